Background: an optimization exercise with open tools, aiming at small area and a short achievable clock period. Do not read the settings as production practice. Where RTL was checked, it was by simulation tests only, not by an equivalence proof against the original. Runs are listed by start time; runs that overlapped did not see each other's results, and the first one shown may already differ from the original design. Not every run is shown, and edits may drop behaviour that the tests do not exercise. Function not checked in runs 1 to 11, 13, 15, 16, 30, 32, 35, 37 to 40 and 43 to 47: the RTL went through the layout flow alone. No driver is modelled on the clock port, so clock power and skew are understated where the tree is cut down; a real chip needs a root buffer or a tree. Power figures rest on the tool's default switching activity, not on a simulated workload.

**flow/design.v**
```verilog
module mac5 #(WIDTH=32)
   (input logic [(WIDTH/2)-1:0] a,
    input logic [(WIDTH/2)-1:0] b,
    input logic               clk, reset,
    output logic [WIDTH-1:0]  out);
   logic [(WIDTH/2)-1:0]        reg_a;
   logic [(WIDTH/2)-1:0]        reg_b;
   logic [WIDTH-1:0]          result[2];
   logic [WIDTH-1:0]          acc;
   always @(posedge clk) begin
      reg_a <= a;
      reg_b <= b;
      result[0] <= (reg_a * reg_b) + acc;
      result[1] <= result[0];
      out <= result[1];
   end
   always @(posedge clk or negedge reset)
      if (!reset)
        acc <= '0;
      else
        acc <= result[1];
endmodule  
```
**flow/run.sh**
```bash
#!/bin/bash
# synth_recipe.tcl (not shown) runs the flow's synth.tcl, then flattens the netlist and writes it again
# the make line also repeats each setting of config.mk as NAME=value (left out here)
make -C /OpenROAD-flow-scripts/flow DESIGN_CONFIG=/design/flow/config.mk WORK_HOME=/design/flow/orfs CLKGATE_MAP_FILE= SYNTH_SCRIPT=/design/flow/synth_recipe.tcl finish
```
**flow/config.mk**
```make
export PLATFORM = sky130hd
export DESIGN_NAME = mac5
export DESIGN_NICKNAME = mac5
export VERILOG_FILES = /design/flow/design.v
export SDC_FILE = /design/flow/constraint.sdc
export NUM_CORES = 4
export LEC_CHECK = 0
export CAP_MARGIN = 20
export CORE_MARGIN = 2
export CORE_UTILIZATION = 40
export SLEW_MARGIN = 20
```
**flow/constraint.sdc**
```tcl
create_clock -name core_clock -period 7.0 [get_ports {clk}]
set_input_delay 1.4000 -clock core_clock [delete_from_list [all_inputs] [get_ports {clk}]]
set_output_delay 1.4000 -clock core_clock [all_outputs]
set_load 0.01 [all_outputs]
```
==> flow_summary.toml, run 1 <==
[logic_synthesis]
seq_area_frac_synth_pct = 26.0
synthDistinctLibCells = 47
yosysWarnings = 2
synth_edf_count = 0
yosysTopAreaCell = "fa_1"
synth.top_cell.area_share_pct = 34.9
ys_ff_latch = 160
synth_ff_type = "dfxtp_1"
syn_inst = 1290
async_flop_share_pct = 20.0
synthTopCellsByArea = "fa_1 35%, dfxtp_1 20%, ha_1 9.6%"
synth_area_um2 = 12900
syn_area_per_cell_um2 = 10.0

[global_route]
antenna_found_initial = 0
grt_pass1_wl_um = 47300
grt_start_max_net_pins = 33
first_global_vias = 8885
track_usage_pct = 18.5
grt_overflow_total = 0

[clocking]
post_cts_resized = 0
postCtsSetupBuffers = 0
cts_made_buffers = 17
clock_path_buffers = 2
clock_latency_ps = 460
clock-root-buffer = "clkbuf_16"
holdBufCountCts = 0
tritoncts = "built"
clkTransAtPathRegs_ps = 70
cts_num_sinks = 160
cts_max_level = 4

[timing]
fmax_ghz = 0.156
clock_skew_ps = 10.7
rsz0062_at_grt = "no"
slew_headroom_pct = 39.7
timing.setup.tns_ps = 0
slew_violations = 0
final-setup-viol-count = 0
hold_viol = 0
setup_ws_ps = 594
final_min_period_over_clock_period_pct = 91.5
tightest_slew_ps = 905
period_needed_ps = 6410

[setup_path]
critPathRequiredTime_ps = 7340
crit_type = "flop to flop"
worstPathMaxFanout = 16
worstPathCellList = "nand2_1, fa_1, inv_1, fa_1, inv_1, fa_1, inv_1, fa_1, fa_1, inv_1, fa_1, inv_1, ha_1, nand3_1, o221ai_1, a211oi_1, o21ai_0, o221ai_2, nor4bb_1, a211o_1"
cp.arrival_ps = 6750
worstSetupEndpointType = "flop"
max_stage_delay_ps = 780
crit_path_start_kind = "flop"
cp_common_cell = "fa_1"
slowest_stage = "dfxtp_1"

[finish]
drive_gt1_share_pct = 3.34
fin_area_um2 = 14600
final_common_cell = "inv_1"
num_antenna_cells = 0
n_fill_cell = 2998
final_cells = 1748
nets = 1691
syn2layout_area_growth_pct = 12.6
layout_common_cells = "325 x inv_1, 225 x fa_1, 160 x nand2_1"

[route]
vias_per_cell = 4.70
drtIter0Drc = 468
wl_per_cell_um = 16.1
route.met2.wl_um = 13200
ant_nets = 0
wl_met1_um = 13100
drc = 0
wl_met3_um = 1260
top_layer_used = "met4"
dr_total_vias = 8213
first_pass_iters = 5
drt_wl_total_um = 28100

[floorplan]
ios = 66
dieHeight_um = 184
start_util_pct = 40.7
die_x_um = 184
row_count = 65
core_um2 = 31700
dieArea_um2 = 33700

[placement]
dp_slack_ps = 660
gp_congestion = 0.849
place_inst = 1716
place_area_um2 = 13900
io_buffers = 65
hpwl_um = 22600

[run]
cap_violations = 0

[outcome]
outcome = "complete, no violations"

[hold_path]
hold_class = "flop to flop"
-- critical path: cells and delay by family (launching register included) --
family | cells | cell delay, ps
and+or+nand+nor | 3 | 420
DFF | 1 | 780
AOI/OAI and AO/OA | 5 | 1230
adders and majority gates | 7 | 3560
buffers and inverters | 5 | 280
-- Yosys cell counts (2+ instances only) --
library cell  instances
a211oi_1              3
a211oi_2              2
a21boi_1              2
a21o_1               15
a21oi_1              26
a31oi_1               6
and2_1              117
and3_1                5
buf_2                 5
clkbuf_1             37
dfrtp_1              32
dfxtp_1             128
fa_1                225
ha_1                 99
inv_1               325
nand2_1             160
nand2b_1              3
nand3_1               9
nand4_1               4
nor2_1               11
nor2b_1               2
nor3_1                3
o211ai_1              3
o21a_1                2
o21ai_0              15
o21bai_1              2
xnor2_1              19
xor2_1               11
-- layer usage --
metal	global-route usage, %	up-vias
met3	4.04	40
li1	-	3862
met1	25.7	4151
met2	28.6	160
met4	6.37	0
met5	0	-
-- logic make-up (layout without fill, tap and decap cells) --
group | count (synthesis) | in the layout | synth area share, %
AOI/OAI and AO/OA | 88 | 88 | 4.52
and+or+nand+nor | 319 | 319 | 12.1
DFF | 160 | 160 | 26.0
xor gates and xnor gates | 30 | 30 | 2.03
adders and majority gates | 324 | 324 | 44.5
buffers and inverters | 369 | 425 | 10.8
-- area by class of cell --
cell class / count / area [um^2] / area share [%]
Multi-Input combinational cell: 761 / 8160 / 56.0
Sequential cell: 160 / 3360 / 23.1
Inverter: 325 / 1220 / 8.38
Timing Repair Buffer: 68 / 668 / 4.59
Tap cell: 402 / 503 / 3.46
Clock buffer: 19 / 453 / 3.11
Clock inverter: 13 / 188 / 1.29
-- through the flow --
| step | utilization [%] | hold slack, ps |
|---|---|---|
| after floorplan | - | 310 |
| after global placement | 43.9 | 310 |
| after detailed placement | 43.9 | 312 |
| after CTS | 45.9 | 328 |
| after global routing | 45.9 | 331 |
| final | 45.9 | 327 |
-- path summary, 6_finish.rpt --
check                                            from               endpoint  slack (ps)  cells past startpoint
worst max-delay path                 reg_b[7]$_DFF_P_  result[0][28]$_DFF_P_         590                     20
worst min-delay path            result[0][28]$_DFF_P_  result[1][28]$_DFF_P_         330                      0
worst max register to register       reg_b[7]$_DFF_P_  result[0][28]$_DFF_P_         590                     20
worst min register to register  result[0][28]$_DFF_P_  result[1][28]$_DFF_P_         330                      0
max in group asynchronous                       reset      acc[30]$_DFF_PN0_        5350                      1
min in group asynchronous                       reset       acc[3]$_DFF_PN0_        1060                      1
-- state kept, by name, indices dropped and copies added, names as in the netlist --
register,cells
reg_b,16
acc,32
result,64
out,32
reg_a,16
Power of run 1 is not shown: default switching activity piles up to over one toggle a cycle in this logic, so the estimate is an artifact.
==> run 2: too many edits to list; what changed since run 1 <==
flow/design.v: 22 -> 1158 lines; modules unchanged: 0
  mac5: edited, 22 -> 1154 lines, shown in part
  mac5_fa: new, 4 lines
==> module mac5, changes in run 2, first 33 of 1171 lines <==
@@ -1,22 +1,1154 @@
-module mac5 #(WIDTH=32)
+module mac5 #(parameter WIDTH=32)
    (input logic [(WIDTH/2)-1:0] a,
     input logic [(WIDTH/2)-1:0] b,
     input logic               clk, reset,
     output logic [WIDTH-1:0]  out);
-   logic [(WIDTH/2)-1:0]        reg_a;
-   logic [(WIDTH/2)-1:0]        reg_b;
-   logic [WIDTH-1:0]          result[2];
-   logic [WIDTH-1:0]          acc;
+   logic [15:0] ra, rb;
+   logic f;
+   logic q2_0_0;
+   logic q2_0_1;
+   logic q2_1_0;
+   logic q2_1_1;
+   logic q2_1_2;
+   logic q2_2_0;
+   logic q2_2_1;
+   logic q2_2_2;
+   logic q2_2_3;
+   logic q2_3_0;
+   logic q2_3_1;
+   logic q2_3_2;
+   logic q2_3_3;
+   logic q2_4_0;
+   logic q2_4_1;
+   logic q2_4_2;
+   logic q2_4_3;
+   logic q2_5_0;
+   logic q2_5_1;
+   logic q2_5_2;
==> module mac5_fa as of run 2 <==
module mac5_fa (input logic a, b, c, output logic s, co);
   assign s = a ^ b ^ c;
   assign co = (a & b) | (a & c) | (b & c);
endmodule
--- a/flow/config.mk
+++ b/flow/config.mk
@@ -10,2 +10,4 @@
 export CORE_UTILIZATION = 40
 export SLEW_MARGIN = 20
+export SYNTH_HIERARCHICAL = 1
+export SYNTH_MINIMUM_KEEP_SIZE = 0
==> flow_summary.toml, run 2 <==
[timing]
rsz0062_at_grt = "no"
fmax_ghz = 0.309
timing.setup.tns_ps = 0
tightest_slew_ps = 947
slew_violations = 0
hold_viol = 0
period_needed_ps = 3240
final-setup-viol-count = 0
slew_headroom_pct = 36.8
clock_skew_ps = 9.42
final_min_period_over_clock_period_pct = 46.3

[hold_path]
hold_class = "flop to flop"
whs_path_depth = 0

[floorplan]
core_um2 = 31600
dieHeight_um = 184
ios = 66
dieArea_um2 = 33700
row_count = 65
start_util_pct = 40.8
die_x_um = 184

[finish]
fin_area_um2 = 14700
multi_input_area_um2 = 7620
final_common_cell = "nand2_1"
num_antenna_cells = 0
top_regs = "out (32), ra (16), rb (16)"
drive_gt1_share_pct = 5.24
largest_reg_flops = 32
layout_common_cells = "304 x nand2_1, 248 x dfxtp_1, 241 x fa_1"
seq_area_um2 = 4990
nets = 1433
largest-register = "out"
n_fill_cell = 2870
syn2layout_area_growth_pct = 14.0

[route]
vias_per_cell = 5.07
drtIter0Drc = 492
wl_per_cell_um = 19.2
drc = 0
drt_wl_total_um = 29800
first_pass_iters = 6
dr_total_vias = 7846
ant_nets = 0

[logic_synthesis]
seq_area_frac_synth_pct = 38.7
synth_edf_count = 0
synth_ff_type = "dfxtp_1"
syn_area_per_cell_um2 = 11.8
yosysTopAreaCell = "dfxtp_1"
syn_inst = 1094
synthDistinctLibCells = 52
synthTopCellsByArea = "dfxtp_1 38%, fa_1 37%, nand2_1 8.8%"
ys_ff_latch = 249
synth_common_cells = "304 x nand2_1, 248 x dfxtp_1, 241 x fa_1"
synth_most_common_cell = "nand2_1"
synth_area_um2 = 12900
async_flop_share_pct = 0.402
yosysWarnings = 7
synth.top_cell.area_share_pct = 38.5

[clocking]
clock_latency_ps = 540
tritoncts = "built"
clock_path_buffers = 3
cts_made_buffers = 26
post_cts_resized = 0
holdBufCountCts = 0
clock-root-buffer = "clkbuf_16"
postCtsSetupBuffers = 0
cts_num_sinks = 249
clkTransAtPathRegs_ps = 60
cts_max_level = 1

[setup_path]
crit_path_start_kind = "flop"
slowest_stage = "dfxtp_1"
worstPathCellList = "nand2_1, fa_1, fa_1, fa_1, fa_1"
cp_common_cell = "fa_1"
cp.arrival_ps = 3650
critPathRequiredTime_ps = 7410
worstSetupEndpointType = "flop"
reg2reg_slack_ps = 3760
crit_type = "flop to flop"
worstPathMaxFanout = 16
max_stage_delay_ps = 800
r2r_cells = 5

[run]
cap_violations = 0

[global_route]
grt_pass1_wl_um = 47600
grt_start_max_net_pins = 21
antenna_found_initial = 0
grt_overflow_total = 0
track_usage_pct = 18.6
first_global_vias = 8713

[placement]
io_buffers = 65
gp_congestion = 0.853
hpwl_um = 23000
place_area_um2 = 13800

[pwr]
leakage_uw = 0.00556
power_density_nw_per_um2 = 463
ir_drop_mv = 0.196

[outcome]
outcome = "complete, no violations"
==> run 2: changes by cell type after synthesis, moves of 4 or more <==
cell / change
ha_1: -67
clkbuf_1: +35
xnor2_1: -4
nand2_1: +144
o21ai_0: -6
dfrtp_1: -31
a31oi_1: -4
fa_1: +16
inv_1: -313
and2_1: -113
dfxtp_1: +120
a21oi_1: +9
==> run 2: final timing paths <==
path,startpoint,endpoint
hold reg to reg,q2_31_0$_DFF_P_,q3_31_0$_DFF_P_
setup reg to reg,ra[6]$_DFF_P_,q2_18_0$_DFF_P_
max in group asynchronous,reset,f$_DFF_PN0_
min in group asynchronous,reset,f$_DFF_PN0_
hold / removal,q2_31_0$_DFF_P_,q3_31_0$_DFF_P_
setup / recovery,ra[6]$_DFF_P_,q2_18_0$_DFF_P_
==> run 2: per-layer routing <==
| layer | GRT usage, % | up-vias | share of wire (%) |
|---|---|---|---|
| li1 | - | 3479 | - |
| met1 | 23.5 | 4088 | 41 |
| met2 | 33.1 | 219 | 51 |
| met3 | 2.32 | 60 | 4.3 |
| met4 | 6.50 | 0 | 3.5 |
| met5 | 0 | - | 0 |
==> run 2: cells by family (layout without fill, tap and decap cells) <==
kind of cell | count (synthesis) | after routing | synth area share, %
other | 1 | 17 | 0.0291
flip-flops | 249 | 249 | 38.7
buffers and inverters | 90 | 125 | 2.73
adder cells (fa/ha/maj) | 273 | 273 | 40.5
AND/OR/NAND/NOR | 359 | 359 | 11.2
AO/OA/AOI/OAI | 95 | 95 | 5.00
XOR/XNOR | 27 | 27 | 1.83
==> run 2: final cells by class <==
cell class,instances,area share [%]
multi-input cells,771,51.8
inverters,12,0.306
clock buffers,33,4.94
clock inverters,14,1.14
repair buffers,66,4.47
flip-flops and latches,249,33.9
well taps,402,3.42
==> run 2: worst max-delay path, delay by kind of cell, from the launching register on <==
kind	cells	cell delay [ps]
adders and majority gates	4	2110
DFF	1	800
and+or+nand+nor	1	190
==> run 2: power breakdown <==
group          switching (uW)  internal, uW
clock                     578           846
combinational            1700          1390
sequential                314          1980
total                    2590          4220
==> run 2: per-module statistics from Yosys (local to each module, per instance) <==
module | times used | cell area [um^2]
mac5_fa | 240 | 20.0
mac5 | 1 | 8100
==> run 2: stage by stage <==
step	cells	power (uW)	setup slack, ps	util [%]	hold WS [ps]
6_report	1547	6800	3760	46.5	326
5_1_grt	1547	7350	3610	46.5	336
4_1_cts	1547	6900	3750	46.5	326
3_5_place_dp	1500	5440	3770	43.7	313
3_3_place_gp	1500	5390	3810	43.7	311
2_1_floorplan	1110	4370	4000	-	310
==> run 3: too many edits to list; what changed since run 2 <==
flow/design.v: 1158 -> 1104 lines; modules unchanged: 1
  mac5: edited, 1154 -> 1100 lines, shown in part
==> module mac5, changes in run 3, first 61 of 498 lines <==
@@ -14,115 +14,88 @@
    logic q2_2_1;
    logic q2_2_2;
-   logic q2_2_3;
    logic q2_3_0;
    logic q2_3_1;
    logic q2_3_2;
-   logic q2_3_3;
    logic q2_4_0;
    logic q2_4_1;
    logic q2_4_2;
-   logic q2_4_3;
    logic q2_5_0;
    logic q2_5_1;
    logic q2_5_2;
-   logic q2_5_3;
    logic q2_6_0;
    logic q2_6_1;
    logic q2_6_2;
-   logic q2_6_3;
    logic q2_7_0;
    logic q2_7_1;
    logic q2_7_2;
-   logic q2_7_3;
    logic q2_8_0;
    logic q2_8_1;
    logic q2_8_2;
-   logic q2_8_3;
    logic q2_9_0;
    logic q2_9_1;
    logic q2_9_2;
-   logic q2_9_3;
    logic q2_10_0;
    logic q2_10_1;
    logic q2_10_2;
-   logic q2_10_3;
    logic q2_11_0;
    logic q2_11_1;
    logic q2_11_2;
-   logic q2_11_3;
    logic q2_12_0;
    logic q2_12_1;
    logic q2_12_2;
-   logic q2_12_3;
    logic q2_13_0;
    logic q2_13_1;
    logic q2_13_2;
-   logic q2_13_3;
    logic q2_14_0;
    logic q2_14_1;
    logic q2_14_2;
-   logic q2_14_3;
    logic q2_15_0;
    logic q2_15_1;
    logic q2_15_2;
-   logic q2_15_3;
    logic q2_16_0;
    logic q2_16_1;
    logic q2_16_2;
-   logic q2_16_3;
    logic q2_17_0;
==> flow_summary.toml, run 3 <==
[clocking]
clkTransAtPathRegs_ps = 60
post_cts_resized = 0
cts_max_level = 1
cts_made_buffers = 26
postCtsSetupBuffers = 0
holdBufCountCts = 0
tritoncts = "built"
cts_num_sinks = 222
clock-root-buffer = "clkbuf_16"
clock_latency_ps = 530
clock_path_buffers = 3

[outcome]
outcome = "complete, no violations"

[timing]
tightest_slew_ps = 976
hold_viol = 0
setup_ws_ps = 3180
final-setup-viol-count = 0
period_needed_ps = 3820
clock_skew_ps = 16.6
fmax_ghz = 0.262
timing.setup.tns_ps = 0
slew_headroom_pct = 34.3
slew_violations = 0
rsz0062_at_grt = "no"
final_min_period_over_clock_period_pct = 54.5

[pwr]
ir_drop_mv = 0.178
leakage_uw = 0.00533
power_density_nw_per_um2 = 468

[logic_synthesis]
yosysWarnings = 7
synth_area_um2 = 12400
seq_area_frac_synth_pct = 36.0
synthTopCellsByArea = "fa_1 39%, dfxtp_1 36%, nand2_1 9.2%"
synth.top_cell.area_share_pct = 39.0
yosysTopAreaCell = "fa_1"
synth_most_common_cell = "nand2_1"
syn_inst = 1067
syn_area_per_cell_um2 = 11.6
synth_ff_type = "dfxtp_1"
synthDistinctLibCells = 52
synth_edf_count = 0
async_flop_share_pct = 0.450
synth_common_cells = "304 x nand2_1, 241 x fa_1, 221 x dfxtp_1"
ys_ff_latch = 222

[hold_path]
min_to = "q3_0_1$_DFF_P_"
hold_path_startpoint = "q2_0_1$_DFF_P_"
whs_path_depth = 0
hold_class = "flop to flop"

[finish]
drive_gt1_share_pct = 5.37
layout_common_cells = "304 x nand2_1, 241 x fa_1, 221 x dfxtp_1"
top_regs = "out (32), ra (16), rb (16)"
largest_reg_flops = 32
final_common_cell = "nand2_1"
syn2layout_area_growth_pct = 14.6
nets = 1407
num_antenna_cells = 0
fin_area_um2 = 14200
largest-register = "out"

[global_route]
first_global_vias = 8719
track_usage_pct = 19.3
grt_overflow_total = 0
grt_start_max_net_pins = 33
antenna_found_initial = 2
grt_pass1_wl_um = 48300

[setup_path]
cp_common_cell = "fa_1"
r2r_cells = 6
worstSetupEndpointType = "flop"
r2r_end = "q2_15_0$_DFF_P_"
path_buf_inv = 0
critPathTopFamily = "adder cells"
critPathRequiredTime_ps = 7390
worstPathMaxFanout = 16
cp.arrival_ps = 4210
reg2reg_slack_ps = 3180
crit_path_start_kind = "flop"
worstPathCellList = "nand2_1, fa_1, fa_1, fa_1, fa_1, fa_1"
reg2reg_from = "ra[9]$_DFF_P_"
slowest_stage = "dfxtp_1"
crit_type = "flop to flop"
max_stage_delay_ps = 880

[route]
drtIter0Drc = 474
ant_nets = 0
wl_per_cell_um = 19.6
dr_total_vias = 7686
vias_per_cell = 5.08
drc = 0
drt_wl_total_um = 29800
first_pass_iters = 5

[floorplan]
die_x_um = 180
dieArea_um2 = 32300
row_count = 64
dieHeight_um = 180
start_util_pct = 40.5
ios = 66
core_um2 = 30500

[placement]
dp_slack_ps = 3200
place_area_um2 = 13300
hpwl_um = 22300
io_buffers = 65
gp_congestion = 0.852

[run]
cap_violations = 0
-- run 3: changes by cell type after synthesis --
cell | before | now
dfxtp_1 | 248 | 221
-- run 3: cell families after synthesis --
family,after synthesis,synth area share [%]
and+or+nand+nor,359,11.7
adders and majority gates,273,42.3
DFF,222,36.0
AOI/OAI and AO/OA,95,5.21
buffers and inverters,90,2.84
xor gates and xnor gates,27,1.91
other,1,0.0303
-- run 3: worst max-delay path by stage --
stage                   start         endpoint  depth (start not counted)
6_report        ra[9]$_DFF_P_  q2_15_0$_DFF_P_                          6
5_1_grt         ra[9]$_DFF_P_  q2_15_0$_DFF_P_                          6
4_1_cts         ra[9]$_DFF_P_  q2_15_0$_DFF_P_                          6
3_5_place_dp    ra[9]$_DFF_P_  q2_15_0$_DFF_P_                          6
3_3_place_gp    rb[9]$_DFF_P_  q2_17_0$_DFF_P_                          6
2_1_floorplan  rb[15]$_DFF_P_  q2_18_0$_DFF_P_                          8
-- run 3: area by class of cell --
cell class,count,area (um^2)
Timing Repair Buffer,67,666
Sequential cell,222,4450
Tap cell,396,495
Inverter,12,45.0
Clock inverter,13,155
Clock buffer,33,738
Fill cell,2728,16300
Multi-Input combinational cell,771,7620
-- run 3: modules after synthesis, one instance, submodules excluded --
module / cells inside / flops+latches
mac5: 827 / 222
mac5_fa: 1 / 0
-- run 3: power breakdown --
group	leakage [uW]	internal [uW]	switching (uW)	total [uW]
clock	0.000435	855	528	1380
sequential	0.00187	1800	290	2090
combinational	0.00303	1400	1750	3160
total	0.00533	4060	2570	6630
-- run 3: worst reg2reg max path, stage by stage (launching register included) --
cell     delay, ps
dfxtp_1        880
nand2_1        190
fa_1           560
fa_1           600
fa_1           450
fa_1           520
fa_1           480
-- run 3: through the flow --
stage | util [%] | hold slack, ps | cells | power [uW]
floorplan | - | 310 | 1083 | 4190
global placement | 43.5 | 310 | 1468 | 5190
detailed placement | 43.5 | 312 | 1468 | 5250
CTS | 46.4 | 322 | 1514 | 6680
global route | 46.4 | 327 | 1514 | 7200
finish | 46.4 | 320 | 1514 | 6630
-- run 3: layer usage --
metal	up-vias	GRT usage, %	wire, um
li1	3398	-	-
met2	277	30.6	13800
met4	0	5.40	797
met3	67	3.57	1970
met5	-	0	0
met1	3944	27.3	13200
--- run 4: outline of the changes from run 3 ---
flow/design.v: 1104 -> 1160 lines; modules unchanged: 1
  mac5: edited, 1100 -> 1156 lines, shown in part
==> module mac5, changes in run 4, first 51 of 507 lines <==
@@ -14,88 +14,115 @@
    logic q2_2_1;
    logic q2_2_2;
+   logic q2_2_3;
    logic q2_3_0;
    logic q2_3_1;
    logic q2_3_2;
+   logic q2_3_3;
    logic q2_4_0;
    logic q2_4_1;
    logic q2_4_2;
+   logic q2_4_3;
    logic q2_5_0;
    logic q2_5_1;
    logic q2_5_2;
+   logic q2_5_3;
    logic q2_6_0;
    logic q2_6_1;
    logic q2_6_2;
+   logic q2_6_3;
    logic q2_7_0;
    logic q2_7_1;
    logic q2_7_2;
+   logic q2_7_3;
    logic q2_8_0;
    logic q2_8_1;
    logic q2_8_2;
+   logic q2_8_3;
    logic q2_9_0;
    logic q2_9_1;
    logic q2_9_2;
+   logic q2_9_3;
    logic q2_10_0;
    logic q2_10_1;
    logic q2_10_2;
+   logic q2_10_3;
    logic q2_11_0;
    logic q2_11_1;
    logic q2_11_2;
+   logic q2_11_3;
    logic q2_12_0;
    logic q2_12_1;
    logic q2_12_2;
+   logic q2_12_3;
    logic q2_13_0;
    logic q2_13_1;
    logic q2_13_2;
+   logic q2_13_3;
    logic q2_14_0;
    logic q2_14_1;
    logic q2_14_2;
--- a/flow/config.mk
+++ b/flow/config.mk
@@ -6,4 +6,5 @@
 export NUM_CORES = 4
 export LEC_CHECK = 0
+export ABC_CLOCK_PERIOD_IN_PS = 2500
 export CAP_MARGIN = 20
 export CORE_MARGIN = 2
==> flow_summary.toml, run 4 <==
[timing]
hold_slack_ps = 326
tightest_slew_ps = 947
clock_skew_ps = 9.42
final_min_period_over_clock_period_pct = 46.3
final-setup-viol-count = 0
slew_violations = 0
rsz0062_at_grt = "no"
slew_headroom_pct = 36.8
setup_ws_ps = 3760
timing.setup.tns_ps = 0
fmax_ghz = 0.309
hold_viol = 0
period_needed_ps = 3240

[floorplan]
core_um2 = 31600
row_count = 65
start_util_pct = 40.8
die_x_um = 184
ios = 66
dieHeight_um = 184
dieArea_um2 = 33700

[setup_path]
crit_path_start_kind = "flop"
worstPathCellList = "nand2_1, fa_1, fa_1, fa_1, fa_1"
path_buf_inv = 0
reg2reg_from = "ra[6]$_DFF_P_"
cp_common_cell = "fa_1"
r2r_cells = 5
critPathRequiredTime_ps = 7410
cp.arrival_ps = 3650
cp-startpoint = "ra[6]$_DFF_P_"
max_stage_delay_ps = 800
reg2reg_slack_ps = 3760
r2r_end = "q2_18_0$_DFF_P_"
critPathTopFamily = "adder cells"
worstPathMaxFanout = 16
worstSetupEndpointType = "flop"
slowest_stage = "dfxtp_1"
crit_type = "flop to flop"

[placement]
hpwl_um = 23000
gp_congestion = 0.853
io_buffers = 65
place_area_um2 = 13800
dp_slack_ps = 3770

[logic_synthesis]
synth_most_common_cell = "nand2_1"
synth_area_um2 = 12900
syn_inst = 1094
ys_ff_latch = 249
yosysTopAreaCell = "dfxtp_1"
synthTopCellsByArea = "dfxtp_1 38%, fa_1 37%, nand2_1 8.8%"
synthDistinctLibCells = 52
syn_area_per_cell_um2 = 11.8
synth_ff_type = "dfxtp_1"
synth_common_cells = "304 x nand2_1, 248 x dfxtp_1, 241 x fa_1"
seq_area_frac_synth_pct = 38.7
async_flop_share_pct = 0.402
synth_edf_count = 0
synth.top_cell.area_share_pct = 38.5
yosysWarnings = 7

[global_route]
grt_start_max_net_pins = 21
grt_pass1_wl_um = 47600
track_usage_pct = 18.6
first_global_vias = 8713
antenna_found_initial = 0
grt_overflow_total = 0

[clocking]
clock-root-buffer = "clkbuf_16"
cts_made_buffers = 26
cts_max_level = 1
post_cts_resized = 0
cts_num_sinks = 249
clkTransAtPathRegs_ps = 60
clock_path_buffers = 3
clock_latency_ps = 540
tritoncts = "built"
postCtsSetupBuffers = 0
holdBufCountCts = 0

[finish]
fin_area_um2 = 14700
layout_common_cells = "304 x nand2_1, 248 x dfxtp_1, 241 x fa_1"
top_regs = "out (32), ra (16), rb (16)"
n_fill_cell = 2870
num_antenna_cells = 0
largest-register = "out"
drive_gt1_share_pct = 5.24
final_common_cell = "nand2_1"
nets = 1433
largest_reg_flops = 32
syn2layout_area_growth_pct = 14.0

[pwr]
power_density_nw_per_um2 = 463
power_uw = 6800
leakage_uw = 0.00556
ir_drop_mv = 0.196

[route]
dr_total_vias = 7846
first_pass_iters = 6
drt_wl_total_um = 29800
drc = 0
drtIter0Drc = 492
ant_nets = 0
vias_per_cell = 5.07
wl_per_cell_um = 19.2

[run]
cap_violations = 0

[hold_path]
min_to = "q3_31_0$_DFF_P_"
hold_class = "flop to flop"
whs_path_depth = 0
hold_path_startpoint = "q2_31_0$_DFF_P_"

[outcome]
outcome = "complete, no violations"
-- run 4: kinds of logic after synthesis --
logic type	after synthesis	share of synthesized area, %
xor gates and xnor gates	27	1.83
DFF	249	38.7
other	1	0.0291
and+or+nand+nor	359	11.2
AOI/OAI and AO/OA	95	5.00
adders and majority gates	273	40.5
buffers and inverters	90	2.73
-- run 4: routing by layer --
layer / part of all wire, % / wire length (um) / up-vias / global-route usage [%]
li1: - / - / 3479 / -
met1: 41 / 12200 / 4088 / 23.5
met2: 51 / 15200 / 219 / 33.1
met3: 4.3 / 1280 / 60 / 2.32
met4: 3.5 / 1050 / 0 / 6.50
met5: 0 / 0 / - / 0
-- run 4: worst max-delay path by stage --
| stage | cells after the start | slack, ps | end |
|---|---|---|---|
| 2_1_floorplan | 7 | 4000 | q2_18_0$_DFF_P_ |
| 3_3_place_gp | 5 | 3810 | q2_16_0$_DFF_P_ |
| 3_5_place_dp | 5 | 3770 | q2_18_0$_DFF_P_ |
| 4_1_cts | 5 | 3750 | q2_18_0$_DFF_P_ |
| 5_1_grt | 5 | 3610 | q2_18_0$_DFF_P_ |
| 6_report | 5 | 3760 | q2_18_0$_DFF_P_ |
-- run 4: through the flow --
stage | instances | util (%)
floorplan | 1110 | -
global placement | 1500 | 43.7
detailed placement | 1500 | 43.7
CTS | 1547 | 46.5
global route | 1547 | 46.5
finish | 1547 | 46.5
-- run 4: layout make-up --
cell class                      instances  area [um^2]  share of cell area [%]
Multi-Input combinational cell        771         7620                    51.8
Sequential cell                       249         4990                    33.9
Clock buffer                           33          727                    4.94
Timing Repair Buffer                   66          658                    4.47
Tap cell                              402          503                    3.42
Clock inverter                         14          168                    1.14
Inverter                               12         45.0                   0.306
-- run 4: per-module statistics from Yosys (local to each module, per instance) --
module	cells inside	cell area, um^2	copies in the design	flip-flops and latches
mac5	854	8100	1	249
mac5_fa	1	20.0	240	0
-- run 4: where the power goes --
part	switching [uW]	total (uW)	leakage, uW	internal, uW
clock network	578	1420	0.000436	846
logic	1700	3090	0.00303	1390
registers	314	2300	0.00209	1980
total	2590	6800	0.00556	4220
-- run 4: worst reg2reg max path: cells and delay by family (launching register included) --
family        cells  cell delay [ps]
fa+ha+maj         4             2110
flops             1              800
simple gates      1              200
==> run 5: changes to the inputs <==
--- a/flow/config.mk
+++ b/flow/config.mk
@@ -10,4 +10,5 @@
 export CORE_MARGIN = 2
 export CORE_UTILIZATION = 40
+export SETUP_SLACK_MARGIN = 4.3
 export SLEW_MARGIN = 20
 export SYNTH_HIERARCHICAL = 1
==> flow_summary.toml, run 5 <==
[outcome]
outcome = "complete, no violations"

[finish]
fin_area_um2 = 15400
largest-register = "out"
final_common_cell = "nand2_1"
layout_common_cells = "298 x nand2_1, 238 x fa_1, 212 x dfxtp_1"
syn2layout_area_growth_pct = 19.6
drive_gt1_share_pct = 14.8
final_cells = 1613
num_antenna_cells = 0
nets = 1500
largest_reg_flops = 32
top_regs = "out (32), ra (16), rb (16)"

[placement]
place_area_um2 = 13800
io_buffers = 65
place_inst = 1502
hpwl_um = 22600
gp_congestion = 0.841

[global_route]
grt_pass1_wl_um = 49800
met3_usage_pct = 3.07
grtUsageMet1_pct = 26.9
first_global_vias = 8770
top_usage_layer = "met2"
grt_start_max_net_pins = 33
antenna_found_initial = 0
grt_overflow_total = 0
grt_util_met2_pct = 33.1
track_usage_pct = 19.7

[setup_path]
critPathRequiredTime_ps = 7430
crit_type = "flop to flop"
cp_common_cell = "fa_1"
slowest_stage = "fa_1"
reg2reg_from = "ra[7]$_DFF_P_"
worstPathMaxFanout = 7
cp.arrival_ps = 3130
path_buf_inv = 0
crit_path_start_kind = "flop"
r2r_end = "q2_18_0$_DFF_P_"
worstPathCellList = "nand2_1, fa_1, fa_1, fa_1, fa_1"
reg2reg_slack_ps = 4300
r2r_cells = 5
max_stage_delay_ps = 610
critPathTopFamily = "adder cells"
worstSetupEndpointType = "flop"

[logic_synthesis]
synth_edf_count = 0
yosysTopAreaCell = "dfxtp_1"
seq_area_frac_synth_pct = 38.7
syn_area_per_cell_um2 = 11.8
synth_area_um2 = 12900
synthTopCellsByArea = "dfxtp_1 38%, fa_1 37%, nand2_1 8.8%"
syn_inst = 1094
synth.top_cell.area_share_pct = 38.5
synthDistinctLibCells = 52
ys_ff_latch = 249
synth_ff_type = "dfxtp_1"
yosysWarnings = 7
async_flop_share_pct = 0.402
synth_most_common_cell = "nand2_1"
synth_common_cells = "304 x nand2_1, 248 x dfxtp_1, 241 x fa_1"

[pwr]
p_sw_uw = 2670
leakage_uw = 0.00597
clock_power_share_pct = 21.4
ir_drop_mv = 0.225
internal_power_uw = 4260
power_density_nw_per_um2 = 449
combinationalPowerShare_pct = 45.5
p_sw_share_pct = 38.6
pwr-share-seq_pct = 33.1

[route]
dr_total_vias = 8191
ant_nets = 0
first_pass_iters = 5
drt_wl_total_um = 32600
wl_per_cell_um = 20.2
vias_per_cell = 5.08
drtIter0Drc = 544
drc = 0

[hold_path]
hold_path_startpoint = "q2_0_0$_DFF_P_"
min_to = "q3_0_0$_DFF_P_"
hold_class = "flop to flop"
whs_path_depth = 0

[floorplan]
start_util_pct = 40.8
core_um2 = 31600
ios = 66
dieHeight_um = 184
dieArea_um2 = 33700
die_x_um = 184
row_count = 65

[timing]
fmax_ghz = 0.370
rsz0062_at_grt = "yes"
slew_headroom_pct = 63.2
period_needed_ps = 2700
slew_violations = 0
hold_viol = 0
final-setup-viol-count = 0
timing.setup.tns_ps = 0
clock_skew_ps = 14.6
final_min_period_over_clock_period_pct = 38.6
tightest_slew_ps = 552

[clocking]
clock_path_buffers = 3
tritoncts = "built"
cts_made_buffers = 29
clock-root-buffer = "clkbuf_16"
holdBufCountCts = 0
clkTransAtPathRegs_ps = 60
cts_max_level = 1
clock_latency_ps = 550
cts_num_sinks = 249

[run]
cap_violations = 0
==> run 5: routing by layer <==
layer,share of wire [%],up-vias
met2,48,283
met5,0,-
met3,6.6,48
li1,-,3611
met4,2.1,0
met1,43,4249
==> run 5: worst max path at each step <==
stage,from,cells past startpoint,to,slack (ps)
finish,ra[7]$_DFF_P_,5,q2_18_0$_DFF_P_,4300
global route,rb[15]$_DFF_P_,6,q2_19_0$_DFF_P_,4230
CTS,ra[6]$_DFF_P_,5,q2_18_0$_DFF_P_,4280
detailed placement,ra[7]$_DFF_P_,5,q2_18_0$_DFF_P_,3740
global placement,ra[7]$_DFF_P_,5,q2_18_0$_DFF_P_,3730
floorplan,rb[11]$_DFF_P_,7,q2_12_0$_DFF_P_,4300
==> run 5: kinds of logic (layout without fill, tap and decap cells) <==
kind of cell,Yosys count,count (layout),synth area share (%)
buffers and inverters,90,191,2.73
XOR/XNOR,27,27,1.83
flip-flops,249,249,38.7
adder cells (fa/ha/maj),273,273,40.5
other,1,17,0.0291
AND/OR/NAND/NOR,359,359,11.2
AO/OA/AOI/OAI,95,95,5.00
==> run 5: metrics by stage <==
step / total power, uW / hold slack (ps) / setup slack (ps) / utilization (%)
3_3_place_gp: 5340 / 311 / 3730 / 43.7
3_5_place_dp: 5420 / 315 / 3740 / 43.7
2_1_floorplan: 4380 / 310 / 4300 / -
5_1_grt: 7490 / 335 / 4230 / 48.8
4_1_cts: 6920 / 323 / 4280 / 47.8
6_report: 6930 / 322 / 4300 / 48.8
==> run 5: worst reg2reg max path: stages, from the launching register on <==
cell	delay, ps
dfxtp_4	430
nand2_1	110
fa_1	490
fa_1	610
fa_1	470
fa_1	480
==> run 5: timing repair <==
item | CTS | global route
setup endpoints to repair | 89 | 30
gates resized for setup | 95 | 21
buffers inserted | 33 | 28
cloned | 0 | 1
pin swaps | 4 | 18
==> run 5: power by group through the flow <==
stage | clock network [uW] | registers [uW] | logic, uW
global placement | 0 | 2340 | 3000
floorplan | 0 | 2240 | 2140
detailed placement | 0 | 2340 | 3080
global route | 1580 | 2340 | 3570
CTS | 1520 | 2300 | 3100
finish | 1480 | 2290 | 3160
==> run 5: modules after synthesis, one instance, submodules excluded <==
module   cells inside  times used  flip-flops and latches
mac5_fa             1         240                       0
mac5              854           1                     249
==> run 5: layout make-up <==
cell class | instances | area [um^2]
inverters | 12 | 45.0
clock buffers | 35 | 788
well taps | 402 | 503
clock inverters | 14 | 153
multi-input cells | 771 | 7690
fillers | 2813 | 16200
repair buffers | 130 | 1160
flip-flops and latches | 249 | 5090
==> run 6: changes to the inputs <==
--- a/flow/config.mk
+++ b/flow/config.mk
@@ -6,8 +6,8 @@
 export NUM_CORES = 4
 export LEC_CHECK = 0
-export ABC_CLOCK_PERIOD_IN_PS = 2500
+export ABC_CLOCK_PERIOD_IN_PS = 1000
 export CAP_MARGIN = 20
 export CORE_MARGIN = 2
-export CORE_UTILIZATION = 40
+export CORE_UTILIZATION = 60
 export SETUP_SLACK_MARGIN = 4.3
 export SLEW_MARGIN = 20
==> flow_summary.toml, run 6 <==
[route]
wl_per_cell_um = 21.3
vias_per_cell = 5.62
ant_nets = 0
drtIter0Drc = 642
dr_total_vias = 8334
drc = 0
drt_wl_total_um = 31500
first_pass_iters = 6

[timing]
tightest_slew_ps = 527
slew_violations = 0
fmax_ghz = 0.369
final_min_period_over_clock_period_pct = 38.7
period_needed_ps = 2710
rsz0062_at_grt = "yes"
final-setup-viol-count = 0
timing.setup.tns_ps = 0
clock_skew_ps = 15.9
slew_headroom_pct = 64.9
hold_viol = 0

[finish]
layout_common_cells = "300 x nand2_1, 240 x fa_1, 215 x dfxtp_1"
largest-register = "out"
drive_gt1_share_pct = 14.2
final_cells = 1482
top_regs = "out (32), ra (16), rb (16)"
n_fill_cell = 1529
final_common_cell = "nand2_1"
syn2layout_area_growth_pct = 18.1
num_antenna_cells = 0
nets = 1493
largest_reg_flops = 32

[clocking]
clock-root-buffer = "clkbuf_16"
clock_latency_ps = 550
cts_max_level = 1
cts_made_buffers = 27
clock_path_buffers = 3
clkTransAtPathRegs_ps = 60
holdBufCountCts = 0
tritoncts = "built"
cts_num_sinks = 249

[setup_path]
max_stage_delay_ps = 620
cp.depth = 5
crit_path_start_kind = "flop"
crit_type = "flop to flop"
reg2reg_from = "ra[6]$_DFF_P_"
cp-startpoint = "ra[6]$_DFF_P_"
slowest_stage = "fa_1"
worstPathMaxFanout = 9
path_buf_inv = 0
cp.arrival_ps = 3120
critPathRequiredTime_ps = 7410
worstSetupEndpointType = "flop"
r2r_cells = 5
cp_common_cell = "fa_1"
worstPathCellList = "nand2_1, fa_1, fa_1, fa_1, fa_1"
critPathTopFamily = "adder cells"

[logic_synthesis]
synth_edf_count = 0
yosysTopAreaCell = "dfxtp_1"
synth_area_um2 = 12900
synth_most_common_cell = "nand2_1"
synthTopCellsByArea = "dfxtp_1 38%, fa_1 37%, nand2_1 8.8%"
syn_area_per_cell_um2 = 11.8
synth.top_cell.area_share_pct = 38.5
ys_ff_latch = 249
async_flop_share_pct = 0.402
syn_inst = 1094
yosysWarnings = 7
synthDistinctLibCells = 52
synth_common_cells = "304 x nand2_1, 248 x dfxtp_1, 241 x fa_1"
synth_ff_type = "dfxtp_1"
seq_area_frac_synth_pct = 38.7

[hold_path]
hold_class = "flop to flop"
hold_path_startpoint = "q2_31_0$_DFF_P_"
whs_path_depth = 0

[global_route]
grt_util_met2_pct = 46.5
antenna_found_initial = 0
grt_overflow_total = 0
met3_usage_pct = 6.55
grt_pass1_wl_um = 48400
top_usage_layer = "met2"
first_global_vias = 8643
grtUsageMet1_pct = 40.3
grt_start_max_net_pins = 33
track_usage_pct = 29.2

[floorplan]
core_um2 = 21100
die_x_um = 151
dieHeight_um = 151
row_count = 53
start_util_pct = 61.2
ios = 66
dieArea_um2 = 22700

[placement]
place_inst = 1376
hpwl_um = 21800
gp_congestion = 0.890
io_buffers = 65

[pwr]
ir_drop_mv = 0.251
power_density_nw_per_um2 = 458
leakage_uw = 0.00594

[run]
cap_violations = 0

[outcome]
outcome = "complete, no violations"
[run 6: final cells by class]
cell class / instances / area, um^2 / area share, %
clock buffers: 38 / 807 / 5.30
clock inverters: 12 / 159 / 1.04
inverters: 12 / 45.0 / 0.296
multi-input cells: 771 / 7700 / 50.6
flip-flops and latches: 249 / 5080 / 33.4
well taps: 275 / 344 / 2.26
repair buffers: 125 / 1090 / 7.15
[run 6: final timing paths]
path / end / slack, ps
setup / recovery: q2_14_0$_DFF_P_ / 4290
hold / removal: q3_31_0$_DFF_P_ / 330
setup reg to reg: q2_14_0$_DFF_P_ / 4290
hold reg to reg: q3_31_0$_DFF_P_ / 330
max in group asynchronous: f$_DFF_PN0_ / 5900
min in group asynchronous: f$_DFF_PN0_ / 1000
[run 6: report_power, final]
group | internal [uW] | total, uW | switching (uW)
combinational | 1400 | 3190 | 1790
sequential | 1980 | 2280 | 296
clock | 917 | 1510 | 592
[run 6: worst reg2reg max path: stages (launching register included)]
cell     delay [ps]
dfxtp_4         430
nand2_1          90
fa_1            480
fa_1            620
fa_1            480
fa_1            480
[run 6: cells by family (layout without fill, tap and decap cells)]
| logic type | count (synthesis) | count (layout) | synth area share [%] |
|---|---|---|---|
| flip-flops | 249 | 249 | 38.7 |
| XOR/XNOR | 27 | 27 | 1.83 |
| buffers and inverters | 90 | 187 | 2.73 |
| AND/OR/NAND/NOR | 359 | 359 | 11.2 |
| adder cells (fa/ha/maj) | 273 | 273 | 40.5 |
| other | 1 | 17 | 0.0291 |
| AO/OA/AOI/OAI | 95 | 95 | 5.00 |
[run 6: stage by stage]
stage / hold slack (ps) / cell area (um^2) / util (%) / worst slack (ps) / power (uW)
final: 331 / 15200 / 72.2 / 4290 / 6980
after global routing: 340 / 15200 / 72.2 / 4220 / 7510
after CTS: 330 / 15000 / 71.4 / 4290 / 6930
after detailed placement: 314 / 13700 / 64.9 / 3800 / 5410
after global placement: 312 / 13700 / 64.9 / 3810 / 5350
after floorplan: 310 / 13400 / - / 4300 / 4380
[run 6: layer usage]
metal | vias up | wire, um
li1 | 3600 | -
met1 | 4211 | 12900
met2 | 448 | 14600
met3 | 75 | 2980
met4 | 0 | 1010
met5 | - | 0
[run 6: what timing repair did]
action / in CTS / in global routing
setup buffers: 39 / 17
gates resized for setup: 93 / 16
pin swaps: 3 / 9
setup endpoints to repair: 83 / 32
[run 6: modules after synthesis, one instance, submodules excluded]
module	copies in the design	area, um^2
mac5_fa	240	20.0
mac5	1	8100
==> run 7: changes to the inputs <==
--- a/flow/config.mk
+++ b/flow/config.mk
@@ -10,4 +10,6 @@
 export CORE_MARGIN = 2
 export CORE_UTILIZATION = 60
+export CTS_BUF_LIST = sky130_fd_sc_hd__clkbuf_4 sky130_fd_sc_hd__clkbuf_8
+export CTS_CLUSTER_SIZE = 30
 export SETUP_SLACK_MARGIN = 4.3
 export SLEW_MARGIN = 20
==> flow_summary.toml, run 7 <==
[logic_synthesis]
async_flop_share_pct = 0.402
yosysWarnings = 7
syn_inst = 1094
yosysTopAreaCell = "dfxtp_1"
synth_ff_type = "dfxtp_1"
ys_ff_latch = 249
synth_area_um2 = 12900
synth_common_cells = "304 x nand2_1, 248 x dfxtp_1, 241 x fa_1"
seq_area_frac_synth_pct = 38.7
syn_area_per_cell_um2 = 11.8
synth_most_common_cell = "nand2_1"
synth.top_cell.area_share_pct = 38.5
synthDistinctLibCells = 52
synth_edf_count = 0
synthTopCellsByArea = "dfxtp_1 38%, fa_1 37%, nand2_1 8.8%"

[placement]
place_inst = 1376
gp_congestion = 0.890
hpwl_um = 21800
io_buffers = 65

[timing]
hold_viol = 0
final-setup-viol-count = 0
clock_skew_ps = 39.5
tightest_slew_ps = 507
timing.setup.tns_ps = 0
slew_headroom_pct = 66.0
slew_violations = 0
period_needed_ps = 2730
rsz0062_at_grt = "yes"
fmax_ghz = 0.366
final_min_period_over_clock_period_pct = 39.0

[finish]
largest_reg_flops = 32
drive_gt1_share_pct = 18.4
n_fill_cell = 1504
final_common_cell = "nand2_1"
nets = 1527
syn2layout_area_growth_pct = 18.8
final_cells = 1525
num_antenna_cells = 0
largest-register = "out"
top_regs = "out (32), ra (16), rb (16)"
layout_common_cells = "290 x nand2_1, 236 x fa_1, 214 x dfxtp_1"

[pwr]
ir_drop_mv = 0.262
leakage_uw = 0.00604
power_density_nw_per_um2 = 443

[floorplan]
dieArea_um2 = 22700
ios = 66
start_util_pct = 61.2
die_x_um = 151
row_count = 53
dieHeight_um = 151
core_um2 = 21100

[setup_path]
max_stage_delay_ps = 570
cp.arrival_ps = 3190
cp_common_cell = "fa_1"
crit_type = "flop to flop"
worstPathMaxFanout = 5
worstPathCellList = "buf_4, nand2_1, fa_1, fa_1, fa_1, fa_1"
crit_path_start_kind = "flop"
critPathRequiredTime_ps = 7460
slowest_stage = "fa_1"
worstSetupEndpointType = "flop"

[global_route]
grt_overflow_total = 0
grt_start_max_net_pins = 33
antenna_found_initial = 1
first_global_vias = 8722
track_usage_pct = 29.2
grt_pass1_wl_um = 48300

[route]
drtIter0Drc = 626
ant_nets = 0
vias_per_cell = 5.57
wl_per_cell_um = 21.2
first_pass_iters = 5
drt_wl_total_um = 32300
dr_total_vias = 8496
drc = 0

[clocking]
holdBufCountCts = 0
tritoncts = "built"
clock_path_buffers = 3
cts_num_sinks = 249
clock_latency_ps = 580
cts_max_level = 2
clkTransAtPathRegs_ps = 60
cts_made_buffers = 42
clock-root-buffer = "clkbuf_8"

[run]
cap_violations = 0

[hold_path]
hold_class = "flop to flop"

[outcome]
outcome = "complete, no violations"
==> run 7: cell counts after synthesis <==
Identical to the previous run, type by type.
==> run 7: layer usage <==
metal | part of all wire, % | up-vias | GRT usage [%]
met4 | 2.4 | 2 | 8.50
met5 | 0.040 | - | 0
met3 | 9.7 | 76 | 6.39
met1 | 41 | 4312 | 40.7
met2 | 47 | 434 | 46.7
li1 | - | 3672 | -
==> run 7: power by group <==
part	switching (uW)	total [uW]	internal (uW)	leakage, uW
clock	587	1310	727	0.000465
combinational	1790	3200	1410	0.00347
sequential	298	2280	1980	0.00210
==> run 7: final cells by class <==
class / instances / area, um^2 / share of cell area [%]
multi-input cells: 771 / 7740 / 50.5
well taps: 275 / 344 / 2.24
clock inverters: 9 / 63.8 / 0.416
clock buffers: 65 / 795 / 5.18
inverters: 12 / 45.0 / 0.294
repair buffers: 144 / 1260 / 8.22
flip-flops and latches: 249 / 5080 / 33.2
==> run 7: modules after synthesis (local to each module, per instance) <==
module   cell area, um^2  flip-flops and latches  copies in the design
mac5                8100                     249                     1
mac5_fa             20.0                       0                   240
==> run 7: worst max-delay path, delay by kind of cell, from the launching register on <==
kind          cells  cell delay (ps)
fa+ha+maj         4             2010
buf+inv           1              150
flops             1              390
simple gates      1               70
==> run 7: cell families after synthesis <==
family | synth area share (%)
and+or+nand+nor | 11.2
buffers and inverters | 2.73
other | 0.0291
xor gates and xnor gates | 1.83
AOI/OAI and AO/OA | 5.00
adders and majority gates | 40.5
DFF | 38.7
==> run 7: final timing paths <==
path / from / to / slack, ps / cells after the start
hold reg to reg: q2_31_0$_DFF_P_ / q3_31_0$_DFF_P_ / 330 / 0
min in group asynchronous: reset / f$_DFF_PN0_ / 970 / 1
hold / removal: q2_31_0$_DFF_P_ / q3_31_0$_DFF_P_ / 330 / 0
setup / recovery: rb[13]$_DFF_P_ / q2_18_0$_DFF_P_ / 4270 / 6
max in group asynchronous: reset / f$_DFF_PN0_ / 5930 / 1
setup reg to reg: rb[13]$_DFF_P_ / q2_18_0$_DFF_P_ / 4270 / 6
==> run 7: metrics by stage <==
step	total power [uW]	worst slack, ps	hold WS (ps)	instance area, um^2	utilization, %
finish	6790	4270	329	15300	72.7
global route	7310	4240	339	15300	72.7
CTS	6730	4270	328	14900	70.7
detailed placement	5410	3800	314	13700	64.9
global placement	5350	3810	312	13700	64.9
floorplan	4380	4300	310	13400	-
==> run 7: repair_timing <==
item	in CTS	in global routing
resized for setup	92	45
pin swaps	2	31
setup buffers	36	39
endpoints found under the setup margin	81	32
--- run 8: outline of the changes from run 7 ---
flow/design.v: 1160 -> 1095 lines; modules unchanged: 1
  mac5: edited, 1156 -> 1091 lines, shown in part
==> module mac5, changes in run 8, first 37 of 1891 lines <==
@@ -4,47 +4,29 @@
     input logic               clk, reset,
     output logic [WIDTH-1:0]  out);
-   logic [15:0] ra, rb;
+   logic [15:0] ra;
+   logic [7:0] bneg, bone, btwo;
+   logic rb15;
+   wire [16:0] bx = {b, 1'b0};
    logic f;
    logic q2_0_0;
-   logic q2_0_1;
    logic q2_1_0;
-   logic q2_1_1;
-   logic q2_1_2;
    logic q2_2_0;
-   logic q2_2_1;
-   logic q2_2_2;
-   logic q2_2_3;
    logic q2_3_0;
    logic q2_3_1;
    logic q2_3_2;
-   logic q2_3_3;
    logic q2_4_0;
    logic q2_4_1;
-   logic q2_4_2;
-   logic q2_4_3;
    logic q2_5_0;
    logic q2_5_1;
-   logic q2_5_2;
-   logic q2_5_3;
    logic q2_6_0;
    logic q2_6_1;
-   logic q2_6_2;
-   logic q2_6_3;
    logic q2_7_0;
    logic q2_7_1;
-   logic q2_7_2;
--- a/flow/config.mk
+++ b/flow/config.mk
@@ -9,8 +9,6 @@
 export CAP_MARGIN = 20
 export CORE_MARGIN = 2
-export CORE_UTILIZATION = 60
-export CTS_BUF_LIST = sky130_fd_sc_hd__clkbuf_4 sky130_fd_sc_hd__clkbuf_8
-export CTS_CLUSTER_SIZE = 30
-export SETUP_SLACK_MARGIN = 4.3
+export CORE_UTILIZATION = 40
+export SETUP_SLACK_MARGIN = 4.5
 export SLEW_MARGIN = 20
 export SYNTH_HIERARCHICAL = 1
==> flow_summary.toml, run 8 <==
[hold_path]
min_to = "q3_29_1$_DFF_P_"
whs_path_depth = 0
hold_class = "flop to flop"
hold_path_startpoint = "q2_29_1$_DFF_P_"

[placement]
hpwl_um = 19800
gp_congestion = 0.877
io_buffers = 65
dp_slack_ps = 3990

[route]
first_pass_iters = 5
wl_per_cell_um = 18.1
vias_per_cell = 5.13
dr_total_vias = 7666
ant_nets = 0
drc = 0
drtIter0Drc = 576
drt_wl_total_um = 27000

[setup_path]
critPathRequiredTime_ps = 7380
worstPathMaxFanout = 16
worstPathCellList = "buf_4, a22oi_2, xnor2_1, fa_1, fa_1, fa_1"
cp.arrival_ps = 2890
cp_common_cell = "fa_1"
reg2reg_slack_ps = 4480
slowest_stage = "fa_1"
r2r_cells = 6
worstSetupEndpointType = "flop"
r2r_end = "q2_21_0$_DFF_P_"
reg2reg_from = "ra[14]$_DFF_P_"
crit_path_start_kind = "flop"
crit_type = "flop to flop"
max_stage_delay_ps = 540

[pwr]
leakage_uw = 0.00542
ir_drop_mv = 0.208
power_density_nw_per_um2 = 471

[floorplan]
start_util_pct = 40.5
row_count = 63
core_um2 = 29500
dieHeight_um = 177
ios = 66
dieArea_um2 = 31200
die_x_um = 177

[clocking]
cts_made_buffers = 23
tritoncts = "built"
clock_path_buffers = 3
clock_latency_ps = 510
cts_num_sinks = 218
cts_max_level = 1
clkTransAtPathRegs_ps = 50
holdBufCountCts = 0
clock-root-buffer = "clkbuf_16"

[finish]
layout_common_cells = "158 x fa_1, 151 x dfxtp_1, 139 x xnor2_1"
largest_reg_flops = 32
multi_input_area_um2 = 7470
seq_area_um2 = 4530
syn2layout_area_growth_pct = 19.8
top_regs = "out (32), ra (16)"
final_util_pct = 48.5
final_common_cell = "fa_1"
nets = 1311
num_antenna_cells = 0
n_fill_cell = 2642
largest-register = "out"
drive_gt1_share_pct = 20.7

[timing]
final-setup-viol-count = 0
period_needed_ps = 2520
slew_violations = 0
fmax_ghz = 0.397
slew_headroom_pct = 62.6
tightest_slew_ps = 556
hold_viol = 0
final_min_period_over_clock_period_pct = 36.0
rsz0062_at_grt = "yes"
clock_skew_ps = 11.1
setup_ws_ps = 4480
timing.setup.tns_ps = 0

[global_route]
track_usage_pct = 17.4
top_usage_layer = "met1"
antenna_found_initial = 0
grt_util_met2_pct = 25.8
met3_usage_pct = 2.68
grtUsageMet1_pct = 26.8
grt_pass1_wl_um = 43300
grt_start_max_net_pins = 33
grt_overflow_total = 0
first_global_vias = 7809

[logic_synthesis]
ys_ff_latch = 218
synth_ff_type = "dfxtp_1"
seq_area_frac_synth_pct = 36.6
syn_area_per_cell_um2 = 11.5
synth_area_um2 = 11900
synthTopCellsByArea = "dfxtp_1 36%, fa_1 26%, xnor2_1 11%"
yosysTopAreaCell = "dfxtp_1"
synth_most_common_cell = "dfxtp_1"
yosysWarnings = 7
synth_edf_count = 0
syn_inst = 1036
synth_common_cells = "217 x dfxtp_1, 158 x fa_1, 152 x xnor2_1"
async_flop_share_pct = 0.459
synthDistinctLibCells = 49
synth.top_cell.area_share_pct = 36.4

[run]
cap_violations = 0

[outcome]
outcome = "complete, no violations"
[run 8: cell types whose count changed in the layout (fill, tap and decap cells not counted), moves of 42 or more]
cell / delta
nand2_1: -207
xnor2_1: +124
a22oi_1: +97
fa_1: -78
dfxtp_1: -63
clkbuf_8: -42
[run 8: timing repair]
action,in CTS,in global routing
setup buffers,15,20
setup endpoints to repair,90,54
hold endpoints to repair,0,0
cloned,0,0
pin swaps,2,16
gates resized for setup,212,40
[run 8: layout make-up]
cell class                      instances  area share [%]
Timing Repair Buffer                  102            6.68
Sequential cell                       218            31.7
Inverter                               27           0.866
Multi-Input combinational cell        719            52.2
Tap cell                              390            3.41
Clock buffer                           34            4.80
Clock inverter                          3           0.306
[run 8: worst max-delay path: cells and delay by family, from the launching register on]
family | cells | cell delay, ps
xor gates and xnor gates | 1 | 160
adders and majority gates | 3 | 1550
buffers and inverters | 1 | 160
DFF | 1 | 470
AOI/OAI and AO/OA | 1 | 50
[run 8: worst max path at each step]
stage | from | endpoint | slack (ps)
2_1_floorplan | ra[11]$_DFF_P_ | q2_13_0$_DFF_P_ | 4480
3_3_place_gp | bneg[7]$_DFF_P_ | q2_14_0$_DFF_P_ | 3990
3_5_place_dp | bneg[7]$_DFF_P_ | q2_14_0$_DFF_P_ | 3990
4_1_cts | out[27]$_DFF_P_ | out[27] | 4490
5_1_grt | ra[12]$_DFF_P_ | q2_23_0$_DFF_P_ | 4410
6_report | ra[14]$_DFF_P_ | q2_21_0$_DFF_P_ | 4480
[run 8: per-module statistics from Yosys, one instance, submodules excluded]
module | cell area, um^2 | flops+latches
mac5 | 8780 | 218
mac5_fa | 20.0 | 0
[run 8: kinds of logic (layout without fill, tap and decap cells)]
| logic type | count (synthesis) | after routing | share of synthesized area (%) |
|---|---|---|---|
| adders and majority gates | 186 | 186 | 29.4 |
| buffers and inverters | 112 | 166 | 3.54 |
| AOI/OAI and AO/OA | 209 | 209 | 12.6 |
| xor gates and xnor gates | 168 | 168 | 12.3 |
| and+or+nand+nor | 142 | 142 | 5.44 |
| DFF | 218 | 218 | 36.6 |
| other | 1 | 14 | 0.0314 |
[run 8: per-layer routing]
layer  wire (um)  up-vias
met5           0        -
met4         576        0
met3        1670       41
met2       11500      237
met1       13200     3837
li1            -     3551
[run 8: where the power goes]
part           switching [uW]  leakage [uW]  internal (uW)
Clock                     464      0.000361            708
Combinational            1820       0.00320           1540
Sequential                317       0.00185           1880
[run 8: metrics by stage]
step / cells / instance area, um^2 / hold slack (ps) / total power [uW]
5_1_grt: 1493 / 14300 / 334 / 7360
6_report: 1493 / 14300 / 327 / 6740
3_3_place_gp: 1421 / 12900 / 313 / 5360
4_1_cts: 1473 / 14000 / 327 / 6740
2_1_floorplan: 1049 / 12300 / 310 / 4460
3_5_place_dp: 1421 / 12900 / 313 / 5450
==> run 9: changes to the inputs <==
--- a/flow/design.v
+++ b/flow/design.v
@@ -683,232 +683,134 @@
    wire [31:0] g = x & y, p = x ^ y;
    wire gc0 = g[0] | p[0];
-   wire G1 = g[31] | (p[31] & g[30]);
-   wire P1 = p[31] & p[30];
-   wire G2 = g[30] | (p[30] & g[29]);
-   wire P2 = p[30] & p[29];
-   wire G3 = g[29] | (p[29] & g[28]);
-   wire P3 = p[29] & p[28];
-   wire G4 = g[28] | (p[28] & g[27]);
-   wire P4 = p[28] & p[27];
-   wire G5 = g[27] | (p[27] & g[26]);
-   wire P5 = p[27] & p[26];
-   wire G6 = g[26] | (p[26] & g[25]);
-   wire P6 = p[26] & p[25];
-   wire G7 = g[25] | (p[25] & g[24]);
-   wire P7 = p[25] & p[24];
-   wire G8 = g[24] | (p[24] & g[23]);
-   wire P8 = p[24] & p[23];
-   wire G9 = g[23] | (p[23] & g[22]);
-   wire P9 = p[23] & p[22];
-   wire G10 = g[22] | (p[22] & g[21]);
-   wire P10 = p[22] & p[21];
+   wire G1 = g[1] | (p[1] & gc0);
+   wire G2 = g[3] | (p[3] & g[2]);
+   wire P2 = p[3] & p[2];
+   wire G3 = g[5] | (p[5] & g[4]);
+   wire P3 = p[5] & p[4];
+   wire G4 = g[7] | (p[7] & g[6]);
+   wire P4 = p[7] & p[6];
+   wire G5 = g[9] | (p[9] & g[8]);
+   wire P5 = p[9] & p[8];
+   wire G6 = g[11] | (p[11] & g[10]);
+   wire P6 = p[11] & p[10];
+   wire G7 = g[13] | (p[13] & g[12]);
+   wire P7 = p[13] & p[12];
+   wire G8 = g[15] | (p[15] & g[14]);
+   wire P8 = p[15] & p[14];
+   wire G9 = g[17] | (p[17] & g[16]);
+   wire P9 = p[17] & p[16];
+   wire G10 = g[19] | (p[19] & g[18]);
+   wire P10 = p[19] & p[18];
    wire G11 = g[21] | (p[21] & g[20]);
    wire P11 = p[21] & p[20];
-   wire G12 = g[20] | (p[20] & g[19]);
-   wire P12 = p[20] & p[19];
-   wire G13 = g[19] | (p[19] & g[18]);
-   wire P13 = p[19] & p[18];
-   wire G14 = g[18] | (p[18] & g[17]);
-   wire P14 = p[18] & p[17];
-   wire G15 = g[17] | (p[17] & g[16]);
-   wire P15 = p[17] & p[16];
-   wire G16 = g[16] | (p[16] & g[15]);
-   wire P16 = p[16] & p[15];
-   wire G17 = g[15] | (p[15] & g[14]);
-   wire P17 = p[15] & p[14];
-   wire G18 = g[14] | (p[14] & g[13]);
-   wire P18 = p[14] & p[13];
-   wire G19 = g[13] | (p[13] & g[12]);
-   wire P19 = p[13] & p[12];
-   wire G20 = g[12] | (p[12] & g[11]);
-   wire P20 = p[12] & p[11];
-   wire G21 = g[11] | (p[11] & g[10]);
-   wire P21 = p[11] & p[10];
-   wire G22 = g[10] | (p[10] & g[9]);
-   wire P22 = p[10] & p[9];
-   wire G23 = g[9] | (p[9] & g[8]);
-   wire P23 = p[9] & p[8];
-   wire G24 = g[8] | (p[8] & g[7]);
-   wire P24 = p[8] & p[7];
-   wire G25 = g[7] | (p[7] & g[6]);
-   wire P25 = p[7] & p[6];
-   wire G26 = g[6] | (p[6] & g[5]);
-   wire P26 = p[6] & p[5];
-   wire G27 = g[5] | (p[5] & g[4]);
-   wire P27 = p[5] & p[4];
-   wire G28 = g[4] | (p[4] & g[3]);
-   wire P28 = p[4] & p[3];
-   wire G29 = g[3] | (p[3] & g[2]);
-   wire P29 = p[3] & p[2];
-   wire G30 = g[2] | (p[2] & g[1]);
-   wire P30 = p[2] & p[1];
-   wire G31 = g[1] | (p[1] & gc0);
-   wire G32 = G1 | (P1 & G3);
-   wire P32 = P1 & P3;
-   wire G33 = G2 | (P2 & G4);
-   wire P33 = P2 & P4;
-   wire G34 = G3 | (P3 & G5);
-   wire P34 = P3 & P5;
-   wire G35 = G4 | (P4 & G6);
-   wire P35 = P4 & P6;
-   wire G36 = G5 | (P5 & G7);
-   wire P36 = P5 & P7;
-   wire G37 = G6 | (P6 & G8);
-   wire P37 = P6 & P8;
-   wire G38 = G7 | (P7 & G9);
-   wire P38 = P7 & P9;
-   wire G39 = G8 | (P8 & G10);
-   wire P39 = P8 & P10;
-   wire G40 = G9 | (P9 & G11);
-   wire P40 = P9 & P11;
-   wire G41 = G10 | (P10 & G12);
-   wire P41 = P10 & P12;
-   wire G42 = G11 | (P11 & G13);
-   wire P42 = P11 & P13;
-   wire G43 = G12 | (P12 & G14);
-   wire P43 = P12 & P14;
-   wire G44 = G13 | (P13 & G15);
-   wire P44 = P13 & P15;
-   wire G45 = G14 | (P14 & G16);
-   wire P45 = P14 & P16;
-   wire G46 = G15 | (P15 & G17);
-   wire P46 = P15 & P17;
-   wire G47 = G16 | (P16 & G18);
-   wire P47 = P16 & P18;
-   wire G48 = G17 | (P17 & G19);
-   wire P48 = P17 & P19;
-   wire G49 = G18 | (P18 & G20);
-   wire P49 = P18 & P20;
-   wire G50 = G19 | (P19 & G21);
-   wire P50 = P19 & P21;
-   wire G51 = G20 | (P20 & G22);
-   wire P51 = P20 & P22;
-   wire G52 = G21 | (P21 & G23);
-   wire P52 = P21 & P23;
-   wire G53 = G22 | (P22 & G24);
-   wire P53 = P22 & P24;
-   wire G54 = G23 | (P23 & G25);
-   wire P54 = P23 & P25;
-   wire G55 = G24 | (P24 & G26);
-   wire P55 = P24 & P26;
-   wire G56 = G25 | (P25 & G27);
-   wire P56 = P25 & P27;
-   wire G57 = G26 | (P26 & G28);
-   wire P57 = P26 & P28;
-   wire G58 = G27 | (P27 & G29);
-   wire P58 = P27 & P29;
-   wire G59 = G28 | (P28 & G30);
-   wire P59 = P28 & P30;
-   wire G60 = G29 | (P29 & G31);
-   wire G61 = G30 | (P30 & gc0);
-   wire G62 = G32 | (P32 & G36);
-   wire P62 = P32 & P36;
-   wire G63 = G33 | (P33 & G37);
-   wire P63 = P33 & P37;
-   wire G64 = G34 | (P34 & G38);
-   wire P64 = P34 & P38;
-   wire G65 = G35 | (P35 & G39);
-   wire P65 = P35 & P39;
-   wire G66 = G36 | (P36 & G40);
-   wire P66 = P36 & P40;
-   wire G67 = G37 | (P37 & G41);
-   wire P67 = P37 & P41;
-   wire G68 = G38 | (P38 & G42);
-   wire P68 = P38 & P42;
-   wire G69 = G39 | (P39 & G43);
-   wire P69 = P39 & P43;
-   wire G70 = G40 | (P40 & G44);
-   wire P70 = P40 & P44;
-   wire G71 = G41 | (P41 & G45);
-   wire P71 = P41 & P45;
-   wire G72 = G42 | (P42 & G46);
-   wire P72 = P42 & P46;
-   wire G73 = G43 | (P43 & G47);
-   wire P73 = P43 & P47;
-   wire G74 = G44 | (P44 & G48);
-   wire P74 = P44 & P48;
-   wire G75 = G45 | (P45 & G49);
-   wire P75 = P45 & P49;
-   wire G76 = G46 | (P46 & G50);
-   wire P76 = P46 & P50;
-   wire G77 = G47 | (P47 & G51);
-   wire P77 = P47 & P51;
-   wire G78 = G48 | (P48 & G52);
-   wire P78 = P48 & P52;
-   wire G79 = G49 | (P49 & G53);
-   wire P79 = P49 & P53;
-   wire G80 = G50 | (P50 & G54);
-   wire P80 = P50 & P54;
-   wire G81 = G51 | (P51 & G55);
-   wire P81 = P51 & P55;
-   wire G82 = G52 | (P52 & G56);
-   wire P82 = P52 & P56;
-   wire G83 = G53 | (P53 & G57);
-   wire P83 = P53 & P57;
-   wire G84 = G54 | (P54 & G58);
-   wire P84 = P54 & P58;
-   wire G85 = G55 | (P55 & G59);
-   wire P85 = P55 & P59;
-   wire G86 = G56 | (P56 & G60);
-   wire G87 = G57 | (P57 & G61);
-   wire G88 = G58 | (P58 & G31);
-   wire G89 = G59 | (P59 & gc0);
-   wire G90 = G62 | (P62 & G70);
-   wire P90 = P62 & P70;
-   wire G91 = G63 | (P63 & G71);
-   wire P91 = P63 & P71;
-   wire G92 = G64 | (P64 & G72);
-   wire P92 = P64 & P72;
-   wire G93 = G65 | (P65 & G73);
-   wire P93 = P65 & P73;
-   wire G94 = G66 | (P66 & G74);
-   wire P94 = P66 & P74;
-   wire G95 = G67 | (P67 & G75);
-   wire P95 = P67 & P75;
-   wire G96 = G68 | (P68 & G76);
-   wire P96 = P68 & P76;
-   wire G97 = G69 | (P69 & G77);
-   wire P97 = P69 & P77;
-   wire G98 = G70 | (P70 & G78);
-   wire P98 = P70 & P78;
-   wire G99 = G71 | (P71 & G79);
-   wire P99 = P71 & P79;
-   wire G100 = G72 | (P72 & G80);
-   wire P100 = P72 & P80;
-   wire G101 = G73 | (P73 & G81);
-   wire P101 = P73 & P81;
-   wire G102 = G74 | (P74 & G82);
-   wire P102 = P74 & P82;
-   wire G103 = G75 | (P75 & G83);
-   wire P103 = P75 & P83;
-   wire G104 = G76 | (P76 & G84);
-   wire P104 = P76 & P84;
-   wire G105 = G77 | (P77 & G85);
-   wire P105 = P77 & P85;
-   wire G106 = G78 | (P78 & G86);
-   wire G107 = G79 | (P79 & G87);
-   wire G108 = G80 | (P80 & G88);
-   wire G109 = G81 | (P81 & G89);
-   wire G110 = G82 | (P82 & G60);
-   wire G111 = G83 | (P83 & G61);
-   wire G112 = G84 | (P84 & G31);
-   wire G113 = G85 | (P85 & gc0);
-   wire G114 = G90 | (P90 & G106);
-   wire G115 = G91 | (P91 & G107);
-   wire G116 = G92 | (P92 & G108);
-   wire G117 = G93 | (P93 & G109);
-   wire G118 = G94 | (P94 & G110);
-   wire G119 = G95 | (P95 & G111);
-   wire G120 = G96 | (P96 & G112);
-   wire G121 = G97 | (P97 & G113);
-   wire G122 = G98 | (P98 & G86);
-   wire G123 = G99 | (P99 & G87);
-   wire G124 = G100 | (P100 & G88);
-   wire G125 = G101 | (P101 & G89);
-   wire G126 = G102 | (P102 & G60);
-   wire G127 = G103 | (P103 & G61);
-   wire G128 = G104 | (P104 & G31);
-   wire G129 = G105 | (P105 & gc0);
-   wire [32:0] c = {G114, G115, G116, G117, G118, G119, G120, G121, G122, G123, G124, G125, G126, G127, G128, G129, G106, G107, G108, G109, G110, G111, G112, G113, G86, G87, G88, G89, G60, G61, G31, gc0, 1'b1};
+   wire G12 = g[23] | (p[23] & g[22]);
+   wire P12 = p[23] & p[22];
+   wire G13 = g[25] | (p[25] & g[24]);
+   wire P13 = p[25] & p[24];
+   wire G14 = g[27] | (p[27] & g[26]);
+   wire P14 = p[27] & p[26];
+   wire G15 = g[29] | (p[29] & g[28]);
+   wire P15 = p[29] & p[28];
+   wire G16 = g[31] | (p[31] & g[30]);
+   wire P16 = p[31] & p[30];
+   wire G17 = g[2] | (p[2] & G1);
+   wire G18 = G2 | (P2 & G1);
+   wire G19 = g[6] | (p[6] & G3);
+   wire P19 = p[6] & P3;
+   wire G20 = G4 | (P4 & G3);
+   wire P20 = P4 & P3;
+   wire G21 = g[10] | (p[10] & G5);
+   wire P21 = p[10] & P5;
+   wire G22 = G6 | (P6 & G5);
+   wire P22 = P6 & P5;
+   wire G23 = g[14] | (p[14] & G7);
+   wire P23 = p[14] & P7;
+   wire G24 = G8 | (P8 & G7);
+   wire P24 = P8 & P7;
+   wire G25 = g[18] | (p[18] & G9);
+   wire P25 = p[18] & P9;
+   wire G26 = G10 | (P10 & G9);
+   wire P26 = P10 & P9;
+   wire G27 = g[22] | (p[22] & G11);
+   wire P27 = p[22] & P11;
+   wire G28 = G12 | (P12 & G11);
+   wire P28 = P12 & P11;
+   wire G29 = g[26] | (p[26] & G13);
+   wire P29 = p[26] & P13;
+   wire G30 = G14 | (P14 & G13);
+   wire P30 = P14 & P13;
+   wire G31 = g[30] | (p[30] & G15);
+   wire P31 = p[30] & P15;
+   wire G32 = G16 | (P16 & G15);
+   wire P32 = P16 & P15;
+   wire G33 = g[4] | (p[4] & G18);
+   wire G34 = G3 | (P3 & G18);
+   wire G35 = G19 | (P19 & G18);
+   wire G36 = G20 | (P20 & G18);
+   wire G37 = g[12] | (p[12] & G22);
+   wire P37 = p[12] & P22;
+   wire G38 = G7 | (P7 & G22);
+   wire P38 = P7 & P22;
+   wire G39 = G23 | (P23 & G22);
+   wire P39 = P23 & P22;
+   wire G40 = G24 | (P24 & G22);
+   wire P40 = P24 & P22;
+   wire G41 = g[20] | (p[20] & G26);
+   wire P41 = p[20] & P26;
+   wire G42 = G11 | (P11 & G26);
+   wire P42 = P11 & P26;
+   wire G43 = G27 | (P27 & G26);
+   wire P43 = P27 & P26;
+   wire G44 = G28 | (P28 & G26);
+   wire P44 = P28 & P26;
+   wire G45 = g[28] | (p[28] & G30);
+   wire P45 = p[28] & P30;
+   wire G46 = G15 | (P15 & G30);
+   wire P46 = P15 & P30;
+   wire G47 = G31 | (P31 & G30);
+   wire P47 = P31 & P30;
+   wire G48 = G32 | (P32 & G30);
+   wire P48 = P32 & P30;
+   wire G49 = g[8] | (p[8] & G36);
+   wire G50 = G5 | (P5 & G36);
+   wire G51 = G21 | (P21 & G36);
+   wire G52 = G22 | (P22 & G36);
+   wire G53 = G37 | (P37 & G36);
+   wire G54 = G38 | (P38 & G36);
+   wire G55 = G39 | (P39 & G36);
+   wire G56 = G40 | (P40 & G36);
+   wire G57 = g[24] | (p[24] & G44);
+   wire P57 = p[24] & P44;
+   wire G58 = G13 | (P13 & G44);
+   wire P58 = P13 & P44;
+   wire G59 = G29 | (P29 & G44);
+   wire P59 = P29 & P44;
+   wire G60 = G30 | (P30 & G44);
+   wire P60 = P30 & P44;
+   wire G61 = G45 | (P45 & G44);
+   wire P61 = P45 & P44;
+   wire G62 = G46 | (P46 & G44);
+   wire P62 = P46 & P44;
+   wire G63 = G47 | (P47 & G44);
+   wire P63 = P47 & P44;
+   wire G64 = G48 | (P48 & G44);
+   wire P64 = P48 & P44;
+   wire G65 = g[16] | (p[16] & G56);
+   wire G66 = G9 | (P9 & G56);
+   wire G67 = G25 | (P25 & G56);
+   wire G68 = G26 | (P26 & G56);
+   wire G69 = G41 | (P41 & G56);
+   wire G70 = G42 | (P42 & G56);
+   wire G71 = G43 | (P43 & G56);
+   wire G72 = G44 | (P44 & G56);
+   wire G73 = G57 | (P57 & G56);
+   wire G74 = G58 | (P58 & G56);
+   wire G75 = G59 | (P59 & G56);
+   wire G76 = G60 | (P60 & G56);
+   wire G77 = G61 | (P61 & G56);
+   wire G78 = G62 | (P62 & G56);
+   wire G79 = G63 | (P63 & G56);
+   wire G80 = G64 | (P64 & G56);
+   wire [32:0] c = {G80, G79, G78, G77, G76, G75, G74, G73, G72, G71, G70, G69, G68, G67, G66, G65, G56, G55, G54, G53, G52, G51, G50, G49, G36, G35, G34, G33, G18, G17, G1, gc0, 1'b1};
    wire [31:0] nsum = ~(p ^ c[31:0]);
    always @(posedge clk or negedge reset)
==> flow_summary.toml, run 9 <==
[outcome]
outcome = "complete, no violations"

[route]
wl_per_cell_um = 17.7
drc = 0
top_layer_used = "met4"
wl_met3_um = 1420
route.met2.wl_um = 11400
vias_per_cell = 4.99
first_pass_iters = 5
drt_wl_total_um = 25400
dr_total_vias = 7148
drtIter0Drc = 452
ant_nets = 0
wl_met1_um = 12300

[logic_synthesis]
synth.top_cell.area_share_pct = 37.4
synth_edf_count = 0
syn_inst = 968
yosysTopAreaCell = "dfxtp_1"
ys_ff_latch = 218
synth_most_common_cell = "dfxtp_1"
async_flop_share_pct = 0.459
synthDistinctLibCells = 46
synth_area_um2 = 11600
synth_common_cells = "217 x dfxtp_1, 161 x fa_1, 145 x xnor2_1"
syn_area_per_cell_um2 = 12.0
seq_area_frac_synth_pct = 37.6
yosysWarnings = 7
synthTopCellsByArea = "dfxtp_1 37%, fa_1 28%, xnor2_1 11%"
synth_ff_type = "dfxtp_1"

[hold_path]
hold_class = "flop to flop"
min_to = "q3_29_1$_DFF_P_"
hold_path_startpoint = "q2_29_1$_DFF_P_"
whs_path_depth = 0

[clocking]
clock-root-buffer = "clkbuf_16"
clock_latency_ps = 520
clock_path_buffers = 3
holdBufCountCts = 0
clkTransAtPathRegs_ps = 60
tritoncts = "built"
cts_made_buffers = 23
cts_num_sinks = 218
cts_max_level = 1

[finish]
final_common_cell = "fa_1"
nets = 1254
final_cells = 1432
num_antenna_cells = 0
syn2layout_area_growth_pct = 21.2
largest-register = "out"
top_regs = "out (32), ra (16)"
largest_reg_flops = 32
drive_gt1_share_pct = 23.6
layout_common_cells = "161 x fa_1, 148 x dfxtp_1, 135 x xnor2_1"

[global_route]
track_usage_pct = 17.0
antenna_found_initial = 0
grt_start_max_net_pins = 33
first_global_vias = 7445
grt_overflow_total = 0
grt_pass1_wl_um = 41200

[floorplan]
die_x_um = 174
core_um2 = 28600
start_util_pct = 40.6
ios = 66
dieHeight_um = 174
row_count = 62
dieArea_um2 = 30400

[timing]
final-setup-viol-count = 0
period_needed_ps = 2560
slew_violations = 0
final_min_period_over_clock_period_pct = 36.6
fmax_ghz = 0.390
rsz0062_at_grt = "yes"
clock_skew_ps = 12.7
hold_viol = 0
timing.setup.tns_ps = 0

[setup_path]
r2r_end = "q2_16_0$_DFF_P_"
reg2reg_from = "ra[14]$_DFF_P_"
worstPathMaxFanout = 10
worstSetupEndpointType = "flop"
crit_path_start_kind = "flop"
crit_type = "flop to flop"
r2r_cells = 6
reg2reg_slack_ps = 4440
cp.arrival_ps = 2960
critPathRequiredTime_ps = 7390

[placement]
io_buffers = 65
place_inst = 1355
gp_congestion = 0.805
hpwl_um = 18200

[run]
cap_violations = 0

[pwr]
leakage_uw = 0.00533
ir_drop_mv = 0.169
power_density_nw_per_um2 = 460
## run 9: cell count changes in the layout (fill, tap and decap cells not counted), moves of 5 or more
cell,previous run,this run
a21o_1,10,3
a21oi_1,25,5
a22oi_1,97,106
a22oi_2,23,14
buf_2,9,22
clkdlybuf4s15_2,21,10
ha_1,28,18
ha_4,0,8
nand2_1,83,77
nand3_1,6,1
o21ai_0,21,8
## run 9: final cells by class
type	instances	area (um^2)
Inverter	25	116
Tap cell	384	480
Multi-Input combinational cell	661	7240
Clock buffer	31	666
Clock inverter	11	150
Timing Repair Buffer	102	878
Sequential cell	218	4540
Fill cell	2522	14500
## run 9: worst max-delay path, cell delays in order (launching register included)
cell     delay [ps]
dfxtp_4         400
buf_6           160
a22oi_1         200
xnor2_1         120
fa_1            620
fa_1            470
fa_1            470
## run 9: timing repair
action / in CTS / in global routing
endpoints found under the hold margin: 0 / 0
pin swaps: 9 / 17
setup buffers: 16 / 19
gates resized for setup: 242 / 36
setup endpoints to repair: 93 / 59
## run 9: stage by stage
step	power (uW)	hold slack, ps	util [%]	cell area, um^2	setup slack (ps)
5_1_grt	7070	337	49.2	14100	4370
4_1_cts	6450	327	48.4	13800	4480
3_3_place_gp	4860	312	44.0	12600	4040
3_5_place_dp	4980	312	44.0	12600	3950
6_report	6480	325	49.2	14100	4440
2_1_floorplan	4090	310	-	12000	4480
## run 9: kinds of logic (layout without fill, tap and decap cells)
logic type      after synthesis  after routing  synth area share [%]
compound gates              166            166                  10.9
buf+inv                     102            169                  3.30
xor+xnor                    162            162                  12.2
fa+ha+maj                   189            189                  30.8
simple gates                130            130                  5.17
other cells                   1             14                0.0323
flops                       218            218                  37.6
## run 9: power by group
part | switching (uW) | total (uW) | internal [uW]
combinational | 1500 | 2970 | 1470
clock | 499 | 1280 | 781
sequential | 344 | 2230 | 1880
## run 9: metal layers
metal / track usage [%] / vias up
li1: - / 3309
met1: 25.9 / 3615
met2: 25.4 / 194
met3: 2.84 / 30
met4: 3.57 / 0
met5: 0 / -
## run 9: Yosys stat by module, one instance, submodules excluded
module / area, um^2 / cells inside / times used
mac5: 8450 / 810 / 1
mac5_fa: 20.0 / 1 / 158
## run 9: how the worst max path moves through the flow
stage                    startpoint              end  slack [ps]  depth (start not counted)
global placement    bneg[7]$_DFF_P_  q2_14_0$_DFF_P_        4040                          5
finish               ra[14]$_DFF_P_  q2_16_0$_DFF_P_        4440                          6
CTS                  ra[14]$_DFF_P_  q2_16_0$_DFF_P_        4480                          6
global route          ra[4]$_DFF_P_   q2_8_0$_DFF_P_        4370                          5
floorplan            ra[11]$_DFF_P_  q2_13_0$_DFF_P_        4480                          7
detailed placement  bneg[7]$_DFF_P_  q2_19_0$_DFF_P_        3950                          5
==> run 10: changes to the inputs <==
==> flow/flow/run.sh (new file) <==
#!/bin/bash
# Standard layout, with port buffers of a plain buffer cell, sizing not held to
# the cells' footprints, and a clock tree without dummy loads.
bash standard.sh MATCH_CELL_FOOTPRINT=0 \
  BUFFER_PORTS_ARGS="-buffer_cell sky130_fd_sc_hd__buf_2" \
  CTS_ARGS="-sink_clustering_enable -repair_clock_nets -dont_use_dummy_load -sink_clustering_size 30 -sink_clustering_max_diameter 60" \
  finish > standard.log 2>&1
==> flow/standard.sh (new file) <==
#!/bin/bash
# synth_recipe.tcl (not shown) runs the flow's synth.tcl, then flattens the netlist and writes it again
# the make line also repeats each setting of config.mk as NAME=value (left out here)
make -C /OpenROAD-flow-scripts/flow DESIGN_CONFIG=/design/flow/config.mk WORK_HOME=/design/flow/orfs CLKGATE_MAP_FILE= SYNTH_SCRIPT=/design/flow/synth_recipe.tcl "${@:-finish}"
removed: flow/run.sh
==> flow_summary.toml, run 10 <==
[logic_synthesis]
synth_top_family_by_area = "adder cells"
synthXorXnorAreaFrac_pct = 12.2
synth-compound-area-share_pct = 10.9
synth_area_um2 = 11600
yosysTopAreaCell = "dfxtp_1"
synth_most_common_cell = "dfxtp_1"
synth_ff_type = "dfxtp_1"
synth.top_cell.area_share_pct = 37.4
synth_common_cells = "217 x dfxtp_1, 161 x fa_1, 145 x xnor2_1"
synthMuxAreaShare_pct = 0
synthTopCellsByArea = "dfxtp_1 37%, fa_1 28%, xnor2_1 11%"
syn_inst = 968
synthSimpleGateAreaFrac_pct = 5.17
ys_ff_latch = 218
synthDistinctLibCells = 46
syn_area_per_cell_um2 = 12.0
yosysWarnings = 7
synth_edf_count = 0
seq_area_frac_synth_pct = 37.6
synth_fa_ha_area_share_pct = 30.8
async_flop_share_pct = 0.459

[floorplan]
dieHeight_um = 174
core_um2 = 28600
die_x_um = 174
ios = 66
row_count = 62
dieArea_um2 = 30400
start_util_pct = 40.6

[finish]
largest-register = "out"
layout_common_cells = "172 x dfxtp_1, 160 x fa_1, 139 x xnor2_1"
n_fill_cell = 2627
nets = 1229
drive_gt1_share_pct = 19.5
final_common_cell = "dfxtp_1"
syn2layout_area_growth_pct = 13.1
final_cells = 1388
largest_reg_flops = 32
final_util_pct = 45.9
fin_area_um2 = 13100
top_regs = "out (32), ra (16)"
multi_input_area_um2 = 7100
num_antenna_cells = 0
seq_area_um2 = 4510

[timing]
hold_viol = 0
fmax_ghz = 0.396
period_needed_ps = 2530
final-setup-viol-count = 0
slew_violations = 0
final_min_period_over_clock_period_pct = 36.1
clock_skew_ps = 57.1
timing.setup.tns_ps = 0
rsz0062_at_grt = "yes"

[pwr]
power_density_nw_per_um2 = 437
ir_drop_mv = 0.193
power_uw = 5740
leakage_uw = 0.00502

[setup_path]
crit_type = "flop to flop"
critPathRequiredTime_ps = 7370
crit_path_start_kind = "flop"
cp.arrival_ps = 2900
worstPathMaxFanout = 17
worstSetupEndpointType = "flop"

[route]
vias_per_cell = 4.97
dr_total_vias = 6900
ant_nets = 0
drt_wl_total_um = 23900
drtIter0Drc = 419
drc = 0
first_pass_iters = 6
wl_per_cell_um = 17.2

[clocking]
holdBufCountCts = 0
clock_path_buffers = 3
cts_made_buffers = 17
tritoncts = "built"
cts_num_sinks = 218
clock_latency_ps = 510
cts_max_level = 1
clock-root-buffer = "clkbuf_16"
clkTransAtPathRegs_ps = 100

[run]
cap_violations = 0

[global_route]
antenna_found_initial = 0
track_usage_pct = 16.1
grt_pass1_wl_um = 39300
grt_start_max_net_pins = 33
grt_overflow_total = 0
first_global_vias = 7098

[outcome]
outcome = "complete, no violations"

[placement]
place_area_um2 = 12200
gp_congestion = 0.818
hpwl_um = 18000
place_inst = 1354
io_buffers = 65

[hold_path]
hold_class = "flop to flop"
## run 10: cell counts after synthesis
Identical to the previous run, type by type.
## run 10: path summary, 6_finish.rpt
check / from / to / slack [ps] / cells past startpoint
worst max-delay path: ra[11]$_DFF_P_ / q2_15_0$_DFF_P_ / 4470 / 5
worst max register to register: ra[11]$_DFF_P_ / q2_15_0$_DFF_P_ / 4470 / 5
min in group asynchronous: reset / f$_DFF_PN0_ / 650 / 1
max in group asynchronous: reset / f$_DFF_PN0_ / 6270 / 1
worst min register to register: q2_30_0$_DFF_P_ / q3_30_0$_DFF_P_ / 310 / 0
worst min-delay path: q2_30_0$_DFF_P_ / q3_30_0$_DFF_P_ / 310 / 0
## run 10: timing repair
action | CTS | global route
resized for setup | 111 | 16
setup buffers | 7 | 10
pin swaps | 12 | 6
endpoints found under the setup margin | 73 | 52
hold endpoints to repair | 0 | 0
## run 10: Yosys stat by module (local to each module, per instance)
module / flip-flops and latches / cells / area, um^2 / copies in the design
mac5: 218 / 810 / 8450 / 1
mac5_fa: 0 / 1 / 20.0 / 158
## run 10: cells by family after synthesis
group,Yosys count
flops,218
xor+xnor,162
other cells,1
fa+ha+maj,189
compound gates,166
buf+inv,102
simple gates,130
## run 10: final cells by class
class	count	share of cell area, %
multi-input combinational	661	54.1
clock buffer	17	3.24
inverter	25	0.886
sequential	218	34.3
timing repair buffer	83	3.85
tap	384	3.66
## run 10: per-layer routing
metal,GRT usage (%),share of wire (%)
met5,0,0
met4,3.08,1.2
met3,2.27,4.8
met2,24.2,44
met1,24.8,50
## run 10: stage by stage
step	worst slack, ps	hold slack [ps]
6_report	4470	311
5_1_grt	4370	306
4_1_cts	4480	311
3_5_place_dp	3830	316
3_3_place_gp	3890	312
2_1_floorplan	4500	310
## run 10: power breakdown
| part | switching (uW) | leakage [uW] | internal [uW] |
|---|---|---|---|
| Clock | 398 | 0.000209 | 429 |
| Combinational | 1410 | 0.00295 | 1300 |
| Sequential | 342 | 0.00185 | 1860 |
## run 10: critical path, stage by stage, from the launching register on
cell	delay, ps
dfxtp_4	490
a22oi_1	140
xnor2_1	200
fa_1	530
fa_1	540
fa_1	490
==> run 11: changes to the inputs <==
==> flow/flow/run.sh (replaced) <==
#!/bin/bash
# Standard layout, with port buffers of a plain buffer cell and sizing not
# held to the cells' footprints. Full tool output goes to orfs/logs and standard.log.
bash standard.sh MATCH_CELL_FOOTPRINT=0 \
  BUFFER_PORTS_ARGS="-buffer_cell sky130_fd_sc_hd__buf_2" \
  finish > standard.log 2>&1
==> flow_summary.toml, run 11 <==
[placement]
gp_congestion = 0.818
place_inst = 1354
io_buffers = 65
place_area_um2 = 12200
hpwl_um = 18000

[setup_path]
cp.arrival_ps = 2960
slowest_stage = "fa_1"
critPathRequiredTime_ps = 7390
crit_type = "flop to flop"
max_stage_delay_ps = 540
crit_path_start_kind = "flop"
worstSetupEndpointType = "flop"
reg2reg_slack_ps = 4430
worstPathCellList = "clkbuf_4, a22oi_1, xnor2_1, fa_1, fa_1, fa_1"
worstPathMaxFanout = 6
cp_common_cell = "fa_1"

[floorplan]
ios = 66
start_util_pct = 40.6
dieArea_um2 = 30400
core_um2 = 28600
die_x_um = 174
row_count = 62
dieHeight_um = 174

[timing]
hold_slack_ps = 328
rsz0062_at_grt = "yes"
hold_viol = 0
final-setup-viol-count = 0
period_needed_ps = 2570
final_min_period_over_clock_period_pct = 36.7
clock_skew_ps = 10.3
slew_violations = 0
fmax_ghz = 0.389
timing.setup.tns_ps = 0

[route]
first_pass_iters = 5
drt_wl_total_um = 25000
vias_per_cell = 4.97
ant_nets = 0
drc = 0
dr_total_vias = 7052
wl_per_cell_um = 17.7
drtIter0Drc = 415

[finish]
num_antenna_cells = 0
top_regs = "out (32), ra (16)"
layout_common_cells = "173 x dfxtp_1, 157 x fa_1, 134 x xnor2_1"
largest-register = "out"
nets = 1243
n_fill_cell = 2599
fin_area_um2 = 13600
largest_reg_flops = 32
final_common_cell = "dfxtp_1"
drive_gt1_share_pct = 23.8
syn2layout_area_growth_pct = 17.4
final_cells = 1419

[pwr]
leakage_uw = 0.00525
ir_drop_mv = 0.229
power_density_nw_per_um2 = 456

[clocking]
cts_max_level = 1
clock-root-buffer = "clkbuf_16"
tritoncts = "built"
cts_made_buffers = 22
clock_path_buffers = 3
clkTransAtPathRegs_ps = 60
holdBufCountCts = 0
cts_num_sinks = 218
clock_latency_ps = 510

[logic_synthesis]
synth_common_cells = "217 x dfxtp_1, 161 x fa_1, 145 x xnor2_1"
synth_area_um2 = 11600
synthDistinctLibCells = 46
synthTopCellsByArea = "dfxtp_1 37%, fa_1 28%, xnor2_1 11%"
yosysTopAreaCell = "dfxtp_1"
async_flop_share_pct = 0.459
seq_area_frac_synth_pct = 37.6
syn_inst = 968
yosysWarnings = 7
ys_ff_latch = 218
synth_edf_count = 0
synth_ff_type = "dfxtp_1"
synth_most_common_cell = "dfxtp_1"
syn_area_per_cell_um2 = 12.0
synth.top_cell.area_share_pct = 37.4

[global_route]
grt_start_max_net_pins = 33
track_usage_pct = 16.4
first_global_vias = 7215
grt_pass1_wl_um = 40000
grt_overflow_total = 0
antenna_found_initial = 0

[run]
cap_violations = 0

[hold_path]
hold_class = "flop to flop"

[outcome]
outcome = "complete, no violations"
==> run 11: cell counts after synthesis <==
No cell type changed its count.
==> run 11: cells by family (layout without fill, tap and decap cells) <==
family / count (synthesis) / after routing / share of synthesized area (%)
flip-flops: 218 / 218 / 37.6
adder cells (fa/ha/maj): 189 / 189 / 30.8
AO/OA/AOI/OAI: 166 / 166 / 10.9
XOR/XNOR: 162 / 162 / 12.2
AND/OR/NAND/NOR: 130 / 130 / 5.17
buffers and inverters: 102 / 156 / 3.30
other: 1 / 14 / 0.0323
==> run 11: stage by stage <==
stage / utilization, % / power [uW] / setup WS (ps)
6_report: 47.6 / 6220 / 4430
5_1_grt: 47.6 / 6810 / 4360
4_1_cts: 46.5 / 6240 / 4500
3_5_place_dp: 42.6 / 4830 / 3830
3_3_place_gp: 42.6 / 4740 / 3890
2_1_floorplan: - / 4080 / 4500
==> run 11: cell type report <==
type	instances	area (um^2)	share of cell area (%)
clock buffer	26	607	4.45
clock inverter	13	174	1.28
inverter	25	114	0.835
multi-input combinational	661	7210	52.9
sequential	218	4510	33.0
tap	384	480	3.52
timing repair buffer	92	543	3.98
==> run 11: final timing paths <==
path,start,end,cells after the start
worst max-delay path,ra[5]$_DFF_P_,q2_10_0$_DFF_P_,6
worst min-delay path,q2_3_2$_DFF_P_,q3_3_1$_DFF_P_,0
worst max register to register,ra[5]$_DFF_P_,q2_10_0$_DFF_P_,6
worst min register to register,q2_3_2$_DFF_P_,q3_3_1$_DFF_P_,0
max in group asynchronous,reset,f$_DFF_PN0_,1
min in group asynchronous,reset,f$_DFF_PN0_,1
==> run 11: report_power, final <==
part	leakage [uW]	switching [uW]	total [uW]	internal, uW
Clock	0.000384	483	1250	767
Sequential	0.00185	350	2210	1860
Combinational	0.00302	1430	2760	1330
==> run 11: Yosys stat by module, one instance, submodules excluded <==
module / cells inside / flip-flops and latches
mac5: 810 / 218
mac5_fa: 1 / 0
==> run 11: metal layers <==
layer	global-route usage, %	share of wire [%]	up-vias
met1	24.9	49	3562
met2	24.7	44	171
li1	-	-	3281
met5	0	0	-
met4	3.64	1.9	0
met3	2.30	4.4	38
==> run 11: critical path: cells and delay by family, from the launching register on <==
kind	cells	cell delay, ps
buffers and inverters	1	190
AOI/OAI and AO/OA	1	190
DFF	1	380
adders and majority gates	3	1530
xor gates and xnor gates	1	170
==> run 11: what timing repair did <==
item	in CTS	in global routing
setup buffers	6	20
gates cloned	0	0
gates resized for setup	110	41
pin swaps	9	30
endpoints found under the setup margin	71	51
==> run 12: changes to the inputs <==
--- a/flow/design.v
+++ b/flow/design.v
@@ -680,138 +680,5 @@
    wire [31:0] sx = {q3_31_0, q3_30_0, q3_29_0, q3_28_0, q3_27_0, q3_26_0, q3_25_0, q3_24_0, q3_23_0, q3_22_0, q3_21_0, q3_20_0, q3_19_0, q3_18_0, q3_17_0, q3_16_0, q3_15_0, q3_14_0, q3_13_0, q3_12_0, q3_11_0, q3_10_0, q3_9_0, q3_8_0, q3_7_0, q3_6_0, q3_5_0, q3_4_0, q3_3_0, q3_2_0, q3_1_0, q3_0_0};
    wire [31:0] sy = {q3_31_1, q3_30_1, q3_29_1, q3_28_1, q3_27_1, q3_26_1, q3_25_1, q3_24_1, q3_23_1, q3_22_1, q3_21_1, q3_20_1, q3_19_1, q3_18_1, q3_17_1, q3_16_1, q3_15_1, q3_14_1, q3_13_1, q3_12_1, q3_11_1, q3_10_1, q3_9_1, q3_8_1, q3_7_1, q3_6_1, q3_5_1, q3_4_1, q3_3_1, 1'b1, 1'b1, 1'b1};
-   wire [31:0] x = sx, y = sy;
-   wire [31:0] g = x & y, p = x ^ y;
-   wire gc0 = g[0] | p[0];
-   wire G1 = g[1] | (p[1] & gc0);
-   wire G2 = g[3] | (p[3] & g[2]);
-   wire P2 = p[3] & p[2];
-   wire G3 = g[5] | (p[5] & g[4]);
-   wire P3 = p[5] & p[4];
-   wire G4 = g[7] | (p[7] & g[6]);
-   wire P4 = p[7] & p[6];
-   wire G5 = g[9] | (p[9] & g[8]);
-   wire P5 = p[9] & p[8];
-   wire G6 = g[11] | (p[11] & g[10]);
-   wire P6 = p[11] & p[10];
-   wire G7 = g[13] | (p[13] & g[12]);
-   wire P7 = p[13] & p[12];
-   wire G8 = g[15] | (p[15] & g[14]);
-   wire P8 = p[15] & p[14];
-   wire G9 = g[17] | (p[17] & g[16]);
-   wire P9 = p[17] & p[16];
-   wire G10 = g[19] | (p[19] & g[18]);
-   wire P10 = p[19] & p[18];
-   wire G11 = g[21] | (p[21] & g[20]);
-   wire P11 = p[21] & p[20];
-   wire G12 = g[23] | (p[23] & g[22]);
-   wire P12 = p[23] & p[22];
-   wire G13 = g[25] | (p[25] & g[24]);
-   wire P13 = p[25] & p[24];
-   wire G14 = g[27] | (p[27] & g[26]);
-   wire P14 = p[27] & p[26];
-   wire G15 = g[29] | (p[29] & g[28]);
-   wire P15 = p[29] & p[28];
-   wire G16 = g[31] | (p[31] & g[30]);
-   wire P16 = p[31] & p[30];
-   wire G17 = g[2] | (p[2] & G1);
-   wire G18 = G2 | (P2 & G1);
-   wire G19 = g[6] | (p[6] & G3);
-   wire P19 = p[6] & P3;
-   wire G20 = G4 | (P4 & G3);
-   wire P20 = P4 & P3;
-   wire G21 = g[10] | (p[10] & G5);
-   wire P21 = p[10] & P5;
-   wire G22 = G6 | (P6 & G5);
-   wire P22 = P6 & P5;
-   wire G23 = g[14] | (p[14] & G7);
-   wire P23 = p[14] & P7;
-   wire G24 = G8 | (P8 & G7);
-   wire P24 = P8 & P7;
-   wire G25 = g[18] | (p[18] & G9);
-   wire P25 = p[18] & P9;
-   wire G26 = G10 | (P10 & G9);
-   wire P26 = P10 & P9;
-   wire G27 = g[22] | (p[22] & G11);
-   wire P27 = p[22] & P11;
-   wire G28 = G12 | (P12 & G11);
-   wire P28 = P12 & P11;
-   wire G29 = g[26] | (p[26] & G13);
-   wire P29 = p[26] & P13;
-   wire G30 = G14 | (P14 & G13);
-   wire P30 = P14 & P13;
-   wire G31 = g[30] | (p[30] & G15);
-   wire P31 = p[30] & P15;
-   wire G32 = G16 | (P16 & G15);
-   wire P32 = P16 & P15;
-   wire G33 = g[4] | (p[4] & G18);
-   wire G34 = G3 | (P3 & G18);
-   wire G35 = G19 | (P19 & G18);
-   wire G36 = G20 | (P20 & G18);
-   wire G37 = g[12] | (p[12] & G22);
-   wire P37 = p[12] & P22;
-   wire G38 = G7 | (P7 & G22);
-   wire P38 = P7 & P22;
-   wire G39 = G23 | (P23 & G22);
-   wire P39 = P23 & P22;
-   wire G40 = G24 | (P24 & G22);
-   wire P40 = P24 & P22;
-   wire G41 = g[20] | (p[20] & G26);
-   wire P41 = p[20] & P26;
-   wire G42 = G11 | (P11 & G26);
-   wire P42 = P11 & P26;
-   wire G43 = G27 | (P27 & G26);
-   wire P43 = P27 & P26;
-   wire G44 = G28 | (P28 & G26);
-   wire P44 = P28 & P26;
-   wire G45 = g[28] | (p[28] & G30);
-   wire P45 = p[28] & P30;
-   wire G46 = G15 | (P15 & G30);
-   wire P46 = P15 & P30;
-   wire G47 = G31 | (P31 & G30);
-   wire P47 = P31 & P30;
-   wire G48 = G32 | (P32 & G30);
-   wire P48 = P32 & P30;
-   wire G49 = g[8] | (p[8] & G36);
-   wire G50 = G5 | (P5 & G36);
-   wire G51 = G21 | (P21 & G36);
-   wire G52 = G22 | (P22 & G36);
-   wire G53 = G37 | (P37 & G36);
-   wire G54 = G38 | (P38 & G36);
-   wire G55 = G39 | (P39 & G36);
-   wire G56 = G40 | (P40 & G36);
-   wire G57 = g[24] | (p[24] & G44);
-   wire P57 = p[24] & P44;
-   wire G58 = G13 | (P13 & G44);
-   wire P58 = P13 & P44;
-   wire G59 = G29 | (P29 & G44);
-   wire P59 = P29 & P44;
-   wire G60 = G30 | (P30 & G44);
-   wire P60 = P30 & P44;
-   wire G61 = G45 | (P45 & G44);
-   wire P61 = P45 & P44;
-   wire G62 = G46 | (P46 & G44);
-   wire P62 = P46 & P44;
-   wire G63 = G47 | (P47 & G44);
-   wire P63 = P47 & P44;
-   wire G64 = G48 | (P48 & G44);
-   wire P64 = P48 & P44;
-   wire G65 = g[16] | (p[16] & G56);
-   wire G66 = G9 | (P9 & G56);
-   wire G67 = G25 | (P25 & G56);
-   wire G68 = G26 | (P26 & G56);
-   wire G69 = G41 | (P41 & G56);
-   wire G70 = G42 | (P42 & G56);
-   wire G71 = G43 | (P43 & G56);
-   wire G72 = G44 | (P44 & G56);
-   wire G73 = G57 | (P57 & G56);
-   wire G74 = G58 | (P58 & G56);
-   wire G75 = G59 | (P59 & G56);
-   wire G76 = G60 | (P60 & G56);
-   wire G77 = G61 | (P61 & G56);
-   wire G78 = G62 | (P62 & G56);
-   wire G79 = G63 | (P63 & G56);
-   wire G80 = G64 | (P64 & G56);
-   wire [32:0] c = {G80, G79, G78, G77, G76, G75, G74, G73, G72, G71, G70, G69, G68, G67, G66, G65, G56, G55, G54, G53, G52, G51, G50, G49, G36, G35, G34, G33, G18, G17, G1, gc0, 1'b1};
-   wire [31:0] nsum = ~(p ^ c[31:0]);
+   wire [32:0] sum = {sx, 1'b1} + {sy, 1'b1};
    always @(posedge clk or negedge reset)
      if (!reset) f <= 1'b0;
@@ -989,5 +856,5 @@
       q3_31_0 <= q2_31_0;
       q3_31_1 <= q2_31_1;
-      out <= nsum;
+      out <= ~sum[32:1];
    end
 endmodule
==> flow/run.sh (new file) <==
#!/bin/bash
# synth_recipe.tcl (not shown) runs the flow's synth.tcl, then flattens the netlist and writes it again
# the make line also repeats each setting of config.mk as NAME=value (left out here)
make -C /OpenROAD-flow-scripts/flow DESIGN_CONFIG=/design/flow/config.mk WORK_HOME=/design/flow/orfs CLKGATE_MAP_FILE= SYNTH_SCRIPT=/design/flow/synth_recipe.tcl finish
--- a/flow/config.mk
+++ b/flow/config.mk
@@ -10,5 +10,5 @@
 export CORE_MARGIN = 2
 export CORE_UTILIZATION = 40
-export SETUP_SLACK_MARGIN = 4.5
+export SETUP_SLACK_MARGIN = 4.4
 export SLEW_MARGIN = 20
 export SYNTH_HIERARCHICAL = 1
removed: flow/flow/run.sh
removed: flow/standard.sh
==> flow_summary.toml, run 12 <==
[setup_path]
critPathRequiredTime_ps = 5600
worstSetupEndpointType = "output port"
worstPathCellList = "clkdlybuf4s15_2"
crit_path_start_kind = "flop"
cp.arrival_ps = 1160
critPathTopFamily = "flip-flops"
crit_type = "flop to output port"
max_stage_delay_ps = 390
slowest_stage = "dfxtp_1"
path_buf_inv = 1
worstPathMaxFanout = 2

[logic_synthesis]
yosysTopAreaCell = "dfxtp_1"
synth_edf_count = 0
yosysWarnings = 7
synthXorXnorAreaFrac_pct = 12.5
synth-compound-area-share_pct = 12.9
synth_most_common_cell = "dfxtp_1"
synth_area_um2 = 12000
synthSimpleGateAreaFrac_pct = 5.00
seq_area_frac_synth_pct = 36.5
async_flop_share_pct = 0.459
synth.top_cell.area_share_pct = 36.3
syn_area_per_cell_um2 = 11.5
synthDistinctLibCells = 49
synth_fa_ha_area_share_pct = 29.5
ys_ff_latch = 218
synthTopCellsByArea = "dfxtp_1 36%, fa_1 27%, xnor2_1 11%"
synthMuxAreaShare_pct = 0
synth_ff_type = "dfxtp_1"
synth_top_family_by_area = "adder cells"
synth_common_cells = "217 x dfxtp_1, 159 x fa_1, 152 x xnor2_1"
syn_inst = 1039

[timing]
timing.setup.tns_ps = 0
final_min_period_over_clock_period_pct = 36.6
fmax_ghz = 0.390
clock_skew_ps = 18.5
rsz0062_at_grt = "yes"
period_needed_ps = 2560
hold_viol = 0
slew_violations = 0
final-setup-viol-count = 0

[pwr]
clock_power_share_pct = 18.7
p_sw_share_pct = 38.7
internal_power_uw = 4120
p_sw_uw = 2600
power_density_nw_per_um2 = 481
pwr-share-seq_pct = 32.8
ir_drop_mv = 0.202
leakage_uw = 0.00533
combinationalPowerShare_pct = 48.5

[route]
wl_met1_um = 13200
route.met2.wl_um = 10900
dr_total_vias = 7544
ant_nets = 0
wl_per_cell_um = 17.8
vias_per_cell = 5.12
drt_wl_total_um = 26200
wl_met3_um = 1610
top_layer_used = "met4"
drc = 0
drtIter0Drc = 502
first_pass_iters = 5

[finish]
largest_reg_flops = 32
layout_common_cells = "175 x dfxtp_1, 158 x fa_1, 145 x xnor2_1"
num_antenna_cells = 0
drive_gt1_share_pct = 12.2
top_regs = "out (32), ra (16)"
final_common_cell = "dfxtp_1"
nets = 1290
final_cells = 1474
syn2layout_area_growth_pct = 16.8
largest-register = "out"

[hold_path]
hold_class = "flop to flop"

[clocking]
tritoncts = "built"
clkTransAtPathRegs_ps = 60
clock-root-buffer = "clkbuf_16"
clock_latency_ps = 520
cts_num_sinks = 218
cts_made_buffers = 24
cts_max_level = 1
holdBufCountCts = 0
clock_path_buffers = 3

[global_route]
grt_pass1_wl_um = 42300
antenna_found_initial = 0
first_global_vias = 7697
grt_overflow_total = 0
grt_start_max_net_pins = 33
track_usage_pct = 17.1

[placement]
place_inst = 1425
io_buffers = 65
gp_congestion = 0.901
hpwl_um = 19800

[floorplan]
row_count = 63
dieArea_um2 = 31300
core_um2 = 29600
die_x_um = 177
ios = 66
dieHeight_um = 177
start_util_pct = 40.5

[run]
cap_violations = 0

[outcome]
outcome = "complete, no violations"
run 12: cell types whose count changed after synthesis, sizes merged, moves of 7 or more:
cell	previous run	this run
a21o	3	13
a21oi	13	30
nand2	78	85
o21ai	11	20
xnor2	145	152
run 12: final timing paths:
kind	from	cells past startpoint	endpoint	slack [ps]
max	out[12]$_DFF_P_	1	out[12]	4440
min	q2_28_0$_DFF_P_	0	q3_28_0$_DFF_P_	330
max reg2reg	q3_3_0$_DFF_P_	10	out[31]$_DFF_P_	4440
min reg2reg	q2_28_0$_DFF_P_	0	q3_28_0$_DFF_P_	330
max in group asynchronous	reset	1	f$_DFF_PN0_	5880
min in group asynchronous	reset	1	f$_DFF_PN0_	1020
run 12: through the flow:
| step | total power [uW] | hold slack, ps | setup slack [ps] | area [um^2] | utilization, % |
|---|---|---|---|---|---|
| after detailed placement | 5430 | 312 | 3890 | 12800 | 43.4 |
| after global placement | 5340 | 311 | 3970 | 12800 | 43.4 |
| after global routing | 7320 | 335 | 4370 | 14000 | 47.3 |
| after floorplan | 4420 | 310 | 4400 | 12100 | - |
| final | 6720 | 326 | 4440 | 14000 | 47.3 |
| after CTS | 6730 | 326 | 4360 | 13800 | 46.7 |
run 12: logic make-up (layout without fill, tap and decap cells):
logic type / Yosys count / count (layout)
AO/OA/AOI/OAI: 219 / 219
XOR/XNOR: 171 / 171
adder cells (fa/ha/maj): 187 / 187
buffers and inverters: 111 / 143
flip-flops: 218 / 218
other: 1 / 14
AND/OR/NAND/NOR: 132 / 132
run 12: metal layers:
metal,vias to the layer above,global-route usage [%]
met5,-,0
met1,3758,26.6
met3,41,2.73
met2,234,24.6
met4,0,4.75
li1,3511,-
run 12: cell type report:
class                      count  area (um^2)
tap                          390          488
clock buffer                  30          674
fill                        2664        15600
inverter                      28          125
timing repair buffer          74          702
sequential                   218         4500
multi-input combinational    723         7360
clock inverter                11          130
run 12: timing repair:
action                                 CTS  global route
setup endpoints to repair               84            56
resized for setup                      113            51
gates cloned                             0             0
endpoints found under the hold margin    0             0
buffers inserted                         2             6
pin swaps                                5             8
run 12: per-module statistics from Yosys, one instance, submodules excluded:
module	flip-flops and latches	cells inside
mac5	218	881
mac5_fa	0	1
run 12: power by group through the flow:
| stage | clock (uW) | combinational, uW | sequential (uW) |
|---|---|---|---|
| final | 1260 | 3260 | 2200 |
| after global routing | 1350 | 3710 | 2260 |
| after CTS | 1290 | 3230 | 2210 |
| after detailed placement | 0 | 3200 | 2230 |
| after global placement | 0 | 3110 | 2230 |
| after floorplan | 0 | 2300 | 2130 |
--- run 13: outline of the changes from run 12 ---
flow/design.v: 864 -> 1242 lines; modules unchanged: 1
  mac5: edited, 860 -> 1232 lines, not shown
  mac5_x2: new, 3 lines, not shown
  mac5_mj: new, 3 lines, not shown
removed: flow/run.sh
==> flow/flow/run.sh (new file) <==
#!/bin/bash
# Standard layout, with port buffers of a plain buffer cell, sizing not held to
# the cells' footprints, and a clock tree without dummy loads.
bash standard.sh MATCH_CELL_FOOTPRINT=0 \
  BUFFER_PORTS_ARGS="-buffer_cell sky130_fd_sc_hd__buf_2" \
  CTS_ARGS="-sink_clustering_enable -repair_clock_nets -dont_use_dummy_load -sink_clustering_size 30 -sink_clustering_max_diameter 60" \
  finish > standard.log 2>&1
==> flow/standard.sh (new file) <==
#!/bin/bash
# synth_recipe.tcl (not shown) runs the flow's synth.tcl, then flattens the netlist and writes it again
# the make line also repeats each setting of config.mk as NAME=value (left out here)
make -C /OpenROAD-flow-scripts/flow DESIGN_CONFIG=/design/flow/config.mk WORK_HOME=/design/flow/orfs CLKGATE_MAP_FILE= SYNTH_SCRIPT=/design/flow/synth_recipe.tcl "${@:-finish}"
--- a/flow/config.mk
+++ b/flow/config.mk
@@ -10,5 +10,5 @@
 export CORE_MARGIN = 2
 export CORE_UTILIZATION = 40
-export SETUP_SLACK_MARGIN = 4.4
+export SETUP_SLACK_MARGIN = 4.5
 export SLEW_MARGIN = 20
 export SYNTH_HIERARCHICAL = 1
==> flow_summary.toml, run 13 <==
[outcome]
outcome = "complete, no violations"

[finish]
largest-register = "out"
drive_gt1_share_pct = 21.9
num_antenna_cells = 0
layout_common_cells = "266 x xor2_1, 175 x dfxtp_1, 142 x xnor2_1"
nets = 1330
final_common_cell = "xor2_1"
top_regs = "out (32), q3_p (28), q3_g (27)"
syn2layout_area_growth_pct = 8.71
largest_reg_flops = 32

[pwr]
combinationalPowerShare_pct = 46.8
clock_power_share_pct = 14.3
internal_power_uw = 3610
power_density_nw_per_um2 = 427
leakage_uw = 0.00538
p_sw_uw = 2240
power_uw = 5850
pwr-share-seq_pct = 39.0
p_sw_share_pct = 38.3
ir_drop_mv = 0.197

[placement]
dp_slack_ps = 4370
gp_congestion = 0.818
io_buffers = 65
hpwl_um = 20100

[setup_path]
reg2reg_slack_ps = 4620
cp.arrival_ps = 1030
crit_path_start_kind = "flop"
worstSetupEndpointType = "output port"
max_stage_delay_ps = 380
worstPathCellList = "buf_2"
slowest_stage = "dfxtp_1"
crit_type = "flop to output port"
critPathTopFamily = "flip-flops"
critPathRequiredTime_ps = 5600
path_buf_inv = 1
worstPathMaxFanout = 2

[logic_synthesis]
ys_ff_latch = 217
syn_area_per_cell_um2 = 10.4
synthTopCellsByArea = "dfxtp_1 34%, xor2_1 19%, maj3_2 11%"
synth_most_common_cell = "xor2_1"
synth_edf_count = 0
synthDistinctLibCells = 39
async_flop_share_pct = 0.461
synth.top_cell.area_share_pct = 34.3
seq_area_frac_synth_pct = 34.5
yosysWarnings = 7
synth_common_cells = "266 x xor2_1, 216 x dfxtp_1, 143 x xnor2_1"
yosysTopAreaCell = "dfxtp_1"
synth_area_um2 = 12600
synth_ff_type = "dfxtp_1"
syn_inst = 1205

[global_route]
antenna_found_initial = 0
track_usage_pct = 16.8
grt_overflow_total = 0
grt_start_max_net_pins = 33
first_global_vias = 8090
grt_pass1_wl_um = 44600

[floorplan]
dieArea_um2 = 32900
die_x_um = 181
dieHeight_um = 181
row_count = 64
ios = 66
core_um2 = 30800
start_util_pct = 40.8

[timing]
rsz0062_at_grt = "yes"
hold_viol = 0
setup_ws_ps = 4570
slew_headroom_pct = 57.4
slew_violations = 0
fmax_ghz = 0.411
period_needed_ps = 2430
hold_slack_ps = 306
clock_skew_ps = 53.9
tightest_slew_ps = 638
timing.setup.tns_ps = 0
final_min_period_over_clock_period_pct = 34.7
final-setup-viol-count = 0

[clocking]
cts_made_buffers = 17
cts_max_level = 1
post_cts_resized = 8
postCtsSetupBuffers = 0
clock_path_buffers = 3
clkTransAtPathRegs_ps = 90
clock-root-buffer = "clkbuf_16"
tritoncts = "built"
holdBufCountCts = 0
clock_latency_ps = 510
cts_num_sinks = 217

[route]
ant_nets = 0
drt_wl_total_um = 27400
first_pass_iters = 5
drtIter0Drc = 522
vias_per_cell = 5.09
dr_total_vias = 8248
drc = 0
wl_per_cell_um = 16.9

[hold_path]
hold_class = "flop to flop"

[run]
cap_violations = 0
==> run 13: path summary, 6_finish.rpt <==
check | from | end | depth (start not counted)
worst min register to register | q2_1_0$_DFF_P_ | q3_lo1$_DFF_P_ | 1
max in group asynchronous | reset | f$_DFF_PN0_ | 1
worst min-delay path | q2_1_0$_DFF_P_ | q3_lo1$_DFF_P_ | 1
worst max-delay path | out[25]$_DFF_P_ | out[25] | 1
min in group asynchronous | reset | f$_DFF_PN0_ | 1
worst max register to register | q3_p[4]$_DFF_P_ | out[30]$_DFF_P_ | 9
==> run 13: modules after synthesis, one instance, submodules excluded <==
module / copies in the design / flops+latches / cell area [um^2]
mac5_mj: 120 / 0 / 11.3
mac5_fa: 36 / 0 / 20.0
mac5_x2: 244 / 0 / 8.76
mac5: 1 / 217 / 8380
==> run 13: power groups by stage <==
stage          sequential (uW)  combinational, uW  clock [uW]
2_1_floorplan             2180               2130           0
3_3_place_gp              2290               2660           0
3_5_place_dp              2300               2750           0
4_1_cts                   2280               2780         866
5_1_grt                   2350               3150         921
6_report                  2280               2730         834
==> run 13: final cells by class <==
type                            count  area (um^2)
Sequential cell                   217         4400
Tap cell                          396          495
Clock buffer                       17          425
Inverter                           29          111
Fill cell                        2918        17100
Multi-Input combinational cell    895         7910
Timing Repair Buffer               67          344
==> run 13: cells by family (layout without fill, tap and decap cells) <==
| group | count (synthesis) | after routing | synth area share (%) |
|---|---|---|---|
| buf+inv | 106 | 113 | 3.16 |
| other cells | 1 | 14 | 0.0298 |
| compound gates | 171 | 171 | 10.2 |
| fa+ha+maj | 189 | 189 | 19.7 |
| flops | 217 | 217 | 34.5 |
| xor+xnor | 409 | 409 | 28.5 |
| simple gates | 112 | 112 | 3.90 |
==> run 13: per-stage QoR <==
step | util [%] | std cells | area (um^2)
floorplan | - | 1218 | 12600
global placement | 42.8 | 1604 | 13200
detailed placement | 42.8 | 1604 | 13200
CTS | 44.2 | 1621 | 13600
global route | 44.4 | 1621 | 13700
finish | 44.4 | 1621 | 13700
==> run 13: layer usage <==
layer | GRT usage [%] | routed length, um | up-vias
met4 | 3.22 | 284 | 0
met3 | 2.27 | 1460 | 22
met1 | 25.4 | 13800 | 3974
li1 | - | - | 4042
met2 | 25.7 | 11900 | 210
met5 | 0 | 0 | -
## Run 14: large edit since run 13, in outline
flow/design.v: 1242 -> 870 lines; modules unchanged: 1
  mac5: edited, 1232 -> 866 lines, shown in part
  removed: mac5_x2, mac5_mj
==> module mac5, changes in run 14, first 28 of 1124 lines <==
@@ -302,687 +302,321 @@
    wire p208 = ~p150;
    wire s209, c210;
-   wire t211;
-   mac5_x2 u_t211 (.a(p18), .b(p169), .y(t211));
-   mac5_x2 u_s209 (.a(t211), .b(p1), .y(s209));
-   mac5_mj u_c210 (.a(p18), .b(p169), .c(p1), .y(c210));
-   wire s212, c213;
-   wire t214;
-   mac5_x2 u_t214 (.a(p37), .b(p171), .y(t214));
-   mac5_x2 u_s212 (.a(t214), .b(p3), .y(s212));
-   mac5_mj u_c213 (.a(p37), .b(p171), .c(p3), .y(c213));
+   mac5_fa u_s209 (.a(p18), .b(p169), .c(p1), .s(s209), .co(c210));
+   wire s211, c212;
+   mac5_fa u_s211 (.a(p37), .b(p171), .c(p3), .s(s211), .co(c212));
+   wire s213, c214;
+   mac5_fa u_s213 (.a(p172), .b(p4), .c(p21), .s(s213), .co(c214));
    wire s215, c216;
-   wire t217;
-   mac5_x2 u_t217 (.a(p172), .b(p4), .y(t217));
-   mac5_x2 u_s215 (.a(t217), .b(p21), .y(s215));
-   mac5_mj u_c216 (.a(p172), .b(p4), .c(p21), .y(c216));
-   wire s218, c219;
-   wire t220;
-   mac5_x2 u_t220 (.a(p56), .b(p173), .y(t220));
-   mac5_x2 u_s218 (.a(t220), .b(p5), .y(s218));
-   mac5_mj u_c219 (.a(p56), .b(p173), .c(p5), .y(c219));
+   mac5_fa u_s215 (.a(p56), .b(p173), .c(p5), .s(s215), .co(c216));
==> flow_summary.toml, run 14 <==
[setup_path]
crit_path_start_kind = "flop"
worstSetupEndpointType = "output port"
cp-startpoint = "out[17]$_DFF_P_"
crit_path_end = "out[17]"
reg2reg_from = "ra[2]$_DFF_P_"
max_stage_delay_ps = 410
crit_type = "flop to output port"
reg2reg_slack_ps = 4560
r2r_end = "q2_10_0$_DFF_P_"
path_buf_inv = 1
worstPathCellList = "buf_2"
slowest_stage = "dfxtp_1"
critPathTopFamily = "flip-flops"
r2r_cells = 5
critPathRequiredTime_ps = 5600
worstPathMaxFanout = 2
cp.depth = 1
cp.arrival_ps = 1050

[logic_synthesis]
synth_most_common_cell = "dfxtp_1"
synth_ff_type = "dfxtp_1"
synthMuxAreaShare_pct = 0
syn_area_per_cell_um2 = 12.0
synthXorXnorAreaFrac_pct = 12.7
ys_ff_latch = 217
async_flop_share_pct = 0.461
yosysWarnings = 7
yosysTopAreaCell = "dfxtp_1"
synthDistinctLibCells = 37
synthSimpleGateAreaFrac_pct = 4.41
synth_fa_ha_area_share_pct = 31.0
synth_area_um2 = 11500
syn_inst = 963
seq_area_frac_synth_pct = 37.7
synth_common_cells = "216 x dfxtp_1, 158 x fa_1, 145 x xnor2_1"
synthTopCellsByArea = "dfxtp_1 38%, fa_1 27%, xnor2_1 11%"
synth_top_family_by_area = "adder cells"
synth_edf_count = 0
synth.top_cell.area_share_pct = 37.5
synth-compound-area-share_pct = 10.7

[route]
ant_nets = 0
route.met2.wl_um = 12000
drc = 0
drtIter0Drc = 613
first_pass_iters = 6
vias_per_cell = 5.07
dr_total_vias = 6974
top_layer_used = "met5"
wl_met3_um = 1920
drt_wl_total_um = 25300
wl_met1_um = 11000
wl_per_cell_um = 18.4

[floorplan]
core_um2 = 28500
die_x_um = 174
dieArea_um2 = 30200
dieHeight_um = 174
row_count = 62
ios = 66
start_util_pct = 40.4

[finish]
num_antenna_cells = 0
layout_common_cells = "176 x dfxtp_1, 158 x fa_1, 141 x xnor2_1"
largest_reg_flops = 32
syn2layout_area_growth_pct = 11.7
drive_gt1_share_pct = 15.4
final_cells = 1375
top_regs = "out (32), q3_p (28), q3_g (27)"
fin_area_um2 = 12900
final_common_cell = "dfxtp_1"
final_util_pct = 45.1
nets = 1218
largest-register = "out"

[global_route]
antenna_found_initial = 1
grt_pass1_wl_um = 41400
grt_overflow_total = 0
first_global_vias = 7454
grt_start_max_net_pins = 33
track_usage_pct = 17.3

[placement]
dp_slack_ps = 3930
io_buffers = 65
place_inst = 1349
hpwl_um = 18400
place_area_um2 = 12100
gp_congestion = 0.838

[clocking]
tritoncts = "built"
clock-root-buffer = "clkbuf_16"
cts_max_level = 1
cts_made_buffers = 21
cts_num_sinks = 217
clkTransAtPathRegs_ps = 50
clock_latency_ps = 500
clock_path_buffers = 3

[timing]
timing.setup.tns_ps = 0
hold_viol = 0
slew_violations = 0
final_min_period_over_clock_period_pct = 35.0
fmax_ghz = 0.408
clock_skew_ps = 42.8
setup_ws_ps = 4550
period_needed_ps = 2450
final-setup-viol-count = 0
rsz0062_at_grt = "no"

[run]
cap_violations = 0

[pwr]
power_density_nw_per_um2 = 419
leakage_uw = 0.00498
ir_drop_mv = 0.228

[hold_path]
hold_class = "flop to flop"

[outcome]
outcome = "complete, no violations"
==> run 14: cell count changes after synthesis, sizes merged, moves of 2 or more <==
cell    previous run  this run
xnor2            143       145
maj3             120         0
nand2             77        73
xor2             266        22
nand4              0         3
fa                36       158
nor3               2         0
o211ai             1         3
a21o               7         4
nor2b              1         4
==> run 14: how the worst min path moves through the flow <==
stage	cells after the start	slack (ps)	endpoint	startpoint
CTS	0	320	out[0]$_DFF_P_	q3_lo0$_DFF_P_
global placement	0	310	out[1]$_DFF_P_	q3_lo1$_DFF_P_
global route	0	330	out[0]$_DFF_P_	q3_lo0$_DFF_P_
finish	0	310	out[0]$_DFF_P_	q3_lo0$_DFF_P_
detailed placement	0	310	out[0]$_DFF_P_	q3_lo0$_DFF_P_
floorplan	0	310	out[0]$_DFF_P_	q3_lo0$_DFF_P_
==> run 14: stage by stage <==
| stage | hold slack [ps] | power [uW] |
|---|---|---|
| after floorplan | 310 | 3750 |
| after global placement | 310 | 4440 |
| after detailed placement | 314 | 4510 |
| after CTS | 316 | 5510 |
| after global routing | 330 | 6020 |
| final | 313 | 5400 |
==> run 14: repair_timing <==
action / in CTS / in global routing
buffers inserted: 1 / 4
resized for setup: 61 / 39
hold buffers: 0 / 0
pin swaps: 1 / 1
gates cloned: 0 / 0
setup endpoints to repair: 54 / 28
==> run 14: cell type report <==
| class | instances | area [um^2] |
|---|---|---|
| fill | 2701 | 15700 |
| multi-input combinational | 654 | 6900 |
| sequential | 217 | 4470 |
| clock buffer | 21 | 526 |
| tap | 384 | 480 |
| timing repair buffer | 71 | 374 |
| inverter | 28 | 128 |
==> run 14: layer usage <==
metal	up-vias	global-route usage, %
li1	3198	-
met5	-	0
met3	38	3.46
met1	3461	23.7
met4	2	3.99
met2	275	28.5
==> run 14: power by group <==
| part | leakage [uW] | internal [uW] | switching (uW) |
|---|---|---|---|
| logic | 0.00288 | 1060 | 1130 |
| registers | 0.00184 | 1860 | 406 |
| clock network | 0.000259 | 525 | 417 |
| total | 0.00498 | 3450 | 1960 |
==> run 14: logic make-up after synthesis <==
| logic type | Yosys count |
|---|---|
| buf+inv | 105 |
| compound gates | 169 |
| other cells | 1 |
| xor+xnor | 167 |
| flops | 217 |
| simple gates | 113 |
| fa+ha+maj | 191 |
==> run 14: modules after synthesis, one instance, submodules excluded <==
| module | flops+latches | area [um^2] | times used | cells |
|---|---|---|---|---|
| mac5 | 217 | 8370 | 1 | 805 |
| mac5_fa | 0 | 20.0 | 158 | 1 |
==> run 15: too many edits to list; what changed since run 14 <==
flow/design.v: 870 -> 908 lines; modules unchanged: 1
  mac5: edited, 866 -> 904 lines, shown in part
==> module mac5, changes in run 15, first 48 of 766 lines <==
@@ -12,7 +12,8 @@
    logic q2_1_0;
    logic q2_2_0;
+   logic q2_2_1;
+   logic q2_2_2;
    logic q2_3_0;
    logic q2_3_1;
-   logic q2_3_2;
    logic q2_4_0;
    logic q2_4_1;
@@ -23,42 +24,54 @@
    logic q2_7_0;
    logic q2_7_1;
+   logic q2_7_2;
+   logic q2_7_3;
    logic q2_8_0;
    logic q2_8_1;
+   logic q2_8_2;
    logic q2_9_0;
    logic q2_9_1;
+   logic q2_9_2;
    logic q2_10_0;
    logic q2_10_1;
+   logic q2_10_2;
    logic q2_11_0;
    logic q2_11_1;
    logic q2_11_2;
    logic q2_11_3;
+   logic q2_11_4;
    logic q2_12_0;
    logic q2_12_1;
    logic q2_12_2;
+   logic q2_12_3;
    logic q2_13_0;
    logic q2_13_1;
    logic q2_13_2;
+   logic q2_13_3;
    logic q2_14_0;
    logic q2_14_1;
    logic q2_14_2;
+   logic q2_14_3;
    logic q2_15_0;
    logic q2_15_1;
    logic q2_15_2;
+   logic q2_15_3;
    logic q2_16_0;
    logic q2_16_1;
    logic q2_16_2;
--- a/flow/config.mk
+++ b/flow/config.mk
@@ -10,5 +10,5 @@
 export CORE_MARGIN = 2
 export CORE_UTILIZATION = 40
-export SETUP_SLACK_MARGIN = 4.5
+export SETUP_SLACK_MARGIN = 4.6
 export SLEW_MARGIN = 20
 export SYNTH_HIERARCHICAL = 1
==> flow_summary.toml, run 15 <==
[setup_path]
path_buf_inv = 1
worstPathMaxFanout = 2
worstPathCellList = "buf_6"
crit_type = "flop to output port"
slowest_stage = "dfxtp_4"
crit_path_start_kind = "flop"
max_stage_delay_ps = 370
worstSetupEndpointType = "output port"
critPathTopFamily = "flip-flops"
critPathRequiredTime_ps = 5600
cp.arrival_ps = 1000

[pwr]
internal_power_uw = 3830
p_sw_share_pct = 35.8
leakage_uw = 0.00521
pwr-share-seq_pct = 41.2
power_density_nw_per_um2 = 446
combinationalPowerShare_pct = 43.2
ir_drop_mv = 0.303
p_sw_uw = 2140
clock_power_share_pct = 15.6

[finish]
fin_area_um2 = 13400
n_fill_cell = 2777
seq_area_um2 = 4810
nets = 1253
largest-register = "out"
layout_common_cells = "176 x dfxtp_1, 159 x fa_1, 145 x xnor2_1"
syn2layout_area_growth_pct = 12.3
top_regs = "out (32), q3_p (28), q3_g (27)"
multi_input_area_um2 = 6880
drive_gt1_share_pct = 17.6
largest_reg_flops = 32
num_antenna_cells = 0
final_common_cell = "dfxtp_1"

[timing]
timing.setup.tns_ps = 0
final_min_period_over_clock_period_pct = 34.3
setup_ws_ps = 4600
fmax_ghz = 0.417
hold_viol = 0
final-setup-viol-count = 0
clock_skew_ps = 55.5
period_needed_ps = 2400
slew_headroom_pct = 54.6
tightest_slew_ps = 681
slew_violations = 0
rsz0062_at_grt = "yes"

[global_route]
track_usage_pct = 17.3
grt_overflow_total = 0
first_global_vias = 7584
antenna_found_initial = 0
grt_pass1_wl_um = 42300
grt_start_max_net_pins = 33

[logic_synthesis]
synthTopCellsByArea = "dfxtp_1 39%, fa_1 27%, xnor2_1 11%"
syn_inst = 983
synth_ff_type = "dfxtp_1"
synth_most_common_cell = "dfxtp_1"
ys_ff_latch = 236
syn_area_per_cell_um2 = 12.1
yosysTopAreaCell = "dfxtp_1"
synth_area_um2 = 11900
seq_area_frac_synth_pct = 39.6
synth.top_cell.area_share_pct = 39.4
synthDistinctLibCells = 37
synth_edf_count = 0
synth_common_cells = "235 x dfxtp_1, 159 x fa_1, 145 x xnor2_1"
async_flop_share_pct = 0.424
yosysWarnings = 7

[floorplan]
row_count = 63
dieHeight_um = 177
die_x_um = 177
ios = 66
dieArea_um2 = 31200
start_util_pct = 40.5
core_um2 = 29500

[route]
vias_per_cell = 5.04
drt_wl_total_um = 26000
drtIter0Drc = 479
dr_total_vias = 7129
drc = 0
ant_nets = 0
wl_per_cell_um = 18.4
first_pass_iters = 6

[run]
cap_violations = 0

[clocking]
clkTransAtPathRegs_ps = 90
clock-root-buffer = "clkbuf_16"
tritoncts = "built"
clock_latency_ps = 510
holdBufCountCts = 0
cts_num_sinks = 236
cts_made_buffers = 19
cts_max_level = 1
clock_path_buffers = 3

[placement]
hpwl_um = 19100
dp_slack_ps = 4340
place_area_um2 = 12500
gp_congestion = 0.810
io_buffers = 65

[outcome]
outcome = "complete, no violations"

[hold_path]
hold_class = "flop to flop"
run 15: changes by cell type after synthesis, sizes merged:
cell and change:
dfxtp +19, fa +1
run 15: per-stage QoR:
stage          power, uW  std cells  hold slack (ps)  utilization, %
3_5_place_dp        4950       1376              317            42.4
5_1_grt             6640       1415              330            45.4
4_1_cts             6010       1409              328            44.7
2_1_floorplan       4100        997              310               -
3_3_place_gp        4850       1376              310            42.4
6_report            5970       1415              325            45.4
run 15: path summary, 6_finish.rpt:
kind / end / startpoint / slack (ps) / depth (start not counted)
max: out[31] / out[31]$_DFF_P_ / 4600 / 1
min: out[3]$_DFF_P_ / q3_lo3$_DFF_P_ / 330 / 0
max reg2reg: q2_19_0$_DFF_P_ / bone[3]$_DFF_P_ / 4700 / 4
min reg2reg: out[3]$_DFF_P_ / q3_lo3$_DFF_P_ / 330 / 0
max in group asynchronous: f$_DFF_PN0_ / reset / 6270 / 1
min in group asynchronous: f$_DFF_PN0_ / reset / 650 / 1
run 15: repair_timing:
action,in CTS,in global routing
buffers inserted,14,6
gates resized for setup,48,44
gates cloned,0,0
pin swaps,1,0
endpoints found under the setup margin,60,60
run 15: power by group through the flow:
stage               combinational [uW]  sequential, uW  clock, uW
finish                            2580            2460        929
detailed placement                2470            2480          0
global route                      3080            2540       1010
global placement                  2380            2480          0
floorplan                         1740            2350          0
CTS                               2590            2460        963
run 15: modules after synthesis, one instance, submodules excluded:
module / flops+latches / cells inside / cell area (um^2) / times used
mac5_fa: 0 / 1 / 20.0 / 158
mac5: 236 / 825 / 8770 / 1
run 15: cell type report:
type	instances	share of cell area, %
Timing Repair Buffer	86	4.73
Sequential cell	236	35.9
Tap cell	390	3.64
Inverter	28	0.785
Clock buffer	19	3.55
Multi-Input combinational cell	656	51.4
run 15: logic make-up (layout without fill, tap and decap cells):
logic type	count (synthesis)	after routing	synth area share, %
DFF	236	236	39.6
and+or+nand+nor	113	113	4.26
AOI/OAI and AO/OA	169	169	10.4
buffers and inverters	105	133	3.30
other	1	15	0.0314
xor gates and xnor gates	167	167	12.3
adders and majority gates	192	192	30.1
run 15: layer usage:
| metal | part of all wire [%] | vias up | wire [um] | global-route usage, % |
|---|---|---|---|---|
| li1 | - | 3283 | - | - |
| met2 | 47 | 226 | 12300 | 28.5 |
| met1 | 44 | 3589 | 11500 | 23.9 |
| met3 | 6.9 | 31 | 1790 | 3.33 |
| met4 | 1.6 | 0 | 403 | 3.65 |
| met5 | 0 | - | 0 | 0 |
==> run 16: too many edits to list; what changed since run 15 <==
flow/design.v: 908 -> 870 lines; modules unchanged: 1
  mac5: edited, 904 -> 866 lines, shown in part
==> module mac5 as of run 16, first 45 of 866 lines <==
module mac5 #(parameter WIDTH=32)
   (input logic [(WIDTH/2)-1:0] a,
    input logic [(WIDTH/2)-1:0] b,
    input logic               clk, reset,
    output logic [WIDTH-1:0]  out);
   logic [15:0] ra;
   logic [7:0] bneg, bone, btwo;
   logic rb15;
   wire [16:0] bx = {b, 1'b0};
   logic f;
   logic q2_0_0;
   logic q2_1_0;
   logic q2_2_0;
   logic q2_3_0;
   logic q2_3_1;
   logic q2_3_2;
   logic q2_4_0;
   logic q2_4_1;
   logic q2_5_0;
   logic q2_5_1;
   logic q2_6_0;
   logic q2_6_1;
   logic q2_7_0;
   logic q2_7_1;
   logic q2_8_0;
   logic q2_8_1;
   logic q2_9_0;
   logic q2_9_1;
   logic q2_10_0;
   logic q2_10_1;
   logic q2_11_0;
   logic q2_11_1;
   logic q2_11_2;
   logic q2_11_3;
   logic q2_12_0;
   logic q2_12_1;
   logic q2_12_2;
   logic q2_13_0;
   logic q2_13_1;
   logic q2_13_2;
   logic q2_14_0;
   logic q2_14_1;
   logic q2_14_2;
   logic q2_15_0;
   logic q2_15_1;
--- a/flow/config.mk
+++ b/flow/config.mk
@@ -10,5 +10,5 @@
 export CORE_MARGIN = 2
 export CORE_UTILIZATION = 40
-export SETUP_SLACK_MARGIN = 4.6
+export SETUP_SLACK_MARGIN = 4.5
 export SLEW_MARGIN = 20
 export SYNTH_HIERARCHICAL = 1
==> flow_summary.toml, run 16 <==
[placement]
gp_congestion = 0.843
place_area_um2 = 11900
io_buffers = 65
dp_slack_ps = 3940
hpwl_um = 17400

[logic_synthesis]
synthTopCellsByArea = "dfxtp_1 37%, fa_1 28%, xnor2_1 11%"
synth_edf_count = 0
synth_ff_type = "dfxtp_1"
yosysTopAreaCell = "dfxtp_1"
synth_area_um2 = 11300
yosysWarnings = 7
ys_ff_latch = 209
synth.top_cell.area_share_pct = 36.7
synthDistinctLibCells = 40
synth_common_cells = "208 x dfxtp_1, 159 x fa_1, 145 x xnor2_1"
seq_area_frac_synth_pct = 37.0
syn_area_per_cell_um2 = 12.0
syn_inst = 944
synth_most_common_cell = "dfxtp_1"
async_flop_share_pct = 0.478

[route]
wl_per_cell_um = 17.8
drt_wl_total_um = 24300
dr_total_vias = 6807
drtIter0Drc = 450
first_pass_iters = 5
drc = 0
ant_nets = 0
vias_per_cell = 5.00

[floorplan]
row_count = 61
core_um2 = 27900
ios = 66
die_x_um = 172
start_util_pct = 40.7
dieHeight_um = 172
dieArea_um2 = 29700

[finish]
fin_area_um2 = 12800
largest_reg_flops = 32
syn2layout_area_growth_pct = 13.2
final_common_cell = "dfxtp_1"
drive_gt1_share_pct = 17.4
num_antenna_cells = 0
top_regs = "out (32), q3_p (20), q3_g (19)"
nets = 1212
seq_area_um2 = 4320
largest-register = "out"
multi_input_area_um2 = 6880
layout_common_cells = "168 x dfxtp_1, 157 x fa_1, 141 x xnor2_1"
n_fill_cell = 2556

[pwr]
power_density_nw_per_um2 = 434
ir_drop_mv = 0.187
leakage_uw = 0.00497
power_uw = 5560

[clocking]
holdBufCountCts = 0
tritoncts = "built"
clock_latency_ps = 520
clock-root-buffer = "clkbuf_16"
clkTransAtPathRegs_ps = 90
cts_max_level = 1
cts_num_sinks = 209
clock_path_buffers = 3
cts_made_buffers = 19

[run]
cap_violations = 0

[timing]
hold_slack_ps = 324
fmax_ghz = 0.383
timing.setup.tns_ps = 0
rsz0062_at_grt = "yes"
hold_viol = 0
clock_skew_ps = 58.6
final_min_period_over_clock_period_pct = 37.3
slew_headroom_pct = 53.8
period_needed_ps = 2610
tightest_slew_ps = 688
slew_violations = 0
final-setup-viol-count = 0
setup_ws_ps = 4390

[global_route]
antenna_found_initial = 0
first_global_vias = 7393
grtUsageMet1_pct = 25.6
grt_start_max_net_pins = 33
grt_pass1_wl_um = 40000
grt_util_met2_pct = 27.4
grt_overflow_total = 0
track_usage_pct = 17.4
top_usage_layer = "met2"
met3_usage_pct = 2.43

[setup_path]
slowest_stage = "fa_1"
worstSetupEndpointType = "flop"
cp_common_cell = "o21a_1"
worstPathCellList = "fa_1, buf_4, ha_4, o21a_1, o21a_1, o21ai_2, nand2b_4, a31o_4, a311oi_4, o21bai_1"
critPathRequiredTime_ps = 7360
crit_path_start_kind = "flop"
cp.arrival_ps = 2970
worstPathMaxFanout = 3
max_stage_delay_ps = 490
crit_type = "flop to flop"

[outcome]
outcome = "complete, no violations"

[hold_path]
hold_class = "flop to flop"
-- run 16: changes by cell type in the layout (fill, tap and decap cells not counted), moves of 5 or more --
cell     delta
buf_4       -8
dfxtp_2    -46
a21oi_1     -5
buf_12      +5
inv_2       -7
inv_4       +6
dfxtp_1     -8
buf_6      -22
dfxtp_4    +27
buf_2      +22
-- run 16: worst max-delay path: cells and delay by family, from the launching register on --
family	cells	cell delay, ps
simple gates	1	80
flops	1	330
buf+inv	1	170
fa+ha+maj	2	630
compound gates	6	1260
-- run 16: cells by family after synthesis --
group           Yosys count  synth area share [%]
simple gates            108                  4.37
fa+ha+maj               193                  31.8
other cells               1                0.0331
flops                   209                  37.0
compound gates          164                  10.7
buf+inv                 106                  3.52
xor+xnor                163                  12.6
-- run 16: power breakdown --
part	total (uW)	leakage [uW]	internal (uW)	switching (uW)
clock network	875	0.000234	477	398
registers	2160	0.00178	1800	365
logic	2530	0.00296	1260	1260
total	5560	0.00497	3530	2030
-- run 16: final timing paths --
path                                start              to  slack, ps  cells past startpoint
max                        q2_3_0$_DFF_P_   q3_ck$_DFF_P_       4390                     10
max in group asynchronous           reset     f$_DFF_PN0_       6280                      1
min in group asynchronous           reset     f$_DFF_PN0_        640                      1
min                        q3_lo7$_DFF_P_  out[7]$_DFF_P_        320                      0
min reg2reg                q3_lo7$_DFF_P_  out[7]$_DFF_P_        320                      0
max reg2reg                q2_3_0$_DFF_P_   q3_ck$_DFF_P_       4390                     10
-- run 16: through the flow --
step                      util (%)  std cells
final                         46.0       1361
after global routing          46.0       1361
after CTS                     44.9       1346
after detailed placement      42.7       1325
after global placement        42.7       1325
after floorplan                  -        957
-- run 16: modules after synthesis, one instance, submodules excluded --
| module | cells | flip-flops and latches | cell area (um^2) |
|---|---|---|---|
| mac5 | 786 | 209 | 8170 |
| mac5_fa | 1 | 0 | 20.0 |
-- run 16: layout make-up --
| cell class | count | area share [%] |
|---|---|---|
| inverters | 29 | 1.04 |
| clock buffers | 19 | 3.71 |
| multi-input cells | 642 | 53.6 |
| flip-flops and latches | 209 | 33.7 |
| well taps | 378 | 3.69 |
| repair buffers | 84 | 4.29 |
-- run 16: layer usage --
layer  vias up  wire length (um)
li1       3143                 -
met1      3414             11500
met2       224             10800
met3        26              1620
met4         0               374
met5         -                 0
-- run 16: timing repair --
| item | CTS | global route |
|---|---|---|
| gates resized for setup | 62 | 47 |
| buffers inserted | 2 | 15 |
| pin swaps | 8 | 8 |
| endpoints found under the setup margin | 59 | 28 |
==> run 17: changes to the inputs <==
==> flow/design.v: back to that of run 14 <==
--- a/flow/config.mk
+++ b/flow/config.mk
@@ -9,5 +9,5 @@
 export CAP_MARGIN = 20
 export CORE_MARGIN = 2
-export CORE_UTILIZATION = 40
+export CORE_UTILIZATION = 70
 export SETUP_SLACK_MARGIN = 4.5
 export SLEW_MARGIN = 20
==> flow_summary.toml, run 17 <==
[floorplan]
row_count = 46
core_um2 = 16000
ios = 66
dieArea_um2 = 17500
die_x_um = 132
start_util_pct = 72.1
dieHeight_um = 132

[clocking]
tritoncts = "built"
clock_latency_ps = 470
cts_made_buffers = 13
clock_path_buffers = 3
cts_num_sinks = 217
clkTransAtPathRegs_ps = 100
clock-root-buffer = "clkbuf_16"
cts_max_level = 1

[finish]
largest-register = "out"
syn2layout_area_growth_pct = 9.25
final_common_cell = "dfxtp_1"
drive_gt1_share_pct = 15.6
final_cells = 1212
fin_area_um2 = 12600
nets = 1223
largest_reg_flops = 32
num_antenna_cells = 0
top_regs = "out (32), q3_p (28), q3_g (27)"
layout_common_cells = "178 x dfxtp_1, 158 x fa_1, 142 x xnor2_1"

[setup_path]
worstPathMaxFanout = 16
cp.arrival_ps = 2800
crit_path_start_kind = "flop"
critPathRequiredTime_ps = 7340
path_buf_inv = 0
crit_type = "flop to flop"
worstPathCellList = "a22oi_1, xnor2_1, fa_1, fa_1, fa_1"
slowest_stage = "dfxtp_4"
max_stage_delay_ps = 520
worstSetupEndpointType = "flop"
cp_common_cell = "fa_1"
critPathTopFamily = "adder cells"

[route]
drc = 0
vias_per_cell = 6.02
ant_nets = 0
drt_wl_total_um = 25000
first_pass_iters = 6
wl_per_cell_um = 20.6
dr_total_vias = 7301
drtIter0Drc = 791

[logic_synthesis]
syn_inst = 963
ys_ff_latch = 217
synthTopCellsByArea = "dfxtp_1 38%, fa_1 27%, xnor2_1 11%"
yosysTopAreaCell = "dfxtp_1"
synth_common_cells = "216 x dfxtp_1, 158 x fa_1, 145 x xnor2_1"
synth_most_common_cell = "dfxtp_1"
synth.top_cell.area_share_pct = 37.5
seq_area_frac_synth_pct = 37.7
synthDistinctLibCells = 37
synth_ff_type = "dfxtp_1"
syn_area_per_cell_um2 = 12.0
async_flop_share_pct = 0.461
synth_area_um2 = 11500
synth_edf_count = 0
yosysWarnings = 7

[placement]
place_inst = 1181
gp_congestion = 0.905
hpwl_um = 18000
place_area_um2 = 11900
io_buffers = 65

[run]
cap_violations = 0

[pwr]
p_sw_uw = 1970
power_density_nw_per_um2 = 418
pwr-share-seq_pct = 42.7
ir_drop_mv = 0.373
clock_power_share_pct = 13.2
internal_power_uw = 3300
p_sw_share_pct = 37.3
leakage_uw = 0.00495
combinationalPowerShare_pct = 44.2

[global_route]
grt_pass1_wl_um = 39800
first_global_vias = 7666
grt_start_max_net_pins = 33
track_usage_pct = 28.7
antenna_found_initial = 0
grt_overflow_total = 0

[timing]
timing.setup.tns_ps = 0
final_min_period_over_clock_period_pct = 35.2
rsz0062_at_grt = "yes"
clock_skew_ps = 32.3
period_needed_ps = 2460
fmax_ghz = 0.406
hold_viol = 0
final-setup-viol-count = 0
slew_violations = 0
hold_slack_ps = 340

[outcome]
outcome = "complete, no violations"

[hold_path]
hold_class = "flop to flop"
-- run 17: worst paths after layout --
kind / end / slack, ps / cells past startpoint / from
setup / recovery: q2_22_0$_DFF_P_ / 4540 / 5 / bone[6]$_DFF_P_
hold / removal: out[3]$_DFF_P_ / 340 / 0 / q3_lo3$_DFF_P_
setup reg to reg: q2_22_0$_DFF_P_ / 4540 / 5 / bone[6]$_DFF_P_
hold reg to reg: out[3]$_DFF_P_ / 340 / 0 / q3_lo3$_DFF_P_
max in group asynchronous: f$_DFF_PN0_ / 6240 / 1 / reset
min in group asynchronous: f$_DFF_PN0_ / 670 / 1 / reset
-- run 17: metrics by stage --
step                      utilization, %  setup slack (ps)  power, uW
after floorplan                        -              4500       3750
after global placement              74.3              4060       4390
after detailed placement            74.3              3980       4570
after CTS                           77.0              4450       5300
after global routing                78.7              4470       5740
final                               78.7              4540       5270
-- run 17: area by class of cell --
class                           count  area, um^2
Multi-Input combinational cell    654        6890
Sequential cell                   217        4470
Fill cell                        1050        3400
Timing Repair Buffer               84         513
Clock buffer                       13         325
Tap cell                          216         270
Inverter                           28         125
-- run 17: timing repair --
item,in CTS,in global routing
setup endpoints to repair,53,21
hold endpoints to repair,0,0
pin swaps,1,3
buffers inserted,0,18
resized for setup,55,39
hold buffers,0,0
-- run 17: power groups by stage --
stage / combinational (uW) / sequential (uW) / clock [uW]
global placement: 2150 / 2240 / 0
CTS: 2330 / 2250 / 713
floorplan: 1580 / 2170 / 0
detailed placement: 2290 / 2270 / 0
finish: 2330 / 2250 / 695
global route: 2680 / 2310 / 754
-- run 17: per-layer routing --
metal	share of wire (%)	global-route usage (%)	vias to the layer above
li1	-	-	3196
met1	42	41.3	3658
met2	46	45.0	391
met3	9.2	5.84	56
met4	2.1	8.12	0
met5	0	0	-
-- run 17: cell families after synthesis --
family          synth area share, %
simple gates                   4.41
xor+xnor                       12.7
compound gates                 10.7
buf+inv                        3.42
other cells                  0.0325
fa+ha+maj                      31.0
flops                          37.7
-- run 17: per-module statistics from Yosys (local to each module, per instance) --
module   times used  flip-flops and latches  area, um^2
mac5              1                     217        8370
mac5_fa         158                       0        20.0
==> run 18: changes to the inputs <==
--- a/flow/config.mk
+++ b/flow/config.mk
@@ -9,6 +9,6 @@
 export CAP_MARGIN = 20
 export CORE_MARGIN = 2
-export CORE_UTILIZATION = 70
-export SETUP_SLACK_MARGIN = 4.5
+export CORE_UTILIZATION = 40
+export SETUP_SLACK_MARGIN = 4.6
 export SLEW_MARGIN = 20
 export SYNTH_HIERARCHICAL = 1
==> flow_summary.toml, run 18 <==
[global_route]
first_global_vias = 7529
track_usage_pct = 17.6
grt_pass1_wl_um = 41900
grt_start_max_net_pins = 33
antenna_found_initial = 0
grt_overflow_total = 0

[logic_synthesis]
synth_area_um2 = 11500
synth-compound-area-share_pct = 10.7
yosysWarnings = 7
syn_inst = 963
yosysTopAreaCell = "dfxtp_1"
synthTopCellsByArea = "dfxtp_1 38%, fa_1 27%, xnor2_1 11%"
synth_ff_type = "dfxtp_1"
synth_top_family_by_area = "adder cells"
ys_ff_latch = 217
synthSimpleGateAreaFrac_pct = 4.41
synth_edf_count = 0
synth_fa_ha_area_share_pct = 31.0
syn_area_per_cell_um2 = 12.0
synthDistinctLibCells = 37
synth_most_common_cell = "dfxtp_1"
synth_common_cells = "216 x dfxtp_1, 158 x fa_1, 145 x xnor2_1"
synthXorXnorAreaFrac_pct = 12.7
synthMuxAreaShare_pct = 0
async_flop_share_pct = 0.461
synth.top_cell.area_share_pct = 37.5
seq_area_frac_synth_pct = 37.7

[clocking]
clock-root-buffer = "clkbuf_16"
cts_max_level = 1
clock_path_buffers = 3
clkTransAtPathRegs_ps = 60
tritoncts = "built"
cts_made_buffers = 20
clock_latency_ps = 500
holdBufCountCts = 0
cts_num_sinks = 217

[setup_path]
worstPathMaxFanout = 5
cp.arrival_ps = 2720
worstSetupEndpointType = "flop"
slowest_stage = "fa_1"
critPathRequiredTime_ps = 7310
path_buf_inv = 1
worstPathCellList = "buf_12, a22oi_2, xnor2_2, fa_2, fa_1, fa_1"
cp_common_cell = "fa_1"
crit_path_start_kind = "flop"
max_stage_delay_ps = 520
critPathTopFamily = "adder cells"
crit_type = "flop to flop"

[floorplan]
core_um2 = 28500
ios = 66
start_util_pct = 40.4
row_count = 62
dieArea_um2 = 30200
dieHeight_um = 174
die_x_um = 174

[finish]
final_util_pct = 48.6
layout_common_cells = "147 x fa_1, 147 x dfxtp_1, 132 x xnor2_1"
top_regs = "out (32), q3_p (28), q3_g (27)"
largest-register = "out"
largest_reg_flops = 32
num_antenna_cells = 0
nets = 1295
syn2layout_area_growth_pct = 20.2
drive_gt1_share_pct = 28.3
final_cells = 1452

[timing]
hold_viol = 0
rsz0062_at_grt = "yes"
final_min_period_over_clock_period_pct = 34.4
fmax_ghz = 0.416
timing.setup.tns_ps = 0
period_needed_ps = 2410
clock_skew_ps = 65.1
final-setup-viol-count = 0
slew_violations = 0

[outcome]
outcome = "complete, no violations"

[route]
dr_total_vias = 7358
drc = 0
wl_per_cell_um = 18.4
drtIter0Drc = 464
ant_nets = 0
vias_per_cell = 5.07
drt_wl_total_um = 26700
first_pass_iters = 5

[pwr]
ir_drop_mv = 0.257
leakage_uw = 0.00545
clock_power_share_pct = 16.3
p_sw_share_pct = 36.0
power_density_nw_per_um2 = 405
combinationalPowerShare_pct = 43.4
pwr-share-seq_pct = 40.2
internal_power_uw = 3600
p_sw_uw = 2020

[hold_path]
hold_class = "flop to flop"

[run]
cap_violations = 0

[placement]
io_buffers = 65
hpwl_um = 18500
place_inst = 1349
gp_congestion = 0.847
[run 18: per-layer routing]
metal  up-vias  part of all wire (%)  wire (um)  global-route usage [%]
met5         -                     0          0                       0
met4         0                   2.7        710                    4.59
met3        51                   6.1       1640                    2.76
met2       265                    48      12800                    29.4
met1      3690                    43      11600                    24.1
li1       3352                     -          -                       -
[run 18: per-stage QoR]
step	total power [uW]	area, um^2	worst slack (ps)	hold slack [ps]
6_report	5620	13900	4590	325
5_1_grt	6210	13900	4530	329
4_1_cts	5570	13100	4530	326
3_5_place_dp	4530	12100	4050	312
3_3_place_gp	4440	12100	4100	310
2_1_floorplan	3770	11700	4580	310
[run 18: cell type report]
cell class	instances	area, um^2
clock buffer	20	500
fill	2630	14700
inverter	28	143
multi-input combinational	654	7120
sequential	217	4530
tap	384	480
timing repair buffer	149	1090
[run 18: cells by family after synthesis]
| group | Yosys count |
|---|---|
| xor gates and xnor gates | 167 |
| DFF | 217 |
| adders and majority gates | 191 |
| and+or+nand+nor | 113 |
| other | 1 |
| AOI/OAI and AO/OA | 169 |
| buffers and inverters | 105 |
[run 18: worst paths after layout]
check	startpoint	slack, ps	end	cells past startpoint
max in group asynchronous	reset	6260	f$_DFF_PN0_	1
max	btwo[2]$_DFF_P_	4590	q2_15_0$_DFF_P_	6
min reg2reg	q3_lo1$_DFF_P_	330	out[1]$_DFF_P_	0
min in group asynchronous	reset	660	f$_DFF_PN0_	1
min	q3_lo1$_DFF_P_	330	out[1]$_DFF_P_	0
max reg2reg	btwo[2]$_DFF_P_	4590	q2_15_0$_DFF_P_	6
[run 18: power by group through the flow]
stage | Clock (uW) | Combinational, uW | Sequential (uW)
global route | 994 | 2880 | 2330
global placement | 0 | 2150 | 2290
CTS | 950 | 2350 | 2270
finish | 918 | 2440 | 2260
floorplan | 0 | 1590 | 2170
detailed placement | 0 | 2230 | 2300
[run 18: what timing repair did]
action / CTS / global route
gates resized for setup: 120 / 73
setup endpoints to repair: 82 / 47
setup buffers: 31 / 52
pin swaps: 1 / 12
[run 18: per-module statistics from Yosys, one instance, submodules excluded]
module	copies in the design	cells	flops+latches
mac5	1	805	217
mac5_fa	158	1	0
[run 18: worst reg2reg max path, delay by kind of cell, from the launching register on]
kind,cells,cell delay [ps]
adder cells (fa/ha/maj),3,1360
buffers and inverters,1,140
XOR/XNOR,1,110
flip-flops,1,380
AO/OA/AOI/OAI,1,220
==> run 19: changes to the inputs <==
--- a/flow/config.mk
+++ b/flow/config.mk
@@ -10,5 +10,5 @@
 export CORE_MARGIN = 2
 export CORE_UTILIZATION = 40
-export SETUP_SLACK_MARGIN = 4.6
+export SETUP_SLACK_MARGIN = 4.7
 export SLEW_MARGIN = 20
 export SYNTH_HIERARCHICAL = 1
==> flow_summary.toml, run 19 <==
[outcome]
outcome = "complete, no violations"

[finish]
num_antenna_cells = 0
largest-register = "out"
final_common_cell = "dfxtp_1"
layout_common_cells = "145 x dfxtp_1, 131 x fa_1, 130 x xnor2_1"
syn2layout_area_growth_pct = 24.5
top_regs = "out (32), q3_p (28), q3_g (27)"
n_fill_cell = 2579
nets = 1325
drive_gt1_share_pct = 33.3
largest_reg_flops = 32
final_util_pct = 50.3

[setup_path]
worstPathMaxFanout = 10
max_stage_delay_ps = 540
crit_path_start_kind = "flop"
crit_type = "flop to flop"
cp.depth = 6
slowest_stage = "fa_2"
critPathTopFamily = "adder cells"
path_buf_inv = 1
cp.arrival_ps = 2780
worstSetupEndpointType = "flop"
critPathRequiredTime_ps = 7390
r2r_cells = 6
cp_common_cell = "fa_2"
worstPathCellList = "buf_12, a22oi_2, xnor2_2, fa_2, fa_2, fa_1"

[placement]
hpwl_um = 18600
dp_slack_ps = 4110
io_buffers = 65
gp_congestion = 0.853

[clocking]
cts_made_buffers = 18
cts_num_sinks = 217
clock_path_buffers = 3
clock_latency_ps = 510
clock-root-buffer = "clkbuf_16"
tritoncts = "built"
clkTransAtPathRegs_ps = 90
cts_max_level = 1

[route]
wl_met1_um = 12000
vias_per_cell = 5.07
wl_met3_um = 1540
route.met2.wl_um = 13500
drtIter0Drc = 552
ant_nets = 0
drt_wl_total_um = 27700
top_layer_used = "met4"
first_pass_iters = 5
wl_per_cell_um = 18.7
dr_total_vias = 7508
drc = 0

[logic_synthesis]
syn_inst = 963
yosysWarnings = 7
synth_common_cells = "216 x dfxtp_1, 158 x fa_1, 145 x xnor2_1"
synth_ff_type = "dfxtp_1"
yosysTopAreaCell = "dfxtp_1"
synth_edf_count = 0
synth.top_cell.area_share_pct = 37.5
synth_most_common_cell = "dfxtp_1"
synth_area_um2 = 11500
async_flop_share_pct = 0.461
syn_area_per_cell_um2 = 12.0
synthTopCellsByArea = "dfxtp_1 38%, fa_1 27%, xnor2_1 11%"
synthDistinctLibCells = 37
ys_ff_latch = 217
seq_area_frac_synth_pct = 37.7

[global_route]
grt_pass1_wl_um = 44200
first_global_vias = 8134
track_usage_pct = 18.5
grt_start_max_net_pins = 33
grt_overflow_total = 0
antenna_found_initial = 0

[timing]
fmax_ghz = 0.418
rsz0062_at_grt = "yes"
period_needed_ps = 2390
final_min_period_over_clock_period_pct = 34.2
final-setup-viol-count = 0
clock_skew_ps = 50.1
timing.setup.tns_ps = 0
slew_violations = 0
setup_ws_ps = 4610
hold_slack_ps = 261
hold_viol = 0

[floorplan]
row_count = 62
ios = 66
dieHeight_um = 174
die_x_um = 174
dieArea_um2 = 30200
start_util_pct = 40.4
core_um2 = 28500

[pwr]
p_sw_uw = 2060
leakage_uw = 0.00565
clock_power_share_pct = 15.2
power_density_nw_per_um2 = 401
internal_power_uw = 3700
ir_drop_mv = 0.273
combinationalPowerShare_pct = 45.6
p_sw_share_pct = 35.7
pwr-share-seq_pct = 39.2

[hold_path]
whs_path_depth = 0
hold_class = "flop to flop"

[run]
cap_violations = 0
[run 19: cell counts after synthesis]
Identical to the previous run, type by type.
[run 19: logic make-up (layout without fill, tap and decap cells)]
logic type | count (synthesis) | after routing | synth area share (%)
other | 1 | 14 | 0.0325
flip-flops | 217 | 217 | 37.7
AND/OR/NAND/NOR | 113 | 113 | 4.41
buffers and inverters | 105 | 227 | 3.42
adder cells (fa/ha/maj) | 191 | 191 | 31.0
AO/OA/AOI/OAI | 169 | 169 | 10.7
XOR/XNOR | 167 | 167 | 12.7
[run 19: worst paths after layout]
path                                 from        endpoint  slack, ps
max in group asynchronous           reset     f$_DFF_PN0_       6260
min in group asynchronous           reset     f$_DFF_PN0_        650
min                        q3_lo2$_DFF_P_  out[2]$_DFF_P_        260
max                         ra[7]$_DFF_P_  q2_8_0$_DFF_P_       4610
max reg2reg                 ra[7]$_DFF_P_  q2_8_0$_DFF_P_       4610
min reg2reg                q3_lo2$_DFF_P_  out[2]$_DFF_P_        260
[run 19: stage by stage]
step                      cells  instance area, um^2  total power [uW]
after floorplan             976                11900              3780
final                      1482                14400              5760
after CTS                  1449                13900              5780
after detailed placement   1350                12200              4540
after global routing       1482                14400              6390
after global placement     1350                12200              4450
[run 19: per-layer routing]
metal  global-route usage (%)  up-vias
met2                     31.4      253
met1                     24.8     3795
met3                     2.89       51
met5                        0        -
met4                     4.66        0
li1                         -     3409
[run 19: worst reg2reg max path, cell delays in order, from the launching register on]
cell and delay [ps]:
dfxtp_4 370, buf_12 150, a22oi_2 220, xnor2_2 140, fa_2 470, fa_2 540, fa_1 390
[run 19: final cells by class]
| type | instances | area, um^2 | share of cell area, % |
|---|---|---|---|
| Timing Repair Buffer | 181 | 1520 | 10.6 |
| Inverter | 28 | 140 | 0.976 |
| Clock buffer | 18 | 450 | 3.14 |
| Tap cell | 384 | 480 | 3.35 |
| Sequential cell | 217 | 4520 | 31.5 |
| Multi-Input combinational cell | 654 | 7240 | 50.4 |
[run 19: per-module statistics from Yosys (local to each module, per instance)]
module	area, um^2	copies in the design	cells
mac5	8370	1	805
mac5_fa	20.0	158	1
[run 19: power groups by stage]
stage               clock network (uW)  registers, uW  logic (uW)
global route                       946           2330        3110
global placement                     0           2280        2170
floorplan                            0           2180        1610
detailed placement                   0           2290        2250
CTS                                904           2260        2610
finish                             874           2260        2630
[run 19: timing repair]
item / CTS / global route
hold buffers: 0 / 0
pin swaps: 20 / 28
setup buffers: 81 / 32
setup endpoints to repair: 107 / 76
gates resized for setup: 201 / 45
gates cloned: 0 / 1
==> run 20: changes to the inputs <==
--- a/flow/config.mk
+++ b/flow/config.mk
@@ -10,5 +10,5 @@
 export CORE_MARGIN = 2
 export CORE_UTILIZATION = 40
-export SETUP_SLACK_MARGIN = 4.7
+export SETUP_SLACK_MARGIN = 4.4
 export SLEW_MARGIN = 20
 export SYNTH_HIERARCHICAL = 1
==> flow_summary.toml, run 20 <==
[timing]
fmax_ghz = 0.396
timing.setup.tns_ps = 0
hold_slack_ps = 306
slew_violations = 0
hold_viol = 0
period_needed_ps = 2520
rsz0062_at_grt = "yes"
final_min_period_over_clock_period_pct = 36.0
final-setup-viol-count = 0
clock_skew_ps = 66.2

[finish]
final_common_cell = "dfxtp_1"
multi_input_area_um2 = 6840
largest_reg_flops = 32
seq_area_um2 = 4430
layout_common_cells = "183 x dfxtp_1, 158 x fa_1, 145 x xnor2_1"
syn2layout_area_growth_pct = 10.6
drive_gt1_share_pct = 13.7
nets = 1213
largest-register = "out"
n_fill_cell = 2697
top_regs = "out (32), q3_p (28), q3_g (27)"

[run]
cap_violations = 0

[route]
drtIter0Drc = 559
vias_per_cell = 5.06
dr_total_vias = 6941
drt_wl_total_um = 25300
first_pass_iters = 5
wl_per_cell_um = 18.5
drc = 0
ant_nets = 0

[logic_synthesis]
synth_edf_count = 0
synthDistinctLibCells = 37
synth_top_family_by_area = "adder cells"
seq_area_frac_synth_pct = 37.7
synth_common_cells = "216 x dfxtp_1, 158 x fa_1, 145 x xnor2_1"
syn_area_per_cell_um2 = 12.0
async_flop_share_pct = 0.461
syn_inst = 963
synth_most_common_cell = "dfxtp_1"
synthMuxAreaShare_pct = 0
synth_fa_ha_area_share_pct = 31.0
synth_ff_type = "dfxtp_1"
synthSimpleGateAreaFrac_pct = 4.41
synth_area_um2 = 11500
synthTopCellsByArea = "dfxtp_1 38%, fa_1 27%, xnor2_1 11%"
synth.top_cell.area_share_pct = 37.5
synth-compound-area-share_pct = 10.7
yosysTopAreaCell = "dfxtp_1"
ys_ff_latch = 217
synthXorXnorAreaFrac_pct = 12.7
yosysWarnings = 7

[placement]
hpwl_um = 18400
gp_congestion = 0.846
io_buffers = 65

[clocking]
clock_path_buffers = 3
clock_latency_ps = 510
cts_max_level = 1
tritoncts = "built"
clock-root-buffer = "clkbuf_16"
cts_made_buffers = 21
cts_num_sinks = 217
clkTransAtPathRegs_ps = 60

[setup_path]
crit_path_end = "q2_10_0$_DFF_P_"
worstPathMaxFanout = 16
r2r_cells = 5
r2r_end = "q2_10_0$_DFF_P_"
critPathRequiredTime_ps = 7370
cp-startpoint = "bone[3]$_DFF_P_"
worstSetupEndpointType = "flop"
reg2reg_slack_ps = 4480
crit_type = "flop to flop"
reg2reg_from = "bone[3]$_DFF_P_"
crit_path_start_kind = "flop"
cp.arrival_ps = 2890

[floorplan]
dieArea_um2 = 30200
ios = 66
row_count = 62
core_um2 = 28500
dieHeight_um = 174
start_util_pct = 40.4
die_x_um = 174

[global_route]
track_usage_pct = 17.5
first_global_vias = 7462
grt_start_max_net_pins = 33
grt_pass1_wl_um = 41800
grt_overflow_total = 0
antenna_found_initial = 1

[pwr]
power_density_nw_per_um2 = 424
clock_power_share_pct = 17.5
p_sw_uw = 1950
leakage_uw = 0.00492
internal_power_uw = 3450
pwr-share-seq_pct = 41.8
p_sw_share_pct = 36.1
combinationalPowerShare_pct = 40.7
ir_drop_mv = 0.220

[outcome]
outcome = "complete, no violations"

[hold_path]
hold_class = "flop to flop"
run 20: cell counts after synthesis:
Identical to the previous run, type by type.
run 20: cell type report:
class	count	area share, %
tap	384	3.77
clock buffer	21	4.12
sequential	217	34.8
inverter	28	0.982
multi-input combinational	654	53.7
timing repair buffer	66	2.64
antenna	1	0.0196
run 20: worst min-delay path by stage:
stage	startpoint	slack (ps)	depth (start not counted)	to
floorplan	q3_lo0$_DFF_P_	310	0	out[0]$_DFF_P_
global placement	q3_lo0$_DFF_P_	310	0	out[0]$_DFF_P_
detailed placement	q3_lo0$_DFF_P_	310	0	out[0]$_DFF_P_
CTS	q3_lo0$_DFF_P_	310	0	out[0]$_DFF_P_
global route	q3_lo0$_DFF_P_	310	0	out[0]$_DFF_P_
finish	q3_lo0$_DFF_P_	310	0	out[0]$_DFF_P_
run 20: modules after synthesis (local to each module, per instance):
module	times used	cell area (um^2)	flip-flops and latches	cells
mac5	1	8370	217	805
mac5_fa	158	20.0	0	1
run 20: worst max-delay path: stages (launching register included):
cell,delay [ps]
dfxtp_2,550
a22oi_1,160
xnor2_1,230
fa_1,480
fa_1,530
fa_1,430
run 20: per-stage QoR:
stage | instance area [um^2] | setup WS (ps) | std cells | power (uW) | utilization (%)
final | 12700 | 4480 | 1371 | 5400 | 44.7
after global routing | 12700 | 4380 | 1370 | 5990 | 44.6
after CTS | 12700 | 4390 | 1370 | 5520 | 44.4
after detailed placement | 12100 | 3900 | 1349 | 4520 | 42.4
after global placement | 12100 | 4060 | 1349 | 4420 | 42.4
after floorplan | 11600 | 4390 | 976 | 3750 | -
run 20: cell families (layout without fill, tap and decap cells):
group | Yosys count | in the layout
adder cells (fa/ha/maj) | 191 | 191
AO/OA/AOI/OAI | 169 | 169
AND/OR/NAND/NOR | 113 | 113
XOR/XNOR | 167 | 167
other | 1 | 15
buffers and inverters | 105 | 115
flip-flops | 217 | 217
run 20: power groups by stage:
stage                     clock [uW]  sequential, uW  combinational [uW]
after CTS                        980            2260                2270
after detailed placement           0            2280                2230
after global routing            1030            2330                2630
after floorplan                    0            2170                1580
final                            947            2260                2200
after global placement             0            2280                2140
run 20: per-layer routing:
metal	GRT usage [%]	wire length, um
met1	24.6	11000
met2	28.7	12100
met3	3.05	1790
met4	3.50	427
met5	0	0
run 20: repair_timing:
| action | in CTS | in global routing |
|---|---|---|
| resized for setup | 39 | 29 |
| setup buffers | 0 | 0 |
| hold buffers | 0 | 0 |
| pin swaps | 1 | 0 |
| endpoints found under the setup margin | 51 | 11 |
| hold endpoints to repair | 0 | 0 |
==> run 21: changes to the inputs <==
--- a/flow/design.v
+++ b/flow/design.v
@@ -623,128 +623,126 @@
    wire lG2 = sg[2] | (sp[2] & sg[1]);
    wire lP2 = sp[2] & sp[1];
-   wire lG3 = sg[1] | (sp[1] & lG1);
-   wire lG4 = lG2 | (lP2 & lG1);
-   wire lG5 = sg[3] | (sp[3] & lG4);
+   wire lG3 = sg[4] | (sp[4] & sg[3]);
+   wire lP3 = sp[4] & sp[3];
+   wire lG4 = sg[6] | (sp[6] & sg[5]);
+   wire lP4 = sp[6] & sp[5];
+   wire lG5 = sg[1] | (sp[1] & lG1);
+   wire lG6 = lG2 | (lP2 & lG1);
+   wire lG7 = sg[5] | (sp[5] & lG3);
+   wire lP7 = sp[5] & lP3;
+   wire lG8 = lG4 | (lP4 & lG3);
+   wire lP8 = lP4 & lP3;
+   wire lG9 = sg[3] | (sp[3] & lG6);
+   wire lG10 = lG3 | (lP3 & lG6);
+   wire lG11 = lG7 | (lP7 & lG6);
+   wire lG12 = lG8 | (lP8 & lG6);
+   wire lG13 = sg[7] | (sp[7] & lG12);
    logic q3_lo0;
    logic q3_lo1;
    logic q3_lo2;
    logic q3_lo3;
+   logic q3_lo4;
+   logic q3_lo5;
+   logic q3_lo6;
+   logic q3_lo7;
    logic q3_ck;
-   logic [31:4] q3_p, q3_g;
-   wire hG1 = q3_g[4] | (q3_p[4] & q3_ck);
-   wire hG2 = q3_g[6] | (q3_p[6] & q3_g[5]);
-   wire hP2 = q3_p[6] & q3_p[5];
-   wire hG3 = q3_g[8] | (q3_p[8] & q3_g[7]);
-   wire hP3 = q3_p[8] & q3_p[7];
-   wire hG4 = q3_g[10] | (q3_p[10] & q3_g[9]);
-   wire hP4 = q3_p[10] & q3_p[9];
-   wire hG5 = q3_g[12] | (q3_p[12] & q3_g[11]);
-   wire hP5 = q3_p[12] & q3_p[11];
-   wire hG6 = q3_g[14] | (q3_p[14] & q3_g[13]);
-   wire hP6 = q3_p[14] & q3_p[13];
-   wire hG7 = q3_g[16] | (q3_p[16] & q3_g[15]);
-   wire hP7 = q3_p[16] & q3_p[15];
-   wire hG8 = q3_g[18] | (q3_p[18] & q3_g[17]);
-   wire hP8 = q3_p[18] & q3_p[17];
-   wire hG9 = q3_g[20] | (q3_p[20] & q3_g[19]);
-   wire hP9 = q3_p[20] & q3_p[19];
-   wire hG10 = q3_g[22] | (q3_p[22] & q3_g[21]);
-   wire hP10 = q3_p[22] & q3_p[21];
-   wire hG11 = q3_g[24] | (q3_p[24] & q3_g[23]);
-   wire hP11 = q3_p[24] & q3_p[23];
-   wire hG12 = q3_g[26] | (q3_p[26] & q3_g[25]);
-   wire hP12 = q3_p[26] & q3_p[25];
-   wire hG13 = q3_g[28] | (q3_p[28] & q3_g[27]);
-   wire hP13 = q3_p[28] & q3_p[27];
-   wire hG14 = q3_g[30] | (q3_p[30] & q3_g[29]);
-   wire hP14 = q3_p[30] & q3_p[29];
-   wire hG15 = q3_g[5] | (q3_p[5] & hG1);
-   wire hG16 = hG2 | (hP2 & hG1);
-   wire hG17 = q3_g[9] | (q3_p[9] & hG3);
-   wire hP17 = q3_p[9] & hP3;
-   wire hG18 = hG4 | (hP4 & hG3);
-   wire hP18 = hP4 & hP3;
-   wire hG19 = q3_g[13] | (q3_p[13] & hG5);
-   wire hP19 = q3_p[13] & hP5;
-   wire hG20 = hG6 | (hP6 & hG5);
-   wire hP20 = hP6 & hP5;
-   wire hG21 = q3_g[17] | (q3_p[17] & hG7);
-   wire hP21 = q3_p[17] & hP7;
-   wire hG22 = hG8 | (hP8 & hG7);
-   wire hP22 = hP8 & hP7;
-   wire hG23 = q3_g[21] | (q3_p[21] & hG9);
-   wire hP23 = q3_p[21] & hP9;
-   wire hG24 = hG10 | (hP10 & hG9);
-   wire hP24 = hP10 & hP9;
-   wire hG25 = q3_g[25] | (q3_p[25] & hG11);
-   wire hP25 = q3_p[25] & hP11;
-   wire hG26 = hG12 | (hP12 & hG11);
-   wire hP26 = hP12 & hP11;
-   wire hG27 = q3_g[29] | (q3_p[29] & hG13);
-   wire hP27 = q3_p[29] & hP13;
-   wire hG28 = hG14 | (hP14 & hG13);
-   wire hP28 = hP14 & hP13;
-   wire hG29 = q3_g[7] | (q3_p[7] & hG16);
-   wire hG30 = hG3 | (hP3 & hG16);
-   wire hG31 = hG17 | (hP17 & hG16);
-   wire hG32 = hG18 | (hP18 & hG16);
-   wire hG33 = q3_g[15] | (q3_p[15] & hG20);
-   wire hP33 = q3_p[15] & hP20;
-   wire hG34 = hG7 | (hP7 & hG20);
-   wire hP34 = hP7 & hP20;
-   wire hG35 = hG21 | (hP21 & hG20);
-   wire hP35 = hP21 & hP20;
-   wire hG36 = hG22 | (hP22 & hG20);
-   wire hP36 = hP22 & hP20;
-   wire hG37 = q3_g[23] | (q3_p[23] & hG24);
-   wire hP37 = q3_p[23] & hP24;
-   wire hG38 = hG11 | (hP11 & hG24);
-   wire hP38 = hP11 & hP24;
-   wire hG39 = hG25 | (hP25 & hG24);
-   wire hP39 = hP25 & hP24;
-   wire hG40 = hG26 | (hP26 & hG24);
-   wire hP40 = hP26 & hP24;
-   wire hG41 = q3_g[31] | (q3_p[31] & hG28);
-   wire hP41 = q3_p[31] & hP28;
-   wire hG42 = q3_g[11] | (q3_p[11] & hG32);
-   wire hG43 = hG5 | (hP5 & hG32);
-   wire hG44 = hG19 | (hP19 & hG32);
-   wire hG45 = hG20 | (hP20 & hG32);
-   wire hG46 = hG33 | (hP33 & hG32);
-   wire hG47 = hG34 | (hP34 & hG32);
-   wire hG48 = hG35 | (hP35 & hG32);
-   wire hG49 = hG36 | (hP36 & hG32);
-   wire hG50 = q3_g[27] | (q3_p[27] & hG40);
-   wire hP50 = q3_p[27] & hP40;
-   wire hG51 = hG13 | (hP13 & hG40);
-   wire hP51 = hP13 & hP40;
-   wire hG52 = hG27 | (hP27 & hG40);
-   wire hP52 = hP27 & hP40;
-   wire hG53 = hG28 | (hP28 & hG40);
-   wire hP53 = hP28 & hP40;
-   wire hG54 = hG41 | (hP41 & hG40);
-   wire hP54 = hP41 & hP40;
-   wire hG55 = q3_g[19] | (q3_p[19] & hG49);
-   wire hG56 = hG9 | (hP9 & hG49);
-   wire hG57 = hG23 | (hP23 & hG49);
-   wire hG58 = hG24 | (hP24 & hG49);
-   wire hG59 = hG37 | (hP37 & hG49);
-   wire hG60 = hG38 | (hP38 & hG49);
-   wire hG61 = hG39 | (hP39 & hG49);
-   wire hG62 = hG40 | (hP40 & hG49);
-   wire hG63 = hG50 | (hP50 & hG49);
-   wire hG64 = hG51 | (hP51 & hG49);
-   wire hG65 = hG52 | (hP52 & hG49);
-   wire hG66 = hG53 | (hP53 & hG49);
-   wire hG67 = hG54 | (hP54 & hG49);
-   wire [31:0] nsum = {~(q3_p[31] ^ hG66), ~(q3_p[30] ^ hG65), ~(q3_p[29] ^ hG64), ~(q3_p[28] ^ hG63), ~(q3_p[27] ^ hG62), ~(q3_p[26] ^ hG61), ~(q3_p[25] ^ hG60), ~(q3_p[24] ^ hG59), ~(q3_p[23] ^ hG58), ~(q3_p[22] ^ hG57), ~(q3_p[21] ^ hG56), ~(q3_p[20] ^ hG55), ~(q3_p[19] ^ hG49), ~(q3_p[18] ^ hG48), ~(q3_p[17] ^ hG47), ~(q3_p[16] ^ hG46), ~(q3_p[15] ^ hG45), ~(q3_p[14] ^ hG44), ~(q3_p[13] ^ hG43), ~(q3_p[12] ^ hG42), ~(q3_p[11] ^ hG32), ~(q3_p[10] ^ hG31), ~(q3_p[9] ^ hG30), ~(q3_p[8] ^ hG29), ~(q3_p[7] ^ hG16), ~(q3_p[6] ^ hG15), ~(q3_p[5] ^ hG1), ~(q3_p[4] ^ q3_ck), q3_lo3, q3_lo2, q3_lo1, q3_lo0};
+   logic [31:8] q3_p, q3_g;
+   wire hG1 = q3_g[8] | (q3_p[8] & q3_ck);
+   wire hG2 = q3_g[10] | (q3_p[10] & q3_g[9]);
+   wire hP2 = q3_p[10] & q3_p[9];
+   wire hG3 = q3_g[12] | (q3_p[12] & q3_g[11]);
+   wire hP3 = q3_p[12] & q3_p[11];
+   wire hG4 = q3_g[14] | (q3_p[14] & q3_g[13]);
+   wire hP4 = q3_p[14] & q3_p[13];
+   wire hG5 = q3_g[16] | (q3_p[16] & q3_g[15]);
+   wire hP5 = q3_p[16] & q3_p[15];
+   wire hG6 = q3_g[18] | (q3_p[18] & q3_g[17]);
+   wire hP6 = q3_p[18] & q3_p[17];
+   wire hG7 = q3_g[20] | (q3_p[20] & q3_g[19]);
+   wire hP7 = q3_p[20] & q3_p[19];
+   wire hG8 = q3_g[22] | (q3_p[22] & q3_g[21]);
+   wire hP8 = q3_p[22] & q3_p[21];
+   wire hG9 = q3_g[24] | (q3_p[24] & q3_g[23]);
+   wire hP9 = q3_p[24] & q3_p[23];
+   wire hG10 = q3_g[26] | (q3_p[26] & q3_g[25]);
+   wire hP10 = q3_p[26] & q3_p[25];
+   wire hG11 = q3_g[28] | (q3_p[28] & q3_g[27]);
+   wire hP11 = q3_p[28] & q3_p[27];
+   wire hG12 = q3_g[30] | (q3_p[30] & q3_g[29]);
+   wire hP12 = q3_p[30] & q3_p[29];
+   wire hG13 = q3_g[9] | (q3_p[9] & hG1);
+   wire hG14 = hG2 | (hP2 & hG1);
+   wire hG15 = q3_g[13] | (q3_p[13] & hG3);
+   wire hP15 = q3_p[13] & hP3;
+   wire hG16 = hG4 | (hP4 & hG3);
+   wire hP16 = hP4 & hP3;
+   wire hG17 = q3_g[17] | (q3_p[17] & hG5);
+   wire hP17 = q3_p[17] & hP5;
+   wire hG18 = hG6 | (hP6 & hG5);
+   wire hP18 = hP6 & hP5;
+   wire hG19 = q3_g[21] | (q3_p[21] & hG7);
+   wire hP19 = q3_p[21] & hP7;
+   wire hG20 = hG8 | (hP8 & hG7);
+   wire hP20 = hP8 & hP7;
+   wire hG21 = q3_g[25] | (q3_p[25] & hG9);
+   wire hP21 = q3_p[25] & hP9;
+   wire hG22 = hG10 | (hP10 & hG9);
+   wire hP22 = hP10 & hP9;
+   wire hG23 = q3_g[29] | (q3_p[29] & hG11);
+   wire hP23 = q3_p[29] & hP11;
+   wire hG24 = hG12 | (hP12 & hG11);
+   wire hP24 = hP12 & hP11;
+   wire hG25 = q3_g[11] | (q3_p[11] & hG14);
+   wire hG26 = hG3 | (hP3 & hG14);
+   wire hG27 = hG15 | (hP15 & hG14);
+   wire hG28 = hG16 | (hP16 & hG14);
+   wire hG29 = q3_g[19] | (q3_p[19] & hG18);
+   wire hP29 = q3_p[19] & hP18;
+   wire hG30 = hG7 | (hP7 & hG18);
+   wire hP30 = hP7 & hP18;
+   wire hG31 = hG19 | (hP19 & hG18);
+   wire hP31 = hP19 & hP18;
+   wire hG32 = hG20 | (hP20 & hG18);
+   wire hP32 = hP20 & hP18;
+   wire hG33 = q3_g[27] | (q3_p[27] & hG22);
+   wire hP33 = q3_p[27] & hP22;
+   wire hG34 = hG11 | (hP11 & hG22);
+   wire hP34 = hP11 & hP22;
+   wire hG35 = hG23 | (hP23 & hG22);
+   wire hP35 = hP23 & hP22;
+   wire hG36 = hG24 | (hP24 & hG22);
+   wire hP36 = hP24 & hP22;
+   wire hG37 = q3_g[15] | (q3_p[15] & hG28);
+   wire hG38 = hG5 | (hP5 & hG28);
+   wire hG39 = hG17 | (hP17 & hG28);
+   wire hG40 = hG18 | (hP18 & hG28);
+   wire hG41 = hG29 | (hP29 & hG28);
+   wire hG42 = hG30 | (hP30 & hG28);
+   wire hG43 = hG31 | (hP31 & hG28);
+   wire hG44 = hG32 | (hP32 & hG28);
+   wire hG45 = q3_g[31] | (q3_p[31] & hG36);
+   wire hP45 = q3_p[31] & hP36;
+   wire hG46 = q3_g[23] | (q3_p[23] & hG44);
+   wire hG47 = hG9 | (hP9 & hG44);
+   wire hG48 = hG21 | (hP21 & hG44);
+   wire hG49 = hG22 | (hP22 & hG44);
+   wire hG50 = hG33 | (hP33 & hG44);
+   wire hG51 = hG34 | (hP34 & hG44);
+   wire hG52 = hG35 | (hP35 & hG44);
+   wire hG53 = hG36 | (hP36 & hG44);
+   wire hG54 = hG45 | (hP45 & hG44);
+   wire [31:0] nsum = {~(q3_p[31] ^ hG53), ~(q3_p[30] ^ hG52), ~(q3_p[29] ^ hG51), ~(q3_p[28] ^ hG50), ~(q3_p[27] ^ hG49), ~(q3_p[26] ^ hG48), ~(q3_p[25] ^ hG47), ~(q3_p[24] ^ hG46), ~(q3_p[23] ^ hG44), ~(q3_p[22] ^ hG43), ~(q3_p[21] ^ hG42), ~(q3_p[20] ^ hG41), ~(q3_p[19] ^ hG40), ~(q3_p[18] ^ hG39), ~(q3_p[17] ^ hG38), ~(q3_p[16] ^ hG37), ~(q3_p[15] ^ hG28), ~(q3_p[14] ^ hG27), ~(q3_p[13] ^ hG26), ~(q3_p[12] ^ hG25), ~(q3_p[11] ^ hG14), ~(q3_p[10] ^ hG13), ~(q3_p[9] ^ hG1), ~(q3_p[8] ^ q3_ck), q3_lo7, q3_lo6, q3_lo5, q3_lo4, q3_lo3, q3_lo2, q3_lo1, q3_lo0};
    always @(posedge clk) begin
       q3_lo0 <= ~(sp[0] ^ 1'b1);
       q3_lo1 <= ~(sp[1] ^ lG1);
-      q3_lo2 <= ~(sp[2] ^ lG3);
-      q3_lo3 <= ~(sp[3] ^ lG4);
-      q3_ck <= lG5;
-      q3_p <= sp[31:4];
-      q3_g <= sg[31:4];
+      q3_lo2 <= ~(sp[2] ^ lG5);
+      q3_lo3 <= ~(sp[3] ^ lG6);
+      q3_lo4 <= ~(sp[4] ^ lG9);
+      q3_lo5 <= ~(sp[5] ^ lG10);
+      q3_lo6 <= ~(sp[6] ^ lG11);
+      q3_lo7 <= ~(sp[7] ^ lG12);
+      q3_ck <= lG13;
+      q3_p <= sp[31:8];
+      q3_g <= sg[31:8];
    end
    always @(posedge clk or negedge reset)
--- a/flow/config.mk
+++ b/flow/config.mk
@@ -10,5 +10,5 @@
 export CORE_MARGIN = 2
 export CORE_UTILIZATION = 40
-export SETUP_SLACK_MARGIN = 4.4
+export SETUP_SLACK_MARGIN = 4.5
 export SLEW_MARGIN = 20
 export SYNTH_HIERARCHICAL = 1
==> flow_summary.toml, run 21 <==
[outcome]
outcome = "complete, no violations"

[route]
vias_per_cell = 5.14
drc = 0
dr_total_vias = 7100
drtIter0Drc = 502
drt_wl_total_um = 25900
first_pass_iters = 8
wl_per_cell_um = 18.8
ant_nets = 0

[logic_synthesis]
synth_common_cells = "212 x dfxtp_1, 159 x fa_1, 143 x xnor2_1"
synth_fa_ha_area_share_pct = 31.3
yosysTopAreaCell = "dfxtp_1"
syn_inst = 966
synth_ff_type = "dfxtp_1"
seq_area_frac_synth_pct = 37.1
async_flop_share_pct = 0.469
synth_top_family_by_area = "adder cells"
ys_ff_latch = 213
synthTopCellsByArea = "dfxtp_1 37%, fa_1 28%, xnor2_1 11%"
syn_area_per_cell_um2 = 11.9
synth_most_common_cell = "dfxtp_1"
synthDistinctLibCells = 47
synth_edf_count = 0
synthMuxAreaShare_pct = 0.185
yosysWarnings = 7
synth.top_cell.area_share_pct = 36.9
synth-compound-area-share_pct = 10.6
synthXorXnorAreaFrac_pct = 12.3
synthSimpleGateAreaFrac_pct = 5.09
synth_area_um2 = 11500

[timing]
hold_viol = 0
fmax_ghz = 0.409
slew_headroom_pct = 61.4
clock_skew_ps = 58.9
tightest_slew_ps = 575
final_min_period_over_clock_period_pct = 34.9
rsz0062_at_grt = "yes"
slew_violations = 0
final-setup-viol-count = 0
timing.setup.tns_ps = 0
period_needed_ps = 2440

[clocking]
cts_max_level = 1
clock_latency_ps = 510
tritoncts = "built"
cts_made_buffers = 20
holdBufCountCts = 0
clkTransAtPathRegs_ps = 70
cts_num_sinks = 213
clock-root-buffer = "clkbuf_16"
clock_path_buffers = 3

[pwr]
power_density_nw_per_um2 = 422
ir_drop_mv = 0.220
leakage_uw = 0.00496

[global_route]
grt_start_max_net_pins = 33
track_usage_pct = 17.7
antenna_found_initial = 0
grt_pass1_wl_um = 41600
first_global_vias = 7525
grt_overflow_total = 0

[hold_path]
hold_class = "flop to flop"
min_to = "out[4]$_DFF_P_"
whs_path_depth = 0
hold_path_startpoint = "q3_lo4$_DFF_P_"

[finish]
largest_reg_flops = 32
syn2layout_area_growth_pct = 11.4
num_antenna_cells = 0
layout_common_cells = "175 x dfxtp_1, 159 x fa_1, 143 x xnor2_1"
top_regs = "out (32), q3_p (24), q3_g (23)"
final_common_cell = "dfxtp_1"
fin_area_um2 = 12800
nets = 1226
largest-register = "out"
drive_gt1_share_pct = 15.1

[setup_path]
cp-startpoint = "ra[3]$_DFF_P_"
reg2reg_from = "ra[3]$_DFF_P_"
r2r_end = "q2_10_0$_DFF_P_"
crit_type = "flop to flop"
reg2reg_slack_ps = 4560
r2r_cells = 5
cp.arrival_ps = 2830
worstSetupEndpointType = "flop"
critPathRequiredTime_ps = 7390
worstPathMaxFanout = 17
crit_path_start_kind = "flop"

[floorplan]
row_count = 62
die_x_um = 174
ios = 66
dieHeight_um = 174
dieArea_um2 = 30100
core_um2 = 28500
start_util_pct = 40.3

[placement]
hpwl_um = 18400
io_buffers = 65
place_area_um2 = 12100
gp_congestion = 0.873

[run]
cap_violations = 0
==> run 21: cell types whose count changed in the layout (fill, tap and decap cells not counted), sizes merged, moves of 4 or more <==
cell | before | now
dfxtp | 216 | 212
xor2 | 22 | 18
nor3 | 0 | 4
nand2 | 73 | 69
a21oi | 17 | 11
nor2 | 9 | 14
buf | 66 | 76
==> run 21: report_power, final <==
group | switching (uW) | internal (uW) | total [uW]
combinational | 1180 | 1110 | 2290
clock | 418 | 501 | 919
sequential | 377 | 1830 | 2200
==> run 21: metal layers <==
metal	global-route usage, %	vias to the layer above	wire length, um
li1	-	3222	-
met1	23.6	3575	10900
met2	28.7	247	12200
met3	3.51	56	1770
met4	6.79	0	1100
met5	0	-	0
==> run 21: kinds of logic after synthesis <==
family          after synthesis
other cells                   1
fa+ha+maj                   192
buf+inv                     106
flops                       213
xor+xnor                    161
simple gates                125
mux                           2
compound gates              166
==> run 21: final cells by class <==
type,instances,area (um^2)
timing repair buffer,76,428
inverter,29,129
clock buffer,20,500
multi-input combinational,660,6890
tap,384,480
sequential,213,4390
fill,2710,15700
==> run 21: what timing repair did <==
action                                  in CTS  in global routing
buffers inserted                             0                  9
endpoints found under the setup margin      56                 16
gates resized for setup                     58                 28
==> run 21: worst max path at each step <==
| stage | end | slack [ps] | cells after the start |
|---|---|---|---|
| floorplan | q2_22_0$_DFF_P_ | 4500 | 7 |
| global placement | q2_22_0$_DFF_P_ | 3920 | 5 |
| detailed placement | q2_22_0$_DFF_P_ | 3850 | 5 |
| CTS | q2_22_0$_DFF_P_ | 4490 | 5 |
| global route | q2_22_0$_DFF_P_ | 4490 | 5 |
| finish | q2_10_0$_DFF_P_ | 4560 | 5 |
==> run 21: worst max-delay path, cell delays in order (launching register included) <==
cell and delay [ps]:
dfxtp_2 560, a22oi_1 170, xnor2_1 180, fa_1 440, fa_1 560, fa_1 400
==> run 21: modules after synthesis, one instance, submodules excluded <==
| module | flip-flops and latches | cells inside | copies in the design |
|---|---|---|---|
| mac5 | 213 | 808 | 1 |
| mac5_fa | 0 | 1 | 158 |
==> run 21: stage by stage <==
step	util, %	std cells	total power (uW)	worst slack, ps	hold WS (ps)
3_5_place_dp	42.3	1353	4580	3850	313
4_1_cts	44.4	1373	5530	4490	310
2_1_floorplan	-	979	3800	4500	310
5_1_grt	44.9	1382	6010	4490	314
6_report	44.9	1382	5410	4560	305
3_3_place_gp	42.3	1353	4490	3920	311
==> run 22: changes to the inputs <==
==> flow/flow/run.sh (replaced) <==
#!/bin/bash
# Standard layout, with port buffers of a plain buffer cell, sizing not held to
# the cells' footprints, and a clock tree without dummy loads.
bash standard.sh MATCH_CELL_FOOTPRINT=0 \
  BUFFER_PORTS_ARGS="-buffer_cell sky130_fd_sc_hd__buf_2" \
  CTS_ARGS="-sink_clustering_enable -repair_clock_nets -dont_use_dummy_load -sink_clustering_size 30 -sink_clustering_max_diameter 60 -sink_clustering_levels 1" \
  finish > standard.log 2>&1
==> flow_summary.toml, run 22 <==
[clocking]
cts_max_level = 1
cts_num_sinks = 213
clkTransAtPathRegs_ps = 70
clock_latency_ps = 510
tritoncts = "built"
cts_made_buffers = 20
clock_path_buffers = 3
clock-root-buffer = "clkbuf_16"

[floorplan]
die_x_um = 174
row_count = 62
ios = 66
start_util_pct = 40.3
dieArea_um2 = 30100
dieHeight_um = 174
core_um2 = 28500

[placement]
gp_congestion = 0.873
io_buffers = 65
hpwl_um = 18400

[setup_path]
worstPathCellList = "a22oi_1, xnor2_1, fa_1, fa_1, fa_1"
worstPathMaxFanout = 17
path_buf_inv = 0
cp.arrival_ps = 2830
critPathTopFamily = "adder cells"
worstSetupEndpointType = "flop"
reg2reg_slack_ps = 4560
crit_type = "flop to flop"
critPathRequiredTime_ps = 7390
cp_common_cell = "fa_1"
slowest_stage = "dfxtp_2"
crit_path_start_kind = "flop"
max_stage_delay_ps = 560

[timing]
final_min_period_over_clock_period_pct = 34.9
period_needed_ps = 2440
slew_headroom_pct = 61.4
timing.setup.tns_ps = 0
rsz0062_at_grt = "yes"
tightest_slew_ps = 575
clock_skew_ps = 58.9
final-setup-viol-count = 0
fmax_ghz = 0.409
hold_viol = 0
slew_violations = 0
hold_slack_ps = 305

[logic_synthesis]
yosysTopAreaCell = "dfxtp_1"
synth_common_cells = "212 x dfxtp_1, 159 x fa_1, 143 x xnor2_1"
synth_edf_count = 0
synth_area_um2 = 11500
synthTopCellsByArea = "dfxtp_1 37%, fa_1 28%, xnor2_1 11%"
syn_inst = 966
yosysWarnings = 7
synthDistinctLibCells = 47
syn_area_per_cell_um2 = 11.9
seq_area_frac_synth_pct = 37.1
synth.top_cell.area_share_pct = 36.9
synth_most_common_cell = "dfxtp_1"
async_flop_share_pct = 0.469
synth_ff_type = "dfxtp_1"
ys_ff_latch = 213

[route]
drc = 0
drt_wl_total_um = 25900
ant_nets = 0
drtIter0Drc = 502
first_pass_iters = 8
wl_per_cell_um = 18.8
vias_per_cell = 5.14
dr_total_vias = 7100

[finish]
nets = 1226
final_common_cell = "dfxtp_1"
final_util_pct = 44.9
num_antenna_cells = 0
syn2layout_area_growth_pct = 11.4
top_regs = "out (32), q3_p (24), q3_g (23)"
largest-register = "out"
largest_reg_flops = 32
layout_common_cells = "175 x dfxtp_1, 159 x fa_1, 143 x xnor2_1"
drive_gt1_share_pct = 15.1
n_fill_cell = 2710

[pwr]
power_density_nw_per_um2 = 422
leakage_uw = 0.00496
ir_drop_mv = 0.220

[global_route]
first_global_vias = 7525
track_usage_pct = 17.7
grt_overflow_total = 0
antenna_found_initial = 0
grt_start_max_net_pins = 33
grt_pass1_wl_um = 41600

[run]
cap_violations = 0

[outcome]
outcome = "complete, no violations"

[hold_path]
hold_class = "flop to flop"
## run 22: layer usage
layer / part of all wire (%) / vias to the layer above / global-route usage (%)
li1: - / 3222 / -
met1: 42 / 3575 / 23.6
met2: 47 / 247 / 28.7
met3: 6.8 / 56 / 3.51
met4: 4.3 / 0 / 6.79
met5: 0 / - / 0
## run 22: final timing paths
kind	from	cells past startpoint	endpoint
max in group asynchronous	reset	1	f$_DFF_PN0_
min reg2reg	q3_lo4$_DFF_P_	0	out[4]$_DFF_P_
max reg2reg	ra[3]$_DFF_P_	5	q2_10_0$_DFF_P_
min	q3_lo4$_DFF_P_	0	out[4]$_DFF_P_
max	ra[3]$_DFF_P_	5	q2_10_0$_DFF_P_
min in group asynchronous	reset	1	f$_DFF_PN0_
## run 22: layout make-up
type	instances	area (um^2)	area share (%)
clock buffers	20	500	3.91
inverters	29	129	1.01
flip-flops and latches	213	4390	34.3
repair buffers	76	428	3.34
well taps	384	480	3.75
multi-input cells	660	6890	53.7
## run 22: modules after synthesis (local to each module, per instance)
module   cell area, um^2  copies in the design
mac5_fa             20.0                   158
mac5                8340                     1
## run 22: report_power, final
group / internal [uW] / switching [uW] / leakage [uW] / total (uW)
Clock: 501 / 418 / 0.000246 / 919
Sequential: 1830 / 377 / 0.00181 / 2200
Combinational: 1110 / 1180 / 0.00291 / 2290
## run 22: repair_timing
| item | CTS | global route |
|---|---|---|
| hold endpoints to repair | 0 | 0 |
| setup endpoints to repair | 56 | 16 |
| resized for setup | 58 | 28 |
| hold buffers | 0 | 0 |
| setup buffers | 0 | 9 |
## run 22: kinds of logic after synthesis
logic type                 Yosys count  synth area share [%]
xor gates and xnor gates           161                  12.3
adders and majority gates          192                  31.3
muxes                                2                 0.185
AOI/OAI and AO/OA                  166                  10.6
DFF                                213                  37.1
buffers and inverters              106                  3.47
other                                1                0.0326
and+or+nand+nor                    125                  5.09
## run 22: worst reg2reg max path: cells and delay by family, from the launching register on
kind	cells	cell delay, ps
flops	1	560
fa+ha+maj	3	1400
xor+xnor	1	180
compound gates	1	180
## run 22: metrics by stage
| stage | power (uW) | std cells | worst slack, ps | cell area [um^2] |
|---|---|---|---|---|
| 2_1_floorplan | 3800 | 979 | 4500 | 11600 |
| 3_3_place_gp | 4490 | 1353 | 3920 | 12100 |
| 3_5_place_dp | 4580 | 1353 | 3850 | 12100 |
| 4_1_cts | 5530 | 1373 | 4490 | 12700 |
| 5_1_grt | 6010 | 1382 | 4490 | 12800 |
| 6_report | 5410 | 1382 | 4560 | 12800 |
==> run 23: changes to the inputs <==
==> flow/flow/run.sh (replaced) <==
#!/bin/bash
# Standard layout, with port buffers of a plain buffer cell, sizing not held to
# the cells' footprints, and a clock tree without dummy loads.
bash standard.sh MATCH_CELL_FOOTPRINT=0 \
  BUFFER_PORTS_ARGS="-buffer_cell sky130_fd_sc_hd__buf_2" \
  CTS_ARGS="-sink_clustering_enable -repair_clock_nets -dont_use_dummy_load -sink_clustering_size 30 -sink_clustering_max_diameter 60 -num_static_layers 1" \
  finish > standard.log 2>&1
==> flow_summary.toml, run 23 <==
[hold_path]
hold_path_startpoint = "q3_lo4$_DFF_P_"
hold_class = "flop to flop"
whs_path_depth = 0

[setup_path]
r2r_cells = 5
reg2reg_slack_ps = 4530
worstSetupEndpointType = "flop"
worstPathMaxFanout = 17
slowest_stage = "dfxtp_2"
cp-startpoint = "ra[3]$_DFF_P_"
max_stage_delay_ps = 580
crit_path_start_kind = "flop"
r2r_end = "q2_10_0$_DFF_P_"
cp.arrival_ps = 2850
cp_common_cell = "fa_1"
critPathRequiredTime_ps = 7390
crit_path_end = "q2_10_0$_DFF_P_"
crit_type = "flop to flop"
reg2reg_from = "ra[3]$_DFF_P_"
worstPathCellList = "a22oi_1, xnor2_1, fa_1, fa_1, fa_1"

[logic_synthesis]
syn_area_per_cell_um2 = 11.9
seq_area_frac_synth_pct = 37.1
yosysTopAreaCell = "dfxtp_1"
async_flop_share_pct = 0.469
syn_inst = 966
synth_area_um2 = 11500
synth.top_cell.area_share_pct = 36.9
yosysWarnings = 7
synthDistinctLibCells = 47
synthTopCellsByArea = "dfxtp_1 37%, fa_1 28%, xnor2_1 11%"
ys_ff_latch = 213
synth_common_cells = "212 x dfxtp_1, 159 x fa_1, 143 x xnor2_1"
synth_ff_type = "dfxtp_1"
synth_edf_count = 0
synth_most_common_cell = "dfxtp_1"

[finish]
num_antenna_cells = 0
layout_common_cells = "175 x dfxtp_1, 159 x fa_1, 143 x xnor2_1"
top_regs = "out (32), q3_p (24), q3_g (23)"
seq_area_um2 = 4390
drive_gt1_share_pct = 15.2
nets = 1227
multi_input_area_um2 = 6890
n_fill_cell = 2705
final_common_cell = "dfxtp_1"
largest_reg_flops = 32
syn2layout_area_growth_pct = 11.4
largest-register = "out"

[route]
drt_wl_total_um = 26100
dr_total_vias = 7122
drc = 0
drtIter0Drc = 545
vias_per_cell = 5.15
ant_nets = 0
first_pass_iters = 6
wl_per_cell_um = 18.8

[clocking]
clock_path_buffers = 3
cts_max_level = 1
clkTransAtPathRegs_ps = 70
clock_latency_ps = 510
tritoncts = "built"
clock-root-buffer = "clkbuf_16"
cts_made_buffers = 20
cts_num_sinks = 213
holdBufCountCts = 0

[timing]
timing.setup.tns_ps = 0
final-setup-viol-count = 0
period_needed_ps = 2470
hold_viol = 0
rsz0062_at_grt = "yes"
slew_violations = 0
final_min_period_over_clock_period_pct = 35.2
clock_skew_ps = 57.5
slew_headroom_pct = 60.3
tightest_slew_ps = 592
fmax_ghz = 0.406

[placement]
io_buffers = 65
hpwl_um = 18400
gp_congestion = 0.873

[floorplan]
ios = 66
start_util_pct = 40.3
dieArea_um2 = 30100
dieHeight_um = 174
die_x_um = 174
core_um2 = 28500
row_count = 62

[global_route]
grt_pass1_wl_um = 41700
antenna_found_initial = 0
first_global_vias = 7553
grt_start_max_net_pins = 33
track_usage_pct = 17.7
grt_overflow_total = 0

[run]
cap_violations = 0

[pwr]
ir_drop_mv = 0.220
power_uw = 5420
leakage_uw = 0.00497
power_density_nw_per_um2 = 423

[outcome]
outcome = "complete, no violations"
run 23: power by group:
part / switching, uW / internal [uW] / total [uW] / leakage (uW)
Combinational: 1180 / 1110 / 2290 / 0.00291
Clock: 419 / 501 / 919 / 0.000246
Sequential: 379 / 1830 / 2200 / 0.00181
run 23: logic make-up (layout without fill, tap and decap cells):
group | after synthesis | after routing | share of synthesized area [%]
AND/OR/NAND/NOR | 125 | 125 | 5.09
flip-flops | 213 | 213 | 37.1
adder cells (fa/ha/maj) | 192 | 192 | 31.3
buffers and inverters | 106 | 126 | 3.47
AO/OA/AOI/OAI | 166 | 166 | 10.6
multiplexers | 2 | 2 | 0.185
other | 1 | 14 | 0.0326
XOR/XNOR | 161 | 161 | 12.3
run 23: critical path, delay by kind of cell, from the launching register on:
kind,cells,cell delay [ps]
compound gates,1,180
xor+xnor,1,180
fa+ha+maj,3,1400
flops,1,580
run 23: metrics by stage:
| stage | cell area (um^2) | util [%] | setup slack (ps) | hold WS [ps] | cells |
|---|---|---|---|---|---|
| after floorplan | 11600 | - | 4500 | 310 | 979 |
| after global placement | 12100 | 42.3 | 3920 | 311 | 1353 |
| after detailed placement | 12100 | 42.3 | 3850 | 313 | 1353 |
| after CTS | 12700 | 44.4 | 4500 | 310 | 1373 |
| after global routing | 12800 | 44.9 | 4490 | 314 | 1383 |
| final | 12800 | 44.9 | 4530 | 306 | 1383 |
run 23: layout make-up:
class,instances,share of cell area (%)
tap,384,3.75
timing repair buffer,77,3.40
inverter,29,1.01
multi-input combinational,660,53.7
sequential,213,34.2
clock buffer,20,3.90
run 23: Yosys stat by module (local to each module, per instance):
| module | cells inside | area [um^2] |
|---|---|---|
| mac5 | 808 | 8340 |
| mac5_fa | 1 | 20.0 |
run 23: worst min-delay path by stage:
stage                endpoint  slack, ps
2_1_floorplan  out[0]$_DFF_P_        310
3_5_place_dp   out[3]$_DFF_P_        310
6_report       out[4]$_DFF_P_        310
3_3_place_gp   out[3]$_DFF_P_        310
4_1_cts        out[4]$_DFF_P_        310
5_1_grt        out[4]$_DFF_P_        310
run 23: per-layer routing:
metal | part of all wire (%) | global-route usage, % | vias to the layer above
met3 | 7.0 | 3.55 | 55
met1 | 42 | 23.5 | 3599
met2 | 47 | 29.0 | 248
li1 | - | - | 3220
met5 | 0 | 0 | -
met4 | 3.8 | 6.62 | 0
run 23: timing repair:
action / 4_1_cts / 5_1_grt
endpoints found under the setup margin: 56 / 15
hold endpoints to repair: 0 / 0
buffers inserted: 0 / 10
pin swaps: 0 / 0
gates resized for setup: 59 / 27
==> run 24: changes to the inputs <==
==> flow/flow/run.sh (replaced) <==
#!/bin/bash
# Standard layout, with port buffers of a plain buffer cell, sizing not held to
# the cells' footprints, and a clock tree without dummy loads.
bash standard.sh MATCH_CELL_FOOTPRINT=0 \
  BUFFER_PORTS_ARGS="-buffer_cell sky130_fd_sc_hd__buf_1" \
  CTS_ARGS="-sink_clustering_enable -repair_clock_nets -dont_use_dummy_load -sink_clustering_size 30 -sink_clustering_max_diameter 60" \
  finish > standard.log 2>&1
--- a/flow/config.mk
+++ b/flow/config.mk
@@ -6,5 +6,5 @@
 export NUM_CORES = 4
 export LEC_CHECK = 0
-export ABC_CLOCK_PERIOD_IN_PS = 1000
+export ABC_CLOCK_PERIOD_IN_PS = 2000
 export CAP_MARGIN = 20
 export CORE_MARGIN = 2
==> flow_summary.toml, run 24 <==
[outcome]
outcome = "complete, no violations"

[finish]
final_cells = 1380
nets = 1224
largest_reg_flops = 32
num_antenna_cells = 0
largest-register = "out"
syn2layout_area_growth_pct = 10.7
final_common_cell = "dfxtp_1"
multi_input_area_um2 = 6900
layout_common_cells = "176 x dfxtp_1, 159 x fa_1, 143 x xnor2_1"
n_fill_cell = 2764
drive_gt1_share_pct = 8.73
top_regs = "out (32), q3_p (24), q3_g (23)"
seq_area_um2 = 4380

[timing]
tightest_slew_ps = 603
final_min_period_over_clock_period_pct = 34.8
period_needed_ps = 2430
slew_violations = 0
final-setup-viol-count = 0
clock_skew_ps = 59.2
rsz0062_at_grt = "yes"
fmax_ghz = 0.411
timing.setup.tns_ps = 0
setup_ws_ps = 4570
hold_viol = 0
slew_headroom_pct = 59.6

[global_route]
antenna_found_initial = 0
grt_overflow_total = 0
first_global_vias = 7475
grt_pass1_wl_um = 42000
grt_start_max_net_pins = 33
track_usage_pct = 17.9

[route]
first_pass_iters = 6
drc = 0
dr_total_vias = 7091
wl_per_cell_um = 18.9
ant_nets = 0
drt_wl_total_um = 26100
vias_per_cell = 5.14
drtIter0Drc = 575

[pwr]
leakage_uw = 0.00477
p_sw_share_pct = 37.0
internal_power_uw = 3400
power_uw = 5390
combinationalPowerShare_pct = 43.1
p_sw_uw = 1990
clock_power_share_pct = 16.0
ir_drop_mv = 0.191
pwr-share-seq_pct = 41.0
power_density_nw_per_um2 = 423

[logic_synthesis]
synth_common_cells = "212 x dfxtp_1, 159 x fa_1, 143 x xnor2_1"
yosysTopAreaCell = "dfxtp_1"
synth_area_um2 = 11500
seq_area_frac_synth_pct = 37.1
syn_area_per_cell_um2 = 11.9
ys_ff_latch = 213
syn_inst = 966
synth.top_cell.area_share_pct = 36.9
synth_most_common_cell = "dfxtp_1"
synthTopCellsByArea = "dfxtp_1 37%, fa_1 28%, xnor2_1 11%"
async_flop_share_pct = 0.469
synth_ff_type = "dfxtp_1"
synth_edf_count = 0
yosysWarnings = 7
synthDistinctLibCells = 47

[setup_path]
reg2reg_from = "q2_3_0$_DFF_P_"
cp.arrival_ps = 2820
cp-startpoint = "q2_3_0$_DFF_P_"
critPathRequiredTime_ps = 7390
worstSetupEndpointType = "flop"
crit_type = "flop to flop"
worstPathMaxFanout = 3
crit_path_start_kind = "flop"

[placement]
place_inst = 1353
dp_slack_ps = 3850
io_buffers = 65
gp_congestion = 0.876
hpwl_um = 18200

[clocking]
cts_max_level = 1
clock-root-buffer = "clkbuf_16"
clock_latency_ps = 510
tritoncts = "built"
cts_made_buffers = 18
cts_num_sinks = 213
clkTransAtPathRegs_ps = 70
clock_path_buffers = 3

[floorplan]
row_count = 62
die_x_um = 174
dieHeight_um = 174
dieArea_um2 = 30100
start_util_pct = 40.3
ios = 66
core_um2 = 28500

[hold_path]
hold_path_startpoint = "q3_lo5$_DFF_P_"
hold_class = "flop to flop"

[run]
cap_violations = 0
## run 24: power by group through the flow
| stage | Sequential (uW) | Clock [uW] | Combinational [uW] |
|---|---|---|---|
| 2_1_floorplan | 2130 | 0 | 1670 |
| 3_3_place_gp | 2230 | 0 | 2240 |
| 3_5_place_dp | 2230 | 0 | 2320 |
| 4_1_cts | 2220 | 889 | 2340 |
| 5_1_grt | 2270 | 937 | 2780 |
| 6_report | 2210 | 860 | 2320 |
## run 24: worst max-delay path: stages, from the launching register on
cell,delay (ps)
dfxtp_2,320
fa_1,560
inv_2,60
ha_4,210
o21a_1,200
o21a_1,220
o21ai_2,150
nand2b_1,90
fa_1,480
inv_1,30
## run 24: final cells by class
class,instances,area share (%)
clock buffers,18,3.54
multi-input cells,660,54.2
inverters,29,1.01
well taps,384,3.77
repair buffers,76,3.06
flip-flops and latches,213,34.4
## run 24: what timing repair did
action,CTS,global route
hold buffers,0,0
buffers inserted,0,9
gates resized for setup,53,36
endpoints found under the setup margin,56,24
pin swaps,0,4
## run 24: cell families (layout without fill, tap and decap cells)
family | after synthesis | after routing | synth area share, %
muxes | 2 | 2 | 0.185
xor gates and xnor gates | 161 | 161 | 12.3
adders and majority gates | 192 | 192 | 31.3
and+or+nand+nor | 125 | 125 | 5.09
AOI/OAI and AO/OA | 166 | 166 | 10.6
buffers and inverters | 106 | 123 | 3.47
other | 1 | 14 | 0.0326
DFF | 213 | 213 | 37.1
## run 24: layer usage
layer  vias to the layer above  track usage [%]  share of wire [%]
met5                         -                0                  0
met4                         0             6.55                4.1
met3                        51             3.00                6.9
met2                       265             28.7                 47
met1                      3557             24.5                 42
li1                       3218                -                  -
## run 24: per-module statistics from Yosys, one instance, submodules excluded
module   flip-flops and latches  cell area (um^2)  times used
mac5                        213              8340           1
mac5_fa                       0              20.0         158
## run 24: worst paths after layout
| path | end | cells after the start | slack (ps) |
|---|---|---|---|
| max reg2reg | q3_lo7$_DFF_P_ | 9 | 4570 |
| max | q3_lo7$_DFF_P_ | 9 | 4570 |
| min reg2reg | out[5]$_DFF_P_ | 0 | 330 |
| max in group asynchronous | f$_DFF_PN0_ | 1 | 6240 |
| min in group asynchronous | f$_DFF_PN0_ | 1 | 670 |
| min | out[5]$_DFF_P_ | 0 | 330 |
## run 24: stage by stage
| stage | hold slack, ps | utilization [%] | cell area [um^2] |
|---|---|---|---|
| floorplan | 310 | - | 11600 |
| global placement | 311 | 42.0 | 12000 |
| detailed placement | 313 | 42.0 | 12000 |
| CTS | 327 | 43.9 | 12500 |
| global route | 328 | 44.6 | 12700 |
| finish | 326 | 44.6 | 12700 |
==> run 25: changes to the inputs <==
==> flow/flow/run.sh (replaced) <==
#!/bin/bash
# Standard layout, with port buffers of a plain buffer cell, sizing not held to
# the cells' footprints, and a clock tree without dummy loads.
bash standard.sh MATCH_CELL_FOOTPRINT=0 \
  BUFFER_PORTS_ARGS="-buffer_cell sky130_fd_sc_hd__buf_1" \
  CTS_ARGS="-sink_clustering_enable -repair_clock_nets -dont_use_dummy_load -sink_clustering_size 24 -sink_clustering_max_diameter 50 -root_buf sky130_fd_sc_hd__clkbuf_16 -buf_list sky130_fd_sc_hd__clkbuf_8" \
  finish > standard.log 2>&1
--- a/flow/config.mk
+++ b/flow/config.mk
@@ -6,5 +6,5 @@
 export NUM_CORES = 4
 export LEC_CHECK = 0
-export ABC_CLOCK_PERIOD_IN_PS = 2000
+export ABC_CLOCK_PERIOD_IN_PS = 1000
 export CAP_MARGIN = 20
 export CORE_MARGIN = 2
==> flow_summary.toml, run 25 <==
[outcome]
outcome = "complete, no violations"

[floorplan]
ios = 66
dieHeight_um = 174
dieArea_um2 = 30100
start_util_pct = 40.3
row_count = 62
core_um2 = 28500
die_x_um = 174

[hold_path]
hold_path_startpoint = "q3_lo5$_DFF_P_"
whs_path_depth = 0
hold_class = "flop to flop"
min_to = "out[5]$_DFF_P_"

[logic_synthesis]
synthTopCellsByArea = "dfxtp_1 37%, fa_1 28%, xnor2_1 11%"
synth_most_common_cell = "dfxtp_1"
yosysTopAreaCell = "dfxtp_1"
async_flop_share_pct = 0.469
synth_common_cells = "212 x dfxtp_1, 159 x fa_1, 143 x xnor2_1"
synth_ff_type = "dfxtp_1"
synth_edf_count = 0
synth_area_um2 = 11500
ys_ff_latch = 213
seq_area_frac_synth_pct = 37.1
synth.top_cell.area_share_pct = 36.9
synthDistinctLibCells = 47
syn_inst = 966
yosysWarnings = 7
syn_area_per_cell_um2 = 11.9

[placement]
io_buffers = 65
hpwl_um = 18200
gp_congestion = 0.876
place_inst = 1353

[clocking]
clock_latency_ps = 500
clock_path_buffers = 3
clkTransAtPathRegs_ps = 90
clock-root-buffer = "clkbuf_16"
cts_max_level = 1
cts_made_buffers = 24
tritoncts = "built"
cts_num_sinks = 213

[route]
dr_total_vias = 7132
vias_per_cell = 5.16
first_pass_iters = 5
drtIter0Drc = 585
ant_nets = 0
drt_wl_total_um = 26000
wl_met3_um = 1640
wl_per_cell_um = 18.8
route.met2.wl_um = 12300
wl_met1_um = 11100
drc = 0
top_layer_used = "met4"

[timing]
period_needed_ps = 2500
final_min_period_over_clock_period_pct = 35.7
tightest_slew_ps = 599
slew_headroom_pct = 59.9
final-setup-viol-count = 0
clock_skew_ps = 61.2
timing.setup.tns_ps = 0
rsz0062_at_grt = "yes"
hold_viol = 0
slew_violations = 0
fmax_ghz = 0.401

[global_route]
first_global_vias = 7510
track_usage_pct = 17.8
grt_overflow_total = 0
grt_pass1_wl_um = 41800
grt_start_max_net_pins = 33
antenna_found_initial = 0

[pwr]
power_density_nw_per_um2 = 417
p_sw_uw = 1980
leakage_uw = 0.00472
p_sw_share_pct = 37.6
internal_power_uw = 3280
ir_drop_mv = 0.180
pwr-share-seq_pct = 41.9
clock_power_share_pct = 14.1
combinationalPowerShare_pct = 43.9

[setup_path]
cp.arrival_ps = 2880
reg2reg_slack_ps = 4500
worstPathMaxFanout = 3
reg2reg_from = "q2_3_0$_DFF_P_"
worstSetupEndpointType = "flop"
r2r_end = "q3_lo7$_DFF_P_"
r2r_cells = 9
crit_path_start_kind = "flop"
critPathRequiredTime_ps = 7380
crit_type = "flop to flop"

[finish]
final_cells = 1383
nets = 1227
top_regs = "out (32), q3_p (24), q3_g (23)"
drive_gt1_share_pct = 9.41
final_common_cell = "dfxtp_1"
syn2layout_area_growth_pct = 9.76
layout_common_cells = "172 x dfxtp_1, 159 x fa_1, 143 x xnor2_1"
n_fill_cell = 2792
largest-register = "out"
largest_reg_flops = 32
num_antenna_cells = 0
multi_input_area_um2 = 6900
seq_area_um2 = 4400

[run]
cap_violations = 0
## run 25: cell counts after synthesis
No cell type changed its count.
## run 25: power groups by stage
| stage | clock, uW | combinational [uW] | sequential [uW] |
|---|---|---|---|
| 2_1_floorplan | 0 | 1670 | 2130 |
| 3_3_place_gp | 0 | 2240 | 2230 |
| 3_5_place_dp | 0 | 2320 | 2230 |
| 4_1_cts | 774 | 2330 | 2210 |
| 5_1_grt | 823 | 2780 | 2270 |
| 6_report | 744 | 2310 | 2200 |
## run 25: modules after synthesis, one instance, submodules excluded
module   times used  cells  flip-flops and latches  area, um^2
mac5              1    808                     213        8340
mac5_fa         158      1                       0        20.0
## run 25: cells by family (layout without fill, tap and decap cells)
logic type | count (synthesis) | count (layout) | synth area share (%)
muxes | 2 | 2 | 0.185
other | 1 | 14 | 0.0326
buffers and inverters | 106 | 126 | 3.47
and+or+nand+nor | 125 | 125 | 5.09
xor gates and xnor gates | 161 | 161 | 12.3
adders and majority gates | 192 | 192 | 31.3
AOI/OAI and AO/OA | 166 | 166 | 10.6
DFF | 213 | 213 | 37.1
## run 25: how the worst max path moves through the flow
| stage | startpoint | endpoint |
|---|---|---|
| after global placement | bneg[7]$_DFF_P_ | q2_22_0$_DFF_P_ |
| after CTS | ra[9]$_DFF_P_ | q2_22_0$_DFF_P_ |
| after detailed placement | bneg[7]$_DFF_P_ | q2_22_0$_DFF_P_ |
| final | q2_3_0$_DFF_P_ | q3_lo7$_DFF_P_ |
| after global routing | q2_3_0$_DFF_P_ | q3_lo7$_DFF_P_ |
| after floorplan | bone[6]$_DFF_P_ | q2_22_0$_DFF_P_ |
## run 25: what timing repair did
| action | in CTS | in global routing |
|---|---|---|
| setup buffers | 0 | 6 |
| setup endpoints to repair | 56 | 23 |
| pin swaps | 0 | 4 |
| resized for setup | 68 | 28 |
| hold buffers | 0 | 0 |
## run 25: worst max-delay path: stages, from the launching register on
cell and delay, ps:
dfxtp_2 330, fa_1 560, inv_2 60, ha_4 210, o21a_1 200, o21a_1 240
o21ai_2 170, nand2b_1 90, fa_1 480, inv_1 30
## run 25: metrics by stage
| step | hold slack [ps] | setup WS (ps) | cell area [um^2] | power, uW | utilization (%) |
|---|---|---|---|---|---|
| finish | 324 | 4500 | 12600 | 5260 | 44.2 |
| global route | 328 | 4400 | 12600 | 5870 | 44.2 |
| CTS | 326 | 4480 | 12500 | 5320 | 43.7 |
| detailed placement | 313 | 3850 | 12000 | 4550 | 42.0 |
| global placement | 311 | 3940 | 12000 | 4470 | 42.0 |
| floorplan | 310 | 4500 | 11600 | 3800 | - |
## run 25: routing by layer
metal	track usage [%]	vias up
met4	6.62	0
met1	24.3	3576
met3	2.87	57
met5	0	-
li1	-	3217
met2	28.6	282
## run 25: final cells by class
class	count	share of cell area, %
Sequential cell	213	34.8
Multi-Input combinational cell	660	54.7
Inverter	29	1.02
Timing Repair Buffer	73	2.81
Tap cell	384	3.80
Clock buffer	24	2.88
==> run 26: changes to the inputs <==
==> flow/flow/run.sh (replaced) <==
#!/bin/bash
# Standard layout, with port buffers of a plain buffer cell, sizing not held to
# the cells' footprints, and a clock tree without dummy loads.
bash standard.sh MATCH_CELL_FOOTPRINT=0 \
  BUFFER_PORTS_ARGS="-buffer_cell sky130_fd_sc_hd__buf_1" \
  CTS_ARGS="-sink_clustering_enable -repair_clock_nets -dont_use_dummy_load -sink_clustering_size 30 -sink_clustering_max_diameter 60 -root_buf sky130_fd_sc_hd__clkbuf_16 -buf_list {sky130_fd_sc_hd__clkbuf_4 sky130_fd_sc_hd__clkbuf_8 sky130_fd_sc_hd__clkbuf_16}" \
  finish > standard.log 2>&1
==> flow_summary.toml, run 26 <==
[clocking]
clkTransAtPathRegs_ps = 70
clock-root-buffer = "clkbuf_16"
clock_path_buffers = 3
holdBufCountCts = 0
tritoncts = "built"
cts_max_level = 1
cts_made_buffers = 18
cts_num_sinks = 213
clock_latency_ps = 510

[finish]
top_regs = "out (32), q3_p (24), q3_g (23)"
layout_common_cells = "176 x dfxtp_1, 159 x fa_1, 143 x xnor2_1"
syn2layout_area_growth_pct = 10.7
num_antenna_cells = 0
fin_area_um2 = 12700
nets = 1224
drive_gt1_share_pct = 8.73
final_common_cell = "dfxtp_1"
largest_reg_flops = 32
final_cells = 1380
largest-register = "out"

[logic_synthesis]
async_flop_share_pct = 0.469
synth.top_cell.area_share_pct = 36.9
yosysTopAreaCell = "dfxtp_1"
synth_ff_type = "dfxtp_1"
synth_area_um2 = 11500
yosysWarnings = 7
seq_area_frac_synth_pct = 37.1
synthTopCellsByArea = "dfxtp_1 37%, fa_1 28%, xnor2_1 11%"
synthDistinctLibCells = 47
syn_area_per_cell_um2 = 11.9
ys_ff_latch = 213
synth_edf_count = 0
syn_inst = 966
synth_common_cells = "212 x dfxtp_1, 159 x fa_1, 143 x xnor2_1"
synth_most_common_cell = "dfxtp_1"

[setup_path]
crit_path_start_kind = "flop"
worstSetupEndpointType = "flop"
critPathRequiredTime_ps = 7390
worstPathMaxFanout = 3
crit_type = "flop to flop"
cp.arrival_ps = 2820

[pwr]
clock_power_share_pct = 16.0
ir_drop_mv = 0.191
combinationalPowerShare_pct = 43.1
leakage_uw = 0.00477
power_density_nw_per_um2 = 423
internal_power_uw = 3400
p_sw_share_pct = 37.0
pwr-share-seq_pct = 41.0
p_sw_uw = 1990

[floorplan]
dieHeight_um = 174
start_util_pct = 40.3
dieArea_um2 = 30100
core_um2 = 28500
row_count = 62
ios = 66
die_x_um = 174

[timing]
slew_headroom_pct = 59.6
hold_viol = 0
timing.setup.tns_ps = 0
final_min_period_over_clock_period_pct = 34.8
slew_violations = 0
tightest_slew_ps = 603
period_needed_ps = 2430
final-setup-viol-count = 0
fmax_ghz = 0.411
setup_ws_ps = 4570
clock_skew_ps = 59.2
hold_slack_ps = 326
rsz0062_at_grt = "yes"

[global_route]
grt_start_max_net_pins = 33
antenna_found_initial = 0
first_global_vias = 7475
grt_overflow_total = 0
grt_pass1_wl_um = 42000
track_usage_pct = 17.9

[route]
wl_per_cell_um = 18.9
first_pass_iters = 6
drc = 0
drtIter0Drc = 575
drt_wl_total_um = 26100
ant_nets = 0
dr_total_vias = 7091
vias_per_cell = 5.14

[placement]
place_area_um2 = 12000
dp_slack_ps = 3850
gp_congestion = 0.876
hpwl_um = 18200
io_buffers = 65
place_inst = 1353

[outcome]
outcome = "complete, no violations"

[hold_path]
hold_class = "flop to flop"

[run]
cap_violations = 0
-- run 26: per-stage QoR --
| stage | total power (uW) | util [%] |
|---|---|---|
| after floorplan | 3800 | - |
| after global placement | 4470 | 42.0 |
| after detailed placement | 4550 | 42.0 |
| after CTS | 5450 | 43.9 |
| after global routing | 5990 | 44.6 |
| final | 5390 | 44.6 |
-- run 26: repair_timing --
item | 4_1_cts | 5_1_grt
buffers inserted | 0 | 9
resized for setup | 53 | 36
endpoints found under the hold margin | 0 | 0
endpoints found under the setup margin | 56 | 24
pin swaps | 0 | 4
-- run 26: worst paths after layout --
| check | to | slack [ps] | cells past startpoint | start |
|---|---|---|---|---|
| min | out[5]$_DFF_P_ | 330 | 0 | q3_lo5$_DFF_P_ |
| max | q3_lo7$_DFF_P_ | 4570 | 9 | q2_3_0$_DFF_P_ |
| max reg2reg | q3_lo7$_DFF_P_ | 4570 | 9 | q2_3_0$_DFF_P_ |
| min in group asynchronous | f$_DFF_PN0_ | 670 | 1 | reset |
| min reg2reg | out[5]$_DFF_P_ | 330 | 0 | q3_lo5$_DFF_P_ |
| max in group asynchronous | f$_DFF_PN0_ | 6240 | 1 | reset |
-- run 26: per-module statistics from Yosys, one instance, submodules excluded --
module,flip-flops and latches,times used,cell area [um^2]
mac5_fa,0,158,20.0
mac5,213,1,8340
-- run 26: cells by family after synthesis --
family	after synthesis	share of synthesized area, %
compound gates	166	10.6
buf+inv	106	3.47
xor+xnor	161	12.3
other cells	1	0.0326
simple gates	125	5.09
flops	213	37.1
fa+ha+maj	192	31.3
mux	2	0.185
-- run 26: power by group through the flow --
stage	Sequential, uW	Combinational [uW]	Clock [uW]
detailed placement	2230	2320	0
CTS	2220	2340	889
global route	2270	2780	937
finish	2210	2320	860
global placement	2230	2240	0
floorplan	2130	1670	0
-- run 26: per-layer routing --
layer	global-route usage [%]	vias to the layer above	share of wire [%]
met5	0	-	0
met1	24.5	3557	42
met2	28.7	265	47
met3	3.00	51	6.9
li1	-	3218	-
met4	6.55	0	4.1
-- run 26: cell type report --
cell class	count	area, um^2
inverter	29	129
timing repair buffer	76	389
clock buffer	18	450
multi-input combinational	660	6900
fill	2764	15800
sequential	213	4380
tap	384	480
-- run 26: worst max-delay path: stages (launching register included) --
cell and delay [ps]:
dfxtp_2 320, fa_1 560, inv_2 60, ha_4 210, o21a_1 200, o21a_1 220
o21ai_2 150, nand2b_1 90, fa_1 480, inv_1 30
==> run 27: changes to the inputs <==
==> flow/flow/run.sh (replaced) <==
#!/bin/bash
# Standard layout, with port buffers of a plain buffer cell, sizing not held to
# the cells' footprints, and a clock tree without dummy loads.
bash standard.sh MATCH_CELL_FOOTPRINT=0 \
  BUFFER_PORTS_ARGS="-buffer_cell sky130_fd_sc_hd__buf_1" \
  CTS_ARGS="-sink_clustering_enable -repair_clock_nets -dont_use_dummy_load -sink_clustering_size 30 -sink_clustering_max_diameter 60" \
  finish > standard.log 2>&1
==> flow_summary.toml, run 27 <==
[placement]
gp_congestion = 0.876
io_buffers = 65
hpwl_um = 18200
place_inst = 1353

[finish]
layout_common_cells = "176 x dfxtp_1, 159 x fa_1, 143 x xnor2_1"
nets = 1224
num_antenna_cells = 0
top_regs = "out (32), q3_p (24), q3_g (23)"
largest_reg_flops = 32
final_common_cell = "dfxtp_1"
final_util_pct = 44.6
n_fill_cell = 2764
final_cells = 1380
syn2layout_area_growth_pct = 10.7
multi_input_area_um2 = 6900
drive_gt1_share_pct = 8.73
seq_area_um2 = 4380
largest-register = "out"

[logic_synthesis]
seq_area_frac_synth_pct = 37.1
yosysTopAreaCell = "dfxtp_1"
async_flop_share_pct = 0.469
synthDistinctLibCells = 47
yosysWarnings = 7
synth_area_um2 = 11500
synthTopCellsByArea = "dfxtp_1 37%, fa_1 28%, xnor2_1 11%"
synth_edf_count = 0
synth_most_common_cell = "dfxtp_1"
synth_ff_type = "dfxtp_1"
synth.top_cell.area_share_pct = 36.9
syn_area_per_cell_um2 = 11.9
ys_ff_latch = 213
synth_common_cells = "212 x dfxtp_1, 159 x fa_1, 143 x xnor2_1"
syn_inst = 966

[route]
dr_total_vias = 7091
drtIter0Drc = 575
drt_wl_total_um = 26100
drc = 0
vias_per_cell = 5.14
wl_per_cell_um = 18.9
ant_nets = 0
first_pass_iters = 6

[floorplan]
ios = 66
dieHeight_um = 174
dieArea_um2 = 30100
row_count = 62
core_um2 = 28500
start_util_pct = 40.3
die_x_um = 174

[clocking]
clock_latency_ps = 510
cts_max_level = 1
clock_path_buffers = 3
cts_made_buffers = 18
tritoncts = "built"
holdBufCountCts = 0
clkTransAtPathRegs_ps = 70
clock-root-buffer = "clkbuf_16"
cts_num_sinks = 213

[setup_path]
slowest_stage = "fa_1"
critPathRequiredTime_ps = 7390
path_buf_inv = 2
crit_path_start_kind = "flop"
crit_type = "flop to flop"
worstPathMaxFanout = 3
cp.arrival_ps = 2820
critPathTopFamily = "adder cells"
worstSetupEndpointType = "flop"
max_stage_delay_ps = 560
worstPathCellList = "fa_1, inv_2, ha_4, o21a_1, o21a_1, o21ai_2, nand2b_1, fa_1, inv_1"

[timing]
clock_skew_ps = 59.2
period_needed_ps = 2430
fmax_ghz = 0.411
tightest_slew_ps = 603
slew_violations = 0
timing.setup.tns_ps = 0
final-setup-viol-count = 0
hold_viol = 0
slew_headroom_pct = 59.6
final_min_period_over_clock_period_pct = 34.8
rsz0062_at_grt = "yes"

[global_route]
track_usage_pct = 17.9
grt_pass1_wl_um = 42000
antenna_found_initial = 0
first_global_vias = 7475
grt_start_max_net_pins = 33
grt_overflow_total = 0

[pwr]
ir_drop_mv = 0.191
leakage_uw = 0.00477
power_density_nw_per_um2 = 423

[run]
cap_violations = 0

[hold_path]
hold_class = "flop to flop"

[outcome]
outcome = "complete, no violations"
==> run 27: metal layers <==
metal,global-route usage [%],up-vias,wire [um]
li1,-,3218,-
met1,24.5,3557,11000
met2,28.7,265,12300
met3,3.00,51,1790
met4,6.55,0,1070
met5,0,-,0
==> run 27: stage by stage <==
stage               total power [uW]  setup WS [ps]  hold WS, ps  cell area, um^2
global placement                4470           3940          311            12000
floorplan                       3800           4500          310            11600
detailed placement              4550           3850          313            12000
CTS                             5450           4490          327            12500
global route                    5990           4450          328            12700
finish                          5390           4570          326            12700
==> run 27: what timing repair did <==
item | in CTS | in global routing
gates resized for setup | 53 | 36
pin swaps | 0 | 4
endpoints found under the setup margin | 56 | 24
setup buffers | 0 | 9
gates cloned | 0 | 0
==> run 27: per-module statistics from Yosys (local to each module, per instance) <==
module | cells inside | flops+latches
mac5_fa | 1 | 0
mac5 | 808 | 213
==> run 27: worst reg2reg max path, delay by kind of cell, from the launching register on <==
kind / cells / cell delay, ps
compound gates: 3 / 570
fa+ha+maj: 3 / 1250
buf+inv: 2 / 90
flops: 1 / 320
simple gates: 1 / 90
==> run 27: final cells by class <==
type / count / share of cell area [%]
clock buffer: 18 / 3.54
inverter: 29 / 1.01
multi-input combinational: 660 / 54.2
sequential: 213 / 34.4
tap: 384 / 3.77
timing repair buffer: 76 / 3.06
==> run 27: cell families after synthesis <==
logic type | Yosys count | synth area share (%)
compound gates | 166 | 10.6
xor+xnor | 161 | 12.3
fa+ha+maj | 192 | 31.3
buf+inv | 106 | 3.47
flops | 213 | 37.1
mux | 2 | 0.185
other cells | 1 | 0.0326
simple gates | 125 | 5.09
==> run 27: report_power, final <==
part           switching [uW]  internal, uW
clock network             407           453
registers                 381          1830
logic                    1200          1120
==> run 27: worst paths after layout <==
check	startpoint	to	slack, ps	cells past startpoint
worst max register to register	q2_3_0$_DFF_P_	q3_lo7$_DFF_P_	4570	9
min in group asynchronous	reset	f$_DFF_PN0_	670	1
max in group asynchronous	reset	f$_DFF_PN0_	6240	1
worst min-delay path	q3_lo5$_DFF_P_	out[5]$_DFF_P_	330	0
worst min register to register	q3_lo5$_DFF_P_	out[5]$_DFF_P_	330	0
worst max-delay path	q2_3_0$_DFF_P_	q3_lo7$_DFF_P_	4570	9
==> run 28: changes to the inputs <==
--- a/flow/config.mk
+++ b/flow/config.mk
@@ -14,2 +14,3 @@
 export SYNTH_HIERARCHICAL = 1
 export SYNTH_MINIMUM_KEEP_SIZE = 0
+export TNS_END_PERCENT = 5
==> flow_summary.toml, run 28 <==
[clocking]
clock_path_buffers = 3
holdBufCountCts = 0
cts_made_buffers = 19
postCtsSetupBuffers = 0
clock-root-buffer = "clkbuf_16"
clkTransAtPathRegs_ps = 70
tritoncts = "built"
cts_num_sinks = 213
clock_latency_ps = 510
cts_max_level = 1

[placement]
io_buffers = 65
hpwl_um = 18100
place_inst = 1353
gp_congestion = 0.866
dp_slack_ps = 3870
place_area_um2 = 12000

[timing]
hold_slack_ps = 326
setup_ws_ps = 4530
timing.setup.tns_ps = 0
clock_skew_ps = 44.5
rsz0062_at_grt = "yes"
slew_headroom_pct = 61.9
hold_viol = 0
tightest_slew_ps = 568
slew_violations = 0
period_needed_ps = 2470
final_min_period_over_clock_period_pct = 35.3
final-setup-viol-count = 0
fmax_ghz = 0.404

[logic_synthesis]
synth_common_cells = "212 x dfxtp_1, 159 x fa_1, 143 x xnor2_1"
ys_ff_latch = 213
synth_edf_count = 0
synth_most_common_cell = "dfxtp_1"
async_flop_share_pct = 0.469
syn_inst = 966
synthDistinctLibCells = 47
synthTopCellsByArea = "dfxtp_1 37%, fa_1 28%, xnor2_1 11%"
synth.top_cell.area_share_pct = 36.9
synth_area_um2 = 11500
yosysTopAreaCell = "dfxtp_1"
seq_area_frac_synth_pct = 37.1
synth_ff_type = "dfxtp_1"
yosysWarnings = 7
syn_area_per_cell_um2 = 11.9

[route]
ant_nets = 0
dr_total_vias = 7035
drtIter0Drc = 608
vias_per_cell = 5.13
wl_per_cell_um = 18.7
drc = 0
drt_wl_total_um = 25600
first_pass_iters = 6

[floorplan]
die_x_um = 174
core_um2 = 28500
ios = 66
dieArea_um2 = 30100
start_util_pct = 40.3
row_count = 62
dieHeight_um = 174

[setup_path]
critPathTopFamily = "adder cells"
critPathRequiredTime_ps = 7360
slowest_stage = "dfxtp_2"
path_buf_inv = 0
worstPathCellList = "nand2_1, xnor2_1, fa_1, fa_1, fa_1"
cp_common_cell = "fa_1"
worstSetupEndpointType = "flop"
crit_path_start_kind = "flop"
reg2reg_from = "btwo[3]$_DFF_P_"
crit_type = "flop to flop"
worstPathMaxFanout = 16
cp-startpoint = "btwo[3]$_DFF_P_"
cp.arrival_ps = 2830
max_stage_delay_ps = 550

[finish]
fin_area_um2 = 12600
num_antenna_cells = 0
nets = 1216
drive_gt1_share_pct = 7.79
largest-register = "out"
syn2layout_area_growth_pct = 9.83
final_common_cell = "dfxtp_1"
final_cells = 1372
largest_reg_flops = 32
layout_common_cells = "177 x dfxtp_1, 159 x fa_1, 141 x xnor2_1"
top_regs = "out (32), q3_p (24), q3_g (23)"

[global_route]
track_usage_pct = 17.5
antenna_found_initial = 0
first_global_vias = 7508
grt_overflow_total = 0
grt_pass1_wl_um = 41300
grt_start_max_net_pins = 33

[outcome]
outcome = "complete, no violations"

[pwr]
p_sw_uw = 1980
p_sw_share_pct = 36.8
clock_power_share_pct = 16.6
combinationalPowerShare_pct = 42.2
internal_power_uw = 3390
power_density_nw_per_um2 = 425
leakage_uw = 0.00474
pwr-share-seq_pct = 41.2
ir_drop_mv = 0.209

[hold_path]
hold_class = "flop to flop"
hold_path_startpoint = "q3_lo0$_DFF_P_"

[run]
cap_violations = 0
## run 28: logic make-up (layout without fill, tap and decap cells)
group                    Yosys count  count (layout)  synth area share (%)
buffers and inverters            106             115                  3.47
flip-flops                       213             213                  37.1
other                              1              14                0.0326
XOR/XNOR                         161             161                  12.3
multiplexers                       2               2                 0.185
adder cells (fa/ha/maj)          192             192                  31.3
AND/OR/NAND/NOR                  125             125                  5.09
AO/OA/AOI/OAI                    166             166                  10.6
## run 28: path summary, 6_finish.rpt
check                      cells after the start  slack, ps               to
setup / recovery                               5       4530  q2_22_0$_DFF_P_
hold / removal                                 0        330   out[0]$_DFF_P_
setup reg to reg                               5       4530  q2_22_0$_DFF_P_
hold reg to reg                                0        330   out[0]$_DFF_P_
max in group asynchronous                      1       6230      f$_DFF_PN0_
min in group asynchronous                      1        670      f$_DFF_PN0_
## run 28: power by group through the flow
stage	clock network, uW	registers [uW]	logic [uW]
CTS	920	2220	2330
finish	889	2210	2270
global placement	0	2230	2240
detailed placement	0	2240	2310
floorplan	0	2130	1670
global route	962	2280	2700
## run 28: what timing repair did
item | in CTS | in global routing
endpoints found under the setup margin | 56 | 19
pin swaps | 0 | 0
cloned | 0 | 0
gates resized for setup | 52 | 33
## run 28: area by class of cell
type                    instances  area, um^2
clock buffers                  19         475
fillers                      2710       15900
inverters                      29         129
multi-input cells             660        6900
flip-flops and latches        213        4380
well taps                     384         480
repair buffers                 67         267
## run 28: per-layer routing
metal	up-vias	share of wire, %	GRT usage, %	wire [um]
met5	-	0	0	0
li1	3200	-	-	-
met2	278	46	28.0	11800
met3	58	6.4	2.15	1650
met4	0	5.1	7.88	1320
met1	3499	42	23.9	10900
## run 28: through the flow
stage	total power [uW]	util, %
finish	5370	44.3
global route	5940	44.3
CTS	5470	44.0
detailed placement	4550	42.0
global placement	4470	42.0
floorplan	3800	-
## run 28: modules after synthesis, one instance, submodules excluded
module | cell area, um^2 | flip-flops and latches | cells
mac5 | 8340 | 213 | 808
mac5_fa | 20.0 | 0 | 1
==> run 29: changes to the inputs <==
--- a/flow/config.mk
+++ b/flow/config.mk
@@ -7,9 +7,9 @@
 export LEC_CHECK = 0
 export ABC_CLOCK_PERIOD_IN_PS = 1000
-export CAP_MARGIN = 20
+export CAP_MARGIN = 10
 export CORE_MARGIN = 2
 export CORE_UTILIZATION = 40
 export SETUP_SLACK_MARGIN = 4.5
-export SLEW_MARGIN = 20
+export SLEW_MARGIN = 10
 export SYNTH_HIERARCHICAL = 1
 export SYNTH_MINIMUM_KEEP_SIZE = 0
==> flow_summary.toml, run 29 <==
[pwr]
leakage_uw = 0.00474
p_sw_share_pct = 36.8
power_density_nw_per_um2 = 425
power_uw = 5370
p_sw_uw = 1980
ir_drop_mv = 0.209
internal_power_uw = 3390
pwr-share-seq_pct = 41.2
clock_power_share_pct = 16.6
combinationalPowerShare_pct = 42.2

[run]
cap_violations = 0

[finish]
syn2layout_area_growth_pct = 9.83
layout_common_cells = "177 x dfxtp_1, 159 x fa_1, 141 x xnor2_1"
largest_reg_flops = 32
drive_gt1_share_pct = 7.79
final_common_cell = "dfxtp_1"
top_regs = "out (32), q3_p (24), q3_g (23)"
num_antenna_cells = 0
nets = 1216
largest-register = "out"

[route]
drtIter0Drc = 608
wl_per_cell_um = 18.7
drt_wl_total_um = 25600
dr_total_vias = 7035
ant_nets = 0
first_pass_iters = 6
drc = 0
vias_per_cell = 5.13

[logic_synthesis]
syn_area_per_cell_um2 = 11.9
yosysWarnings = 7
synthDistinctLibCells = 47
synthTopCellsByArea = "dfxtp_1 37%, fa_1 28%, xnor2_1 11%"
synth_ff_type = "dfxtp_1"
synth.top_cell.area_share_pct = 36.9
async_flop_share_pct = 0.469
synth_edf_count = 0
synthSimpleGateAreaFrac_pct = 5.09
synthMuxAreaShare_pct = 0.185
synth-compound-area-share_pct = 10.6
synth_top_family_by_area = "adder cells"
ys_ff_latch = 213
synth_area_um2 = 11500
seq_area_frac_synth_pct = 37.1
synth_fa_ha_area_share_pct = 31.3
syn_inst = 966
synth_most_common_cell = "dfxtp_1"
synth_common_cells = "212 x dfxtp_1, 159 x fa_1, 143 x xnor2_1"
synthXorXnorAreaFrac_pct = 12.3
yosysTopAreaCell = "dfxtp_1"

[timing]
fmax_ghz = 0.404
slew_violations = 0
final_min_period_over_clock_period_pct = 35.3
timing.setup.tns_ps = 0
final-setup-viol-count = 0
tightest_slew_ps = 568
period_needed_ps = 2470
hold_viol = 0
hold_slack_ps = 326
slew_headroom_pct = 61.9
clock_skew_ps = 44.5
rsz0062_at_grt = "yes"

[setup_path]
critPathRequiredTime_ps = 7360
worstPathMaxFanout = 16
crit_path_start_kind = "flop"
slowest_stage = "dfxtp_2"
cp_common_cell = "fa_1"
cp.arrival_ps = 2830
max_stage_delay_ps = 550
crit_type = "flop to flop"
worstSetupEndpointType = "flop"
worstPathCellList = "nand2_1, xnor2_1, fa_1, fa_1, fa_1"

[global_route]
grt_pass1_wl_um = 41300
first_global_vias = 7508
track_usage_pct = 17.5
grt_overflow_total = 0
grt_start_max_net_pins = 33
antenna_found_initial = 0

[floorplan]
dieHeight_um = 174
core_um2 = 28500
ios = 66
start_util_pct = 40.3
row_count = 62
dieArea_um2 = 30100
die_x_um = 174

[clocking]
cts_num_sinks = 213
cts_made_buffers = 19
clock_path_buffers = 3
clkTransAtPathRegs_ps = 70
clock-root-buffer = "clkbuf_16"
cts_max_level = 1
holdBufCountCts = 0
tritoncts = "built"
postCtsSetupBuffers = 0
clock_latency_ps = 510

[placement]
io_buffers = 65
gp_congestion = 0.866
hpwl_um = 18100

[outcome]
outcome = "complete, no violations"

[hold_path]
hold_class = "flop to flop"
run 29: cell counts after synthesis:
Identical to the previous run, type by type.
run 29: power groups by stage:
stage,sequential [uW],combinational (uW),clock [uW]
final,2210,2270,889
after global routing,2280,2700,962
after CTS,2220,2330,920
after detailed placement,2240,2310,0
after global placement,2230,2240,0
after floorplan,2130,1670,0
run 29: area by class of cell:
cell class	count	area [um^2]
flip-flops and latches	213	4380
well taps	384	480
inverters	29	129
fillers	2710	15900
repair buffers	67	267
multi-input cells	660	6900
clock buffers	19	475
run 29: metrics by stage:
stage / setup slack, ps / util [%] / cells / area (um^2)
finish: 4530 / 44.3 / 1372 / 12600
global route: 4450 / 44.3 / 1372 / 12600
CTS: 4460 / 44.0 / 1372 / 12500
detailed placement: 3870 / 42.0 / 1353 / 12000
global placement: 3940 / 42.0 / 1353 / 12000
floorplan: 4500 / - / 979 / 11600
run 29: kinds of logic after synthesis:
logic type / Yosys count
AOI/OAI and AO/OA: 166
DFF: 213
adders and majority gates: 192
buffers and inverters: 106
and+or+nand+nor: 125
muxes: 2
xor gates and xnor gates: 161
other: 1
run 29: modules after synthesis (local to each module, per instance):
| module | area [um^2] | copies in the design | flip-flops and latches |
|---|---|---|---|
| mac5_fa | 20.0 | 158 | 0 |
| mac5 | 8340 | 1 | 213 |
run 29: timing repair:
item,in CTS,in global routing
resized for setup,52,33
cloned,0,0
endpoints found under the hold margin,0,0
pin swaps,0,0
setup endpoints to repair,56,19
run 29: final timing paths:
check                                startpoint               to  slack (ps)  depth (start not counted)
worst max-delay path            btwo[3]$_DFF_P_  q2_22_0$_DFF_P_        4530                          5
worst min-delay path             q3_lo0$_DFF_P_   out[0]$_DFF_P_         330                          0
worst max register to register  btwo[3]$_DFF_P_  q2_22_0$_DFF_P_        4530                          5
worst min register to register   q3_lo0$_DFF_P_   out[0]$_DFF_P_         330                          0
max in group asynchronous                 reset      f$_DFF_PN0_        6230                          1
min in group asynchronous                 reset      f$_DFF_PN0_         670                          1
run 29: metal layers:
metal,global-route usage (%),wire (um)
met1,23.9,10900
met2,28.0,11800
met3,2.15,1650
met4,7.88,1320
met5,0,0
run 29: worst max-delay path: cells and delay by family (launching register included):
family / cells / cell delay [ps]
XOR/XNOR: 1 / 240
adder cells (fa/ha/maj): 3 / 1450
flip-flops: 1 / 550
AND/OR/NAND/NOR: 1 / 120
==> run 30: changes to the inputs <==
--- a/flow/design.v
+++ b/flow/design.v
@@ -546,13 +546,18 @@
    mac5_fa u_s451 (.a(c322), .b(c402), .c(s323), .s(s451), .co(c452));
    wire s453, c454;
-   mac5_fa u_s453 (.a(1'b1), .b(q2_11_0), .c(q2_11_1), .s(s453), .co(c454));
+   mac5_xn u_s453 (.a(q2_11_0), .b(q2_11_1), .y(s453));
+   mac5_or u_c454 (.a(q2_11_0), .b(q2_11_1), .y(c454));
    wire s455, c456;
-   mac5_fa u_s455 (.a(1'b1), .b(q2_12_0), .c(q2_12_1), .s(s455), .co(c456));
+   mac5_xn u_s455 (.a(q2_12_0), .b(q2_12_1), .y(s455));
+   mac5_or u_c456 (.a(q2_12_0), .b(q2_12_1), .y(c456));
    wire s457, c458;
-   mac5_fa u_s457 (.a(1'b1), .b(q2_13_0), .c(q2_13_1), .s(s457), .co(c458));
+   mac5_xn u_s457 (.a(q2_13_0), .b(q2_13_1), .y(s457));
+   mac5_or u_c458 (.a(q2_13_0), .b(q2_13_1), .y(c458));
    wire s459, c460;
-   mac5_fa u_s459 (.a(1'b1), .b(q2_14_0), .c(q2_14_1), .s(s459), .co(c460));
+   mac5_xn u_s459 (.a(q2_14_0), .b(q2_14_1), .y(s459));
+   mac5_or u_c460 (.a(q2_14_0), .b(q2_14_1), .y(c460));
    wire s461, c462;
-   mac5_fa u_s461 (.a(1'b1), .b(q2_15_0), .c(q2_15_1), .s(s461), .co(c462));
+   mac5_xn u_s461 (.a(q2_15_0), .b(q2_15_1), .y(s461));
+   mac5_or u_c462 (.a(q2_15_0), .b(q2_15_1), .y(c462));
    wire s463, c464;
    mac5_fa u_s463 (.a(q2_16_0), .b(q2_16_1), .c(q2_16_2), .s(s463), .co(c464));
@@ -568,29 +573,37 @@
    mac5_fa u_s473 (.a(q2_21_0), .b(q2_21_1), .c(q2_21_2), .s(s473), .co(c474));
    wire s475, c476;
-   mac5_fa u_s475 (.a(1'b1), .b(q2_3_0), .c(q2_3_1), .s(s475), .co(c476));
+   mac5_xn u_s475 (.a(q2_3_0), .b(q2_3_1), .y(s475));
+   mac5_or u_c476 (.a(q2_3_0), .b(q2_3_1), .y(c476));
    wire s477, c478;
-   mac5_fa u_s477 (.a(1'b1), .b(q2_4_0), .c(q2_4_1), .s(s477), .co(c478));
+   mac5_xn u_s477 (.a(q2_4_0), .b(q2_4_1), .y(s477));
+   mac5_or u_c478 (.a(q2_4_0), .b(q2_4_1), .y(c478));
    wire s479, c480;
-   mac5_fa u_s479 (.a(1'b1), .b(q2_5_0), .c(q2_5_1), .s(s479), .co(c480));
+   mac5_xn u_s479 (.a(q2_5_0), .b(q2_5_1), .y(s479));
+   mac5_or u_c480 (.a(q2_5_0), .b(q2_5_1), .y(c480));
    wire s481, c482;
-   mac5_fa u_s481 (.a(1'b1), .b(q2_6_0), .c(q2_6_1), .s(s481), .co(c482));
+   mac5_xn u_s481 (.a(q2_6_0), .b(q2_6_1), .y(s481));
+   mac5_or u_c482 (.a(q2_6_0), .b(q2_6_1), .y(c482));
    wire s483, c484;
-   mac5_fa u_s483 (.a(1'b1), .b(q2_7_0), .c(q2_7_1), .s(s483), .co(c484));
+   mac5_xn u_s483 (.a(q2_7_0), .b(q2_7_1), .y(s483));
+   mac5_or u_c484 (.a(q2_7_0), .b(q2_7_1), .y(c484));
    wire s485, c486;
-   mac5_fa u_s485 (.a(1'b1), .b(q2_8_0), .c(q2_8_1), .s(s485), .co(c486));
+   mac5_xn u_s485 (.a(q2_8_0), .b(q2_8_1), .y(s485));
+   mac5_or u_c486 (.a(q2_8_0), .b(q2_8_1), .y(c486));
    wire s487, c488;
-   mac5_fa u_s487 (.a(1'b1), .b(q2_9_0), .c(q2_9_1), .s(s487), .co(c488));
+   mac5_xn u_s487 (.a(q2_9_0), .b(q2_9_1), .y(s487));
+   mac5_or u_c488 (.a(q2_9_0), .b(q2_9_1), .y(c488));
    wire s489, c490;
-   mac5_fa u_s489 (.a(1'b1), .b(q2_10_0), .c(q2_10_1), .s(s489), .co(c490));
+   mac5_xn u_s489 (.a(q2_10_0), .b(q2_10_1), .y(s489));
+   mac5_or u_c490 (.a(q2_10_0), .b(q2_10_1), .y(c490));
    wire s491, c492;
    mac5_fa u_s491 (.a(q2_11_2), .b(q2_11_3), .c(s453), .s(s491), .co(c492));
    wire s493, c494;
-   mac5_fa u_s493 (.a(q2_12_2), .b(c454), .c(s455), .s(s493), .co(c494));
+   mac5_fa u_s493 (.a(q2_12_2), .b(s455), .c(c454), .s(s493), .co(c494));
    wire s495, c496;
-   mac5_fa u_s495 (.a(q2_13_2), .b(c456), .c(s457), .s(s495), .co(c496));
+   mac5_fa u_s495 (.a(q2_13_2), .b(s457), .c(c456), .s(s495), .co(c496));
    wire s497, c498;
-   mac5_fa u_s497 (.a(q2_14_2), .b(c458), .c(s459), .s(s497), .co(c498));
+   mac5_fa u_s497 (.a(q2_14_2), .b(s459), .c(c458), .s(s497), .co(c498));
    wire s499, c500;
-   mac5_fa u_s499 (.a(q2_15_2), .b(c460), .c(s461), .s(s499), .co(c500));
+   mac5_fa u_s499 (.a(q2_15_2), .b(s461), .c(c460), .s(s499), .co(c500));
    wire s501, c502;
    mac5_fa u_s501 (.a(q2_16_3), .b(c462), .c(s463), .s(s501), .co(c502));
@@ -867,2 +880,8 @@
    assign co = (a & b) | (a & c) | (b & c);
 endmodule
+module mac5_xn (input logic a, b, output logic y);
+   assign y = ~(a ^ b);
+endmodule
+module mac5_or (input logic a, b, output logic y);
+   assign y = a | b;
+endmodule
--- a/flow/config.mk
+++ b/flow/config.mk
@@ -7,10 +7,9 @@
 export LEC_CHECK = 0
 export ABC_CLOCK_PERIOD_IN_PS = 1000
-export CAP_MARGIN = 10
+export CAP_MARGIN = 20
 export CORE_MARGIN = 2
 export CORE_UTILIZATION = 40
 export SETUP_SLACK_MARGIN = 4.5
-export SLEW_MARGIN = 10
+export SLEW_MARGIN = 20
 export SYNTH_HIERARCHICAL = 1
 export SYNTH_MINIMUM_KEEP_SIZE = 0
-export TNS_END_PERCENT = 5
==> flow_summary.toml, run 30 <==
[outcome]
outcome = "complete, no violations"

[timing]
hold_viol = 0
clock_skew_ps = 36.0
slew_violations = 0
slew_headroom_pct = 66.1
tightest_slew_ps = 506
final_min_period_over_clock_period_pct = 35.2
rsz0062_at_grt = "yes"
fmax_ghz = 0.406
period_needed_ps = 2460
timing.setup.tns_ps = 0
final-setup-viol-count = 0
setup_ws_ps = 4540

[floorplan]
dieHeight_um = 173
die_x_um = 173
ios = 66
core_um2 = 27900
row_count = 61
start_util_pct = 41.0
dieArea_um2 = 30000

[placement]
place_inst = 1346
place_area_um2 = 11900
dp_slack_ps = 4010
gp_congestion = 0.836
hpwl_um = 19200
io_buffers = 65

[route]
drtIter0Drc = 618
drc = 0
dr_total_vias = 7063
drt_wl_total_um = 26100
first_pass_iters = 7
vias_per_cell = 5.17
ant_nets = 0
wl_per_cell_um = 19.1

[global_route]
grt_pass1_wl_um = 41700
grt_start_max_net_pins = 33
grt_overflow_total = 0
first_global_vias = 7465
antenna_found_initial = 0
track_usage_pct = 17.7

[logic_synthesis]
async_flop_share_pct = 0.469
synth_ff_type = "dfxtp_1"
seq_area_frac_synth_pct = 37.3
yosysTopAreaCell = "dfxtp_1"
synth_top_family_by_area = "adder cells"
synthSimpleGateAreaFrac_pct = 5.83
synthXorXnorAreaFrac_pct = 13.3
synth_most_common_cell = "dfxtp_1"
synth_edf_count = 0
synth-compound-area-share_pct = 10.7
syn_area_per_cell_um2 = 11.7
synth.top_cell.area_share_pct = 37.1
synth_area_um2 = 11400
synthTopCellsByArea = "dfxtp_1 37%, fa_1 26%, xnor2_1 12%"
ys_ff_latch = 213
synth_fa_ha_area_share_pct = 29.2
yosysWarnings = 7
synthDistinctLibCells = 48
synth_common_cells = "212 x dfxtp_1, 156 x xnor2_1, 146 x fa_1"
synthMuxAreaShare_pct = 0.186
syn_inst = 979

[clocking]
cts_made_buffers = 18
clock-root-buffer = "clkbuf_16"
cts_num_sinks = 213
holdBufCountCts = 0
clock_latency_ps = 490
clkTransAtPathRegs_ps = 70
cts_max_level = 1
clock_path_buffers = 3
tritoncts = "built"

[finish]
final_cells = 1366
fin_area_um2 = 12500
final_common_cell = "dfxtp_1"
num_antenna_cells = 0
top_regs = "out (32), q3_p (24), q3_g (23)"
syn2layout_area_growth_pct = 9.36
largest-register = "out"
nets = 1203
drive_gt1_share_pct = 8.30
layout_common_cells = "172 x dfxtp_1, 156 x xnor2_1, 146 x fa_1"
largest_reg_flops = 32

[hold_path]
whs_path_depth = 0
hold_class = "flop to flop"
hold_path_startpoint = "q3_lo6$_DFF_P_"
min_to = "out[6]$_DFF_P_"

[pwr]
leakage_uw = 0.00463
power_density_nw_per_um2 = 432
ir_drop_mv = 0.195

[setup_path]
r2r_cells = 6
slowest_stage = "dfxtp_1"
crit_type = "flop to output port"
reg2reg_slack_ps = 4570
critPathTopFamily = "flip-flops"
worstSetupEndpointType = "output port"
crit_path_start_kind = "flop"
critPathRequiredTime_ps = 5600
worstPathMaxFanout = 2
reg2reg_from = "ra[15]$_DFF_P_"
r2r_end = "q2_22_0$_DFF_P_"
path_buf_inv = 1
worstPathCellList = "clkbuf_2"
cp.arrival_ps = 1060
max_stage_delay_ps = 410

[run]
cap_violations = 0
==> run 30: worst max-delay path by stage <==
stage                               start              end  slack, ps  cells after the start
after floorplan           bone[6]$_DFF_P_  q2_22_0$_DFF_P_       4500                      7
after global placement    bneg[7]$_DFF_P_  q2_22_0$_DFF_P_       4080                      5
after detailed placement  bneg[7]$_DFF_P_  q2_22_0$_DFF_P_       4010                      5
after CTS                  ra[12]$_DFF_P_  q2_22_0$_DFF_P_       4490                      5
after global routing       ra[15]$_DFF_P_  q2_22_0$_DFF_P_       4480                      6
final                     out[10]$_DFF_P_          out[10]       4540                      1
==> run 30: per-module statistics from Yosys (local to each module, per instance) <==
module	copies in the design	cells	cell area, um^2	flip-flops and latches
mac5	1	808	8340	213
mac5_fa	145	1	20.0	0
mac5_or	13	1	6.26	0
mac5_xn	13	1	8.76	0
==> run 30: area by class of cell <==
| type | instances | area [um^2] |
|---|---|---|
| timing repair buffer | 68 | 285 |
| fill | 2624 | 15400 |
| multi-input combinational | 660 | 6780 |
| sequential | 213 | 4390 |
| tap | 378 | 473 |
| clock buffer | 18 | 450 |
| inverter | 29 | 131 |
==> run 30: metal layers <==
metal,global-route usage (%),wire length [um],vias up
li1,-,-,3235
met1,24.9,11900,3562
met2,29.0,12400,240
met3,2.31,1430,26
met4,4.31,361,0
met5,0,0,-
==> run 30: what timing repair did <==
action / 4_1_cts / 5_1_grt
setup buffers: 0 / 2
gates resized for setup: 65 / 26
pin swaps: 0 / 0
gates cloned: 0 / 0
endpoints found under the setup margin: 52 / 19
==> run 30: cell families after synthesis <==
logic type,count (synthesis)
flops,213
fa+ha+maj,179
xor+xnor,174
compound gates,166
simple gates,138
buf+inv,106
mux,2
other cells,1
==> run 30: through the flow <==
step                hold slack (ps)  utilization [%]  power [uW]
floorplan                       310                -        3830
global placement                310             42.5        4510
detailed placement              312             42.5        4620
CTS                             325             44.5        5500
global route                    335             44.8        5980
finish                          324             44.8        5400
==> run 30: worst register-to-register path: cells and delay by family, from the launching register on <==
kind,cells,cell delay (ps)
flip-flops,1,490
buffers and inverters,1,110
AND/OR/NAND/NOR,1,100
XOR/XNOR,1,240
adder cells (fa/ha/maj),3,1360
==> run 30: where the power goes <==
part / switching [uW] / leakage (uW) / internal, uW / total, uW
clock: 393 / 0.000222 / 453 / 847
combinational: 1190 / 0.00260 / 1120 / 2300
sequential: 419 / 0.00181 / 1830 / 2250
==> run 31: changes to the inputs <==
==> flow/design.v: back to that of run 21 <==
--- a/flow/config.mk
+++ b/flow/config.mk
@@ -10,6 +10,7 @@
 export CORE_MARGIN = 2
 export CORE_UTILIZATION = 40
-export SETUP_SLACK_MARGIN = 4.5
+export SETUP_SLACK_MARGIN = 4.6
 export SLEW_MARGIN = 20
 export SYNTH_HIERARCHICAL = 1
 export SYNTH_MINIMUM_KEEP_SIZE = 0
+export TNS_END_PERCENT = 10
==> flow_summary.toml, run 31 <==
[setup_path]
path_buf_inv = 1
r2r_cells = 5
crit_type = "flop to output port"
crit_path_start_kind = "flop"
worstSetupEndpointType = "output port"
critPathTopFamily = "flip-flops"
cp.arrival_ps = 1020
worstPathMaxFanout = 2
max_stage_delay_ps = 350
cp.depth = 1
slowest_stage = "dfxtp_1"
critPathRequiredTime_ps = 5600
worstPathCellList = "buf_1"

[floorplan]
start_util_pct = 40.3
core_um2 = 28500
dieHeight_um = 174
dieArea_um2 = 30100
die_x_um = 174
row_count = 62
ios = 66

[route]
first_pass_iters = 5
wl_per_cell_um = 18.2
ant_nets = 0
drc = 0
dr_total_vias = 7087
drt_wl_total_um = 25400
drtIter0Drc = 552
vias_per_cell = 5.09

[timing]
clock_skew_ps = 65.4
period_needed_ps = 2420
rsz0062_at_grt = "yes"
hold_slack_ps = 310
slew_violations = 0
fmax_ghz = 0.414
hold_viol = 0
final_min_period_over_clock_period_pct = 34.5
final-setup-viol-count = 0
timing.setup.tns_ps = 0

[clocking]
clkTransAtPathRegs_ps = 80
cts_num_sinks = 213
holdBufCountCts = 0
cts_made_buffers = 19
clock_path_buffers = 3
cts_max_level = 1
clock_latency_ps = 510
tritoncts = "built"
clock-root-buffer = "clkbuf_16"

[logic_synthesis]
syn_inst = 966
synth_most_common_cell = "dfxtp_1"
yosysTopAreaCell = "dfxtp_1"
synthTopCellsByArea = "dfxtp_1 37%, fa_1 28%, xnor2_1 11%"
seq_area_frac_synth_pct = 37.1
ys_ff_latch = 213
yosysWarnings = 7
async_flop_share_pct = 0.469
synth.top_cell.area_share_pct = 36.9
synth_common_cells = "212 x dfxtp_1, 159 x fa_1, 143 x xnor2_1"
synth_area_um2 = 11500
synth_edf_count = 0
synthDistinctLibCells = 47
syn_area_per_cell_um2 = 11.9
synth_ff_type = "dfxtp_1"

[finish]
syn2layout_area_growth_pct = 12.5
final_util_pct = 45.3
fin_area_um2 = 12900
num_antenna_cells = 0
nets = 1236
layout_common_cells = "160 x dfxtp_1, 158 x fa_1, 138 x xnor2_1"
largest-register = "out"
drive_gt1_share_pct = 13.9
final_common_cell = "dfxtp_1"
top_regs = "out (32), q3_p (24), q3_g (23)"
largest_reg_flops = 32

[placement]
hpwl_um = 18200
gp_congestion = 0.845
place_area_um2 = 12000
io_buffers = 65

[global_route]
antenna_found_initial = 0
grt_pass1_wl_um = 40600
track_usage_pct = 16.9
grt_overflow_total = 0
first_global_vias = 7333
grt_start_max_net_pins = 33

[pwr]
power_density_nw_per_um2 = 419
ir_drop_mv = 0.172
leakage_uw = 0.00492

[run]
cap_violations = 0

[hold_path]
hold_class = "flop to flop"
whs_path_depth = 0

[outcome]
outcome = "complete, no violations"
-- run 31: cell count changes after synthesis, sizes merged --
cell and change:
buf -1, or2 -13, fa +13, clkbuf +1
xnor2 -13
-- run 31: cells by family (layout without fill, tap and decap cells) --
family | Yosys count | in the layout | share of synthesized area (%)
DFF | 213 | 213 | 37.1
adders and majority gates | 192 | 192 | 31.3
AOI/OAI and AO/OA | 166 | 166 | 10.6
xor gates and xnor gates | 161 | 161 | 12.3
and+or+nand+nor | 125 | 125 | 5.09
buffers and inverters | 106 | 135 | 3.47
muxes | 2 | 2 | 0.185
other | 1 | 14 | 0.0326
-- run 31: area by class of cell --
type,instances,area (um^2)
flip-flops and latches,213,4420
well taps,384,480
inverters,29,141
clock buffers,19,475
repair buffers,87,473
multi-input cells,660,6960
fillers,2718,15600
-- run 31: power breakdown --
| part | switching (uW) | total [uW] | internal, uW |
|---|---|---|---|
| clock | 410 | 887 | 477 |
| combinational | 1190 | 2310 | 1120 |
| sequential | 390 | 2220 | 1830 |
| total | 1990 | 5420 | 3440 |
-- run 31: routing by layer --
| layer | up-vias | wire (um) | track usage, % |
|---|---|---|---|
| met5 | - | 0 | 0 |
| met4 | 0 | 423 | 3.57 |
| met3 | 35 | 1760 | 3.22 |
| met2 | 237 | 11400 | 26.6 |
| met1 | 3565 | 11800 | 24.6 |
| li1 | 3250 | - | - |
-- run 31: path summary, 6_finish.rpt --
path,startpoint,end,slack [ps]
worst max-delay path,out[9]$_DFF_P_,out[9],4580
worst min-delay path,q3_lo3$_DFF_P_,out[3]$_DFF_P_,310
worst max register to register,ra[4]$_DFF_P_,q2_10_0$_DFF_P_,4610
worst min register to register,q3_lo3$_DFF_P_,out[3]$_DFF_P_,310
max in group asynchronous,reset,f$_DFF_PN0_,6250
min in group asynchronous,reset,f$_DFF_PN0_,650
-- run 31: timing repair --
item                                    in CTS  in global routing
endpoints found under the setup margin      85                 51
buffers inserted                             3                 18
endpoints found under the hold margin        0                  0
resized for setup                          122                 23
-- run 31: modules after synthesis (local to each module, per instance) --
| module | cells inside | times used |
|---|---|---|
| mac5 | 808 | 1 |
| mac5_fa | 1 | 158 |
-- run 31: stage by stage --
step                setup slack, ps  power [uW]  std cells
floorplan                      4570        3810        979
global placement               4040        4470       1352
detailed placement             3960        4550       1352
CTS                            4570        5510       1374
global route                   4530        6010       1392
finish                         4580        5420       1392
## Run 32: large edit since run 31, in outline
flow/design.v: 868 -> 915 lines; modules unchanged: 1
  mac5: edited, 864 -> 905 lines, shown in part
  mac5_xn: new, 3 lines
  mac5_or: new, 3 lines
==> module mac5, changes in run 32, first 48 of 771 lines <==
@@ -23,14 +23,18 @@
    logic q2_7_0;
    logic q2_7_1;
+   logic q2_7_2;
+   logic q2_7_3;
    logic q2_8_0;
    logic q2_8_1;
+   logic q2_8_2;
    logic q2_9_0;
    logic q2_9_1;
+   logic q2_9_2;
    logic q2_10_0;
    logic q2_10_1;
+   logic q2_10_2;
    logic q2_11_0;
    logic q2_11_1;
    logic q2_11_2;
-   logic q2_11_3;
    logic q2_12_0;
    logic q2_12_1;
@@ -39,22 +43,27 @@
    logic q2_13_1;
    logic q2_13_2;
+   logic q2_13_3;
+   logic q2_13_4;
    logic q2_14_0;
    logic q2_14_1;
    logic q2_14_2;
+   logic q2_14_3;
    logic q2_15_0;
    logic q2_15_1;
    logic q2_15_2;
+   logic q2_15_3;
    logic q2_16_0;
    logic q2_16_1;
    logic q2_16_2;
    logic q2_16_3;
+   logic q2_16_4;
    logic q2_17_0;
    logic q2_17_1;
    logic q2_17_2;
    logic q2_17_3;
+   logic q2_17_4;
    logic q2_18_0;
    logic q2_18_1;
    logic q2_18_2;
-   logic q2_18_3;
    logic q2_19_0;
==> module mac5_xn as of run 32 <==
module mac5_xn (input logic a, b, output logic y);
   assign y = ~(a ^ b);
endmodule
==> module mac5_or as of run 32 <==
module mac5_or (input logic a, b, output logic y);
   assign y = a | b;
endmodule
==> flow_summary.toml, run 32 <==
[logic_synthesis]
synth.top_cell.area_share_pct = 38.6
synth_most_common_cell = "dfxtp_1"
syn_inst = 992
yosysWarnings = 7
synth_common_cells = "226 x dfxtp_1, 156 x xnor2_1, 146 x fa_1"
synthTopCellsByArea = "dfxtp_1 39%, fa_1 25%, xnor2_1 12%"
synthDistinctLibCells = 48
yosysTopAreaCell = "dfxtp_1"
syn_area_per_cell_um2 = 11.8
ys_ff_latch = 227
synth_edf_count = 0
seq_area_frac_synth_pct = 38.8
async_flop_share_pct = 0.441
synth_ff_type = "dfxtp_1"
synth_area_um2 = 11700

[route]
vias_per_cell = 5.09
first_pass_iters = 6
drtIter0Drc = 636
drc = 0
drt_wl_total_um = 24800
wl_per_cell_um = 17.9
dr_total_vias = 7057
ant_nets = 0

[finish]
layout_common_cells = "194 x dfxtp_1, 156 x xnor2_1, 146 x fa_1"
largest-register = "out"
largest_reg_flops = 32
final_common_cell = "dfxtp_1"
top_regs = "out (32), q3_p (24), q3_g (23)"
num_antenna_cells = 0
syn2layout_area_growth_pct = 8.61
final_util_pct = 44.2
drive_gt1_share_pct = 8.48
nets = 1217

[timing]
clock_skew_ps = 63.5
fmax_ghz = 0.413
timing.setup.tns_ps = 0
slew_headroom_pct = 53.9
final-setup-viol-count = 0
tightest_slew_ps = 690
rsz0062_at_grt = "yes"
period_needed_ps = 2420
slew_violations = 0
hold_viol = 0
final_min_period_over_clock_period_pct = 34.6

[setup_path]
max_stage_delay_ps = 370
critPathRequiredTime_ps = 5600
r2r_end = "q2_20_3$_DFF_P_"
cp.depth = 1
crit_path_start_kind = "flop"
critPathTopFamily = "flip-flops"
r2r_cells = 5
cp.arrival_ps = 1020
slowest_stage = "dfxtp_1"
crit_path_end = "out[17]"
reg2reg_slack_ps = 4580
cp-startpoint = "out[17]$_DFF_P_"
reg2reg_from = "f$_DFF_PN0_"
crit_type = "flop to output port"
worstSetupEndpointType = "output port"
worstPathCellList = "buf_1"
path_buf_inv = 1
worstPathMaxFanout = 2

[clocking]
cts_made_buffers = 19
cts_max_level = 1
cts_num_sinks = 227
holdBufCountCts = 0
clock_path_buffers = 3
clkTransAtPathRegs_ps = 60
clock-root-buffer = "clkbuf_16"
clock_latency_ps = 510
tritoncts = "built"

[run]
cap_violations = 0

[global_route]
first_global_vias = 7331
track_usage_pct = 16.6
grt_overflow_total = 0
grt_start_max_net_pins = 33
antenna_found_initial = 0
grt_pass1_wl_um = 40200

[floorplan]
dieArea_um2 = 30700
row_count = 62
core_um2 = 28800
ios = 66
die_x_um = 175
start_util_pct = 40.7
dieHeight_um = 175

[placement]
gp_congestion = 0.903
hpwl_um = 19200
io_buffers = 65

[outcome]
outcome = "complete, no violations"

[hold_path]
hold_class = "flop to flop"

[pwr]
power_density_nw_per_um2 = 451
ir_drop_mv = 0.229
leakage_uw = 0.00480
==> run 32: worst min-delay path by stage <==
stage / startpoint / to / slack [ps] / cells after the start
global placement: q3_lo7$_DFF_P_ / out[7]$_DFF_P_ / 310 / 0
floorplan: q3_lo0$_DFF_P_ / out[0]$_DFF_P_ / 310 / 0
global route: q3_lo7$_DFF_P_ / out[7]$_DFF_P_ / 340 / 0
finish: q3_lo5$_DFF_P_ / out[5]$_DFF_P_ / 320 / 0
CTS: q3_lo5$_DFF_P_ / out[5]$_DFF_P_ / 320 / 0
detailed placement: q3_lo5$_DFF_P_ / out[5]$_DFF_P_ / 310 / 0
==> run 32: metrics by stage <==
step,hold slack (ps),cell area [um^2],worst slack (ps),total power (uW),std cells
after floorplan,310,11700,4530,4110,992
after global placement,310,12200,4380,4820,1367
after detailed placement,312,12200,4410,4910,1367
after CTS,323,12700,4550,5860,1386
after global routing,337,12700,4510,6390,1386
final,322,12700,4580,5740,1386
==> run 32: area by class of cell <==
cell class	count	area (um^2)
Tap cell	384	480
Multi-Input combinational cell	660	6770
Clock buffer	19	475
Sequential cell	227	4590
Inverter	28	113
Fill cell	2699	16100
Timing Repair Buffer	68	295
==> run 32: timing repair <==
item,CTS,global route
buffers inserted,0,0
resized for setup,40,14
endpoints found under the hold margin,0,0
endpoints found under the setup margin,45,58
==> run 32: cell families (layout without fill, tap and decap cells) <==
family                   after synthesis  after routing  synth area share (%)
flip-flops                           227            227                  38.8
adder cells (fa/ha/maj)              179            179                  28.5
XOR/XNOR                             174            174                  13.0
AO/OA/AOI/OAI                        166            166                  10.4
AND/OR/NAND/NOR                      138            138                  5.69
buffers and inverters                105            115                  3.37
multiplexers                           2              2                 0.182
other                                  1              1                0.0320
==> run 32: power breakdown <==
part	switching [uW]	total, uW	internal, uW
logic	1270	2470	1200
registers	404	2360	1960
clock network	433	912	478
total	2100	5740	3640
==> run 32: modules after synthesis, one instance, submodules excluded <==
module	flops+latches	times used
mac5_fa	0	145
mac5_or	0	13
mac5_xn	0	13
mac5	227	1
==> run 32: layer usage <==
metal	share of wire, %	track usage, %
met2	44	25.6
met4	2.0	3.72
met1	46	24.3
met5	0	0
met3	8.1	3.18
--- run 33: outline of the changes from run 32 ---
flow/design.v: 915 -> 887 lines; modules unchanged: 3
  mac5: edited, 905 -> 877 lines, shown in part
==> module mac5, changes in run 33, first 60 of 767 lines <==
@@ -23,18 +23,14 @@
    logic q2_7_0;
    logic q2_7_1;
-   logic q2_7_2;
-   logic q2_7_3;
    logic q2_8_0;
    logic q2_8_1;
-   logic q2_8_2;
    logic q2_9_0;
    logic q2_9_1;
-   logic q2_9_2;
    logic q2_10_0;
    logic q2_10_1;
-   logic q2_10_2;
    logic q2_11_0;
    logic q2_11_1;
    logic q2_11_2;
+   logic q2_11_3;
    logic q2_12_0;
    logic q2_12_1;
@@ -43,27 +39,22 @@
    logic q2_13_1;
    logic q2_13_2;
-   logic q2_13_3;
-   logic q2_13_4;
    logic q2_14_0;
    logic q2_14_1;
    logic q2_14_2;
-   logic q2_14_3;
    logic q2_15_0;
    logic q2_15_1;
    logic q2_15_2;
-   logic q2_15_3;
    logic q2_16_0;
    logic q2_16_1;
    logic q2_16_2;
    logic q2_16_3;
-   logic q2_16_4;
    logic q2_17_0;
    logic q2_17_1;
    logic q2_17_2;
    logic q2_17_3;
-   logic q2_17_4;
    logic q2_18_0;
    logic q2_18_1;
    logic q2_18_2;
+   logic q2_18_3;
    logic q2_19_0;
    logic q2_19_1;
@@ -80,27 +71,22 @@
    logic q2_22_0;
    logic q2_22_1;
-   logic q2_22_2;
-   logic q2_22_3;
    logic q2_23_0;
    logic q2_23_1;
    logic q2_23_2;
-   logic q2_23_3;
    logic q2_24_0;
    logic q2_24_1;
==> flow_summary.toml, run 33 <==
[outcome]
outcome = "complete, no violations"

[floorplan]
start_util_pct = 40.9
die_x_um = 173
dieHeight_um = 173
row_count = 61
dieArea_um2 = 30000
core_um2 = 27900
ios = 66

[setup_path]
cp.arrival_ps = 1030
critPathRequiredTime_ps = 5600
max_stage_delay_ps = 390
crit_type = "flop to output port"
path_buf_inv = 1
worstPathCellList = "clkbuf_2"
worstSetupEndpointType = "output port"
slowest_stage = "dfxtp_1"
critPathTopFamily = "flip-flops"
crit_path_start_kind = "flop"
worstPathMaxFanout = 2

[global_route]
grt_pass1_wl_um = 41900
antenna_found_initial = 1
grt_start_max_net_pins = 33
grt_overflow_total = 0
first_global_vias = 7489
track_usage_pct = 17.4

[hold_path]
hold_class = "flop to flop"

[finish]
n_fill_cell = 2621
top_regs = "out (32), q3_p (24), q3_g (23)"
nets = 1231
fin_area_um2 = 12800
largest-register = "out"
drive_gt1_share_pct = 13.0
largest_reg_flops = 32
syn2layout_area_growth_pct = 12.3
layout_common_cells = "171 x dfxtp_1, 152 x xnor2_1, 143 x fa_1"
final_common_cell = "dfxtp_1"
num_antenna_cells = 0
final_util_pct = 46.0

[timing]
fmax_ghz = 0.411
final_min_period_over_clock_period_pct = 34.8
clock_skew_ps = 50.3
final-setup-viol-count = 0
hold_viol = 0
rsz0062_at_grt = "yes"
timing.setup.tns_ps = 0
setup_ws_ps = 4570
period_needed_ps = 2430
slew_violations = 0

[logic_synthesis]
synth_ff_type = "dfxtp_1"
seq_area_frac_synth_pct = 37.3
syn_area_per_cell_um2 = 11.7
synthDistinctLibCells = 48
synthSimpleGateAreaFrac_pct = 5.83
syn_inst = 978
yosysWarnings = 7
yosysTopAreaCell = "dfxtp_1"
synth-compound-area-share_pct = 10.7
synth_fa_ha_area_share_pct = 29.2
synth_common_cells = "212 x dfxtp_1, 156 x xnor2_1, 146 x fa_1"
synthTopCellsByArea = "dfxtp_1 37%, fa_1 26%, xnor2_1 12%"
synth_top_family_by_area = "adder cells"
synth_most_common_cell = "dfxtp_1"
synth_area_um2 = 11400
synthMuxAreaShare_pct = 0.186
async_flop_share_pct = 0.469
synthXorXnorAreaFrac_pct = 13.3
ys_ff_latch = 213
synth.top_cell.area_share_pct = 37.1
synth_edf_count = 0

[placement]
hpwl_um = 18200
gp_congestion = 0.882
io_buffers = 65
dp_slack_ps = 4060
place_area_um2 = 11900

[route]
drc = 0
first_pass_iters = 5
vias_per_cell = 5.13
dr_total_vias = 7157
drt_wl_total_um = 25600
ant_nets = 0
drtIter0Drc = 574
wl_per_cell_um = 18.4

[pwr]
power_density_nw_per_um2 = 422
power_uw = 5420
leakage_uw = 0.00484
ir_drop_mv = 0.203

[clocking]
cts_num_sinks = 213
tritoncts = "built"
holdBufCountCts = 0
cts_made_buffers = 17
clock-root-buffer = "clkbuf_16"
clkTransAtPathRegs_ps = 70
clock_latency_ps = 510
cts_max_level = 1
clock_path_buffers = 3

[run]
cap_violations = 0
[run 33: layout make-up]
type / count / area [um^2] / area share [%]
multi-input cells: 660 / 6850 / 53.3
flip-flops and latches: 213 / 4400 / 34.2
repair buffers: 98 / 562 / 4.37
well taps: 378 / 473 / 3.68
clock buffers: 17 / 425 / 3.31
inverters: 28 / 138 / 1.07
[run 33: metrics by stage]
stage / cells / hold slack [ps]
after detailed placement: 1346 / 313
after floorplan: 978 / 310
after global routing: 1394 / 340
after global placement: 1346 / 310
after CTS: 1371 / 332
final: 1394 / 329
[run 33: final timing paths]
| kind | slack [ps] | endpoint | from | depth (start not counted) |
|---|---|---|---|---|
| min in group asynchronous | 660 | f$_DFF_PN0_ | reset | 1 |
| setup reg to reg | 4600 | q2_22_0$_DFF_P_ | ra[14]$_DFF_P_ | 5 |
| hold reg to reg | 330 | out[7]$_DFF_P_ | q3_lo7$_DFF_P_ | 0 |
| max in group asynchronous | 6250 | f$_DFF_PN0_ | reset | 1 |
| hold / removal | 330 | out[7]$_DFF_P_ | q3_lo7$_DFF_P_ | 0 |
| setup / recovery | 4570 | out[19] | out[19]$_DFF_P_ | 1 |
[run 33: Yosys stat by module, one instance, submodules excluded]
| module | flip-flops and latches | cell area (um^2) |
|---|---|---|
| mac5_xn | 0 | 8.76 |
| mac5 | 213 | 8340 |
| mac5_or | 0 | 6.26 |
| mac5_fa | 0 | 20.0 |
[run 33: metal layers]
| layer | up-vias | GRT usage [%] | part of all wire (%) |
|---|---|---|---|
| met5 | - | 0 | 0 |
| met4 | 0 | 3.85 | 1.6 |
| met3 | 36 | 3.76 | 8.1 |
| met2 | 282 | 26.7 | 45 |
| met1 | 3553 | 25.1 | 46 |
| li1 | 3286 | - | - |
[run 33: where the power goes]
part	switching, uW	internal (uW)	leakage, uW
Sequential	383	1830	0.00181
Combinational	1220	1160	0.00282
Clock	401	429	0.000209
[run 33: cell families after synthesis]
kind of cell	after synthesis
other	1
XOR/XNOR	174
multiplexers	2
flip-flops	213
adder cells (fa/ha/maj)	179
buffers and inverters	105
AO/OA/AOI/OAI	166
AND/OR/NAND/NOR	138
[run 33: timing repair]
item,4_1_cts,5_1_grt
pin swaps,0,1
buffers inserted,8,23
gates cloned,0,0
endpoints found under the hold margin,0,0
setup endpoints to repair,82,52
resized for setup,96,24
==> run 34: changes to the inputs <==
--- a/flow/config.mk
+++ b/flow/config.mk
@@ -10,7 +10,6 @@
 export CORE_MARGIN = 2
 export CORE_UTILIZATION = 40
-export SETUP_SLACK_MARGIN = 4.6
+export SETUP_SLACK_MARGIN = 4.5
 export SLEW_MARGIN = 20
 export SYNTH_HIERARCHICAL = 1
 export SYNTH_MINIMUM_KEEP_SIZE = 0
-export TNS_END_PERCENT = 10
==> flow_summary.toml, run 34 <==
[route]
ant_nets = 0
drt_wl_total_um = 24500
first_pass_iters = 5
wl_per_cell_um = 18.0
vias_per_cell = 5.06
drtIter0Drc = 470
drc = 0
dr_total_vias = 6898

[setup_path]
reg2reg_slack_ps = 4590
crit_path_start_kind = "flop"
cp.arrival_ps = 1070
critPathRequiredTime_ps = 5600
slowest_stage = "dfxtp_1"
worstPathMaxFanout = 2
path_buf_inv = 1
crit_type = "flop to output port"
reg2reg_from = "bneg[4]$_DFF_P_"
critPathTopFamily = "flip-flops"
worstSetupEndpointType = "output port"
r2r_cells = 5
max_stage_delay_ps = 390
worstPathCellList = "buf_1"
r2r_end = "q2_15_0$_DFF_P_"

[clocking]
cts_num_sinks = 213
cts_max_level = 1
tritoncts = "built"
clock-root-buffer = "clkbuf_16"
cts_made_buffers = 17
clkTransAtPathRegs_ps = 80
clock_path_buffers = 3
clock_latency_ps = 500

[floorplan]
core_um2 = 27900
dieArea_um2 = 30000
start_util_pct = 40.9
dieHeight_um = 173
ios = 66
die_x_um = 173
row_count = 61

[pwr]
clock_power_share_pct = 15.4
internal_power_uw = 3400
leakage_uw = 0.00464
ir_drop_mv = 0.247
p_sw_share_pct = 36.8
pwr-share-seq_pct = 41.3
p_sw_uw = 1980
power_density_nw_per_um2 = 431
combinationalPowerShare_pct = 43.3

[finish]
final_cells = 1362
largest_reg_flops = 32
nets = 1199
n_fill_cell = 2677
drive_gt1_share_pct = 8.33
final_common_cell = "dfxtp_1"
num_antenna_cells = 0
layout_common_cells = "173 x dfxtp_1, 155 x xnor2_1, 146 x fa_1"
top_regs = "out (32), q3_p (24), q3_g (23)"
syn2layout_area_growth_pct = 8.98
largest-register = "out"

[logic_synthesis]
synthDistinctLibCells = 48
synth_most_common_cell = "dfxtp_1"
async_flop_share_pct = 0.469
synth_area_um2 = 11400
synth_edf_count = 0
synth_common_cells = "212 x dfxtp_1, 156 x xnor2_1, 146 x fa_1"
yosysTopAreaCell = "dfxtp_1"
synth.top_cell.area_share_pct = 37.1
syn_area_per_cell_um2 = 11.7
seq_area_frac_synth_pct = 37.3
syn_inst = 978
yosysWarnings = 7
ys_ff_latch = 213
synthTopCellsByArea = "dfxtp_1 37%, fa_1 26%, xnor2_1 12%"
synth_ff_type = "dfxtp_1"

[global_route]
grt_overflow_total = 0
first_global_vias = 7275
grt_start_max_net_pins = 33
track_usage_pct = 16.7
antenna_found_initial = 1
grt_pass1_wl_um = 40200

[timing]
timing.setup.tns_ps = 0
setup_ws_ps = 4530
rsz0062_at_grt = "no"
fmax_ghz = 0.405
clock_skew_ps = 52.5
final-setup-viol-count = 0
slew_violations = 0
period_needed_ps = 2470
final_min_period_over_clock_period_pct = 35.3
hold_viol = 0

[hold_path]
whs_path_depth = 0
hold_path_startpoint = "q3_lo5$_DFF_P_"
hold_class = "flop to flop"
min_to = "out[5]$_DFF_P_"

[placement]
place_inst = 1345
gp_congestion = 0.896
hpwl_um = 18100
io_buffers = 65
dp_slack_ps = 4050

[run]
cap_violations = 0

[outcome]
outcome = "complete, no violations"
==> run 34: cell counts after synthesis <==
No cell type changed its count.
==> run 34: what timing repair did <==
action,4_1_cts,5_1_grt
hold buffers,0,0
buffers inserted,0,0
resized for setup,61,35
endpoints found under the hold margin,0,0
endpoints found under the setup margin,50,19
==> run 34: per-stage QoR <==
step                cell area (um^2)  util [%]  total power, uW  hold slack, ps
detailed placement             11900      42.5             4620             312
floorplan                      11500         -             3860             310
global route                   12500      44.6             5990             331
global placement               11900      42.5             4510             312
CTS                            12400      44.3             5480             328
finish                         12500      44.6             5380             328
==> run 34: area by class of cell <==
cell class,count,area (um^2),share of cell area (%)
multi-input cells,660,6780,54.4
clock buffers,17,425,3.41
well taps,378,473,3.79
repair buffers,66,265,2.13
inverters,28,128,1.02
flip-flops and latches,213,4390,35.2
==> run 34: worst max-delay path by stage <==
stage | start | end | slack [ps] | cells after the start
after CTS | bneg[3]$_DFF_P_ | q2_22_0$_DFF_P_ | 4490 | 5
final | out[18]$_DFF_P_ | out[18] | 4530 | 1
after detailed placement | bneg[7]$_DFF_P_ | q2_22_0$_DFF_P_ | 4050 | 5
after floorplan | btwo[5]$_DFF_P_ | q2_15_0$_DFF_P_ | 4500 | 7
after global routing | btwo[0]$_DFF_P_ | q2_15_0$_DFF_P_ | 4500 | 5
after global placement | bneg[7]$_DFF_P_ | q2_22_0$_DFF_P_ | 4120 | 5
==> run 34: cells by family after synthesis <==
group | synth area share, %
xor gates and xnor gates | 13.3
other | 0.0328
DFF | 37.3
and+or+nand+nor | 5.83
buffers and inverters | 3.46
AOI/OAI and AO/OA | 10.7
muxes | 0.186
adders and majority gates | 29.2
==> run 34: power by group through the flow <==
stage | clock, uW | sequential, uW | combinational, uW
after floorplan | 0 | 2150 | 1720
after global placement | 0 | 2240 | 2270
after detailed placement | 0 | 2250 | 2370
after CTS | 857 | 2230 | 2390
after global routing | 901 | 2300 | 2800
final | 826 | 2220 | 2330
==> run 34: per-layer routing <==
metal / track usage (%) / part of all wire [%] / wire [um] / vias up
met1: 24.2 / 47 / 11500 / 3453
met4: 3.46 / 1.5 / 375 / 0
met3: 2.66 / 6.2 / 1510 / 30
met2: 26.5 / 45 / 11100 / 188
li1: - / - / - / 3227
met5: 0 / 0 / 0 / -
==> run 34: modules after synthesis (local to each module, per instance) <==
module / area (um^2) / flip-flops and latches / copies in the design / cells inside
mac5: 8340 / 213 / 1 / 807
mac5_fa: 20.0 / 0 / 145 / 1
mac5_xn: 8.76 / 0 / 13 / 1
mac5_or: 6.26 / 0 / 13 / 1
==> run 35: changes to the inputs <==
==> flow/design.v: back to that of run 32 <==
==> flow/flow/run.sh (replaced) <==
#!/bin/bash
# Standard layout (bash standard.sh) with: port buffers of a plain buffer cell,
# sizing not held to the cells' footprints, a clock tree without dummy loads,
# and the root clock buffer removed after CTS, so that the clock port drives the two buffers below it (clock_root.tcl).
# Each tool's output goes to its own log here and under orfs/logs.
set -e
ARGS=(MATCH_CELL_FOOTPRINT=0
  BUFFER_PORTS_ARGS="-buffer_cell sky130_fd_sc_hd__buf_1"
  CTS_ARGS="-sink_clustering_enable -repair_clock_nets -dont_use_dummy_load -sink_clustering_size 30 -sink_clustering_max_diameter 60")
bash standard.sh "${ARGS[@]}" cts > standard_cts.log 2>&1
CTS_DB=$PWD/orfs/results/sky130hd/mac5/base/4_cts.odb openroad -no_init -exit flow/clock_root.tcl > flatten_clock.log 2>&1
bash standard.sh "${ARGS[@]}" finish > standard.log 2>&1
==> flow/flow/clock_root.tcl (new file) <==
set db_file $::env(CTS_DB)
read_db $db_file
set block [ord::get_db_block]
set clk_net [$block findNet clk]
set roots {}
foreach it [$clk_net getITerms] { lappend roots [$it getInst] }
foreach root $roots {
  set rout [[$root findITerm X] getNet]
  set sinks {}
  foreach it [$rout getITerms] { if {[$it getInst] ne $root} { lappend sinks $it } }
  puts "removing root [$root getName] ([llength $sinks] sinks)"
  foreach it $sinks { $it disconnect; $it connect $clk_net }
  [$root findITerm A] disconnect
  [$root findITerm X] disconnect
  odb::dbInst_destroy $root
  odb::dbNet_destroy $rout
}
set n 0
foreach it [$clk_net getITerms] { incr n }
puts "clock port now drives $n cell pins"
write_db $db_file
==> flow_summary.toml, run 35 <==
[finish]
fin_area_um2 = 12600
largest_reg_flops = 32
nets = 1215
top_regs = "out (32), q3_p (24), q3_g (23)"
num_antenna_cells = 0
largest-register = "out"
syn2layout_area_growth_pct = 7.80
drive_gt1_share_pct = 6.40
final_common_cell = "dfxtp_1"
layout_common_cells = "200 x dfxtp_1, 156 x xnor2_1, 146 x fa_1"

[floorplan]
ios = 66
start_util_pct = 40.7
dieHeight_um = 175
row_count = 62
dieArea_um2 = 30700
core_um2 = 28800
die_x_um = 175

[route]
first_pass_iters = 7
wl_per_cell_um = 17.8
ant_nets = 0
drt_wl_total_um = 24700
vias_per_cell = 5.11
drc = 0
dr_total_vias = 7066
drtIter0Drc = 537

[timing]
clock_skew_ps = 44.4
period_needed_ps = 2490
timing.setup.tns_ps = 0
hold_viol = 0
fmax_ghz = 0.402
slew_headroom_pct = 54.0
slew_violations = 0
final-setup-viol-count = 0
rsz0062_at_grt = "yes"
final_min_period_over_clock_period_pct = 35.5
tightest_slew_ps = 689

[logic_synthesis]
ys_ff_latch = 227
async_flop_share_pct = 0.441
synthDistinctLibCells = 48
synth_ff_type = "dfxtp_1"
seq_area_frac_synth_pct = 38.8
synth_area_um2 = 11700
synth_top_family_by_area = "adder cells"
synth.top_cell.area_share_pct = 38.6
synth_most_common_cell = "dfxtp_1"
synthTopCellsByArea = "dfxtp_1 39%, fa_1 25%, xnor2_1 12%"
yosysWarnings = 7
synth_fa_ha_area_share_pct = 28.5
synthSimpleGateAreaFrac_pct = 5.69
synth-compound-area-share_pct = 10.4
syn_area_per_cell_um2 = 11.8
synthMuxAreaShare_pct = 0.182
synthXorXnorAreaFrac_pct = 13.0
yosysTopAreaCell = "dfxtp_1"
synth_edf_count = 0
synth_common_cells = "226 x dfxtp_1, 156 x xnor2_1, 146 x fa_1"
syn_inst = 992

[setup_path]
crit_type = "flop to flop"
worstSetupEndpointType = "flop"
worstPathCellList = "a22oi_1, xnor2_1, fa_1, fa_1, fa_1"
worstPathMaxFanout = 17
path_buf_inv = 0
crit_path_start_kind = "flop"
slowest_stage = "dfxtp_1"
cp.arrival_ps = 2730
critPathTopFamily = "adder cells"
cp_common_cell = "fa_1"
max_stage_delay_ps = 760
critPathRequiredTime_ps = 7250

[global_route]
top_usage_layer = "met2"
track_usage_pct = 16.5
met3_usage_pct = 3.37
grt_util_met2_pct = 24.9
grtUsageMet1_pct = 24.5
grt_overflow_total = 0
grt_pass1_wl_um = 40100
grt_start_max_net_pins = 33
antenna_found_initial = 0
first_global_vias = 7254

[pwr]
leakage_uw = 0.00472
power_density_nw_per_um2 = 447
ir_drop_mv = 0.171

[placement]
gp_congestion = 0.860
place_area_um2 = 12200
hpwl_um = 18600
io_buffers = 65

[clocking]
clkTransAtPathRegs_ps = 90
holdBufCountCts = 0
postCtsSetupBuffers = 0
cts_num_sinks = 227
clock_latency_ps = 360
post_cts_resized = 17

[run]
cap_violations = 0

[outcome]
outcome = "complete, no violations"

[hold_path]
hold_class = "flop to flop"
==> run 35: worst paths after layout <==
path                       depth (start not counted)  slack (ps)            from         endpoint
min                                                0         300  q3_lo4$_DFF_P_   out[4]$_DFF_P_
min in group asynchronous                          1         780           reset      f$_DFF_PN0_
min reg2reg                                        0         300  q3_lo4$_DFF_P_   out[4]$_DFF_P_
max                                                5        4510  ra[13]$_DFF_P_  q2_29_0$_DFF_P_
max reg2reg                                        5        4510  ra[13]$_DFF_P_  q2_29_0$_DFF_P_
max in group asynchronous                          1        6120           reset      f$_DFF_PN0_
==> run 35: routing by layer <==
| layer | vias to the layer above | routed length [um] |
|---|---|---|
| met5 | - | 0 |
| met1 | 3533 | 11500 |
| met4 | 0 | 333 |
| met2 | 245 | 10800 |
| li1 | 3264 | - |
| met3 | 24 | 2080 |
==> run 35: area by class of cell <==
cell class / count / area [um^2]
tap: 384 / 480
fill: 2671 / 16200
sequential: 227 / 4580
clock buffer: 16 / 400
inverter: 28 / 115
multi-input combinational: 660 / 6770
timing repair buffer: 69 / 278
==> run 35: logic make-up after synthesis <==
logic type / Yosys count
flops: 227
fa+ha+maj: 179
xor+xnor: 174
compound gates: 166
simple gates: 138
buf+inv: 105
mux: 2
other cells: 1
==> run 35: where the power goes <==
part	internal, uW	switching [uW]	total, uW
clock network	405	398	803
registers	1950	412	2370
logic	1200	1280	2480
==> run 35: through the flow <==
step / power, uW / hold WS [ps] / setup slack (ps) / std cells / utilization [%]
finish: 5650 / 296 / 4510 / 1384 / 43.9
global route: 6320 / 307 / 4440 / 1384 / 43.9
CTS: 5810 / 298 / 4480 / 1385 / 43.9
detailed placement: 4940 / 312 / 4100 / 1368 / 42.3
global placement: 4810 / 311 / 4220 / 1368 / 42.3
floorplan: 4110 / 310 / 4520 / 992 / -
==> run 35: modules after synthesis, one instance, submodules excluded <==
module	copies in the design	flops+latches	area [um^2]
mac5_or	13	0	6.26
mac5	1	227	8620
mac5_fa	145	0	20.0
mac5_xn	13	0	8.76
==> run 35: worst register-to-register path: cells and delay by family (launching register included) <==
kind                       cells  cell delay [ps]
xor gates and xnor gates       1              180
AOI/OAI and AO/OA              1              220
adders and majority gates      3             1210
DFF                            1              760
==> run 36: changes to the inputs <==
==> flow/design.v: back to that of run 33 <==
--- a/flow/config.mk
+++ b/flow/config.mk
@@ -10,5 +10,5 @@
 export CORE_MARGIN = 2
 export CORE_UTILIZATION = 40
-export SETUP_SLACK_MARGIN = 4.5
+export SETUP_SLACK_MARGIN = 4.65
 export SLEW_MARGIN = 20
 export SYNTH_HIERARCHICAL = 1
==> flow_summary.toml, run 36 <==
[logic_synthesis]
synthTopCellsByArea = "dfxtp_1 37%, fa_1 26%, xnor2_1 12%"
seq_area_frac_synth_pct = 37.3
synth.top_cell.area_share_pct = 37.1
synthDistinctLibCells = 48
synth_top_family_by_area = "adder cells"
async_flop_share_pct = 0.469
synth-compound-area-share_pct = 10.7
synth_fa_ha_area_share_pct = 29.2
syn_inst = 978
yosysTopAreaCell = "dfxtp_1"
syn_area_per_cell_um2 = 11.7
synthSimpleGateAreaFrac_pct = 5.83
ys_ff_latch = 213
synth_ff_type = "dfxtp_1"
yosysWarnings = 7
synthXorXnorAreaFrac_pct = 13.3
synthMuxAreaShare_pct = 0.186
synth_area_um2 = 11400
synth_common_cells = "212 x dfxtp_1, 156 x xnor2_1, 146 x fa_1"
synth_edf_count = 0
synth_most_common_cell = "dfxtp_1"

[floorplan]
ios = 66
dieArea_um2 = 30000
die_x_um = 173
row_count = 61
start_util_pct = 40.9
core_um2 = 27900
dieHeight_um = 173

[pwr]
power_uw = 5530
leakage_uw = 0.00512
power_density_nw_per_um2 = 413
ir_drop_mv = 0.178

[finish]
final_util_pct = 47.9
nets = 1263
largest_reg_flops = 32
drive_gt1_share_pct = 23.0
final_common_cell = "xnor2_1"
largest-register = "out"
num_antenna_cells = 0
top_regs = "out (32), q3_p (24), q3_g (23)"
n_fill_cell = 2632
syn2layout_area_growth_pct = 17.1
layout_common_cells = "148 x xnor2_1, 147 x dfxtp_1, 134 x fa_1"
seq_area_um2 = 4430
multi_input_area_um2 = 6990

[placement]
io_buffers = 65
gp_congestion = 0.866
hpwl_um = 18200

[setup_path]
cp_common_cell = "fa_1"
crit_path_start_kind = "flop"
worstPathMaxFanout = 5
critPathRequiredTime_ps = 7240
worstPathCellList = "clkbuf_4, a22oi_1, xnor2_1, fa_2, fa_1, fa_1"
max_stage_delay_ps = 540
slowest_stage = "fa_1"
crit_type = "flop to flop"
cp.arrival_ps = 2640
worstSetupEndpointType = "flop"

[route]
ant_nets = 0
dr_total_vias = 7199
drt_wl_total_um = 26100
first_pass_iters = 6
wl_per_cell_um = 18.3
drtIter0Drc = 663
vias_per_cell = 5.05
drc = 0

[clocking]
holdBufCountCts = 0
cts_num_sinks = 213
clkTransAtPathRegs_ps = 90
clock_latency_ps = 360

[global_route]
grt_pass1_wl_um = 40900
grt_overflow_total = 0
track_usage_pct = 17.2
antenna_found_initial = 0
first_global_vias = 7331
grt_start_max_net_pins = 33

[run]
cap_violations = 0

[outcome]
outcome = "complete, no violations"

[timing]
period_needed_ps = 2400
clock_skew_ps = 38.9
hold_viol = 0
fmax_ghz = 0.416
slew_violations = 0
rsz0062_at_grt = "yes"
timing.setup.tns_ps = 0
final-setup-viol-count = 0
final_min_period_over_clock_period_pct = 34.3

[hold_path]
hold_class = "flop to flop"
==> run 36: changes by cell type in the layout (fill, tap and decap cells not counted), moves of 7 or more <==
cell      previous run  this run
xnor2_1            156       148
buf_6                1        19
fa_1               146       134
buf_12               0         7
dfxtp_2             25        33
dfxtp_4              1        32
dfxtp_1            200       147
buf_4                3        58
a22oi_2              0        22
a22oi_1            120        98
clkbuf_2             0        11
xnor2_2              0         8
fa_2                 0        12
buf_1               65        33
==> run 36: area by class of cell <==
| cell class | instances | share of cell area [%] |
|---|---|---|
| multi-input cells | 660 | 52.2 |
| flip-flops and latches | 213 | 33.1 |
| repair buffers | 132 | 7.40 |
| well taps | 378 | 3.53 |
| clock buffers | 15 | 2.80 |
| inverters | 28 | 1.01 |
==> run 36: power breakdown <==
part | internal [uW] | switching [uW]
registers | 1850 | 386
logic | 1290 | 1250
clock network | 381 | 374
total | 3520 | 2010
==> run 36: path summary, 6_finish.rpt <==
path / slack, ps / start / to / cells after the start
hold reg to reg: 330 / q3_lo5$_DFF_P_ / out[5]$_DFF_P_ / 0
hold / removal: 330 / q3_lo5$_DFF_P_ / out[5]$_DFF_P_ / 0
setup / recovery: 4600 / btwo[0]$_DFF_P_ / q2_16_0$_DFF_P_ / 6
setup reg to reg: 4600 / btwo[0]$_DFF_P_ / q2_16_0$_DFF_P_ / 6
max in group asynchronous: 6120 / reset / f$_DFF_PN0_ / 1
min in group asynchronous: 790 / reset / f$_DFF_PN0_ / 1
==> run 36: metrics by stage <==
stage	instances	instance area [um^2]	hold slack (ps)	setup WS, ps
final	1426	13400	328	4600
after global routing	1426	13400	332	4510
after CTS	1389	12900	329	4620
after detailed placement	1345	11900	313	4070
after global placement	1345	11900	310	4150
after floorplan	978	11700	310	4630
==> run 36: cell families (layout without fill, tap and decap cells) <==
family / Yosys count / count (layout)
AO/OA/AOI/OAI: 166 / 166
XOR/XNOR: 174 / 174
adder cells (fa/ha/maj): 179 / 179
buffers and inverters: 105 / 175
flip-flops: 213 / 213
multiplexers: 2 / 2
other: 1 / 1
AND/OR/NAND/NOR: 138 / 138
==> run 36: repair_timing <==
action	CTS	global route
gates resized for setup	193	36
buffers inserted	28	38
gates cloned	0	0
pin swaps	0	12
endpoints found under the setup margin	96	31
hold endpoints to repair	0	0
==> run 36: per-module statistics from Yosys, one instance, submodules excluded <==
module   area [um^2]  flip-flops and latches  cells inside  copies in the design
mac5_fa         20.0                       0             1                   145
mac5_or         6.26                       0             1                    13
mac5_xn         8.76                       0             1                    13
mac5            8340                     213           807                     1
==> run 36: layer usage <==
| metal | GRT usage, % | share of wire (%) | wire length, um |
|---|---|---|---|
| met1 | 24.7 | 45 | 11900 |
| met2 | 27.0 | 46 | 11900 |
| met3 | 3.63 | 8.0 | 2090 |
| met4 | 3.25 | 0.87 | 226 |
| met5 | 0 | 0 | 0 |
==> run 36: critical path: cells and delay by family (launching register included) <==
family,cells,cell delay (ps)
AOI/OAI and AO/OA,1,230
buffers and inverters,1,190
adders and majority gates,3,1370
DFF,1,370
xor gates and xnor gates,1,130
==> run 37: changes to the inputs <==
==> flow/design.v: back to that of run 32 <==
==> flow_summary.toml, run 37 <==
[finish]
top_regs = "out (32), q3_p (24), q3_g (23)"
final_util_pct = 46.2
layout_common_cells = "163 x dfxtp_1, 156 x xnor2_1, 146 x fa_1"
largest_reg_flops = 32
largest-register = "out"
drive_gt1_share_pct = 16.3
num_antenna_cells = 0
fin_area_um2 = 13300
final_common_cell = "dfxtp_1"
nets = 1249
syn2layout_area_growth_pct = 13.6
final_cells = 1418

[logic_synthesis]
yosysTopAreaCell = "dfxtp_1"
seq_area_frac_synth_pct = 38.8
synth_edf_count = 0
ys_ff_latch = 227
synth_common_cells = "226 x dfxtp_1, 156 x xnor2_1, 146 x fa_1"
yosysWarnings = 7
synthDistinctLibCells = 48
synth_area_um2 = 11700
synth.top_cell.area_share_pct = 38.6
synth_most_common_cell = "dfxtp_1"
synthTopCellsByArea = "dfxtp_1 39%, fa_1 25%, xnor2_1 12%"
syn_area_per_cell_um2 = 11.8
async_flop_share_pct = 0.441
syn_inst = 992
synth_ff_type = "dfxtp_1"

[route]
top_layer_used = "met4"
drtIter0Drc = 556
dr_total_vias = 7123
drc = 0
route.met2.wl_um = 12800
drt_wl_total_um = 26800
vias_per_cell = 5.02
wl_met3_um = 1230
wl_met1_um = 11600
first_pass_iters = 7
wl_per_cell_um = 18.9
ant_nets = 0

[hold_path]
hold_class = "flop to flop"
whs_path_depth = 0
hold_path_startpoint = "q3_lo3$_DFF_P_"
min_to = "out[3]$_DFF_P_"

[placement]
gp_congestion = 0.862
io_buffers = 65
place_inst = 1367
place_area_um2 = 12200
hpwl_um = 19500

[setup_path]
path_buf_inv = 1
crit_type = "flop to flop"
worstPathCellList = "inv_2, xnor2_1, fa_1, fa_1, fa_1"
critPathTopFamily = "adder cells"
cp.arrival_ps = 2570
reg2reg_slack_ps = 4680
r2r_cells = 5
worstPathMaxFanout = 18
cp_common_cell = "fa_1"
max_stage_delay_ps = 430
r2r_end = "q2_29_0$_DFF_P_"
crit_path_start_kind = "flop"
critPathRequiredTime_ps = 7250
slowest_stage = "fa_1"
worstSetupEndpointType = "flop"
reg2reg_from = "bneg[6]$_DFF_P_"

[global_route]
grt_pass1_wl_um = 42400
antenna_found_initial = 0
grt_start_max_net_pins = 33
first_global_vias = 7662
grt_overflow_total = 0
track_usage_pct = 17.9

[clocking]
holdBufCountCts = 0
clock_latency_ps = 380
clkTransAtPathRegs_ps = 80
cts_num_sinks = 227

[timing]
clock_skew_ps = 39.4
fmax_ghz = 0.432
tightest_slew_ps = 586
hold_slack_ps = 327
rsz0062_at_grt = "yes"
slew_violations = 0
final-setup-viol-count = 0
period_needed_ps = 2320
hold_viol = 0
timing.setup.tns_ps = 0
final_min_period_over_clock_period_pct = 33.1
slew_headroom_pct = 60.9

[floorplan]
die_x_um = 175
dieArea_um2 = 30700
core_um2 = 28800
start_util_pct = 40.7
ios = 66
dieHeight_um = 175
row_count = 62

[pwr]
ir_drop_mv = 0.213
power_density_nw_per_um2 = 462
leakage_uw = 0.00509

[outcome]
outcome = "complete, no violations"

[run]
cap_violations = 0
## run 37: cell families (layout without fill, tap and decap cells)
logic type	Yosys count	count (layout)	share of synthesized area, %
flops	227	227	38.8
fa+ha+maj	179	179	28.5
xor+xnor	174	174	13.0
compound gates	166	166	10.4
simple gates	138	138	5.69
buf+inv	105	147	3.37
mux	2	2	0.182
other cells	1	1	0.0320
## run 37: worst max path at each step
| stage | start | to | cells past startpoint |
|---|---|---|---|
| 2_1_floorplan | ra[1]$_DFF_P_ | q2_18_0$_DFF_P_ | 6 |
| 5_1_grt | bneg[6]$_DFF_P_ | q2_29_0$_DFF_P_ | 5 |
| 4_1_cts | btwo[7]$_DFF_P_ | q2_29_0$_DFF_P_ | 5 |
| 3_5_place_dp | ra[13]$_DFF_P_ | q2_29_0$_DFF_P_ | 5 |
| 6_report | bneg[6]$_DFF_P_ | q2_29_0$_DFF_P_ | 5 |
| 3_3_place_gp | ra[14]$_DFF_P_ | q2_29_0$_DFF_P_ | 5 |
## run 37: metal layers
metal,vias to the layer above,track usage [%]
li1,3337,-
met1,3531,24.0
met2,196,29.7
met3,59,2.09
met4,0,6.88
met5,-,0
## run 37: timing repair
item	4_1_cts	5_1_grt
setup endpoints to repair	53	32
cloned	0	1
setup buffers	27	2
pin swaps	0	1
gates resized for setup	163	20
## run 37: area by class of cell
| class | count | area (um^2) |
|---|---|---|
| Fill cell | 2651 | 15500 |
| Multi-Input combinational cell | 660 | 6770 |
| Sequential cell | 227 | 4650 |
| Timing Repair Buffer | 98 | 762 |
| Clock buffer | 21 | 526 |
| Tap cell | 384 | 480 |
| Inverter | 28 | 118 |
## run 37: Yosys stat by module (local to each module, per instance)
module,cell area (um^2),copies in the design
mac5_or,6.26,13
mac5_fa,20.0,145
mac5_xn,8.76,13
mac5,8620,1
## run 37: power by group
| part | leakage [uW] | total (uW) | switching (uW) | internal, uW |
|---|---|---|---|---|
| registers | 0.00192 | 2380 | 407 | 1980 |
| clock network | 0.000259 | 964 | 439 | 525 |
| logic | 0.00291 | 2800 | 1360 | 1440 |
| total | 0.00509 | 6140 | 2210 | 3940 |
## run 37: stage by stage
stage	setup WS [ps]	total power, uW
final	4680	6140
after global routing	4580	6810
after CTS	4600	6310
after detailed placement	4420	4970
after global placement	4460	4900
after floorplan	4650	4110
--- run 38: outline of the changes from run 37 ---
flow/design.v: 915 -> 930 lines; modules unchanged: 3
  mac5: edited, 905 -> 920 lines, shown in part
==> module mac5, changes in run 38, first 48 of 664 lines <==
@@ -12,7 +12,8 @@
    logic q2_1_0;
    logic q2_2_0;
+   logic q2_2_1;
+   logic q2_2_2;
    logic q2_3_0;
    logic q2_3_1;
-   logic q2_3_2;
    logic q2_4_0;
    logic q2_4_1;
@@ -37,12 +38,14 @@
    logic q2_11_1;
    logic q2_11_2;
+   logic q2_11_3;
+   logic q2_11_4;
    logic q2_12_0;
    logic q2_12_1;
    logic q2_12_2;
+   logic q2_12_3;
    logic q2_13_0;
    logic q2_13_1;
    logic q2_13_2;
    logic q2_13_3;
-   logic q2_13_4;
    logic q2_14_0;
    logic q2_14_1;
@@ -66,16 +69,19 @@
    logic q2_18_1;
    logic q2_18_2;
+   logic q2_18_3;
+   logic q2_18_4;
    logic q2_19_0;
    logic q2_19_1;
    logic q2_19_2;
    logic q2_19_3;
+   logic q2_19_4;
    logic q2_20_0;
    logic q2_20_1;
    logic q2_20_2;
    logic q2_20_3;
+   logic q2_20_4;
    logic q2_21_0;
    logic q2_21_1;
    logic q2_21_2;
-   logic q2_21_3;
    logic q2_22_0;
    logic q2_22_1;
@@ -103,6 +109,7 @@
--- a/flow/config.mk
+++ b/flow/config.mk
@@ -10,5 +10,5 @@
 export CORE_MARGIN = 2
 export CORE_UTILIZATION = 40
-export SETUP_SLACK_MARGIN = 4.65
+export SETUP_SLACK_MARGIN = 4.5
 export SLEW_MARGIN = 20
 export SYNTH_HIERARCHICAL = 1
==> flow_summary.toml, run 38 <==
[clocking]
clock_latency_ps = 380
clkTransAtPathRegs_ps = 90
cts_num_sinks = 234

[route]
drt_wl_total_um = 25800
first_pass_iters = 5
ant_nets = 0
drtIter0Drc = 421
drc = 0
dr_total_vias = 7111
vias_per_cell = 5.08
wl_per_cell_um = 18.4

[floorplan]
row_count = 63
core_um2 = 29500
start_util_pct = 40.3
dieHeight_um = 176
die_x_um = 176
dieArea_um2 = 31100
ios = 66

[setup_path]
max_stage_delay_ps = 860
cp.arrival_ps = 2660
worstPathCellList = "a22oi_1, xnor2_1, fa_1, fa_1"
crit_type = "flop to flop"
cp_common_cell = "fa_1"
critPathTopFamily = "adder cells"
worstSetupEndpointType = "flop"
critPathRequiredTime_ps = 7230
worstPathMaxFanout = 17
crit_path_start_kind = "flop"
path_buf_inv = 0
slowest_stage = "dfxtp_1"

[placement]
io_buffers = 65
hpwl_um = 18800
gp_congestion = 0.816

[logic_synthesis]
yosysTopAreaCell = "dfxtp_1"
synthDistinctLibCells = 48
synth_most_common_cell = "dfxtp_1"
syn_inst = 1005
yosysWarnings = 7
synth_ff_type = "dfxtp_1"
synthTopCellsByArea = "dfxtp_1 39%, fa_1 25%, xnor2_1 12%"
async_flop_share_pct = 0.427
synth_edf_count = 0
synth_common_cells = "233 x dfxtp_1, 157 x xnor2_1, 146 x fa_1"
ys_ff_latch = 234
synth.top_cell.area_share_pct = 39.3
syn_area_per_cell_um2 = 11.8
seq_area_frac_synth_pct = 39.5
synth_area_um2 = 11900

[global_route]
grt_pass1_wl_um = 42000
first_global_vias = 7549
grt_overflow_total = 0
track_usage_pct = 17.1
grt_start_max_net_pins = 33
antenna_found_initial = 0

[timing]
slew_violations = 0
period_needed_ps = 2430
rsz0062_at_grt = "no"
final_min_period_over_clock_period_pct = 34.7
clock_skew_ps = 51.4
slew_headroom_pct = 44.6
timing.setup.tns_ps = 0
final-setup-viol-count = 0
fmax_ghz = 0.412
hold_viol = 0
tightest_slew_ps = 829

[hold_path]
hold_class = "flop to flop"

[finish]
layout_common_cells = "220 x dfxtp_1, 157 x xnor2_1, 146 x fa_1"
top_regs = "out (32), q3_p (24), q3_g (23)"
drive_gt1_share_pct = 4.75
nets = 1226
final_common_cell = "dfxtp_1"
syn2layout_area_growth_pct = 7.50
largest-register = "out"
n_fill_cell = 2831
num_antenna_cells = 0
largest_reg_flops = 32

[outcome]
outcome = "complete, no violations"

[pwr]
power_uw = 5850
leakage_uw = 0.00480
power_density_nw_per_um2 = 458
ir_drop_mv = 0.301

[run]
cap_violations = 0
run 38: worst reg2reg max path, delay by kind of cell (launching register included):
kind | cells | cell delay (ps)
compound gates | 1 | 230
xor+xnor | 1 | 190
fa+ha+maj | 2 | 1020
flops | 1 | 860
run 38: power by group:
part / internal, uW / switching (uW)
Clock: 430 / 422
Combinational: 1240 / 1310
Sequential: 2010 / 439
Total: 3680 / 2170
run 38: final timing paths:
path / cells after the start / startpoint / slack [ps] / to
setup reg to reg: 4 / ra[2]$_DFF_P_ / 4570 / q2_12_0$_DFF_P_
hold / removal: 0 / q3_lo1$_DFF_P_ / 310 / out[1]$_DFF_P_
setup / recovery: 4 / ra[2]$_DFF_P_ / 4570 / q2_12_0$_DFF_P_
hold reg to reg: 0 / q3_lo1$_DFF_P_ / 310 / out[1]$_DFF_P_
max in group asynchronous: 1 / reset / 6120 / f$_DFF_PN0_
min in group asynchronous: 1 / reset / 790 / f$_DFF_PN0_
run 38: layer usage:
metal / wire [um] / vias up / global-route usage, % / part of all wire [%]
met5: 0 / - / 0 / 0
met1: 12100 / 3583 / 24.8 / 47
li1: - / 3300 / - / -
met4: 290 / 0 / 3.13 / 1.1
met3: 1440 / 24 / 2.37 / 5.6
met2: 11900 / 204 / 27.7 / 46
run 38: modules after synthesis, one instance, submodules excluded:
module | cell area [um^2] | flops+latches
mac5 | 8790 | 234
mac5_fa | 20.0 | 0
mac5_or | 6.26 | 0
mac5_xn | 8.76 | 0
run 38: timing repair:
item                       in CTS  in global routing
setup buffers                   0                  0
resized for setup               2                 12
pin swaps                       0                  0
cloned                          0                  0
setup endpoints to repair       4                 13
hold buffers                    0                  0
run 38: layout make-up:
type / count / area (um^2) / area share [%]
inverter: 31 / 116 / 0.911
sequential: 234 / 4710 / 36.8
tap: 390 / 488 / 3.82
clock buffer: 17 / 425 / 3.33
timing repair buffer: 66 / 251 / 1.97
multi-input combinational: 663 / 6790 / 53.1
run 38: logic make-up (layout without fill, tap and decap cells):
family                   count (synthesis)  count (layout)  synth area share (%)
buffers and inverters                  108             114                  3.42
XOR/XNOR                               175             175                  12.9
other                                    1               1                0.0316
AND/OR/NAND/NOR                        140             140                  5.72
AO/OA/AOI/OAI                          166             166                  10.2
flip-flops                             234             234                  39.5
multiplexers                             2               2                 0.179
adder cells (fa/ha/maj)                179             179                  28.1
run 38: metrics by stage:
step / setup slack, ps / instance area (um^2) / hold slack (ps) / std cells / util [%]
final: 4570 / 12800 / 311 / 1401 / 43.3
after global routing: 4500 / 12800 / 318 / 1401 / 43.3
after CTS: 4510 / 12800 / 314 / 1402 / 43.4
after detailed placement: 4460 / 12300 / 314 / 1384 / 41.8
after global placement: 4540 / 12300 / 311 / 1384 / 41.8
after floorplan: 4690 / 11900 / 310 / 1005 / -
==> run 39: changes to the inputs <==
--- a/flow/config.mk
+++ b/flow/config.mk
@@ -10,5 +10,5 @@
 export CORE_MARGIN = 2
 export CORE_UTILIZATION = 40
-export SETUP_SLACK_MARGIN = 4.5
+export SETUP_SLACK_MARGIN = 4.7
 export SLEW_MARGIN = 20
 export SYNTH_HIERARCHICAL = 1
==> flow_summary.toml, run 39 <==
[outcome]
outcome = "complete, no violations"

[logic_synthesis]
syn_area_per_cell_um2 = 11.8
yosysTopAreaCell = "dfxtp_1"
seq_area_frac_synth_pct = 39.5
async_flop_share_pct = 0.427
ys_ff_latch = 234
synthTopCellsByArea = "dfxtp_1 39%, fa_1 25%, xnor2_1 12%"
synth_common_cells = "233 x dfxtp_1, 157 x xnor2_1, 146 x fa_1"
synth.top_cell.area_share_pct = 39.3
synth_area_um2 = 11900
synth_edf_count = 0
yosysWarnings = 7
synth_most_common_cell = "dfxtp_1"
synthDistinctLibCells = 48
synth_ff_type = "dfxtp_1"
syn_inst = 1005

[setup_path]
crit_path_start_kind = "flop"
worstSetupEndpointType = "output port"
cp.arrival_ps = 840
critPathRequiredTime_ps = 5600
worstPathCellList = "buf_6"
path_buf_inv = 1
worstPathMaxFanout = 2
critPathTopFamily = "flip-flops"
max_stage_delay_ps = 350
slowest_stage = "dfxtp_2"
crit_type = "flop to output port"

[timing]
slew_violations = 0
slew_headroom_pct = 55.8
final_min_period_over_clock_period_pct = 32.0
period_needed_ps = 2240
clock_skew_ps = 50.2
tightest_slew_ps = 662
hold_viol = 0
fmax_ghz = 0.447
rsz0062_at_grt = "no"
final-setup-viol-count = 0
timing.setup.tns_ps = 0

[finish]
final_util_pct = 45.6
top_regs = "out (32), q3_p (24), q3_g (23)"
drive_gt1_share_pct = 15.9
layout_common_cells = "168 x dfxtp_1, 157 x xnor2_1, 146 x fa_1"
num_antenna_cells = 0
syn2layout_area_growth_pct = 13.1
largest-register = "out"
largest_reg_flops = 32
nets = 1257
final_common_cell = "dfxtp_1"

[pwr]
combinationalPowerShare_pct = 44.9
leakage_uw = 0.00515
power_density_nw_per_um2 = 468
internal_power_uw = 4040
ir_drop_mv = 0.259
pwr-share-seq_pct = 39.1
power_uw = 6300
p_sw_share_pct = 35.8
clock_power_share_pct = 16.0
p_sw_uw = 2250

[run]
cap_violations = 0

[global_route]
grt_pass1_wl_um = 42500
first_global_vias = 7716
grt_start_max_net_pins = 33
antenna_found_initial = 0
grt_overflow_total = 0
track_usage_pct = 17.6

[floorplan]
dieArea_um2 = 31100
start_util_pct = 40.3
core_um2 = 29500
row_count = 63
die_x_um = 176
ios = 66
dieHeight_um = 176

[placement]
io_buffers = 65
hpwl_um = 19100
gp_congestion = 0.836

[clocking]
clkTransAtPathRegs_ps = 80
clock_latency_ps = 390
cts_num_sinks = 234
holdBufCountCts = 0

[route]
drtIter0Drc = 649
first_pass_iters = 5
vias_per_cell = 5.08
dr_total_vias = 7278
drc = 0
ant_nets = 0
wl_per_cell_um = 18.3
drt_wl_total_um = 26200

[hold_path]
hold_class = "flop to flop"
[run 39: cell types whose count changed in the layout (fill, tap and decap cells not counted), moves of 2 or more]
cell | before | now
clkbuf_16 | 17 | 22
buf_1 | 65 | 33
dfxtp_2 | 13 | 63
buf_6 | 0 | 32
buf_4 | 1 | 26
dfxtp_4 | 0 | 2
dfxtp_1 | 220 | 168
[run 39: metal layers]
| layer | GRT usage (%) | up-vias | part of all wire, % | wire, um |
|---|---|---|---|---|
| met5 | 0 | - | 0 | 0 |
| met4 | 5.23 | 0 | 2.5 | 655 |
| met3 | 2.30 | 44 | 4.9 | 1290 |
| met2 | 30.3 | 212 | 50 | 13100 |
| met1 | 23.3 | 3662 | 43 | 11200 |
| li1 | - | 3360 | - | - |
[run 39: worst paths after layout]
check / start / to / slack [ps] / cells after the start
max: out[19]$_DFF_P_ / out[19] / 4760 / 1
min: q3_lo5$_DFF_P_ / out[5]$_DFF_P_ / 330 / 0
max reg2reg: f$_DFF_PN0_ / q2_22_0$_DFF_P_ / 4790 / 5
min reg2reg: q3_lo5$_DFF_P_ / out[5]$_DFF_P_ / 330 / 0
max in group asynchronous: reset / f$_DFF_PN0_ / 6150 / 1
min in group asynchronous: reset / f$_DFF_PN0_ / 760 / 1
[run 39: repair_timing]
item / 4_1_cts / 5_1_grt
gates cloned: 0 / 0
resized for setup: 148 / 28
setup buffers: 26 / 0
endpoints found under the setup margin: 69 / 46
pin swaps: 0 / 0
[run 39: cells by family (layout without fill, tap and decap cells)]
family                     after synthesis  after routing  synth area share (%)
DFF                                    234            234                  39.5
adders and majority gates              179            179                  28.1
xor gates and xnor gates               175            175                  12.9
AOI/OAI and AO/OA                      166            166                  10.2
and+or+nand+nor                        140            140                  5.72
buffers and inverters                  108            145                  3.42
muxes                                    2              2                 0.179
other                                    1              1                0.0316
[run 39: modules after synthesis (local to each module, per instance)]
module / copies in the design / cells inside / cell area, um^2 / flops+latches
mac5: 1 / 833 / 8790 / 234
mac5_xn: 14 / 1 / 8.76 / 0
mac5_fa: 144 / 1 / 20.0 / 0
mac5_or: 14 / 1 / 6.26 / 0
[run 39: power by group through the flow]
stage	clock network, uW	registers [uW]	logic [uW]
6_report	1010	2460	2820
5_1_grt	1090	2540	3350
3_5_place_dp	0	2490	2610
4_1_cts	1080	2470	2900
3_3_place_gp	0	2480	2510
2_1_floorplan	0	2340	1900
[run 39: area by class of cell]
| type | count | area (um^2) |
|---|---|---|
| Tap cell | 390 | 488 |
| Multi-Input combinational cell | 663 | 6800 |
| Sequential cell | 234 | 4780 |
| Inverter | 31 | 119 |
| Clock buffer | 22 | 551 |
| Fill cell | 2759 | 16000 |
| Timing Repair Buffer | 92 | 699 |
[run 39: per-stage QoR]
stage / hold slack [ps] / std cells / instance area, um^2 / setup slack, ps
2_1_floorplan: 310 / 1005 / 11900 / 4750
3_3_place_gp: 310 / 1384 / 12300 / 4520
3_5_place_dp: 313 / 1384 / 12300 / 4430
4_1_cts: 327 / 1433 / 13400 / 4610
5_1_grt: 332 / 1432 / 13400 / 4700
6_report: 326 / 1432 / 13400 / 4760
==> run 40: changes to the inputs <==
==> flow/flow/run.sh (replaced) <==
#!/bin/bash
# Standard layout (bash standard.sh) with: port buffers of a plain buffer cell;
# sizing not held to the cells' footprints; a fanout limit of 9 for the
# placement repair step (fanout.tcl); a clock tree without dummy loads; and
# the root clock buffer removed after CTS (clock_root.tcl), so that the clock
# port drives the two buffers below it. Each tool's output goes to its own log
# here and under orfs/logs.
set -e
ARGS=(MATCH_CELL_FOOTPRINT=0
  BUFFER_PORTS_ARGS="-buffer_cell sky130_fd_sc_hd__buf_1"
  PRE_RESIZE_TCL=$PWD/flow/fanout.tcl
  CTS_ARGS="-sink_clustering_enable -repair_clock_nets -dont_use_dummy_load -sink_clustering_size 30 -sink_clustering_max_diameter 60")
bash standard.sh "${ARGS[@]}" cts > standard_cts.log 2>&1
CTS_DB=$PWD/orfs/results/sky130hd/mac5/base/4_cts.odb openroad -no_init -exit flow/clock_root.tcl > clock_root.log 2>&1
bash standard.sh "${ARGS[@]}" finish > standard.log 2>&1
==> flow/flow/fanout.tcl (new file) <==
set_max_fanout 9 [current_design]
--- a/flow/config.mk
+++ b/flow/config.mk
@@ -10,5 +10,5 @@
 export CORE_MARGIN = 2
 export CORE_UTILIZATION = 40
-export SETUP_SLACK_MARGIN = 4.7
+export SETUP_SLACK_MARGIN = 4.6
 export SLEW_MARGIN = 20
 export SYNTH_HIERARCHICAL = 1
==> flow_summary.toml, run 40 <==
[outcome]
outcome = "complete, no violations"

[logic_synthesis]
synth_most_common_cell = "dfxtp_1"
syn_area_per_cell_um2 = 11.8
seq_area_frac_synth_pct = 39.5
synthTopCellsByArea = "dfxtp_1 39%, fa_1 25%, xnor2_1 12%"
ys_ff_latch = 234
synth_common_cells = "233 x dfxtp_1, 157 x xnor2_1, 146 x fa_1"
syn_inst = 1005
synth_area_um2 = 11900
yosysWarnings = 7
yosysTopAreaCell = "dfxtp_1"
synth_ff_type = "dfxtp_1"
async_flop_share_pct = 0.427
synthDistinctLibCells = 48
synth.top_cell.area_share_pct = 39.3
synth_edf_count = 0

[pwr]
p_sw_uw = 2230
clock_power_share_pct = 15.1
p_sw_share_pct = 36.6
internal_power_uw = 3850
combinationalPowerShare_pct = 45.6
pwr-share-seq_pct = 39.4
leakage_uw = 0.00573
power_density_nw_per_um2 = 441
ir_drop_mv = 0.227

[finish]
largest_reg_flops = 32
fin_area_um2 = 13800
top_regs = "out (32), q3_p (24), q3_g (23)"
drive_gt1_share_pct = 15.0
largest-register = "out"
final_common_cell = "dfxtp_1"
layout_common_cells = "199 x dfxtp_1, 155 x xnor2_1, 146 x fa_1"
nets = 1325
multi_input_area_um2 = 6810
seq_area_um2 = 4730
num_antenna_cells = 0
syn2layout_area_growth_pct = 15.9
n_fill_cell = 2751

[route]
first_pass_iters = 5
drc = 0
drtIter0Drc = 513
ant_nets = 0
vias_per_cell = 5.10
wl_per_cell_um = 19.1
drt_wl_total_um = 28600
dr_total_vias = 7654

[global_route]
grt_overflow_total = 0
track_usage_pct = 18.8
grt_start_max_net_pins = 26
antenna_found_initial = 0
first_global_vias = 8232
grt_pass1_wl_um = 45500

[setup_path]
worstSetupEndpointType = "flop"
crit_type = "flop to flop"
critPathRequiredTime_ps = 7190
worstPathMaxFanout = 9
cp-startpoint = "ra[9]$_DFF_P_"
cp.arrival_ps = 2570
reg2reg_from = "ra[9]$_DFF_P_"
crit_path_start_kind = "flop"

[timing]
fmax_ghz = 0.421
hold_slack_ps = 273
hold_viol = 0
slew_violations = 0
setup_ws_ps = 4620
final-setup-viol-count = 0
final_min_period_over_clock_period_pct = 33.9
period_needed_ps = 2380
rsz0062_at_grt = "yes"
clock_skew_ps = 75.8
timing.setup.tns_ps = 0

[floorplan]
row_count = 63
die_x_um = 176
core_um2 = 29500
dieArea_um2 = 31100
start_util_pct = 40.3
ios = 66
dieHeight_um = 176

[hold_path]
hold_class = "flop to flop"
hold_path_startpoint = "q3_lo1$_DFF_P_"

[placement]
gp_congestion = 0.816
io_buffers = 65
hpwl_um = 22500
dp_slack_ps = 3270
place_area_um2 = 13200

[clocking]
clkTransAtPathRegs_ps = 90
cts_num_sinks = 234
clock_latency_ps = 390

[run]
cap_violations = 0
run 40: changes by cell type in the layout (fill, tap and decap cells not counted), moves of 3 or more:
cell,previous run,this run
buf_6,32,7
clkbuf_4,0,17
clkbuf_2,0,46
buf_4,26,11
buf_2,0,13
dfxtp_2,63,34
clkbuf_16,22,19
dlymetal6s2s_1,0,36
dfxtp_1,168,199
run 40: kinds of logic (layout without fill, tap and decap cells):
kind of cell	count (synthesis)	count (layout)	share of synthesized area, %
fa+ha+maj	179	179	28.1
xor+xnor	175	175	12.9
other cells	1	1	0.0316
buf+inv	108	213	3.42
simple gates	140	140	5.72
mux	2	2	0.179
compound gates	166	166	10.2
flops	234	234	39.5
run 40: metal layers:
metal,vias up,global-route usage [%],wire length (um)
met5,-,0,0
met4,0,6.65,1020
met3,71,2.80,2120
met2,342,30.8,13200
met1,3737,25.6,12300
li1,3504,-,-
run 40: metrics by stage:
step / cells / power, uW / utilization [%]
6_report: 1500 / 6080 / 46.7
5_1_grt: 1500 / 6770 / 46.7
4_1_cts: 1501 / 6220 / 46.9
3_5_place_dp: 1474 / 5170 / 44.9
3_3_place_gp: 1384 / 4960 / 41.8
2_1_floorplan: 1005 / 4240 / -
run 40: final timing paths:
kind / endpoint / slack [ps] / cells past startpoint
max reg2reg: q2_21_0$_DFF_P_ / 4620 / 6
min reg2reg: out[1]$_DFF_P_ / 270 / 0
max in group asynchronous: f$_DFF_PN0_ / 6120 / 1
min in group asynchronous: f$_DFF_PN0_ / 780 / 1
max: q2_21_0$_DFF_P_ / 4620 / 6
min: out[1]$_DFF_P_ / 270 / 0
run 40: per-module statistics from Yosys (local to each module, per instance):
module   flip-flops and latches  times used  area, um^2
mac5                        234           1        8790
mac5_fa                       0         144        20.0
mac5_xn                       0          14        8.76
mac5_or                       0          14        6.26
run 40: timing repair:
action	4_1_cts	5_1_grt
endpoints found under the setup margin	137	36
hold buffers	0	0
buffers inserted	7	0
pin swaps	1	2
gates resized for setup	241	50
cloned	0	0
run 40: layout make-up:
cell class / count / share of cell area, %
multi-input cells: 663 / 49.4
flip-flops and latches: 234 / 34.4
repair buffers: 163 / 8.41
well taps: 390 / 3.54
clock buffers: 19 / 3.45
inverters: 31 / 0.845
run 40: power groups by stage:
stage	clock [uW]	sequential [uW]	combinational (uW)
5_1_grt	995	2470	3310
6_report	916	2390	2770
2_1_floorplan	0	2340	1900
4_1_cts	978	2410	2840
3_3_place_gp	0	2480	2480
3_5_place_dp	0	2420	2750
run 40: worst max-delay path, stage by stage, from the launching register on:
cell and delay, ps:
dfxtp_1 320, clkbuf_2 280, buf_2 300, a22oi_1 150, xnor2_1 210, fa_1 470, fa_1 450
==> run 41: changes to the inputs <==
==> flow/design.v: back to that of run 33 <==
==> flow_summary.toml, run 41 <==
[outcome]
outcome = "complete, no violations"

[placement]
hpwl_um = 21600
place_inst = 1432
io_buffers = 65
gp_congestion = 0.855

[pwr]
power_density_nw_per_um2 = 400
leakage_uw = 0.00548
ir_drop_mv = 0.200

[setup_path]
critPathTopFamily = "adder cells"
crit_path_start_kind = "flop"
critPathRequiredTime_ps = 7260
cp.depth = 6
crit_type = "flop to flop"
reg2reg_slack_ps = 4440
cp_common_cell = "fa_2"
worstSetupEndpointType = "flop"
slowest_stage = "fa_2"
max_stage_delay_ps = 560
r2r_cells = 6
worstPathMaxFanout = 9
worstPathCellList = "inv_2, clkbuf_4, xnor2_2, fa_1, fa_2, fa_2"
r2r_end = "q2_22_0$_DFF_P_"
path_buf_inv = 2
reg2reg_from = "bneg[3]$_DFF_P_"
cp.arrival_ps = 2810

[finish]
drive_gt1_share_pct = 28.0
layout_common_cells = "181 x dfxtp_1, 137 x xnor2_1, 104 x fa_1"
largest_reg_flops = 32
nets = 1322
final_cells = 1486
top_regs = "out (32), q3_p (24), q3_g (23)"
syn2layout_area_growth_pct = 22.7
final_common_cell = "dfxtp_1"
n_fill_cell = 2536
largest-register = "out"

[floorplan]
dieArea_um2 = 30000
die_x_um = 173
start_util_pct = 40.9
ios = 66
dieHeight_um = 173
core_um2 = 27900
row_count = 61

[timing]
fmax_ghz = 0.391
clock_skew_ps = 71.0
period_needed_ps = 2560
hold_viol = 0
final-setup-viol-count = 0
timing.setup.tns_ps = 0
rsz0062_at_grt = "yes"
slew_violations = 0
final_min_period_over_clock_period_pct = 36.5

[route]
dr_total_vias = 7728
drt_wl_total_um = 28300
ant_nets = 0
drc = 0
vias_per_cell = 5.20
drtIter0Drc = 587
wl_per_cell_um = 19.1
first_pass_iters = 5

[clocking]
cts_num_sinks = 213
clock_latency_ps = 390
holdBufCountCts = 0
clkTransAtPathRegs_ps = 90

[logic_synthesis]
synth_edf_count = 0
synth_area_um2 = 11400
syn_area_per_cell_um2 = 11.7
synth_common_cells = "212 x dfxtp_1, 156 x xnor2_1, 146 x fa_1"
synth_ff_type = "dfxtp_1"
synth.top_cell.area_share_pct = 37.1
seq_area_frac_synth_pct = 37.3
synth_most_common_cell = "dfxtp_1"
syn_inst = 978
yosysWarnings = 7
synthTopCellsByArea = "dfxtp_1 37%, fa_1 26%, xnor2_1 12%"
yosysTopAreaCell = "dfxtp_1"
async_flop_share_pct = 0.469
synthDistinctLibCells = 48
ys_ff_latch = 213

[global_route]
track_usage_pct = 18.8
first_global_vias = 8128
grt_start_max_net_pins = 26
grt_overflow_total = 0
grt_pass1_wl_um = 44600
antenna_found_initial = 2

[run]
cap_violations = 0

[hold_path]
min_to = "out[0]$_DFF_P_"
hold_path_startpoint = "q3_lo0$_DFF_P_"
hold_class = "flop to flop"
whs_path_depth = 0
-- run 41: layer usage --
metal	track usage [%]	routed length (um)
met1	25.0	12000
met2	30.0	12700
met3	4.71	2580
met4	6.29	1020
met5	0	13
-- run 41: Yosys stat by module, one instance, submodules excluded --
module / cells inside / flops+latches / cell area (um^2)
mac5_fa: 1 / 0 / 20.0
mac5_xn: 1 / 0 / 8.76
mac5_or: 1 / 0 / 6.26
mac5: 807 / 213 / 8340
-- run 41: worst reg2reg max path, delay by kind of cell, from the launching register on --
| kind | cells | cell delay [ps] |
|---|---|---|
| xor+xnor | 1 | 260 |
| fa+ha+maj | 3 | 1460 |
| buf+inv | 2 | 320 |
| flops | 1 | 390 |
-- run 41: cell type report --
cell class	count	area [um^2]	share of cell area [%]
Timing Repair Buffer	189	1490	10.6
Antenna cell	1	2.50	0.0178
Sequential cell	213	4320	30.8
Tap cell	378	473	3.37
Multi-Input combinational cell	660	7210	51.4
Inverter	28	115	0.820
Clock buffer	17	425	3.03
-- run 41: worst max path at each step --
stage / start / endpoint
final: bneg[3]$_DFF_P_ / q2_22_0$_DFF_P_
after global routing: ra[2]$_DFF_P_ / q2_10_0$_DFF_P_
after CTS: bneg[2]$_DFF_P_ / q2_10_0$_DFF_P_
after detailed placement: bneg[7]$_DFF_P_ / q2_28_0$_DFF_P_
after global placement: bneg[7]$_DFF_P_ / q2_28_0$_DFF_P_
after floorplan: btwo[0]$_DFF_P_ / q2_9_0$_DFF_P_
-- run 41: kinds of logic (layout without fill, tap and decap cells) --
kind of cell	after synthesis	count (layout)	share of synthesized area, %
flip-flops	213	213	37.3
buffers and inverters	105	234	3.46
XOR/XNOR	174	174	13.3
AO/OA/AOI/OAI	166	166	10.7
adder cells (fa/ha/maj)	179	179	29.2
multiplexers	2	2	0.186
AND/OR/NAND/NOR	138	138	5.83
other	1	2	0.0328
-- run 41: where the power goes --
group	internal (uW)	switching (uW)	total, uW	leakage, uW
Sequential	1850	324	2170	0.00180
Clock	429	399	828	0.000209
Combinational	1280	1340	2620	0.00347
Total	3560	2060	5620	0.00548
-- run 41: stage by stage --
step	power, uW	hold slack, ps	util, %	area, um^2	worst slack [ps]
after floorplan	3880	310	-	11600	4600
after global placement	4520	310	42.6	11900	4140
after CTS	5680	295	48.9	13700	4430
after global routing	6220	309	50.2	14000	4390
after detailed placement	4680	312	45.7	12800	2390
final	5620	295	50.2	14000	4440
-- run 41: what timing repair did --
| action | 4_1_cts | 5_1_grt |
|---|---|---|
| pin swaps | 43 | 33 |
| buffers inserted | 15 | 20 |
| gates cloned | 0 | 1 |
| endpoints found under the setup margin | 105 | 32 |
| resized for setup | 528 | 85 |
==> run 42: changes to the inputs <==
==> flow/flow/run.sh (replaced) <==
#!/bin/bash
# Standard layout (bash standard.sh) with: port buffers of a plain buffer cell,
# sizing not held to the cells' footprints, a clock tree without dummy loads,
# and the clock tree's middle level removed after CTS (flatten_clock.tcl).
# Each tool's output goes to its own log here and under orfs/logs.
set -e
ARGS=(MATCH_CELL_FOOTPRINT=0
  BUFFER_PORTS_ARGS="-buffer_cell sky130_fd_sc_hd__buf_1"
  CTS_ARGS="-sink_clustering_enable -repair_clock_nets -dont_use_dummy_load -sink_clustering_size 30 -sink_clustering_max_diameter 60")
bash standard.sh "${ARGS[@]}" cts > standard_cts.log 2>&1
CTS_DB=$PWD/orfs/results/sky130hd/mac5/base/4_cts.odb openroad -no_init -exit flow/flatten_clock.tcl > flatten_clock.log 2>&1
bash standard.sh "${ARGS[@]}" finish > standard.log 2>&1
==> flow/flow/flatten_clock.tcl (new file) <==
# Removes the middle level of the clock tree that CTS built (the buffers the
# root clock buffer drives), so the root drives the leaf buffers directly.
# Every register keeps the same number of buffers (two) on its clock path.
set db_file $::env(CTS_DB)
read_db $db_file
set block [ord::get_db_block]
set clk_net [$block findNet clk]
set roots {}
foreach it [$clk_net getITerms] { lappend roots [$it getInst] }
foreach root $roots {
  set rout [[$root findITerm X] getNet]
  set mids {}
  foreach it [$rout getITerms] {
    if {[$it isInputSignal] || [[$it getMTerm] getName] eq "A"} {
      set inst [$it getInst]
      if {$inst ne $root && [string match "*clkbuf*" [[$inst getMaster] getName]]} { lappend mids $inst }
    }
  }
  puts "root [$root getName] drives [llength $mids] buffers"
  foreach m $mids {
    set mout [[$m findITerm X] getNet]
    set sinks {}
    foreach it [$mout getITerms] { if {[$it getInst] ne $m} { lappend sinks $it } }
    puts "  removing [$m getName] ([llength $sinks] sinks)"
    foreach it $sinks { $it disconnect; $it connect $rout }
    [$m findITerm A] disconnect
    [$m findITerm X] disconnect
    odb::dbInst_destroy $m
    odb::dbNet_destroy $mout
  }
}
write_db $db_file
--- a/flow/config.mk
+++ b/flow/config.mk
@@ -10,5 +10,5 @@
 export CORE_MARGIN = 2
 export CORE_UTILIZATION = 40
-export SETUP_SLACK_MARGIN = 4.6
+export SETUP_SLACK_MARGIN = 4.5
 export SLEW_MARGIN = 20
 export SYNTH_HIERARCHICAL = 1
removed: flow/flow/clock_root.tcl
removed: flow/flow/fanout.tcl
==> flow_summary.toml, run 42 <==
[outcome]
outcome = "complete, no violations"

[floorplan]
ios = 66
row_count = 61
core_um2 = 27900
start_util_pct = 40.9
die_x_um = 173
dieHeight_um = 173
dieArea_um2 = 30000

[logic_synthesis]
synth_ff_type = "dfxtp_1"
syn_area_per_cell_um2 = 11.7
synth_most_common_cell = "dfxtp_1"
yosysTopAreaCell = "dfxtp_1"
synth_common_cells = "212 x dfxtp_1, 156 x xnor2_1, 146 x fa_1"
synthDistinctLibCells = 48
async_flop_share_pct = 0.469
ys_ff_latch = 213
synth_edf_count = 0
synth.top_cell.area_share_pct = 37.1
seq_area_frac_synth_pct = 37.3
synthTopCellsByArea = "dfxtp_1 37%, fa_1 26%, xnor2_1 12%"
yosysWarnings = 7
syn_inst = 978
synth_area_um2 = 11400

[timing]
final_min_period_over_clock_period_pct = 34.7
clock_skew_ps = 52.1
slew_violations = 0
final-setup-viol-count = 0
rsz0062_at_grt = "no"
fmax_ghz = 0.412
period_needed_ps = 2430
timing.setup.tns_ps = 0
hold_viol = 0

[route]
dr_total_vias = 6894
first_pass_iters = 6
vias_per_cell = 5.07
drt_wl_total_um = 24300
drtIter0Drc = 470
wl_per_cell_um = 17.9
drc = 0
ant_nets = 0

[finish]
drive_gt1_share_pct = 7.64
final_common_cell = "dfxtp_1"
layout_common_cells = "174 x dfxtp_1, 155 x xnor2_1, 146 x fa_1"
nets = 1197
top_regs = "out (32), q3_p (24), q3_g (23)"
largest_reg_flops = 32
final_util_pct = 44.4
syn2layout_area_growth_pct = 8.51
largest-register = "out"

[setup_path]
worstPathMaxFanout = 2
worstPathCellList = "buf_1"
crit_type = "flop to output port"
critPathRequiredTime_ps = 5600
path_buf_inv = 1
cp.arrival_ps = 1030
slowest_stage = "dfxtp_1"
critPathTopFamily = "flip-flops"
crit_path_start_kind = "flop"
max_stage_delay_ps = 390
worstSetupEndpointType = "output port"

[clocking]
holdBufCountCts = 0
postCtsSetupBuffers = 0
post_cts_resized = 61
cts_num_sinks = 213
clock_latency_ps = 460
clkTransAtPathRegs_ps = 90

[placement]
hpwl_um = 18100
io_buffers = 65
gp_congestion = 0.896

[pwr]
leakage_uw = 0.00460
ir_drop_mv = 0.240
power_uw = 5300
power_density_nw_per_um2 = 427

[global_route]
antenna_found_initial = 1
grt_overflow_total = 0
first_global_vias = 7234
grt_start_max_net_pins = 33
track_usage_pct = 17.3
grt_pass1_wl_um = 40100

[hold_path]
hold_class = "flop to flop"

[run]
cap_violations = 0
==> run 42: logic make-up (layout without fill, tap and decap cells) <==
group	after synthesis	count (layout)	share of synthesized area, %
flops	213	213	37.3
fa+ha+maj	179	179	29.2
xor+xnor	174	174	13.3
compound gates	166	166	10.7
simple gates	138	138	5.83
buf+inv	105	109	3.46
mux	2	2	0.186
other cells	1	2	0.0328
==> run 42: area by class of cell <==
| class | instances | area, um^2 |
|---|---|---|
| antenna | 1 | 2.50 |
| tap | 378 | 473 |
| fill | 2682 | 15500 |
| sequential | 213 | 4390 |
| multi-input combinational | 660 | 6780 |
| timing repair buffer | 66 | 260 |
| clock buffer | 15 | 375 |
| inverter | 28 | 128 |
==> run 42: per-stage QoR <==
| stage | std cells | instance area [um^2] | hold WS (ps) | worst slack (ps) |
|---|---|---|---|---|
| after detailed placement | 1345 | 11900 | 312 | 4050 |
| after global placement | 1345 | 11900 | 312 | 4120 |
| after floorplan | 978 | 11500 | 310 | 4500 |
| after global routing | 1360 | 12400 | 331 | 4500 |
| after CTS | 1362 | 12400 | 328 | 4490 |
| final | 1361 | 12400 | 328 | 4570 |
==> run 42: path summary, 6_finish.rpt <==
kind,cells after the start,end,slack [ps],from
setup / recovery,1,out[17],4570,out[17]$_DFF_P_
hold / removal,0,out[5]$_DFF_P_,330,q3_lo5$_DFF_P_
setup reg to reg,5,q2_16_0$_DFF_P_,4590,ra[11]$_DFF_P_
hold reg to reg,0,out[5]$_DFF_P_,330,q3_lo5$_DFF_P_
max in group asynchronous,1,f$_DFF_PN0_,6170,reset
min in group asynchronous,1,f$_DFF_PN0_,730,reset
==> run 42: routing by layer <==
metal  GRT usage, %  vias to the layer above  wire length, um
met5              0                        -                0
met4           5.47                        0              361
met3           4.13                       24             1610
met2           26.5                      226            11000
met1           24.3                     3421            11300
li1               -                     3223                -
==> run 42: power by group <==
| part | total (uW) | switching (uW) | internal, uW |
|---|---|---|---|
| clock | 754 | 380 | 374 |
| combinational | 2320 | 1200 | 1130 |
| sequential | 2220 | 388 | 1830 |
==> run 42: per-module statistics from Yosys (local to each module, per instance) <==
module | times used | flops+latches | cells
mac5_or | 13 | 0 | 1
mac5_fa | 145 | 0 | 1
mac5 | 1 | 213 | 807
mac5_xn | 13 | 0 | 1
==> run 43: changes to the inputs <==
==> flow/design.v: back to that of run 38 <==
--- a/flow/config.mk
+++ b/flow/config.mk
@@ -10,5 +10,5 @@
 export CORE_MARGIN = 2
 export CORE_UTILIZATION = 40
-export SETUP_SLACK_MARGIN = 4.5
+export SETUP_SLACK_MARGIN = 4.7
 export SLEW_MARGIN = 20
 export SYNTH_HIERARCHICAL = 1
==> flow_summary.toml, run 43 <==
[outcome]
outcome = "complete, no violations"

[finish]
largest_reg_flops = 32
drive_gt1_share_pct = 16.3
top_regs = "out (32), q3_p (24), q3_g (23)"
num_antenna_cells = 0
syn2layout_area_growth_pct = 13.2
n_fill_cell = 2758
final_common_cell = "dfxtp_1"
multi_input_area_um2 = 6800
largest-register = "out"
layout_common_cells = "168 x dfxtp_1, 157 x xnor2_1, 146 x fa_1"
nets = 1261
seq_area_um2 = 4780
final_cells = 1436

[run]
cap_violations = 0

[setup_path]
crit_type = "flop to output port"
worstPathMaxFanout = 2
slowest_stage = "dfxtp_2"
critPathRequiredTime_ps = 5600
cp.arrival_ps = 970
max_stage_delay_ps = 330
worstSetupEndpointType = "output port"
critPathTopFamily = "flip-flops"
worstPathCellList = "buf_6"
crit_path_start_kind = "flop"
path_buf_inv = 1

[placement]
place_inst = 1384
hpwl_um = 19100
gp_congestion = 0.836
io_buffers = 65

[floorplan]
core_um2 = 29500
dieArea_um2 = 31100
start_util_pct = 40.3
ios = 66
die_x_um = 176
dieHeight_um = 176
row_count = 63

[route]
dr_total_vias = 7340
vias_per_cell = 5.11
ant_nets = 0
wl_per_cell_um = 18.3
first_pass_iters = 6
drc = 0
drtIter0Drc = 635
drt_wl_total_um = 26300

[timing]
rsz0062_at_grt = "yes"
period_needed_ps = 2370
clock_skew_ps = 52.9
slew_violations = 0
final-setup-viol-count = 0
final_min_period_over_clock_period_pct = 33.8
timing.setup.tns_ps = 0
slew_headroom_pct = 56.7
tightest_slew_ps = 649
fmax_ghz = 0.422
hold_viol = 0

[logic_synthesis]
seq_area_frac_synth_pct = 39.5
syn_area_per_cell_um2 = 11.8
yosysTopAreaCell = "dfxtp_1"
synth_ff_type = "dfxtp_1"
async_flop_share_pct = 0.427
ys_ff_latch = 234
synth_edf_count = 0
syn_inst = 1005
synth_area_um2 = 11900
synth.top_cell.area_share_pct = 39.3
synthDistinctLibCells = 48
synth_most_common_cell = "dfxtp_1"
yosysWarnings = 7
synthTopCellsByArea = "dfxtp_1 39%, fa_1 25%, xnor2_1 12%"
synth_common_cells = "233 x dfxtp_1, 157 x xnor2_1, 146 x fa_1"

[pwr]
leakage_uw = 0.00516
ir_drop_mv = 0.258
power_density_nw_per_um2 = 467

[clocking]
holdBufCountCts = 0
cts_num_sinks = 234
clkTransAtPathRegs_ps = 90
clock_latency_ps = 520

[global_route]
first_global_vias = 7682
grt_pass1_wl_um = 42500
track_usage_pct = 18.4
grt_overflow_total = 0
grt_start_max_net_pins = 33
antenna_found_initial = 0

[hold_path]
hold_class = "flop to flop"
-- run 43: cell types whose count changed after synthesis, sizes merged --
cell and delta:
nand2b +1, clkbuf -4, o21ai +1, nand3 +1, o21a -2, xnor2 +1
inv +3, buf +4, nor3 -1, nor2b +1, a21oi +1, dfxtp +21
-- run 43: layer usage --
metal / routed length (um) / vias up / share of wire, % / GRT usage (%)
met1: 11100 / 3697 / 42 / 23.3
met3: 1450 / 44 / 5.5 / 4.63
met2: 13000 / 230 / 50 / 30.3
met5: 0 / - / 0 / 0
li1: - / 3369 / - / -
met4: 692 / 0 / 2.6 / 7.27
-- run 43: cells by family after synthesis --
| group | synth area share [%] |
|---|---|
| xor gates and xnor gates | 12.9 |
| adders and majority gates | 28.1 |
| other | 0.0316 |
| muxes | 0.179 |
| and+or+nand+nor | 5.72 |
| DFF | 39.5 |
| AOI/OAI and AO/OA | 10.2 |
| buffers and inverters | 3.42 |
-- run 43: what timing repair did --
item                                    CTS  global route
pin swaps                                 0             1
resized for setup                       148            28
endpoints found under the setup margin   69            82
buffers inserted                         26             5
-- run 43: per-module statistics from Yosys, one instance, submodules excluded --
module | cells inside | area [um^2] | times used
mac5_or | 1 | 6.26 | 14
mac5 | 833 | 8790 | 1
mac5_fa | 1 | 20.0 | 144
mac5_xn | 1 | 8.76 | 14
-- run 43: stage by stage --
stage | util (%) | cell area, um^2 | setup slack, ps | hold slack, ps | total power, uW
floorplan | - | 11900 | 4750 | 310 | 4240
global placement | 41.8 | 12300 | 4520 | 310 | 4980
detailed placement | 41.8 | 12300 | 4430 | 313 | 5090
CTS | 45.5 | 13400 | 4610 | 327 | 6440
global route | 45.6 | 13400 | 4580 | 333 | 6980
finish | 45.6 | 13400 | 4630 | 326 | 6280
-- run 43: final timing paths --
path	end	slack [ps]	cells after the start	from
max in group asynchronous	f$_DFF_PN0_	6270	1	reset
min in group asynchronous	f$_DFF_PN0_	630	1	reset
max	out[7]	4630	1	out[7]$_DFF_P_
min	out[5]$_DFF_P_	330	0	q3_lo5$_DFF_P_
max reg2reg	q2_22_0$_DFF_P_	4780	5	f$_DFF_PN0_
min reg2reg	out[5]$_DFF_P_	330	0	q3_lo5$_DFF_P_
-- run 43: cell type report --
cell class,instances,area share [%]
clock buffers,21,3.91
inverters,31,0.884
multi-input cells,663,50.6
flip-flops and latches,234,35.5
well taps,390,3.63
repair buffers,97,5.48
-- run 43: report_power, final --
part	internal [uW]	switching [uW]	total, uW
clock	516	460	976
combinational	1480	1370	2850
sequential	2030	430	2460
total	4030	2260	6280
--- run 44: outline of the changes from run 43 ---
flow/design.v: 930 -> 932 lines; modules unchanged: 3
  mac5: edited, 920 -> 922 lines, not shown
changed, not shown: flow/flow/run.sh
removed: flow/flow/flatten_clock.tcl
==> flow/flow/clock_root.tcl (new file) <==
set db_file $::env(CTS_DB)
read_db $db_file
set block [ord::get_db_block]
set clk_net [$block findNet clk]
set roots {}
foreach it [$clk_net getITerms] { lappend roots [$it getInst] }
foreach root $roots {
  set rout [[$root findITerm X] getNet]
  set sinks {}
  foreach it [$rout getITerms] { if {[$it getInst] ne $root} { lappend sinks $it } }
  puts "removing root [$root getName] ([llength $sinks] sinks)"
  foreach it $sinks { $it disconnect; $it connect $clk_net }
  [$root findITerm A] disconnect
  [$root findITerm X] disconnect
  odb::dbInst_destroy $root
  odb::dbNet_destroy $rout
}
set n 0
foreach it [$clk_net getITerms] { incr n }
puts "clock port now drives $n cell pins"
write_db $db_file
==> flow/flow/size.tcl (new file) <==
# Sourced at the start of ORFS's CTS step (before clock_tree_synthesis, whose
# detailed placement then legalizes): sets the drive strength of the registers
# on the critical paths - the operand and Booth-digit registers, which each
# drive 17 gates, and the output registers - and of the output port buffers.
foreach inst [get_cells *] {
  set n [get_full_name $inst]
  set ref [get_property $inst ref_name]
  if {[regexp {^(ra|bone|btwo|bneg)\[} $n] && [string match sky130_fd_sc_hd__dfxtp_* $ref]} {
    replace_cell $inst sky130_fd_sc_hd__dfxtp_4
  } elseif {[regexp {^out\[} $n] && [string match sky130_fd_sc_hd__dfxtp_* $ref]} {
    replace_cell $inst sky130_fd_sc_hd__dfxtp_2
  } elseif {[string match output* $n] && [string match sky130_fd_sc_hd__buf_* $ref]} {
    replace_cell $inst sky130_fd_sc_hd__buf_2
  }
}
--- a/flow/config.mk
+++ b/flow/config.mk
@@ -10,5 +10,5 @@
 export CORE_MARGIN = 2
 export CORE_UTILIZATION = 40
-export SETUP_SLACK_MARGIN = 4.7
+export SETUP_SLACK_MARGIN = 4.5
 export SLEW_MARGIN = 20
 export SYNTH_HIERARCHICAL = 1
==> flow_summary.toml, run 44 <==
[outcome]
outcome = "complete, no violations"

[timing]
setup_ws_ps = 4610
hold_viol = 0
slew_headroom_pct = 57.9
timing.setup.tns_ps = 0
rsz0062_at_grt = "yes"
tightest_slew_ps = 631
slew_violations = 0
final_min_period_over_clock_period_pct = 34.1
clock_skew_ps = 64.4
period_needed_ps = 2390
final-setup-viol-count = 0
fmax_ghz = 0.419

[floorplan]
die_x_um = 176
core_um2 = 29500
dieArea_um2 = 31100
ios = 66
start_util_pct = 40.4
dieHeight_um = 176
row_count = 63

[route]
first_pass_iters = 6
dr_total_vias = 7168
drt_wl_total_um = 26200
vias_per_cell = 5.13
drc = 0
drtIter0Drc = 528
ant_nets = 0
wl_per_cell_um = 18.7

[setup_path]
reg2reg_slack_ps = 4610
r2r_end = "q2_26_0$_DFF_P_"
r2r_cells = 5
cp-startpoint = "f$_DFF_PN0_"
crit_path_start_kind = "flop"
worstSetupEndpointType = "flop"
reg2reg_from = "f$_DFF_PN0_"
crit_path_end = "q2_26_0$_DFF_P_"
crit_type = "flop to flop"
cp.arrival_ps = 2590
worstPathMaxFanout = 32
critPathRequiredTime_ps = 7200

[finish]
layout_common_cells = "165 x dfxtp_1, 159 x xnor2_1, 145 x fa_1"
top_regs = "out (32), q3_p (28), q3_g (27)"
largest-register = "out"
drive_gt1_share_pct = 13.9
nets = 1221
num_antenna_cells = 0
syn2layout_area_growth_pct = 9.96
largest_reg_flops = 32
final_common_cell = "dfxtp_1"
n_fill_cell = 2793

[logic_synthesis]
synthMuxAreaShare_pct = 0
yosysWarnings = 7
seq_area_frac_synth_pct = 40.1
synth_fa_ha_area_share_pct = 27.9
async_flop_share_pct = 0.420
syn_area_per_cell_um2 = 11.9
synth_area_um2 = 11900
ys_ff_latch = 238
yosysTopAreaCell = "dfxtp_1"
synth-compound-area-share_pct = 10.4
synth_common_cells = "237 x dfxtp_1, 159 x xnor2_1, 145 x fa_1"
synth_most_common_cell = "dfxtp_1"
synthTopCellsByArea = "dfxtp_1 40%, fa_1 24%, xnor2_1 12%"
synth_edf_count = 0
synthXorXnorAreaFrac_pct = 13.3
syn_inst = 998
synth_ff_type = "dfxtp_1"
synth_top_family_by_area = "adder cells"
synth.top_cell.area_share_pct = 39.9
synthDistinctLibCells = 38
synthSimpleGateAreaFrac_pct = 5.01

[hold_path]
whs_path_depth = 0
hold_class = "flop to flop"

[global_route]
track_usage_pct = 17.5
grt_pass1_wl_um = 42800
grt_overflow_total = 0
grt_start_max_net_pins = 33
antenna_found_initial = 1
first_global_vias = 7646

[placement]
hpwl_um = 18900
io_buffers = 65
dp_slack_ps = 4360
gp_congestion = 0.840

[run]
cap_violations = 0

[clocking]
cts_num_sinks = 238
clkTransAtPathRegs_ps = 60
clock_latency_ps = 390
holdBufCountCts = 0

[pwr]
ir_drop_mv = 0.217
leakage_uw = 0.00492
power_density_nw_per_um2 = 454
power_uw = 5940
run 44: cell types whose count changed after synthesis, sizes merged, moves of 3 or more:
cell | previous run | this run
nand2 | 69 | 73
inv | 31 | 27
dfxtp | 233 | 237
a311oi | 3 | 0
nand4 | 0 | 3
nor3 | 3 | 0
xor2 | 18 | 22
and3 | 3 | 0
a21oi | 12 | 17
nand2b | 14 | 11
nor2 | 14 | 9
run 44: where the power goes:
part           switching, uW  internal [uW]
Sequential               447           2060
Clock                    449            479
Combinational           1280           1220
run 44: kinds of logic after synthesis:
group,count (synthesis)
DFF,238
xor gates and xnor gates,181
adders and majority gates,178
AOI/OAI and AO/OA,169
and+or+nand+nor,127
buffers and inverters,104
other,1
run 44: area by class of cell:
class	count	area, um^2	share of cell area (%)
clock buffer	19	475	3.63
inverter	27	101	0.775
multi-input combinational	656	6750	51.6
sequential	238	4960	37.9
tap	390	488	3.73
timing repair buffer	67	303	2.31
run 44: what timing repair did:
action / in CTS / in global routing
gates resized for setup: 2 / 3
pin swaps: 1 / 1
endpoints found under the setup margin: 4 / 4
setup buffers: 0 / 1
run 44: worst min path at each step:
stage	from	endpoint	slack [ps]
finish	q3_lo1$_DFF_P_	out[1]$_DFF_P_	330
global route	q3_lo1$_DFF_P_	out[1]$_DFF_P_	330
CTS	q3_lo1$_DFF_P_	out[1]$_DFF_P_	330
detailed placement	q3_lo3$_DFF_P_	out[3]$_DFF_P_	310
global placement	q3_lo3$_DFF_P_	out[3]$_DFF_P_	310
floorplan	q3_lo0$_DFF_P_	out[0]$_DFF_P_	310
run 44: metal layers:
layer | up-vias | track usage [%] | part of all wire, %
met5 | - | 0 | 0
met1 | 3613 | 25.4 | 46
met3 | 26 | 2.99 | 6.9
li1 | 3275 | - | -
met2 | 254 | 27.4 | 45
met4 | 0 | 4.03 | 1.4
run 44: worst max-delay path, cell delays in order, from the launching register on:
cell and delay, ps:
dfrtp_1 340, buf_6 320, nand2_1 210, fa_1 420, fa_1 510, fa_1 420
run 44: per-module statistics from Yosys (local to each module, per instance):
module	flops+latches	cells inside	cell area (um^2)
mac5_xn	0	1	8.76
mac5	238	826	8800
mac5_fa	0	1	20.0
mac5_or	0	1	6.26
run 44: stage by stage:
step	area, um^2	instances	utilization [%]	hold WS (ps)
2_1_floorplan	11900	998	-	310
3_3_place_gp	12300	1377	41.9	312
3_5_place_dp	12300	1377	41.9	313
4_1_cts	13100	1397	44.4	328
5_1_grt	13100	1397	44.4	334
6_report	13100	1397	44.4	326
==> run 45: changes to the inputs <==
==> flow/design.v: back to that of run 38 <==
==> flow_summary.toml, run 45 <==
[placement]
hpwl_um = 18800
dp_slack_ps = 4460
io_buffers = 65
gp_congestion = 0.816

[finish]
num_antenna_cells = 0
nets = 1226
layout_common_cells = "161 x dfxtp_1, 157 x xnor2_1, 146 x fa_1"
final_common_cell = "dfxtp_1"
largest_reg_flops = 32
drive_gt1_share_pct = 13.7
syn2layout_area_growth_pct = 9.30
final_util_pct = 44.1
largest-register = "out"
seq_area_um2 = 4880
multi_input_area_um2 = 6790
top_regs = "out (32), q3_p (24), q3_g (23)"
n_fill_cell = 2818

[route]
dr_total_vias = 7157
drt_wl_total_um = 25800
first_pass_iters = 5
vias_per_cell = 5.11
drtIter0Drc = 434
drc = 0
wl_per_cell_um = 18.4
ant_nets = 0

[setup_path]
crit_path_start_kind = "flop"
cp.arrival_ps = 2620
worstPathCellList = "buf_4, nand2_1, fa_1, fa_1, fa_1"
worstSetupEndpointType = "flop"
cp_common_cell = "fa_1"
critPathRequiredTime_ps = 7220
worstPathMaxFanout = 32
slowest_stage = "fa_1"
r2r_cells = 5
max_stage_delay_ps = 520
crit_type = "flop to flop"

[timing]
final-setup-viol-count = 0
slew_headroom_pct = 56.3
slew_violations = 0
period_needed_ps = 2400
fmax_ghz = 0.417
setup_ws_ps = 4600
hold_viol = 0
timing.setup.tns_ps = 0
clock_skew_ps = 49.3
rsz0062_at_grt = "no"
tightest_slew_ps = 654
final_min_period_over_clock_period_pct = 34.2

[global_route]
first_global_vias = 7576
track_usage_pct = 17.2
antenna_found_initial = 0
grt_overflow_total = 0
grt_start_max_net_pins = 33
grt_pass1_wl_um = 42100

[floorplan]
dieHeight_um = 176
die_x_um = 176
core_um2 = 29500
row_count = 63
dieArea_um2 = 31100
ios = 66
start_util_pct = 40.3

[clocking]
postCtsSetupBuffers = 0
clock_latency_ps = 370
holdBufCountCts = 0
cts_num_sinks = 234
clkTransAtPathRegs_ps = 90

[pwr]
ir_drop_mv = 0.310
leakage_uw = 0.00491
power_density_nw_per_um2 = 453

[logic_synthesis]
async_flop_share_pct = 0.427
yosysTopAreaCell = "dfxtp_1"
synthDistinctLibCells = 48
synth_ff_type = "dfxtp_1"
synth_most_common_cell = "dfxtp_1"
synth_edf_count = 0
yosysWarnings = 7
synth.top_cell.area_share_pct = 39.3
synth_common_cells = "233 x dfxtp_1, 157 x xnor2_1, 146 x fa_1"
syn_area_per_cell_um2 = 11.8
seq_area_frac_synth_pct = 39.5
synthTopCellsByArea = "dfxtp_1 39%, fa_1 25%, xnor2_1 12%"
ys_ff_latch = 234
syn_inst = 1005
synth_area_um2 = 11900

[run]
cap_violations = 0

[hold_path]
whs_path_depth = 0
hold_class = "flop to flop"

[outcome]
outcome = "complete, no violations"
[run 45: repair_timing]
action                     CTS  global route
hold endpoints to repair     0             0
gates resized for setup      0             1
setup endpoints to repair    0             1
[run 45: logic make-up after synthesis]
family	Yosys count	synth area share [%]
xor gates and xnor gates	175	12.9
DFF	234	39.5
and+or+nand+nor	140	5.72
adders and majority gates	179	28.1
muxes	2	0.179
buffers and inverters	108	3.42
AOI/OAI and AO/OA	166	10.2
other	1	0.0316
[run 45: layout make-up]
class | instances | area share [%]
multi-input cells | 663 | 52.3
flip-flops and latches | 234 | 37.6
well taps | 390 | 3.76
clock buffers | 17 | 3.28
repair buffers | 66 | 2.24
inverters | 31 | 0.896
[run 45: path summary, 6_finish.rpt]
kind,from,end,slack (ps)
min in group asynchronous,reset,f$_DFF_PN0_,790
setup / recovery,f$_DFF_PN0_,q2_22_0$_DFF_P_,4600
setup reg to reg,f$_DFF_PN0_,q2_22_0$_DFF_P_,4600
hold reg to reg,q3_lo1$_DFF_P_,out[1]$_DFF_P_,310
max in group asynchronous,reset,f$_DFF_PN0_,6120
hold / removal,q3_lo1$_DFF_P_,out[1]$_DFF_P_,310
[run 45: critical path, delay by kind of cell (launching register included)]
| kind | cells | cell delay (ps) |
|---|---|---|
| fa+ha+maj | 3 | 1360 |
| buf+inv | 1 | 360 |
| flops | 1 | 330 |
| simple gates | 1 | 190 |
[run 45: report_power, final]
| group | leakage, uW | internal (uW) | total [uW] | switching, uW |
|---|---|---|---|---|
| Combinational | 0.00270 | 1270 | 2570 | 1310 |
| Sequential | 0.00199 | 2020 | 2460 | 437 |
| Clock | 0.000209 | 430 | 853 | 422 |
[run 45: through the flow]
| stage | area (um^2) | hold slack [ps] | power, uW | cells |
|---|---|---|---|---|
| 2_1_floorplan | 11900 | 310 | 4240 | 1005 |
| 3_3_place_gp | 12300 | 311 | 4960 | 1384 |
| 3_5_place_dp | 12300 | 314 | 5090 | 1384 |
| 4_1_cts | 13000 | 310 | 6050 | 1402 |
| 5_1_grt | 13000 | 310 | 6590 | 1401 |
| 6_report | 13000 | 307 | 5890 | 1401 |
[run 45: per-module statistics from Yosys (local to each module, per instance)]
module | cell area [um^2] | cells inside | flops+latches | times used
mac5 | 8790 | 833 | 234 | 1
mac5_fa | 20.0 | 1 | 0 | 144
mac5_or | 6.26 | 1 | 0 | 14
mac5_xn | 8.76 | 1 | 0 | 14
[run 45: metal layers]
metal	up-vias	wire, um	share of wire, %	global-route usage (%)
li1	3304	-	-	-
met1	3576	11800	46	24.7
met2	247	12000	47	27.7
met3	30	1640	6.3	2.69
met4	0	347	1.3	3.34
met5	-	0	0	0
## Run 46: large edit since run 45, in outline
flow/design.v: 930 -> 938 lines; modules unchanged: 3
  mac5: edited, 920 -> 928 lines, shown in part
==> module mac5, changes in run 46, first 23 of 883 lines <==
@@ -84,8 +84,9 @@
    logic q2_21_1;
    logic q2_21_2;
+   logic q2_21_3;
+   logic q2_21_4;
    logic q2_22_0;
    logic q2_22_1;
    logic q2_22_2;
-   logic q2_22_3;
    logic q2_23_0;
    logic q2_23_1;
@@ -102,7 +103,8 @@
    logic q2_26_0;
    logic q2_26_1;
+   logic q2_26_2;
+   logic q2_26_3;
    logic q2_27_0;
    logic q2_27_1;
-   logic q2_27_2;
    logic q2_28_0;
    logic q2_28_1;
@@ -112,6 +114,7 @@
    logic q2_29_2;
--- a/flow/flow/size.tcl
+++ b/flow/flow/size.tcl
@@ -2,5 +2,5 @@
 # detailed placement then legalizes): sets the drive strength of the registers
 # on the critical paths - the operand and Booth-digit registers, which each
-# drive 17 gates, and the output registers - and of the output port buffers.
+# drive 17 gates, the reset flag, which drives 32, and the output registers - and of the output port buffers.
 foreach inst [get_cells *] {
   set n [get_full_name $inst]
@@ -8,4 +8,6 @@
   if {[regexp {^(ra|bone|btwo|bneg)\[} $n] && [string match sky130_fd_sc_hd__dfxtp_* $ref]} {
     replace_cell $inst sky130_fd_sc_hd__dfxtp_4
+  } elseif {[regexp {^f\$} $n] && [string match sky130_fd_sc_hd__dfrtp_* $ref]} {
+    replace_cell $inst sky130_fd_sc_hd__dfrtp_4
   } elseif {[regexp {^out\[} $n] && [string match sky130_fd_sc_hd__dfxtp_* $ref]} {
     replace_cell $inst sky130_fd_sc_hd__dfxtp_2
==> flow_summary.toml, run 46 <==
[timing]
clock_skew_ps = 47.2
tightest_slew_ps = 668
fmax_ghz = 0.431
final-setup-viol-count = 0
timing.setup.tns_ps = 0
slew_violations = 0
final_min_period_over_clock_period_pct = 33.1
period_needed_ps = 2320
slew_headroom_pct = 55.4
rsz0062_at_grt = "yes"
hold_slack_ps = 307
hold_viol = 0

[floorplan]
start_util_pct = 40.4
row_count = 63
dieArea_um2 = 31300
ios = 66
die_x_um = 177
dieHeight_um = 177
core_um2 = 29600

[finish]
layout_common_cells = "168 x dfxtp_1, 159 x xnor2_1, 145 x fa_1"
multi_input_area_um2 = 6750
final_util_pct = 44.7
largest_reg_flops = 32
final_common_cell = "dfxtp_1"
largest-register = "out"
num_antenna_cells = 0
top_regs = "out (32), q3_p (28), q3_g (27)"
seq_area_um2 = 5020
fin_area_um2 = 13200
n_fill_cell = 2751
syn2layout_area_growth_pct = 10.5
nets = 1228
drive_gt1_share_pct = 14.4

[global_route]
grt_overflow_total = 0
grt_pass1_wl_um = 43100
antenna_found_initial = 0
track_usage_pct = 17.9
first_global_vias = 7704
grt_start_max_net_pins = 33

[clocking]
cts_num_sinks = 241
clkTransAtPathRegs_ps = 80
clock_latency_ps = 390
holdBufCountCts = 0

[placement]
io_buffers = 65
place_area_um2 = 12400
gp_congestion = 0.812
hpwl_um = 19100

[logic_synthesis]
yosysWarnings = 7
synth_edf_count = 0
synth_ff_type = "dfxtp_1"
yosysTopAreaCell = "dfxtp_1"
syn_area_per_cell_um2 = 11.9
synth_common_cells = "240 x dfxtp_1, 159 x xnor2_1, 145 x fa_1"
synthDistinctLibCells = 38
ys_ff_latch = 241
syn_inst = 1001
synth.top_cell.area_share_pct = 40.2
seq_area_frac_synth_pct = 40.4
synth_area_um2 = 12000
synth_most_common_cell = "dfxtp_1"
synthTopCellsByArea = "dfxtp_1 40%, fa_1 24%, xnor2_1 12%"
async_flop_share_pct = 0.415

[hold_path]
hold_class = "flop to flop"

[setup_path]
cp.arrival_ps = 2590
crit_path_start_kind = "flop"
critPathRequiredTime_ps = 7270
worstPathMaxFanout = 3
crit_type = "flop to flop"
worstSetupEndpointType = "flop"

[route]
drc = 0
vias_per_cell = 5.11
dr_total_vias = 7170
ant_nets = 0
wl_per_cell_um = 19.2
first_pass_iters = 5
drtIter0Drc = 478
drt_wl_total_um = 27000

[pwr]
ir_drop_mv = 0.238
power_density_nw_per_um2 = 466
power_uw = 6160
leakage_uw = 0.00498

[outcome]
outcome = "complete, no violations"

[run]
cap_violations = 0
run 46: where the power goes:
part           switching, uW  total [uW]  internal (uW)
Sequential               448        2520           2070
Clock                    458        1010            550
Combinational           1360        2630           1270
run 46: layer usage:
layer / vias to the layer above / routed length [um] / part of all wire, % / global-route usage [%]
met2: 231 / 12800 / 48 / 29.3
met4: 0 / 906 / 3.4 / 6.96
met5: - / 0 / 0 / 0
li1: 3307 / - / - / -
met1: 3569 / 11700 / 43 / 23.8
met3: 63 / 1500 / 5.5 / 3.11
run 46: timing repair:
item                       4_1_cts  5_1_grt
resized for setup                1        1
setup endpoints to repair        6        2
pin swaps                        1        0
setup buffers                    2        0
gates cloned                     0        0
run 46: logic make-up after synthesis:
group / share of synthesized area (%)
buffers and inverters: 3.27
adders and majority gates: 27.7
and+or+nand+nor: 4.98
DFF: 40.4
xor gates and xnor gates: 13.3
other: 0.0314
AOI/OAI and AO/OA: 10.3
run 46: path summary, 6_finish.rpt:
path                       depth (start not counted)              end           start  slack, ps
setup / recovery                                  10  out[30]$_DFF_P_   q3_ck$_DFF_P_       4680
hold / removal                                     0   out[0]$_DFF_P_  q3_lo0$_DFF_P_        310
setup reg to reg                                  10  out[30]$_DFF_P_   q3_ck$_DFF_P_       4680
hold reg to reg                                    0   out[0]$_DFF_P_  q3_lo0$_DFF_P_        310
max in group asynchronous                          1      f$_DFF_PN0_           reset       6070
min in group asynchronous                          1      f$_DFF_PN0_           reset        820
run 46: worst max-delay path: stages, from the launching register on:
cell and delay (ps):
dfxtp_1 320, ha_1 180, o211ai_2 110, a21oi_2 230, o21ai_4 100, o41ai_4 200
buf_4 210, a31oi_2 140, o31ai_2 410, a21oi_1 140, xor2_1 150
run 46: cell type report:
| type | instances | area share, % |
|---|---|---|
| Sequential cell | 241 | 38.0 |
| Timing Repair Buffer | 68 | 2.32 |
| Clock buffer | 22 | 4.17 |
| Inverter | 27 | 0.767 |
| Tap cell | 390 | 3.69 |
| Multi-Input combinational cell | 656 | 51.1 |
run 46: stage by stage:
step / setup WS [ps] / std cells
2_1_floorplan: 4620 / 1001
3_3_place_gp: 4370 / 1380
3_5_place_dp: 4300 / 1380
4_1_cts: 4540 / 1405
5_1_grt: 4490 / 1404
6_report: 4680 / 1404
run 46: per-module statistics from Yosys (local to each module, per instance):
| module | copies in the design | flip-flops and latches | cells inside |
|---|---|---|---|
| mac5 | 1 | 241 | 829 |
| mac5_fa | 144 | 0 | 1 |
| mac5_xn | 14 | 0 | 1 |
| mac5_or | 14 | 0 | 1 |
==> run 47: changes to the inputs <==
--- a/flow/design.v
+++ b/flow/design.v
@@ -661,128 +661,126 @@
    wire lG2 = sg[2] | (sp[2] & sg[1]);
    wire lP2 = sp[2] & sp[1];
-   wire lG3 = sg[1] | (sp[1] & lG1);
-   wire lG4 = lG2 | (lP2 & lG1);
-   wire lG5 = sg[3] | (sp[3] & lG4);
+   wire lG3 = sg[4] | (sp[4] & sg[3]);
+   wire lP3 = sp[4] & sp[3];
+   wire lG4 = sg[6] | (sp[6] & sg[5]);
+   wire lP4 = sp[6] & sp[5];
+   wire lG5 = sg[1] | (sp[1] & lG1);
+   wire lG6 = lG2 | (lP2 & lG1);
+   wire lG7 = sg[5] | (sp[5] & lG3);
+   wire lP7 = sp[5] & lP3;
+   wire lG8 = lG4 | (lP4 & lG3);
+   wire lP8 = lP4 & lP3;
+   wire lG9 = sg[3] | (sp[3] & lG6);
+   wire lG10 = lG3 | (lP3 & lG6);
+   wire lG11 = lG7 | (lP7 & lG6);
+   wire lG12 = lG8 | (lP8 & lG6);
+   wire lG13 = sg[7] | (sp[7] & lG12);
    logic q3_lo0;
    logic q3_lo1;
    logic q3_lo2;
    logic q3_lo3;
+   logic q3_lo4;
+   logic q3_lo5;
+   logic q3_lo6;
+   logic q3_lo7;
    logic q3_ck;
-   logic [31:4] q3_p, q3_g;
-   wire hG1 = q3_g[4] | (q3_p[4] & q3_ck);
-   wire hG2 = q3_g[6] | (q3_p[6] & q3_g[5]);
-   wire hP2 = q3_p[6] & q3_p[5];
-   wire hG3 = q3_g[8] | (q3_p[8] & q3_g[7]);
-   wire hP3 = q3_p[8] & q3_p[7];
-   wire hG4 = q3_g[10] | (q3_p[10] & q3_g[9]);
-   wire hP4 = q3_p[10] & q3_p[9];
-   wire hG5 = q3_g[12] | (q3_p[12] & q3_g[11]);
-   wire hP5 = q3_p[12] & q3_p[11];
-   wire hG6 = q3_g[14] | (q3_p[14] & q3_g[13]);
-   wire hP6 = q3_p[14] & q3_p[13];
-   wire hG7 = q3_g[16] | (q3_p[16] & q3_g[15]);
-   wire hP7 = q3_p[16] & q3_p[15];
-   wire hG8 = q3_g[18] | (q3_p[18] & q3_g[17]);
-   wire hP8 = q3_p[18] & q3_p[17];
-   wire hG9 = q3_g[20] | (q3_p[20] & q3_g[19]);
-   wire hP9 = q3_p[20] & q3_p[19];
-   wire hG10 = q3_g[22] | (q3_p[22] & q3_g[21]);
-   wire hP10 = q3_p[22] & q3_p[21];
-   wire hG11 = q3_g[24] | (q3_p[24] & q3_g[23]);
-   wire hP11 = q3_p[24] & q3_p[23];
-   wire hG12 = q3_g[26] | (q3_p[26] & q3_g[25]);
-   wire hP12 = q3_p[26] & q3_p[25];
-   wire hG13 = q3_g[28] | (q3_p[28] & q3_g[27]);
-   wire hP13 = q3_p[28] & q3_p[27];
-   wire hG14 = q3_g[30] | (q3_p[30] & q3_g[29]);
-   wire hP14 = q3_p[30] & q3_p[29];
-   wire hG15 = q3_g[5] | (q3_p[5] & hG1);
-   wire hG16 = hG2 | (hP2 & hG1);
-   wire hG17 = q3_g[9] | (q3_p[9] & hG3);
-   wire hP17 = q3_p[9] & hP3;
-   wire hG18 = hG4 | (hP4 & hG3);
-   wire hP18 = hP4 & hP3;
-   wire hG19 = q3_g[13] | (q3_p[13] & hG5);
-   wire hP19 = q3_p[13] & hP5;
-   wire hG20 = hG6 | (hP6 & hG5);
-   wire hP20 = hP6 & hP5;
-   wire hG21 = q3_g[17] | (q3_p[17] & hG7);
-   wire hP21 = q3_p[17] & hP7;
-   wire hG22 = hG8 | (hP8 & hG7);
-   wire hP22 = hP8 & hP7;
-   wire hG23 = q3_g[21] | (q3_p[21] & hG9);
-   wire hP23 = q3_p[21] & hP9;
-   wire hG24 = hG10 | (hP10 & hG9);
-   wire hP24 = hP10 & hP9;
-   wire hG25 = q3_g[25] | (q3_p[25] & hG11);
-   wire hP25 = q3_p[25] & hP11;
-   wire hG26 = hG12 | (hP12 & hG11);
-   wire hP26 = hP12 & hP11;
-   wire hG27 = q3_g[29] | (q3_p[29] & hG13);
-   wire hP27 = q3_p[29] & hP13;
-   wire hG28 = hG14 | (hP14 & hG13);
-   wire hP28 = hP14 & hP13;
-   wire hG29 = q3_g[7] | (q3_p[7] & hG16);
-   wire hG30 = hG3 | (hP3 & hG16);
-   wire hG31 = hG17 | (hP17 & hG16);
-   wire hG32 = hG18 | (hP18 & hG16);
-   wire hG33 = q3_g[15] | (q3_p[15] & hG20);
-   wire hP33 = q3_p[15] & hP20;
-   wire hG34 = hG7 | (hP7 & hG20);
-   wire hP34 = hP7 & hP20;
-   wire hG35 = hG21 | (hP21 & hG20);
-   wire hP35 = hP21 & hP20;
-   wire hG36 = hG22 | (hP22 & hG20);
-   wire hP36 = hP22 & hP20;
-   wire hG37 = q3_g[23] | (q3_p[23] & hG24);
-   wire hP37 = q3_p[23] & hP24;
-   wire hG38 = hG11 | (hP11 & hG24);
-   wire hP38 = hP11 & hP24;
-   wire hG39 = hG25 | (hP25 & hG24);
-   wire hP39 = hP25 & hP24;
-   wire hG40 = hG26 | (hP26 & hG24);
-   wire hP40 = hP26 & hP24;
-   wire hG41 = q3_g[31] | (q3_p[31] & hG28);
-   wire hP41 = q3_p[31] & hP28;
-   wire hG42 = q3_g[11] | (q3_p[11] & hG32);
-   wire hG43 = hG5 | (hP5 & hG32);
-   wire hG44 = hG19 | (hP19 & hG32);
-   wire hG45 = hG20 | (hP20 & hG32);
-   wire hG46 = hG33 | (hP33 & hG32);
-   wire hG47 = hG34 | (hP34 & hG32);
-   wire hG48 = hG35 | (hP35 & hG32);
-   wire hG49 = hG36 | (hP36 & hG32);
-   wire hG50 = q3_g[27] | (q3_p[27] & hG40);
-   wire hP50 = q3_p[27] & hP40;
-   wire hG51 = hG13 | (hP13 & hG40);
-   wire hP51 = hP13 & hP40;
-   wire hG52 = hG27 | (hP27 & hG40);
-   wire hP52 = hP27 & hP40;
-   wire hG53 = hG28 | (hP28 & hG40);
-   wire hP53 = hP28 & hP40;
-   wire hG54 = hG41 | (hP41 & hG40);
-   wire hP54 = hP41 & hP40;
-   wire hG55 = q3_g[19] | (q3_p[19] & hG49);
-   wire hG56 = hG9 | (hP9 & hG49);
-   wire hG57 = hG23 | (hP23 & hG49);
-   wire hG58 = hG24 | (hP24 & hG49);
-   wire hG59 = hG37 | (hP37 & hG49);
-   wire hG60 = hG38 | (hP38 & hG49);
-   wire hG61 = hG39 | (hP39 & hG49);
-   wire hG62 = hG40 | (hP40 & hG49);
-   wire hG63 = hG50 | (hP50 & hG49);
-   wire hG64 = hG51 | (hP51 & hG49);
-   wire hG65 = hG52 | (hP52 & hG49);
-   wire hG66 = hG53 | (hP53 & hG49);
-   wire hG67 = hG54 | (hP54 & hG49);
-   wire [31:0] nsum = {~(q3_p[31] ^ hG66), ~(q3_p[30] ^ hG65), ~(q3_p[29] ^ hG64), ~(q3_p[28] ^ hG63), ~(q3_p[27] ^ hG62), ~(q3_p[26] ^ hG61), ~(q3_p[25] ^ hG60), ~(q3_p[24] ^ hG59), ~(q3_p[23] ^ hG58), ~(q3_p[22] ^ hG57), ~(q3_p[21] ^ hG56), ~(q3_p[20] ^ hG55), ~(q3_p[19] ^ hG49), ~(q3_p[18] ^ hG48), ~(q3_p[17] ^ hG47), ~(q3_p[16] ^ hG46), ~(q3_p[15] ^ hG45), ~(q3_p[14] ^ hG44), ~(q3_p[13] ^ hG43), ~(q3_p[12] ^ hG42), ~(q3_p[11] ^ hG32), ~(q3_p[10] ^ hG31), ~(q3_p[9] ^ hG30), ~(q3_p[8] ^ hG29), ~(q3_p[7] ^ hG16), ~(q3_p[6] ^ hG15), ~(q3_p[5] ^ hG1), ~(q3_p[4] ^ q3_ck), q3_lo3, q3_lo2, q3_lo1, q3_lo0};
+   logic [31:8] q3_p, q3_g;
+   wire hG1 = q3_g[8] | (q3_p[8] & q3_ck);
+   wire hG2 = q3_g[10] | (q3_p[10] & q3_g[9]);
+   wire hP2 = q3_p[10] & q3_p[9];
+   wire hG3 = q3_g[12] | (q3_p[12] & q3_g[11]);
+   wire hP3 = q3_p[12] & q3_p[11];
+   wire hG4 = q3_g[14] | (q3_p[14] & q3_g[13]);
+   wire hP4 = q3_p[14] & q3_p[13];
+   wire hG5 = q3_g[16] | (q3_p[16] & q3_g[15]);
+   wire hP5 = q3_p[16] & q3_p[15];
+   wire hG6 = q3_g[18] | (q3_p[18] & q3_g[17]);
+   wire hP6 = q3_p[18] & q3_p[17];
+   wire hG7 = q3_g[20] | (q3_p[20] & q3_g[19]);
+   wire hP7 = q3_p[20] & q3_p[19];
+   wire hG8 = q3_g[22] | (q3_p[22] & q3_g[21]);
+   wire hP8 = q3_p[22] & q3_p[21];
+   wire hG9 = q3_g[24] | (q3_p[24] & q3_g[23]);
+   wire hP9 = q3_p[24] & q3_p[23];
+   wire hG10 = q3_g[26] | (q3_p[26] & q3_g[25]);
+   wire hP10 = q3_p[26] & q3_p[25];
+   wire hG11 = q3_g[28] | (q3_p[28] & q3_g[27]);
+   wire hP11 = q3_p[28] & q3_p[27];
+   wire hG12 = q3_g[30] | (q3_p[30] & q3_g[29]);
+   wire hP12 = q3_p[30] & q3_p[29];
+   wire hG13 = q3_g[9] | (q3_p[9] & hG1);
+   wire hG14 = hG2 | (hP2 & hG1);
+   wire hG15 = q3_g[13] | (q3_p[13] & hG3);
+   wire hP15 = q3_p[13] & hP3;
+   wire hG16 = hG4 | (hP4 & hG3);
+   wire hP16 = hP4 & hP3;
+   wire hG17 = q3_g[17] | (q3_p[17] & hG5);
+   wire hP17 = q3_p[17] & hP5;
+   wire hG18 = hG6 | (hP6 & hG5);
+   wire hP18 = hP6 & hP5;
+   wire hG19 = q3_g[21] | (q3_p[21] & hG7);
+   wire hP19 = q3_p[21] & hP7;
+   wire hG20 = hG8 | (hP8 & hG7);
+   wire hP20 = hP8 & hP7;
+   wire hG21 = q3_g[25] | (q3_p[25] & hG9);
+   wire hP21 = q3_p[25] & hP9;
+   wire hG22 = hG10 | (hP10 & hG9);
+   wire hP22 = hP10 & hP9;
+   wire hG23 = q3_g[29] | (q3_p[29] & hG11);
+   wire hP23 = q3_p[29] & hP11;
+   wire hG24 = hG12 | (hP12 & hG11);
+   wire hP24 = hP12 & hP11;
+   wire hG25 = q3_g[11] | (q3_p[11] & hG14);
+   wire hG26 = hG3 | (hP3 & hG14);
+   wire hG27 = hG15 | (hP15 & hG14);
+   wire hG28 = hG16 | (hP16 & hG14);
+   wire hG29 = q3_g[19] | (q3_p[19] & hG18);
+   wire hP29 = q3_p[19] & hP18;
+   wire hG30 = hG7 | (hP7 & hG18);
+   wire hP30 = hP7 & hP18;
+   wire hG31 = hG19 | (hP19 & hG18);
+   wire hP31 = hP19 & hP18;
+   wire hG32 = hG20 | (hP20 & hG18);
+   wire hP32 = hP20 & hP18;
+   wire hG33 = q3_g[27] | (q3_p[27] & hG22);
+   wire hP33 = q3_p[27] & hP22;
+   wire hG34 = hG11 | (hP11 & hG22);
+   wire hP34 = hP11 & hP22;
+   wire hG35 = hG23 | (hP23 & hG22);
+   wire hP35 = hP23 & hP22;
+   wire hG36 = hG24 | (hP24 & hG22);
+   wire hP36 = hP24 & hP22;
+   wire hG37 = q3_g[15] | (q3_p[15] & hG28);
+   wire hG38 = hG5 | (hP5 & hG28);
+   wire hG39 = hG17 | (hP17 & hG28);
+   wire hG40 = hG18 | (hP18 & hG28);
+   wire hG41 = hG29 | (hP29 & hG28);
+   wire hG42 = hG30 | (hP30 & hG28);
+   wire hG43 = hG31 | (hP31 & hG28);
+   wire hG44 = hG32 | (hP32 & hG28);
+   wire hG45 = q3_g[31] | (q3_p[31] & hG36);
+   wire hP45 = q3_p[31] & hP36;
+   wire hG46 = q3_g[23] | (q3_p[23] & hG44);
+   wire hG47 = hG9 | (hP9 & hG44);
+   wire hG48 = hG21 | (hP21 & hG44);
+   wire hG49 = hG22 | (hP22 & hG44);
+   wire hG50 = hG33 | (hP33 & hG44);
+   wire hG51 = hG34 | (hP34 & hG44);
+   wire hG52 = hG35 | (hP35 & hG44);
+   wire hG53 = hG36 | (hP36 & hG44);
+   wire hG54 = hG45 | (hP45 & hG44);
+   wire [31:0] nsum = {~(q3_p[31] ^ hG53), ~(q3_p[30] ^ hG52), ~(q3_p[29] ^ hG51), ~(q3_p[28] ^ hG50), ~(q3_p[27] ^ hG49), ~(q3_p[26] ^ hG48), ~(q3_p[25] ^ hG47), ~(q3_p[24] ^ hG46), ~(q3_p[23] ^ hG44), ~(q3_p[22] ^ hG43), ~(q3_p[21] ^ hG42), ~(q3_p[20] ^ hG41), ~(q3_p[19] ^ hG40), ~(q3_p[18] ^ hG39), ~(q3_p[17] ^ hG38), ~(q3_p[16] ^ hG37), ~(q3_p[15] ^ hG28), ~(q3_p[14] ^ hG27), ~(q3_p[13] ^ hG26), ~(q3_p[12] ^ hG25), ~(q3_p[11] ^ hG14), ~(q3_p[10] ^ hG13), ~(q3_p[9] ^ hG1), ~(q3_p[8] ^ q3_ck), q3_lo7, q3_lo6, q3_lo5, q3_lo4, q3_lo3, q3_lo2, q3_lo1, q3_lo0};
    always @(posedge clk) begin
       q3_lo0 <= ~(sp[0] ^ 1'b1);
       q3_lo1 <= ~(sp[1] ^ lG1);
-      q3_lo2 <= ~(sp[2] ^ lG3);
-      q3_lo3 <= ~(sp[3] ^ lG4);
-      q3_ck <= lG5;
-      q3_p <= sp[31:4];
-      q3_g <= sg[31:4];
+      q3_lo2 <= ~(sp[2] ^ lG5);
+      q3_lo3 <= ~(sp[3] ^ lG6);
+      q3_lo4 <= ~(sp[4] ^ lG9);
+      q3_lo5 <= ~(sp[5] ^ lG10);
+      q3_lo6 <= ~(sp[6] ^ lG11);
+      q3_lo7 <= ~(sp[7] ^ lG12);
+      q3_ck <= lG13;
+      q3_p <= sp[31:8];
+      q3_g <= sg[31:8];
    end
    always @(posedge clk or negedge reset)
==> flow_summary.toml, run 47 <==
[placement]
gp_congestion = 0.840
io_buffers = 65
place_area_um2 = 12400
hpwl_um = 18900

[setup_path]
critPathTopFamily = "flip-flops"
worstPathCellList = "buf_2"
slowest_stage = "dfxtp_2"
max_stage_delay_ps = 380
cp.arrival_ps = 900
path_buf_inv = 1
worstPathMaxFanout = 2
crit_type = "flop to output port"
crit_path_start_kind = "flop"
critPathRequiredTime_ps = 5600
worstSetupEndpointType = "output port"

[route]
drtIter0Drc = 575
ant_nets = 0
dr_total_vias = 7274
wl_per_cell_um = 19.1
first_pass_iters = 5
drc = 0
drt_wl_total_um = 26800
vias_per_cell = 5.17

[floorplan]
dieArea_um2 = 31300
die_x_um = 177
row_count = 63
core_um2 = 29600
start_util_pct = 40.4
dieHeight_um = 177
ios = 66

[global_route]
grt_start_max_net_pins = 25
top_usage_layer = "met2"
grt_util_met2_pct = 27.2
met3_usage_pct = 3.99
grt_overflow_total = 0
grtUsageMet1_pct = 25.7
first_global_vias = 7655
antenna_found_initial = 0
track_usage_pct = 17.8
grt_pass1_wl_um = 43000

[outcome]
outcome = "complete, no violations"

[timing]
slew_violations = 0
tightest_slew_ps = 657
final_min_period_over_clock_period_pct = 32.9
timing.setup.tns_ps = 0
clock_skew_ps = 52.8
rsz0062_at_grt = "no"
slew_headroom_pct = 56.2
period_needed_ps = 2300
hold_viol = 0
final-setup-viol-count = 0
fmax_ghz = 0.435

[pwr]
ir_drop_mv = 0.225
power_density_nw_per_um2 = 454
leakage_uw = 0.00496

[logic_synthesis]
synth_ff_type = "dfxtp_1"
synthSimpleGateAreaFrac_pct = 5.69
synth_area_um2 = 11900
synthDistinctLibCells = 48
synthTopCellsByArea = "dfxtp_1 40%, fa_1 24%, xnor2_1 12%"
synth_top_family_by_area = "adder cells"
ys_ff_latch = 237
yosysTopAreaCell = "dfxtp_1"
synthMuxAreaShare_pct = 0.178
syn_inst = 1008
synth_most_common_cell = "dfxtp_1"
yosysWarnings = 7
synth-compound-area-share_pct = 10.2
syn_area_per_cell_um2 = 11.8
seq_area_frac_synth_pct = 39.8
synth_edf_count = 0
async_flop_share_pct = 0.422
synth.top_cell.area_share_pct = 39.6
synth_common_cells = "236 x dfxtp_1, 157 x xnor2_1, 146 x fa_1"
synth_fa_ha_area_share_pct = 27.9
synthXorXnorAreaFrac_pct = 12.8

[finish]
largest-register = "out"
drive_gt1_share_pct = 14.1
num_antenna_cells = 0
top_regs = "out (32), q3_p (24), q3_g (23)"
fin_area_um2 = 13100
syn2layout_area_growth_pct = 9.91
nets = 1232
layout_common_cells = "164 x dfxtp_1, 157 x xnor2_1, 146 x fa_1"
largest_reg_flops = 32
final_common_cell = "dfxtp_1"

[clocking]
clkTransAtPathRegs_ps = 70
clock_latency_ps = 400
cts_num_sinks = 237

[run]
cap_violations = 0

[hold_path]
hold_class = "flop to flop"
[run 47: path summary, 6_finish.rpt]
check,startpoint,end,slack (ps),cells past startpoint
setup / recovery,out[15]$_DFF_P_,out[15],4700,1
hold / removal,q3_lo6$_DFF_P_,out[6]$_DFF_P_,300,0
setup reg to reg,q3_ck$_DFF_P_,out[31]$_DFF_P_,4760,7
hold reg to reg,q3_lo6$_DFF_P_,out[6]$_DFF_P_,300,0
max in group asynchronous,reset,f$_DFF_PN0_,6130,1
min in group asynchronous,reset,f$_DFF_PN0_,760,1
[run 47: metal layers]
layer / share of wire [%] / vias up
li1: - / 3324
met1: 46 / 3600
met2: 44 / 303
met3: 8.5 / 47
met4: 2.1 / 0
met5: 0 / -
[run 47: stage by stage]
stage | worst slack (ps) | hold slack [ps] | power [uW] | utilization, % | cells
after detailed placement | 4420 | 313 | 5050 | 41.9 | 1387
after global placement | 4500 | 311 | 4940 | 41.9 | 1387
after global routing | 4560 | 307 | 6640 | 44.4 | 1407
final | 4700 | 299 | 5960 | 44.4 | 1407
after CTS | 4560 | 303 | 6120 | 44.5 | 1408
after floorplan | 4690 | 310 | 4230 | - | 1008
[run 47: Yosys stat by module (local to each module, per instance)]
module	cell area, um^2	flip-flops and latches
mac5_xn	8.76	0
mac5_fa	20.0	0
mac5_or	6.26	0
mac5	8850	237
[run 47: cell type report]
cell class / instances / area (um^2)
Fill cell: 2740 / 16400
Multi-Input combinational cell: 663 / 6790
Sequential cell: 237 / 4940
Clock buffer: 20 / 500
Tap cell: 390 / 488
Timing Repair Buffer: 66 / 292
Inverter: 31 / 116
[run 47: kinds of logic after synthesis]
logic type,count (synthesis)
AO/OA/AOI/OAI,166
multiplexers,2
buffers and inverters,108
other,1
AND/OR/NAND/NOR,140
flip-flops,237
XOR/XNOR,175
adder cells (fa/ha/maj),179
[run 47: what timing repair did]
action,CTS,global route
setup buffers,0,0
setup endpoints to repair,0,2
hold buffers,0,0
resized for setup,0,2
[run 47: where the power goes]
group	switching, uW	internal [uW]	total [uW]
registers	446	2030	2480
clock network	458	502	961
logic	1280	1250	2520

## what the ideal ports hide
In the flow no input, the clock included, has a driving cell. The finished layouts below were timed again as built, in two steps. Step 1 (the two cells are an assumption about what drives the block):
set clk [get_ports {clk}]
set_driving_cell -lib_cell sky130_fd_sc_hd__clkbuf_16 $clk
set_driving_cell -lib_cell sky130_fd_sc_hd__buf_2 [delete_from_list [all_inputs] $clk]
Step 2 also shifts input and output timing later by t, the mid clock arrival at the registers, as if the neighbouring blocks saw the same clock. a / b / c = ideal / step 1 / step 2; a / b = the first two.
run | shift t [ns] | slack for setup (ns) | worst hold slack (ns) | worst data-port slew with drivers (ns) | pins driven straight from the clock port
run 1 | 0.498 | 0.594 / 0.594 / 0.594 | 0.327 / 0.327 / 0.327 | 0.04 | 1
run 2 | 0.583 | 3.759 / 3.759 / 3.759 | 0.326 / 0.326 / 0.326 | 0.04 | 1
run 3 | 0.568 | 3.184 / 3.184 / 3.184 | 0.320 / 0.320 / 0.320 | 0.04 | 1
run 4 | 0.583 | 3.759 / 3.759 / 3.759 | 0.326 / 0.326 / 0.326 | 0.04 | 1
run 5 | 0.593 | 4.298 / 4.296 / 4.298 | 0.322 / 0.322 / 0.322 | 0.04 | 1
run 6 | 0.589 | 4.289 / 4.289 / 4.289 | 0.331 / 0.331 / 0.331 | 0.06 | 1
run 7 | 0.605 | 4.267 / 4.267 / 4.267 | 0.329 / 0.329 / 0.329 | 0.06 | 1
run 8 | 0.549 | 4.482 / 4.482 / 4.482 | 0.327 / 0.327 / 0.327 | 0.04 | 1
run 9 | 0.563 | 4.436 / 4.436 / 4.436 | 0.325 / 0.325 / 0.325 | 0.03 | 1
run 10 | 0.526 | 4.472 / 4.472 / 4.472 | 0.311 / 0.311 / 0.311 | 0.03 | 1
run 11 | 0.556 | 4.428 / 4.428 / 4.428 | 0.328 / 0.328 / 0.328 | 0.03 | 1
run 12 | 0.560 | 4.435 / 4.387 / 4.440 | 0.326 / 0.326 / 0.326 | 0.03 | 1
run 13 | 0.529 | 4.569 / 4.523 / 4.615 | 0.306 / 0.306 / 0.306 | 0.04 | 1
run 14 | 0.526 | 4.550 / 4.505 / 4.560 | 0.313 / 0.313 / 0.313 | 0.07 | 1
run 15 | 0.530 | 4.602 / 4.554 / 4.702 | 0.325 / 0.325 / 0.325 | 0.04 | 1
run 16 | 0.533 | 4.388 / 4.388 / 4.388 | 0.324 / 0.324 / 0.324 | 0.03 | 1
run 17 | 0.505 | 4.539 / 4.510 / 4.539 | 0.340 / 0.340 / 0.340 | 0.04 | 1
run 18 | 0.527 | 4.594 / 4.582 / 4.594 | 0.325 / 0.325 / 0.325 | 0.05 | 1
run 19 | 0.534 | 4.609 / 4.581 / 4.609 | 0.261 / 0.261 / 0.261 | 0.05 | 1
run 20 | 0.529 | 4.477 / 4.477 / 4.477 | 0.306 / 0.306 / 0.306 | 0.07 | 1
run 21 | 0.533 | 4.558 / 4.528 / 4.558 | 0.305 / 0.305 / 0.305 | 0.04 | 1
run 22 | 0.533 | 4.558 / 4.528 / 4.558 | 0.305 / 0.305 / 0.305 | 0.04 | 1
run 23 | 0.534 | 4.535 / 4.527 / 4.535 | 0.306 / 0.306 / 0.306 | 0.04 | 1
run 24 | 0.530 | 4.567 / 4.516 / 4.567 | 0.326 / 0.326 / 0.326 | 0.04 | 1
run 25 | 0.516 | 4.504 / 4.504 / 4.504 | 0.324 / 0.324 / 0.324 | 0.04 | 1
run 26 | 0.530 | 4.567 / 4.516 / 4.567 | 0.326 / 0.326 / 0.326 | 0.04 | 1
run 27 | 0.530 | 4.567 / 4.516 / 4.567 | 0.326 / 0.326 / 0.326 | 0.04 | 1
run 28 | 0.536 | 4.527 / 4.508 / 4.527 | 0.326 / 0.326 / 0.326 | 0.04 | 1
run 29 | 0.536 | 4.527 / 4.508 / 4.527 | 0.326 / 0.326 / 0.326 | 0.04 | 1
run 30 | 0.519 | 4.537 / 4.491 / 4.569 | 0.324 / 0.324 / 0.324 | 0.04 | 1
run 31 | 0.532 | 4.583 / 4.535 / 4.611 | 0.310 / 0.310 / 0.310 | 0.04 | 1
run 32 | 0.534 | 4.577 / 4.525 / 4.583 | 0.322 / 0.322 / 0.322 | 0.04 | 1
run 33 | 0.532 | 4.567 / 4.517 / 4.599 | 0.329 / 0.329 / 0.329 | 0.04 | 1
run 34 | 0.520 | 4.531 / 4.485 / 4.588 | 0.328 / 0.328 / 0.328 | 0.04 | 1
run 35 | 0.402 | 4.514 / 4.514 / 4.514 | 0.296 / 0.296 / 0.296 | 0.03 | 2
run 36 | 0.403 | 4.596 / 4.596 / 4.596 | 0.328 / 0.328 / 0.328 | 0.04 | 2
run 37 | 0.426 | 4.684 / 4.684 / 4.684 | 0.327 / 0.327 / 0.327 | 0.04 | 2
run 38 | 0.417 | 4.574 / 4.574 / 4.574 | 0.311 / 0.311 / 0.311 | 0.04 | 2
run 39 | 0.433 | 4.761 / 4.696 / 4.786 | 0.326 / 0.326 / 0.326 | 0.04 | 2
run 40 | 0.420 | 4.624 / 4.624 / 4.624 | 0.273 / 0.273 / 0.273 | 0.04 | 2
run 41 | 0.411 | 4.443 / 4.443 / 4.443 | 0.295 / 0.295 / 0.295 | 0.03 | 2
run 42 | 0.484 | 4.571 / 4.525 / 4.593 | 0.328 / 0.328 / 0.328 | 0.04 | 1
run 43 | 0.544 | 4.632 / 4.584 / 4.777 | 0.326 / 0.326 / 0.326 | 0.04 | 1
run 44 | 0.421 | 4.613 / 4.613 / 4.613 | 0.326 / 0.326 / 0.326 | 0.04 | 2
run 45 | 0.412 | 4.605 / 4.605 / 4.605 | 0.307 / 0.307 / 0.307 | 0.04 | 2
run 46 | 0.424 | 4.681 / 4.631 / 4.681 | 0.307 / 0.307 / 0.307 | 0.04 | 2
run 47 | 0.436 | 4.700 / 4.640 / 4.760 | 0.299 / 0.299 / 0.299 | 0.04 | 2
After both steps every run listed still meets setup and hold.
